This is an optimization exercise on Yosys and OpenROAD, whose aim is small area, a short achievable clock period and few clock cycles, not a production implementation.
Function was checked by simulation only, so behaviour that the tests miss may differ from the original.
Order is by start time. A run may have started before the one above it ended, and the first run may already hold edits.
The series may have gaps, and a smaller design here may also do less where the tests do not look.

## flow/config.mk

```make
export PLATFORM = sky130hd
export DESIGN_NAME = tinyqv_top
export DESIGN_NICKNAME = tinyqv_top
export VERILOG_FILES = /design/flow/design.v
export SDC_FILE = /design/flow/constraint.sdc
export NUM_CORES = 4
export LEC_CHECK = 0
export CAP_MARGIN = 20
export CORE_MARGIN = 2
export CORE_UTILIZATION = 40
export SLEW_MARGIN = 20
```

## flow/constraint.sdc

```tcl
create_clock -name core_clock -period 15.0 [get_ports {clk}]
set_input_delay 3.0000 -clock core_clock [delete_from_list [all_inputs] [get_ports {clk}]]
set_output_delay 3.0000 -clock core_clock [all_outputs]
set_load 0.01 [all_outputs]
```

## flow/design.v

```verilog
module tinyqv_alu (
    input [3:0] op,
    input [3:0] a,
    input [3:0] b,
    input cy_in,
    input cmp_in,
    output reg [3:0] d,
    output cy_out,
    output reg cmp_res    
);
    wire [4:0] a_for_add = {1'b0, a};
    wire [4:0] b_for_add = {1'b0, (op[1] || op[3]) ? ~b : b};
    wire [4:0] sum = a_for_add + b_for_add + {4'b0, cy_in};
    wire [3:0] a_xor_b = a ^ b;
    always @(*) begin
        case (op[2:0])
            3'b000: d = sum[3:0];
            3'b111: d = a & b;
            3'b110: d = a | b;
            3'b100: d = a_xor_b;
            default: d = 4'b0;
        endcase
    end
    always @(*) begin
        if (op[0])      cmp_res = ~sum[4];
        else if (op[1]) cmp_res = a[3] ^ b_for_add[3] ^ sum[4];
        else            cmp_res = cmp_in && a_xor_b == 0;
    end
    assign cy_out = sum[4];
endmodule
module tinyqv_shifter (
    input [3:2] op,
    input [2:0] counter,
    input [31:0] a,
    input [4:0] b,
    output [3:0] d
);
    wire top_bit = op[3] ? a[31] : 1'b0;
    wire shift_right = op[2];
    wire [31:0] a_for_shift_right = shift_right ? a :
      { a[ 0], a[ 1], a[ 2], a[ 3], a[ 4], a[ 5], a[ 6], a[ 7],
        a[ 8], a[ 9], a[10], a[11], a[12], a[13], a[14], a[15],
        a[16], a[17], a[18], a[19], a[20], a[21], a[22], a[23],
        a[24], a[25], a[26], a[27], a[28], a[29], a[30], a[31]
      };
    wire [2:0] c = shift_right ? counter : ~counter;
    wire [5:0] shift_amt = {1'b0, b} + {1'b0, c, 2'b0};
    wire [5:0] adjusted_shift_amt = {1'b0, shift_amt[4:0]};
    wire [34:0] a_for_shift = {{3{top_bit}}, a_for_shift_right};
    reg [3:0] dr;
    always @(*) begin
        if (shift_amt[5]) dr = {4{top_bit}};
        else dr = a_for_shift[adjusted_shift_amt+:4];
    end
    assign d = shift_right ? dr : { dr[ 0], dr[ 1], dr[ 2], dr[ 3]};
endmodule
module tinyqv_mul #(parameter B_BITS=16) (
    input clk,
    input [3:0] a,
    input [B_BITS-1:0] b,
    output [3:0] d
);
    reg [B_BITS-1:0] accum;
    wire [B_BITS+3:0] next_accum = {4'b0, accum} + {{B_BITS{1'b0}}, a} * {4'd0, b};
    always @(posedge clk) begin
        accum <= (a != 4'b0000) ? next_accum[B_BITS+3:4] : {4'b0000, accum[B_BITS-1:4]};
    end
    assign d = next_accum[3:0];
endmodule
module tinyqv_counter #(parameter OUTPUT_WIDTH=4) (
    input clk,
    input rstn,
    input add,
    input [2:0] counter,
    input set,
    input [3:0] data_in,
    output [OUTPUT_WIDTH-1:0] data,
    output cy_out
);
    reg [31:0] register;
    reg cy;
    wire [4:0] increment_result = set ? {1'b0, data_in} : {1'b0, register[7:4]} + {4'b0000, (counter == 0) ? add : cy};
    always @(posedge clk) begin
        if (!rstn) begin
            register[3:0] <= 4'h0;
            cy <= 0;
        end else begin
            {cy, register[3:0]} <= increment_result;
        end
    end
    wire [31:4] reg_buf;
    assign reg_buf = {register[3:0], register[31:8]};
    always @(posedge clk) register[31:4] <= reg_buf;
    assign data = register[3 + OUTPUT_WIDTH:4];
    assign cy_out = increment_result[4];
endmodule
module tinyqv_registers #(parameter NUM_REGS=16, parameter REG_ADDR_BITS=4) (
    input clk,
    input rstn,
    input wr_en,   
    input [2:0] counter,
    input [REG_ADDR_BITS-1:0] rs1,
    input [REG_ADDR_BITS-1:0] rs2,
    input [REG_ADDR_BITS-1:0] rd,
    output [3:0] data_rs1,
    output [3:0] data_rs2,
    input [3:0] data_rd,
    output [23:1] return_addr
);
    reg [31:0] registers [1:NUM_REGS-1];
    wire [3:0] reg_access [0:2**REG_ADDR_BITS-1];
    genvar i;
    generate
        for (i = 0; i < 2**REG_ADDR_BITS; i = i + 1) begin
            if (i == 0 || i >= NUM_REGS) begin : gen_reg_zero
                assign reg_access[i] = 0;
            end else if (i == 3) begin : gen_reg_gp  
                assign reg_access[i] = {1'b0, (counter == 2), 1'b0, (counter == 6)};
            end else if (i == 4) begin : gen_reg_tp  
                assign reg_access[i] = {(counter == 6), 3'b0};
            end else begin : gen_reg_normal
                always @(posedge clk) begin
                    if (wr_en && rd == i)
                        registers[i][3:0] <= data_rd;
                    else
                        registers[i][3:0] <= registers[i][7:4];
                end
                wire [31:4] reg_buf;
                assign reg_buf = {registers[i][3:0], registers[i][31:8]};
                always @(posedge clk) registers[i][31:4] <= reg_buf;
                assign reg_access[i] = registers[i][7:4];
            end
        end
    endgenerate 
    assign data_rs1 = reg_access[rs1];
    assign data_rs2 = reg_access[rs2];
    assign return_addr = registers[1][31:9];
    wire _unused = &{rstn, 1'b0};
endmodule
module tinyqv_decoder #(parameter REG_ADDR_BITS=4) (
    input [31:0] instr,
    output reg [31:0] imm,
    output reg is_load,
    output reg is_alu_imm,
    output reg is_auipc,
    output reg is_store,
    output reg is_alu_reg,
    output reg is_lui,
    output reg is_branch,
    output reg is_jalr,
    output reg is_jal,
    output reg is_ret,
    output reg is_system,
    output [2:1] instr_len,
    output reg [3:0] alu_op,   
    output reg [2:0] mem_op,       
    output reg [REG_ADDR_BITS-1:0] rs1,
    output reg [REG_ADDR_BITS-1:0] rs2,
    output reg [REG_ADDR_BITS-1:0] rd,
    output reg [2:0] additional_mem_ops,
    output reg       mem_op_increment_reg
);
    wire [31:0] Uimm = {    instr[31],   instr[30:12], {12{1'b0}}};
    wire [31:0] Iimm = {{21{instr[31]}}, instr[30:20]};
    wire [31:0] Simm = {{21{instr[31]}}, instr[30:25],instr[11:7]};
    wire [31:0] Bimm = {{20{instr[31]}}, instr[7],instr[30:25],instr[11:8],1'b0};
    wire [31:0] Jimm = {{12{instr[31]}}, instr[19:12],instr[20],instr[30:21],1'b0};
    wire [31:0] CLWSPimm     = {24'b0, instr[3:2], instr[12], instr[6:4], 2'b00};
    wire [31:0] CSWSPimm     = {24'b0, instr[8:7], instr[12:9], 2'b00};
    wire [31:0] CLSWimm      = {25'b0, instr[5], instr[12:10], instr[6], 2'b00};   
    wire [31:0] CLSHimm      = {30'b0, instr[5], 1'b0};   
    wire [31:0] CLSBimm      = {30'b0, instr[5], instr[6]};   
    wire [31:0] CJimm        = {{21{instr[12]}}, instr[8], instr[10:9], instr[6], instr[7], instr[2], instr[11], instr[5:3], 1'b0};
    wire [31:0] CBimm        = {{24{instr[12]}}, instr[6:5], instr[2], instr[11:10], instr[4:3], 1'b0};
    wire [31:0] CALUimm      = {{27{instr[12]}}, instr[6:2]};           
    wire [31:0] CLUIimm      = {{15{instr[12]}}, instr[6:2], 12'b0};
    wire [31:0] CADDI16SPimm = {{23{instr[12]}}, instr[4:3], instr[5], instr[2], instr[6], 4'b0};
    wire [31:0] CADDI4SPimm  = {22'b0, instr[10:7], instr[12:11], instr[5], instr[6], 2'b0};
    wire [31:0] CSCXTimm     = {{23{instr[12]}}, instr[9:7], instr[10], instr[11], 4'b0};
    always @(*) begin
        additional_mem_ops = 3'b000;
        mem_op_increment_reg = 1;
        is_ret = 0;
        if (instr[1:0] == 2'b11) begin
            is_load    =  (instr[6:2] == 5'b00000);  
            is_alu_imm =  (instr[6:2] == 5'b00100);  
            is_auipc   =  (instr[6:2] == 5'b00101);  
            is_store   =  (instr[6:2] == 5'b01000);  
            is_alu_reg =  (instr[6:2] == 5'b01100);  
            is_lui     =  (instr[6:2] == 5'b01101);  
            is_branch  =  (instr[6:2] == 5'b11000);  
            is_jalr    =  (instr[6:2] == 5'b11001);  
            is_jal     =  (instr[6:2] == 5'b11011);  
            is_system  =  (instr[6:2] == 5'b11100);  
            if (is_auipc || is_lui) imm = Uimm;
            else if (is_store) imm = Simm;
            else if (is_branch) imm = Bimm;
            else if (is_jal) imm = Jimm;
            else imm = Iimm;
            if (is_load || is_auipc || is_store || is_jalr || is_jal) alu_op = 4'b0000;   
            else if (is_branch) alu_op = {1'b0, !instr[14], instr[14:13]};
            else if (instr[26] && is_alu_reg) alu_op = {1'b1, instr[27:26], instr[13]};   
            else alu_op = {instr[30] && (instr[5] || instr[13:12] == 2'b01),instr[14:12]};
            mem_op = instr[14:12];
            if ((is_load || is_store) && instr[13:12] == 2'b11) begin
                mem_op = 3'b010;
                additional_mem_ops = {1'b0, instr[14], 1'b1};
            end
            if (is_store && instr[14:12] == 3'b110) begin
                mem_op = 3'b010;
                additional_mem_ops = {1'b0, instr[14], 1'b1};
                mem_op_increment_reg = 0;
            end
            rs1 = instr[15+:REG_ADDR_BITS];
            rs2 = instr[20+:REG_ADDR_BITS];
            rd  = instr[ 7+:REG_ADDR_BITS];
        end else begin
            is_load    = 0;
            is_alu_imm = 0;
            is_auipc   = 0;
            is_store   = 0;
            is_alu_reg = 0;
            is_lui     = 0;
            is_branch  = 0;
            is_jalr    = 0;
            is_jal     = 0;
            is_system  = 0;
            imm = {32{1'bx}};
            alu_op = 4'b0000;
            mem_op = 3'bxxx;
            rs1 = {REG_ADDR_BITS{1'bx}};
            rs2 = {REG_ADDR_BITS{1'bx}};
            rd = {REG_ADDR_BITS{1'bx}};
            case ({instr[1:0], instr[15:13]})
                5'b00000: begin  
                    is_alu_imm = 1;
                    imm = CADDI4SPimm;
                    rs1 = 4'd2;
                    rd  = {1'b1, instr[4:2]};
                end
                5'b00010: begin  
                    is_load = 1;
                    mem_op = 3'b010;
                    imm = CLSWimm;
                    rs1 = {1'b1, instr[9:7]};
                    rd  = {1'b1, instr[4:2]};
                end 
                5'b00100: begin  
                    imm = instr[10] ? CLSHimm : CLSBimm;
                    rs1 = {1'b1, instr[9:7]};
                    if (instr[11]) begin
                        is_store = 1;
                        mem_op = {2'b00, instr[10]};
                        rs2 = {1'b1, instr[4:2]};
                    end else begin
                        is_load = 1;
                        mem_op = {~(instr[10] & instr[6]), 1'b0, instr[10]};
                        rd = {1'b1, instr[4:2]};
                    end
                end
                5'b00110: begin  
                    is_store = 1;
                    mem_op = 3'b010;
                    imm = CLSWimm;
                    rs1 = {1'b1, instr[9:7]};
                    rs2 = {1'b1, instr[4:2]};
                end
                5'b00111: begin  
                    is_store = 1;     
                    mem_op = 3'b010;
                    imm = CSCXTimm;
                    rs1 = 4'd3;
                    rs2 = {instr[5], 3'b001};
                    additional_mem_ops = instr[4:2];
                end
                5'b01000: begin  
                    is_alu_imm = 1;
                    imm = CALUimm;
                    rs1 = instr[10:7];
                    rd  = instr[10:7];
                end
                5'b01001: begin  
                    is_jal = 1;
                    imm = CJimm;
                    rd  = 4'd1;
                end
                5'b01010: begin  
                    is_alu_imm = 1;
                    imm = CALUimm;
                    rs1 = 4'd0;
                    rd  = instr[10:7];
                end
                5'b01011: begin  
                    rd  = instr[10:7];
                    if (instr[10:7] == 4'd2) begin
                        is_alu_imm = 1;
                        imm = CADDI16SPimm;
                        rs1 = 4'd2;
                    end else begin
                        is_lui = 1;
                        imm = CLUIimm;
                    end
                end
                5'b01100: begin  
                    rs1 = {1'b1, instr[9:7]};
                    rs2 = {1'b1, instr[4:2]};
                    rd  = {1'b1, instr[9:7]};
                    imm = CALUimm;
                    if (instr[11:10] != 2'b11) begin
                        is_alu_imm = 1;
                        if (instr[11] == 1'b0) begin  
                            alu_op = {instr[10], 3'b101};
                        end else begin
                            alu_op = 4'b0111;
                        end
                    end else if (instr[12]) begin
                        is_alu_imm = 1;
                        case (instr[4:2])
                            3'b101: begin   
                                    alu_op = 4'b0100;  
                                    imm = 32'hffffffff;
                            end
                            default: begin  
                                    alu_op = 4'b0111;  
                                    imm = {16'h0000, {8{instr[3]}}, 8'hff};
                            end
                        endcase
                    end else begin
                        is_alu_reg = 1;
                        case (instr[6:5])
                            2'b00: alu_op = 4'b1000;   
                            2'b01: alu_op = 4'b0100;   
                            2'b10: alu_op = 4'b0110;   
                            2'b11: alu_op = 4'b0111;   
                        endcase
                    end
                end
                5'b01101: begin  
                    is_jal = 1;
                    imm = CJimm;
                    rd  = 4'd0;
                end                
                5'b01110: begin  
                    is_branch = 1;
                    imm = CBimm;
                    rs1 = {1'b1, instr[9:7]};
                    rs2 = 4'd0;
                    alu_op = 4'b0100;
                    mem_op = 3'b000;
                end    
                5'b01111: begin  
                    is_branch = 1;
                    imm = CBimm;
                    rs1 = {1'b1, instr[9:7]};
                    rs2 = 4'd0;
                    alu_op = 4'b0100;
                    mem_op = 3'b001;
                end
                5'b10000: begin  
                    is_alu_imm = 1;
                    imm = CALUimm;
                    rs1 = instr[10:7];
                    rd  = instr[10:7];
                    alu_op = 4'b0001;
                end
                5'b10001: begin  
                    is_load = 1;      
                    mem_op = 3'b010;
                    imm = CADDI16SPimm;
                    rs1 = 4'd3;
                    rd  = {instr[10], 3'b001};
                    additional_mem_ops = instr[9:7];
                end
                5'b10010: begin  
                    is_load = 1;
                    mem_op = 3'b010;
                    imm = CLWSPimm;
                    rs1 = 4'd2;
                    rd  = instr[10:7];
                end
                5'b10011: begin  
                    is_load = 1;
                    mem_op = 3'b010;
                    imm = CLWSPimm;
                    rs1 = 4'd4;
                    rd  = instr[10:7];
                end
                5'b10100: begin 
                    if (instr[6:2] == 0) begin
                        if (instr[11:7] == 0) begin   
                            is_system = 1;
                            imm = 1;
                        end else begin  
                            if (instr[10:7] == 4'd1 && !instr[12]) is_ret = 1;
                            is_jalr = 1;
                            imm = 0;
                            rs1 = instr[10:7];
                            rd = {3'b000, instr[12]};
                        end
                    end else begin   
                        is_alu_reg = 1;
                        rs1 = instr[12] ? instr[10:7] : 4'd0;
                        rs2 = instr[5:2];
                        rd  = instr[10:7];
                    end
                end
                5'b10101: begin  
                    is_alu_reg = 1;
                    alu_op = 4'b1010;
                    rs1 = instr[10:7];
                    rs2 = instr[5:2];
                    rd  = instr[10:7];                    
                end
                5'b10110: begin  
                    is_store = 1;
                    mem_op = 3'b010;
                    imm = CSWSPimm;
                    rs1 = 4'd2;
                    rs2 = instr[5:2];
                end
                5'b10111: begin  
                    is_store = 1;
                    mem_op = 3'b010;
                    imm = CSWSPimm;
                    rs1 = 4'd4;
                    rs2 = instr[5:2];
                end
                default: begin
                    is_system = 1;
                    imm = 32'd2;
                end
            endcase
        end
    end
    assign instr_len = (instr[1:0] == 2'b11) ? 2'b10 : 2'b01;
endmodule
module tinyqv_core #(parameter NUM_REGS=16, parameter REG_ADDR_BITS=4) (
    input clk,
    input rstn,
    input [3:0] imm,
    input [11:0] imm_lo,
    input is_load,
    input is_alu_imm,
    input is_auipc,
    input is_store,
    input is_alu_reg,
    input is_lui,
    input is_branch,
    input is_jalr,
    input is_jal,
    input is_system,
    input is_interrupt,
    input is_stall,
    input [3:0] alu_op,   
    input [2:0] mem_op,
    input [REG_ADDR_BITS-1:0] rs1,
    input [REG_ADDR_BITS-1:0] rs2,
    input [REG_ADDR_BITS-1:0] rd,
    input [2:0] counter,     
    input [3:0] pc,
    input [3:0] next_pc,
    input [3:0] data_in,
    input load_data_ready,
    output reg [3:0] data_out,   
    output [27:0] addr_out,
    output address_ready,    
    output reg instr_complete,   
    output branch,           
    output [23:1] return_addr,  
    input [15:0] interrupt_req,
    input       timer_interrupt,
    output interrupt_pending,
    output       debug_reg_wen,
    output [3:0] debug_rd
);
    wire last_count = (counter == 7);
    reg [1:0] cycle;
    wire is_shift = alu_op[1:0] == 2'b01;
    wire is_mul = alu_op[3:1] == 3'b101;
    wire is_czero = alu_op[3:1] == 3'b111;
    wire is_priv = is_system && (alu_op[2:0] == 3'b000);
    wire is_trap = is_priv && (imm_lo[9:8] == 2'b00);
    wire is_exception = is_trap || is_interrupt;
    wire is_mret = is_priv && (imm_lo[9:8] == 2'b11);
    reg [23:0] mepc;
    reg mstatus_mte;    
    reg mstatus_mie;    
    reg mstatus_mpie;   
    wire is_csr = is_system && alu_op[1:0] != 2'b00;
    reg [3:0] csr_read;
    wire is_csr_write = is_csr && alu_op[1:0] == 2'b01;
    wire is_csr_set   = is_csr && alu_op[1:0] == 2'b10;
    wire is_csr_clear = is_csr && alu_op[1:0] == 2'b11;
    wire [3:0] data_rs1;
    wire [3:0] data_rs2;
    reg [3:0] data_rd;
    reg wr_en;
    reg [31:0] tmp_data;
    tinyqv_registers #(.REG_ADDR_BITS(REG_ADDR_BITS), .NUM_REGS(NUM_REGS)) 
        i_registers(clk, rstn, wr_en, counter, rs1, rs2, rd, data_rs1, data_rs2, data_rd, return_addr);
    wire is_slt = alu_op[3:1] == 3'b001;
    reg [0:0] alu_cycles;
    always @(*) begin
        if (is_slt || is_shift || is_mul) alu_cycles = 1;
        else alu_cycles = 0;
    end
    reg cy;
    reg cmp;
    wire [3:0] alu_op_in = is_czero ? 4'b0100 : alu_op;
    wire [3:0] alu_a_in = is_czero ? 4'b0000 : 
                          (is_auipc || is_jal) ? pc : data_rs1;
    wire [3:0] alu_b_in = (is_alu_reg || is_branch) ? data_rs2 : imm;
    wire [3:0] alu_out;
    wire cy_in = (counter == 0) ? (alu_op_in[1] || alu_op_in[3]) : cy;
    wire cmp_in = (counter == 0) ? 1'b1 : cmp;
    wire cy_out, cmp_out;
    tinyqv_alu i_alu(alu_op_in, alu_a_in, alu_b_in, cy_in, cmp_in, alu_out, cy_out, cmp_out);
    always @(posedge clk) begin
        cy <= cy_out;
        cmp <= cmp_out;
    end
    reg [4:0] shift_amt;
    always @(posedge clk) begin
        if (cycle == 0) begin
            if (counter == 0) shift_amt[3:0] <= is_alu_imm ? imm : data_rs2;
            else if (counter == 1) shift_amt[4] <= is_alu_imm ? imm[0] : data_rs2[0];
        end
    end
    wire [3:0] shift_out;
    tinyqv_shifter i_shift(alu_op[3:2], counter, tmp_data, shift_amt, shift_out);
    wire [3:0] mul_out;
    tinyqv_mul #(.B_BITS(16)) multiplier(clk, data_rs1 & {4{cycle[0]}}, tmp_data[15:0], mul_out);
    reg load_top_bit_next;
    reg load_top_bit;
    always @(*) begin
        load_top_bit_next = (counter == 0) ? 0 : load_top_bit;
        if (is_load && load_data_ready &&
            ((mem_op == 3'b001 && counter == 3) || 
             (mem_op == 3'b000 && counter == 1)))
        begin
            load_top_bit_next = data_in[3];
        end
    end
    always @(posedge clk)
        load_top_bit <= load_top_bit_next;
    always @(*) begin
        wr_en = 0;
        data_rd = 0;
        if (is_alu_imm || is_alu_reg || is_auipc) begin
            wr_en = 1;
            if (is_czero) begin
                if (cycle == 1) data_rd = tmp_data[3:0];
            end else if (is_slt && cycle == 1 && counter == 0)
                data_rd = {3'b000, cmp};
            else if (is_shift && cycle == 1)
                data_rd = shift_out;
            else if (is_mul) begin
                wr_en = cycle[0];
                data_rd = mul_out;
            end else
                data_rd = alu_out;
        end else if (is_load && load_data_ready) begin
            wr_en = 1;
            if ((mem_op[1:0] == 2'b00 && counter > 1) ||
                (mem_op[1:0] == 2'b01 && counter > 3))
                data_rd = {4{load_top_bit}};
            else
                data_rd = data_in;
        end else if (is_lui) begin
            wr_en = 1;
            data_rd = imm;
        end else if (is_jal || is_jalr) begin
            wr_en = 1;
            data_rd = next_pc;
        end else if (is_csr) begin
            wr_en = 1;
            data_rd = csr_read;
        end
    end
    wire take_branch = last_count && (cmp_out ^ mem_op[0]);
    assign branch = last_count && ((is_jal || is_jalr || is_trap || is_interrupt || is_mret) || (is_branch && take_branch));
    always @(posedge clk) begin
        if (!rstn) cycle <= 0;
        else if (last_count) begin
            if (instr_complete) cycle <= 0;
            else if (cycle != 2'b11) cycle <= cycle + 1;
        end
    end
    reg load_done;
    always @(*) begin
        instr_complete = 0;
        if (last_count) begin
            if (is_auipc || is_lui || is_jal || is_jalr || is_system || is_stall || is_exception || is_branch)
                instr_complete = 1;
            else if (is_store)
                if (tmp_data[31:30] == 2'b11) instr_complete = cycle[0];   
                else instr_complete = 1;
            else if (is_czero)
                instr_complete = cycle[0] || (cmp_out ^ alu_op[0]);
            else if (is_alu_imm || is_alu_reg)
                instr_complete = cycle[0:0] == alu_cycles;
            else if (load_done && is_load)
                instr_complete = 1;
        end
    end
    always @(posedge clk) begin
        if (counter == 0)
            load_done <= load_data_ready && (cycle != 0);
    end
    assign address_ready = last_count && (cycle == 0) && (is_load || is_store);
    reg [3:0] tmp_data_in;
    reg tmp_data_shift;
    always @(*) begin
        tmp_data_shift = 1;
        if (is_exception)
            tmp_data_in = (counter == 0) ? {is_interrupt, is_trap && mstatus_mte, 2'b00} : 4'b0000;
        else if (is_shift || is_czero)
            tmp_data_in = data_rs1;
        else if (is_mul)
            tmp_data_in = data_rs2;
        else if (cycle == 0)
            tmp_data_in = alu_out;
        else
            tmp_data_in = data_rs2;
        if (cycle == 1 && (is_shift || is_mul))
            tmp_data_shift = 0;
    end
    always @(posedge clk) begin
        if (tmp_data_shift)
            tmp_data <= {tmp_data_in, tmp_data[31:4]};
    end
    assign addr_out = is_mret ? {4'b0000, mepc} : tmp_data[31:4];
    always @(*) begin
        data_out = data_rs2;
        if ((mem_op[1:0] == 2'b00 && counter > 1) ||
            (mem_op[1:0] == 2'b01 && counter > 3))
            data_out = 0;
    end
    wire [6:0] cycle_count_wide;
    wire cycle_cy;
    tinyqv_counter #(.OUTPUT_WIDTH(7)) i_cycles (
        .clk(clk),
        .rstn(rstn),
        .add(1'b1),
        .counter(counter),
        .set(1'b0),
        .data_in(4'b0),
        .data(cycle_count_wide),
        .cy_out(cycle_cy)
    );
    reg [2:0] time_hi;
    always @(posedge clk) begin
        if (!rstn) time_hi <= 0;
        else if (counter == 7 && cycle_cy) time_hi <= time_hi + 3'b001;
    end
    wire [3:0] cycle_count = cycle_count_wide[3:0];
    wire [3:0] time_count = (counter == 7) ? {time_hi, cycle_count_wide[3]} : cycle_count_wide[6:3];
    wire [3:0] instrret_count;
    reg instr_retired;
    always @(posedge clk) begin
        instr_retired <= instr_complete && !is_stall;
    end
    /*verilator lint_off PINMISSING*/   
    tinyqv_counter i_instrret (
        .clk(clk),
        .rstn(rstn),
        .add(instr_retired),
        .counter(counter),
        .set(1'b0),
        .data_in(4'b0),
        .data(instrret_count)
    );
    /*verilator lint_on PINMISSING*/
    reg [17:16] mip_reg;
    wire [16:0] mip = {timer_interrupt, interrupt_req[15:2], mip_reg};
    reg [16:0] mie;
    reg [5:0] mcause;
    always @(posedge clk) begin
        if (!rstn) mcause <= 0;
        else if (counter == 0) begin
            if (is_interrupt) begin
                mcause[5] <= 1;
                casez (mip[16:0] & mie[16:0])
                    17'b1????????????????: mcause[4:0] <= 5'h07;
                    17'b0???????????????1: mcause[4:0] <= 5'h10;
                    17'b0??????????????10: mcause[4:0] <= 5'h11;
                    17'b0?????????????100: mcause[4:0] <= 5'h12;
                    17'b0????????????1000: mcause[4:0] <= 5'h13;
                    17'b0???????????10000: mcause[4:0] <= 5'h14;
                    17'b0??????????100000: mcause[4:0] <= 5'h15;
                    17'b0?????????1000000: mcause[4:0] <= 5'h16;
                    17'b0????????10000000: mcause[4:0] <= 5'h17;
                    17'b0???????100000000: mcause[4:0] <= 5'h18;
                    17'b0??????1000000000: mcause[4:0] <= 5'h19;
                    17'b0?????10000000000: mcause[4:0] <= 5'h1a;
                    17'b0????100000000000: mcause[4:0] <= 5'h1b;
                    17'b0???1000000000000: mcause[4:0] <= 5'h1c;
                    17'b0??10000000000000: mcause[4:0] <= 5'h1d;
                    17'b0?100000000000000: mcause[4:0] <= 5'h1e;
                    17'b01000000000000000: mcause[4:0] <= 5'h1f;
                    default:  mcause[4:0] <= 5'h10;   
                endcase
            end else if (is_trap) begin
                if (imm == 4'b0000)      mcause <= 6'd11;   
                else if (imm == 4'b0001) mcause <= 6'd3;    
                else                     mcause <= 6'd2;    
            end
        end
    end
    reg is_double_fault_r;
    always @(posedge clk) begin
        if (counter == 0)
            is_double_fault_r <= is_trap && !mstatus_mte;
    end
    wire is_double_fault = (counter == 0 && is_trap && !mstatus_mte) || is_double_fault_r;
    always @(posedge clk) begin
        if (counter <= 5) begin
            mepc[23:20] <= (!rstn)                             ? 4'b0000 :
                           (is_exception)                      ? pc : 
                           (is_csr_write && imm_lo == 12'h341) ? data_rs1 :
                                                                 mepc[3:0];
            mepc[19:0] <= mepc[23:4];
        end
    end
    /*verilator lint_off SYNCASYNCNET*/
    always @(posedge clk or negedge rstn) begin
        if (!rstn) begin
            mstatus_mte <= 1;
        end else if (is_double_fault) begin
            mstatus_mte <= 1;
        end else if (counter == 0 && (is_exception)) begin
            mstatus_mte <= 0;
        end else if (is_mret) begin
            mstatus_mte <= 1;
        end
    end
    /*verilator lint_on SYNCASYNCNET*/
    always @(posedge clk) begin
        if (!rstn || is_double_fault) begin
            mstatus_mie <= 1;
            mstatus_mpie <= 0;
        end else if (counter == 0 && (is_exception)) begin
            mstatus_mpie <= mstatus_mie;
            mstatus_mie <= 0;
        end else if (is_mret) begin
            mstatus_mie <= mstatus_mpie;
        end else if (imm_lo == 12'h300) begin
            if (counter == 0) begin
                if (is_csr_write) mstatus_mie <= data_rs1[3];
                else if (is_csr_set && data_rs1[3]) mstatus_mie <= 1;
                else if (is_csr_clear && data_rs1[3]) mstatus_mie <= 0;
            end else if (counter == 1) begin
                if (is_csr_write) mstatus_mpie <= data_rs1[3];
                else if (is_csr_set && data_rs1[3]) mstatus_mpie <= 1;
                else if (is_csr_clear && data_rs1[3]) mstatus_mpie <= 0;
            end
        end
    end    
    reg [1:0] last_interrupt_req;
    always @(posedge clk) begin
        if (!rstn || is_double_fault) begin
            mie <= 0;
            mip_reg <= 0;
        end else if (counter == 1) begin
            if (imm_lo == 12'h304) begin
                if (is_csr_write) mie[16] <= data_rs1[3];
                else if (is_csr_set) mie[16] <= mie[16] | data_rs1[3];
                else if (is_csr_clear) mie[16] <= mie[16] & ~data_rs1[3];
            end
        end else if (counter == 4) begin
            if (imm_lo == 12'h304) begin
                if (is_csr_write) mie[3:0] <= data_rs1;
                else if (is_csr_set) mie[3:0] <= mie[3:0] | data_rs1;
                else if (is_csr_clear) mie[3:0] <= mie[3:0] & ~data_rs1;
            end else if (imm_lo == 12'h344) begin 
                if (is_csr_write) mip_reg <= data_rs1[1:0];
                else if (is_csr_set) mip_reg <= mip_reg | data_rs1[1:0];
                else if (is_csr_clear) mip_reg <= mip_reg & ~data_rs1[1:0];
            end
        end else if (counter == 5) begin
            last_interrupt_req <= interrupt_req[1:0];
            mip_reg <= mip_reg | (interrupt_req[1:0] & ~last_interrupt_req);
            if (imm_lo == 12'h304) begin
                if (is_csr_write) mie[7:4] <= data_rs1;
                else if (is_csr_set) mie[7:4] <= mie[7:4] | data_rs1;
                else if (is_csr_clear) mie[7:4] <= mie[7:4] & ~data_rs1;
            end
        end else if (counter == 6) begin
            if (imm_lo == 12'h304) begin
                if (is_csr_write) mie[11:8] <= data_rs1;
                else if (is_csr_set) mie[11:8] <= mie[11:8] | data_rs1;
                else if (is_csr_clear) mie[11:8] <= mie[11:8] & ~data_rs1;
            end
        end else if (counter == 7) begin
            if (imm_lo == 12'h304) begin
                if (is_csr_write) mie[15:12] <= data_rs1;
                else if (is_csr_set) mie[15:12] <= mie[15:12] | data_rs1;
                else if (is_csr_clear) mie[15:12] <= mie[15:12] & ~data_rs1;
            end
        end
    end
    assign interrupt_pending = mstatus_mie && |(mip & mie);
    always @(*) begin
        case (imm_lo) 
            12'h300: csr_read = (counter == 0) ? {mstatus_mie, mstatus_mte, 2'b00} :
                                (counter == 1) ? {mstatus_mpie, 3'b000} :
                                                 4'b0000;
            12'h301: csr_read = (counter == 0 || counter == 7) ? 4'b0100 :   
                                (counter == 1) ?                 4'b0001 :   
                                                                 4'b0000;
            12'h304: csr_read = (counter == 1) ? {mie[16], 3'b000} :
                                (counter == 4) ? mie[3:0] :
                                (counter == 5) ? mie[7:4] :
                                (counter == 6) ? mie[11:8] :
                                (counter == 7) ? mie[15:12] : 4'b0000;
            12'h341: csr_read = (counter <= 5) ? mepc[3:0] : 4'b0000;
            12'h342: csr_read = (counter == 0) ? mcause[3:0] :
                                (counter == 1) ? {3'b000, mcause[4]} :
                                (counter == 7) ? {mcause[5], 3'b000} :
                                                 4'b0000;
            12'h344: csr_read = (counter == 1) ? {mip[16], 3'b000} :
                                (counter == 4) ? mip[3:0] :
                                (counter == 5) ? mip[7:4] :
                                (counter == 6) ? mip[11:8] :
                                (counter == 7) ? mip[15:12] : 4'b0000;
            12'hC00: csr_read = cycle_count;
            12'hC02: csr_read = instrret_count;
            12'hC01: csr_read = time_count;
            12'hF13: csr_read = (counter == 0) ? 4'b0011 : 4'b0000;
            default: csr_read = 4'b0000;
        endcase
    end
    assign debug_reg_wen = wr_en;
    assign debug_rd = data_rd;
endmodule
`default_nettype none
module tinyQV_time (
    input         clk,
    input         rstn,
    input         time_pulse,      
    input         set_mtime,
    input         set_mtimecmp,
    input [3:0]   data_in,
    input [2:0]   counter,
    input         read_mtimecmp,   
    output [3:0]  data_out,
    output reg    timer_interrupt
);
    wire [3:0] mtime_out;
    reg [31:0] mtimecmp;
    reg time_pulse_r;
    /*verilator lint_off PINMISSING*/   
    tinyqv_counter i_mtime (
        .clk(clk),
        .rstn(rstn),
        .add(time_pulse | time_pulse_r),
        .counter(counter),
        .set(set_mtime),
        .data_in(data_in),
        .data(mtime_out)
    );
    /*verilator lint_on PINMISSING*/
    wire [31:4] reg_buf;
    assign reg_buf = {mtimecmp[3:0], mtimecmp[31:8]};
    always @(posedge clk) mtimecmp[31:4] <= reg_buf;
    always @(posedge clk) begin
        if (!rstn)
            mtimecmp[3:0] <= 0;
        else begin
            if (set_mtimecmp) mtimecmp[3:0] <= data_in;
            else mtimecmp[3:0] <= mtimecmp[7:4];
        end
    end
    reg cy;
    wire [4:0] comparison = {1'b0, mtime_out} + {1'b0, ~mtimecmp[7:4]} + {4'b0, cy};
    always @(posedge clk) begin
        cy <= (counter == 3'd7) ? 1'b1 : comparison[4];
    end
    always @(posedge clk) begin
        if (counter == 3'd7) timer_interrupt <= (comparison[3:2] == 2'b0);
    end
    always @(posedge clk) begin
        if (counter == 0) time_pulse_r <= 0;
        else time_pulse_r <= time_pulse | time_pulse_r;
    end
    assign data_out = read_mtimecmp ? mtimecmp[7:4] : mtime_out;
    wire _unused = &{comparison[1:0], 1'b0};
endmodule
module tinyqv_cpu #(parameter NUM_REGS=16, parameter REG_ADDR_BITS=4) (
    input clk,
    input rstn,
    output [23:1] instr_addr,
    output        instr_fetch_restart,
    output        instr_fetch_stall,
    input         instr_fetch_started,
    input         instr_fetch_stopped,
    input  [15:0] instr_data_in,
    input         instr_ready,
    input  [15:0] interrupt_req,
    output reg [27:0] data_addr,
    output reg [1:0]  data_write_n,  
    output reg [1:0]  data_read_n,   
    output            data_read_complete,
    output reg [31:0] data_out,
    output reg    data_continue,
    input         data_ready,   
    input  [31:0] data_in,
    input         time_pulse,   
    output        debug_instr_complete,
    output        debug_instr_valid,
    output        debug_interrupt_pending,
    output        debug_branch,
    output        debug_early_branch,
    output        debug_ret,
    output        debug_reg_wen,
    output        debug_counter_0,
    output [3:0] debug_rd
);
    wire [31:0] instr;
    wire [31:0] imm_de;
    wire is_load_de;
    wire is_alu_imm_de;
    wire is_auipc_de;
    wire is_store_de;
    wire is_alu_reg_de;
    wire is_lui_de;
    wire is_branch_de;
    wire is_jalr_de;
    wire is_jal_de;
    wire is_ret_de;
    wire is_system_de;
    wire [2:1] instr_len_de;
    wire [3:0] alu_op_de;
    wire [2:0] mem_op_de;
    wire [3:0] rs1_de;
    wire [3:0] rs2_de;
    wire [3:0] rd_de;
    wire [2:0] additional_mem_ops_de;
    wire mem_op_increment_reg_de;
    tinyqv_decoder i_decoder(
        .instr(instr),
        .imm(imm_de),
        .is_load(is_load_de),
        .is_alu_imm(is_alu_imm_de),
        .is_auipc(is_auipc_de),
        .is_store(is_store_de),
        .is_alu_reg(is_alu_reg_de),
        .is_lui(is_lui_de),
        .is_branch(is_branch_de),
        .is_jalr(is_jalr_de),
        .is_jal(is_jal_de),
        .is_ret(is_ret_de),
        .is_system(is_system_de),
        .instr_len(instr_len_de),
        .alu_op(alu_op_de),   
        .mem_op(mem_op_de),
        .rs1(rs1_de),
        .rs2(rs2_de),
        .rd(rd_de),
        .additional_mem_ops(additional_mem_ops_de),
        .mem_op_increment_reg(mem_op_increment_reg_de)
    );
    reg [31:0] imm;
    reg is_load;
    reg is_alu_imm;
    reg is_auipc;
    reg is_store;
    reg is_alu_reg;
    reg is_lui;
    reg is_branch;
    reg is_jalr;
    reg is_jal;
    reg is_system;
    reg [2:1] instr_len;
    reg [3:0] alu_op;
    reg [2:0] mem_op;
    reg [3:0] rs1;
    reg [3:0] rs2;
    reg [3:0] rd;
    reg [2:0] additional_mem_ops;
    reg [3:2] addr_offset;
    reg mem_op_increment_reg;
    reg interrupt_core;
    reg instr_valid;
    wire [31:0] pc;
    wire [31:0] next_pc_for_core;
    wire [27:0] addr_out;
    wire address_ready;
    wire instr_complete_core;
    wire branch;
    wire [23:1] return_addr;
    wire interrupt_pending;
    wire any_additional_mem_ops = additional_mem_ops != 3'b000;
    reg [4:2] counter_hi;
    wire [4:0] counter = {counter_hi, 2'b00};
    wire timer_interrupt;
    wire [3:0] timer_data;
    wire is_timer_addr;
    reg no_write_in_progress;
    reg load_started;
    wire stall_core = !instr_valid || ((is_store || is_load) && !no_write_in_progress);
    wire instr_complete = instr_complete_core && !stall_core && !any_additional_mem_ops;
    reg [2:1] pc_offset;
    reg [3:1] instr_write_offset;
    reg was_early_branch;
    wire [3:1] next_pc_offset = {1'b0, pc_offset} + {1'b0, instr_len};
    wire [3:1] instr_avail_len = was_early_branch ? 3'b000 :
                                                    instr_write_offset - (instr_valid ? next_pc_offset : {1'b0, pc_offset});
    always @(posedge clk) begin
        if (!rstn) begin
            instr_valid <= 0;
            is_load <= 0;
            is_alu_imm <= 0;
            is_auipc <= 0;
            is_store <= 0;
            is_alu_reg <= 0;
            is_lui <= 0;
            is_branch <= 0;
            is_jalr <= 0;
            is_jal <= 0;
            is_system <= 0;
            alu_op <= 0;
            imm[9:8] <= 0;   
            instr_len <= 2'b10;
            additional_mem_ops <= 3'b000;
            addr_offset <= 2'b00;
            interrupt_core <= 0;
        end else if (any_additional_mem_ops && instr_complete_core && !stall_core) begin
            rs2 <= rs2 + {3'b000, mem_op_increment_reg};
            rd <= rd + 4'b0001;
            additional_mem_ops <= additional_mem_ops - 3'b001;
            addr_offset <= addr_offset + 2'b01;
        end else if (instr_complete_core && !any_additional_mem_ops && no_write_in_progress && interrupt_pending) begin
            instr_valid <= 0;
            interrupt_core <= 1;
        end else if ((counter_hi == 3'd7 && !instr_valid) || instr_complete || branch) begin
            interrupt_core <= 0;
            if ({1'b0,instr_len_de} <= instr_avail_len) begin
                imm <= imm_de;
                is_load <= is_load_de;
                is_alu_imm <= is_alu_imm_de;
                is_auipc <= is_auipc_de;
                is_store <= is_store_de;
                is_alu_reg <= is_alu_reg_de;
                is_lui <= is_lui_de;
                is_branch <= is_branch_de;
                is_jalr <= is_jalr_de;
                is_jal <= is_jal_de;
                is_system <= is_system_de;
                instr_len <= instr_len_de;
                alu_op <= alu_op_de;
                mem_op <= mem_op_de;
                rs1 <= rs1_de;
                rs2 <= rs2_de;
                rd <= rd_de;
                additional_mem_ops <= additional_mem_ops_de;
                addr_offset <= 2'b00;
                mem_op_increment_reg <= mem_op_increment_reg_de;
                instr_valid <= !branch && !is_ret_de;
            end else begin
                instr_valid <= 0;
            end
        end
    end
    reg early_branch;
    reg is_ret;
    always @(*) begin
        early_branch = 0;
        is_ret = 0;
        if (!rstn) begin
        end else if (any_additional_mem_ops && instr_complete_core && !stall_core) begin
        end else if (instr_complete_core && interrupt_pending) begin
        end else if (((counter_hi == 3'd7 && !instr_valid) || instr_complete) && {1'b0,instr_len_de} <= instr_avail_len) begin
            early_branch = is_jal_de && !branch;
            is_ret = is_ret_de && !branch;
        end
    end
    wire [3:0] data_out_slice;
    wire data_ready_ext = data_ready && data_addr[27:26] != 2'b11;
    reg data_ready_latch;
    reg data_ready_sync;
    wire data_ready_core;
    always @(posedge clk) begin
        if (!rstn) begin
            counter_hi <= 0;
            data_ready_sync <= 0;
            data_ready_latch <= 0;
        end else begin
            counter_hi <= counter_hi + 1;
            if (counter_hi == 3'd0) begin
                data_ready_latch <= 0;
                if (data_ready_ext || data_ready_latch || is_timer_addr) begin
                    data_ready_sync <= 1;
                end else begin
                    data_ready_sync <= 0;
                end
            end else if (!data_ready_latch) begin
                data_ready_latch <= data_ready_ext;
            end else if (address_ready) begin
                data_ready_latch <= 0;
            end
        end
    end
    assign data_ready_core = (counter_hi == 3'd0) ? (data_ready_ext || data_ready_latch || is_timer_addr) : data_ready_sync;
    always @(posedge clk) begin
        if (!rstn) begin
            data_addr <= 0;
        end else if (address_ready) begin
            data_addr <= {addr_out[27:4], addr_out[3:2] + addr_offset, addr_out[1:0]};
        end
    end
    always @(posedge clk) begin
        if (!rstn) begin
            data_write_n <= 2'b11;
            no_write_in_progress <= 1;
            data_continue <= 0;
        end else if (is_store && address_ready) begin
            data_write_n <= mem_op[1:0];
            no_write_in_progress <= addr_out[27];      
            data_continue <= any_additional_mem_ops;
        end else if (data_ready_ext) begin
            data_write_n <= 2'b11;
            if (counter_hi == 3'b111) no_write_in_progress <= 1;
        end else if (counter_hi == 3'b111) begin
            if (data_ready_sync) begin
                data_write_n <= 2'b11;
                no_write_in_progress <= 1;
            end else begin    
                no_write_in_progress <= data_write_n == 2'b11;
            end
        end
        if (is_load && !instr_complete) begin
            if (address_ready) begin
                data_read_n <= mem_op[1:0]; 
                load_started <= 1;
                data_continue <= any_additional_mem_ops;
            end 
            if (data_ready_ext && load_started) begin
                data_read_n <= 2'b11;
            end 
        end else begin
            data_read_n <= 2'b11;
            load_started <= 0;
        end
    end
    assign data_read_complete = is_load && instr_complete_core && !stall_core;
    always @(posedge clk) begin
        if (!rstn) begin
            data_out <= 0;
        end else if (is_store && no_write_in_progress) begin
            data_out[counter+:4] <= data_out_slice;
        end
    end
    always @(posedge clk) begin
        if (!rstn)
            was_early_branch <= 0;
        else if (counter_hi == 3'd7)
            was_early_branch <= early_branch && !branch;
    end
    tinyqv_core #(.REG_ADDR_BITS(REG_ADDR_BITS), .NUM_REGS(NUM_REGS))  i_core(
        .clk(clk),
        .rstn(rstn),
        .imm(imm[counter+:4]),
        .imm_lo(imm[11:0]),
        .is_load(is_load && instr_valid && no_write_in_progress),
        .is_alu_imm(is_alu_imm && instr_valid),
        .is_auipc(is_auipc && instr_valid),
        .is_store(is_store && instr_valid && no_write_in_progress),
        .is_alu_reg(is_alu_reg && instr_valid),
        .is_lui(is_lui && instr_valid),
        .is_branch(is_branch && instr_valid),
        .is_jalr(is_jalr && instr_valid),
        .is_jal(is_jal && instr_valid),
        .is_system(is_system && instr_valid),
        .is_interrupt(interrupt_core),
        .is_stall(stall_core && !interrupt_core),
        .alu_op(alu_op),
        .mem_op(mem_op),
        .rs1(rs1),
        .rs2(rs2),
        .rd(rd),
        .counter(counter[4:2]),
        .pc(pc[counter+:4]),
        .next_pc(next_pc_for_core[counter+:4]),
        .data_in(is_timer_addr ? timer_data : data_in[counter+:4]),
        .load_data_ready(data_ready_core),
        .data_out(data_out_slice),
        .addr_out(addr_out),
        .address_ready(address_ready),
        .instr_complete(instr_complete_core),
        .branch(branch),
        .return_addr(return_addr),
        .interrupt_req(interrupt_req),
        .timer_interrupt(timer_interrupt),
        .interrupt_pending(interrupt_pending),
        .debug_reg_wen(debug_reg_wen),
        .debug_rd(debug_rd)
    );
    reg [15:0] instr_data[0:3];
    reg [23:3] instr_data_start;
    reg instr_fetch_running;
    wire [23:0] next_pc = {instr_data_start, 3'b000} + {20'd0, next_pc_offset, 1'b0};
    wire pc_wrap = next_pc_offset[3] && instr_complete;
    wire [3:1] next_instr_write_offset = instr_write_offset + (instr_ready && instr_fetch_running ? 3'b001 : 3'b000) - (pc_wrap ? 3'b100 : 3'b000);
    wire next_instr_stall = (next_instr_write_offset == {1'b1, pc_offset});
    wire [23:1] early_branch_addr = pc[23:1] + imm[23:1];
    always @(posedge clk) begin
        if (!rstn) begin
            instr_data[0][1:0] <= 2'b11;
            instr_data[1][1:0] <= 2'b11;
            instr_data[2][1:0] <= 2'b11;
            instr_data[3][1:0] <= 2'b11;
            instr_data_start <= 0;
            pc_offset <= 0;
            instr_write_offset <= 0;
            instr_fetch_running <= 0;
        end else begin
            if (branch) begin
                if (is_branch && instr_valid) begin
                    instr_data_start <= early_branch_addr[23:3];
                    instr_write_offset <= {1'b0, early_branch_addr[2:1]};
                    pc_offset <= early_branch_addr[2:1];
                end else begin
                    instr_data_start <= addr_out[23:3];
                    instr_write_offset <= {1'b0, addr_out[2:1]};
                    pc_offset <= addr_out[2:1];
                end
                instr_fetch_running <= was_early_branch;
            end
            else if (is_ret) begin
                instr_data_start <= return_addr[23:3];
                instr_write_offset <= {1'b0, return_addr[2:1]};
                pc_offset <= return_addr[2:1];
                instr_fetch_running <= 0;
            end
            else begin
                if (early_branch)             instr_fetch_running <= 0;
                else if (instr_fetch_started) instr_fetch_running <= 1;
                else if (instr_fetch_stopped) instr_fetch_running <= 0;
                instr_write_offset <= next_instr_write_offset;
                if (instr_complete) begin
                    pc_offset <= next_pc_offset[2:1];
                    instr_data_start <= next_pc[23:3];
                end
                if (instr_ready && instr_fetch_running) begin
                    instr_data[instr_write_offset[2:1]] <= instr_data_in;
                end
            end
        end
    end
    assign instr_fetch_restart = !instr_fetch_running && (!branch || was_early_branch) && !early_branch && !is_ret;
    assign instr_fetch_stall = next_instr_stall;
    assign instr_addr = was_early_branch ? early_branch_addr : {instr_data_start, 2'b00} + {20'd0, instr_write_offset};
    wire [2:1] pc_offset_hi = pc_offset + 2'b01;
    wire [2:1] next_pc_offset_hi = next_pc_offset[2:1] + 2'b01;
    assign instr = instr_valid ? {instr_data[next_pc_offset_hi], instr_data[next_pc_offset[2:1]]} : {instr_data[pc_offset_hi], instr_data[pc_offset]};
    assign pc = {8'h00, instr_data_start, pc_offset, 1'b0};
    assign next_pc_for_core = {8'h00, next_pc};
    assign is_timer_addr = data_addr[27:4] == 24'hfffff0 && data_addr[3] == 0;
    wire is_timer_write = is_timer_addr && data_write_n != 2'b11;
    tinyQV_time i_timer (
        .clk(clk),
        .rstn(rstn),
        .time_pulse(time_pulse),
        .set_mtime(is_timer_write && !data_addr[2]),
        .set_mtimecmp(is_timer_write && data_addr[2]),
        .data_in(data_out_slice),
        .counter(counter_hi),
        .read_mtimecmp(data_addr[2]),
        .data_out(timer_data),
        .timer_interrupt(timer_interrupt)
    );
    assign debug_instr_complete = instr_complete;
    assign debug_instr_valid = instr_valid;
    assign debug_interrupt_pending = interrupt_pending;
    assign debug_branch = branch;
    assign debug_early_branch = early_branch;
    assign debug_ret = is_ret;
    assign debug_counter_0 = (counter_hi == 3'b000);
endmodule
module qspi_controller (
    input clk,
    input rstn,
    input      [3:0] spi_data_in,
    output reg [3:0] spi_data_out,
    output reg [3:0] spi_data_oe,
    output           spi_clk_out,
    output reg       spi_flash_select,
    output reg       spi_ram_a_select,
    output reg       spi_ram_b_select,
    input [24:0] addr_in,
    input  [7:0] data_in,
    input        start_read,
    input        start_write,
    input        stall_txn,
    input        stop_txn,
    output [7:0] data_out,
    output reg   data_req,
    output reg   data_ready,
    output       busy
);
    localparam ADDR_BITS = 24;
    localparam DATA_WIDTH_BITS = 8;   
    localparam FSM_IDLE = 0;
    localparam FSM_CMD  = 1;
    localparam FSM_ADDR = 2;
    localparam FSM_DUMMY1 = 3;
    localparam FSM_DUMMY2 = 4;
    localparam FSM_DATA = 5;
    localparam FSM_STALLED = 6;
    localparam FSM_STALL_RECOVER = 7;
    reg [2:0] fsm_state;
    reg       is_writing;
    reg [ADDR_BITS-1:0]       addr;
    reg [DATA_WIDTH_BITS-1:0] data;
    reg [2:0] nibbles_remaining;
    reg [1:0] delay_cycles_cfg;
    reg       spi_clk_use_neg;
    reg       spi_clk_pos;
    reg       spi_clk_neg;
    reg [3:0] spi_in_buffer;
    assign data_out = data;
    assign busy = fsm_state != FSM_IDLE;
    reg stop_txn_reg;
    wire stop_txn_now = stop_txn_reg || (stop_txn && (!is_writing || spi_clk_pos));
    always @(posedge clk) begin
        if (!rstn) 
            stop_txn_reg <= 0;
        else
            stop_txn_reg <= stop_txn && !stop_txn_now;
    end
    reg [1:0] read_cycles_count;
    reg last_ram_a_sel;
    reg last_ram_b_sel;
    wire ram_a_block = (last_ram_a_sel == 0) && addr_in[24:23] == 2'b10;
    wire ram_b_block = (last_ram_b_sel == 0) && addr_in[24:23] == 2'b11;
    always @(posedge clk) begin
        if (!rstn) begin
            delay_cycles_cfg <= spi_data_in[1:0];
            spi_clk_use_neg <= spi_data_in[2];
        end
    end
/*verilator lint_off WIDTH*/
    always @(posedge clk) begin
        if (!rstn || stop_txn_now) begin
            fsm_state <= FSM_IDLE;
            is_writing <= 0;
            nibbles_remaining <= 0;
            data_ready <= 0;
            spi_clk_pos <= 0;
            spi_data_oe <= 4'b0000;
            spi_flash_select <= 1;
            spi_ram_a_select <= 1;
            spi_ram_b_select <= 1;
            data_req <= 0;
            read_cycles_count <= 0;
        end else begin
            data_ready <= 0;
            data_req <= 0;
            if (fsm_state == FSM_IDLE) begin
                if ((start_read || start_write) && !ram_a_block && !ram_b_block) begin
                    fsm_state <= addr_in[24] ? FSM_CMD : FSM_ADDR;
                    is_writing <= !start_read && addr_in[24];   
                    nibbles_remaining <= addr_in[24] ? 2-1 : 6-1;
                    spi_data_oe <= 4'b1111;
                    spi_clk_pos <= 0;
                    spi_flash_select <= addr_in[24];
                    spi_ram_a_select <= addr_in[24:23] != 2'b10;
                    spi_ram_b_select <= addr_in[24:23] != 2'b11;
                end
            end else begin
                if (read_cycles_count == 0) read_cycles_count <= 2'b01;
                else read_cycles_count <= read_cycles_count - 2'b01;
                if (fsm_state == FSM_STALLED) begin
                    spi_clk_pos <= 0;
                    if (!stall_txn && !read_cycles_count[1]) begin
                        data_ready <= !is_writing;
                        if (is_writing) begin
                            fsm_state <= FSM_DATA;
                            read_cycles_count <= 2'b00;
                        end else begin
                            fsm_state <= (delay_cycles_cfg[1] == 0) ? FSM_DATA : FSM_STALL_RECOVER;
                            read_cycles_count <= {1'b0, delay_cycles_cfg[0]};
                        end
                    end
                end else begin
                    spi_clk_pos <= !spi_clk_pos;
                    if (((fsm_state == FSM_DATA && !is_writing) || fsm_state == FSM_STALL_RECOVER) ? (read_cycles_count == 0) : spi_clk_pos) begin
                        if (nibbles_remaining == 0) begin
                            if (fsm_state == FSM_DATA || fsm_state == FSM_STALL_RECOVER) begin
                                data_ready <= !is_writing && !stall_txn;
                                nibbles_remaining <= (DATA_WIDTH_BITS >> 2)-1;
                                if (stall_txn) begin
                                    fsm_state <= FSM_STALLED;
                                    read_cycles_count <= delay_cycles_cfg | 2'b01;
                                end else begin
                                    fsm_state <= FSM_DATA;
                                end
                            end else begin
                                fsm_state <= fsm_state + 1;
                                if (fsm_state == FSM_CMD) begin
                                    nibbles_remaining <= (ADDR_BITS >> 2)-1;
                                end
                                else if (fsm_state == FSM_ADDR) begin
                                    if (is_writing) begin
                                        fsm_state <= FSM_DATA;
                                        nibbles_remaining <= (DATA_WIDTH_BITS >> 2)-1;
                                    end else if (spi_flash_select) begin
                                        fsm_state <= FSM_DUMMY2;
                                        spi_data_oe <= 4'b0000;
                                        nibbles_remaining <= 4-1;
                                    end else begin
                                        nibbles_remaining <= 2-1;
                                    end
                                end
                                else if (fsm_state == FSM_DUMMY1) begin
                                    spi_data_oe <= 4'b0000;
                                    nibbles_remaining <= 4-1;
                                end
                                else if (fsm_state == FSM_DUMMY2) begin
                                    nibbles_remaining <= (DATA_WIDTH_BITS >> 2)-1;
                                    read_cycles_count <= delay_cycles_cfg;
                                end
                            end
                        end else begin
                            if (fsm_state == FSM_STALL_RECOVER) fsm_state <= FSM_DATA;
                            nibbles_remaining <= nibbles_remaining - 1;
                        end
                    end else begin
                        data_req <= is_writing && (fsm_state == FSM_DATA) && nibbles_remaining == 0;
                    end
                end
            end
        end
    end
/*verilator lint_on WIDTH*/
    always @(posedge clk) begin
        if (fsm_state == FSM_IDLE && (start_read || start_write)) begin
            addr <= addr_in[23:0];
        end else if (fsm_state == FSM_ADDR && spi_clk_pos) begin
            addr <= {addr[ADDR_BITS-5:0], 4'b0000};
        end
    end
    always @(posedge clk) begin
        if (is_writing) begin
            if (fsm_state == FSM_STALLED) begin
                data <= data_in;
            end else if (spi_clk_pos) begin
                if (nibbles_remaining == 0) begin
                    data <= data_in;
                end else if (fsm_state == FSM_DATA) begin
                    data <= {data[DATA_WIDTH_BITS-5:0], spi_data_in};
                end
            end
        end else if (read_cycles_count == 0 && fsm_state == FSM_DATA) begin
            data <= {data[DATA_WIDTH_BITS-5:0], spi_data_in};
        end else if (read_cycles_count == 0 && fsm_state == FSM_STALL_RECOVER) begin
            data <= {data[DATA_WIDTH_BITS-5:0], spi_in_buffer};
        end else if (read_cycles_count == 2'b10 && fsm_state == FSM_STALLED) begin
            spi_in_buffer <= spi_data_in;
        end
    end
    always @(*) begin
        case (fsm_state)
            FSM_CMD: begin  
                if (is_writing) begin
                    if (nibbles_remaining[0])
                        spi_data_out = 4'b0000;
                    else
                        spi_data_out = 4'b0010;
                end else begin
                    if (nibbles_remaining[0])
                        spi_data_out = 4'b0000;
                    else
                        spi_data_out = 4'b1011;
                end
            end
            FSM_ADDR:   spi_data_out = addr[ADDR_BITS-1:ADDR_BITS-4];
            FSM_DUMMY1: spi_data_out = 4'b1010;
            FSM_DATA:   spi_data_out = is_writing ? data[DATA_WIDTH_BITS-1:DATA_WIDTH_BITS-4] : 4'b1111;
            default:    spi_data_out = 4'b1010;
        endcase
    end
    always @(posedge clk) begin
        if (!rstn) begin
            last_ram_a_sel <= 1;
            last_ram_b_sel <= 1;
        end else begin
            last_ram_a_sel <= spi_ram_a_select;
            last_ram_b_sel <= spi_ram_b_select;
        end
    end
    always @(negedge clk) spi_clk_neg <= spi_clk_pos;
    assign spi_clk_out = spi_clk_use_neg ? spi_clk_neg : spi_clk_pos;
endmodule
module tinyqv_mem_ctrl (
    input clk,
    input rstn,
    input [23:1] instr_addr,
    input        instr_fetch_restart,
    input        instr_fetch_stall,
    output reg     instr_fetch_started,
    output reg     instr_fetch_stopped,
    output  [15:0] instr_data,
    output         instr_ready,
    input [24:0] data_addr,
    input [1:0]  data_write_n,  
    input [1:0]  data_read_n,   
    input [31:0] data_to_write,
    input        data_continue,  
    output         data_ready,   
    output  [31:0] data_from_read,
    input      [3:0] spi_data_in,
    output     [3:0] spi_data_out,
    output     [3:0] spi_data_oe,
    output           spi_clk_out,
    output           spi_flash_select,
    output           spi_ram_a_select,
    output           spi_ram_b_select,
    output        debug_stall_txn,
    output        debug_stop_txn
);
    reg start_instr;
    reg start_read;
    reg start_write;
    reg stop_txn;
    reg continue_txn;
    reg [1:0] data_txn_n;
    reg [1:0] data_txn_len;
    reg qspi_write_done;
    wire qspi_busy;
    reg instr_active;
    wire is_instr = instr_active || start_instr;
    wire [1:0] txn_len = is_instr ? 2'b01 : data_txn_len;
    wire [24:0] addr_in = is_instr ? {1'b0, instr_addr, 1'b0} : data_addr[24:0];
    reg [31:0] qspi_data_buf;
    reg [1:0] qspi_data_byte_idx;
    wire qspi_data_req;
    wire qspi_data_ready;
    wire [7:0] qspi_data_out;
    wire stall_txn = instr_active && instr_fetch_stall && !instr_ready && qspi_data_byte_idx == 2'b01;
    reg data_stall;
    always @(*) begin
        start_instr = 0;
        start_read = 0;
        start_write = 0;
        stop_txn = 0;
        data_txn_n = data_write_n & data_read_n;
        if (qspi_busy || qspi_write_done) begin
            if (instr_active) begin
                if (instr_fetch_restart && (!instr_fetch_started || stall_txn)) begin
                    stop_txn = 1;
                end else if ((qspi_data_ready && qspi_data_byte_idx == 2'b01) || instr_fetch_stall) begin
                    if (data_txn_n != 2'b11) begin
                        stop_txn = 1;
                    end
                end
            end else if ((qspi_data_ready || qspi_data_req) && qspi_data_byte_idx == data_txn_len && !continue_txn) begin
                stop_txn = 1;
            end
        end else begin
            if (data_read_n != 2'b11)
                start_read = 1;
            else if (data_write_n != 2'b11)
                start_write = 1;
            else if (instr_fetch_restart)
                start_instr = 1;
        end
    end
    always @(posedge clk) begin
        if (!rstn || stop_txn) begin
            instr_active <= 0;
        end else begin
            instr_active <= qspi_busy ? instr_active : start_instr;
        end
    end
    wire [1:0] write_qspi_data_byte_idx = qspi_data_byte_idx + (qspi_data_req ? 2'b01 : 2'b00);
    qspi_controller q_ctrl(
        .clk(clk),
        .rstn(rstn),
        .spi_data_in(spi_data_in),
        .spi_data_out(spi_data_out),
        .spi_data_oe(spi_data_oe),
        .spi_clk_out(spi_clk_out),
        .spi_flash_select(spi_flash_select),
        .spi_ram_a_select(spi_ram_a_select),
        .spi_ram_b_select(spi_ram_b_select),
        .addr_in(addr_in),
        .data_in(qspi_data_buf[{write_qspi_data_byte_idx,3'b000} +:8]),
        .start_read(start_read || start_instr),
        .start_write(start_write),
        .stall_txn(stall_txn || data_stall),
        .stop_txn(stop_txn),
        .data_out(qspi_data_out),
        .data_req(qspi_data_req),
        .data_ready(qspi_data_ready),
        .busy(qspi_busy)
    );
    always @(posedge clk) begin
        if (!rstn) begin
            instr_fetch_started <= 1'b0;
            instr_fetch_stopped <= 1'b0;
        end else begin
            instr_fetch_started <= start_instr;
            instr_fetch_stopped <= stop_txn;
        end
    end
    always @(posedge clk) begin
        if (!rstn || start_instr || start_read || start_write) begin
            qspi_data_byte_idx <= 2'b00;
        end else begin
            if (qspi_data_ready || qspi_data_req) begin
                qspi_data_byte_idx <= qspi_data_byte_idx + 2'b01;
                if (qspi_data_byte_idx == txn_len) begin
                    qspi_data_byte_idx <= 0;
                end
            end
        end
    end
    always @(posedge clk) begin
        if (qspi_data_ready) begin
            qspi_data_buf[{qspi_data_byte_idx,3'b000} +:8] <= qspi_data_out;
        end else if (data_write_n != 2'b11 && (data_stall || start_write)) begin
            qspi_data_buf <= data_to_write;
        end
    end
    assign instr_data = {qspi_data_out, qspi_data_buf[7:0]};
    assign instr_ready = instr_active && qspi_data_ready && qspi_data_byte_idx == 2'b01;
    always @(posedge clk) begin
        qspi_write_done <= qspi_data_req && qspi_data_byte_idx == data_txn_len;
    end
    always @(posedge clk) begin
        if (!rstn)
            data_txn_len <= 2'b11;
        else if (start_read || start_write) begin
            data_txn_len <= {data_txn_n[1], data_txn_n[1] | data_txn_n[0]};   
        end
    end
    always @(posedge clk) begin
        if (!rstn) begin
            continue_txn <= 0;
        end else begin
            if (continue_txn) begin
                if ((qspi_data_req && qspi_data_byte_idx + 2'b01 == data_txn_len) ||
                    (qspi_data_ready && qspi_data_byte_idx == data_txn_len))
                begin
                    data_stall <= 1;
                end else if (data_stall && qspi_data_byte_idx == 2'b00 && ((data_read_n != 2'b11 && !data_ready) || data_write_n != 2'b11)) begin
                    data_stall <= 0;
                    continue_txn <= data_continue;
                end
            end else begin
                data_stall <= 0;
                if (start_write || start_read) begin
                    continue_txn <= data_continue;
                end
            end
        end
    end
    assign data_ready = !instr_active && ((qspi_data_ready && qspi_data_byte_idx == data_txn_len) || (data_write_n != 2'b11 && ((data_stall && qspi_data_byte_idx == 2'b00) || start_write)));
    assign data_from_read = data_ready ? ({qspi_data_out, qspi_data_buf[23:16],
        data_txn_len == 2'b01 ? qspi_data_out : qspi_data_buf[15:8],
        data_txn_len == 2'b00 ? qspi_data_out : qspi_data_buf[7:0]}) : qspi_data_buf;
    assign debug_stall_txn = stall_txn;
    assign debug_stop_txn = stop_txn;
endmodule
`default_nettype none
module tinyQV (
    input clk,
    input rstn,
    output [27:0] data_addr,
    output  [1:0] data_write_n,  
    output  [1:0] data_read_n,   
    output        data_read_complete,
    output [31:0] data_out,    
    input         data_ready,   
    input  [31:0] data_in,
    input  [15:0] interrupt_req,
    input         time_pulse,
    input   [3:0] spi_data_in,
    output  [3:0] spi_data_out,
    output  [3:0] spi_data_oe,
    output        spi_clk_out,
    output        spi_flash_select,
    output        spi_ram_a_select,
    output        spi_ram_b_select,
    output        debug_instr_complete,
    output        debug_instr_ready,
    output        debug_instr_valid,
    output        debug_fetch_restart,
    output        debug_data_ready,
    output        debug_interrupt_pending,
    output        debug_branch,
    output        debug_early_branch,
    output        debug_ret,
    output        debug_reg_wen,
    output        debug_counter_0,
    output        debug_data_continue,
    output        debug_stall_txn,
    output        debug_stop_txn,
    output  [3:0] debug_rd
);
  wire [23:1] instr_addr;
  wire        instr_fetch_restart;
  wire        instr_fetch_stall;
  wire        instr_fetch_started;
  wire        instr_fetch_stopped;
  wire [15:0] instr_data;
  wire        instr_ready;
  wire [27:0] qv_data_addr;
  wire  [1:0] qv_data_write_n;
  wire  [1:0] qv_data_read_n;
  wire        qv_data_read_complete;
  wire [31:0] qv_data_to_write;
  wire        qv_data_ready;
  wire [31:0] qv_data_from_read;
  wire        qv_data_continue;
  wire  [1:0] mem_data_write_n;
  wire  [1:0] mem_data_read_n;
  wire        mem_data_ready;
  wire [31:0] mem_data_from_read;
  wire is_mem = qv_data_addr[27:25] == 0;
  assign qv_data_ready = is_mem ? mem_data_ready : data_ready;
  assign qv_data_from_read = is_mem ? mem_data_from_read : data_in;
  assign mem_data_write_n = is_mem ? qv_data_write_n : 2'b11;
  assign mem_data_read_n =  is_mem ? qv_data_read_n  : 2'b11;
  assign data_addr = qv_data_addr;
  assign data_write_n =       !is_mem ? qv_data_write_n       : 2'b11;
  assign data_read_n =        !is_mem ? qv_data_read_n        : 2'b11;
  assign data_read_complete = !is_mem ? qv_data_read_complete : 0;
  assign data_out = qv_data_to_write;
  reg rst_reg_n;
  always @(posedge clk) rst_reg_n <= rstn;
  tinyqv_cpu cpu(
        .clk(clk),
        .rstn(rst_reg_n),
        .instr_addr(instr_addr),
        .instr_fetch_restart(instr_fetch_restart),
        .instr_fetch_stall(instr_fetch_stall),
        .instr_fetch_started(instr_fetch_started),
        .instr_fetch_stopped(instr_fetch_stopped),
        .instr_data_in(instr_data),
        .instr_ready(instr_ready),
        .interrupt_req(interrupt_req),
        .data_addr(qv_data_addr),
        .data_write_n(qv_data_write_n),
        .data_read_n(qv_data_read_n),
        .data_read_complete(qv_data_read_complete),
        .data_out(qv_data_to_write),
        .data_continue(qv_data_continue),
        .data_ready(qv_data_ready),
        .data_in(qv_data_from_read),
        .time_pulse(time_pulse),
        .debug_instr_complete(debug_instr_complete),
        .debug_instr_valid(debug_instr_valid),
        .debug_interrupt_pending(debug_interrupt_pending),
        .debug_branch(debug_branch),
        .debug_early_branch(debug_early_branch),
        .debug_ret(debug_ret),
        .debug_reg_wen(debug_reg_wen),
        .debug_counter_0(debug_counter_0),
        .debug_rd(debug_rd)
    );
  tinyqv_mem_ctrl mem(
        .clk(clk),
        .rstn(rstn),
        .instr_addr(instr_addr),
        .instr_fetch_restart(instr_fetch_restart),
        .instr_fetch_stall(instr_fetch_stall),
        .instr_fetch_started(instr_fetch_started),
        .instr_fetch_stopped(instr_fetch_stopped),
        .instr_data(instr_data),
        .instr_ready(instr_ready),
        .data_addr(qv_data_addr[24:0]),
        .data_write_n(mem_data_write_n),
        .data_read_n(mem_data_read_n),
        .data_to_write(qv_data_to_write),
        .data_continue(qv_data_continue),
        .data_ready(mem_data_ready),
        .data_from_read(mem_data_from_read),
        .spi_data_in(spi_data_in),
        .spi_data_out(spi_data_out),
        .spi_data_oe(spi_data_oe),
        .spi_flash_select(spi_flash_select),
        .spi_ram_a_select(spi_ram_a_select),
        .spi_ram_b_select(spi_ram_b_select),
        .spi_clk_out(spi_clk_out),
        .debug_stall_txn(debug_stall_txn),
        .debug_stop_txn(debug_stop_txn)
    );
    assign debug_instr_ready = instr_ready;
    assign debug_fetch_restart = instr_fetch_restart;
    assign debug_data_ready = qv_data_ready;
    assign debug_data_continue = qv_data_continue;
endmodule
`default_nettype none
module tinyqv_top (
    input         clk,
    input         rst_n,
    output [27:0] data_addr,
    output  [1:0] data_write_n,
    output  [1:0] data_read_n,
    output [31:0] data_out,
    input         data_ready,
    input  [31:0] data_in,
    input   [3:0] spi_data_in,
    output  [3:0] spi_data_out,
    output  [3:0] spi_data_oe,
    output        spi_clk_out,
    output        spi_flash_select,
    output        spi_ram_a_select,
    output        spi_ram_b_select
);
    wire        data_read_complete;
    wire [15:0] debug_unused;
    wire  [3:0] debug_rd;
    tinyQV i_tinyqv (
        .clk(clk),
        .rstn(rst_n),
        .data_addr(data_addr),
        .data_write_n(data_write_n),
        .data_read_n(data_read_n),
        .data_read_complete(data_read_complete),
        .data_out(data_out),
        .data_ready(data_ready),
        .data_in(data_in),
        .interrupt_req(16'd0),
        .time_pulse(1'b0),
        .spi_data_in(spi_data_in),
        .spi_data_out(spi_data_out),
        .spi_data_oe(spi_data_oe),
        .spi_clk_out(spi_clk_out),
        .spi_flash_select(spi_flash_select),
        .spi_ram_a_select(spi_ram_a_select),
        .spi_ram_b_select(spi_ram_b_select),
        .debug_instr_complete(debug_unused[0]),
        .debug_instr_ready(debug_unused[1]),
        .debug_instr_valid(debug_unused[2]),
        .debug_fetch_restart(debug_unused[3]),
        .debug_data_ready(debug_unused[4]),
        .debug_interrupt_pending(debug_unused[5]),
        .debug_branch(debug_unused[6]),
        .debug_early_branch(debug_unused[7]),
        .debug_ret(debug_unused[8]),
        .debug_reg_wen(debug_unused[9]),
        .debug_counter_0(debug_unused[10]),
        .debug_data_continue(debug_unused[11]),
        .debug_stall_txn(debug_unused[12]),
        .debug_stop_txn(debug_unused[13]),
        .debug_rd(debug_rd)
    );
    assign debug_unused[15:14] = 2'b00;
    wire _unused = &{data_read_complete, debug_unused, debug_rd, 1'b0};
endmodule
```

## flow/run.sh

```bash
#!/bin/bash
# synth_recipe.tcl (not shown) runs the flow's synth.tcl, then flattens the netlist and writes it again
# the make line also repeats each setting of config.mk as NAME=value (left out here)
make -C /OpenROAD-flow-scripts/flow DESIGN_CONFIG=/design/flow/config.mk WORK_HOME=/design/flow/orfs CLKGATE_MAP_FILE= SYNTH_SCRIPT=/design/flow/synth_recipe.tcl finish
```

==> insert_results.sql, run 1 <==
INSERT INTO impl_metrics (metric_group, metric, value, unit) VALUES
('floorplan', 'die_y', '344', 'um'),
('worst_setup_path', 'reg2regPathDepth', '0', ''),
('synth', 'yosys_warnings', '14', ''),
('global_route', 'first_global_vias', '34500', ''),
('sta', 'finalHoldViolations', '0', ''),
('placement', 'globalplace.congestion', '0.989', ''),
('layout', 'largest_register', 'i_tinyqv.cpu.i_core.i_registers.registers', ''),
('floorplan', 'initial_utilization', '40.3', '%'),
('detailed_routing', 'antenna_violating_nets_post_route', '0', ''),
('placement', 'buffer_ports.inserted', '114', ''),
('synth', 'synth_top_cells_by_area', 'dfxtp_1 33%, edfxtp_1 16%, mux4_2 5.3%, nor2_1 3.9%, mux2i_1 3.5%', ''),
('synth', 'syn_area', '46100', 'um^2'),
('layout', 'layout-drive-gt1-share', '10.3', '%'),
('synth', 'synth-main-ff-cell', 'dfxtp_1', ''),
('synth', 'number_of_enable_flip_flop_cells_after_synthesis', '247', ''),
('floorplan', 'die_area', '118000', 'um^2'),
('synth', 'synth_common_cells', '756 x dfxtp_1, 479 x nor2_1, 421 x nand2_1', ''),
('clock_tree', 'post_cts_setup_repair_buffer_count', '0', ''),
('detailed_routing', 'wl_per_cell', '25.0', 'um'),
('global_route', 'grt_util_all_layers', '25.7', '%'),
('sta', 'maxSlewViolCount', '0', ''),
('synth', 'synth_largest_type_area_fraction', '32.8', '%'),
('synth', 'yosys.cell_types.count', '91', ''),
('worst_setup_path', 'worst_setup_path_start_kind', 'flip-flop', ''),
('hold_path', 'min_delay_path_depth', '0', ''),
('sta', 'clock_skew', '62.8', 'ps'),
('worst_setup_path', 'kind_of_capture_point_of_the_worst_setup_path', 'output port', ''),
('hold_path', 'min_path_type', 'flip-flop to flip-flop', ''),
('clock_tree', 'cts_resizes', '0', ''),
('global_route', 'antenna_found_initial', '3', ''),
('outcome', 'outcome', 'no timing/DRC/antenna violations', ''),
('sta', 'timing.slew.headroom', '24.1', '%'),
('global_route', 'grt_max_degree', '69', ''),
('clock_tree', 'cts-htree-levels', '3', ''),
('worst_setup_path', 'arrival', '9220', 'ps'),
('layout', 'num-nets-final', '4787', ''),
('layout', 'areaGrowthSynthToFinish', '13.5', '%'),
('global_route', 'grt_first_pass_wirelength', '228', 'mm'),
('worst_setup_path', 'worst-endpoint-required', '12000', 'ps'),
('clock_tree', 'source_to_sink_clock_delay_at_the_later_pin_of_the_worst_skew_pair', '730', 'ps'),
('synth', 'syn-num-nets', '4753', ''),
('clock_tree', 'clk_pin_slew_worst_paths', '60', 'ps'),
('clock_tree', 'holdBufCountCts', '0', ''),
('sta', 'max_slew.worst_pin.slew', '1130', 'ps'),
('layout', 'largest_reg_flops', '416', ''),
('synth', 'syn-mean-instance-area', '10.2', 'um^2'),
('worst_setup_path', 'worst-setup-path-type', 'flip-flop to output port', ''),
('placement', 'estimated_wirelength_of_the_detail_placed_design', '114', 'mm'),
('synth', 'netlist_instances', '4544', ''),
('synth', 'synth_most_common_cell', 'dfxtp_1', ''),
('global_route', 'grt-ovfl-total', '0', ''),
('clock_tree', 'clock_sinks', '1004', ''),
('synth', 'ys_async_sr_fraction', '0.0996', '%'),
('detailed_routing', 'remaining_drc_errors', '0', ''),
('sta', 'setup_total_negative_slack', '0', 'ps'),
('synth', 'seq_area_frac_synth', '48.9', '%'),
('detailed_routing', 'totalWireLength', '155', 'mm'),
('floorplan', 'num_rows', '124', ''),
('worst_setup_path', 'critical_path.max_fanout', '1', ''),
('detailed_routing', 'routed_via_density', '5.93', ''),
('clock_tree', 'tritoncts_buffer_count', '101', ''),
('run', 'maxCapViolCount', '0', ''),
('sta', 'fin_worst_hold_slack', '283', 'ps'),
('floorplan', 'die_wd', '344', 'um'),
('sta', 'rsz0062_at_grt', 'no', ''),
('detailed_routing', 'dr.first_iter.drc_count', '4143', ''),
('sta', 'final_setup_vio_count', '0', ''),
('layout', 'number_of_diodes_added_for_antenna_fixing', '0', ''),
('layout', 'nFillCells', '10600', ''),
('clock_tree', 'clock_path_buffers', '3', ''),
('detailed_routing', 'route.vias.total', '36600', ''),
('synth', 'synth.ff_latch_count', '1004', ''),
('floorplan', 'core_area', '114000', 'um^2'),
('detailed_routing', 'firstDrtPassIters', '6', ''),
('floorplan', 'design.portCount', '115', ''),
('synth', 'synthDominantAreaCellType', 'dfxtp_1', ''),
('clock_tree', 'cts_root_buf', 'clkbuf_16', ''),
('clock_tree', 'tritoncts', 'built', '');
## cells by family after synthesis
group                    synth area share, %
flip-flops                              48.9
buffers and inverters                   3.54
XOR/XNOR                                2.01
AO/OA/AOI/OAI                           14.5
AND/OR/NAND/NOR                         14.8
adder cells (fa/ha/maj)                 5.41
multiplexers                            10.8
## stage by stage
step | cells | util [%] | worst slack, ps | cell area [um^2]
2_1_floorplan | 4544 | - | 3950 | 46100
3_3_place_gp | 5985 | 42.7 | 3480 | 48800
5_1_grt | 6177 | 45.8 | 2690 | 52300
4_1_cts | 6175 | 45.7 | 2750 | 52300
6_report | 6177 | 45.8 | 2780 | 52300
3_5_place_dp | 5985 | 42.7 | 3500 | 48800
## path summary, 6_finish.rpt
| check | startpoint | end | slack [ps] |
|---|---|---|---|
| worst max-delay path | i_tinyqv.mem.q_ctrl.spi_clk_neg$_DFF_N_ | spi_clk_out | 2780 |
| max in group asynchronous | i_tinyqv.rst_reg_n$_DFF_P_ | i_tinyqv.cpu.i_core.mstatus_mte$_DFFE_PN1P_ | 14030 |
| worst min-delay path | i_tinyqv.cpu.i_core.i_registers.registers[12][2]$_DFF_P_ | i_tinyqv.cpu.i_core.i_registers.registers[12][30]$_DFF_P_ | 280 |
| worst min register to register | i_tinyqv.cpu.i_core.i_registers.registers[12][2]$_DFF_P_ | i_tinyqv.cpu.i_core.i_registers.registers[12][30]$_DFF_P_ | 280 |
| worst max register to register | i_tinyqv.mem.q_ctrl.spi_clk_pos$_SDFFE_PP0P_ | i_tinyqv.mem.q_ctrl.spi_clk_neg$_DFF_N_ | 6810 |
| min in group asynchronous | i_tinyqv.rst_reg_n$_DFF_P_ | i_tinyqv.cpu.i_core.mstatus_mte$_DFFE_PN1P_ | 950 |
## critical path, stage by stage, from the launching register on
cell             delay, ps
dfxtp_1                280
mux2_2                 250
clkdlybuf4s50_1        480
## layout make-up
class / count / area (um^2) / area share (%)
flip-flops and latches: 1004 / 22600 / 43.1
multi-input cells: 3129 / 22000 / 42.1
clock buffers: 132 / 2790 / 5.33
well taps: 1512 / 1890 / 3.61
repair buffers: 199 / 1810 / 3.46
clock inverters: 59 / 707 / 1.35
inverters: 142 / 536 / 1.02
## cell usage in the layout (no fill, tap or decap), types with 29 or more instances in the layout
master / n
dfxtp_1: 753
nor2_1: 476
nand2_1: 420
a21oi_1: 276
o21ai_0: 248
edfxtp_1: 247
mux2i_1: 155
inv_1: 134
nand3_1: 124
ha_1: 120
clkdlybuf4s50_1: 114
mux4_2: 109
nor3_1: 106
clkbuf_16: 105
a211oi_1: 87
buf_4: 83
and3_1: 68
xnor2_1: 57
a22oi_1: 56
mux2_2: 56
a221oi_1: 51
and2_1: 51
xor2_1: 49
fa_1: 48
nor2b_1: 40
a31oi_1: 40
nand2b_1: 36
o22ai_1: 33
o211ai_1: 31
nand4_1: 29
## per-layer routing
| metal | GRT usage, % | part of all wire [%] | wire [um] | up-vias |
|---|---|---|---|---|
| li1 | - | - | - | 16600 |
| met1 | 34.5 | 42 | 64600 | 17900 |
| met2 | 41.3 | 46 | 70600 | 1773 |
| met3 | 3.39 | 7.4 | 11500 | 357 |
| met5 | 0 | 0.012 | 18 | - |
| met4 | 12.2 | 5.1 | 7890 | 2 |
Testbench counts, summed over its fixed seeds: cycles 1,962,716.
Power of run 1 is not shown: the default activity estimate is doubtful for this run.
==> run 2: changes to the inputs <==
--- a/flow/design.v
+++ b/flow/design.v
@@ -480,13 +480,13 @@
     wire is_czero = alu_op[3:1] == 3'b111;
     wire is_priv = is_system && (alu_op[2:0] == 3'b000);
-    wire is_trap = is_priv && (imm_lo[9:8] == 2'b00);
+    wire is_trap = 1'b0;
     wire is_exception = is_trap || is_interrupt;
-    wire is_mret = is_priv && (imm_lo[9:8] == 2'b11);
-    reg [23:0] mepc;
+    wire is_mret = 1'b0;
+    wire [23:0] mepc = 24'd0;   
     reg mstatus_mte;    
     reg mstatus_mie;    
     reg mstatus_mpie;   
     wire is_csr = is_system && alu_op[1:0] != 2'b00;
-    reg [3:0] csr_read;
+    wire [3:0] csr_read = 4'b0000;
     wire is_csr_write = is_csr && alu_op[1:0] == 2'b01;
     wire is_csr_set   = is_csr && alu_op[1:0] == 2'b10;
@@ -614,5 +614,5 @@
         tmp_data_shift = 1;
         if (is_exception)
-            tmp_data_in = (counter == 0) ? {is_interrupt, is_trap && mstatus_mte, 2'b00} : 4'b0000;
+            tmp_data_in = (counter == 0) ? {is_interrupt, 3'b000} : 4'b0000;
         else if (is_shift || is_czero)
             tmp_data_in = data_rs1;
@@ -637,198 +637,7 @@
             data_out = 0;
     end
-    wire [6:0] cycle_count_wide;
-    wire cycle_cy;
-    tinyqv_counter #(.OUTPUT_WIDTH(7)) i_cycles (
-        .clk(clk),
-        .rstn(rstn),
-        .add(1'b1),
-        .counter(counter),
-        .set(1'b0),
-        .data_in(4'b0),
-        .data(cycle_count_wide),
-        .cy_out(cycle_cy)
-    );
-    reg [2:0] time_hi;
-    always @(posedge clk) begin
-        if (!rstn) time_hi <= 0;
-        else if (counter == 7 && cycle_cy) time_hi <= time_hi + 3'b001;
-    end
-    wire [3:0] cycle_count = cycle_count_wide[3:0];
-    wire [3:0] time_count = (counter == 7) ? {time_hi, cycle_count_wide[3]} : cycle_count_wide[6:3];
-    wire [3:0] instrret_count;
-    reg instr_retired;
-    always @(posedge clk) begin
-        instr_retired <= instr_complete && !is_stall;
-    end
-    /*verilator lint_off PINMISSING*/   
-    tinyqv_counter i_instrret (
-        .clk(clk),
-        .rstn(rstn),
-        .add(instr_retired),
-        .counter(counter),
-        .set(1'b0),
-        .data_in(4'b0),
-        .data(instrret_count)
-    );
-    /*verilator lint_on PINMISSING*/
-    reg [17:16] mip_reg;
-    wire [16:0] mip = {timer_interrupt, interrupt_req[15:2], mip_reg};
-    reg [16:0] mie;
-    reg [5:0] mcause;
-    always @(posedge clk) begin
-        if (!rstn) mcause <= 0;
-        else if (counter == 0) begin
-            if (is_interrupt) begin
-                mcause[5] <= 1;
-                casez (mip[16:0] & mie[16:0])
-                    17'b1????????????????: mcause[4:0] <= 5'h07;
-                    17'b0???????????????1: mcause[4:0] <= 5'h10;
-                    17'b0??????????????10: mcause[4:0] <= 5'h11;
-                    17'b0?????????????100: mcause[4:0] <= 5'h12;
-                    17'b0????????????1000: mcause[4:0] <= 5'h13;
-                    17'b0???????????10000: mcause[4:0] <= 5'h14;
-                    17'b0??????????100000: mcause[4:0] <= 5'h15;
-                    17'b0?????????1000000: mcause[4:0] <= 5'h16;
-                    17'b0????????10000000: mcause[4:0] <= 5'h17;
-                    17'b0???????100000000: mcause[4:0] <= 5'h18;
-                    17'b0??????1000000000: mcause[4:0] <= 5'h19;
-                    17'b0?????10000000000: mcause[4:0] <= 5'h1a;
-                    17'b0????100000000000: mcause[4:0] <= 5'h1b;
-                    17'b0???1000000000000: mcause[4:0] <= 5'h1c;
-                    17'b0??10000000000000: mcause[4:0] <= 5'h1d;
-                    17'b0?100000000000000: mcause[4:0] <= 5'h1e;
-                    17'b01000000000000000: mcause[4:0] <= 5'h1f;
-                    default:  mcause[4:0] <= 5'h10;   
-                endcase
-            end else if (is_trap) begin
-                if (imm == 4'b0000)      mcause <= 6'd11;   
-                else if (imm == 4'b0001) mcause <= 6'd3;    
-                else                     mcause <= 6'd2;    
-            end
-        end
-    end
-    reg is_double_fault_r;
-    always @(posedge clk) begin
-        if (counter == 0)
-            is_double_fault_r <= is_trap && !mstatus_mte;
-    end
-    wire is_double_fault = (counter == 0 && is_trap && !mstatus_mte) || is_double_fault_r;
-    always @(posedge clk) begin
-        if (counter <= 5) begin
-            mepc[23:20] <= (!rstn)                             ? 4'b0000 :
-                           (is_exception)                      ? pc : 
-                           (is_csr_write && imm_lo == 12'h341) ? data_rs1 :
-                                                                 mepc[3:0];
-            mepc[19:0] <= mepc[23:4];
-        end
-    end
-    /*verilator lint_off SYNCASYNCNET*/
-    always @(posedge clk or negedge rstn) begin
-        if (!rstn) begin
-            mstatus_mte <= 1;
-        end else if (is_double_fault) begin
-            mstatus_mte <= 1;
-        end else if (counter == 0 && (is_exception)) begin
-            mstatus_mte <= 0;
-        end else if (is_mret) begin
-            mstatus_mte <= 1;
-        end
-    end
-    /*verilator lint_on SYNCASYNCNET*/
-    always @(posedge clk) begin
-        if (!rstn || is_double_fault) begin
-            mstatus_mie <= 1;
-            mstatus_mpie <= 0;
-        end else if (counter == 0 && (is_exception)) begin
-            mstatus_mpie <= mstatus_mie;
-            mstatus_mie <= 0;
-        end else if (is_mret) begin
-            mstatus_mie <= mstatus_mpie;
-        end else if (imm_lo == 12'h300) begin
-            if (counter == 0) begin
-                if (is_csr_write) mstatus_mie <= data_rs1[3];
-                else if (is_csr_set && data_rs1[3]) mstatus_mie <= 1;
-                else if (is_csr_clear && data_rs1[3]) mstatus_mie <= 0;
-            end else if (counter == 1) begin
-                if (is_csr_write) mstatus_mpie <= data_rs1[3];
-                else if (is_csr_set && data_rs1[3]) mstatus_mpie <= 1;
-                else if (is_csr_clear && data_rs1[3]) mstatus_mpie <= 0;
-            end
-        end
-    end    
-    reg [1:0] last_interrupt_req;
-    always @(posedge clk) begin
-        if (!rstn || is_double_fault) begin
-            mie <= 0;
-            mip_reg <= 0;
-        end else if (counter == 1) begin
-            if (imm_lo == 12'h304) begin
-                if (is_csr_write) mie[16] <= data_rs1[3];
-                else if (is_csr_set) mie[16] <= mie[16] | data_rs1[3];
-                else if (is_csr_clear) mie[16] <= mie[16] & ~data_rs1[3];
-            end
-        end else if (counter == 4) begin
-            if (imm_lo == 12'h304) begin
-                if (is_csr_write) mie[3:0] <= data_rs1;
-                else if (is_csr_set) mie[3:0] <= mie[3:0] | data_rs1;
-                else if (is_csr_clear) mie[3:0] <= mie[3:0] & ~data_rs1;
-            end else if (imm_lo == 12'h344) begin 
-                if (is_csr_write) mip_reg <= data_rs1[1:0];
-                else if (is_csr_set) mip_reg <= mip_reg | data_rs1[1:0];
-                else if (is_csr_clear) mip_reg <= mip_reg & ~data_rs1[1:0];
-            end
-        end else if (counter == 5) begin
-            last_interrupt_req <= interrupt_req[1:0];
-            mip_reg <= mip_reg | (interrupt_req[1:0] & ~last_interrupt_req);
-            if (imm_lo == 12'h304) begin
-                if (is_csr_write) mie[7:4] <= data_rs1;
-                else if (is_csr_set) mie[7:4] <= mie[7:4] | data_rs1;
-                else if (is_csr_clear) mie[7:4] <= mie[7:4] & ~data_rs1;
-            end
-        end else if (counter == 6) begin
-            if (imm_lo == 12'h304) begin
-                if (is_csr_write) mie[11:8] <= data_rs1;
-                else if (is_csr_set) mie[11:8] <= mie[11:8] | data_rs1;
-                else if (is_csr_clear) mie[11:8] <= mie[11:8] & ~data_rs1;
-            end
-        end else if (counter == 7) begin
-            if (imm_lo == 12'h304) begin
-                if (is_csr_write) mie[15:12] <= data_rs1;
-                else if (is_csr_set) mie[15:12] <= mie[15:12] | data_rs1;
-                else if (is_csr_clear) mie[15:12] <= mie[15:12] & ~data_rs1;
-            end
-        end
-    end
-    assign interrupt_pending = mstatus_mie && |(mip & mie);
-    always @(*) begin
-        case (imm_lo) 
-            12'h300: csr_read = (counter == 0) ? {mstatus_mie, mstatus_mte, 2'b00} :
-                                (counter == 1) ? {mstatus_mpie, 3'b000} :
-                                                 4'b0000;
-            12'h301: csr_read = (counter == 0 || counter == 7) ? 4'b0100 :   
-                                (counter == 1) ?                 4'b0001 :   
-                                                                 4'b0000;
-            12'h304: csr_read = (counter == 1) ? {mie[16], 3'b000} :
-                                (counter == 4) ? mie[3:0] :
-                                (counter == 5) ? mie[7:4] :
-                                (counter == 6) ? mie[11:8] :
-                                (counter == 7) ? mie[15:12] : 4'b0000;
-            12'h341: csr_read = (counter <= 5) ? mepc[3:0] : 4'b0000;
-            12'h342: csr_read = (counter == 0) ? mcause[3:0] :
-                                (counter == 1) ? {3'b000, mcause[4]} :
-                                (counter == 7) ? {mcause[5], 3'b000} :
-                                                 4'b0000;
-            12'h344: csr_read = (counter == 1) ? {mip[16], 3'b000} :
-                                (counter == 4) ? mip[3:0] :
-                                (counter == 5) ? mip[7:4] :
-                                (counter == 6) ? mip[11:8] :
-                                (counter == 7) ? mip[15:12] : 4'b0000;
-            12'hC00: csr_read = cycle_count;
-            12'hC02: csr_read = instrret_count;
-            12'hC01: csr_read = time_count;
-            12'hF13: csr_read = (counter == 0) ? 4'b0011 : 4'b0000;
-            default: csr_read = 4'b0000;
-        endcase
-    end
+    assign interrupt_pending = 1'b0;
+    wire is_double_fault = 1'b0;
+    wire _unused_irq = &{interrupt_req, timer_interrupt, is_csr_write, is_csr_set, is_csr_clear, 1'b0};
     assign debug_reg_wen = wr_en;
     assign debug_rd = data_rd;
@@ -1257,18 +1066,8 @@
     assign pc = {8'h00, instr_data_start, pc_offset, 1'b0};
     assign next_pc_for_core = {8'h00, next_pc};
-    assign is_timer_addr = data_addr[27:4] == 24'hfffff0 && data_addr[3] == 0;
+    assign is_timer_addr = 1'b0;
+    assign timer_data = 4'b0;
+    assign timer_interrupt = 1'b0;
     wire is_timer_write = is_timer_addr && data_write_n != 2'b11;
-    tinyQV_time i_timer (
-        .clk(clk),
-        .rstn(rstn),
-        .time_pulse(time_pulse),
-        .set_mtime(is_timer_write && !data_addr[2]),
-        .set_mtimecmp(is_timer_write && data_addr[2]),
-        .data_in(data_out_slice),
-        .counter(counter_hi),
-        .read_mtimecmp(data_addr[2]),
-        .data_out(timer_data),
-        .timer_interrupt(timer_interrupt)
-    );
     assign debug_instr_complete = instr_complete;
     assign debug_instr_valid = instr_valid;
@@ -1315,8 +1114,6 @@
     reg [DATA_WIDTH_BITS-1:0] data;
     reg [2:0] nibbles_remaining;
-    reg [1:0] delay_cycles_cfg;
-    reg       spi_clk_use_neg;
+    wire [1:0] delay_cycles_cfg = 2'b01;   
     reg       spi_clk_pos;
-    reg       spi_clk_neg;
     reg [3:0] spi_in_buffer;
     assign data_out = data;
@@ -1335,10 +1132,4 @@
     wire ram_a_block = (last_ram_a_sel == 0) && addr_in[24:23] == 2'b10;
     wire ram_b_block = (last_ram_b_sel == 0) && addr_in[24:23] == 2'b11;
-    always @(posedge clk) begin
-        if (!rstn) begin
-            delay_cycles_cfg <= spi_data_in[1:0];
-            spi_clk_use_neg <= spi_data_in[2];
-        end
-    end
 /*verilator lint_off WIDTH*/
     always @(posedge clk) begin
@@ -1491,6 +1282,5 @@
         end
     end
-    always @(negedge clk) spi_clk_neg <= spi_clk_pos;
-    assign spi_clk_out = spi_clk_use_neg ? spi_clk_neg : spi_clk_pos;
+    assign spi_clk_out = spi_clk_pos;
 endmodule
 module tinyqv_mem_ctrl (
==> run 2 against run 1 <==
Compared with the run above:
- die area shrank 14%
- highest routed layer unchanged
- sequential share of layout area shrank 2.1 points
- via count shrank 14%
- count of clock-buffer cells in the layout shrank 13
- final cell count shrank 14%
- first-iteration DRC count shrank 9.7%
- core utilization shrank 0.11 points
- global-route usage grew 0.42 points
==> insert_results.sql, run 2 <==
INSERT INTO impl_metrics (metric_group, metric, value, unit) VALUES
('synth', 'number_of_enable_flip_flop_cells_after_synthesis', '218', ''),
('worst_setup_path', 'reg_to_reg_slack_setup', '7390', 'ps'),
('global_route', 'first_global_vias', '29500', ''),
('global_route', 'grt_first_pass_wirelength', '199', 'mm'),
('global_route', 'grt-ovfl-total', '0', ''),
('detailed_routing', 'routed_via_density', '5.94', ''),
('worst_setup_path', 'worst_setup_path_start_kind', 'flip-flop', ''),
('layout', 'layout_common_cells', '588 x dfxtp_1, 426 x nand2_1, 323 x nor2_1, 305 x a21oi_1, 219 x o21ai_0', ''),
('synth', 'synth.ff_latch_count', '809', ''),
('hold_path', 'hold-path-endpoint', 'i_tinyqv.cpu.i_core.i_registers.registers[2][4]$_DFF_P_', ''),
('clock_tree', 'clock_sinks', '809', ''),
('worst_setup_path', 'slowest_stage', 'a2111oi_0', ''),
('sta', 'fmax', '0.131', 'GHz'),
('floorplan', 'core_area', '98000', 'um^2'),
('worst_setup_path', 'critPathMaxStageDelay', '860', 'ps'),
('layout', 'layout.core_utilization', '45.7', '%'),
('clock_tree', 'cts_root_buf', 'clkbuf_16', ''),
('worst_setup_path', 'timing.rr.start', 'i_tinyqv.cpu.counter_hi[2]$_SDFF_PN0_', ''),
('detailed_routing', 'firstDrtPassIters', '6', ''),
('global_route', 'grt_max_degree', '72', ''),
('synth', 'synth_top_cells_by_area', 'dfxtp_1 30%, edfxtp_1 17%, mux4_2 6.5%, nand2_1 4.1%, a21oi_1 3.9%', ''),
('worst_setup_path', 'timing.critical_path.cells', 'buf_4, inv_1, ha_1, nand2_1, o21ai_0, a22oi_1, a21oi_1, a211oi_1, mux2_2, inv_1, ha_1, nor4_1, a21oi_1, or4b_2, o211ai_1, a21oi_1, nand2_1, o311ai_2, buf_4, a2111oi_0, o211ai_1, a21oi_1', ''),
('worst_setup_path', 'arrival', '8200', 'ps'),
('clock_tree', 'post_cts_setup_repair_buffer_count', '0', ''),
('sta', 'layout_min_cycle_time', '7610', 'ps'),
('clock_tree', 'clk_pin_slew_worst_paths', '60', 'ps'),
('layout', 'num-nets-final', '4150', ''),
('sta', 'fin_ws', '7390', 'ps'),
('placement', 'dp_slack', '7070', 'ps'),
('sta', 'max_slew.worst_pin.slew', '1190', 'ps'),
('placement', 'globalplace.congestion', '1.00', ''),
('synth', 'syn_area', '39400', 'um^2'),
('worst_setup_path', 'worstPathBufferInverterCount', '4', ''),
('worst_setup_path', 'worst-setup-path-type', 'flip-flop to flip-flop', ''),
('synth', 'synth_most_common_cell', 'dfxtp_1', ''),
('hold_path', 'hold_path_startpoint', 'i_tinyqv.cpu.i_core.i_registers.registers[2][8]$_DFF_P_', ''),
('synth', 'netlist_instances', '3925', ''),
('worst_setup_path', 'timing.critical_path.from', 'i_tinyqv.cpu.counter_hi[2]$_SDFF_PN0_', ''),
('worst_setup_path', 'kind_of_capture_point_of_the_worst_setup_path', 'flip-flop', ''),
('floorplan', 'num_rows', '115', ''),
('detailed_routing', 'wl_per_cell', '25.6', 'um'),
('clock_tree', 'clock_path_buffers', '3', ''),
('sta', 'final_setup_vio_count', '0', ''),
('detailed_routing', 'route.vias.total', '31600', ''),
('worst_setup_path', 'rr_endpoint', 'i_tinyqv.cpu.alu_op[1]$_SDFFE_PN0P_', ''),
('layout', 'non_filler_cells_in_the_finished_layout', '5312', ''),
('sta', 'timing.slew.headroom', '20.1', '%'),
('worst_setup_path', 'critical_path.max_fanout', '36', ''),
('worst_setup_path', 'reg2regPathDepth', '22', ''),
('floorplan', 'design.portCount', '115', ''),
('synth', 'synthDominantAreaCellType', 'dfxtp_1', ''),
('synth', 'synth_largest_type_area_fraction', '30.0', '%'),
('worst_setup_path', 'most_frequent_cell_on_the_critical_path', 'a21oi_1', ''),
('sta', 'clock_skew', '39.9', 'ps'),
('sta', 'maxSlewViolCount', '0', ''),
('synth', 'syn-mean-instance-area', '10.0', 'um^2'),
('hold_path', 'min_path_type', 'flip-flop to flip-flop', ''),
('detailed_routing', 'dr.first_iter.drc_count', '3742', ''),
('global_route', 'antenna_found_initial', '7', ''),
('layout', 'largest_register', 'i_tinyqv.cpu.i_core.i_registers.registers', ''),
('worst_setup_path', 'critical-path-top-delay-family', 'compound AO/OA/AOI/OAI gates', ''),
('layout', 'layout-drive-gt1-share', '11.5', '%'),
('layout', 'final_common_cell', 'dfxtp_1', ''),
('floorplan', 'die_y', '318', 'um'),
('placement', 'place_inst', '5152', ''),
('synth', 'synth_common_cells', '591 x dfxtp_1, 426 x nand2_1, 324 x nor2_1', ''),
('placement', 'buffer_ports.inserted', '114', ''),
('sta', 'final_min_period_over_clock_period', '50.7', '%'),
('detailed_routing', 'remaining_drc_errors', '0', ''),
('synth', 'yosys_warnings', '11', ''),
('detailed_routing', 'antenna_violating_nets_post_route', '0', ''),
('detailed_routing', 'totalWireLength', '136', 'mm'),
('placement', 'estimated_wirelength_of_the_detail_placed_design', '102', 'mm'),
('hold_path', 'min_delay_path_depth', '0', ''),
('clock_tree', 'cts-htree-levels', '3', ''),
('synth', 'yosys.cell_types.count', '102', ''),
('floorplan', 'die_area', '101000', 'um^2'),
('clock_tree', 'tritoncts', 'built', ''),
('outcome', 'outcome', 'no timing/DRC/antenna violations', ''),
('clock_tree', 'tritoncts_buffer_count', '84', ''),
('synth', 'syn-num-nets', '4122', ''),
('sta', 'setup_total_negative_slack', '0', 'ps'),
('clock_tree', 'source_to_sink_clock_delay_at_the_later_pin_of_the_worst_skew_pair', '670', 'ps'),
('worst_setup_path', 'worst-endpoint-required', '15580', 'ps'),
('synth', 'ys_async_sr_fraction', '0', '%'),
('clock_tree', 'holdBufCountCts', '0', ''),
('floorplan', 'initial_utilization', '40.2', '%'),
('clock_tree', 'cts_resizes', '0', ''),
('layout', 'areaGrowthSynthToFinish', '13.5', '%'),
('global_route', 'grt_util_all_layers', '26.2', '%'),
('synth', 'synth-main-ff-cell', 'dfxtp_1', ''),
('synth', 'seq_area_frac_synth', '46.6', '%'),
('run', 'maxCapViolCount', '0', ''),
('sta', 'rsz0062_at_grt', 'no', ''),
('floorplan', 'die_wd', '318', 'um'),
('layout', 'largest_reg_flops', '416', ''),
('sta', 'finalHoldViolations', '0', '');
==> run 2: cell types whose count changed after synthesis, sizes merged, moves of 25 or more <==
cell | previous run | this run
mux2 | 56 | 82
mux2i | 159 | 118
a211oi | 89 | 52
inv | 138 | 111
and3 | 68 | 40
dfxtp | 756 | 591
a221oi | 52 | 16
nor3 | 110 | 85
nor2b | 40 | 71
nor2 | 479 | 325
a21oi | 278 | 308
edfxtp | 247 | 218
nand3 | 124 | 93
o21ai | 254 | 227
==> run 2: kinds of logic (layout without fill, tap and decap cells) <==
kind of cell	count (synthesis)	count (layout)	share of synthesized area (%)
AOI/OAI and AO/OA	930	930	14.9
and+or+nand+nor	1252	1252	14.9
xor gates and xnor gates	99	99	2.20
other	0	1	0
muxes	314	314	11.8
DFF	809	809	46.6
buffers and inverters	363	462	3.65
adders and majority gates	158	158	5.95
==> run 2: layout make-up <==
class / instances / area [um^2]
Fill cell: 9256 / 53200
Antenna cell: 1 / 2.50
Multi-Input combinational cell: 2753 / 19700
Clock inverter: 38 / 445
Inverter: 115 / 433
Tap cell: 1287 / 1610
Clock buffer: 119 / 2420
Sequential cell: 809 / 18400
Timing Repair Buffer: 190 / 1730
==> run 2: worst reg2reg max path, cell delays in order (launching register included) <==
cell and delay (ps):
dfxtp_2 310, buf_4 420, inv_1 460, ha_1 420, nand2_1 160, o21ai_0 110, a22oi_1 180, a21oi_1 90
a211oi_1 760, mux2_2 340, inv_1 50, ha_1 290, nor4_1 510, a21oi_1 120, or4b_2 730, o211ai_1 160
a21oi_1 260, nand2_1 510, o311ai_2 180, buf_4 250, a2111oi_0 860, o211ai_1 200, a21oi_1 190
==> run 2: worst max path at each step <==
| stage | to | slack, ps | depth (start not counted) |
|---|---|---|---|
| 2_1_floorplan | i_tinyqv.cpu.imm[0]$_DFFE_PP_ | 8210 | 21 |
| 3_3_place_gp | i_tinyqv.mem.q_ctrl.addr[17]$_DFFE_PP_ | 7420 | 20 |
| 3_5_place_dp | i_tinyqv.mem.q_ctrl.addr[8]$_DFFE_PP_ | 7070 | 20 |
| 4_1_cts | i_tinyqv.mem.q_ctrl.addr[6]$_DFFE_PP_ | 7060 | 20 |
| 5_1_grt | i_tinyqv.cpu.alu_op[1]$_SDFFE_PN0P_ | 6980 | 22 |
| 6_report | i_tinyqv.cpu.alu_op[1]$_SDFFE_PN0P_ | 7390 | 22 |
==> run 2: per-stage QoR <==
| stage | area (um^2) | hold slack [ps] |
|---|---|---|
| 2_1_floorplan | 39400 | 310 |
| 3_3_place_gp | 41800 | 310 |
| 3_5_place_dp | 41800 | 312 |
| 4_1_cts | 44700 | 310 |
| 5_1_grt | 44700 | 312 |
| 6_report | 44700 | 314 |
==> run 2: per-layer routing <==
metal / track usage [%] / routed length, um
met1: 35.9 / 57300
met2: 40.5 / 59800
met3: 4.76 / 12200
met4: 11.3 / 6490
met5: 0 / 26
Testbench counts for the RTL of run 2, summed over its fixed seeds: cycles 1,962,716.
Power of run 2 is not shown: the default activity estimate is doubtful for this run.
==> run 3: changes to the inputs <==
--- a/flow/design.v
+++ b/flow/design.v
@@ -1,141 +1,2 @@
-module tinyqv_alu (
-    input [3:0] op,
-    input [3:0] a,
-    input [3:0] b,
-    input cy_in,
-    input cmp_in,
-    output reg [3:0] d,
-    output cy_out,
-    output reg cmp_res    
-);
-    wire [4:0] a_for_add = {1'b0, a};
-    wire [4:0] b_for_add = {1'b0, (op[1] || op[3]) ? ~b : b};
-    wire [4:0] sum = a_for_add + b_for_add + {4'b0, cy_in};
-    wire [3:0] a_xor_b = a ^ b;
-    always @(*) begin
-        case (op[2:0])
-            3'b000: d = sum[3:0];
-            3'b111: d = a & b;
-            3'b110: d = a | b;
-            3'b100: d = a_xor_b;
-            default: d = 4'b0;
-        endcase
-    end
-    always @(*) begin
-        if (op[0])      cmp_res = ~sum[4];
-        else if (op[1]) cmp_res = a[3] ^ b_for_add[3] ^ sum[4];
-        else            cmp_res = cmp_in && a_xor_b == 0;
-    end
-    assign cy_out = sum[4];
-endmodule
-module tinyqv_shifter (
-    input [3:2] op,
-    input [2:0] counter,
-    input [31:0] a,
-    input [4:0] b,
-    output [3:0] d
-);
-    wire top_bit = op[3] ? a[31] : 1'b0;
-    wire shift_right = op[2];
-    wire [31:0] a_for_shift_right = shift_right ? a :
-      { a[ 0], a[ 1], a[ 2], a[ 3], a[ 4], a[ 5], a[ 6], a[ 7],
-        a[ 8], a[ 9], a[10], a[11], a[12], a[13], a[14], a[15],
-        a[16], a[17], a[18], a[19], a[20], a[21], a[22], a[23],
-        a[24], a[25], a[26], a[27], a[28], a[29], a[30], a[31]
-      };
-    wire [2:0] c = shift_right ? counter : ~counter;
-    wire [5:0] shift_amt = {1'b0, b} + {1'b0, c, 2'b0};
-    wire [5:0] adjusted_shift_amt = {1'b0, shift_amt[4:0]};
-    wire [34:0] a_for_shift = {{3{top_bit}}, a_for_shift_right};
-    reg [3:0] dr;
-    always @(*) begin
-        if (shift_amt[5]) dr = {4{top_bit}};
-        else dr = a_for_shift[adjusted_shift_amt+:4];
-    end
-    assign d = shift_right ? dr : { dr[ 0], dr[ 1], dr[ 2], dr[ 3]};
-endmodule
-module tinyqv_mul #(parameter B_BITS=16) (
-    input clk,
-    input [3:0] a,
-    input [B_BITS-1:0] b,
-    output [3:0] d
-);
-    reg [B_BITS-1:0] accum;
-    wire [B_BITS+3:0] next_accum = {4'b0, accum} + {{B_BITS{1'b0}}, a} * {4'd0, b};
-    always @(posedge clk) begin
-        accum <= (a != 4'b0000) ? next_accum[B_BITS+3:4] : {4'b0000, accum[B_BITS-1:4]};
-    end
-    assign d = next_accum[3:0];
-endmodule
-module tinyqv_counter #(parameter OUTPUT_WIDTH=4) (
-    input clk,
-    input rstn,
-    input add,
-    input [2:0] counter,
-    input set,
-    input [3:0] data_in,
-    output [OUTPUT_WIDTH-1:0] data,
-    output cy_out
-);
-    reg [31:0] register;
-    reg cy;
-    wire [4:0] increment_result = set ? {1'b0, data_in} : {1'b0, register[7:4]} + {4'b0000, (counter == 0) ? add : cy};
-    always @(posedge clk) begin
-        if (!rstn) begin
-            register[3:0] <= 4'h0;
-            cy <= 0;
-        end else begin
-            {cy, register[3:0]} <= increment_result;
-        end
-    end
-    wire [31:4] reg_buf;
-    assign reg_buf = {register[3:0], register[31:8]};
-    always @(posedge clk) register[31:4] <= reg_buf;
-    assign data = register[3 + OUTPUT_WIDTH:4];
-    assign cy_out = increment_result[4];
-endmodule
-module tinyqv_registers #(parameter NUM_REGS=16, parameter REG_ADDR_BITS=4) (
-    input clk,
-    input rstn,
-    input wr_en,   
-    input [2:0] counter,
-    input [REG_ADDR_BITS-1:0] rs1,
-    input [REG_ADDR_BITS-1:0] rs2,
-    input [REG_ADDR_BITS-1:0] rd,
-    output [3:0] data_rs1,
-    output [3:0] data_rs2,
-    input [3:0] data_rd,
-    output [23:1] return_addr
-);
-    reg [31:0] registers [1:NUM_REGS-1];
-    wire [3:0] reg_access [0:2**REG_ADDR_BITS-1];
-    genvar i;
-    generate
-        for (i = 0; i < 2**REG_ADDR_BITS; i = i + 1) begin
-            if (i == 0 || i >= NUM_REGS) begin : gen_reg_zero
-                assign reg_access[i] = 0;
-            end else if (i == 3) begin : gen_reg_gp  
-                assign reg_access[i] = {1'b0, (counter == 2), 1'b0, (counter == 6)};
-            end else if (i == 4) begin : gen_reg_tp  
-                assign reg_access[i] = {(counter == 6), 3'b0};
-            end else begin : gen_reg_normal
-                always @(posedge clk) begin
-                    if (wr_en && rd == i)
-                        registers[i][3:0] <= data_rd;
-                    else
-                        registers[i][3:0] <= registers[i][7:4];
-                end
-                wire [31:4] reg_buf;
-                assign reg_buf = {registers[i][3:0], registers[i][31:8]};
-                always @(posedge clk) registers[i][31:4] <= reg_buf;
-                assign reg_access[i] = registers[i][7:4];
-            end
-        end
-    endgenerate 
-    assign data_rs1 = reg_access[rs1];
-    assign data_rs2 = reg_access[rs2];
-    assign return_addr = registers[1][31:9];
-    wire _unused = &{rstn, 1'b0};
-endmodule
 module tinyqv_decoder #(parameter REG_ADDR_BITS=4) (
     input [31:0] instr,
@@ -435,265 +296,4 @@
     assign instr_len = (instr[1:0] == 2'b11) ? 2'b10 : 2'b01;
 endmodule
-module tinyqv_core #(parameter NUM_REGS=16, parameter REG_ADDR_BITS=4) (
-    input clk,
-    input rstn,
-    input [3:0] imm,
-    input [11:0] imm_lo,
-    input is_load,
-    input is_alu_imm,
-    input is_auipc,
-    input is_store,
-    input is_alu_reg,
-    input is_lui,
-    input is_branch,
-    input is_jalr,
-    input is_jal,
-    input is_system,
-    input is_interrupt,
-    input is_stall,
-    input [3:0] alu_op,   
-    input [2:0] mem_op,
-    input [REG_ADDR_BITS-1:0] rs1,
-    input [REG_ADDR_BITS-1:0] rs2,
-    input [REG_ADDR_BITS-1:0] rd,
-    input [2:0] counter,     
-    input [3:0] pc,
-    input [3:0] next_pc,
-    input [3:0] data_in,
-    input load_data_ready,
-    output reg [3:0] data_out,   
-    output [27:0] addr_out,
-    output address_ready,    
-    output reg instr_complete,   
-    output branch,           
-    output [23:1] return_addr,  
-    input [15:0] interrupt_req,
-    input       timer_interrupt,
-    output interrupt_pending,
-    output       debug_reg_wen,
-    output [3:0] debug_rd
-);
-    wire last_count = (counter == 7);
-    reg [1:0] cycle;
-    wire is_shift = alu_op[1:0] == 2'b01;
-    wire is_mul = alu_op[3:1] == 3'b101;
-    wire is_czero = alu_op[3:1] == 3'b111;
-    wire is_priv = is_system && (alu_op[2:0] == 3'b000);
-    wire is_trap = 1'b0;
-    wire is_exception = is_trap || is_interrupt;
-    wire is_mret = 1'b0;
-    wire [23:0] mepc = 24'd0;   
-    reg mstatus_mte;    
-    reg mstatus_mie;    
-    reg mstatus_mpie;   
-    wire is_csr = is_system && alu_op[1:0] != 2'b00;
-    wire [3:0] csr_read = 4'b0000;
-    wire is_csr_write = is_csr && alu_op[1:0] == 2'b01;
-    wire is_csr_set   = is_csr && alu_op[1:0] == 2'b10;
-    wire is_csr_clear = is_csr && alu_op[1:0] == 2'b11;
-    wire [3:0] data_rs1;
-    wire [3:0] data_rs2;
-    reg [3:0] data_rd;
-    reg wr_en;
-    reg [31:0] tmp_data;
-    tinyqv_registers #(.REG_ADDR_BITS(REG_ADDR_BITS), .NUM_REGS(NUM_REGS)) 
-        i_registers(clk, rstn, wr_en, counter, rs1, rs2, rd, data_rs1, data_rs2, data_rd, return_addr);
-    wire is_slt = alu_op[3:1] == 3'b001;
-    reg [0:0] alu_cycles;
-    always @(*) begin
-        if (is_slt || is_shift || is_mul) alu_cycles = 1;
-        else alu_cycles = 0;
-    end
-    reg cy;
-    reg cmp;
-    wire [3:0] alu_op_in = is_czero ? 4'b0100 : alu_op;
-    wire [3:0] alu_a_in = is_czero ? 4'b0000 : 
-                          (is_auipc || is_jal) ? pc : data_rs1;
-    wire [3:0] alu_b_in = (is_alu_reg || is_branch) ? data_rs2 : imm;
-    wire [3:0] alu_out;
-    wire cy_in = (counter == 0) ? (alu_op_in[1] || alu_op_in[3]) : cy;
-    wire cmp_in = (counter == 0) ? 1'b1 : cmp;
-    wire cy_out, cmp_out;
-    tinyqv_alu i_alu(alu_op_in, alu_a_in, alu_b_in, cy_in, cmp_in, alu_out, cy_out, cmp_out);
-    always @(posedge clk) begin
-        cy <= cy_out;
-        cmp <= cmp_out;
-    end
-    reg [4:0] shift_amt;
-    always @(posedge clk) begin
-        if (cycle == 0) begin
-            if (counter == 0) shift_amt[3:0] <= is_alu_imm ? imm : data_rs2;
-            else if (counter == 1) shift_amt[4] <= is_alu_imm ? imm[0] : data_rs2[0];
-        end
-    end
-    wire [3:0] shift_out;
-    tinyqv_shifter i_shift(alu_op[3:2], counter, tmp_data, shift_amt, shift_out);
-    wire [3:0] mul_out;
-    tinyqv_mul #(.B_BITS(16)) multiplier(clk, data_rs1 & {4{cycle[0]}}, tmp_data[15:0], mul_out);
-    reg load_top_bit_next;
-    reg load_top_bit;
-    always @(*) begin
-        load_top_bit_next = (counter == 0) ? 0 : load_top_bit;
-        if (is_load && load_data_ready &&
-            ((mem_op == 3'b001 && counter == 3) || 
-             (mem_op == 3'b000 && counter == 1)))
-        begin
-            load_top_bit_next = data_in[3];
-        end
-    end
-    always @(posedge clk)
-        load_top_bit <= load_top_bit_next;
-    always @(*) begin
-        wr_en = 0;
-        data_rd = 0;
-        if (is_alu_imm || is_alu_reg || is_auipc) begin
-            wr_en = 1;
-            if (is_czero) begin
-                if (cycle == 1) data_rd = tmp_data[3:0];
-            end else if (is_slt && cycle == 1 && counter == 0)
-                data_rd = {3'b000, cmp};
-            else if (is_shift && cycle == 1)
-                data_rd = shift_out;
-            else if (is_mul) begin
-                wr_en = cycle[0];
-                data_rd = mul_out;
-            end else
-                data_rd = alu_out;
-        end else if (is_load && load_data_ready) begin
-            wr_en = 1;
-            if ((mem_op[1:0] == 2'b00 && counter > 1) ||
-                (mem_op[1:0] == 2'b01 && counter > 3))
-                data_rd = {4{load_top_bit}};
-            else
-                data_rd = data_in;
-        end else if (is_lui) begin
-            wr_en = 1;
-            data_rd = imm;
-        end else if (is_jal || is_jalr) begin
-            wr_en = 1;
-            data_rd = next_pc;
-        end else if (is_csr) begin
-            wr_en = 1;
-            data_rd = csr_read;
-        end
-    end
-    wire take_branch = last_count && (cmp_out ^ mem_op[0]);
-    assign branch = last_count && ((is_jal || is_jalr || is_trap || is_interrupt || is_mret) || (is_branch && take_branch));
-    always @(posedge clk) begin
-        if (!rstn) cycle <= 0;
-        else if (last_count) begin
-            if (instr_complete) cycle <= 0;
-            else if (cycle != 2'b11) cycle <= cycle + 1;
-        end
-    end
-    reg load_done;
-    always @(*) begin
-        instr_complete = 0;
-        if (last_count) begin
-            if (is_auipc || is_lui || is_jal || is_jalr || is_system || is_stall || is_exception || is_branch)
-                instr_complete = 1;
-            else if (is_store)
-                if (tmp_data[31:30] == 2'b11) instr_complete = cycle[0];   
-                else instr_complete = 1;
-            else if (is_czero)
-                instr_complete = cycle[0] || (cmp_out ^ alu_op[0]);
-            else if (is_alu_imm || is_alu_reg)
-                instr_complete = cycle[0:0] == alu_cycles;
-            else if (load_done && is_load)
-                instr_complete = 1;
-        end
-    end
-    always @(posedge clk) begin
-        if (counter == 0)
-            load_done <= load_data_ready && (cycle != 0);
-    end
-    assign address_ready = last_count && (cycle == 0) && (is_load || is_store);
-    reg [3:0] tmp_data_in;
-    reg tmp_data_shift;
-    always @(*) begin
-        tmp_data_shift = 1;
-        if (is_exception)
-            tmp_data_in = (counter == 0) ? {is_interrupt, 3'b000} : 4'b0000;
-        else if (is_shift || is_czero)
-            tmp_data_in = data_rs1;
-        else if (is_mul)
-            tmp_data_in = data_rs2;
-        else if (cycle == 0)
-            tmp_data_in = alu_out;
-        else
-            tmp_data_in = data_rs2;
-        if (cycle == 1 && (is_shift || is_mul))
-            tmp_data_shift = 0;
-    end
-    always @(posedge clk) begin
-        if (tmp_data_shift)
-            tmp_data <= {tmp_data_in, tmp_data[31:4]};
-    end
-    assign addr_out = is_mret ? {4'b0000, mepc} : tmp_data[31:4];
-    always @(*) begin
-        data_out = data_rs2;
-        if ((mem_op[1:0] == 2'b00 && counter > 1) ||
-            (mem_op[1:0] == 2'b01 && counter > 3))
-            data_out = 0;
-    end
-    assign interrupt_pending = 1'b0;
-    wire is_double_fault = 1'b0;
-    wire _unused_irq = &{interrupt_req, timer_interrupt, is_csr_write, is_csr_set, is_csr_clear, 1'b0};
-    assign debug_reg_wen = wr_en;
-    assign debug_rd = data_rd;
-endmodule
-`default_nettype none
-module tinyQV_time (
-    input         clk,
-    input         rstn,
-    input         time_pulse,      
-    input         set_mtime,
-    input         set_mtimecmp,
-    input [3:0]   data_in,
-    input [2:0]   counter,
-    input         read_mtimecmp,   
-    output [3:0]  data_out,
-    output reg    timer_interrupt
-);
-    wire [3:0] mtime_out;
-    reg [31:0] mtimecmp;
-    reg time_pulse_r;
-    /*verilator lint_off PINMISSING*/   
-    tinyqv_counter i_mtime (
-        .clk(clk),
-        .rstn(rstn),
-        .add(time_pulse | time_pulse_r),
-        .counter(counter),
-        .set(set_mtime),
-        .data_in(data_in),
-        .data(mtime_out)
-    );
-    /*verilator lint_on PINMISSING*/
-    wire [31:4] reg_buf;
-    assign reg_buf = {mtimecmp[3:0], mtimecmp[31:8]};
-    always @(posedge clk) mtimecmp[31:4] <= reg_buf;
-    always @(posedge clk) begin
-        if (!rstn)
-            mtimecmp[3:0] <= 0;
-        else begin
-            if (set_mtimecmp) mtimecmp[3:0] <= data_in;
-            else mtimecmp[3:0] <= mtimecmp[7:4];
-        end
-    end
-    reg cy;
-    wire [4:0] comparison = {1'b0, mtime_out} + {1'b0, ~mtimecmp[7:4]} + {4'b0, cy};
-    always @(posedge clk) begin
-        cy <= (counter == 3'd7) ? 1'b1 : comparison[4];
-    end
-    always @(posedge clk) begin
-        if (counter == 3'd7) timer_interrupt <= (comparison[3:2] == 2'b0);
-    end
-    always @(posedge clk) begin
-        if (counter == 0) time_pulse_r <= 0;
-        else time_pulse_r <= time_pulse | time_pulse_r;
-    end
-    assign data_out = read_mtimecmp ? mtimecmp[7:4] : mtime_out;
-    wire _unused = &{comparison[1:0], 1'b0};
-endmodule
 module tinyqv_cpu #(parameter NUM_REGS=16, parameter REG_ADDR_BITS=4) (
     input clk,
@@ -715,5 +315,5 @@
     input         data_ready,   
     input  [31:0] data_in,
-    input         time_pulse,   
+    input         time_pulse,
     output        debug_instr_complete,
     output        debug_instr_valid,
@@ -726,23 +326,23 @@
     output [3:0] debug_rd
 );
-    wire [31:0] instr;
+    reg  [23:1] pc_d;                    
+    wire [23:1] pc_d2 = pc_d + 23'd1;    
+    reg  [15:0] cache_e [0:15];          
+    reg  [15:0] cache_o [0:15];          
+    reg  [31:0] cache_v;                 
+    reg  [14:6] cache_tag [0:3];         
+    wire [3:0]  idx_e = pc_d[5:2] + {3'b000, pc_d[1]};
+    wire [15:0] hw_e = cache_e[idx_e];
+    wire [15:0] hw_o = cache_o[pc_d[5:2]];
+    wire [31:0] instr = pc_d[1] ? {hw_e, hw_o} : {hw_o, hw_e};
+    wire hit0 = cache_v[pc_d[5:1]]  && cache_tag[pc_d[5:4]]  == pc_d[14:6];
+    wire hit1 = cache_v[pc_d2[5:1]] && cache_tag[pc_d2[5:4]] == pc_d2[14:6];
     wire [31:0] imm_de;
-    wire is_load_de;
-    wire is_alu_imm_de;
-    wire is_auipc_de;
-    wire is_store_de;
-    wire is_alu_reg_de;
-    wire is_lui_de;
-    wire is_branch_de;
-    wire is_jalr_de;
-    wire is_jal_de;
-    wire is_ret_de;
-    wire is_system_de;
+    wire is_load_de, is_alu_imm_de, is_auipc_de, is_store_de, is_alu_reg_de, is_lui_de;
+    wire is_branch_de, is_jalr_de, is_jal_de, is_ret_de, is_system_de;
     wire [2:1] instr_len_de;
     wire [3:0] alu_op_de;
     wire [2:0] mem_op_de;
-    wire [3:0] rs1_de;
-    wire [3:0] rs2_de;
-    wire [3:0] rd_de;
+    wire [3:0] rs1_de, rs2_de, rd_de;
     wire [2:0] additional_mem_ops_de;
     wire mem_op_increment_reg_de;
@@ -762,5 +362,5 @@
         .is_system(is_system_de),
         .instr_len(instr_len_de),
-        .alu_op(alu_op_de),   
+        .alu_op(alu_op_de),
         .mem_op(mem_op_de),
         .rs1(rs1_de),
@@ -770,80 +370,179 @@
         .mem_op_increment_reg(mem_op_increment_reg_de)
     );
+    wire ready_d = hit0 && (!instr_len_de[2] || hit1);
+    wire [23:1] miss_addr = hit0 ? pc_d2 : pc_d;
+    localparam F_IDLE = 2'd0;    
+    localparam F_REQ  = 2'd1;    
+    localparam F_RUN  = 2'd2;    
+    reg [1:0]  fstate;
+    reg [23:1] stream_addr;
+    wire [14:1] stream_ahead = stream_addr[14:1] - pc_d[14:1];
+    wire redirect_stream = !ready_d && stream_addr != miss_addr;
+    always @(posedge clk) begin
+        if (!rstn) begin
+            fstate <= F_IDLE;
+        end else begin
+            case (fstate)
+                F_IDLE: if (!ready_d) begin
+                            fstate <= F_REQ;
+                            stream_addr <= miss_addr;
+                        end
+                F_REQ:  if (instr_fetch_started) fstate <= F_RUN;
+                default: begin
+                    if (redirect_stream) begin
+                        fstate <= F_REQ;
+                        stream_addr <= miss_addr;
+                    end else if (instr_fetch_stopped) begin
+                        fstate <= F_IDLE;
+                    end else if (instr_ready) begin
+                        stream_addr <= stream_addr + 23'd1;
+                    end
+                end
+            endcase
+        end
+    end
+    wire cache_write = fstate == F_RUN && instr_ready;
+    always @(posedge clk) begin
+        if (cache_write) begin
+            if (stream_addr[1]) cache_o[stream_addr[5:2]] <= instr_data_in;
+            else                cache_e[stream_addr[5:2]] <= instr_data_in;
+        end
+    end
+    always @(posedge clk) begin
+        if (!rstn) begin
+            cache_v <= 32'd0;
+        end else if (cache_write) begin
+            if (cache_tag[stream_addr[5:4]] != stream_addr[14:6]) begin
+                cache_tag[stream_addr[5:4]] <= stream_addr[14:6];
+                cache_v[{stream_addr[5:4], 3'b000} +: 8] <= 8'd1 << stream_addr[3:1];
+            end else begin
+                cache_v[stream_addr[5:1]] <= 1'b1;
+            end
+        end
+    end
+    assign instr_addr = stream_addr;
+    assign instr_fetch_restart = fstate == F_REQ;
+    assign instr_fetch_stall = fstate == F_RUN && stream_ahead >= 14'd8;
+    reg        e_valid;
+    reg [23:1] pc_e;
     reg [31:0] imm;
-    reg is_load;
-    reg is_alu_imm;
-    reg is_auipc;
-    reg is_store;
-    reg is_alu_reg;
-    reg is_lui;
-    reg is_branch;
-    reg is_jalr;
-    reg is_jal;
-    reg is_system;
-    reg [2:1] instr_len;
+    reg is_load, is_alu_imm, is_auipc, is_store, is_alu_reg, is_lui, is_branch, is_jalr, is_jal;
     reg [3:0] alu_op;
     reg [2:0] mem_op;
-    reg [3:0] rs1;
-    reg [3:0] rs2;
-    reg [3:0] rd;
+    reg [3:0] rs1, rs2, rd;
     reg [2:0] additional_mem_ops;
-    reg [3:2] addr_offset;
-    reg mem_op_increment_reg;
-    reg interrupt_core;
-    reg instr_valid;
-    wire [31:0] pc;
-    wire [31:0] next_pc_for_core;
-    wire [27:0] addr_out;
-    wire address_ready;
-    wire instr_complete_core;
-    wire branch;
-    wire [23:1] return_addr;
-    wire interrupt_pending;
-    wire any_additional_mem_ops = additional_mem_ops != 3'b000;
-    reg [4:2] counter_hi;
-    wire [4:0] counter = {counter_hi, 2'b00};
-    wire timer_interrupt;
-    wire [3:0] timer_data;
-    wire is_timer_addr;
-    reg no_write_in_progress;
-    reg load_started;
-    wire stall_core = !instr_valid || ((is_store || is_load) && !no_write_in_progress);
-    wire instr_complete = instr_complete_core && !stall_core && !any_additional_mem_ops;
-    reg [2:1] pc_offset;
-    reg [3:1] instr_write_offset;
-    reg was_early_branch;
-    wire [3:1] next_pc_offset = {1'b0, pc_offset} + {1'b0, instr_len};
-    wire [3:1] instr_avail_len = was_early_branch ? 3'b000 :
-                                                    instr_write_offset - (instr_valid ? next_pc_offset : {1'b0, pc_offset});
+    reg       mem_op_increment_reg;
+    localparam X_EXEC = 2'd0;    
+    localparam X_MEM  = 2'd1;    
+    localparam X_NEXT = 2'd2;    
+    localparam X_MUL  = 2'd3;    
+    reg [1:0]  xstate;
+    reg [31:0] acc;
+    reg [3:0]  mul_count;
+    reg [31:0] regs [0:15];
+    reg        wr_en;
+    reg [31:0] wr_data;
+    genvar i;
+    generate
+        for (i = 1; i < 16; i = i + 1) begin : gen_regs
+            if (i != 3 && i != 4) begin : gen_reg
+                always @(posedge clk)
+                    if (wr_en && rd == i) regs[i] <= wr_data;
+            end
+        end
+    endgenerate
+    function [31:0] read_reg(input [3:0] r);
+        case (r)
+            4'd0: read_reg = 32'd0;
+            4'd3: read_reg = 32'h01000400;   
+            4'd4: read_reg = 32'h08000000;   
+            default: read_reg = regs[r];
+        endcase
+    endfunction
+    wire [31:0] r1 = read_reg(rs1);
+    wire [31:0] r2 = read_reg(rs2);
+    wire is_mul   = alu_op[3:1] == 3'b101;
+    wire is_czero = alu_op[3:1] == 3'b111;
+    wire in_mul   = xstate == X_MUL;
+    wire [31:0] pc_e_full = {8'h00, pc_e, 1'b0};
+    wire [31:0] opa = in_mul ? {acc[30:0], 1'b0} : is_auipc ? pc_e_full : r1;
+    wire [31:0] opb = in_mul ? (r1 & {32{r2[mul_count]}}) : (is_alu_reg || is_branch) ? r2 : imm;
+    wire        sub = (alu_op[1] || alu_op[3]) && !in_mul;
+    wire [32:0] sum = {1'b0, opa} + {1'b0, opb ^ {32{sub}}} + {32'd0, sub};
+    wire eq  = r1 == opb;
+    wire ltu = !sum[32];
+    wire lt  = (r1[31] != opb[31]) ? r1[31] : sum[31];
+    wire cmp = alu_op[0] ? ltu : alu_op[1] ? lt : eq;
+    function [31:0] reverse(input [31:0] x);
+        integer k;
+        for (k = 0; k < 32; k = k + 1) reverse[k] = x[31-k];
+    endfunction
+    wire        shift_left = !alu_op[2];
+    wire [31:0] shift_in = shift_left ? reverse(r1) : r1;
+    wire        shift_fill = alu_op[3] && alu_op[2] && r1[31];
+    wire [63:0] shift_ext = {{32{shift_fill}}, shift_in} >> opb[4:0];
+    wire [31:0] shift_out = shift_left ? reverse(shift_ext[31:0]) : shift_ext[31:0];
+    reg [31:0] alu_out;
+    always @(*) begin
+        if (is_czero)
+            alu_out = ((r2 == 32'd0) ^ alu_op[0]) ? 32'd0 : r1;
+        else case (alu_op[2:0])
+            3'b000:  alu_out = sum[31:0];
+            3'b010,
+            3'b011:  alu_out = {31'd0, cmp};
+            3'b100:  alu_out = r1 ^ opb;
+            3'b110:  alu_out = r1 | opb;
+            3'b111:  alu_out = r1 & opb;
+            default: alu_out = shift_out;
+        endcase
+    end
+    wire [23:1] pc_target = pc_e + imm[23:1];
+    wire take_branch = is_jal || is_jalr || (is_branch && (cmp ^ mem_op[0]));
+    wire in_exec = e_valid && xstate == X_EXEC;
+    wire redirect = in_exec && take_branch;
+    wire is_mem_op = is_load || is_store;
+    wire mem_done  = xstate == X_MEM && data_ready;
+    wire exec_done = (in_exec && !is_mem_op && !((is_alu_imm || is_alu_reg) && is_mul)) ||
+                     (mem_done && additional_mem_ops == 3'b000) ||
+                     (in_mul && mul_count == 4'd0);
+    wire exec_free = !e_valid || exec_done;
+    wire accept = exec_free && ready_d;
+    wire [31:0] load_data = mem_op[1] ? data_in :
+                            mem_op[0] ? {{16{!mem_op[2] && data_in[15]}}, data_in[15:0]} :
+                                        {{24{!mem_op[2] && data_in[7]}}, data_in[7:0]};
+    always @(*) begin
+        wr_en = 1'b0;
+        wr_data = alu_out;
+        if (in_exec) begin
+            if (is_alu_imm || is_alu_reg) begin
+                wr_en = !is_mul;
+            end else if (is_auipc) begin
+                wr_en = 1'b1;
+            end else if (is_lui) begin
+                wr_en = 1'b1;
+                wr_data = imm;
+            end else if (is_jal || is_jalr) begin
+                wr_en = 1'b1;
+                wr_data = {8'h00, pc_d, 1'b0};
+            end
+        end else if (xstate == X_MEM) begin
+            wr_en = data_ready && is_load;
+            wr_data = load_data;
+        end else if (in_mul) begin
+            wr_en = mul_count == 4'd0;
+            wr_data = sum[31:0];
+        end
+    end
     always @(posedge clk) begin
         if (!rstn) begin
-            instr_valid <= 0;
-            is_load <= 0;
-            is_alu_imm <= 0;
-            is_auipc <= 0;
-            is_store <= 0;
-            is_alu_reg <= 0;
-            is_lui <= 0;
-            is_branch <= 0;
-            is_jalr <= 0;
-            is_jal <= 0;
-            is_system <= 0;
-            alu_op <= 0;
-            imm[9:8] <= 0;   
-            instr_len <= 2'b10;
-            additional_mem_ops <= 3'b000;
-            addr_offset <= 2'b00;
-            interrupt_core <= 0;
-        end else if (any_additional_mem_ops && instr_complete_core && !stall_core) begin
-            rs2 <= rs2 + {3'b000, mem_op_increment_reg};
-            rd <= rd + 4'b0001;
-            additional_mem_ops <= additional_mem_ops - 3'b001;
-            addr_offset <= addr_offset + 2'b01;
-        end else if (instr_complete_core && !any_additional_mem_ops && no_write_in_progress && interrupt_pending) begin
-            instr_valid <= 0;
-            interrupt_core <= 1;
-        end else if ((counter_hi == 3'd7 && !instr_valid) || instr_complete || branch) begin
-            interrupt_core <= 0;
-            if ({1'b0,instr_len_de} <= instr_avail_len) begin
+            pc_d <= 23'd0;
+            e_valid <= 1'b0;
+            xstate <= X_EXEC;
+            data_read_n <= 2'b11;
+            data_write_n <= 2'b11;
+            data_continue <= 1'b0;
+        end else begin
+            if (accept) begin
+                pc_e <= pc_d;
                 imm <= imm_de;
                 is_load <= is_load_de;
@@ -856,6 +555,4 @@
                 is_jalr <= is_jalr_de;
                 is_jal <= is_jal_de;
-                is_system <= is_system_de;
-                instr_len <= instr_len_de;
                 alu_op <= alu_op_de;
                 mem_op <= mem_op_de;
@@ -864,217 +561,69 @@
                 rd <= rd_de;
                 additional_mem_ops <= additional_mem_ops_de;
-                addr_offset <= 2'b00;
                 mem_op_increment_reg <= mem_op_increment_reg_de;
-                instr_valid <= !branch && !is_ret_de;
-            end else begin
-                instr_valid <= 0;
             end
-        end
-    end
-    reg early_branch;
-    reg is_ret;
-    always @(*) begin
-        early_branch = 0;
-        is_ret = 0;
-        if (!rstn) begin
-        end else if (any_additional_mem_ops && instr_complete_core && !stall_core) begin
-        end else if (instr_complete_core && interrupt_pending) begin
-        end else if (((counter_hi == 3'd7 && !instr_valid) || instr_complete) && {1'b0,instr_len_de} <= instr_avail_len) begin
-            early_branch = is_jal_de && !branch;
-            is_ret = is_ret_de && !branch;
-        end
-    end
-    wire [3:0] data_out_slice;
-    wire data_ready_ext = data_ready && data_addr[27:26] != 2'b11;
-    reg data_ready_latch;
-    reg data_ready_sync;
-    wire data_ready_core;
-    always @(posedge clk) begin
-        if (!rstn) begin
-            counter_hi <= 0;
-            data_ready_sync <= 0;
-            data_ready_latch <= 0;
-        end else begin
-            counter_hi <= counter_hi + 1;
-            if (counter_hi == 3'd0) begin
-                data_ready_latch <= 0;
-                if (data_ready_ext || data_ready_latch || is_timer_addr) begin
-                    data_ready_sync <= 1;
-                end else begin
-                    data_ready_sync <= 0;
-                end
-            end else if (!data_ready_latch) begin
-                data_ready_latch <= data_ready_ext;
-            end else if (address_ready) begin
-                data_ready_latch <= 0;
-            end
-        end
-    end
-    assign data_ready_core = (counter_hi == 3'd0) ? (data_ready_ext || data_ready_latch || is_timer_addr) : data_ready_sync;
-    always @(posedge clk) begin
-        if (!rstn) begin
-            data_addr <= 0;
-        end else if (address_ready) begin
-            data_addr <= {addr_out[27:4], addr_out[3:2] + addr_offset, addr_out[1:0]};
-        end
-    end
-    always @(posedge clk) begin
-        if (!rstn) begin
-            data_write_n <= 2'b11;
-            no_write_in_progress <= 1;
-            data_continue <= 0;
-        end else if (is_store && address_ready) begin
-            data_write_n <= mem_op[1:0];
-            no_write_in_progress <= addr_out[27];      
-            data_continue <= any_additional_mem_ops;
-        end else if (data_ready_ext) begin
-            data_write_n <= 2'b11;
-            if (counter_hi == 3'b111) no_write_in_progress <= 1;
-        end else if (counter_hi == 3'b111) begin
-            if (data_ready_sync) begin
-                data_write_n <= 2'b11;
-                no_write_in_progress <= 1;
-            end else begin    
-                no_write_in_progress <= data_write_n == 2'b11;
+            if (redirect) begin
+                pc_d <= is_jalr ? sum[23:1] : pc_target;
+                e_valid <= 1'b0;
+            end else if (accept) begin
+                pc_d <= pc_d + {21'd0, instr_len_de};
+                e_valid <= 1'b1;
+            end else if (exec_done) begin
+                e_valid <= 1'b0;
             end
-        end
-        if (is_load && !instr_complete) begin
-            if (address_ready) begin
-                data_read_n <= mem_op[1:0]; 
-                load_started <= 1;
-                data_continue <= any_additional_mem_ops;
-            end 
-            if (data_ready_ext && load_started) begin
-                data_read_n <= 2'b11;
-            end 
-        end else begin
-            data_read_n <= 2'b11;
-            load_started <= 0;
-        end
-    end
-    assign data_read_complete = is_load && instr_complete_core && !stall_core;
-    always @(posedge clk) begin
-        if (!rstn) begin
-            data_out <= 0;
-        end else if (is_store && no_write_in_progress) begin
-            data_out[counter+:4] <= data_out_slice;
-        end
-    end
-    always @(posedge clk) begin
-        if (!rstn)
-            was_early_branch <= 0;
-        else if (counter_hi == 3'd7)
-            was_early_branch <= early_branch && !branch;
-    end
-    tinyqv_core #(.REG_ADDR_BITS(REG_ADDR_BITS), .NUM_REGS(NUM_REGS))  i_core(
-        .clk(clk),
-        .rstn(rstn),
-        .imm(imm[counter+:4]),
-        .imm_lo(imm[11:0]),
-        .is_load(is_load && instr_valid && no_write_in_progress),
-        .is_alu_imm(is_alu_imm && instr_valid),
-        .is_auipc(is_auipc && instr_valid),
-        .is_store(is_store && instr_valid && no_write_in_progress),
-        .is_alu_reg(is_alu_reg && instr_valid),
-        .is_lui(is_lui && instr_valid),
-        .is_branch(is_branch && instr_valid),
-        .is_jalr(is_jalr && instr_valid),
-        .is_jal(is_jal && instr_valid),
-        .is_system(is_system && instr_valid),
-        .is_interrupt(interrupt_core),
-        .is_stall(stall_core && !interrupt_core),
-        .alu_op(alu_op),
-        .mem_op(mem_op),
-        .rs1(rs1),
-        .rs2(rs2),
-        .rd(rd),
-        .counter(counter[4:2]),
-        .pc(pc[counter+:4]),
-        .next_pc(next_pc_for_core[counter+:4]),
-        .data_in(is_timer_addr ? timer_data : data_in[counter+:4]),
-        .load_data_ready(data_ready_core),
-        .data_out(data_out_slice),
-        .addr_out(addr_out),
-        .address_ready(address_ready),
-        .instr_complete(instr_complete_core),
-        .branch(branch),
-        .return_addr(return_addr),
-        .interrupt_req(interrupt_req),
-        .timer_interrupt(timer_interrupt),
-        .interrupt_pending(interrupt_pending),
-        .debug_reg_wen(debug_reg_wen),
-        .debug_rd(debug_rd)
-    );
-    reg [15:0] instr_data[0:3];
-    reg [23:3] instr_data_start;
-    reg instr_fetch_running;
-    wire [23:0] next_pc = {instr_data_start, 3'b000} + {20'd0, next_pc_offset, 1'b0};
-    wire pc_wrap = next_pc_offset[3] && instr_complete;
-    wire [3:1] next_instr_write_offset = instr_write_offset + (instr_ready && instr_fetch_running ? 3'b001 : 3'b000) - (pc_wrap ? 3'b100 : 3'b000);
-    wire next_instr_stall = (next_instr_write_offset == {1'b1, pc_offset});
-    wire [23:1] early_branch_addr = pc[23:1] + imm[23:1];
-    always @(posedge clk) begin
-        if (!rstn) begin
-            instr_data[0][1:0] <= 2'b11;
-            instr_data[1][1:0] <= 2'b11;
-            instr_data[2][1:0] <= 2'b11;
-            instr_data[3][1:0] <= 2'b11;
-            instr_data_start <= 0;
-            pc_offset <= 0;
-            instr_write_offset <= 0;
-            instr_fetch_running <= 0;
-        end else begin
-            if (branch) begin
-                if (is_branch && instr_valid) begin
-                    instr_data_start <= early_branch_addr[23:3];
-                    instr_write_offset <= {1'b0, early_branch_addr[2:1]};
-                    pc_offset <= early_branch_addr[2:1];
-                end else begin
-                    instr_data_start <= addr_out[23:3];
-                    instr_write_offset <= {1'b0, addr_out[2:1]};
-                    pc_offset <= addr_out[2:1];
+            case (xstate)
+                X_EXEC: if (e_valid) begin
+                    if (is_mem_op) begin
+                        data_addr <= sum[27:0];
+                        data_read_n <= is_load ? mem_op[1:0] : 2'b11;
+                        data_write_n <= is_store ? mem_op[1:0] : 2'b11;
+                        data_out <= r2;
+                        data_continue <= additional_mem_ops != 3'b000;
+                        xstate <= X_MEM;
+                    end else if ((is_alu_imm || is_alu_reg) && is_mul) begin
+                        acc <= 32'd0;
+                        mul_count <= 4'd15;
+                        xstate <= X_MUL;
+                    end
                 end
-                instr_fetch_running <= was_early_branch;
-            end
-            else if (is_ret) begin
-                instr_data_start <= return_addr[23:3];
-                instr_write_offset <= {1'b0, return_addr[2:1]};
-                pc_offset <= return_addr[2:1];
-                instr_fetch_running <= 0;
-            end
-            else begin
-                if (early_branch)             instr_fetch_running <= 0;
-                else if (instr_fetch_started) instr_fetch_running <= 1;
-                else if (instr_fetch_stopped) instr_fetch_running <= 0;
-                instr_write_offset <= next_instr_write_offset;
-                if (instr_complete) begin
-                    pc_offset <= next_pc_offset[2:1];
-                    instr_data_start <= next_pc[23:3];
+                X_MEM: if (data_ready) begin
+                    data_read_n <= 2'b11;
+                    data_write_n <= 2'b11;
+                    if (additional_mem_ops != 3'b000) begin
+                        additional_mem_ops <= additional_mem_ops - 3'd1;
+                        rd <= rd + 4'd1;
+                        rs2 <= rs2 + {3'd0, mem_op_increment_reg};
+                        data_addr[3:2] <= data_addr[3:2] + 2'd1;
+                        xstate <= X_NEXT;
+                    end else begin
+                        xstate <= X_EXEC;
+                    end
                 end
-                if (instr_ready && instr_fetch_running) begin
-                    instr_data[instr_write_offset[2:1]] <= instr_data_in;
+                X_NEXT: begin
+                    data_read_n <= is_load ? mem_op[1:0] : 2'b11;
+                    data_write_n <= is_store ? mem_op[1:0] : 2'b11;
+                    data_out <= r2;
+                    data_continue <= additional_mem_ops != 3'b000;
+                    xstate <= X_MEM;
                 end
-            end
+                default: begin
+                    acc <= sum[31:0];
+                    mul_count <= mul_count - 4'd1;
+                    if (mul_count == 4'd0) xstate <= X_EXEC;
+                end
+            endcase
         end
     end
-    assign instr_fetch_restart = !instr_fetch_running && (!branch || was_early_branch) && !early_branch && !is_ret;
-    assign instr_fetch_stall = next_instr_stall;
-    assign instr_addr = was_early_branch ? early_branch_addr : {instr_data_start, 2'b00} + {20'd0, instr_write_offset};
-    wire [2:1] pc_offset_hi = pc_offset + 2'b01;
-    wire [2:1] next_pc_offset_hi = next_pc_offset[2:1] + 2'b01;
-    assign instr = instr_valid ? {instr_data[next_pc_offset_hi], instr_data[next_pc_offset[2:1]]} : {instr_data[pc_offset_hi], instr_data[pc_offset]};
-    assign pc = {8'h00, instr_data_start, pc_offset, 1'b0};
-    assign next_pc_for_core = {8'h00, next_pc};
-    assign is_timer_addr = 1'b0;
-    assign timer_data = 4'b0;
-    assign timer_interrupt = 1'b0;
-    wire is_timer_write = is_timer_addr && data_write_n != 2'b11;
-    assign debug_instr_complete = instr_complete;
-    assign debug_instr_valid = instr_valid;
-    assign debug_interrupt_pending = interrupt_pending;
-    assign debug_branch = branch;
-    assign debug_early_branch = early_branch;
-    assign debug_ret = is_ret;
-    assign debug_counter_0 = (counter_hi == 3'b000);
+    assign data_read_complete = 1'b0;
+    assign debug_instr_complete = exec_done;
+    assign debug_instr_valid = e_valid;
+    assign debug_interrupt_pending = 1'b0;
+    assign debug_branch = redirect;
+    assign debug_early_branch = 1'b0;
+    assign debug_ret = 1'b0;
+    assign debug_reg_wen = wr_en;
+    assign debug_counter_0 = 1'b0;
+    assign debug_rd = wr_data[3:0];
+    wire _unused = &{interrupt_req, time_pulse, is_ret_de, is_system_de, 1'b0};
 endmodule
 module qspi_controller (
==> run 3 against run 2 <==
Compared with the run above:
- still clean on timing, DRC and antenna
- fmax fell by 34%
- die area is 86% higher
- flip-flop and latch count rose by 529
- critical path depth increased by 5
- final area increased by 86%
- non-clock buffer count increased by 178
- sequential share of layout area up 5.9 points
- synthesized area is 87% higher
- routed wire length increased by 130%
- core utilization decreased by 0.15 points
- first-iteration DRC count grew to 2.6 times the previous value
- synthesized cell count is 65% higher
- critical path type unchanged
==> insert_results.sql, run 3 <==
INSERT INTO impl_metrics (metric_group, metric, value, unit) VALUES
('outcome', 'outcome', 'no timing/DRC/antenna violations', ''),
('floorplan', 'num_rows', '157', ''),
('sta', 'rsz0062_at_grt', 'no', ''),
('floorplan', 'core_area', '183000', 'um^2'),
('sta', 'finalHoldViolations', '0', ''),
('layout', 'layout_common_cells', '1,238 x edfxtp_1, 577 x nor2_1, 568 x nand2_1, 441 x a21oi_1, 306 x o21ai_0', ''),
('synth', 'seq_area_frac_synth', '53.2', '%'),
('detailed_routing', 'remaining_drc_errors', '0', ''),
('sta', 'setup_total_negative_slack', '0', 'ps'),
('synth', 'ys_async_sr_fraction', '0', '%'),
('detailed_routing', 'totalWireLength', '315', 'mm'),
('detailed_routing', 'firstDrtPassIters', '9', ''),
('clock_tree', 'cts_root_buf', 'clkbuf_16', ''),
('sta', 'max_slew.worst_pin.slew', '1280', 'ps'),
('clock_tree', 'tritoncts', 'built', ''),
('placement', 'buffer_ports.inserted', '114', ''),
('hold_path', 'min_path_type', 'flip-flop to flip-flop', ''),
('clock_tree', 'holdBufCountCts', '0', ''),
('layout', 'largest_register', 'i_tinyqv.cpu.regs', ''),
('global_route', 'grt-ovfl-total', '0', ''),
('synth', 'synth-main-ff-cell', 'edfxtp_1', ''),
('synth', 'number_of_enable_flip_flop_cells_after_synthesis', '1238', ''),
('clock_tree', 'post_cts_setup_repair_buffer_count', '0', ''),
('synth', 'syn_area', '73700', 'um^2'),
('floorplan', 'die_wd', '433', 'um'),
('floorplan', 'die_area', '188000', 'um^2'),
('worst_setup_path', 'worst-setup-path-type', 'flip-flop to flip-flop', ''),
('synth', 'yosys.cell_types.count', '106', ''),
('synth', 'netlist_instances', '6475', ''),
('floorplan', 'design.portCount', '115', ''),
('clock_tree', 'cts_resizes', '0', ''),
('detailed_routing', 'wl_per_cell', '34.5', 'um'),
('synth', 'yosys_warnings', '102', ''),
('global_route', 'antenna_found_initial', '12', ''),
('worst_setup_path', 'arrival', '12310', 'ps'),
('detailed_routing', 'route.vias.total', '60000', ''),
('worst_setup_path', 'critical_path.max_fanout', '56', ''),
('synth', 'synth_common_cells', '1,238 x edfxtp_1, 596 x nor2_1, 569 x nand2_1', ''),
('synth', 'synth_most_common_cell', 'edfxtp_1', ''),
('synth', 'synth.ff_latch_count', '1338', ''),
('detailed_routing', 'antenna_violating_nets_post_route', '0', ''),
('detailed_routing', 'routed_via_density', '6.58', ''),
('global_route', 'grt_util_all_layers', '32.8', '%'),
('synth', 'synth_largest_type_area_fraction', '50.4', '%'),
('detailed_routing', 'dr.first_iter.drc_count', '9751', ''),
('synth', 'syn-mean-instance-area', '11.4', 'um^2'),
('global_route', 'grt_first_pass_wirelength', '435', 'mm'),
('synth', 'synth_top_cells_by_area', 'edfxtp_1 50%, mux4_2 6.2%, a21oi_1 3.0%, nor2_1 3.0%, ha_1 3.0%', ''),
('clock_tree', 'clock_path_buffers', '3', ''),
('layout', 'num-nets-final', '6751', ''),
('clock_tree', 'clock_sinks', '1338', ''),
('floorplan', 'die_y', '433', 'um'),
('placement', 'globalplace.congestion', '1.04', ''),
('layout', 'final_common_cell', 'edfxtp_1', ''),
('sta', 'fmax', '0.0861', 'GHz'),
('synth', 'syn-num-nets', '6693', ''),
('global_route', 'grt_max_degree', '91', ''),
('clock_tree', 'tritoncts_buffer_count', '149', ''),
('clock_tree', 'cts-htree-levels', '4', ''),
('sta', 'clock_skew', '85.1', 'ps'),
('sta', 'final_min_period_over_clock_period', '77.4', '%'),
('layout', 'areaGrowthSynthToFinish', '13.1', '%'),
('floorplan', 'initial_utilization', '40.3', '%'),
('worst_setup_path', 'worst_setup_path_start_kind', 'flip-flop', ''),
('layout', 'largest_reg_flops', '416', ''),
('sta', 'final_setup_vio_count', '0', ''),
('sta', 'layout_min_cycle_time', '11620', 'ps'),
('run', 'maxCapViolCount', '0', ''),
('clock_tree', 'source_to_sink_clock_delay_at_the_later_pin_of_the_worst_skew_pair', '850', 'ps'),
('placement', 'estimated_wirelength_of_the_detail_placed_design', '222', 'mm'),
('sta', 'maxSlewViolCount', '0', ''),
('worst_setup_path', 'worst-endpoint-required', '15700', 'ps'),
('layout', 'layout.core_utilization', '45.5', '%'),
('clock_tree', 'clk_pin_slew_worst_paths', '60', 'ps'),
('global_route', 'first_global_vias', '55900', ''),
('sta', 'timing.slew.headroom', '14.4', '%'),
('layout', 'layout-drive-gt1-share', '12.9', '%'),
('worst_setup_path', 'kind_of_capture_point_of_the_worst_setup_path', 'flip-flop', ''),
('synth', 'synthDominantAreaCellType', 'edfxtp_1', '');
## run 3: per-layer routing
layer	up-vias	global-route usage, %	part of all wire (%)
met5	-	0	0.0044
met4	2	17.9	6.4
met3	855	7.43	11
met2	4121	48.0	43
met1	30000	45.0	40
li1	25100	-	-
## run 3: cell families after synthesis
kind of cell             after synthesis  share of synthesized area (%)
multiplexers                         454                           9.69
XOR/XNOR                             183                           2.17
buffers and inverters                656                           3.65
flip-flops                          1338                           53.2
AO/OA/AOI/OAI                       1757                           16.1
adder cells (fa/ha/maj)              179                           3.07
AND/OR/NAND/NOR                     1908                           12.1
## run 3: metrics by stage
stage | setup slack (ps) | hold slack (ps) | cells | area (um^2)
6_report | 3380 | 463 | 9126 | 83300
5_1_grt | 3020 | 493 | 9116 | 83300
4_1_cts | 3920 | 469 | 9116 | 83200
3_5_place_dp | 3930 | 456 | 8846 | 78300
3_3_place_gp | 4080 | 454 | 8845 | 78300
2_1_floorplan | 7670 | 403 | 6475 | 73700
## run 3: final timing paths
path / startpoint / endpoint / slack (ps) / depth (start not counted)
max: i_tinyqv.cpu.rs2[0]$_DFFE_PP_ / flip-flop / 3380 / 27
min: i_tinyqv.mem.q_ctrl.spi_ram_a_select$_SDFFE_PP1P_ / i_tinyqv.mem.q_ctrl.last_ram_a_sel$_SDFF_PN1_ / 460 / 1
max reg2reg: i_tinyqv.cpu.rs2[0]$_DFFE_PP_ / flip-flop / 3380 / 27
min reg2reg: i_tinyqv.mem.q_ctrl.spi_ram_a_select$_SDFFE_PP1P_ / i_tinyqv.mem.q_ctrl.last_ram_a_sel$_SDFF_PN1_ / 460 / 1
## run 3: final cells by class
type                       instances  area (um^2)
sequential                      1338        39200
fill                           16800        99800
clock buffer                     195         3990
clock inverter                    75          902
timing repair buffer             368         3050
antenna                           10         25.0
inverter                         195          732
multi-input combinational       4481        32400
tap                             2464         3080
## run 3: worst max-delay path: stages, from the launching register on
cell and delay (ps):
edfxtp_1 740, buf_4 720, and2_2 350, or3_1 650
nor2_1 160, a211oi_2 250, a2111oi_0 120, or4_4 570
nor4_1 470, or2_2 840, inv_2 500, a21oi_1 390
ha_1 330, nor2b_1 170, o31ai_1 490, a21oi_1 290
a211oi_1 510, o21ai_0 290, a221oi_1 540, o41ai_2 270
a31o_2 340, nand2_1 120, a21o_1 160, or4bb_1 470
o211ai_1 670, o21a_1 590, mux2i_1 280, nor2_1 80
Testbench counts for the RTL of run 3, summed over its fixed seeds: cycles 537,805.
Power of run 3 is not shown: the default activity estimate is doubtful for this run.
==> run 4: changes to the inputs <==
--- a/flow/design.v
+++ b/flow/design.v
@@ -326,16 +326,14 @@
     output [3:0] debug_rd
 );
+    localparam CB = 6;                   
+    localparam NE = 1 << (CB - 2);       
+    localparam NL = 1 << (CB - 4);       
+    reg  [15:0] cache_e [0:NE-1];        
+    reg  [15:0] cache_o [0:NE-1];        
+    reg  [2*NE-1:0] cache_v;             
+    reg  [14:CB] cache_tag [0:NL-1];     
     reg  [23:1] pc_d;                    
-    wire [23:1] pc_d2 = pc_d + 23'd1;    
-    reg  [15:0] cache_e [0:15];          
-    reg  [15:0] cache_o [0:15];          
-    reg  [31:0] cache_v;                 
-    reg  [14:6] cache_tag [0:3];         
-    wire [3:0]  idx_e = pc_d[5:2] + {3'b000, pc_d[1]};
-    wire [15:0] hw_e = cache_e[idx_e];
-    wire [15:0] hw_o = cache_o[pc_d[5:2]];
-    wire [31:0] instr = pc_d[1] ? {hw_e, hw_o} : {hw_o, hw_e};
-    wire hit0 = cache_v[pc_d[5:1]]  && cache_tag[pc_d[5:4]]  == pc_d[14:6];
-    wire hit1 = cache_v[pc_d2[5:1]] && cache_tag[pc_d2[5:4]] == pc_d2[14:6];
+    reg  [31:0] ibuf;                    
+    reg         ibuf_valid;
     wire [31:0] imm_de;
     wire is_load_de, is_alu_imm_de, is_auipc_de, is_store_de, is_alu_reg_de, is_lui_de;
@@ -348,5 +346,5 @@
     wire mem_op_increment_reg_de;
     tinyqv_decoder i_decoder(
-        .instr(instr),
+        .instr(ibuf),
         .imm(imm_de),
         .is_load(is_load_de),
@@ -370,6 +368,40 @@
         .mem_op_increment_reg(mem_op_increment_reg_de)
     );
-    wire ready_d = hit0 && (!instr_len_de[2] || hit1);
-    wire [23:1] miss_addr = hit0 ? pc_d2 : pc_d;
+    wire accept;                         
+    wire redirect;                       
+    wire [23:1] redirect_target;
+    wire [23:1] pc_next  = pc_d + {21'd0, instr_len_de};
+    wire [23:1] pc_next2 = pc_next + 23'd1;
+    wire [23:1] pc_d2    = pc_d + 23'd1;
+    wire [CB-1:2] idx_e_d = pc_d[CB-1:2] + {{(CB-3){1'b0}}, pc_d[1]};
+    wire [CB-1:2] idx_e_n = pc_next[CB-1:2] + {{(CB-3){1'b0}}, pc_next[1]};
+    wire [CB-1:2] idx_e = accept ? idx_e_n : idx_e_d;
+    wire [CB-1:2] idx_o = accept ? pc_next[CB-1:2] : pc_d[CB-1:2];
+    wire          swap  = accept ? pc_next[1] : pc_d[1];
+    wire [15:0] hw_e = cache_e[idx_e];
+    wire [15:0] hw_o = cache_o[idx_o];
+    wire [31:0] instr_f = swap ? {hw_e, hw_o} : {hw_o, hw_e};
+    wire hit0_d = cache_v[pc_d[CB-1:1]]     && cache_tag[pc_d[CB-1:4]]     == pc_d[14:CB];
+    wire hit1_d = cache_v[pc_d2[CB-1:1]]    && cache_tag[pc_d2[CB-1:4]]    == pc_d2[14:CB];
+    wire hit0_n = cache_v[pc_next[CB-1:1]]  && cache_tag[pc_next[CB-1:4]]  == pc_next[14:CB];
+    wire hit1_n = cache_v[pc_next2[CB-1:1]] && cache_tag[pc_next2[CB-1:4]] == pc_next2[14:CB];
+    wire hit0 = accept ? hit0_n : hit0_d;
+    wire hit1 = accept ? hit1_n : hit1_d;
+    wire valid_f = hit0 && (instr_f[1:0] != 2'b11 || hit1);
+    always @(posedge clk) begin
+        if (!rstn) begin
+            pc_d <= 23'd0;
+            ibuf_valid <= 1'b0;
+        end else if (redirect) begin
+            pc_d <= redirect_target;
+            ibuf_valid <= 1'b0;
+        end else begin
+            if (accept) pc_d <= pc_next;
+            if (accept || !ibuf_valid) begin
+                ibuf <= instr_f;
+                ibuf_valid <= valid_f;
+            end
+        end
+    end
     localparam F_IDLE = 2'd0;    
     localparam F_REQ  = 2'd1;    
@@ -377,6 +409,8 @@
     reg [1:0]  fstate;
     reg [23:1] stream_addr;
+    wire [15:0] hw_d = pc_d[1] ? cache_o[pc_d[CB-1:2]] : cache_e[pc_d[CB-1:2]];
+    wire fetch_miss = !ibuf_valid && !(hit0_d && (hw_d[1:0] != 2'b11 || hit1_d));
+    wire [23:1] miss_addr = hit0_d ? pc_d2 : pc_d;
     wire [14:1] stream_ahead = stream_addr[14:1] - pc_d[14:1];
-    wire redirect_stream = !ready_d && stream_addr != miss_addr;
     always @(posedge clk) begin
         if (!rstn) begin
@@ -384,5 +418,5 @@
         end else begin
             case (fstate)
-                F_IDLE: if (!ready_d) begin
+                F_IDLE: if (fetch_miss) begin
                             fstate <= F_REQ;
                             stream_addr <= miss_addr;
@@ -390,5 +424,5 @@
                 F_REQ:  if (instr_fetch_started) fstate <= F_RUN;
                 default: begin
-                    if (redirect_stream) begin
+                    if (fetch_miss && stream_addr != miss_addr) begin
                         fstate <= F_REQ;
                         stream_addr <= miss_addr;
@@ -405,17 +439,17 @@
     always @(posedge clk) begin
         if (cache_write) begin
-            if (stream_addr[1]) cache_o[stream_addr[5:2]] <= instr_data_in;
-            else                cache_e[stream_addr[5:2]] <= instr_data_in;
+            if (stream_addr[1]) cache_o[stream_addr[CB-1:2]] <= instr_data_in;
+            else                cache_e[stream_addr[CB-1:2]] <= instr_data_in;
         end
     end
     always @(posedge clk) begin
         if (!rstn) begin
-            cache_v <= 32'd0;
+            cache_v <= {(2*NE){1'b0}};
         end else if (cache_write) begin
-            if (cache_tag[stream_addr[5:4]] != stream_addr[14:6]) begin
-                cache_tag[stream_addr[5:4]] <= stream_addr[14:6];
-                cache_v[{stream_addr[5:4], 3'b000} +: 8] <= 8'd1 << stream_addr[3:1];
+            if (cache_tag[stream_addr[CB-1:4]] != stream_addr[14:CB]) begin
+                cache_tag[stream_addr[CB-1:4]] <= stream_addr[14:CB];
+                cache_v[{stream_addr[CB-1:4], 3'b000} +: 8] <= 8'd1 << stream_addr[3:1];
             end else begin
-                cache_v[stream_addr[5:1]] <= 1'b1;
+                cache_v[stream_addr[CB-1:1]] <= 1'b1;
             end
         end
@@ -425,22 +459,26 @@
     assign instr_fetch_stall = fstate == F_RUN && stream_ahead >= 14'd8;
     reg        e_valid;
-    reg [23:1] pc_e;
-    reg [31:0] imm;
-    reg is_load, is_alu_imm, is_auipc, is_store, is_alu_reg, is_lui, is_branch, is_jalr, is_jal;
+    reg is_load, is_store, is_alu, is_lui, is_branch, is_jalr, is_jal, is_mul, is_czero, e_sub;
     reg [3:0] alu_op;
     reg [2:0] mem_op;
-    reg [3:0] rs1, rs2, rd;
+    reg [3:0] rs2, rd;
     reg [2:0] additional_mem_ops;
     reg       mem_op_increment_reg;
-    localparam X_EXEC = 2'd0;    
-    localparam X_MEM  = 2'd1;    
-    localparam X_NEXT = 2'd2;    
-    localparam X_MUL  = 2'd3;    
-    reg [1:0]  xstate;
-    reg [31:0] acc;
-    reg [3:0]  mul_count;
+    reg [31:0] a;                
+    reg [31:0] b;                
+    reg [31:0] r2;               
+    reg [23:1] target;           
+    localparam X_EXEC = 3'd0;    
+    localparam X_MEM  = 3'd1;    
+    localparam X_WB   = 3'd2;    
+    localparam X_NEXT = 3'd3;    
+    localparam X_MUL  = 3'd4;    
+    reg [2:0]  xstate;
+    reg [3:0]  mul_count;        
+    reg [31:0] load_data;
     reg [31:0] regs [0:15];
     reg        wr_en;
     reg [31:0] wr_data;
+    wire       wr_reg = wr_en && rd != 4'd0 && rd != 4'd3 && rd != 4'd4;
     genvar i;
     generate
@@ -448,5 +486,5 @@
             if (i != 3 && i != 4) begin : gen_reg
                 always @(posedge clk)
-                    if (wr_en && rd == i) regs[i] <= wr_data;
+                    if (wr_reg && rd == i) regs[i] <= wr_data;
             end
         end
@@ -460,17 +498,48 @@
         endcase
     endfunction
-    wire [31:0] r1 = read_reg(rs1);
-    wire [31:0] r2 = read_reg(rs2);
-    wire is_mul   = alu_op[3:1] == 3'b101;
-    wire is_czero = alu_op[3:1] == 3'b111;
-    wire in_mul   = xstate == X_MUL;
-    wire [31:0] pc_e_full = {8'h00, pc_e, 1'b0};
-    wire [31:0] opa = in_mul ? {acc[30:0], 1'b0} : is_auipc ? pc_e_full : r1;
-    wire [31:0] opb = in_mul ? (r1 & {32{r2[mul_count]}}) : (is_alu_reg || is_branch) ? r2 : imm;
-    wire        sub = (alu_op[1] || alu_op[3]) && !in_mul;
-    wire [32:0] sum = {1'b0, opa} + {1'b0, opb ^ {32{sub}}} + {32'd0, sub};
-    wire eq  = r1 == opb;
+    wire [3:0]  rb = xstate == X_NEXT ? rs2 : rs2_de;
+    wire [31:0] rf_a = (wr_reg && rd == rs1_de) ? wr_data : read_reg(rs1_de);
+    wire [31:0] rf_b = (wr_reg && rd == rb) ? wr_data : read_reg(rb);
+    wire is_mul_de = (is_alu_imm_de || is_alu_reg_de) && alu_op_de[3:1] == 3'b101;
+    always @(posedge clk) begin
+        if (accept) begin
+            is_load <= is_load_de;
+            is_store <= is_store_de;
+            is_alu <= is_alu_imm_de || is_alu_reg_de || is_auipc_de;
+            is_lui <= is_lui_de;
+            is_branch <= is_branch_de;
+            is_jalr <= is_jalr_de;
+            is_jal <= is_jal_de;
+            is_mul <= is_mul_de;
+            is_czero <= is_alu_reg_de && alu_op_de[3:1] == 3'b111;
+            e_sub <= (alu_op_de[1] || alu_op_de[3]) && !is_mul_de && !is_auipc_de;
+            alu_op <= is_auipc_de ? 4'b0000 : alu_op_de;
+            mem_op <= mem_op_de;
+            rs2 <= rs2_de;
+            rd <= rd_de;
+            additional_mem_ops <= additional_mem_ops_de;
+            mem_op_increment_reg <= mem_op_increment_reg_de;
+            a <= is_auipc_de ? {8'h00, pc_d, 1'b0} : rf_a;
+            b <= (is_alu_reg_de || is_branch_de) ? rf_b : imm_de;
+            r2 <= rf_b;
+            target <= pc_d + imm_de[23:1];
+        end else if (xstate == X_MUL && mul_count != 4'd0) begin
+            a <= {sum[30:0], 1'b0};
+            b <= r2[15] ? data_out : 32'd0;
+            r2 <= {r2[30:0], 1'b0};
+        end else if (e_valid && xstate == X_EXEC && is_mul) begin
+            a <= 32'd0;
+            b <= r2[15] ? a : 32'd0;
+            r2 <= {r2[30:0], 1'b0};
+        end else if (xstate == X_WB && additional_mem_ops != 3'b000) begin
+            additional_mem_ops <= additional_mem_ops - 3'd1;
+            rd <= rd + 4'd1;
+            rs2 <= rs2 + {3'd0, mem_op_increment_reg};
+        end
+    end
+    wire [32:0] sum = {1'b0, a} + {1'b0, b ^ {32{e_sub}}} + {32'd0, e_sub};
+    wire eq  = a == b;
     wire ltu = !sum[32];
-    wire lt  = (r1[31] != opb[31]) ? r1[31] : sum[31];
+    wire lt  = (a[31] != b[31]) ? a[31] : sum[31];
     wire cmp = alu_op[0] ? ltu : alu_op[1] ? lt : eq;
     function [31:0] reverse(input [31:0] x);
@@ -479,54 +548,50 @@
     endfunction
     wire        shift_left = !alu_op[2];
-    wire [31:0] shift_in = shift_left ? reverse(r1) : r1;
-    wire        shift_fill = alu_op[3] && alu_op[2] && r1[31];
-    wire [63:0] shift_ext = {{32{shift_fill}}, shift_in} >> opb[4:0];
+    wire [31:0] shift_in = shift_left ? reverse(a) : a;
+    wire        shift_fill = alu_op[3] && alu_op[2] && a[31];
+    wire [63:0] shift_ext = {{32{shift_fill}}, shift_in} >> b[4:0];
     wire [31:0] shift_out = shift_left ? reverse(shift_ext[31:0]) : shift_ext[31:0];
     reg [31:0] alu_out;
     always @(*) begin
         if (is_czero)
-            alu_out = ((r2 == 32'd0) ^ alu_op[0]) ? 32'd0 : r1;
+            alu_out = ((r2 == 32'd0) ^ alu_op[0]) ? 32'd0 : a;
         else case (alu_op[2:0])
             3'b000:  alu_out = sum[31:0];
             3'b010,
             3'b011:  alu_out = {31'd0, cmp};
-            3'b100:  alu_out = r1 ^ opb;
-            3'b110:  alu_out = r1 | opb;
-            3'b111:  alu_out = r1 & opb;
+            3'b100:  alu_out = a ^ b;
+            3'b110:  alu_out = a | b;
+            3'b111:  alu_out = a & b;
             default: alu_out = shift_out;
         endcase
     end
-    wire [23:1] pc_target = pc_e + imm[23:1];
-    wire take_branch = is_jal || is_jalr || (is_branch && (cmp ^ mem_op[0]));
     wire in_exec = e_valid && xstate == X_EXEC;
-    wire redirect = in_exec && take_branch;
+    wire in_mul = xstate == X_MUL;
     wire is_mem_op = is_load || is_store;
-    wire mem_done  = xstate == X_MEM && data_ready;
-    wire exec_done = (in_exec && !is_mem_op && !((is_alu_imm || is_alu_reg) && is_mul)) ||
-                     (mem_done && additional_mem_ops == 3'b000) ||
+    assign redirect = in_exec && (is_jal || is_jalr || (is_branch && (cmp ^ mem_op[0])));
+    assign redirect_target = is_jalr ? sum[23:1] : target;
+    wire exec_done = (in_exec && !is_mem_op && !is_mul) ||
+                     (xstate == X_WB && additional_mem_ops == 3'b000) ||
                      (in_mul && mul_count == 4'd0);
-    wire exec_free = !e_valid || exec_done;
-    wire accept = exec_free && ready_d;
-    wire [31:0] load_data = mem_op[1] ? data_in :
-                            mem_op[0] ? {{16{!mem_op[2] && data_in[15]}}, data_in[15:0]} :
-                                        {{24{!mem_op[2] && data_in[7]}}, data_in[7:0]};
+    assign accept = (!e_valid || exec_done) && ibuf_valid;
+    wire [31:0] load_ext = mem_op[1] ? load_data :
+                           mem_op[0] ? {{16{!mem_op[2] && load_data[15]}}, load_data[15:0]} :
+                                       {{24{!mem_op[2] && load_data[7]}}, load_data[7:0]};
     always @(*) begin
         wr_en = 1'b0;
         wr_data = alu_out;
         if (in_exec) begin
-            if (is_alu_imm || is_alu_reg) begin
+            if (is_alu) begin
                 wr_en = !is_mul;
-            end else if (is_auipc) begin
-                wr_en = 1'b1;
             end else if (is_lui) begin
                 wr_en = 1'b1;
-                wr_data = imm;
+                wr_data = b;
             end else if (is_jal || is_jalr) begin
                 wr_en = 1'b1;
                 wr_data = {8'h00, pc_d, 1'b0};
             end
-        end else if (xstate == X_MEM) begin
-            wr_en = data_ready && is_load;
-            wr_data = load_data;
+        end else if (xstate == X_WB) begin
+            wr_en = is_load;
+            wr_data = load_ext;
         end else if (in_mul) begin
             wr_en = mul_count == 4'd0;
@@ -536,5 +601,4 @@
     always @(posedge clk) begin
         if (!rstn) begin
-            pc_d <= 23'd0;
             e_valid <= 1'b0;
             xstate <= X_EXEC;
@@ -543,33 +607,7 @@
             data_continue <= 1'b0;
         end else begin
-            if (accept) begin
-                pc_e <= pc_d;
-                imm <= imm_de;
-                is_load <= is_load_de;
-                is_alu_imm <= is_alu_imm_de;
-                is_auipc <= is_auipc_de;
-                is_store <= is_store_de;
-                is_alu_reg <= is_alu_reg_de;
-                is_lui <= is_lui_de;
-                is_branch <= is_branch_de;
-                is_jalr <= is_jalr_de;
-                is_jal <= is_jal_de;
-                alu_op <= alu_op_de;
-                mem_op <= mem_op_de;
-                rs1 <= rs1_de;
-                rs2 <= rs2_de;
-                rd <= rd_de;
-                additional_mem_ops <= additional_mem_ops_de;
-                mem_op_increment_reg <= mem_op_increment_reg_de;
-            end
-            if (redirect) begin
-                pc_d <= is_jalr ? sum[23:1] : pc_target;
-                e_valid <= 1'b0;
-            end else if (accept) begin
-                pc_d <= pc_d + {21'd0, instr_len_de};
-                e_valid <= 1'b1;
-            end else if (exec_done) begin
-                e_valid <= 1'b0;
-            end
+            if (redirect)       e_valid <= 1'b0;
+            else if (accept)    e_valid <= 1'b1;
+            else if (exec_done) e_valid <= 1'b0;
             case (xstate)
                 X_EXEC: if (e_valid) begin
@@ -581,6 +619,6 @@
                         data_continue <= additional_mem_ops != 3'b000;
                         xstate <= X_MEM;
-                    end else if ((is_alu_imm || is_alu_reg) && is_mul) begin
-                        acc <= 32'd0;
+                    end else if (is_mul) begin
+                        data_out <= a;
                         mul_count <= 4'd15;
                         xstate <= X_MUL;
@@ -588,10 +626,11 @@
                 end
                 X_MEM: if (data_ready) begin
+                    load_data <= data_in;
                     data_read_n <= 2'b11;
                     data_write_n <= 2'b11;
+                    xstate <= X_WB;
+                end
+                X_WB: begin
                     if (additional_mem_ops != 3'b000) begin
-                        additional_mem_ops <= additional_mem_ops - 3'd1;
-                        rd <= rd + 4'd1;
-                        rs2 <= rs2 + {3'd0, mem_op_increment_reg};
                         data_addr[3:2] <= data_addr[3:2] + 2'd1;
                         xstate <= X_NEXT;
@@ -603,10 +642,9 @@
                     data_read_n <= is_load ? mem_op[1:0] : 2'b11;
                     data_write_n <= is_store ? mem_op[1:0] : 2'b11;
-                    data_out <= r2;
+                    data_out <= rf_b;
                     data_continue <= additional_mem_ops != 3'b000;
                     xstate <= X_MEM;
                 end
                 default: begin
-                    acc <= sum[31:0];
                     mul_count <= mul_count - 4'd1;
                     if (mul_count == 4'd0) xstate <= X_EXEC;
==> run 4 against run 3 <==
Compared with the run above:
- still clean on timing, DRC and antenna
- synthesized area is 9.3% higher
- synthesized cell count is 7.1% higher
- sequential share of layout area is 0.85 points lower
- fmax is 73% higher
- critical path depth is 11 lower
- count of clock-buffer cells in the layout is 6 higher
- global-route usage is 0.61 points higher
- first-iteration DRC count is 15% higher
- largest cell class unchanged
- worst hold slack worse by 10 ps
==> insert_results.sql, run 4 <==
INSERT INTO impl_metrics (metric_group, metric, value, unit) VALUES
('outcome', 'outcome', 'no timing/DRC/antenna violations', ''),
('clock_tree', 'cts_resizes', '0', ''),
('global_route', 'grt-ovfl-total', '0', ''),
('global_route', 'grt_util_all_layers', '33.4', '%'),
('synth', 'netlist_instances', '6936', ''),
('layout', 'areaGrowthSynthToFinish', '13.1', '%'),
('synth', 'syn-mean-instance-area', '11.6', 'um^2'),
('floorplan', 'core_area', '200000', 'um^2'),
('worst_setup_path', 'rr_endpoint', 'i_tinyqv.cpu.ibuf[18]$_DFFE_PP_', ''),
('detailed_routing', 'totalWireLength', '351', 'mm'),
('sta', 'maxSlewViolCount', '0', ''),
('clock_tree', 'cts-htree-levels', '4', ''),
('sta', 'final_min_period_over_clock_period', '44.8', '%'),
('sta', 'max_slew.worst_pin.slew', '1220', 'ps'),
('clock_tree', 'tritoncts', 'built', ''),
('synth', 'yosys.cell_types.count', '107', ''),
('floorplan', 'die_area', '205000', 'um^2'),
('worst_setup_path', 'worst-setup-path-type', 'flip-flop to flip-flop', ''),
('synth', 'synth_common_cells', '1,332 x edfxtp_1, 667 x nand2_1, 461 x a21oi_1', ''),
('worst_setup_path', 'most_frequent_cell_on_the_critical_path', 'buf_4', ''),
('worst_setup_path', 'worst_setup_path_start_kind', 'flip-flop', ''),
('hold_path', 'min_path_type', 'flip-flop to flip-flop', ''),
('global_route', 'antenna_found_initial', '20', ''),
('layout', 'layout-drive-gt1-share', '14.8', '%'),
('worst_setup_path', 'critPathMaxStageDelay', '870', 'ps'),
('worst_setup_path', 'kind_of_capture_point_of_the_worst_setup_path', 'flip-flop', ''),
('clock_tree', 'post_cts_setup_repair_buffer_count', '0', ''),
('worst_setup_path', 'worstPathBufferInverterCount', '3', ''),
('clock_tree', 'cts_root_buf', 'clkbuf_16', ''),
('synth', 'synth_largest_type_area_fraction', '49.7', '%'),
('sta', 'setup_total_negative_slack', '0', 'ps'),
('synth', 'synth_top_cells_by_area', 'edfxtp_1 50%, mux4_2 8.1%, nand2_1 3.1%, a21oi_1 2.9%, ha_1 2.7%', ''),
('worst_setup_path', 'critical-path-top-delay-family', 'compound AO/OA/AOI/OAI gates', ''),
('worst_setup_path', 'slowest_stage', 'nor2_2', ''),
('synth', 'syn-num-nets', '7153', ''),
('worst_setup_path', 'timing.critical_path.from', 'i_tinyqv.cpu.b[0]$_DFFE_PP_', ''),
('sta', 'rsz0062_at_grt', 'no', ''),
('synth', 'ys_async_sr_fraction', '0', '%'),
('detailed_routing', 'firstDrtPassIters', '10', ''),
('clock_tree', 'clk_pin_slew_worst_paths', '70', 'ps'),
('worst_setup_path', 'arrival', '7200', 'ps'),
('layout', 'final_common_cell', 'edfxtp_1', ''),
('detailed_routing', 'antenna_violating_nets_post_route', '0', ''),
('detailed_routing', 'route.vias.total', '66500', ''),
('synth', 'synth.ff_latch_count', '1434', ''),
('detailed_routing', 'dr.first_iter.drc_count', '11200', ''),
('worst_setup_path', 'capture_point_of_the_worst_path', 'i_tinyqv.cpu.ibuf[18]$_DFFE_PP_', ''),
('sta', 'finalHoldViolations', '0', ''),
('worst_setup_path', 'timing.critical_path.cells', 'buf_4, mux2i_2, fa_1, nor2b_1, o31a_1, o311a_1, o311ai_0, a211o_1, a31oi_1, o211ai_1, a2111oi_0, a41o_1, buf_4, nor2_2, and3_1, buf_4', ''),
('worst_setup_path', 'timing.rr.start', 'i_tinyqv.cpu.b[0]$_DFFE_PP_', ''),
('layout', 'layout_common_cells', '1,332 x edfxtp_1, 667 x nand2_1, 457 x a21oi_1, 419 x nor2_1, 375 x o21ai_0', ''),
('worst_setup_path', 'critical_path.max_fanout', '40', ''),
('clock_tree', 'source_to_sink_clock_delay_at_the_later_pin_of_the_worst_skew_pair', '860', 'ps'),
('clock_tree', 'tritoncts_buffer_count', '159', ''),
('placement', 'buffer_ports.inserted', '114', ''),
('placement', 'globalplace.congestion', '1.06', ''),
('layout', 'multi_input_area', '36400', 'um^2'),
('floorplan', 'die_wd', '453', 'um'),
('global_route', 'grt_first_pass_wirelength', '486', 'mm'),
('layout', 'num-nets-final', '7207', ''),
('sta', 'fmax', '0.149', 'GHz'),
('floorplan', 'design.portCount', '115', ''),
('placement', 'estimated_wirelength_of_the_detail_placed_design', '244', 'mm'),
('worst_setup_path', 'worst-endpoint-required', '15480', 'ps'),
('sta', 'clock_skew', '83.5', 'ps'),
('worst_setup_path', 'reg2regPathDepth', '16', ''),
('sta', 'timing.slew.headroom', '18.1', '%'),
('run', 'maxCapViolCount', '0', ''),
('detailed_routing', 'wl_per_cell', '35.9', 'um'),
('global_route', 'first_global_vias', '62200', ''),
('synth', 'yosys_warnings', '102', ''),
('synth', 'synth_most_common_cell', 'edfxtp_1', ''),
('synth', 'synthDominantAreaCellType', 'edfxtp_1', ''),
('floorplan', 'initial_utilization', '40.3', '%'),
('worst_setup_path', 'reg_to_reg_slack_setup', '8280', 'ps'),
('floorplan', 'num_rows', '164', ''),
('layout', 'sequential_cell_area', '42000', 'um^2'),
('layout', 'largest_reg_flops', '416', ''),
('clock_tree', 'clock_sinks', '1434', ''),
('worst_setup_path', 'critical_path_cell_count', '16', ''),
('synth', 'number_of_enable_flip_flop_cells_after_synthesis', '1332', ''),
('synth', 'syn_area', '80500', 'um^2'),
('synth', 'seq_area_frac_synth', '52.2', '%'),
('layout', 'nFillCells', '18300', ''),
('clock_tree', 'holdBufCountCts', '0', ''),
('global_route', 'grt_max_degree', '110', ''),
('sta', 'final_setup_vio_count', '0', ''),
('detailed_routing', 'remaining_drc_errors', '0', ''),
('clock_tree', 'clock_path_buffers', '3', ''),
('synth', 'synth-main-ff-cell', 'edfxtp_1', ''),
('floorplan', 'die_y', '453', 'um'),
('detailed_routing', 'routed_via_density', '6.80', ''),
('layout', 'largest_register', 'i_tinyqv.cpu.regs', ''),
('sta', 'layout_min_cycle_time', '6720', 'ps');
## run 4: per-layer routing
metal,vias up,GRT usage [%],part of all wire (%)
met5,-,0.280,0.032
met4,12,19.7,7.1
met3,1106,9.67,13
met2,5104,48.0,42
met1,33000,44.7,38
li1,27300,-,-
## run 4: cell families after synthesis
logic type	share of synthesized area, %
and+or+nand+nor	10.9
AOI/OAI and AO/OA	16.3
adders and majority gates	2.81
buffers and inverters	3.47
xor gates and xnor gates	2.65
muxes	11.7
DFF	52.2
## run 4: per-stage QoR
step	cell area [um^2]	hold WS [ps]	worst slack [ps]	instances	utilization, %
detailed placement	85600	454	8280	9483	42.9
global route	91000	494	8220	9775	45.5
finish	91000	452	8280	9784	45.6
floorplan	80500	432	8960	6936	-
CTS	90900	462	8270	9772	45.5
global placement	85600	442	8310	9483	42.8
## run 4: worst min-delay path by stage
stage | startpoint | to | slack (ps) | cells past startpoint
finish | i_tinyqv.mem.q_ctrl.nibbles_remaining[1]$_SDFFE_PP0P_ | i_tinyqv.mem.q_ctrl.nibbles_remaining[1]$_SDFFE_PP0P_ | 450 | 2
global route | i_tinyqv.mem.q_ctrl.nibbles_remaining[1]$_SDFFE_PP0P_ | i_tinyqv.mem.q_ctrl.nibbles_remaining[1]$_SDFFE_PP0P_ | 490 | 2
CTS | i_tinyqv.mem.q_ctrl.nibbles_remaining[1]$_SDFFE_PP0P_ | i_tinyqv.mem.q_ctrl.nibbles_remaining[1]$_SDFFE_PP0P_ | 460 | 2
detailed placement | i_tinyqv.mem.q_ctrl.nibbles_remaining[1]$_SDFFE_PP0P_ | i_tinyqv.mem.q_ctrl.nibbles_remaining[1]$_SDFFE_PP0P_ | 450 | 2
global placement | i_tinyqv.mem.q_ctrl.nibbles_remaining[1]$_SDFFE_PP0P_ | i_tinyqv.mem.q_ctrl.nibbles_remaining[1]$_SDFFE_PP0P_ | 440 | 2
floorplan | i_tinyqv.mem.q_ctrl.nibbles_remaining[1]$_SDFFE_PP0P_ | i_tinyqv.mem.q_ctrl.nibbles_remaining[1]$_SDFFE_PP0P_ | 430 | 2
## run 4: area by class of cell
cell class / instances / share of cell area (%)
flip-flops and latches: 1434 / 46.2
multi-input cells: 4809 / 39.9
clock buffers: 201 / 4.64
well taps: 2656 / 3.65
repair buffers: 389 / 3.56
clock inverters: 88 / 1.18
inverters: 197 / 0.815
diodes: 10 / 0.0275
## run 4: tightest hold or removal path: cells and delay by family, from the launching register on
kind	cells	cell delay [ps]
simple gates	1	50
flops	1	310
compound gates	1	50
Testbench counts for the RTL of run 4, summed over its fixed seeds: cycles 554,562.
Power of run 4 is not shown: the default activity estimate is doubtful for this run.
==> run 5: changes to the inputs <==
--- a/flow/design.v
+++ b/flow/design.v
@@ -328,5 +328,7 @@
     localparam CB = 6;                   
     localparam NE = 1 << (CB - 2);       
-    localparam NL = 1 << (CB - 4);       
+    localparam LB = 4;                   
+    localparam NL = 1 << (CB - LB);      
+    localparam LIM = 8;                  
     reg  [15:0] cache_e [0:NE-1];        
     reg  [15:0] cache_o [0:NE-1];        
@@ -369,4 +371,6 @@
     );
     wire accept;                         
+    wire [23:1] target_de = pc_d + imm_de[23:1];
+    wire predict_de = is_jal_de || (is_branch_de && imm_de[31]);
     wire redirect;                       
     wire [23:1] redirect_target;
@@ -376,16 +380,16 @@
     wire [CB-1:2] idx_e_d = pc_d[CB-1:2] + {{(CB-3){1'b0}}, pc_d[1]};
     wire [CB-1:2] idx_e_n = pc_next[CB-1:2] + {{(CB-3){1'b0}}, pc_next[1]};
-    wire [CB-1:2] idx_e = accept ? idx_e_n : idx_e_d;
-    wire [CB-1:2] idx_o = accept ? pc_next[CB-1:2] : pc_d[CB-1:2];
-    wire          swap  = accept ? pc_next[1] : pc_d[1];
+    wire [CB-1:2] idx_e = ibuf_valid ? idx_e_n : idx_e_d;
+    wire [CB-1:2] idx_o = ibuf_valid ? pc_next[CB-1:2] : pc_d[CB-1:2];
+    wire          swap  = ibuf_valid ? pc_next[1] : pc_d[1];
     wire [15:0] hw_e = cache_e[idx_e];
     wire [15:0] hw_o = cache_o[idx_o];
     wire [31:0] instr_f = swap ? {hw_e, hw_o} : {hw_o, hw_e};
-    wire hit0_d = cache_v[pc_d[CB-1:1]]     && cache_tag[pc_d[CB-1:4]]     == pc_d[14:CB];
-    wire hit1_d = cache_v[pc_d2[CB-1:1]]    && cache_tag[pc_d2[CB-1:4]]    == pc_d2[14:CB];
-    wire hit0_n = cache_v[pc_next[CB-1:1]]  && cache_tag[pc_next[CB-1:4]]  == pc_next[14:CB];
-    wire hit1_n = cache_v[pc_next2[CB-1:1]] && cache_tag[pc_next2[CB-1:4]] == pc_next2[14:CB];
-    wire hit0 = accept ? hit0_n : hit0_d;
-    wire hit1 = accept ? hit1_n : hit1_d;
+    wire hit0_d = cache_v[pc_d[CB-1:1]]     && cache_tag[pc_d[CB-1:LB]]     == pc_d[14:CB];
+    wire hit1_d = cache_v[pc_d2[CB-1:1]]    && cache_tag[pc_d2[CB-1:LB]]    == pc_d2[14:CB];
+    wire hit0_n = cache_v[pc_next[CB-1:1]]  && cache_tag[pc_next[CB-1:LB]]  == pc_next[14:CB];
+    wire hit1_n = cache_v[pc_next2[CB-1:1]] && cache_tag[pc_next2[CB-1:LB]] == pc_next2[14:CB];
+    wire hit0 = ibuf_valid ? hit0_n : hit0_d;
+    wire hit1 = ibuf_valid ? hit1_n : hit1_d;
     wire valid_f = hit0 && (instr_f[1:0] != 2'b11 || hit1);
     always @(posedge clk) begin
@@ -396,4 +400,7 @@
             pc_d <= redirect_target;
             ibuf_valid <= 1'b0;
+        end else if (accept && predict_de) begin
+            pc_d <= target_de;
+            ibuf_valid <= 1'b0;
         end else begin
             if (accept) pc_d <= pc_next;
@@ -447,7 +454,7 @@
             cache_v <= {(2*NE){1'b0}};
         end else if (cache_write) begin
-            if (cache_tag[stream_addr[CB-1:4]] != stream_addr[14:CB]) begin
-                cache_tag[stream_addr[CB-1:4]] <= stream_addr[14:CB];
-                cache_v[{stream_addr[CB-1:4], 3'b000} +: 8] <= 8'd1 << stream_addr[3:1];
+            if (cache_tag[stream_addr[CB-1:LB]] != stream_addr[14:CB]) begin
+                cache_tag[stream_addr[CB-1:LB]] <= stream_addr[14:CB];
+                cache_v[{stream_addr[CB-1:LB], {(LB-1){1'b0}}} +: (1 << (LB-1))] <= {{((1 << (LB-1))-1){1'b0}}, 1'b1} << stream_addr[LB-1:1];
             end else begin
                 cache_v[stream_addr[CB-1:1]] <= 1'b1;
@@ -457,5 +464,5 @@
     assign instr_addr = stream_addr;
     assign instr_fetch_restart = fstate == F_REQ;
-    assign instr_fetch_stall = fstate == F_RUN && stream_ahead >= 14'd8;
+    assign instr_fetch_stall = fstate == F_RUN && stream_ahead >= LIM;
     reg        e_valid;
     reg is_load, is_store, is_alu, is_lui, is_branch, is_jalr, is_jal, is_mul, is_czero, e_sub;
@@ -469,4 +476,5 @@
     reg [31:0] r2;               
     reg [23:1] target;           
+    reg        e_predict;
     localparam X_EXEC = 3'd0;    
     localparam X_MEM  = 3'd1;    
@@ -476,5 +484,4 @@
     reg [2:0]  xstate;
     reg [3:0]  mul_count;        
-    reg [31:0] load_data;
     reg [31:0] regs [0:15];
     reg        wr_en;
@@ -523,5 +530,6 @@
             b <= (is_alu_reg_de || is_branch_de) ? rf_b : imm_de;
             r2 <= rf_b;
-            target <= pc_d + imm_de[23:1];
+            target <= predict_de ? pc_next : target_de;
+            e_predict <= predict_de;
         end else if (xstate == X_MUL && mul_count != 4'd0) begin
             a <= {sum[30:0], 1'b0};
@@ -532,4 +540,6 @@
             b <= r2[15] ? a : 32'd0;
             r2 <= {r2[30:0], 1'b0};
+        end else if (xstate == X_MEM && data_ready) begin
+            b <= data_in;
         end else if (xstate == X_WB && additional_mem_ops != 3'b000) begin
             additional_mem_ops <= additional_mem_ops - 3'd1;
@@ -569,5 +579,5 @@
     wire in_mul = xstate == X_MUL;
     wire is_mem_op = is_load || is_store;
-    assign redirect = in_exec && (is_jal || is_jalr || (is_branch && (cmp ^ mem_op[0])));
+    assign redirect = in_exec && (is_jalr || (is_branch && (cmp ^ mem_op[0] ^ e_predict)));
     assign redirect_target = is_jalr ? sum[23:1] : target;
     wire exec_done = (in_exec && !is_mem_op && !is_mul) ||
@@ -575,7 +585,7 @@
                      (in_mul && mul_count == 4'd0);
     assign accept = (!e_valid || exec_done) && ibuf_valid;
-    wire [31:0] load_ext = mem_op[1] ? load_data :
-                           mem_op[0] ? {{16{!mem_op[2] && load_data[15]}}, load_data[15:0]} :
-                                       {{24{!mem_op[2] && load_data[7]}}, load_data[7:0]};
+    wire [31:0] load_ext = mem_op[1] ? b :
+                           mem_op[0] ? {{16{!mem_op[2] && b[15]}}, b[15:0]} :
+                                       {{24{!mem_op[2] && b[7]}}, b[7:0]};
     always @(*) begin
         wr_en = 1'b0;
@@ -589,5 +599,5 @@
             end else if (is_jal || is_jalr) begin
                 wr_en = 1'b1;
-                wr_data = {8'h00, pc_d, 1'b0};
+                wr_data = {8'h00, is_jal ? target : pc_d, 1'b0};
             end
         end else if (xstate == X_WB) begin
@@ -626,5 +636,4 @@
                 end
                 X_MEM: if (data_ready) begin
-                    load_data <= data_in;
                     data_read_n <= 2'b11;
                     data_write_n <= 2'b11;
==> run 5 against run 4 <==
Compared with the run above:
- still clean
- core utilization shrank 0.30 points
- critical path depth shrank 11
- synthesized area shrank 0.27%
- first-iteration DRC count grew 1.7%
- worst setup slack gained 170 ps
- global-route usage shrank 0.71 points
- non-clock buffer count shrank 2
- synthesized cell count grew 3.7%
- final cell count grew 2.0%
- critical endpoint is now spi_data_out[2]
- largest cell class unchanged
==> insert_results.sql, run 5 <==
INSERT INTO impl_metrics (metric_group, metric, value, unit) VALUES
('layout', 'largest_reg_flops', '416', ''),
('layout', 'nFillCells', '18200', ''),
('synth', 'syn_area', '80300', 'um^2'),
('worst_setup_path', 'arrival', '3550', 'ps'),
('hold_path', 'min_path_type', 'flip-flop to flip-flop', ''),
('clock_tree', 'clk_pin_slew_worst_paths', '60', 'ps'),
('sta', 'final_setup_vio_count', '0', ''),
('placement', 'buffer_ports.inserted', '114', ''),
('worst_setup_path', 'reg2regPathDepth', '14', ''),
('clock_tree', 'source_to_sink_clock_delay_at_the_later_pin_of_the_worst_skew_pair', '860', 'ps'),
('worst_setup_path', 'worst_setup_path_start_kind', 'flip-flop', ''),
('clock_tree', 'clock_path_buffers', '3', ''),
('layout', 'non_filler_cells_in_the_finished_layout', '9979', ''),
('worst_setup_path', 'rr_endpoint', 'i_tinyqv.cpu.a[11]$_DFFE_PP_', ''),
('detailed_routing', 'firstDrtPassIters', '14', ''),
('synth', 'yosys.cell_types.count', '96', ''),
('sta', 'final_min_period_over_clock_period', '43.7', '%'),
('sta', 'layout_min_cycle_time', '6550', 'ps'),
('clock_tree', 'tritoncts_buffer_count', '153', ''),
('synth', 'yosys_warnings', '102', ''),
('sta', 'maxSlewViolCount', '0', ''),
('detailed_routing', 'wl_per_cell', '34.4', 'um'),
('synth', 'synth_common_cells', '1,301 x edfxtp_1, 733 x nand2_1, 591 x a21oi_1', ''),
('layout', 'layout_common_cells', '1,301 x edfxtp_1, 731 x nand2_1, 584 x a21oi_1, 513 x nor2_1, 375 x o21ai_0', ''),
('floorplan', 'die_y', '452', 'um'),
('hold_path', 'hold-path-endpoint', 'i_tinyqv.mem.q_ctrl.last_ram_a_sel$_SDFF_PN1_', ''),
('global_route', 'grt_first_pass_wirelength', '481', 'mm'),
('sta', 'clock_skew', '65.0', 'ps'),
('global_route', 'grt_max_degree', '71', ''),
('detailed_routing', 'dr.first_iter.drc_count', '11400', ''),
('layout', 'final_common_cell', 'edfxtp_1', ''),
('sta', 'rsz0062_at_grt', 'no', ''),
('global_route', 'antenna_found_initial', '12', ''),
('sta', 'setup_total_negative_slack', '0', 'ps'),
('detailed_routing', 'antenna_violating_nets_post_route', '0', ''),
('synth', 'synth.ff_latch_count', '1403', ''),
('sta', 'fmax', '0.153', 'GHz'),
('worst_setup_path', 'slowest_stage', 'dfxtp_1', ''),
('synth', 'syn-num-nets', '7408', ''),
('floorplan', 'die_area', '204000', 'um^2'),
('synth', 'syn-mean-instance-area', '11.2', 'um^2'),
('worst_setup_path', 'critical-path-top-delay-family', 'buffers and inverters', ''),
('worst_setup_path', 'timing.critical_path.cells', 'inv_1, buf_4, nor2_1, o21ai_0, clkdlybuf4s50_1', ''),
('detailed_routing', 'totalWireLength', '343', 'mm'),
('worst_setup_path', 'worst-endpoint-required', '12000', 'ps'),
('global_route', 'grt_util_all_layers', '32.7', '%'),
('floorplan', 'core_area', '200000', 'um^2'),
('floorplan', 'num_rows', '164', ''),
('synth', 'synth_top_cells_by_area', 'edfxtp_1 49%, mux4_2 7.6%, a21oi_1 3.7%, nand2_1 3.4%, ha_1 2.7%', ''),
('global_route', 'grt-ovfl-total', '0', ''),
('worst_setup_path', 'reg_to_reg_slack_setup', '8580', 'ps'),
('clock_tree', 'cts_root_buf', 'clkbuf_16', ''),
('clock_tree', 'cts_resizes', '0', ''),
('layout', 'areaGrowthSynthToFinish', '12.5', '%'),
('hold_path', 'min_delay_path_depth', '1', ''),
('sta', 'finalHoldViolations', '0', ''),
('synth', 'number_of_enable_flip_flop_cells_after_synthesis', '1301', ''),
('clock_tree', 'clock_sinks', '1403', ''),
('detailed_routing', 'route.vias.total', '67400', ''),
('sta', 'timing.slew.headroom', '15.7', '%'),
('outcome', 'outcome', 'no timing/DRC/antenna violations', ''),
('detailed_routing', 'remaining_drc_errors', '0', ''),
('floorplan', 'die_wd', '452', 'um'),
('synth', 'synthDominantAreaCellType', 'edfxtp_1', ''),
('floorplan', 'initial_utilization', '40.2', '%'),
('clock_tree', 'post_cts_setup_repair_buffer_count', '0', ''),
('global_route', 'first_global_vias', '63700', ''),
('clock_tree', 'cts-htree-levels', '4', ''),
('layout', 'num-nets-final', '7412', ''),
('synth', 'synth-main-ff-cell', 'edfxtp_1', ''),
('worst_setup_path', 'worst-setup-path-type', 'flip-flop to output port', ''),
('synth', 'seq_area_frac_synth', '51.2', '%'),
('run', 'maxCapViolCount', '0', ''),
('placement', 'globalplace.congestion', '1.04', ''),
('hold_path', 'hold_path_startpoint', 'i_tinyqv.mem.q_ctrl.spi_ram_a_select$_SDFFE_PP1P_', ''),
('synth', 'synth_largest_type_area_fraction', '48.6', '%'),
('clock_tree', 'tritoncts', 'built', ''),
('synth', 'synth_most_common_cell', 'edfxtp_1', ''),
('worst_setup_path', 'worstPathBufferInverterCount', '3', ''),
('layout', 'layout-drive-gt1-share', '13.4', '%'),
('synth', 'ys_async_sr_fraction', '0', '%'),
('worst_setup_path', 'critPathMaxStageDelay', '850', 'ps'),
('worst_setup_path', 'critical_path.max_fanout', '12', ''),
('detailed_routing', 'routed_via_density', '6.76', ''),
('worst_setup_path', 'timing.rr.start', 'i_tinyqv.cpu.alu_op[2]$_SDFFCE_PP0P_', ''),
('placement', 'estimated_wirelength_of_the_detail_placed_design', '235', 'mm'),
('clock_tree', 'holdBufCountCts', '0', ''),
('synth', 'netlist_instances', '7190', ''),
('placement', 'place_inst', '9694', ''),
('floorplan', 'design.portCount', '115', ''),
('sta', 'max_slew.worst_pin.slew', '1240', 'ps'),
('worst_setup_path', 'kind_of_capture_point_of_the_worst_setup_path', 'output port', ''),
('layout', 'largest_register', 'i_tinyqv.cpu.regs', '');
## run 5: cell count changes in the layout (fill, tap and decap cells not counted), sizes merged, moves of 39 or more
cell | previous run | this run
a22oi | 253 | 160
a221oi | 109 | 148
a21oi | 461 | 591
a211oi | 101 | 152
nand2 | 667 | 733
nor2 | 452 | 546
and3 | 42 | 81
a22o | 63 | 104
## run 5: cell type report
cell class	instances	area [um^2]	area share (%)
Tap cell	2656	3320	3.68
Clock buffer	180	3960	4.38
Inverter	186	703	0.778
Clock inverter	97	1090	1.21
Multi-Input combinational cell	5063	36900	40.9
Sequential cell	1403	41100	45.5
Antenna cell	7	17.5	0.0194
Timing Repair Buffer	387	3220	3.56
## run 5: logic make-up after synthesis
kind of cell	synth area share (%)
xor gates and xnor gates	2.70
buffers and inverters	3.59
adders and majority gates	2.82
DFF	51.2
and+or+nand+nor	11.7
muxes	10.7
AOI/OAI and AO/OA	17.4
## run 5: layer usage
metal	up-vias	part of all wire, %	global-route usage [%]
met4	12	8.1	21.3
met5	-	0.036	0.163
met3	1186	13	8.43
met1	33200	37	42.9
met2	5213	42	47.9
li1	27900	-	-
## run 5: worst max path at each step
stage,start,slack [ps],cells past startpoint,end
global placement,i_tinyqv.cpu.e_sub$_DFFE_PP_,8700,16,i_tinyqv.cpu.ibuf[21]$_DFFE_PP_
finish,i_tinyqv.mem.q_ctrl.is_writing$_SDFFE_PP0P_,8450,5,spi_data_out[2]
floorplan,i_tinyqv.cpu.b[3]$_DFFE_PP_,9340,16,i_tinyqv.cpu.ibuf[0]$_DFFE_PP_
CTS,i_tinyqv.cpu.e_sub$_DFFE_PP_,8540,16,i_tinyqv.cpu.ibuf[31]$_DFFE_PP_
detailed placement,i_tinyqv.cpu.e_sub$_DFFE_PP_,8600,16,i_tinyqv.cpu.ibuf[21]$_DFFE_PP_
global route,i_tinyqv.cpu.ibuf[4]$_DFFE_PP_,8260,21,i_tinyqv.cpu.pc_d[23]$_SDFFE_PN0N_
## run 5: worst reg2reg max path: cells and delay by family (launching register included)
| family | cells | cell delay (ps) |
|---|---|---|
| AOI/OAI and AO/OA | 6 | 2790 |
| buffers and inverters | 3 | 1440 |
| DFF | 1 | 330 |
| muxes | 3 | 1400 |
| and+or+nand+nor | 2 | 180 |
## run 5: metrics by stage
stage | hold slack [ps] | cell area [um^2] | setup WS (ps) | util (%)
after CTS | 486 | 90300 | 8540 | 45.2
final | 479 | 90400 | 8450 | 45.3
after global routing | 519 | 90300 | 8260 | 45.2
after detailed placement | 472 | 85200 | 8600 | 42.7
after global placement | 464 | 85200 | 8700 | 42.7
after floorplan | 454 | 80300 | 9340 | -
Testbench counts for the RTL of run 5, summed over its fixed seeds: cycles 547,246.
Power of run 5 is not shown: the default activity estimate is doubtful for this run.
==> run 6: changes to the inputs <==
--- a/flow/design.v
+++ b/flow/design.v
@@ -376,20 +376,25 @@
     wire [23:1] redirect_target;
     wire [23:1] pc_next  = pc_d + {21'd0, instr_len_de};
-    wire [23:1] pc_next2 = pc_next + 23'd1;
-    wire [23:1] pc_d2    = pc_d + 23'd1;
-    wire [CB-1:2] idx_e_d = pc_d[CB-1:2] + {{(CB-3){1'b0}}, pc_d[1]};
-    wire [CB-1:2] idx_e_n = pc_next[CB-1:2] + {{(CB-3){1'b0}}, pc_next[1]};
-    wire [CB-1:2] idx_e = ibuf_valid ? idx_e_n : idx_e_d;
-    wire [CB-1:2] idx_o = ibuf_valid ? pc_next[CB-1:2] : pc_d[CB-1:2];
-    wire          swap  = ibuf_valid ? pc_next[1] : pc_d[1];
+    wire [CB-1:1] h_d   = pc_d[CB-1:1];
+    wire [14:CB]  tag_d = pc_d[14:CB];
+    wire [14:CB]  tag_d1 = tag_d + 1'b1;
+    wire [1:0]    step  = ibuf_valid ? instr_len_de : 2'd0;
+    wire [CB-1:0] hf0   = {1'b0, h_d} + {{(CB-2){1'b0}}, step};
+    wire [CB-1:0] hf1   = {1'b0, h_d} + {{(CB-2){1'b0}}, step} + 1'b1;
+    wire [14:CB]  tag_f0 = hf0[CB-1] ? tag_d1 : tag_d;
+    wire [14:CB]  tag_f1 = hf1[CB-1] ? tag_d1 : tag_d;
+    wire [CB-1:2] idx_o = hf0[CB-2:1];
+    wire [CB-1:2] idx_e = hf1[CB-2:1];
+    wire          swap  = hf0[0];
     wire [15:0] hw_e = cache_e[idx_e];
     wire [15:0] hw_o = cache_o[idx_o];
     wire [31:0] instr_f = swap ? {hw_e, hw_o} : {hw_o, hw_e};
-    wire hit0_d = cache_v[pc_d[CB-1:1]]     && cache_tag[pc_d[CB-1:LB]]     == pc_d[14:CB];
-    wire hit1_d = cache_v[pc_d2[CB-1:1]]    && cache_tag[pc_d2[CB-1:LB]]    == pc_d2[14:CB];
-    wire hit0_n = cache_v[pc_next[CB-1:1]]  && cache_tag[pc_next[CB-1:LB]]  == pc_next[14:CB];
-    wire hit1_n = cache_v[pc_next2[CB-1:1]] && cache_tag[pc_next2[CB-1:LB]] == pc_next2[14:CB];
-    wire hit0 = ibuf_valid ? hit0_n : hit0_d;
-    wire hit1 = ibuf_valid ? hit1_n : hit1_d;
+    wire hit0 = cache_v[hf0[CB-2:0]] && cache_tag[hf0[CB-2:LB-1]] == tag_f0;
+    wire hit1 = cache_v[hf1[CB-2:0]] && cache_tag[hf1[CB-2:LB-1]] == tag_f1;
+    wire [CB-1:0] hd1    = {1'b0, h_d} + 1'b1;
+    wire [14:CB]  tag_dd1 = hd1[CB-1] ? tag_d1 : tag_d;
+    wire hit0_d = cache_v[h_d] && cache_tag[h_d[CB-1:LB]] == tag_d;
+    wire hit1_d = cache_v[hd1[CB-2:0]] && cache_tag[hd1[CB-2:LB-1]] == tag_dd1;
+    wire [23:1] pc_d2 = pc_d + 23'd1;
     wire valid_f = hit0 && (instr_f[1:0] != 2'b11 || hit1);
     always @(posedge clk) begin
@@ -397,18 +402,13 @@
             pc_d <= 23'd0;
             ibuf_valid <= 1'b0;
-        end else if (redirect) begin
-            pc_d <= redirect_target;
-            ibuf_valid <= 1'b0;
-        end else if (accept && predict_de) begin
-            pc_d <= target_de;
-            ibuf_valid <= 1'b0;
         end else begin
-            if (accept) pc_d <= pc_next;
-            if (accept || !ibuf_valid) begin
-                ibuf <= instr_f;
-                ibuf_valid <= valid_f;
-            end
+            if (redirect)    pc_d <= redirect_target;
+            else if (accept) pc_d <= predict_de ? target_de : pc_next;
+            if (redirect || (accept && predict_de)) ibuf_valid <= 1'b0;
+            else if (accept || !ibuf_valid)         ibuf_valid <= valid_f;
         end
     end
+    always @(posedge clk)
+        if (accept || !ibuf_valid) ibuf <= instr_f;
     localparam F_IDLE = 2'd0;    
     localparam F_REQ  = 2'd1;    
--- a/flow/config.mk
+++ b/flow/config.mk
@@ -9,3 +9,5 @@
 export CORE_MARGIN = 2
 export CORE_UTILIZATION = 40
+export CTS_CLUSTER_DIAMETER = 60
+export CTS_CLUSTER_SIZE = 25
 export SLEW_MARGIN = 20
==> run 6 against run 5 <==
Compared with the run above:
- worst hold slack lost 63 ps
- clock skew rose by 16 ps
- critical path type is now flip-flop to flip-flop
- worst setup slack worse by 230 ps
- synthesized area up 0.16%
- non-clock buffer count up 33
- routed wire length is 2.9% higher
- highest routed layer unchanged
- die area grew 0.15%
- via count rose by 1.3%
==> insert_results.sql, run 6 <==
INSERT INTO impl_metrics (metric_group, metric, value, unit) VALUES
('floorplan', 'die_y', '452', 'um'),
('outcome', 'outcome', 'no timing/DRC/antenna violations', ''),
('sta', 'finalHoldViolations', '0', ''),
('sta', 'max_slew.worst_pin.slew', '1310', 'ps'),
('synth', 'yosys_warnings', '102', ''),
('worst_setup_path', 'critical-path-top-delay-family', 'compound AO/OA/AOI/OAI gates', ''),
('worst_setup_path', 'timing.critical_path.from', 'i_tinyqv.cpu.ibuf[1]$_DFFE_PP_', ''),
('synth', 'synth_top_cells_by_area', 'edfxtp_1 49%, mux4_2 8.4%, a21oi_1 3.6%, nand2_1 3.4%, nor2_1 2.9%', ''),
('floorplan', 'die_wd', '452', 'um'),
('floorplan', 'die_area', '205000', 'um^2'),
('placement', 'buffer_ports.inserted', '114', ''),
('sta', 'rsz0062_at_grt', 'no', ''),
('floorplan', 'initial_utilization', '40.2', '%'),
('layout', 'layout-drive-gt1-share', '14.4', '%'),
('synth', 'syn-num-nets', '7401', ''),
('clock_tree', 'cts_root_buf', 'clkbuf_16', ''),
('clock_tree', 'tritoncts', 'built', ''),
('worst_setup_path', 'kind_of_capture_point_of_the_worst_setup_path', 'flip-flop', ''),
('worst_setup_path', 'critPathMaxStageDelay', '1000', 'ps'),
('synth', 'synth_largest_type_area_fraction', '48.6', '%'),
('clock_tree', 'post_cts_setup_repair_buffer_count', '0', ''),
('clock_tree', 'clock_path_buffers', '3', ''),
('layout', 'num-nets-final', '7390', ''),
('clock_tree', 'cts_resizes', '0', ''),
('detailed_routing', 'routed_via_density', '6.87', ''),
('detailed_routing', 'dr.first_iter.drc_count', '11900', ''),
('synth', 'yosys.cell_types.count', '90', ''),
('synth', 'synth-main-ff-cell', 'edfxtp_1', ''),
('worst_setup_path', 'timing.rr.start', 'i_tinyqv.cpu.ibuf[1]$_DFFE_PP_', ''),
('global_route', 'grt_util_all_layers', '33.4', '%'),
('worst_setup_path', 'worst-endpoint-required', '15470', 'ps'),
('worst_setup_path', 'worst_setup_path_start_kind', 'flip-flop', ''),
('layout', 'final_common_cell', 'edfxtp_1', ''),
('worst_setup_path', 'worst-setup-path-type', 'flip-flop to flip-flop', ''),
('worst_setup_path', 'slowest_stage', 'o31ai_1', ''),
('detailed_routing', 'antenna_violating_nets_post_route', '0', ''),
('clock_tree', 'clk_pin_slew_worst_paths', '90', 'ps'),
('sta', 'setup_total_negative_slack', '0', 'ps'),
('placement', 'estimated_wirelength_of_the_detail_placed_design', '245', 'mm'),
('clock_tree', 'holdBufCountCts', '0', ''),
('hold_path', 'min_delay_path_depth', '1', ''),
('global_route', 'grt-ovfl-total', '0', ''),
('worst_setup_path', 'critical_path_cell_count', '14', ''),
('synth', 'seq_area_frac_synth', '51.1', '%'),
('run', 'maxCapViolCount', '0', ''),
('global_route', 'antenna_found_initial', '24', ''),
('sta', 'final_min_period_over_clock_period', '45.2', '%'),
('detailed_routing', 'route.vias.total', '68300', ''),
('detailed_routing', 'totalWireLength', '353', 'mm'),
('worst_setup_path', 'timing.critical_path.cells', 'buf_4, nand2b_1, o22ai_1, a222oi_1, o21a_1, nand3_1, nor2_2, buf_4, a222oi_1, nand2_1, nor2_1, o21ai_0, a211oi_1, o31ai_1', ''),
('layout', 'largest_reg_flops', '416', ''),
('hold_path', 'min_path_type', 'flip-flop to flip-flop', ''),
('sta', 'final_setup_vio_count', '0', ''),
('worst_setup_path', 'reg2regPathDepth', '14', ''),
('synth', 'syn_area', '80400', 'um^2'),
('worst_setup_path', 'critical_path.max_fanout', '46', ''),
('clock_tree', 'cts-htree-levels', '3', ''),
('layout', 'largest_register', 'i_tinyqv.cpu.regs', ''),
('worst_setup_path', 'worstPathBufferInverterCount', '2', ''),
('sta', 'timing.slew.headroom', '11.9', '%'),
('layout', 'areaGrowthSynthToFinish', '11.9', '%'),
('sta', 'fin_ws', '8220', 'ps'),
('synth', 'synth.ff_latch_count', '1403', ''),
('sta', 'maxSlewViolCount', '0', ''),
('sta', 'fmax', '0.148', 'GHz'),
('clock_tree', 'tritoncts_buffer_count', '116', ''),
('synth', 'number_of_enable_flip_flop_cells_after_synthesis', '1301', ''),
('worst_setup_path', 'arrival', '7250', 'ps'),
('detailed_routing', 'wl_per_cell', '35.5', 'um'),
('global_route', 'grt_first_pass_wirelength', '490', 'mm'),
('synth', 'ys_async_sr_fraction', '0', '%'),
('clock_tree', 'clock_sinks', '1403', ''),
('layout', 'layout_common_cells', '1,301 x edfxtp_1, 723 x nand2_1, 591 x nor2_1, 570 x a21oi_1, 344 x o21ai_0', ''),
('detailed_routing', 'remaining_drc_errors', '0', ''),
('placement', 'globalplace.congestion', '1.06', ''),
('global_route', 'first_global_vias', '63300', ''),
('synth', 'synth_common_cells', '1,301 x edfxtp_1, 725 x nand2_1, 627 x nor2_1', ''),
('floorplan', 'num_rows', '164', ''),
('global_route', 'grt_max_degree', '80', ''),
('clock_tree', 'source_to_sink_clock_delay_at_the_later_pin_of_the_worst_skew_pair', '840', 'ps'),
('floorplan', 'core_area', '200000', 'um^2'),
('placement', 'dp_slack', '8800', 'ps'),
('hold_path', 'hold_path_startpoint', 'i_tinyqv.mem.q_ctrl.stop_txn_reg$_SDFF_PN0_', ''),
('synth', 'syn-mean-instance-area', '11.2', 'um^2'),
('synth', 'synth_most_common_cell', 'edfxtp_1', ''),
('synth', 'netlist_instances', '7182', ''),
('synth', 'synthDominantAreaCellType', 'edfxtp_1', ''),
('sta', 'layout_min_cycle_time', '6780', 'ps'),
('sta', 'clock_skew', '80.9', 'ps'),
('floorplan', 'design.portCount', '115', ''),
('detailed_routing', 'firstDrtPassIters', '10', '');
==> run 6: changes by cell type in the layout (fill, tap and decap cells not counted), sizes merged, moves of 33 or more <==
| cell | change |
|---|---|
| clkbuf | -58 |
| nor2 | +81 |
| clkinv | -38 |
| nor2b | -68 |
| inv | +61 |
| a211oi | -78 |
| buf | +33 |
==> run 6: metal layers <==
| metal | routed length, um | vias up | track usage [%] |
|---|---|---|---|
| li1 | - | 27800 | - |
| met1 | 132000 | 33800 | 44.4 |
| met2 | 149000 | 5518 | 48.3 |
| met3 | 46600 | 1166 | 9.75 |
| met4 | 25600 | 14 | 19.7 |
| met5 | 94 | - | 0 |
==> run 6: cell families (layout without fill, tap and decap cells) <==
group / count (synthesis) / count (layout) / share of synthesized area, %
AOI/OAI and AO/OA: 2050 / 2050 / 17.0
xor gates and xnor gates: 255 / 255 / 2.85
adders and majority gates: 180 / 180 / 2.84
buffers and inverters: 741 / 831 / 3.59
DFF: 1403 / 1403 / 51.1
muxes: 519 / 519 / 11.3
other: 0 / 19 / 0
and+or+nand+nor: 2034 / 2034 / 11.4
==> run 6: worst reg2reg max path: cells and delay by family, from the launching register on <==
kind                   cells  cell delay [ps]
AO/OA/AOI/OAI              7             3230
buffers and inverters      2              890
flip-flops                 1              330
AND/OR/NAND/NOR            5             1960
==> run 6: final cells by class <==
class,instances,area (um^2)
inverter,192,723
fill,18500,110000
clock buffer,122,2950
antenna,19,47.5
sequential,1403,41100
clock inverter,97,1340
multi-input combinational,5038,37100
tap,2656,3320
timing repair buffer,420,3470
==> run 6: per-stage QoR <==
| stage | util [%] | instances | area, um^2 | hold slack (ps) |
|---|---|---|---|---|
| after floorplan | - | 7182 | 80400 | 389 |
| after global placement | 42.8 | 9706 | 85600 | 395 |
| after detailed placement | 42.9 | 9709 | 85700 | 402 |
| after CTS | 45.0 | 9928 | 90000 | 414 |
| after global routing | 45.0 | 9929 | 90000 | 426 |
| final | 45.0 | 9947 | 90000 | 416 |
==> run 6: final timing paths <==
check | end | slack (ps)
worst max-delay path | i_tinyqv.cpu.a[10]$_DFFE_PP_ | 8220
worst min-delay path | i_tinyqv.mem.q_ctrl.stop_txn_reg$_SDFF_PN0_ | 420
worst max register to register | i_tinyqv.cpu.a[10]$_DFFE_PP_ | 8220
worst min register to register | i_tinyqv.mem.q_ctrl.stop_txn_reg$_SDFF_PN0_ | 420
Testbench counts for the RTL of run 6, summed over its fixed seeds: cycles 547,246.
Power of run 6 is not shown: the default activity estimate is doubtful for this run.
==> run 7: changes to the inputs <==
--- a/flow/config.mk
+++ b/flow/config.mk
@@ -6,4 +6,5 @@
 export NUM_CORES = 4
 export LEC_CHECK = 0
+export ABC_AREA = 1
 export CAP_MARGIN = 20
 export CORE_MARGIN = 2
==> run 7 against run 6 <==
Compared with the run above:
- still clean on timing, DRC and antenna
- final cell count increased by 33%
- die area increased by 4.4%
- count of clock-buffer cells in the layout increased by 6
- first-iteration DRC count increased by 19%
==> insert_results.sql, run 7 <==
INSERT INTO impl_metrics (metric_group, metric, value, unit) VALUES
('worst_setup_path', 'worstPathBufferInverterCount', '7', ''),
('synth', 'synth-main-ff-cell', 'edfxtp_1', ''),
('placement', 'globalplace.congestion', '1.07', ''),
('layout', 'layout-drive-gt1-share', '6.00', '%'),
('global_route', 'globalRouteMet1Util', '48.2', '%'),
('placement', 'buffer_ports.inserted', '114', ''),
('global_route', 'grt_util_all_layers', '35.2', '%'),
('detailed_routing', 'totalWireLength', '387', 'mm'),
('detailed_routing', 'dr.first_iter.drc_count', '14100', ''),
('synth', 'synth_most_common_cell', 'nand2_1', ''),
('synth', 'synth.ff_latch_count', '1403', ''),
('clock_tree', 'holdBufCountCts', '0', ''),
('synth', 'ys_async_sr_fraction', '0', '%'),
('detailed_routing', 'wl_per_cell', '29.3', 'um'),
('synth', 'syn_area', '84000', 'um^2'),
('synth', 'syn-mean-instance-area', '8.09', 'um^2'),
('synth', 'number_of_enable_flip_flop_cells_after_synthesis', '1301', ''),
('clock_tree', 'post_cts_setup_repair_buffer_count', '0', ''),
('floorplan', 'initial_utilization', '40.2', '%'),
('synth', 'synthDominantAreaCellType', 'edfxtp_1', ''),
('run', 'maxCapViolCount', '0', ''),
('detailed_routing', 'route.vias.total', '80900', ''),
('clock_tree', 'cts_root_buf', 'clkbuf_16', ''),
('global_route', 'grt_max_degree', '103', ''),
('sta', 'final_setup_vio_count', '0', ''),
('layout', 'largest_register', 'i_tinyqv.cpu.regs', ''),
('sta', 'fin_ws', '9000', 'ps'),
('sta', 'maxSlewViolCount', '0', ''),
('global_route', 'grt_use_met2', '50.2', '%'),
('floorplan', 'core_area', '209000', 'um^2'),
('sta', 'clock_skew', '82.9', 'ps'),
('worst_setup_path', 'critical_path.max_fanout', '58', ''),
('floorplan', 'die_area', '214000', 'um^2'),
('clock_tree', 'source_to_sink_clock_delay_at_the_later_pin_of_the_worst_skew_pair', '850', 'ps'),
('clock_tree', 'tritoncts', 'built', ''),
('layout', 'areaGrowthSynthToFinish', '10.6', '%'),
('sta', 'layout_min_cycle_time', '6000', 'ps'),
('sta', 'timing.slew.headroom', '18.8', '%'),
('worst_setup_path', 'kind_of_capture_point_of_the_worst_setup_path', 'flip-flop', ''),
('worst_setup_path', 'worst-setup-path-type', 'flip-flop to flip-flop', ''),
('sta', 'fmax', '0.167', 'GHz'),
('placement', 'dp_slack', '9160', 'ps'),
('worst_setup_path', 'slowest_stage', 'fa_2', ''),
('sta', 'rsz0062_at_grt', 'no', ''),
('sta', 'setup_total_negative_slack', '0', 'ps'),
('global_route', 'antenna_found_initial', '25', ''),
('synth', 'synth_common_cells', '2,760 x nand2_1, 1,301 x edfxtp_1, 920 x inv_1', ''),
('worst_setup_path', 'critical-path-top-delay-family', 'buffers and inverters', ''),
('layout', 'layout_common_cells', '2,750 x nand2_1, 1,301 x edfxtp_1, 917 x inv_1, 825 x o21ai_0, 818 x nand3_1', ''),
('global_route', 'grt_busiest_layer', 'met2', ''),
('layout', 'final_common_cell', 'nand2_1', ''),
('sta', 'max_slew.worst_pin.slew', '1210', 'ps'),
('synth', 'syn-num-nets', '10600', ''),
('global_route', 'grt_first_pass_wirelength', '543', 'mm'),
('worst_setup_path', 'arrival', '6560', 'ps'),
('floorplan', 'die_wd', '462', 'um'),
('layout', 'num-nets-final', '10500', ''),
('worst_setup_path', 'timing.critical_path.cells', 'nand2_1, buf_4, inv_1, nor2_1, ha_2, fa_2, inv_2, nor3_1, inv_1, nand2_1, nand2_4, inv_2, buf_4, nand2_1, a21oi_1, nor3_1, o32ai_1, inv_1, o21ai_0', ''),
('placement', 'estimated_wirelength_of_the_detail_placed_design', '272', 'mm'),
('floorplan', 'die_y', '462', 'um'),
('clock_tree', 'clk_pin_slew_worst_paths', '90', 'ps'),
('outcome', 'outcome', 'no timing/DRC/antenna violations', ''),
('global_route', 'grt_use_met3', '10.2', '%'),
('detailed_routing', 'antenna_violating_nets_post_route', '0', ''),
('worst_setup_path', 'worst-endpoint-required', '15570', 'ps'),
('clock_tree', 'clock_sinks', '1403', ''),
('worst_setup_path', 'critPathMaxStageDelay', '810', 'ps'),
('synth', 'synth_top_cells_by_area', 'edfxtp_1 47%, nand2_1 12%, o21ai_0 4.9%, nand3_1 4.9%, inv_1 4.1%', ''),
('sta', 'finalHoldViolations', '0', ''),
('clock_tree', 'tritoncts_buffer_count', '121', ''),
('synth', 'synth_largest_type_area_fraction', '46.5', '%'),
('clock_tree', 'cts-htree-levels', '3', ''),
('floorplan', 'design.portCount', '115', ''),
('layout', 'largest_reg_flops', '416', ''),
('global_route', 'first_global_vias', '73800', ''),
('sta', 'final_min_period_over_clock_period', '40.0', '%'),
('clock_tree', 'clock_path_buffers', '3', ''),
('hold_path', 'min_path_type', 'flip-flop to flip-flop', ''),
('clock_tree', 'cts_resizes', '0', ''),
('floorplan', 'num_rows', '168', ''),
('synth', 'yosys.cell_types.count', '73', ''),
('detailed_routing', 'routed_via_density', '6.12', ''),
('synth', 'yosys_warnings', '102', ''),
('synth', 'seq_area_frac_synth', '48.9', '%'),
('worst_setup_path', 'worst_setup_path_start_kind', 'flip-flop', ''),
('synth', 'netlist_instances', '10400', ''),
('global_route', 'grt-ovfl-total', '0', ''),
('detailed_routing', 'firstDrtPassIters', '7', ''),
('detailed_routing', 'remaining_drc_errors', '0', '');
-- run 7: changes by cell type in the layout (fill, tap and decap cells not counted), sizes merged, moves of 151 or more --
cell and change:
inv +778, mux4 -301, nand2 +2052, nand3 +685, nor2 +198, o21ai +550, xnor2 -151
-- run 7: layout make-up --
class / count / area [um^2]
antenna: 13 / 32.5
clock buffer: 128 / 3080
clock inverter: 102 / 1420
fill: 20600 / 116000
inverter: 993 / 3730
multi-input combinational: 7434 / 37200
sequential: 1403 / 41100
tap: 2805 / 3510
timing repair buffer: 327 / 2800
-- run 7: worst paths after layout --
path	slack, ps	end	from	cells after the start
worst max-delay path	9000	i_tinyqv.cpu.ibuf[13]$_DFFE_PP_	i_tinyqv.cpu.ibuf[1]$_DFFE_PP_	19
worst min-delay path	480	i_tinyqv.mem.q_ctrl.last_ram_b_sel$_SDFF_PN1_	i_tinyqv.mem.q_ctrl.spi_ram_b_select$_SDFFE_PP1P_	2
worst max register to register	9000	i_tinyqv.cpu.ibuf[13]$_DFFE_PP_	i_tinyqv.cpu.ibuf[1]$_DFFE_PP_	19
worst min register to register	480	i_tinyqv.mem.q_ctrl.last_ram_b_sel$_SDFF_PN1_	i_tinyqv.mem.q_ctrl.spi_ram_b_select$_SDFFE_PP1P_	2
-- run 7: tightest hold or removal path, stage by stage, from the launching register on --
cell	delay [ps]
dfxtp_1	340
inv_1	60
nand2_1	50
-- run 7: metal layers --
layer  share of wire (%)  up-vias
met1                  39    38600
met4                 5.9       26
li1                    -    35500
met2                  41     5708
met3                  14     1006
met5               0.081        -
-- run 7: per-stage QoR --
| stage | cell area [um^2] | instances | util, % | hold WS (ps) |
|---|---|---|---|---|
| 6_report | 92900 | 13200 | 44.4 | 478 |
| 5_1_grt | 92900 | 13200 | 44.4 | 503 |
| 4_1_cts | 92800 | 13200 | 44.4 | 477 |
| 3_5_place_dp | 88300 | 13000 | 42.2 | 457 |
| 3_3_place_gp | 88200 | 13000 | 42.2 | 445 |
| 2_1_floorplan | 84000 | 10400 | - | 441 |
-- run 7: cells by family after synthesis --
logic type | count (synthesis) | synth area share, %
simple gates | 4761 | 23.5
fa+ha+maj | 180 | 2.72
flops | 1403 | 48.9
compound gates | 2317 | 15.8
xor+xnor | 167 | 1.76
mux | 9 | 0.107
buf+inv | 1551 | 7.25
Power of run 7 is not shown: the default activity estimate is doubtful for this run.
==> run 8: changes to the inputs <==
--- a/flow/design.v
+++ b/flow/design.v
@@ -371,6 +371,11 @@
     );
     wire accept;                         
-    wire [23:1] target_de = pc_d + imm_de[23:1];
-    wire predict_de = is_jal_de || (is_branch_de && imm_de[31]);
+    wire [23:1] offset_de = (ibuf[1:0] == 2'b11) ?
+        (ibuf[3] ? {{4{ibuf[31]}}, ibuf[19:12], ibuf[20], ibuf[30:21]} :                       
+                   {{12{ibuf[31]}}, ibuf[7], ibuf[30:25], ibuf[11:8]}) :                       
+        (ibuf[14] ? {{16{ibuf[12]}}, ibuf[6:5], ibuf[2], ibuf[11:10], ibuf[4:3]} :             
+                    {{13{ibuf[12]}}, ibuf[8], ibuf[10:9], ibuf[6], ibuf[7], ibuf[2], ibuf[11], ibuf[5:3]});  
+    wire [23:1] target_de = pc_d + offset_de;
+    wire predict_de = is_jal_de || (is_branch_de && offset_de[23]);
     wire redirect;                       
     wire [23:1] redirect_target;
@@ -415,8 +420,8 @@
     localparam F_RUN  = 2'd2;    
     reg [1:0]  fstate;
-    reg [23:1] stream_addr;
+    reg [14:1] stream_addr;              
     wire [15:0] hw_d = pc_d[1] ? cache_o[pc_d[CB-1:2]] : cache_e[pc_d[CB-1:2]];
     wire fetch_miss = !ibuf_valid && !(hit0_d && (hw_d[1:0] != 2'b11 || hit1_d));
-    wire [23:1] miss_addr = hit0_d ? pc_d2 : pc_d;
+    wire [14:1] miss_addr = hit0_d ? pc_d2[14:1] : pc_d[14:1];
     wire [14:1] stream_ahead = stream_addr[14:1] - pc_d[14:1];
     always @(posedge clk) begin
@@ -437,5 +442,5 @@
                         fstate <= F_IDLE;
                     end else if (instr_ready) begin
-                        stream_addr <= stream_addr + 23'd1;
+                        stream_addr <= stream_addr + 14'd1;
                     end
                 end
@@ -462,5 +467,5 @@
         end
     end
-    assign instr_addr = stream_addr;
+    assign instr_addr = {9'd0, stream_addr};
     assign instr_fetch_restart = fstate == F_REQ;
     assign instr_fetch_stall = fstate == F_RUN && stream_ahead >= LIM;
==> flow/flow/run.sh (new file) <==
#!/bin/bash
set -e
export SETUP_SLACK_MARGIN=8.5
bash standard.sh > standard.log 2>&1
==> flow/standard.sh (new file) <==
#!/bin/bash
# synth_recipe.tcl (not shown) runs the flow's synth.tcl, then flattens the netlist and writes it again
# the make line also repeats each setting of config.mk as NAME=value (left out here)
make -C /OpenROAD-flow-scripts/flow DESIGN_CONFIG=/design/flow/config.mk WORK_HOME=/design/flow/orfs CLKGATE_MAP_FILE= SYNTH_SCRIPT=/design/flow/synth_recipe.tcl "${@:-finish}"
--- a/flow/config.mk
+++ b/flow/config.mk
@@ -6,5 +6,4 @@
 export NUM_CORES = 4
 export LEC_CHECK = 0
-export ABC_AREA = 1
 export CAP_MARGIN = 20
 export CORE_MARGIN = 2
removed: flow/run.sh
==> run 8 against run 7 <==
Compared with the run above:
- via count shrank 18%
- critical path type unchanged
- first-iteration DRC count fell by 23%
- non-clock buffer count is 77 higher
- die area shrank 4.6%
- still clean on timing, DRC and antenna
- final cell count is 26% lower
- global-route usage down 2.8 points
- register-to-register slack got worse by 230 ps
- worst setup slack worse by 230 ps
- final area down 3.8%
==> insert_results.sql, run 8 <==
INSERT INTO impl_metrics (metric_group, metric, value, unit) VALUES
('synth', 'yosys_warnings', '102', ''),
('worst_setup_path', 'critical_path.max_fanout', '47', ''),
('worst_setup_path', 'most_frequent_cell_on_the_critical_path', 'buf_4', ''),
('floorplan', 'core_area', '199000', 'um^2'),
('layout', 'final_common_cell', 'edfxtp_1', ''),
('layout', 'num-nets-final', '7290', ''),
('global_route', 'grt_util_all_layers', '32.5', '%'),
('worst_setup_path', 'kind_of_capture_point_of_the_worst_setup_path', 'flip-flop', ''),
('worst_setup_path', 'rr_endpoint', 'i_tinyqv.cpu.ibuf_valid$_SDFFE_PP0P_', ''),
('synth', 'syn-mean-instance-area', '11.3', 'um^2'),
('clock_tree', 'cts_root_buf', 'clkbuf_16', ''),
('sta', 'fmax', '0.161', 'GHz'),
('worst_setup_path', 'worst-setup-path-type', 'flip-flop to flip-flop', ''),
('sta', 'final_min_period_over_clock_period', '41.5', '%'),
('clock_tree', 'clock_path_buffers', '3', ''),
('synth', 'synth_common_cells', '1,292 x edfxtp_1, 747 x nand2_1, 545 x a21oi_1', ''),
('worst_setup_path', 'worst-endpoint-required', '15730', 'ps'),
('synth', 'synthDominantAreaCellType', 'edfxtp_1', ''),
('global_route', 'grt-ovfl-total', '0', ''),
('placement', 'place_inst', '9610', ''),
('synth', 'synth_top_cells_by_area', 'edfxtp_1 48%, mux4_2 8.4%, nand2_1 3.5%, a21oi_1 3.4%, ha_1 2.8%', ''),
('sta', 'timing.slew.headroom', '8.31', '%'),
('layout', 'areaGrowthSynthToFinish', '11.6', '%'),
('layout', 'layout_common_cells', '1,292 x edfxtp_1, 745 x nand2_1, 542 x a21oi_1, 479 x nor2_1, 411 x o21ai_0', ''),
('clock_tree', 'source_to_sink_clock_delay_at_the_later_pin_of_the_worst_skew_pair', '860', 'ps'),
('synth', 'ys_async_sr_fraction', '0', '%'),
('detailed_routing', 'routed_via_density', '6.78', ''),
('sta', 'clock_skew', '105', 'ps'),
('layout', 'nFillCells', '18400', ''),
('clock_tree', 'tritoncts_buffer_count', '110', ''),
('detailed_routing', 'route.vias.total', '66600', ''),
('floorplan', 'die_area', '204000', 'um^2'),
('clock_tree', 'cts-htree-levels', '3', ''),
('placement', 'buffer_ports.inserted', '114', ''),
('synth', 'syn-num-nets', '7316', ''),
('layout', 'largest_reg_flops', '416', ''),
('synth', 'synth_most_common_cell', 'edfxtp_1', ''),
('global_route', 'grt_max_degree', '118', ''),
('worst_setup_path', 'timing.critical_path.cells', 'buf_4, nand2_1, buf_4, and2_1, ha_2, fa_4, nand2_1, a2111oi_0, buf_4, nor2_1, nor3_1, xnor2_1, xnor2_1, nor4_1, nand4_1, a311o_1, a211oi_2', ''),
('floorplan', 'die_wd', '451', 'um'),
('placement', 'estimated_wirelength_of_the_detail_placed_design', '235', 'mm'),
('detailed_routing', 'remaining_drc_errors', '0', ''),
('hold_path', 'hold-path-endpoint', 'i_tinyqv.mem.q_ctrl.last_ram_b_sel$_SDFF_PN1_', ''),
('sta', 'final_setup_vio_count', '0', ''),
('clock_tree', 'clk_pin_slew_worst_paths', '90', 'ps'),
('sta', 'rsz0062_at_grt', 'yes', ''),
('layout', 'layout-drive-gt1-share', '14.4', '%'),
('sta', 'finalHoldViolations', '0', ''),
('floorplan', 'die_y', '451', 'um'),
('sta', 'maxSlewViolCount', '0', ''),
('detailed_routing', 'dr.first_iter.drc_count', '10800', ''),
('synth', 'yosys.cell_types.count', '105', ''),
('worst_setup_path', 'critPathMaxStageDelay', '1170', 'ps'),
('clock_tree', 'clock_sinks', '1394', ''),
('sta', 'setup_total_negative_slack', '0', 'ps'),
('sta', 'layout_min_cycle_time', '6220', 'ps'),
('synth', 'syn_area', '80100', 'um^2'),
('worst_setup_path', 'worst_setup_path_start_kind', 'flip-flop', ''),
('detailed_routing', 'firstDrtPassIters', '10', ''),
('hold_path', 'hold_path_startpoint', 'i_tinyqv.mem.q_ctrl.spi_ram_b_select$_SDFFE_PP1P_', ''),
('floorplan', 'num_rows', '164', ''),
('sta', 'max_slew.worst_pin.slew', '1360', 'ps'),
('detailed_routing', 'wl_per_cell', '34.8', 'um'),
('synth', 'seq_area_frac_synth', '51.0', '%'),
('worst_setup_path', 'arrival', '6950', 'ps'),
('sta', 'fin_worst_hold_slack', '481', 'ps'),
('worst_setup_path', 'slowest_stage', 'fa_4', ''),
('synth', 'synth-main-ff-cell', 'edfxtp_1', ''),
('layout', 'non_filler_cells_in_the_finished_layout', '9825', ''),
('worst_setup_path', 'critical-path-top-delay-family', 'compound AO/OA/AOI/OAI gates', ''),
('detailed_routing', 'antenna_violating_nets_post_route', '0', ''),
('hold_path', 'min_delay_path_depth', '1', ''),
('hold_path', 'min_path_type', 'flip-flop to flip-flop', ''),
('worst_setup_path', 'reg_to_reg_slack_setup', '8780', 'ps'),
('detailed_routing', 'totalWireLength', '342', 'mm'),
('layout', 'largest_register', 'i_tinyqv.cpu.regs', ''),
('synth', 'synth_largest_type_area_fraction', '48.4', '%'),
('layout', 'layout.core_utilization', '44.8', '%'),
('synth', 'synth.ff_latch_count', '1394', ''),
('run', 'maxCapViolCount', '0', ''),
('synth', 'number_of_enable_flip_flop_cells_after_synthesis', '1292', ''),
('worst_setup_path', 'reg2regPathDepth', '17', ''),
('floorplan', 'initial_utilization', '40.2', '%'),
('worst_setup_path', 'timing.rr.start', 'i_tinyqv.cpu.ibuf[0]$_DFFE_PP_', ''),
('synth', 'netlist_instances', '7096', ''),
('global_route', 'first_global_vias', '62100', ''),
('clock_tree', 'tritoncts', 'built', ''),
('placement', 'globalplace.congestion', '1.05', ''),
('worst_setup_path', 'worstPathBufferInverterCount', '3', ''),
('floorplan', 'design.portCount', '115', ''),
('global_route', 'antenna_found_initial', '16', ''),
('global_route', 'grt_first_pass_wirelength', '477', 'mm'),
('outcome', 'outcome', 'no timing/DRC/antenna violations', '');
==> run 8: cell count changes in the layout (fill, tap and decap cells not counted), moves of 297 or more <==
| cell | previous run | this run |
|---|---|---|
| inv_1 | 917 | 161 |
| nand2_1 | 2750 | 745 |
| nor2_1 | 776 | 479 |
| o21ai_0 | 825 | 411 |
| nand3_1 | 818 | 175 |
| mux4_2 | 0 | 298 |
==> run 8: worst register-to-register path, cell delays in order, from the launching register on <==
cell	delay, ps
edfxtp_1	330
buf_4	420
nand2_1	120
buf_4	280
and2_1	210
ha_2	200
fa_4	1170
nand2_1	140
a2111oi_0	860
buf_4	250
nor2_1	150
nor3_1	230
xnor2_1	120
xnor2_1	170
nor4_1	350
nand4_1	390
a311o_1	490
a211oi_2	220
==> run 8: timing repair <==
item / in CTS / in global routing
endpoints found under the setup margin: 1 / 2
hold buffers: 0 / 0
setup buffers: 0 / 1
pin swaps: 0 / 1
gates cloned: 0 / 0
gates resized for setup: 1 / 2
==> run 8: worst max-delay path by stage <==
stage,slack [ps],cells after the start,from,endpoint
6_report,8780,17,i_tinyqv.cpu.ibuf[0]$_DFFE_PP_,i_tinyqv.cpu.ibuf_valid$_SDFFE_PP0P_
3_3_place_gp,8390,18,i_tinyqv.cpu.ibuf[1]$_DFFE_PP_,i_tinyqv.cpu.ibuf_valid$_SDFFE_PP0P_
4_1_cts,8540,18,i_tinyqv.cpu.ibuf[0]$_DFFE_PP_,i_tinyqv.cpu.ibuf_valid$_SDFFE_PP0P_
2_1_floorplan,9620,15,i_tinyqv.cpu.ibuf[1]$_DFFE_PP_,i_tinyqv.cpu.ibuf[15]$_DFFE_PP_
5_1_grt,8490,18,i_tinyqv.cpu.ibuf[0]$_DFFE_PP_,i_tinyqv.cpu.ibuf_valid$_SDFFE_PP0P_
3_5_place_dp,8380,18,i_tinyqv.cpu.ibuf[1]$_DFFE_PP_,i_tinyqv.cpu.ibuf_valid$_SDFFE_PP0P_
==> run 8: per-layer routing <==
layer  vias to the layer above  routed length [um]  global-route usage, %
met5                         -                 125                      0
met4                        18               22600                   18.1
met3                       945               42300                   7.87
met2                      4872              146000                   47.7
met1                     33300              131000                   44.1
li1                      27500                   -                      -
==> run 8: kinds of logic after synthesis <==
kind of cell | share of synthesized area, %
compound gates | 17.2
xor+xnor | 2.62
fa+ha+maj | 2.87
buf+inv | 3.61
flops | 51.0
mux | 11.4
simple gates | 11.3
==> run 8: final cells by class <==
cell class                 count  area [um^2]  share of cell area (%)
sequential                  1394        40800                    45.7
multi-input combinational   4980        37000                    41.4
timing repair buffer         404         3380                    3.78
tap                         2656         3320                    3.72
clock buffer                 113         2760                    3.09
clock inverter                94         1380                    1.55
inverter                     180          681                   0.762
antenna                        4         10.0                  0.0112
==> run 8: stage by stage <==
step | setup slack [ps] | cell area, um^2
3_5_place_dp | 8380 | 85100
3_3_place_gp | 8390 | 85100
4_1_cts | 8540 | 89300
5_1_grt | 8490 | 89400
6_report | 8780 | 89400
2_1_floorplan | 9620 | 80100
Testbench counts for the RTL of run 8, summed over its fixed seeds: cycles 547,246.
Power of run 8 is not shown: the default activity estimate is doubtful for this run.
==> run 9: changes to the inputs <==
==> flow/run.sh (new file) <==
#!/bin/bash
# synth_recipe.tcl (not shown) runs the flow's synth.tcl, then flattens the netlist and writes it again
# the make line also repeats each setting of config.mk as NAME=value (left out here)
make -C /OpenROAD-flow-scripts/flow DESIGN_CONFIG=/design/flow/config.mk WORK_HOME=/design/flow/orfs CLKGATE_MAP_FILE= SYNTH_SCRIPT=/design/flow/synth_recipe.tcl finish
--- a/flow/config.mk
+++ b/flow/config.mk
@@ -6,4 +6,5 @@
 export NUM_CORES = 4
 export LEC_CHECK = 0
+export ABC_AREA = 1
 export CAP_MARGIN = 20
 export CORE_MARGIN = 2
removed: flow/flow/run.sh
removed: flow/standard.sh
==> run 9 against run 8 <==
Compared with the run above:
- die area rose by 3.7%
- final area up 2.6%
- via count is 19% higher
- global-route usage rose by 1.7 points
- non-clock buffer count down 65
- still clean on timing, DRC and antenna
- clock skew fell by 42 ps
- critical endpoint is now i_tinyqv.cpu.ibuf[11]$_DFFE_PP_
==> insert_results.sql, run 9 <==
INSERT INTO impl_metrics (metric_group, metric, value, unit) VALUES
('placement', 'estimated_wirelength_of_the_detail_placed_design', '258', 'mm'),
('global_route', 'grt_util_all_layers', '34.2', '%'),
('synth', 'syn-mean-instance-area', '8.14', 'um^2'),
('floorplan', 'die_y', '460', 'um'),
('synth', 'seq_area_frac_synth', '49.1', '%'),
('clock_tree', 'clock_path_buffers', '3', ''),
('detailed_routing', 'antenna_violating_nets_post_route', '0', ''),
('placement', 'globalplace.congestion', '1.08', ''),
('detailed_routing', 'routed_via_density', '6.15', ''),
('detailed_routing', 'wl_per_cell', '28.9', 'um'),
('synth', 'ys_async_sr_fraction', '0', '%'),
('clock_tree', 'cts-htree-levels', '3', ''),
('synth', 'yosys_warnings', '102', ''),
('synth', 'synth-main-ff-cell', 'edfxtp_1', ''),
('clock_tree', 'tritoncts_buffer_count', '117', ''),
('global_route', 'grt_first_pass_wirelength', '525', 'mm'),
('clock_tree', 'tritoncts', 'built', ''),
('clock_tree', 'post_cts_setup_repair_buffer_count', '0', ''),
('placement', 'buffer_ports.inserted', '114', ''),
('clock_tree', 'holdBufCountCts', '0', ''),
('layout', 'num-nets-final', '10300', ''),
('synth', 'synth_top_cells_by_area', 'edfxtp_1 47%, nand2_1 12%, nand3_1 5.8%, o21ai_0 4.5%, inv_1 4.2%', ''),
('worst_setup_path', 'worst_setup_path_start_kind', 'flip-flop', ''),
('hold_path', 'min_path_type', 'flip-flop to flip-flop', ''),
('sta', 'maxSlewViolCount', '0', ''),
('floorplan', 'core_area', '207000', 'um^2'),
('clock_tree', 'cts_resizes', '0', ''),
('detailed_routing', 'firstDrtPassIters', '8', ''),
('synth', 'syn_area', '83100', 'um^2'),
('floorplan', 'die_wd', '460', 'um'),
('worst_setup_path', 'worst-endpoint-required', '15650', 'ps'),
('layout', 'final_common_cell', 'nand2_1', ''),
('layout', 'largest_reg_flops', '416', ''),
('synth', 'yosys.cell_types.count', '70', ''),
('sta', 'finalHoldViolations', '0', ''),
('floorplan', 'die_area', '211000', 'um^2'),
('synth', 'netlist_instances', '10200', ''),
('layout', 'layout_common_cells', '2,616 x nand2_1, 1,292 x edfxtp_1, 961 x nand3_1, 917 x inv_1, 747 x o21ai_0', ''),
('sta', 'max_slew.worst_pin.slew', '1240', 'ps'),
('detailed_routing', 'dr.first_iter.drc_count', '12500', ''),
('run', 'maxCapViolCount', '0', ''),
('global_route', 'grt_max_degree', '95', ''),
('sta', 'layout_min_cycle_time', '5940', 'ps'),
('layout', 'nFillCells', '20500', ''),
('detailed_routing', 'route.vias.total', '79500', ''),
('sta', 'setup_total_negative_slack', '0', 'ps'),
('outcome', 'outcome', 'no timing/DRC/antenna violations', ''),
('synth', 'synth_largest_type_area_fraction', '46.7', '%'),
('worst_setup_path', 'worst-setup-path-type', 'flip-flop to flip-flop', ''),
('clock_tree', 'clock_sinks', '1394', ''),
('synth', 'synthDominantAreaCellType', 'edfxtp_1', ''),
('synth', 'synth_common_cells', '2,622 x nand2_1, 1,292 x edfxtp_1, 961 x nand3_1', ''),
('global_route', 'first_global_vias', '72800', ''),
('detailed_routing', 'totalWireLength', '373', 'mm'),
('worst_setup_path', 'arrival', '6590', 'ps'),
('sta', 'final_setup_vio_count', '0', ''),
('layout', 'areaGrowthSynthToFinish', '10.3', '%'),
('sta', 'rsz0062_at_grt', 'no', ''),
('synth', 'number_of_enable_flip_flop_cells_after_synthesis', '1292', ''),
('detailed_routing', 'remaining_drc_errors', '0', ''),
('layout', 'layout-drive-gt1-share', '6.40', '%'),
('sta', 'timing.slew.headroom', '17.2', '%'),
('clock_tree', 'clk_pin_slew_worst_paths', '90', 'ps'),
('sta', 'fmax', '0.168', 'GHz'),
('synth', 'synth_most_common_cell', 'nand2_1', ''),
('synth', 'synth.ff_latch_count', '1394', ''),
('sta', 'final_min_period_over_clock_period', '39.6', '%'),
('layout', 'largest_register', 'i_tinyqv.cpu.regs', ''),
('clock_tree', 'source_to_sink_clock_delay_at_the_later_pin_of_the_worst_skew_pair', '840', 'ps'),
('global_route', 'grt-ovfl-total', '0', ''),
('global_route', 'antenna_found_initial', '12', ''),
('synth', 'syn-num-nets', '10400', ''),
('floorplan', 'design.portCount', '115', ''),
('sta', 'clock_skew', '63.5', 'ps'),
('worst_setup_path', 'critical_path.max_fanout', '94', ''),
('floorplan', 'num_rows', '167', ''),
('clock_tree', 'cts_root_buf', 'clkbuf_16', ''),
('worst_setup_path', 'kind_of_capture_point_of_the_worst_setup_path', 'flip-flop', ''),
('floorplan', 'initial_utilization', '40.2', '%');
==> run 9: changes by cell type after synthesis, sizes merged, moves of 85 or more <==
cell    delta
nand2   +1900
inv      +804
nand3    +792
o21ai    +378
mux4     -300
nor2     +263
o22ai    +176
mux2i    -164
a22oi    -154
xnor2    -146
a21oi    +125
o211ai   +117
a221oi    -96
buf       +85
==> run 9: logic make-up (layout without fill, tap and decap cells) <==
kind of cell	after synthesis	in the layout	share of synthesized area, %
AOI/OAI and AO/OA	2182	2182	15.1
xor gates and xnor gates	152	152	1.63
adders and majority gates	181	181	2.76
buffers and inverters	1549	1552	7.34
DFF	1394	1394	49.1
muxes	8	8	0.0963
other	0	6	0
and+or+nand+nor	4739	4739	24.0
==> run 9: layout make-up <==
class	instances	area [um^2]	share of cell area [%]
antenna	6	15.0	0.0164
clock buffer	123	2970	3.24
clock inverter	98	1310	1.43
inverter	992	3730	4.06
multi-input combinational	7262	36600	39.9
sequential	1394	40800	44.5
tap	2704	3380	3.69
timing repair buffer	339	2860	3.12
==> run 9: final timing paths <==
kind / cells past startpoint / slack, ps / start / endpoint
setup / recovery: 19 / 9060 / i_tinyqv.cpu.ibuf[1]$_DFFE_PP_ / i_tinyqv.cpu.ibuf[11]$_DFFE_PP_
hold / removal: 2 / 480 / i_tinyqv.mem.q_ctrl.nibbles_remaining[1]$_SDFFE_PP0P_ / i_tinyqv.mem.q_ctrl.nibbles_remaining[1]$_SDFFE_PP0P_
setup reg to reg: 19 / 9060 / i_tinyqv.cpu.ibuf[1]$_DFFE_PP_ / i_tinyqv.cpu.ibuf[11]$_DFFE_PP_
hold reg to reg: 2 / 480 / i_tinyqv.mem.q_ctrl.nibbles_remaining[1]$_SDFFE_PP0P_ / i_tinyqv.mem.q_ctrl.nibbles_remaining[1]$_SDFFE_PP0P_
==> run 9: worst max-delay path: stages (launching register included) <==
cell and delay [ps]:
edfxtp_1 500, nand2_1 80, buf_4 280, inv_1 140
nor2_1 60, ha_2 220, fa_4 1030, inv_2 360
nor3_1 430, inv_1 80, nand2_1 120, nand2_4 230
clkinv_2 290, buf_4 810, nand2_1 130, a21oi_1 170
nor3_1 70, o32ai_1 390, inv_1 110, o21ai_1 160
==> run 9: per-layer routing <==
| metal | track usage, % | share of wire, % |
|---|---|---|
| met5 | 0 | 0.0062 |
| met4 | 17.4 | 5.9 |
| met3 | 8.84 | 13 |
| met2 | 50.2 | 42 |
| met1 | 46.4 | 40 |
==> run 9: stage by stage <==
| stage | setup slack (ps) | cell area [um^2] | util, % | hold slack [ps] | std cells |
|---|---|---|---|---|---|
| global route | 8560 | 91700 | 44.3 | 499 | 12900 |
| floorplan | 9070 | 83100 | - | 441 | 10200 |
| finish | 9060 | 91700 | 44.3 | 478 | 12900 |
| global placement | 9210 | 87400 | 42.2 | 449 | 12700 |
| detailed placement | 9180 | 87400 | 42.2 | 467 | 12700 |
| CTS | 9160 | 91700 | 44.3 | 478 | 12900 |
Power of run 9 is not shown: the default activity estimate is doubtful for this run.
==> run 10: changes to the inputs <==
--- a/flow/config.mk
+++ b/flow/config.mk
@@ -9,6 +9,7 @@
 export CAP_MARGIN = 20
 export CORE_MARGIN = 2
-export CORE_UTILIZATION = 40
+export CORE_UTILIZATION = 50
 export CTS_CLUSTER_DIAMETER = 60
 export CTS_CLUSTER_SIZE = 25
+export PLACE_DENSITY = 0.7
 export SLEW_MARGIN = 20
==> run 10 against run 9 <==
Compared with the run above:
- fmax shrank 4.5%
- synthesized area is the same
- die area shrank 20%
- worst setup slack lost 280 ps
- sequential share of layout area grew 0.27 points
- global-route usage grew 8.5 points
- register-to-register slack lost 280 ps
- count of clock-buffer cells in the layout shrank 2
- core utilization grew 11 points
- flip-flop and latch count is the same
==> insert_results.sql, run 10 <==
INSERT INTO impl_metrics (metric_group, metric, value, unit) VALUES
('outcome', 'outcome', 'no timing/DRC/antenna violations', ''),
('detailed_routing', 'antenna_violating_nets_post_route', '0', ''),
('layout', 'num-nets-final', '10300', ''),
('synth', 'synth_common_cells', '2,622 x nand2_1, 1,292 x edfxtp_1, 961 x nand3_1', ''),
('layout', 'layout-drive-gt1-share', '6.44', '%'),
('worst_setup_path', 'reg2regPathDepth', '21', ''),
('synth', 'synth_top_cells_by_area', 'edfxtp_1 47%, nand2_1 12%, nand3_1 5.8%, o21ai_0 4.5%, inv_1 4.2%', ''),
('clock_tree', 'cts-htree-levels', '3', ''),
('hold_path', 'hold-path-endpoint', 'i_tinyqv.mem.q_ctrl.last_ram_b_sel$_SDFF_PN1_', ''),
('detailed_routing', 'firstDrtPassIters', '9', ''),
('worst_setup_path', 'worst-setup-path-type', 'flip-flop to flip-flop', ''),
('sta', 'layout_min_cycle_time', '6220', 'ps'),
('hold_path', 'min_path_type', 'flip-flop to flip-flop', ''),
('layout', 'final_common_cell', 'nand2_1', ''),
('detailed_routing', 'totalWireLength', '372', 'mm'),
('clock_tree', 'post_cts_setup_repair_buffer_count', '0', ''),
('sta', 'finalHoldViolations', '0', ''),
('synth', 'yosys_warnings', '102', ''),
('global_route', 'antenna_found_initial', '17', ''),
('floorplan', 'initial_utilization', '50.4', '%'),
('worst_setup_path', 'rr_endpoint', 'i_tinyqv.cpu.ibuf[30]$_DFFE_PP_', ''),
('run', 'maxCapViolCount', '0', ''),
('global_route', 'grt_max_degree', '140', ''),
('placement', 'globalplace.congestion', '1.08', ''),
('layout', 'areaGrowthSynthToFinish', '9.67', '%'),
('synth', 'synth-main-ff-cell', 'edfxtp_1', ''),
('clock_tree', 'clock_sinks', '1394', ''),
('synth', 'ys_async_sr_fraction', '0', '%'),
('global_route', 'grt-ovfl-total', '0', ''),
('worst_setup_path', 'worst-endpoint-required', '15630', 'ps'),
('layout', 'nFillCells', '15300', ''),
('worst_setup_path', 'critical_path.max_fanout', '89', ''),
('global_route', 'grt_first_pass_wirelength', '526', 'mm'),
('placement', 'estimated_wirelength_of_the_detail_placed_design', '263', 'mm'),
('synth', 'syn-mean-instance-area', '8.14', 'um^2'),
('detailed_routing', 'route.vias.total', '80700', ''),
('worst_setup_path', 'timing.critical_path.cells', 'nand2_1, buf_4, inv_1, nor2_1, ha_2, fa_2, buf_4, inv_2, buf_4, nor3_1, inv_1, nand2_1, nand2_4, clkinv_2, buf_4, nand2_1, a21oi_1, o31ai_1, o21ai_0, inv_1, o21ai_0', ''),
('synth', 'syn-num-nets', '10400', ''),
('clock_tree', 'holdBufCountCts', '0', ''),
('worst_setup_path', 'critPathMaxStageDelay', '830', 'ps'),
('floorplan', 'die_area', '170000', 'um^2'),
('placement', 'place_inst', '12200', ''),
('floorplan', 'core_area', '165000', 'um^2'),
('layout', 'non_filler_cells_in_the_finished_layout', '12400', ''),
('worst_setup_path', 'kind_of_capture_point_of_the_worst_setup_path', 'flip-flop', ''),
('sta', 'setup_total_negative_slack', '0', 'ps'),
('synth', 'number_of_enable_flip_flop_cells_after_synthesis', '1292', ''),
('worst_setup_path', 'most_frequent_cell_on_the_critical_path', 'buf_4', ''),
('layout', 'multi_input_area', '36600', 'um^2'),
('sta', 'final_min_period_over_clock_period', '41.5', '%'),
('floorplan', 'num_rows', '149', ''),
('sta', 'max_slew.worst_pin.slew', '1340', 'ps'),
('worst_setup_path', 'timing.critical_path.from', 'i_tinyqv.cpu.ibuf[0]$_DFFE_PP_', ''),
('global_route', 'first_global_vias', '73200', ''),
('floorplan', 'design.portCount', '115', ''),
('layout', 'largest_reg_flops', '416', ''),
('synth', 'netlist_instances', '10200', ''),
('hold_path', 'min_delay_path_depth', '2', ''),
('sta', 'maxSlewViolCount', '0', ''),
('hold_path', 'hold_path_startpoint', 'i_tinyqv.mem.q_ctrl.spi_ram_b_select$_SDFFE_PP1P_', ''),
('sta', 'rsz0062_at_grt', 'no', ''),
('synth', 'syn_area', '83100', 'um^2'),
('clock_tree', 'tritoncts_buffer_count', '119', ''),
('worst_setup_path', 'reg_to_reg_slack_setup', '8780', 'ps'),
('synth', 'yosys.cell_types.count', '70', ''),
('synth', 'synth.ff_latch_count', '1394', ''),
('worst_setup_path', 'timing.rr.start', 'i_tinyqv.cpu.ibuf[0]$_DFFE_PP_', ''),
('clock_tree', 'tritoncts', 'built', ''),
('worst_setup_path', 'worst_setup_path_start_kind', 'flip-flop', ''),
('synth', 'seq_area_frac_synth', '49.1', '%'),
('synth', 'synthDominantAreaCellType', 'edfxtp_1', ''),
('layout', 'largest_register', 'i_tinyqv.cpu.regs', ''),
('sta', 'final_setup_vio_count', '0', ''),
('clock_tree', 'cts_root_buf', 'clkbuf_16', ''),
('clock_tree', 'source_to_sink_clock_delay_at_the_later_pin_of_the_worst_skew_pair', '830', 'ps'),
('clock_tree', 'cts_resizes', '0', ''),
('floorplan', 'die_y', '412', 'um'),
('layout', 'layout_common_cells', '2,615 x nand2_1, 1,292 x edfxtp_1, 961 x nand3_1, 916 x inv_1, 745 x o21ai_0', ''),
('worst_setup_path', 'arrival', '6850', 'ps'),
('global_route', 'grt_util_all_layers', '42.7', '%'),
('sta', 'timing.slew.headroom', '10.1', '%'),
('worst_setup_path', 'slowest_stage', 'buf_4', ''),
('floorplan', 'die_wd', '412', 'um'),
('detailed_routing', 'remaining_drc_errors', '0', ''),
('clock_tree', 'clk_pin_slew_worst_paths', '100', 'ps'),
('synth', 'synth_largest_type_area_fraction', '46.7', '%'),
('clock_tree', 'clock_path_buffers', '3', ''),
('detailed_routing', 'routed_via_density', '6.50', ''),
('synth', 'synth_most_common_cell', 'nand2_1', ''),
('detailed_routing', 'wl_per_cell', '30.0', 'um'),
('placement', 'buffer_ports.inserted', '114', ''),
('sta', 'clock_skew', '77.1', 'ps'),
('sta', 'fmax', '0.161', 'GHz'),
('detailed_routing', 'dr.first_iter.drc_count', '15300', ''),
('layout', 'sequential_cell_area', '40800', 'um^2');
-- run 10: cell counts after synthesis --
Identical to the previous run, type by type.
-- run 10: worst max path at each step --
| stage | cells past startpoint | to |
|---|---|---|
| 2_1_floorplan | 4 | i_tinyqv.cpu.b[0]$_DFFE_PP_ |
| 3_3_place_gp | 21 | i_tinyqv.cpu.ibuf[14]$_DFFE_PP_ |
| 3_5_place_dp | 21 | i_tinyqv.cpu.ibuf[30]$_DFFE_PP_ |
| 4_1_cts | 21 | i_tinyqv.cpu.ibuf[30]$_DFFE_PP_ |
| 5_1_grt | 21 | i_tinyqv.cpu.ibuf[30]$_DFFE_PP_ |
| 6_report | 21 | i_tinyqv.cpu.ibuf[30]$_DFFE_PP_ |
-- run 10: cell families (layout without fill, tap and decap cells) --
logic type	count (synthesis)	count (layout)	synth area share, %
AND/OR/NAND/NOR	4739	4739	24.0
AO/OA/AOI/OAI	2182	2182	15.1
buffers and inverters	1549	1554	7.34
flip-flops	1394	1394	49.1
adder cells (fa/ha/maj)	181	181	2.76
XOR/XNOR	152	152	1.63
multiplexers	8	8	0.0963
other	0	11	0
-- run 10: layout make-up --
cell class | instances | share of cell area, %
sequential | 1394 | 44.8
multi-input combinational | 7262 | 40.1
inverter | 992 | 4.09
clock buffer | 121 | 3.28
timing repair buffer | 338 | 3.16
tap | 2189 | 3.00
clock inverter | 103 | 1.51
antenna | 11 | 0.0302
-- run 10: stage by stage --
stage / area (um^2) / util [%] / hold slack [ps] / setup WS, ps
global placement: 86700 / 52.5 / 435 / 8950
CTS: 91100 / 55.2 / 464 / 8860
global route: 91100 / 55.2 / 519 / 8380
floorplan: 83100 / - / 441 / 9070
finish: 91200 / 55.2 / 466 / 8780
detailed placement: 86800 / 52.6 / 448 / 8900
-- run 10: routing by layer --
| metal | GRT usage [%] | part of all wire, % | up-vias |
|---|---|---|---|
| met5 | 0 | 0.018 | - |
| met4 | 19.0 | 5.1 | 12 |
| met3 | 12.1 | 15 | 1010 |
| met2 | 59.7 | 40 | 6535 |
| met1 | 61.2 | 39 | 38100 |
| li1 | - | - | 35000 |
-- run 10: critical path: cells and delay by family, from the launching register on --
family          cells  cell delay [ps]
buf+inv             9             2580
simple gates        6             1160
compound gates      4              980
fa+ha+maj           2              730
flops               1              480
Power of run 10 is not shown: the default activity estimate is doubtful for this run.
==> run 11: changes to the inputs <==
==> flow/flow/run.sh (new file) <==
#!/bin/bash
# The standard layout (standard.sh: standard synthesis, then ORFS to
# finish at the design's clock period and constraints), with clock tree
# synthesis told not to add dummy loads for balancing.
set -e
export CTS_ARGS="-sink_clustering_enable -repair_clock_nets -sink_clustering_size 25 -sink_clustering_max_diameter 60 -dont_use_dummy_load"
bash standard.sh > standard.log 2>&1
==> flow/standard.sh (new file) <==
#!/bin/bash
# synth_recipe.tcl (not shown) runs the flow's synth.tcl, then flattens the netlist and writes it again
# the make line also repeats each setting of config.mk as NAME=value (left out here)
make -C /OpenROAD-flow-scripts/flow DESIGN_CONFIG=/design/flow/config.mk WORK_HOME=/design/flow/orfs CLKGATE_MAP_FILE= SYNTH_SCRIPT=/design/flow/synth_recipe.tcl "${@:-finish}"
--- a/flow/config.mk
+++ b/flow/config.mk
@@ -9,7 +9,6 @@
 export CAP_MARGIN = 20
 export CORE_MARGIN = 2
-export CORE_UTILIZATION = 50
+export CORE_UTILIZATION = 40
 export CTS_CLUSTER_DIAMETER = 60
 export CTS_CLUSTER_SIZE = 25
-export PLACE_DENSITY = 0.7
 export SLEW_MARGIN = 20
removed: flow/run.sh
==> run 11 against run 10 <==
Compared with the run above:
- core utilization fell by 12 points
- final area fell by 0.88%
- fmax rose by 4.8%
- critical path depth fell by 2
- sequential share of layout area rose by 0.40 points
- largest cell class unchanged
==> insert_results.sql, run 11 <==
INSERT INTO impl_metrics (metric_group, metric, value, unit) VALUES
('run', 'maxCapViolCount', '0', ''),
('synth', 'synthDominantAreaCellType', 'edfxtp_1', ''),
('clock_tree', 'tritoncts', 'built', ''),
('sta', 'finalHoldViolations', '0', ''),
('global_route', 'grt_first_pass_wirelength', '524', 'mm'),
('global_route', 'first_global_vias', '72600', ''),
('sta', 'timing.slew.headroom', '20.2', '%'),
('clock_tree', 'cts_resizes', '0', ''),
('placement', 'globalplace.congestion', '1.08', ''),
('worst_setup_path', 'kind_of_capture_point_of_the_worst_setup_path', 'flip-flop', ''),
('floorplan', 'die_y', '460', 'um'),
('worst_setup_path', 'worstPathBufferInverterCount', '7', ''),
('synth', 'ys_async_sr_fraction', '0', '%'),
('worst_setup_path', 'worst-endpoint-required', '15660', 'ps'),
('synth', 'number_of_enable_flip_flop_cells_after_synthesis', '1292', ''),
('sta', 'maxSlewViolCount', '0', ''),
('synth', 'synth_common_cells', '2,622 x nand2_1, 1,292 x edfxtp_1, 961 x nand3_1', ''),
('floorplan', 'num_rows', '167', ''),
('synth', 'syn-num-nets', '10400', ''),
('clock_tree', 'holdBufCountCts', '0', ''),
('clock_tree', 'cts-htree-levels', '3', ''),
('sta', 'setup_total_negative_slack', '0', 'ps'),
('clock_tree', 'clock_sinks', '1394', ''),
('placement', 'estimated_wirelength_of_the_detail_placed_design', '258', 'mm'),
('detailed_routing', 'firstDrtPassIters', '8', ''),
('layout', 'num-nets-final', '10300', ''),
('worst_setup_path', 'critPathMaxStageDelay', '1030', 'ps'),
('synth', 'netlist_instances', '10200', ''),
('floorplan', 'design.portCount', '115', ''),
('clock_tree', 'tritoncts_buffer_count', '117', ''),
('detailed_routing', 'remaining_drc_errors', '0', ''),
('clock_tree', 'post_cts_setup_repair_buffer_count', '0', ''),
('synth', 'yosys_warnings', '102', ''),
('layout', 'layout_common_cells', '2,616 x nand2_1, 1,292 x edfxtp_1, 961 x nand3_1, 917 x inv_1, 747 x o21ai_0', ''),
('synth', 'synth-main-ff-cell', 'edfxtp_1', ''),
('layout', 'areaGrowthSynthToFinish', '8.71', '%'),
('placement', 'buffer_ports.inserted', '114', ''),
('synth', 'synth_top_cells_by_area', 'edfxtp_1 47%, nand2_1 12%, nand3_1 5.8%, o21ai_0 4.5%, inv_1 4.2%', ''),
('layout', 'largest_register', 'i_tinyqv.cpu.regs', ''),
('clock_tree', 'clock_path_buffers', '3', ''),
('detailed_routing', 'antenna_violating_nets_post_route', '0', ''),
('worst_setup_path', 'critical_path.max_fanout', '94', ''),
('layout', 'final_common_cell', 'nand2_1', ''),
('hold_path', 'hold_path_startpoint', 'i_tinyqv.mem.q_ctrl.nibbles_remaining[1]$_SDFFE_PP0P_', ''),
('sta', 'final_min_period_over_clock_period', '39.6', '%'),
('sta', 'max_slew.worst_pin.slew', '1190', 'ps'),
('floorplan', 'initial_utilization', '40.2', '%'),
('synth', 'synth_largest_type_area_fraction', '46.7', '%'),
('clock_tree', 'clk_pin_slew_worst_paths', '80', 'ps'),
('global_route', 'grt_util_all_layers', '34.1', '%'),
('detailed_routing', 'route.vias.total', '79200', ''),
('layout', 'nFillCells', '20600', ''),
('floorplan', 'core_area', '207000', 'um^2'),
('sta', 'layout_min_cycle_time', '5940', 'ps'),
('clock_tree', 'cts_root_buf', 'clkbuf_16', ''),
('hold_path', 'min_delay_path_depth', '2', ''),
('floorplan', 'die_wd', '460', 'um'),
('sta', 'clock_skew', '110', 'ps'),
('synth', 'synth.ff_latch_count', '1394', ''),
('worst_setup_path', 'timing.rr.start', 'i_tinyqv.cpu.ibuf[0]$_DFFE_PP_', ''),
('global_route', 'grt-ovfl-total', '0', ''),
('worst_setup_path', 'timing.critical_path.cells', 'nand2_1, buf_4, inv_1, nor2_1, ha_2, fa_4, inv_2, nor3_1, inv_1, nand2_1, nand2_4, clkinv_2, buf_4, nand2_1, a21oi_1, o31ai_1, o21ai_0, inv_1, o21ai_0', ''),
('worst_setup_path', 'arrival', '6590', 'ps'),
('worst_setup_path', 'reg2regPathDepth', '19', ''),
('detailed_routing', 'dr.first_iter.drc_count', '12400', ''),
('sta', 'final_setup_vio_count', '0', ''),
('detailed_routing', 'routed_via_density', '6.18', ''),
('synth', 'yosys.cell_types.count', '70', ''),
('worst_setup_path', 'critical-path-top-delay-family', 'buffers and inverters', ''),
('synth', 'syn-mean-instance-area', '8.14', 'um^2'),
('hold_path', 'hold-path-endpoint', 'i_tinyqv.mem.q_ctrl.nibbles_remaining[1]$_SDFFE_PP0P_', ''),
('worst_setup_path', 'reg_to_reg_slack_setup', '9060', 'ps'),
('worst_setup_path', 'worst_setup_path_start_kind', 'flip-flop', ''),
('layout', 'sequential_cell_area', '40800', 'um^2'),
('layout', 'largest_reg_flops', '416', ''),
('worst_setup_path', 'critical_path_cell_count', '19', ''),
('floorplan', 'die_area', '211000', 'um^2'),
('outcome', 'outcome', 'no timing/DRC/antenna violations', ''),
('hold_path', 'min_path_type', 'flip-flop to flip-flop', ''),
('sta', 'fmax', '0.168', 'GHz'),
('global_route', 'antenna_found_initial', '13', ''),
('global_route', 'grt_max_degree', '95', ''),
('detailed_routing', 'totalWireLength', '372', 'mm'),
('clock_tree', 'source_to_sink_clock_delay_at_the_later_pin_of_the_worst_skew_pair', '830', 'ps'),
('detailed_routing', 'wl_per_cell', '29.1', 'um'),
('worst_setup_path', 'worst-setup-path-type', 'flip-flop to flip-flop', ''),
('sta', 'rsz0062_at_grt', 'no', ''),
('worst_setup_path', 'slowest_stage', 'fa_4', ''),
('synth', 'seq_area_frac_synth', '49.1', '%'),
('layout', 'layout-drive-gt1-share', '5.52', '%'),
('layout', 'multi_input_area', '36600', 'um^2'),
('synth', 'syn_area', '83100', 'um^2'),
('synth', 'synth_most_common_cell', 'nand2_1', ''),
('worst_setup_path', 'rr_endpoint', 'i_tinyqv.cpu.ibuf[30]$_DFFE_PP_', '');
==> run 11: stage by stage <==
step                      instance area [um^2]  setup WS, ps  hold slack (ps)  std cells  util, %
after floorplan                          83100          9070              441      10200        -
after global placement                   87400          9210              449      12700     42.2
after detailed placement                 87400          9180              467      12700     42.2
after CTS                                90300          9190              478      12800     43.7
after global routing                     90300          8580              499      12800     43.7
final                                    90400          9060              479      12800     43.7
==> run 11: kinds of logic (layout without fill, tap and decap cells) <==
family                   after synthesis  count (layout)  share of synthesized area [%]
multiplexers                           8               8                         0.0963
flip-flops                          1394            1394                           49.1
adder cells (fa/ha/maj)              181             181                           2.76
AND/OR/NAND/NOR                     4739            4739                           24.0
other                                  0               9                              0
XOR/XNOR                             152             152                           1.63
AO/OA/AOI/OAI                       2182            2182                           15.1
buffers and inverters               1549            1448                           7.34
==> run 11: cell type report <==
type / count / area share [%]
Antenna cell: 9 / 0.0249
Clock buffer: 117 / 3.24
Inverter: 992 / 4.12
Multi-Input combinational cell: 7262 / 40.5
Sequential cell: 1394 / 45.2
Tap cell: 2704 / 3.74
Timing Repair Buffer: 339 / 3.16
==> run 11: worst max-delay path by stage <==
stage,from,end,slack [ps]
floorplan,data_ready,i_tinyqv.cpu.b[0]$_DFFE_PP_,9070
global placement,i_tinyqv.cpu.ibuf[1]$_DFFE_PP_,i_tinyqv.cpu.ibuf[14]$_DFFE_PP_,9210
detailed placement,i_tinyqv.cpu.ibuf[1]$_DFFE_PP_,i_tinyqv.cpu.ibuf[30]$_DFFE_PP_,9180
CTS,i_tinyqv.cpu.ibuf[0]$_DFFE_PP_,i_tinyqv.cpu.ibuf[30]$_DFFE_PP_,9190
global route,i_tinyqv.cpu.ibuf[1]$_DFFE_PP_,i_tinyqv.cpu.ibuf[8]$_DFFE_PP_,8580
finish,i_tinyqv.cpu.ibuf[0]$_DFFE_PP_,i_tinyqv.cpu.ibuf[30]$_DFFE_PP_,9060
==> run 11: worst min-delay path: stages (launching register included) <==
cell and delay (ps):
dfxtp_1 320, nand2_1 60, a21oi_1 60
==> run 11: metal layers <==
metal	GRT usage, %	wire length (um)	vias to the layer above
met3	8.32	47000	964
met4	17.4	22100	8
met5	0	45	-
met1	46.6	147000	38000
li1	-	-	34800
met2	50.2	156000	5372
Power of run 11 is not shown: the default activity estimate is doubtful for this run.
==> run 12: changes to the inputs <==
==> flow/flow/run.sh (replaced) <==
#!/bin/bash
# The standard layout (standard.sh: standard synthesis, then ORFS to
# finish at the design's clock period and constraints), with clock tree
# synthesis told not to add dummy loads for balancing, and timing repair
# aiming for 9 ns of setup slack.
set -e
export CTS_ARGS="-sink_clustering_enable -repair_clock_nets -sink_clustering_size 25 -sink_clustering_max_diameter 60 -dont_use_dummy_load"
export SETUP_SLACK_MARGIN=9
bash standard.sh > standard.log 2>&1
==> run 12 against run 11 <==
Compared with the run above:
- register-to-register slack improved by 170 ps
- synthesized cell count did not move
- worst setup slack improved by 170 ps
- still clean
- final cell count about the same
- critical path type unchanged
- die area did not move
==> insert_results.sql, run 12 <==
INSERT INTO impl_metrics (metric_group, metric, value, unit) VALUES
('worst_setup_path', 'worst-setup-path-type', 'flip-flop to flip-flop', ''),
('layout', 'layout_common_cells', '2,616 x nand2_1, 1,292 x edfxtp_1, 961 x nand3_1, 917 x inv_1, 747 x o21ai_0', ''),
('floorplan', 'design.portCount', '115', ''),
('sta', 'timing.slew.headroom', '18.4', '%'),
('detailed_routing', 'remaining_drc_errors', '0', ''),
('synth', 'synthDominantAreaCellType', 'edfxtp_1', ''),
('synth', 'synth_top_cells_by_area', 'edfxtp_1 47%, nand2_1 12%, nand3_1 5.8%, o21ai_0 4.5%, inv_1 4.2%', ''),
('synth', 'synth_largest_type_area_fraction', '46.7', '%'),
('worst_setup_path', 'arrival', '6280', 'ps'),
('global_route', 'first_global_vias', '72600', ''),
('sta', 'clock_skew', '106', 'ps'),
('layout', 'sequential_cell_area', '40800', 'um^2'),
('sta', 'final_setup_vio_count', '0', ''),
('sta', 'setup_total_negative_slack', '0', 'ps'),
('global_route', 'grt_use_met2', '50.2', '%'),
('floorplan', 'num_rows', '167', ''),
('worst_setup_path', 'slowest_stage', 'edfxtp_1', ''),
('detailed_routing', 'dr.first_iter.drc_count', '12400', ''),
('synth', 'synth_common_cells', '2,622 x nand2_1, 1,292 x edfxtp_1, 961 x nand3_1', ''),
('sta', 'final_min_period_over_clock_period', '38.4', '%'),
('layout', 'layout-drive-gt1-share', '5.52', '%'),
('floorplan', 'die_area', '211000', 'um^2'),
('global_route', 'grt_busiest_layer', 'met2', ''),
('synth', 'synth-main-ff-cell', 'edfxtp_1', ''),
('synth', 'synth.ff_latch_count', '1394', ''),
('synth', 'netlist_instances', '10200', ''),
('global_route', 'grt_first_pass_wirelength', '524', 'mm'),
('worst_setup_path', 'critical_path.max_fanout', '27', ''),
('synth', 'synth_most_common_cell', 'nand2_1', ''),
('clock_tree', 'cts_resizes', '0', ''),
('synth', 'syn-mean-instance-area', '8.14', 'um^2'),
('sta', 'layout_min_cycle_time', '5760', 'ps'),
('synth', 'number_of_enable_flip_flop_cells_after_synthesis', '1292', ''),
('detailed_routing', 'firstDrtPassIters', '8', ''),
('sta', 'fmax', '0.173', 'GHz'),
('worst_setup_path', 'worstPathBufferInverterCount', '3', ''),
('sta', 'maxSlewViolCount', '0', ''),
('clock_tree', 'tritoncts', 'built', ''),
('detailed_routing', 'route.vias.total', '79200', ''),
('sta', 'max_slew.worst_pin.slew', '1220', 'ps'),
('layout', 'multi_input_area', '36600', 'um^2'),
('clock_tree', 'post_cts_setup_repair_buffer_count', '0', ''),
('floorplan', 'die_wd', '460', 'um'),
('layout', 'largest_register', 'i_tinyqv.cpu.regs', ''),
('synth', 'ys_async_sr_fraction', '0', '%'),
('run', 'maxCapViolCount', '0', ''),
('clock_tree', 'clk_pin_slew_worst_paths', '80', 'ps'),
('synth', 'seq_area_frac_synth', '49.1', '%'),
('global_route', 'grt_max_degree', '95', ''),
('layout', 'num-nets-final', '10300', ''),
('placement', 'buffer_ports.inserted', '114', ''),
('detailed_routing', 'wl_per_cell', '29.1', 'um'),
('sta', 'rsz0062_at_grt', 'no', ''),
('floorplan', 'core_area', '207000', 'um^2'),
('synth', 'yosys_warnings', '102', ''),
('clock_tree', 'clock_sinks', '1394', ''),
('layout', 'nFillCells', '20600', ''),
('placement', 'estimated_wirelength_of_the_detail_placed_design', '258', 'mm'),
('worst_setup_path', 'kind_of_capture_point_of_the_worst_setup_path', 'flip-flop', ''),
('clock_tree', 'tritoncts_buffer_count', '117', ''),
('worst_setup_path', 'worst_setup_path_start_kind', 'flip-flop', ''),
('global_route', 'grt_util_all_layers', '34.1', '%'),
('placement', 'globalplace.congestion', '1.08', ''),
('detailed_routing', 'antenna_violating_nets_post_route', '0', ''),
('synth', 'syn-num-nets', '10400', ''),
('synth', 'yosys.cell_types.count', '70', ''),
('detailed_routing', 'routed_via_density', '6.18', ''),
('global_route', 'grt-ovfl-total', '0', ''),
('worst_setup_path', 'critPathMaxStageDelay', '860', 'ps'),
('global_route', 'antenna_found_initial', '13', ''),
('floorplan', 'initial_utilization', '40.2', '%'),
('layout', 'final_common_cell', 'nand2_1', ''),
('layout', 'largest_reg_flops', '416', ''),
('synth', 'syn_area', '83100', 'um^2'),
('worst_setup_path', 'worst-endpoint-required', '15520', 'ps'),
('detailed_routing', 'totalWireLength', '372', 'mm'),
('sta', 'finalHoldViolations', '0', ''),
('worst_setup_path', 'critical-path-top-delay-family', 'simple AND/OR/NAND/NOR gates', ''),
('layout', 'areaGrowthSynthToFinish', '8.72', '%'),
('floorplan', 'die_y', '460', 'um'),
('clock_tree', 'cts_root_buf', 'clkbuf_16', ''),
('clock_tree', 'holdBufCountCts', '0', ''),
('global_route', 'globalRouteMet1Util', '46.6', '%'),
('hold_path', 'min_path_type', 'flip-flop to flip-flop', ''),
('outcome', 'outcome', 'no timing/DRC/antenna violations', ''),
('worst_setup_path', 'timing.critical_path.cells', 'nand2_1, inv_2, nand3_2, nand3_2, nand2_1, nand3_1, nand3_1, nand2_2, inv_2, nor2_4, buf_4, nand2_2, o21ai_0, nor2_1, nand3_1, nand2_1, a31oi_1', ''),
('clock_tree', 'source_to_sink_clock_delay_at_the_later_pin_of_the_worst_skew_pair', '830', 'ps'),
('clock_tree', 'cts-htree-levels', '3', ''),
('clock_tree', 'clock_path_buffers', '3', ''),
('global_route', 'grt_use_met3', '8.32', '%');
[run 12: cell families after synthesis]
kind of cell             count (synthesis)  share of synthesized area (%)
AND/OR/NAND/NOR                       4739                           24.0
multiplexers                             8                         0.0963
buffers and inverters                 1549                           7.34
AO/OA/AOI/OAI                         2182                           15.1
flip-flops                            1394                           49.1
XOR/XNOR                               152                           1.63
adder cells (fa/ha/maj)                181                           2.76
[run 12: through the flow]
| stage | cells | hold slack [ps] | setup WS [ps] | instance area [um^2] | util, % |
|---|---|---|---|---|---|
| floorplan | 10200 | 441 | 9070 | 83100 | - |
| global placement | 12700 | 449 | 9210 | 87400 | 42.2 |
| detailed placement | 12700 | 467 | 9180 | 87400 | 42.2 |
| CTS | 12800 | 478 | 9190 | 90300 | 43.7 |
| global route | 12800 | 499 | 9050 | 90300 | 43.7 |
| finish | 12800 | 478 | 9240 | 90400 | 43.7 |
[run 12: final timing paths]
path | from | depth (start not counted) | to | slack, ps
max | i_tinyqv.cpu.ibuf[14]$_DFFE_PP_ | 17 | i_tinyqv.cpu.data_out[11]$_DFFE_PP_ | 9240
min | i_tinyqv.mem.q_ctrl.nibbles_remaining[1]$_SDFFE_PP0P_ | 2 | i_tinyqv.mem.q_ctrl.nibbles_remaining[1]$_SDFFE_PP0P_ | 480
max reg2reg | i_tinyqv.cpu.ibuf[14]$_DFFE_PP_ | 17 | i_tinyqv.cpu.data_out[11]$_DFFE_PP_ | 9240
min reg2reg | i_tinyqv.mem.q_ctrl.nibbles_remaining[1]$_SDFFE_PP0P_ | 2 | i_tinyqv.mem.q_ctrl.nibbles_remaining[1]$_SDFFE_PP0P_ | 480
[run 12: tightest hold or removal path: cells and delay by family (launching register included)]
kind	cells	cell delay [ps]
AO/OA/AOI/OAI	1	60
flip-flops	1	320
AND/OR/NAND/NOR	1	60
[run 12: final cells by class]
type	instances	area share, %
Multi-Input combinational cell	7262	40.5
Tap cell	2704	3.74
Inverter	992	4.12
Antenna cell	6	0.0166
Timing Repair Buffer	339	3.18
Sequential cell	1394	45.2
Clock buffer	117	3.24
[run 12: layer usage]
layer  vias up  part of all wire [%]
met5         -                 0.012
met4         8                   5.9
met3       969                    13
met2      5491                    42
met1     37900                    39
li1      34800                     -
Power of run 12 is not shown: the default activity estimate is doubtful for this run.
==> run 13: changes to the inputs <==
--- a/flow/design.v
+++ b/flow/design.v
@@ -384,7 +384,6 @@
     wire [14:CB]  tag_d = pc_d[14:CB];
     wire [14:CB]  tag_d1 = tag_d + 1'b1;
-    wire [1:0]    step  = ibuf_valid ? instr_len_de : 2'd0;
-    wire [CB-1:0] hf0   = {1'b0, h_d} + {{(CB-2){1'b0}}, step};
-    wire [CB-1:0] hf1   = {1'b0, h_d} + {{(CB-2){1'b0}}, step} + 1'b1;
+    reg  [CB-1:0] hf0;
+    wire [CB-1:0] hf1   = hf0 + 1'b1;
     wire [14:CB]  tag_f0 = hf0[CB-1] ? tag_d1 : tag_d;
     wire [14:CB]  tag_f1 = hf1[CB-1] ? tag_d1 : tag_d;
@@ -414,4 +413,11 @@
         end
     end
+    wire [CB-1:0] hf0_fill = {1'b0, hf0[CB-2:0]} + {{(CB-2){1'b0}}, valid_f ? (instr_f[1:0] == 2'b11 ? 2'd2 : 2'd1) : 2'd0};
+    always @(posedge clk) begin
+        if (!rstn)                        hf0 <= {CB{1'b0}};
+        else if (redirect)                hf0 <= {1'b0, redirect_target[CB-1:1]};
+        else if (accept && predict_de)    hf0 <= {1'b0, target_de[CB-1:1]};
+        else if (accept || !ibuf_valid)   hf0 <= hf0_fill;
+    end
     always @(posedge clk)
         if (accept || !ibuf_valid) ibuf <= instr_f;
==> flow/run.sh (new file) <==
#!/bin/bash
# synth_recipe.tcl (not shown) runs the flow's synth.tcl, then flattens the netlist and writes it again
# the make line also repeats each setting of config.mk as NAME=value (left out here)
make -C /OpenROAD-flow-scripts/flow DESIGN_CONFIG=/design/flow/config.mk WORK_HOME=/design/flow/orfs CLKGATE_MAP_FILE= SYNTH_SCRIPT=/design/flow/synth_recipe.tcl finish
removed: flow/flow/run.sh
removed: flow/standard.sh
==> run 13 against run 12 <==
Compared with the run above:
- still clean on timing, DRC and antenna
- first-iteration DRC count decreased by 0.16%
- critical path depth decreased by 11
- global-route usage increased by 0.56 points
- routed wire length increased by 1.4%
- clock skew decreased by 52 ps
- worst hold slack got worse by 6.9 ps
- count of clock-buffer cells in the layout increased by 29
- non-clock buffer count decreased by 25
==> insert_results.sql, run 13 <==
INSERT INTO impl_metrics (metric_group, metric, value, unit) VALUES
('sta', 'maxSlewViolCount', '0', ''),
('layout', 'layout-drive-gt1-share', '5.91', '%'),
('detailed_routing', 'wl_per_cell', '29.2', 'um'),
('floorplan', 'initial_utilization', '40.2', '%'),
('layout', 'num-nets-final', '10200', ''),
('sta', 'finalHoldViolations', '0', ''),
('clock_tree', 'source_to_sink_clock_delay_at_the_later_pin_of_the_worst_skew_pair', '860', 'ps'),
('layout', 'areaGrowthSynthToFinish', '10.8', '%'),
('synth', 'synth_largest_type_area_fraction', '46.6', '%'),
('worst_setup_path', 'worst-setup-path-type', 'flip-flop to output port', ''),
('floorplan', 'num_rows', '167', ''),
('synth', 'ys_async_sr_fraction', '0', '%'),
('synth', 'syn-mean-instance-area', '8.24', 'um^2'),
('outcome', 'outcome', 'no timing/DRC/antenna violations', ''),
('sta', 'final_min_period_over_clock_period', '39.0', '%'),
('synth', 'number_of_enable_flip_flop_cells_after_synthesis', '1292', ''),
('synth', 'syn-num-nets', '10300', ''),
('worst_setup_path', 'worstPathBufferInverterCount', '4', ''),
('synth', 'synth_top_cells_by_area', 'edfxtp_1 47%, nand2_1 10%, nand3_1 5.5%, o21ai_0 4.9%, inv_1 4.8%', ''),
('detailed_routing', 'firstDrtPassIters', '10', ''),
('global_route', 'first_global_vias', '70400', ''),
('run', 'maxCapViolCount', '0', ''),
('placement', 'estimated_wirelength_of_the_detail_placed_design', '271', 'mm'),
('worst_setup_path', 'critical_path.max_fanout', '61', ''),
('hold_path', 'min_path_type', 'flip-flop to flip-flop', ''),
('sta', 'fmax', '0.171', 'GHz'),
('global_route', 'grt_busiest_layer', 'met1', ''),
('synth', 'synthDominantAreaCellType', 'edfxtp_1', ''),
('floorplan', 'die_wd', '460', 'um'),
('synth', 'synth_common_cells', '2,327 x nand2_1, 1,292 x edfxtp_1, 1,067 x inv_1', ''),
('synth', 'synth-main-ff-cell', 'edfxtp_1', ''),
('synth', 'syn_area', '83300', 'um^2'),
('worst_setup_path', 'arrival', '2840', 'ps'),
('floorplan', 'die_area', '212000', 'um^2'),
('detailed_routing', 'routed_via_density', '6.04', ''),
('sta', 'rsz0062_at_grt', 'no', ''),
('floorplan', 'design.portCount', '115', ''),
('global_route', 'grt_use_met2', '48.6', '%'),
('global_route', 'grt_max_degree', '137', ''),
('global_route', 'grt_use_met3', '8.69', '%'),
('sta', 'max_slew.worst_pin.slew', '1160', 'ps'),
('worst_setup_path', 'reg_to_reg_slack_setup', '9510', 'ps'),
('floorplan', 'die_y', '460', 'um'),
('worst_setup_path', 'kind_of_capture_point_of_the_worst_setup_path', 'output port', ''),
('synth', 'yosys_warnings', '102', ''),
('detailed_routing', 'totalWireLength', '378', 'mm'),
('detailed_routing', 'route.vias.total', '78100', ''),
('worst_setup_path', 'most_frequent_cell_on_the_critical_path', 'buf_4', ''),
('clock_tree', 'clock_path_buffers', '3', ''),
('detailed_routing', 'antenna_violating_nets_post_route', '0', ''),
('clock_tree', 'clock_sinks', '1404', ''),
('detailed_routing', 'dr.first_iter.drc_count', '12300', ''),
('global_route', 'grt_util_all_layers', '34.7', '%'),
('global_route', 'globalRouteMet1Util', '51.1', '%'),
('clock_tree', 'cts_resizes', '0', ''),
('clock_tree', 'tritoncts_buffer_count', '131', ''),
('clock_tree', 'holdBufCountCts', '0', ''),
('global_route', 'antenna_found_initial', '19', ''),
('worst_setup_path', 'slowest_stage', 'clkdlybuf4s50_1', ''),
('placement', 'buffer_ports.inserted', '114', ''),
('worst_setup_path', 'worst_setup_path_start_kind', 'flip-flop', ''),
('layout', 'largest_reg_flops', '416', ''),
('clock_tree', 'tritoncts', 'built', ''),
('global_route', 'grt_first_pass_wirelength', '528', 'mm'),
('layout', 'largest_register', 'i_tinyqv.cpu.regs', ''),
('floorplan', 'core_area', '207000', 'um^2'),
('global_route', 'grt-ovfl-total', '0', ''),
('placement', 'globalplace.congestion', '1.04', ''),
('sta', 'final_setup_vio_count', '0', ''),
('synth', 'yosys.cell_types.count', '71', ''),
('clock_tree', 'clk_pin_slew_worst_paths', '70', 'ps'),
('synth', 'seq_area_frac_synth', '49.3', '%'),
('sta', 'layout_min_cycle_time', '5840', 'ps'),
('clock_tree', 'cts-htree-levels', '4', ''),
('detailed_routing', 'remaining_drc_errors', '0', ''),
('worst_setup_path', 'critical-path-top-delay-family', 'buffers and inverters', ''),
('sta', 'clock_skew', '53.2', 'ps'),
('layout', 'layout_common_cells', '2,321 x nand2_1, 1,292 x edfxtp_1, 1,063 x inv_1, 914 x nand3_1, 813 x o21ai_0', ''),
('worst_setup_path', 'worst-endpoint-required', '12000', 'ps'),
('sta', 'setup_total_negative_slack', '0', 'ps'),
('synth', 'synth_most_common_cell', 'nand2_1', ''),
('clock_tree', 'post_cts_setup_repair_buffer_count', '0', ''),
('synth', 'netlist_instances', '10100', ''),
('worst_setup_path', 'timing.critical_path.cells', 'nor3_2, buf_4, clkinv_1, buf_4, nand2_1, clkdlybuf4s50_1', ''),
('sta', 'timing.slew.headroom', '21.9', '%'),
('worst_setup_path', 'critPathMaxStageDelay', '550', 'ps'),
('synth', 'synth.ff_latch_count', '1404', ''),
('layout', 'final_common_cell', 'nand2_1', ''),
('clock_tree', 'cts_root_buf', 'clkbuf_16', '');
==> run 13: final cells by class <==
cell class	instances	area, um^2
fill	20500	115000
clock buffer	146	3410
clock inverter	98	1310
timing repair buffer	314	2660
inverter	1128	4240
tap	2788	3490
multi-input combinational	7038	36100
sequential	1404	41000
antenna	16	40.0
==> run 13: routing by layer <==
layer | vias up | routed length, um
met2 | 4948 | 153000
met4 | 16 | 15300
li1 | 34800 | -
met5 | - | 114
met3 | 664 | 46000
met1 | 37700 | 163000
==> run 13: cell families after synthesis <==
kind of cell             count (synthesis)  synth area share (%)
multiplexers                            61                 0.735
AND/OR/NAND/NOR                       4319                  21.8
XOR/XNOR                               161                  1.69
AO/OA/AOI/OAI                         2317                  16.0
adder cells (fa/ha/maj)                180                  2.74
flip-flops                            1404                  49.3
buffers and inverters                 1668                  7.79
==> run 13: per-stage QoR <==
step,hold slack (ps),instances,worst slack [ps],util [%],instance area [um^2]
floorplan,441,10100,9080,-,83300
global placement,452,12700,9670,42.2,87500
detailed placement,462,12700,9700,42.3,87500
CTS,472,12900,9070,44.5,92200
global route,510,12900,9000,44.5,92200
finish,471,12900,9160,44.6,92200
==> run 13: worst paths after layout <==
check | to | from | cells after the start
max | data_read_n[1] | i_tinyqv.cpu.data_addr[26]$_DFFE_PP_ | 6
min | i_tinyqv.mem.q_ctrl.nibbles_remaining[1]$_SDFFE_PP0P_ | i_tinyqv.mem.q_ctrl.nibbles_remaining[1]$_SDFFE_PP0P_ | 2
max reg2reg | i_tinyqv.cpu.data_out[18]$_DFFE_PP_ | i_tinyqv.cpu.ibuf[1]$_DFFE_PP_ | 18
min reg2reg | i_tinyqv.mem.q_ctrl.nibbles_remaining[1]$_SDFFE_PP0P_ | i_tinyqv.mem.q_ctrl.nibbles_remaining[1]$_SDFFE_PP0P_ | 2
==> run 13: worst min-delay path, cell delays in order (launching register included) <==
cell	delay [ps]
dfxtp_1	320
nand2_1	60
a21oi_1	50
Testbench counts for the RTL of run 13, summed over its fixed seeds: cycles 547,246.
Power of run 13 is not shown: the default activity estimate is doubtful for this run.
==> run 14: changes to the inputs <==
==> flow/flow/run.sh (new file) <==
#!/bin/bash
# The standard layout (standard.sh: standard synthesis, then ORFS to
# finish at the design's clock period and constraints), with clock tree
# synthesis told not to add dummy loads for balancing, and timing repair
# aiming for 9 ns of setup slack.
set -e
export CTS_ARGS="-sink_clustering_enable -repair_clock_nets -sink_clustering_size 25 -sink_clustering_max_diameter 60 -dont_use_dummy_load"
export SETUP_SLACK_MARGIN=9
bash standard.sh > standard.log 2>&1
==> flow/standard.sh (new file) <==
#!/bin/bash
# synth_recipe.tcl (not shown) runs the flow's synth.tcl, then flattens the netlist and writes it again
# the make line also repeats each setting of config.mk as NAME=value (left out here)
make -C /OpenROAD-flow-scripts/flow DESIGN_CONFIG=/design/flow/config.mk WORK_HOME=/design/flow/orfs CLKGATE_MAP_FILE= SYNTH_SCRIPT=/design/flow/synth_recipe.tcl "${@:-finish}"
removed: flow/run.sh
==> run 14 against run 13 <==
Compared with the run above:
- still clean on timing, DRC and antenna
- count of clock-buffer cells in the layout shrank 15
- sequential share of layout area grew 0.72 points
- routed wire length is 0.29% lower
==> insert_results.sql, run 14 <==
INSERT INTO impl_metrics (metric_group, metric, value, unit) VALUES
('synth', 'seq_area_frac_synth', '49.3', '%'),
('synth', 'yosys_warnings', '102', ''),
('layout', 'largest_reg_flops', '416', ''),
('detailed_routing', 'route.vias.total', '77900', ''),
('global_route', 'antenna_found_initial', '23', ''),
('placement', 'buffer_ports.inserted', '114', ''),
('clock_tree', 'cts_root_buf', 'clkbuf_16', ''),
('clock_tree', 'post_cts_setup_repair_buffer_count', '0', ''),
('hold_path', 'min_path_type', 'flip-flop to flip-flop', ''),
('global_route', 'grt_first_pass_wirelength', '527', 'mm'),
('layout', 'num-nets-final', '10200', ''),
('global_route', 'first_global_vias', '70200', ''),
('worst_setup_path', 'worst_setup_path_start_kind', 'flip-flop', ''),
('sta', 'clock_skew', '94.1', 'ps'),
('sta', 'final_min_period_over_clock_period', '38.4', '%'),
('synth', 'syn-mean-instance-area', '8.24', 'um^2'),
('synth', 'synth_most_common_cell', 'nand2_1', ''),
('clock_tree', 'holdBufCountCts', '0', ''),
('worst_setup_path', 'timing.critical_path.cells', 'inv_1, o21ai_0, nand4_1, clkdlybuf4s50_1', ''),
('synth', 'ys_async_sr_fraction', '0', '%'),
('synth', 'synth-main-ff-cell', 'edfxtp_1', ''),
('detailed_routing', 'antenna_violating_nets_post_route', '0', ''),
('floorplan', 'num_rows', '167', ''),
('detailed_routing', 'remaining_drc_errors', '0', ''),
('detailed_routing', 'wl_per_cell', '29.4', 'um'),
('clock_tree', 'cts-htree-levels', '4', ''),
('clock_tree', 'tritoncts_buffer_count', '131', ''),
('floorplan', 'die_y', '460', 'um'),
('placement', 'dpl-instance-area', '87500', 'um^2'),
('detailed_routing', 'routed_via_density', '6.08', ''),
('floorplan', 'die_wd', '460', 'um'),
('layout', 'layout_common_cells', '2,321 x nand2_1, 1,292 x edfxtp_1, 1,063 x inv_1, 914 x nand3_1, 813 x o21ai_0', ''),
('detailed_routing', 'dr.first_iter.drc_count', '12100', ''),
('placement', 'globalplace.congestion', '1.04', ''),
('layout', 'areaGrowthSynthToFinish', '9.02', '%'),
('synth', 'synth.ff_latch_count', '1404', ''),
('detailed_routing', 'totalWireLength', '377', 'mm'),
('worst_setup_path', 'worst-setup-path-type', 'flip-flop to output port', ''),
('layout', 'layout-drive-gt1-share', '5.01', '%'),
('layout', 'largest_register', 'i_tinyqv.cpu.regs', ''),
('detailed_routing', 'firstDrtPassIters', '6', ''),
('synth', 'syn-num-nets', '10300', ''),
('sta', 'setup_total_negative_slack', '0', 'ps'),
('clock_tree', 'cts_resizes', '0', ''),
('synth', 'netlist_instances', '10100', ''),
('floorplan', 'design.portCount', '115', ''),
('global_route', 'grt-ovfl-total', '0', ''),
('clock_tree', 'clk_pin_slew_worst_paths', '60', 'ps'),
('clock_tree', 'clock_sinks', '1404', ''),
('synth', 'synthDominantAreaCellType', 'edfxtp_1', ''),
('sta', 'max_slew.worst_pin.slew', '1200', 'ps'),
('layout', 'fin_area', '90800', 'um^2'),
('worst_setup_path', 'reg2regPathDepth', '18', ''),
('sta', 'rsz0062_at_grt', 'no', ''),
('synth', 'synth_common_cells', '2,327 x nand2_1, 1,292 x edfxtp_1, 1,067 x inv_1', ''),
('synth', 'number_of_enable_flip_flop_cells_after_synthesis', '1292', ''),
('sta', 'finalHoldViolations', '0', ''),
('synth', 'synth_largest_type_area_fraction', '46.6', '%'),
('global_route', 'grt_util_all_layers', '34.6', '%'),
('clock_tree', 'source_to_sink_clock_delay_at_the_later_pin_of_the_worst_skew_pair', '840', 'ps'),
('hold_path', 'min_delay_path_depth', '2', ''),
('worst_setup_path', 'critPathMaxStageDelay', '620', 'ps'),
('worst_setup_path', 'kind_of_capture_point_of_the_worst_setup_path', 'output port', ''),
('layout', 'final_common_cell', 'nand2_1', ''),
('floorplan', 'core_area', '207000', 'um^2'),
('clock_tree', 'tritoncts', 'built', ''),
('sta', 'maxSlewViolCount', '0', ''),
('run', 'maxCapViolCount', '0', ''),
('worst_setup_path', 'worst-endpoint-required', '12000', 'ps'),
('floorplan', 'initial_utilization', '40.2', '%'),
('synth', 'synth_top_cells_by_area', 'edfxtp_1 47%, nand2_1 10%, nand3_1 5.5%, o21ai_0 4.9%, inv_1 4.8%', ''),
('synth', 'syn_area', '83300', 'um^2'),
('global_route', 'grt_max_degree', '137', ''),
('clock_tree', 'clock_path_buffers', '3', ''),
('outcome', 'outcome', 'no timing/DRC/antenna violations', ''),
('placement', 'estimated_wirelength_of_the_detail_placed_design', '271', 'mm'),
('worst_setup_path', 'slowest_stage', 'dfxtp_1', ''),
('worst_setup_path', 'critical_path.max_fanout', '17', ''),
('synth', 'yosys.cell_types.count', '71', ''),
('floorplan', 'die_area', '212000', 'um^2'),
('sta', 'final_setup_vio_count', '0', ''),
('sta', 'layout_min_cycle_time', '5760', 'ps'),
('layout', 'layout.core_utilization', '43.8', '%'),
('worst_setup_path', 'arrival', '2760', 'ps'),
('sta', 'fmax', '0.173', 'GHz'),
('sta', 'timing.slew.headroom', '19.5', '%');
[run 14: per-stage QoR]
step | instances | setup slack [ps] | hold slack [ps]
global route | 12800 | 9060 | 507
detailed placement | 12700 | 9700 | 462
global placement | 12700 | 9670 | 452
finish | 12800 | 9240 | 470
floorplan | 10100 | 9080 | 441
CTS | 12800 | 9140 | 470
[run 14: area by class of cell]
type	instances	area [um^2]
fill	20600	116000
antenna	3	7.51
inverter	1128	4240
multi-input combinational	7038	36100
sequential	1404	41000
tap	2788	3490
clock buffer	131	3280
timing repair buffer	314	2660
[run 14: final timing paths]
check	to	slack [ps]	start
max reg2reg	i_tinyqv.cpu.b[2]$_DFFE_PP_	9530	i_tinyqv.cpu.ibuf[1]$_DFFE_PP_
min reg2reg	i_tinyqv.mem.q_ctrl.nibbles_remaining[1]$_SDFFE_PP0P_	470	i_tinyqv.mem.q_ctrl.nibbles_remaining[1]$_SDFFE_PP0P_
max	spi_data_out[1]	9240	i_tinyqv.mem.q_ctrl.is_writing$_SDFFE_PP0P_
min	i_tinyqv.mem.q_ctrl.nibbles_remaining[1]$_SDFFE_PP0P_	470	i_tinyqv.mem.q_ctrl.nibbles_remaining[1]$_SDFFE_PP0P_
[run 14: worst max-delay path: cells and delay by family (launching register included)]
kind,cells,cell delay (ps)
buffers and inverters,2,920
AO/OA/AOI/OAI,1,300
AND/OR/NAND/NOR,1,110
flip-flops,1,620
[run 14: per-layer routing]
layer  track usage (%)  vias up  wire length, um
met5                 0        -              120
met1              51.0    37600           162000
met2              48.5     4915           152000
li1                  -    34700                -
met4              12.9       18            16100
met3              8.53      705            46400
[run 14: cell families after synthesis]
group	synth area share, %
adder cells (fa/ha/maj)	2.74
multiplexers	0.735
AO/OA/AOI/OAI	16.0
AND/OR/NAND/NOR	21.8
buffers and inverters	7.79
flip-flops	49.3
XOR/XNOR	1.69
Power of run 14 is not shown: the default activity estimate is doubtful for this run.
==> run 15: changes to the inputs <==
==> flow/flow/run.sh (replaced) <==
#!/bin/bash
# The standard layout (standard.sh: standard synthesis, then ORFS to
# finish at the design's clock period and constraints), with clock tree
# synthesis told not to add dummy loads for balancing, and timing repair
# aiming for 9.5 ns of setup slack.
set -e
export CTS_ARGS="-sink_clustering_enable -repair_clock_nets -sink_clustering_size 25 -sink_clustering_max_diameter 60 -dont_use_dummy_load"
export SETUP_SLACK_MARGIN=9.5
bash standard.sh > standard.log 2>&1
==> run 15 against run 14 <==
Compared with the run above:
- routed wire length is 2.7% lower
- fmax up 7.6%
- synthesized area did not move
- global-route usage shrank 0.92 points
- final area about the same
- flip-flop and latch count stayed put
- critical path depth increased by 2
- worst setup slack better by 410 ps
- sequential share of layout area is essentially flat
- core utilization hardly changed
- worst hold slack got worse by 6.6 ps
- critical path type unchanged
==> insert_results.sql, run 15 <==
INSERT INTO impl_metrics (metric_group, metric, value, unit) VALUES
('layout', 'layout.core_utilization', '43.8', '%'),
('layout', 'layout_common_cells', '2,317 x nand2_1, 1,292 x edfxtp_1, 1,059 x inv_1, 913 x nand3_1, 813 x o21ai_0', ''),
('worst_setup_path', 'worst-setup-path-type', 'flip-flop to output port', ''),
('layout', 'final_common_cell', 'nand2_1', ''),
('run', 'maxCapViolCount', '0', ''),
('clock_tree', 'clock_sinks', '1404', ''),
('clock_tree', 'source_to_sink_clock_delay_at_the_later_pin_of_the_worst_skew_pair', '840', 'ps'),
('worst_setup_path', 'worstPathBufferInverterCount', '2', ''),
('layout', 'largest_reg_flops', '416', ''),
('detailed_routing', 'met1Wirelength', '152', 'mm'),
('detailed_routing', 'dr.first_iter.drc_count', '12400', ''),
('synth', 'syn_area', '83300', 'um^2'),
('worst_setup_path', 'worst_setup_path_start_kind', 'flip-flop', ''),
('synth', 'syn-num-nets', '10300', ''),
('global_route', 'first_global_vias', '71000', ''),
('worst_setup_path', 'arrival', '2360', 'ps'),
('detailed_routing', 'detailroute.wirelength.met3', '46.9', 'mm'),
('clock_tree', 'tritoncts_buffer_count', '119', ''),
('synth', 'syn-mean-instance-area', '8.24', 'um^2'),
('sta', 'max_slew.worst_pin.slew', '1180', 'ps'),
('hold_path', 'min_path_type', 'flip-flop to flip-flop', ''),
('synth', 'synth_largest_type_area_fraction', '46.6', '%'),
('synth', 'yosys_warnings', '102', ''),
('detailed_routing', 'wl_per_cell', '28.6', 'um'),
('sta', 'rsz0062_at_grt', 'no', ''),
('placement', 'estimated_wirelength_of_the_detail_placed_design', '263', 'mm'),
('worst_setup_path', 'timing.critical_path.cells', 'inv_1, ha_1, nand2_2, nand2_1, nand4_1, clkdlybuf4s50_1', ''),
('synth', 'netlist_instances', '10100', ''),
('sta', 'final_setup_vio_count', '0', ''),
('detailed_routing', 'antenna_violating_nets_post_route', '0', ''),
('detailed_routing', 'met2WireLength', '152', 'mm'),
('worst_setup_path', 'kind_of_capture_point_of_the_worst_setup_path', 'output port', ''),
('placement', 'globalplace.congestion', '1.06', ''),
('detailed_routing', 'firstDrtPassIters', '7', ''),
('synth', 'synth_top_cells_by_area', 'edfxtp_1 47%, nand2_1 10%, nand3_1 5.5%, o21ai_0 4.9%, inv_1 4.8%', ''),
('placement', 'buffer_ports.inserted', '114', ''),
('floorplan', 'core_area', '207000', 'um^2'),
('worst_setup_path', 'worst-endpoint-required', '12000', 'ps'),
('global_route', 'grt_max_degree', '87', ''),
('worst_setup_path', 'critical_path.max_fanout', '5', ''),
('sta', 'final_min_period_over_clock_period', '35.7', '%'),
('global_route', 'grt_first_pass_wirelength', '518', 'mm'),
('synth', 'synthDominantAreaCellType', 'edfxtp_1', ''),
('synth', 'number_of_enable_flip_flop_cells_after_synthesis', '1292', ''),
('sta', 'finalHoldViolations', '0', ''),
('synth', 'seq_area_frac_synth', '49.3', '%'),
('sta', 'clock_skew', '126', 'ps'),
('clock_tree', 'clock_path_buffers', '3', ''),
('floorplan', 'num_rows', '167', ''),
('sta', 'fmax', '0.187', 'GHz'),
('detailed_routing', 'routed_via_density', '6.07', ''),
('layout', 'areaGrowthSynthToFinish', '8.97', '%'),
('global_route', 'antenna_found_initial', '16', ''),
('outcome', 'outcome', 'no timing/DRC/antenna violations', ''),
('layout', 'largest_register', 'i_tinyqv.cpu.regs', ''),
('clock_tree', 'cts_root_buf', 'clkbuf_16', ''),
('global_route', 'grt-ovfl-total', '0', ''),
('layout', 'num-nets-final', '10200', ''),
('sta', 'setup_total_negative_slack', '0', 'ps'),
('worst_setup_path', 'critPathMaxStageDelay', '540', 'ps'),
('detailed_routing', 'route.vias.total', '77900', ''),
('sta', 'layout_min_cycle_time', '5360', 'ps'),
('sta', 'timing.slew.headroom', '20.7', '%'),
('sta', 'fin_worst_hold_slack', '463', 'ps'),
('detailed_routing', 'top_layer_used', 'met5', ''),
('clock_tree', 'cts-htree-levels', '3', ''),
('synth', 'ys_async_sr_fraction', '0', '%'),
('synth', 'synth-main-ff-cell', 'edfxtp_1', ''),
('floorplan', 'design.portCount', '115', ''),
('detailed_routing', 'remaining_drc_errors', '0', ''),
('synth', 'synth_most_common_cell', 'nand2_1', ''),
('clock_tree', 'clk_pin_slew_worst_paths', '50', 'ps'),
('worst_setup_path', 'reg_to_reg_slack_setup', '9670', 'ps'),
('clock_tree', 'tritoncts', 'built', ''),
('synth', 'synth_common_cells', '2,327 x nand2_1, 1,292 x edfxtp_1, 1,067 x inv_1', ''),
('sta', 'maxSlewViolCount', '0', ''),
('floorplan', 'die_y', '460', 'um'),
('synth', 'yosys.cell_types.count', '71', ''),
('layout', 'fin_area', '90700', 'um^2'),
('floorplan', 'die_area', '212000', 'um^2'),
('worst_setup_path', 'slowest_stage', 'clkdlybuf4s50_1', ''),
('global_route', 'grt_util_all_layers', '33.7', '%'),
('placement', 'dpl-instance-area', '87500', 'um^2'),
('layout', 'layout-drive-gt1-share', '5.20', '%'),
('synth', 'synth.ff_latch_count', '1404', ''),
('detailed_routing', 'totalWireLength', '366', 'mm'),
('floorplan', 'die_wd', '460', 'um'),
('worst_setup_path', 'critical-path-top-delay-family', 'buffers and inverters', ''),
('floorplan', 'initial_utilization', '40.2', '%');
[run 15: cell counts after synthesis]
No cell type changed its count.
[run 15: timing repair]
item / 4_1_cts / 5_1_grt
buffers inserted: 5 / 2
setup endpoints to repair: 10 / 33
hold buffers: 0 / 0
pin swaps: 1 / 0
cloned: 1 / 0
resized for setup: 16 / 13
[run 15: cell type report]
type	count	area, um^2
tap	2788	3490
timing repair buffer	331	2830
sequential	1404	41100
multi-input combinational	7038	36100
fill	20400	116000
clock buffer	119	2980
antenna	10	25.0
inverter	1128	4260
[run 15: logic make-up (layout without fill, tap and decap cells)]
logic type                 after synthesis  in the layout  synth area share [%]
xor gates and xnor gates               161            161                  1.69
and+or+nand+nor                       4319           4319                  21.8
DFF                                   1404           1404                  49.3
muxes                                   61             61                 0.735
buffers and inverters                 1668           1578                  7.79
adders and majority gates              180            180                  2.74
other                                    0             10                     0
AOI/OAI and AO/OA                     2317           2317                  16.0
[run 15: final timing paths]
kind	start	to	cells after the start
worst max-delay path	i_tinyqv.mem.q_ctrl.fsm_state[0]$_SDFFE_PP0P_	spi_data_out[3]	6
worst min register to register	i_tinyqv.mem.q_ctrl.nibbles_remaining[1]$_SDFFE_PP0P_	i_tinyqv.mem.q_ctrl.nibbles_remaining[1]$_SDFFE_PP0P_	2
worst min-delay path	i_tinyqv.mem.q_ctrl.nibbles_remaining[1]$_SDFFE_PP0P_	i_tinyqv.mem.q_ctrl.nibbles_remaining[1]$_SDFFE_PP0P_	2
worst max register to register	i_tinyqv.cpu.b[0]$_DFFE_PP_	i_tinyqv.cpu.pc_d[3]$_SDFFE_PN0N_	28
[run 15: metrics by stage]
stage | setup WS, ps | instances
after floorplan | 9950 | 10100
after global placement | 9300 | 12700
after detailed placement | 9480 | 12700
after CTS | 9530 | 12800
after global routing | 9510 | 12800
final | 9640 | 12800
[run 15: per-layer routing]
metal / up-vias / GRT usage, %
met5: - / 0
met4: 8 / 12.9
met3: 703 / 8.71
met2: 4983 / 48.7
met1: 37500 / 48.0
li1: 34600 / -
[run 15: worst min-delay path, cell delays in order, from the launching register on]
cell and delay, ps:
dfxtp_1 310, nand2_1 60, a21oi_1 50
Power of run 15 is not shown: the default activity estimate is doubtful for this run.
==> run 16: changes to the inputs <==
--- a/flow/design.v
+++ b/flow/design.v
@@ -313,4 +313,6 @@
     output reg [31:0] data_out,
     output reg    data_continue,
+    output reg [1:0] per_write_n,    
+    output reg [1:0] per_read_n,
     input         data_ready,   
     input  [31:0] data_in,
@@ -626,4 +628,6 @@
             data_read_n <= 2'b11;
             data_write_n <= 2'b11;
+            per_read_n <= 2'b11;
+            per_write_n <= 2'b11;
             data_continue <= 1'b0;
         end else begin
@@ -637,4 +641,6 @@
                         data_read_n <= is_load ? mem_op[1:0] : 2'b11;
                         data_write_n <= is_store ? mem_op[1:0] : 2'b11;
+                        per_read_n <= (is_load && sum[27:25] != 3'b000) ? mem_op[1:0] : 2'b11;
+                        per_write_n <= (is_store && sum[27:25] != 3'b000) ? mem_op[1:0] : 2'b11;
                         data_out <= r2;
                         data_continue <= additional_mem_ops != 3'b000;
@@ -649,4 +655,6 @@
                     data_read_n <= 2'b11;
                     data_write_n <= 2'b11;
+                    per_read_n <= 2'b11;
+                    per_write_n <= 2'b11;
                     xstate <= X_WB;
                 end
@@ -662,4 +670,6 @@
                     data_read_n <= is_load ? mem_op[1:0] : 2'b11;
                     data_write_n <= is_store ? mem_op[1:0] : 2'b11;
+                    per_read_n <= (is_load && data_addr[27:25] != 3'b000) ? mem_op[1:0] : 2'b11;
+                    per_write_n <= (is_store && data_addr[27:25] != 3'b000) ? mem_op[1:0] : 2'b11;
                     data_out <= rf_b;
                     data_continue <= additional_mem_ops != 3'b000;
@@ -859,23 +869,106 @@
         end
     end
+    reg [2:0] fsm_state_n;
+    reg       is_writing_n;
+    reg [2:0] nibbles_remaining_n;
+    reg [ADDR_BITS-1:0] addr_n;
+    reg [DATA_WIDTH_BITS-1:0] data_n;
+/*verilator lint_off WIDTH*/
     always @(*) begin
-        case (fsm_state)
+        fsm_state_n = fsm_state;
+        is_writing_n = is_writing;
+        nibbles_remaining_n = nibbles_remaining;
+        if (!rstn || stop_txn_now) begin
+            fsm_state_n = FSM_IDLE;
+            is_writing_n = 0;
+            nibbles_remaining_n = 0;
+        end else if (fsm_state == FSM_IDLE) begin
+            if ((start_read || start_write) && !ram_a_block && !ram_b_block) begin
+                fsm_state_n = addr_in[24] ? FSM_CMD : FSM_ADDR;
+                is_writing_n = !start_read && addr_in[24];
+                nibbles_remaining_n = addr_in[24] ? 2-1 : 6-1;
+            end
+        end else if (fsm_state == FSM_STALLED) begin
+            if (!stall_txn && !read_cycles_count[1]) begin
+                if (is_writing) fsm_state_n = FSM_DATA;
+                else            fsm_state_n = (delay_cycles_cfg[1] == 0) ? FSM_DATA : FSM_STALL_RECOVER;
+            end
+        end else if (((fsm_state == FSM_DATA && !is_writing) || fsm_state == FSM_STALL_RECOVER) ? (read_cycles_count == 0) : spi_clk_pos) begin
+            if (nibbles_remaining == 0) begin
+                if (fsm_state == FSM_DATA || fsm_state == FSM_STALL_RECOVER) begin
+                    nibbles_remaining_n = (DATA_WIDTH_BITS >> 2)-1;
+                    fsm_state_n = stall_txn ? FSM_STALLED : FSM_DATA;
+                end else begin
+                    fsm_state_n = fsm_state + 1;
+                    if (fsm_state == FSM_CMD) begin
+                        nibbles_remaining_n = (ADDR_BITS >> 2)-1;
+                    end else if (fsm_state == FSM_ADDR) begin
+                        if (is_writing) begin
+                            fsm_state_n = FSM_DATA;
+                            nibbles_remaining_n = (DATA_WIDTH_BITS >> 2)-1;
+                        end else if (spi_flash_select) begin
+                            fsm_state_n = FSM_DUMMY2;
+                            nibbles_remaining_n = 4-1;
+                        end else begin
+                            nibbles_remaining_n = 2-1;
+                        end
+                    end else if (fsm_state == FSM_DUMMY1) begin
+                        nibbles_remaining_n = 4-1;
+                    end else if (fsm_state == FSM_DUMMY2) begin
+                        nibbles_remaining_n = (DATA_WIDTH_BITS >> 2)-1;
+                    end
+                end
+            end else begin
+                if (fsm_state == FSM_STALL_RECOVER) fsm_state_n = FSM_DATA;
+                nibbles_remaining_n = nibbles_remaining - 1;
+            end
+        end
+    end
+/*verilator lint_on WIDTH*/
+    always @(*) begin
+        addr_n = addr;
+        if (fsm_state == FSM_IDLE && (start_read || start_write)) begin
+            addr_n = addr_in[23:0];
+        end else if (fsm_state == FSM_ADDR && spi_clk_pos) begin
+            addr_n = {addr[ADDR_BITS-5:0], 4'b0000};
+        end
+    end
+    always @(*) begin
+        data_n = data;
+        if (is_writing) begin
+            if (fsm_state == FSM_STALLED) begin
+                data_n = data_in;
+            end else if (spi_clk_pos) begin
+                if (nibbles_remaining == 0) begin
+                    data_n = data_in;
+                end else if (fsm_state == FSM_DATA) begin
+                    data_n = {data[DATA_WIDTH_BITS-5:0], spi_data_in};
+                end
+            end
+        end else if (read_cycles_count == 0 && fsm_state == FSM_DATA) begin
+            data_n = {data[DATA_WIDTH_BITS-5:0], spi_data_in};
+        end else if (read_cycles_count == 0 && fsm_state == FSM_STALL_RECOVER) begin
+            data_n = {data[DATA_WIDTH_BITS-5:0], spi_in_buffer};
+        end
+    end
+    always @(posedge clk) begin
+        case (fsm_state_n)
             FSM_CMD: begin  
-                if (is_writing) begin
-                    if (nibbles_remaining[0])
-                        spi_data_out = 4'b0000;
+                if (is_writing_n) begin
+                    if (nibbles_remaining_n[0])
+                        spi_data_out <= 4'b0000;
                     else
-                        spi_data_out = 4'b0010;
+                        spi_data_out <= 4'b0010;
                 end else begin
-                    if (nibbles_remaining[0])
-                        spi_data_out = 4'b0000;
+                    if (nibbles_remaining_n[0])
+                        spi_data_out <= 4'b0000;
                     else
-                        spi_data_out = 4'b1011;
+                        spi_data_out <= 4'b1011;
                 end
             end
-            FSM_ADDR:   spi_data_out = addr[ADDR_BITS-1:ADDR_BITS-4];
-            FSM_DUMMY1: spi_data_out = 4'b1010;
-            FSM_DATA:   spi_data_out = is_writing ? data[DATA_WIDTH_BITS-1:DATA_WIDTH_BITS-4] : 4'b1111;
-            default:    spi_data_out = 4'b1010;
+            FSM_ADDR:   spi_data_out <= addr_n[ADDR_BITS-1:ADDR_BITS-4];
+            FSM_DUMMY1: spi_data_out <= 4'b1010;
+            FSM_DATA:   spi_data_out <= is_writing_n ? data_n[DATA_WIDTH_BITS-1:DATA_WIDTH_BITS-4] : 4'b1111;
+            default:    spi_data_out <= 4'b1010;
         endcase
     end
@@ -1123,6 +1216,8 @@
   assign mem_data_read_n =  is_mem ? qv_data_read_n  : 2'b11;
   assign data_addr = qv_data_addr;
-  assign data_write_n =       !is_mem ? qv_data_write_n       : 2'b11;
-  assign data_read_n =        !is_mem ? qv_data_read_n        : 2'b11;
+  wire  [1:0] per_write_n;
+  wire  [1:0] per_read_n;
+  assign data_write_n = per_write_n;
+  assign data_read_n = per_read_n;
   assign data_read_complete = !is_mem ? qv_data_read_complete : 0;
   assign data_out = qv_data_to_write;
@@ -1146,4 +1241,6 @@
         .data_out(qv_data_to_write),
         .data_continue(qv_data_continue),
+        .per_write_n(per_write_n),
+        .per_read_n(per_read_n),
         .data_ready(qv_data_ready),
         .data_in(qv_data_from_read),
==> run 16 against run 15 <==
Compared with the run above:
- core utilization barely moved
- fmax fell by 2.4%
- flip-flop and latch count rose by 8
- worst hold slack improved by 2.7 ps
- die area rose by 1.2%
- sequential share of layout area fell by 0.42 points
- final cell count rose by 0.64%
- worst setup slack got worse by 130 ps
- routed wire length rose by 2.6%
- final area rose by 1.1%
- critical path type is now flip-flop to flip-flop
- largest cell class unchanged
- highest routed layer unchanged
==> insert_results.sql, run 16 <==
INSERT INTO impl_metrics (metric_group, metric, value, unit) VALUES
('layout', 'final_common_cell', 'nand2_1', ''),
('detailed_routing', 'routed_via_density', '6.12', ''),
('layout', 'layout-drive-gt1-share', '5.97', '%'),
('layout', 'layout.core_utilization', '43.8', '%'),
('placement', 'estimated_wirelength_of_the_detail_placed_design', '266', 'mm'),
('synth', 'syn_area', '84300', 'um^2'),
('floorplan', 'initial_utilization', '40.2', '%'),
('synth', 'syn-num-nets', '10400', ''),
('worst_setup_path', 'critical_path.max_fanout', '32', ''),
('synth', 'yosys.cell_types.count', '75', ''),
('placement', 'dpl-instance-area', '88400', 'um^2'),
('synth', 'synth_common_cells', '2,326 x nand2_1, 1,284 x edfxtp_1, 1,045 x inv_1', ''),
('worst_setup_path', 'worst-setup-path-type', 'flip-flop to flip-flop', ''),
('worst_setup_path', 'worst_setup_path_start_kind', 'flip-flop', ''),
('layout', 'largest_register', 'i_tinyqv.cpu.regs', ''),
('sta', 'clock_skew', '125', 'ps'),
('sta', 'maxSlewViolCount', '0', ''),
('detailed_routing', 'totalWireLength', '376', 'mm'),
('worst_setup_path', 'worst-endpoint-required', '15470', 'ps'),
('global_route', 'grt_max_degree', '153', ''),
('floorplan', 'die_y', '463', 'um'),
('sta', 'fin_worst_hold_slack', '466', 'ps'),
('clock_tree', 'clk_pin_slew_worst_paths', '60', 'ps'),
('synth', 'seq_area_frac_synth', '48.8', '%'),
('synth', 'synth_largest_type_area_fraction', '45.7', '%'),
('synth', 'synth_most_common_cell', 'nand2_1', ''),
('clock_tree', 'clock_sinks', '1412', ''),
('placement', 'buffer_ports.inserted', '114', ''),
('synth', 'synth-main-ff-cell', 'edfxtp_1', ''),
('global_route', 'antenna_found_initial', '28', ''),
('synth', 'synth_top_family_by_area', 'simple AND/OR/NAND/NOR gates', ''),
('hold_path', 'min_path_type', 'flip-flop to flip-flop', ''),
('clock_tree', 'clock_path_buffers', '3', ''),
('synth', 'post_synth_and_or_nand_nor_area_fraction', '20.9', '%'),
('sta', 'setup_total_negative_slack', '0', 'ps'),
('synth', 'yosys_warnings', '102', ''),
('global_route', 'grt_first_pass_wirelength', '531', 'mm'),
('outcome', 'outcome', 'no timing/DRC/antenna violations', ''),
('floorplan', 'die_area', '214000', 'um^2'),
('detailed_routing', 'wl_per_cell', '29.2', 'um'),
('synth', 'synth_top_cells_by_area', 'edfxtp_1 46%, nand2_1 10%, o21ai_0 4.9%, inv_1 4.7%, a21oi_1 4.6%', ''),
('detailed_routing', 'route.vias.total', '79000', ''),
('clock_tree', 'source_to_sink_clock_delay_at_the_later_pin_of_the_worst_skew_pair', '850', 'ps'),
('sta', 'finalHoldViolations', '0', ''),
('layout', 'areaGrowthSynthToFinish', '8.85', '%'),
('synth', 'post_synth_fa_ha_maj_area_fraction', '2.72', '%'),
('sta', 'final_setup_vio_count', '0', ''),
('clock_tree', 'tritoncts', 'built', ''),
('layout', 'fin_area', '91800', 'um^2'),
('floorplan', 'die_wd', '463', 'um'),
('clock_tree', 'cts_root_buf', 'clkbuf_16', ''),
('sta', 'timing.slew.headroom', '11.9', '%'),
('synth', 'muxShareOfSynthArea', '0.784', '%'),
('synth', 'synth_xor_area_share', '1.77', '%'),
('clock_tree', 'cts-htree-levels', '4', ''),
('synth', 'ys_async_sr_fraction', '0', '%'),
('clock_tree', 'tritoncts_buffer_count', '131', ''),
('floorplan', 'num_rows', '168', ''),
('synth', 'synthDominantAreaCellType', 'edfxtp_1', ''),
('detailed_routing', 'remaining_drc_errors', '0', ''),
('layout', 'layout_common_cells', '2,319 x nand2_1, 1,284 x edfxtp_1, 1,039 x inv_1, 828 x o21ai_0', ''),
('global_route', 'grt_util_all_layers', '33.8', '%'),
('placement', 'globalplace.congestion', '1.08', ''),
('sta', 'layout_min_cycle_time', '5490', 'ps'),
('synth', 'syn-mean-instance-area', '8.26', 'um^2'),
('synth', 'number_of_enable_flip_flop_cells_after_synthesis', '1284', ''),
('layout', 'num-nets-final', '10300', ''),
('global_route', 'first_global_vias', '72700', ''),
('sta', 'fmax', '0.182', 'GHz'),
('sta', 'rsz0062_at_grt', 'yes', ''),
('detailed_routing', 'dr.first_iter.drc_count', '12700', ''),
('layout', 'nFillCells', '20800', ''),
('synth', 'synth.ff_latch_count', '1412', ''),
('worst_setup_path', 'kind_of_capture_point_of_the_worst_setup_path', 'flip-flop', ''),
('detailed_routing', 'firstDrtPassIters', '9', ''),
('synth', 'netlist_instances', '10200', ''),
('detailed_routing', 'antenna_violating_nets_post_route', '0', ''),
('sta', 'max_slew.worst_pin.slew', '1320', 'ps'),
('layout', 'largest_reg_flops', '416', ''),
('synth', 'synth_compound_gate_area_share', '17.2', '%'),
('sta', 'final_min_period_over_clock_period', '36.6', '%'),
('global_route', 'grt-ovfl-total', '0', ''),
('worst_setup_path', 'arrival', '5960', 'ps'),
('floorplan', 'design.portCount', '115', ''),
('floorplan', 'core_area', '210000', 'um^2'),
('run', 'maxCapViolCount', '0', '');
-- run 16: cell count changes in the layout (fill, tap and decap cells not counted), moves of 20 or more --
cell and change:
nand3_1 -147, a21oi_1 +99, nor2_1 -81, o21ai_1 +69, o211ai_1 +34, o22ai_1 -29, nor3_1 +25, inv_2 +24
inv_1 -20
-- run 16: kinds of logic after synthesis --
family,count (synthesis)
flops,1412
buf+inv,1689
simple gates,4158
compound gates,2531
xor+xnor,168
fa+ha+maj,181
mux,66
-- run 16: layout make-up --
cell class              instances  area [um^2]  area share, %
diodes                          7         17.5         0.0191
clock buffers                 131         3280           3.57
inverters                    1126         4240           4.62
multi-input cells            7104        36900           40.2
flip-flops and latches       1412        41100           44.8
well taps                    2805         3510           3.82
repair buffers                314         2680           2.92
repair inverters                1         5.00        0.00545
-- run 16: stage by stage --
stage	setup slack, ps	std cells
detailed placement	9430	12800
floorplan	9870	10200
global placement	9400	12800
finish	9510	12900
global route	9410	12900
CTS	9540	12900
-- run 16: path summary, 6_finish.rpt --
kind	from	end	slack, ps	cells past startpoint
max reg2reg	i_tinyqv.cpu.e_sub$_DFFE_PP_	i_tinyqv.cpu.b[3]$_DFFE_PP_	9510	18
max	i_tinyqv.cpu.e_sub$_DFFE_PP_	i_tinyqv.cpu.b[3]$_DFFE_PP_	9510	18
min reg2reg	i_tinyqv.cpu.cache_v[12]$_SDFFE_PN0P_	i_tinyqv.cpu.cache_v[12]$_SDFFE_PN0P_	470	2
min	i_tinyqv.cpu.cache_v[12]$_SDFFE_PN0P_	i_tinyqv.cpu.cache_v[12]$_SDFFE_PN0P_	470	2
-- run 16: worst max-delay path: stages (launching register included) --
cell       delay, ps
edfxtp_1         320
buf_4            480
xor2_1           150
ha_1             360
nand2_1           90
nand2_1           40
inv_1             40
nand2_1          120
or2_2            300
nand2_1          480
nor2_1            90
a2111oi_0        840
o21ai_0          660
nand2_1          220
o21ai_0          190
nand3_1          200
nand3_1          110
nand2_1          290
nand2_1          180
-- run 16: routing by layer --
metal	routed length (um)	up-vias	track usage, %	part of all wire [%]
met5	170	-	0	0.045
met4	23000	22	18.1	6.1
met3	46100	955	8.56	12
met2	158000	5284	49.7	42
met1	149000	37800	45.7	40
li1	-	35000	-	-
-- run 16: what timing repair did --
item	CTS	global route
resized for setup	1	13
endpoints found under the setup margin	8	79
cloned	0	1
hold buffers	0	0
setup buffers	1	0
Testbench counts for the RTL of run 16, summed over its fixed seeds: cycles 547,246.
Power of run 16 is not shown: the default activity estimate is doubtful for this run.
==> run 17: changes to the inputs <==
==> flow/run.sh (new file) <==
#!/bin/bash
# synth_recipe.tcl (not shown) runs the flow's synth.tcl, then flattens the netlist and writes it again
# the make line also repeats each setting of config.mk as NAME=value (left out here)
make -C /OpenROAD-flow-scripts/flow DESIGN_CONFIG=/design/flow/config.mk WORK_HOME=/design/flow/orfs CLKGATE_MAP_FILE= SYNTH_SCRIPT=/design/flow/synth_recipe.tcl finish
removed: flow/flow/run.sh
removed: flow/standard.sh
==> run 17 against run 16 <==
Compared with the run above:
- still clean
- routed wire length about the same
- count of clock-buffer cells in the layout is 5 higher
- register-to-register slack lost 440 ps
- sequential share of layout area down 0.57 points
- core utilization increased by 0.57 points
- flip-flop and latch count is the same
- critical path type unchanged
==> insert_results.sql, run 17 <==
INSERT INTO impl_metrics (metric_group, metric, value, unit) VALUES
('sta', 'fmax', '0.169', 'GHz'),
('layout', 'largest_register', 'i_tinyqv.cpu.regs', ''),
('synth', 'seq_area_frac_synth', '48.8', '%'),
('layout', 'layout-drive-gt1-share', '6.78', '%'),
('placement', 'buffer_ports.inserted', '114', ''),
('detailed_routing', 'dr.first_iter.drc_count', '12500', ''),
('detailed_routing', 'route.vias.total', '79200', ''),
('synth', 'number_of_enable_flip_flop_cells_after_synthesis', '1284', ''),
('sta', 'layout_min_cycle_time', '5920', 'ps'),
('worst_setup_path', 'worst_setup_path_start_kind', 'flip-flop', ''),
('clock_tree', 'clk_pin_slew_worst_paths', '80', 'ps'),
('synth', 'ys_async_sr_fraction', '0', '%'),
('layout', 'areaGrowthSynthToFinish', '10.3', '%'),
('global_route', 'grt_util_all_layers', '33.8', '%'),
('clock_tree', 'clock_path_buffers', '3', ''),
('detailed_routing', 'antenna_violating_nets_post_route', '0', ''),
('layout', 'num-nets-final', '10300', ''),
('clock_tree', 'cts_root_buf', 'clkbuf_16', ''),
('floorplan', 'die_area', '214000', 'um^2'),
('synth', 'synth-main-ff-cell', 'edfxtp_1', ''),
('placement', 'globalplace.congestion', '1.08', ''),
('worst_setup_path', 'critPathMaxStageDelay', '1150', 'ps'),
('floorplan', 'num_rows', '168', ''),
('worst_setup_path', 'worstPathBufferInverterCount', '6', ''),
('clock_tree', 'tritoncts', 'built', ''),
('synth', 'synth_xor_area_share', '1.77', '%'),
('clock_tree', 'cts-htree-levels', '4', ''),
('run', 'maxCapViolCount', '0', ''),
('sta', 'fin_ws', '9080', 'ps'),
('sta', 'fin_worst_hold_slack', '469', 'ps'),
('floorplan', 'initial_utilization', '40.2', '%'),
('synth', 'post_synth_fa_ha_maj_area_fraction', '2.72', '%'),
('synth', 'synth_common_cells', '2,326 x nand2_1, 1,284 x edfxtp_1, 1,045 x inv_1', ''),
('sta', 'timing.slew.headroom', '10.3', '%'),
('floorplan', 'design.portCount', '115', ''),
('worst_setup_path', 'arrival', '6540', 'ps'),
('synth', 'muxShareOfSynthArea', '0.784', '%'),
('synth', 'synth_compound_gate_area_share', '17.2', '%'),
('synth', 'synth.ff_latch_count', '1412', ''),
('synth', 'post_synth_and_or_nand_nor_area_fraction', '20.9', '%'),
('synth', 'synth_top_cells_by_area', 'edfxtp_1 46%, nand2_1 10%, o21ai_0 4.9%, inv_1 4.7%, a21oi_1 4.6%', ''),
('synth', 'yosys_warnings', '102', ''),
('sta', 'finalHoldViolations', '0', ''),
('detailed_routing', 'routed_via_density', '6.09', ''),
('sta', 'setup_total_negative_slack', '0', 'ps'),
('synth', 'syn-num-nets', '10400', ''),
('clock_tree', 'source_to_sink_clock_delay_at_the_later_pin_of_the_worst_skew_pair', '850', 'ps'),
('worst_setup_path', 'critical_path.max_fanout', '35', ''),
('sta', 'max_slew.worst_pin.slew', '1350', 'ps'),
('synth', 'netlist_instances', '10200', ''),
('layout', 'final_common_cell', 'nand2_1', ''),
('worst_setup_path', 'timing.critical_path.cells', 'inv_1, a21oi_2, buf_4, clkinv_1, buf_4, o211ai_1, and3_1, inv_2, a21oi_1, nand3_1, nand2b_4, inv_2, nand3_1, nand3_1, nand2_1, nand2_1', ''),
('sta', 'final_setup_vio_count', '0', ''),
('synth', 'synthDominantAreaCellType', 'edfxtp_1', ''),
('synth', 'syn_area', '84300', 'um^2'),
('placement', 'dp_slack', '9430', 'ps'),
('hold_path', 'min_path_type', 'flip-flop to flip-flop', ''),
('detailed_routing', 'firstDrtPassIters', '12', ''),
('layout', 'largest_reg_flops', '416', ''),
('synth', 'synth_most_common_cell', 'nand2_1', ''),
('detailed_routing', 'remaining_drc_errors', '0', ''),
('sta', 'clock_skew', '61.1', 'ps'),
('layout', 'layout_common_cells', '2,320 x nand2_1, 1,284 x edfxtp_1, 1,041 x inv_1, 829 x o21ai_0, 767 x a21oi_1', ''),
('worst_setup_path', 'worst-setup-path-type', 'flip-flop to flip-flop', ''),
('sta', 'maxSlewViolCount', '0', ''),
('global_route', 'first_global_vias', '72800', ''),
('worst_setup_path', 'most_frequent_cell_on_the_critical_path', 'nand3_1', ''),
('floorplan', 'die_wd', '463', 'um'),
('placement', 'estimated_wirelength_of_the_detail_placed_design', '266', 'mm'),
('worst_setup_path', 'slowest_stage', 'edfxtp_1', ''),
('synth', 'syn-mean-instance-area', '8.26', 'um^2'),
('synth', 'synth_largest_type_area_fraction', '45.7', '%'),
('worst_setup_path', 'worst-endpoint-required', '15620', 'ps'),
('global_route', 'grt_first_pass_wirelength', '532', 'mm'),
('worst_setup_path', 'kind_of_capture_point_of_the_worst_setup_path', 'flip-flop', ''),
('detailed_routing', 'wl_per_cell', '28.9', 'um'),
('clock_tree', 'clock_sinks', '1412', ''),
('worst_setup_path', 'critical-path-top-delay-family', 'buffers and inverters', ''),
('clock_tree', 'holdBufCountCts', '0', ''),
('detailed_routing', 'totalWireLength', '377', 'mm'),
('synth', 'yosys.cell_types.count', '75', ''),
('floorplan', 'core_area', '210000', 'um^2'),
('floorplan', 'die_y', '463', 'um'),
('global_route', 'antenna_found_initial', '28', ''),
('outcome', 'outcome', 'no timing/DRC/antenna violations', ''),
('sta', 'rsz0062_at_grt', 'no', ''),
('global_route', 'grt_max_degree', '153', ''),
('synth', 'synth_top_family_by_area', 'simple AND/OR/NAND/NOR gates', ''),
('clock_tree', 'cts_resizes', '0', ''),
('sta', 'final_min_period_over_clock_period', '39.5', '%'),
('global_route', 'grt-ovfl-total', '0', ''),
('clock_tree', 'tritoncts_buffer_count', '131', ''),
('clock_tree', 'post_cts_setup_repair_buffer_count', '0', '');
## run 17: cell counts after synthesis
No cell type changed its count.
## run 17: final cells by class
cell class	instances	area, um^2
Antenna cell	12	30.0
Clock buffer	136	3350
Clock inverter	102	1160
Fill cell	20700	117000
Inverter	1126	4230
Multi-Input combinational cell	7104	36900
Sequential cell	1412	41100
Tap cell	2805	3510
Timing Repair Buffer	313	2660
## run 17: cell families (layout without fill, tap and decap cells)
family	count (synthesis)	after routing
AND/OR/NAND/NOR	4158	4158
AO/OA/AOI/OAI	2531	2531
buffers and inverters	1689	1677
flip-flops	1412	1412
adder cells (fa/ha/maj)	181	181
XOR/XNOR	168	168
multiplexers	66	66
other	0	12
## run 17: worst register-to-register path: stages, from the launching register on
cell	delay, ps
edfxtp_1	1150
inv_1	740
a21oi_2	300
buf_4	310
clkinv_1	120
buf_4	240
o211ai_1	300
and3_1	320
inv_2	80
a21oi_1	120
nand3_1	80
nand2b_4	260
inv_2	670
nand3_1	460
nand3_1	160
nand2_1	150
nand2_1	240
## run 17: worst paths after layout
path | depth (start not counted) | slack, ps | to | startpoint
min | 2 | 470 | i_tinyqv.cpu.cache_v[12]$_SDFFE_PN0P_ | i_tinyqv.cpu.cache_v[12]$_SDFFE_PN0P_
min reg2reg | 2 | 470 | i_tinyqv.cpu.cache_v[12]$_SDFFE_PN0P_ | i_tinyqv.cpu.cache_v[12]$_SDFFE_PN0P_
max reg2reg | 16 | 9080 | i_tinyqv.cpu.b[0]$_DFFE_PP_ | i_tinyqv.cpu.is_lui$_DFFE_PP_
max | 16 | 9080 | i_tinyqv.cpu.b[0]$_DFFE_PP_ | i_tinyqv.cpu.is_lui$_DFFE_PP_
## run 17: routing by layer
metal	part of all wire, %	track usage, %
met2	42	49.8
met3	12	7.95
met4	6.0	17.8
met1	40	46.1
met5	0.037	0
## run 17: stage by stage
step	util [%]	instance area, um^2	std cells
final	44.4	92900	13000
after global routing	44.3	92900	13000
after CTS	44.3	92900	13000
after detailed placement	42.2	88400	12800
after global placement	42.2	88400	12800
after floorplan	-	84300	10200
Power of run 17 is not shown: the default activity estimate is doubtful for this run.
==> run 18: changes to the inputs <==
==> flow/design.v: back to that of run 13 <==
==> flow/flow/run.sh (new file) <==
#!/bin/bash
# The standard layout (standard.sh: standard synthesis, then ORFS to
# finish at the design's clock period and constraints), with clock tree
# synthesis told not to add dummy loads for balancing, and timing repair
# aiming for 10.5 ns of setup slack.
set -e
export CTS_ARGS="-sink_clustering_enable -repair_clock_nets -sink_clustering_size 25 -sink_clustering_max_diameter 60 -dont_use_dummy_load"
export SETUP_SLACK_MARGIN=10.5
bash standard.sh > standard.log 2>&1
==> flow/standard.sh (new file) <==
#!/bin/bash
# synth_recipe.tcl (not shown) runs the flow's synth.tcl, then flattens the netlist and writes it again
# the make line also repeats each setting of config.mk as NAME=value (left out here)
make -C /OpenROAD-flow-scripts/flow DESIGN_CONFIG=/design/flow/config.mk WORK_HOME=/design/flow/orfs CLKGATE_MAP_FILE= SYNTH_SCRIPT=/design/flow/synth_recipe.tcl "${@:-finish}"
removed: flow/run.sh
==> run 18 against run 17 <==
Compared with the run above:
- final area hardly changed
- synthesized area decreased by 1.2%
- largest cell class unchanged
- sequential share of layout area down 0.062 points
- critical endpoint is now data_read_n[1]
- non-clock buffer count rose by 126
- count of clock-buffer cells in the layout decreased by 5
- first-iteration DRC count is 2.6% higher
==> insert_results.sql, run 18 <==
INSERT INTO impl_metrics (metric_group, metric, value, unit) VALUES
('outcome', 'outcome', 'no timing/DRC/antenna violations', ''),
('worst_setup_path', 'slowest_stage', 'edfxtp_1', ''),
('clock_tree', 'clock_path_buffers', '3', ''),
('layout', 'largest_reg_flops', '416', ''),
('layout', 'areaGrowthSynthToFinish', '11.6', '%'),
('layout', 'num-nets-final', '10400', ''),
('global_route', 'grt_first_pass_wirelength', '522', 'mm'),
('worst_setup_path', 'critical-path-top-delay-family', 'buffers and inverters', ''),
('clock_tree', 'clock_sinks', '1404', ''),
('clock_tree', 'cts-htree-levels', '4', ''),
('synth', 'synth_most_common_cell', 'nand2_1', ''),
('layout', 'largest_register', 'i_tinyqv.cpu.regs', ''),
('floorplan', 'die_wd', '460', 'um'),
('worst_setup_path', 'kind_of_capture_point_of_the_worst_setup_path', 'output port', ''),
('placement', 'estimated_wirelength_of_the_detail_placed_design', '264', 'mm'),
('floorplan', 'initial_utilization', '40.2', '%'),
('clock_tree', 'tritoncts', 'built', ''),
('sta', 'clock_skew', '114', 'ps'),
('worst_setup_path', 'most_frequent_cell_on_the_critical_path', 'buf_6', ''),
('synth', 'yosys.cell_types.count', '71', ''),
('clock_tree', 'tritoncts_buffer_count', '131', ''),
('detailed_routing', 'wl_per_cell', '28.9', 'um'),
('detailed_routing', 'totalWireLength', '373', 'mm'),
('synth', 'seq_area_frac_synth', '49.3', '%'),
('sta', 'final_min_period_over_clock_period', '32.7', '%'),
('worst_setup_path', 'reg_to_reg_slack_setup', '10540', 'ps'),
('detailed_routing', 'antenna_violating_nets_post_route', '0', ''),
('global_route', 'grt_util_all_layers', '34.1', '%'),
('worst_setup_path', 'worst-setup-path-type', 'flip-flop to output port', ''),
('floorplan', 'die_y', '460', 'um'),
('sta', 'final_setup_vio_count', '0', ''),
('worst_setup_path', 'critical_path.max_fanout', '5', ''),
('worst_setup_path', 'critPathMaxStageDelay', '410', 'ps'),
('floorplan', 'num_rows', '167', ''),
('synth', 'syn-mean-instance-area', '8.24', 'um^2'),
('sta', 'rsz0062_at_grt', 'yes', ''),
('sta', 'timing.slew.headroom', '22.2', '%'),
('layout', 'layout.core_utilization', '44.9', '%'),
('worst_setup_path', 'worst_setup_path_start_kind', 'flip-flop', ''),
('clock_tree', 'source_to_sink_clock_delay_at_the_later_pin_of_the_worst_skew_pair', '840', 'ps'),
('detailed_routing', 'dr.first_iter.drc_count', '12800', ''),
('floorplan', 'core_area', '207000', 'um^2'),
('worst_setup_path', 'worst-endpoint-required', '12000', 'ps'),
('synth', 'synth_largest_type_area_fraction', '46.6', '%'),
('floorplan', 'die_area', '212000', 'um^2'),
('global_route', 'first_global_vias', '71700', ''),
('synth', 'synth.ff_latch_count', '1404', ''),
('detailed_routing', 'firstDrtPassIters', '8', ''),
('hold_path', 'min_path_type', 'flip-flop to flip-flop', ''),
('placement', 'globalplace.congestion', '1.05', ''),
('worst_setup_path', 'arrival', '1910', 'ps'),
('synth', 'syn_area', '83300', 'um^2'),
('detailed_routing', 'routed_via_density', '6.07', ''),
('global_route', 'grt_max_degree', '95', ''),
('synth', 'syn-num-nets', '10300', ''),
('detailed_routing', 'route.vias.total', '78500', ''),
('synth', 'ys_async_sr_fraction', '0', '%'),
('global_route', 'antenna_found_initial', '16', ''),
('layout', 'non_filler_cells_in_the_finished_layout', '12900', ''),
('clock_tree', 'clk_pin_slew_worst_paths', '70', 'ps'),
('layout', 'layout_common_cells', '2,305 x nand2_1, 1,292 x edfxtp_1, 1,040 x inv_1, 909 x nand3_1, 792 x o21ai_0', ''),
('clock_tree', 'cts_root_buf', 'clkbuf_16', ''),
('detailed_routing', 'remaining_drc_errors', '0', ''),
('synth', 'synth_common_cells', '2,327 x nand2_1, 1,292 x edfxtp_1, 1,067 x inv_1', ''),
('sta', 'max_slew.worst_pin.slew', '1160', 'ps'),
('run', 'maxCapViolCount', '0', ''),
('sta', 'maxSlewViolCount', '0', ''),
('placement', 'buffer_ports.inserted', '114', ''),
('sta', 'layout_min_cycle_time', '4910', 'ps'),
('worst_setup_path', 'worstPathBufferInverterCount', '4', ''),
('synth', 'synthDominantAreaCellType', 'edfxtp_1', ''),
('sta', 'finalHoldViolations', '0', ''),
('worst_setup_path', 'timing.critical_path.cells', 'nor3_2, buf_6, clkinv_8, buf_16, nand2_4, buf_6', ''),
('synth', 'yosys_warnings', '102', ''),
('layout', 'nFillCells', '20400', ''),
('placement', 'place_inst', '12700', ''),
('clock_tree', 'holdBufCountCts', '0', ''),
('sta', 'fmax', '0.204', 'GHz'),
('global_route', 'grt-ovfl-total', '0', ''),
('sta', 'setup_total_negative_slack', '0', 'ps'),
('floorplan', 'design.portCount', '115', ''),
('synth', 'netlist_instances', '10100', ''),
('synth', 'number_of_enable_flip_flop_cells_after_synthesis', '1292', ''),
('synth', 'synth-main-ff-cell', 'edfxtp_1', ''),
('layout', 'final_common_cell', 'nand2_1', ''),
('synth', 'synth_top_cells_by_area', 'edfxtp_1 47%, nand2_1 10%, nand3_1 5.5%, o21ai_0 4.9%, inv_1 4.8%', ''),
('layout', 'layout-drive-gt1-share', '7.86', '%');
-- run 18: cell count changes in the layout (fill, tap and decap cells not counted), sizes merged, moves of 65 or more --
cell / previous run / this run
buf: 199 / 379
o21ai: 977 / 889
inv: 1149 / 1084
nand3: 771 / 916
clkdlybuf4s50: 114 / 38
a21oi: 773 / 672
-- run 18: timing repair --
item | 4_1_cts | 5_1_grt
gates resized for setup | 430 | 163
cloned | 2 | 5
endpoints found under the setup margin | 410 | 565
pin swaps | 6 | 7
setup buffers | 82 | 25
-- run 18: metrics by stage --
| stage | hold WS [ps] | setup slack (ps) | cell area, um^2 |
|---|---|---|---|
| floorplan | 441 | 10560 | 83300 |
| global placement | 451 | 9390 | 87500 |
| detailed placement | 476 | 9330 | 87600 |
| CTS | 487 | 10040 | 92100 |
| global route | 506 | 10030 | 92900 |
| finish | 484 | 10090 | 93000 |
-- run 18: worst reg2reg max path: stages (launching register included) --
cell and delay (ps):
edfxtp_1 770, ha_1 550, nand2_1 120, nor2_1 210
inv_1 120, nor3_2 240, nand2_1 100, nand2_1 220
xor2_1 240, buf_4 260, nand2_1 80, o2111ai_1 90
o21ai_1 150, o21ai_1 520, nand2_1 140, inv_1 390
-- run 18: layout make-up --
| class | count | area [um^2] | area share, % |
|---|---|---|---|
| flip-flops and latches | 1404 | 41100 | 44.2 |
| multi-input cells | 7038 | 36500 | 39.2 |
| inverters | 1128 | 4380 | 4.71 |
| repair buffers | 439 | 4210 | 4.53 |
| well taps | 2788 | 3490 | 3.75 |
| clock buffers | 131 | 3280 | 3.53 |
| repair inverters | 3 | 23.8 | 0.0256 |
| diodes | 5 | 12.5 | 0.0135 |
-- run 18: logic make-up (layout without fill, tap and decap cells) --
family | after synthesis | count (layout) | synth area share (%)
AND/OR/NAND/NOR | 4319 | 4319 | 21.8
AO/OA/AOI/OAI | 2317 | 2317 | 16.0
buffers and inverters | 1668 | 1701 | 7.79
flip-flops | 1404 | 1404 | 49.3
adder cells (fa/ha/maj) | 180 | 180 | 2.74
XOR/XNOR | 161 | 161 | 1.69
multiplexers | 61 | 61 | 0.735
other | 0 | 5 | 0
-- run 18: final timing paths --
check             depth (start not counted)                                                   from                                               endpoint
setup / recovery                          6                   i_tinyqv.cpu.data_addr[27]$_DFFE_PP_                                         data_read_n[1]
hold / removal                            2  i_tinyqv.mem.q_ctrl.read_cycles_count[1]$_SDFFE_PP0N_  i_tinyqv.mem.q_ctrl.read_cycles_count[1]$_SDFFE_PP0N_
setup reg to reg                         15                           i_tinyqv.cpu.a[11]$_DFFE_PP_                     i_tinyqv.cpu.regs[7][13]$_DFFE_PP_
hold reg to reg                           2  i_tinyqv.mem.q_ctrl.read_cycles_count[1]$_SDFFE_PP0N_  i_tinyqv.mem.q_ctrl.read_cycles_count[1]$_SDFFE_PP0N_
-- run 18: per-layer routing --
| metal | part of all wire, % | vias up | GRT usage, % | wire length (um) |
|---|---|---|---|---|
| li1 | - | 34900 | - | - |
| met1 | 41 | 37600 | 48.3 | 154000 |
| met2 | 41 | 5134 | 49.0 | 154000 |
| met3 | 13 | 776 | 8.86 | 47300 |
| met4 | 4.8 | 8 | 14.4 | 18000 |
| met5 | 0.012 | - | 0 | 46 |
Testbench counts for the RTL of run 18, summed over its fixed seeds: cycles 547,246.
Power of run 18 is not shown: the default activity estimate is doubtful for this run.
==> run 19: changes to the inputs <==
==> flow/design.v: back to that of run 16 <==
==> run 19 against run 18 <==
Compared with the run above:
- fmax up 7.4%
- die area is 1.2% higher
- flip-flop and latch count is 8 higher
- worst setup slack gained 340 ps
- sequential share of layout area decreased by 0.26 points
- synthesized cell count increased by 0.94%
- synthesized area up 1.2%
- core utilization down 0.20 points
- final area up 0.75%
==> insert_results.sql, run 19 <==
INSERT INTO impl_metrics (metric_group, metric, value, unit) VALUES
('floorplan', 'die_wd', '463', 'um'),
('floorplan', 'design.portCount', '115', ''),
('placement', 'estimated_wirelength_of_the_detail_placed_design', '273', 'mm'),
('sta', 'clock_skew', '115', 'ps'),
('sta', 'fmax', '0.219', 'GHz'),
('synth', 'synth_largest_type_area_fraction', '45.7', '%'),
('synth', 'netlist_instances', '10200', ''),
('synth', 'synth_top_cells_by_area', 'edfxtp_1 46%, nand2_1 10%, o21ai_0 4.9%, inv_1 4.7%, a21oi_1 4.6%', ''),
('clock_tree', 'source_to_sink_clock_delay_at_the_later_pin_of_the_worst_skew_pair', '820', 'ps'),
('synth', 'synth-main-ff-cell', 'edfxtp_1', ''),
('sta', 'rsz0062_at_grt', 'yes', ''),
('layout', 'largest_register', 'i_tinyqv.cpu.regs', ''),
('detailed_routing', 'wl_per_cell', '29.7', 'um'),
('global_route', 'grt_util_all_layers', '34.7', '%'),
('worst_setup_path', 'worst_setup_path_start_kind', 'flip-flop', ''),
('floorplan', 'core_area', '210000', 'um^2'),
('sta', 'finalHoldViolations', '0', ''),
('sta', 'max_slew.worst_pin.slew', '1320', 'ps'),
('worst_setup_path', 'kind_of_capture_point_of_the_worst_setup_path', 'output port', ''),
('clock_tree', 'cts_root_buf', 'clkbuf_16', ''),
('layout', 'final_common_cell', 'nand2_1', ''),
('outcome', 'outcome', 'no timing/DRC/antenna violations', ''),
('clock_tree', 'clock_sinks', '1412', ''),
('global_route', 'first_global_vias', '72300', ''),
('synth', 'number_of_enable_flip_flop_cells_after_synthesis', '1284', ''),
('sta', 'final_setup_vio_count', '0', ''),
('synth', 'synth_common_cells', '2,326 x nand2_1, 1,284 x edfxtp_1, 1,045 x inv_1', ''),
('sta', 'timing.slew.headroom', '11.1', '%'),
('detailed_routing', 'remaining_drc_errors', '0', ''),
('worst_setup_path', 'worst-setup-path-type', 'flip-flop to output port', ''),
('layout', 'largest_reg_flops', '416', ''),
('synth', 'yosys.cell_types.count', '75', ''),
('sta', 'setup_total_negative_slack', '0', 'ps'),
('sta', 'maxSlewViolCount', '0', ''),
('layout', 'num-nets-final', '10400', ''),
('layout', 'areaGrowthSynthToFinish', '11.1', '%'),
('floorplan', 'initial_utilization', '40.2', '%'),
('clock_tree', 'tritoncts_buffer_count', '135', ''),
('detailed_routing', 'totalWireLength', '387', 'mm'),
('global_route', 'antenna_found_initial', '26', ''),
('worst_setup_path', 'critical-path-top-delay-family', 'flip-flops', ''),
('synth', 'synth_most_common_cell', 'nand2_1', ''),
('clock_tree', 'cts-htree-levels', '4', ''),
('worst_setup_path', 'worst-endpoint-required', '12000', 'ps'),
('synth', 'synth.ff_latch_count', '1412', ''),
('synth', 'ys_async_sr_fraction', '0', '%'),
('floorplan', 'die_y', '463', 'um'),
('worst_setup_path', 'timing.critical_path.cells', 'buf_2', ''),
('detailed_routing', 'antenna_violating_nets_post_route', '0', ''),
('synth', 'syn-num-nets', '10400', ''),
('synth', 'synthDominantAreaCellType', 'edfxtp_1', ''),
('hold_path', 'min_path_type', 'flip-flop to flip-flop', ''),
('detailed_routing', 'routed_via_density', '6.12', ''),
('detailed_routing', 'route.vias.total', '79600', ''),
('worst_setup_path', 'slowest_stage', 'edfxtp_1', ''),
('detailed_routing', 'dr.first_iter.drc_count', '12300', ''),
('placement', 'globalplace.congestion', '1.06', ''),
('global_route', 'grt_first_pass_wirelength', '540', 'mm'),
('worst_setup_path', 'critPathMaxStageDelay', '580', 'ps'),
('sta', 'layout_min_cycle_time', '4570', 'ps'),
('worst_setup_path', 'critical_path.max_fanout', '2', ''),
('synth', 'syn-mean-instance-area', '8.26', 'um^2'),
('synth', 'yosys_warnings', '102', ''),
('worst_setup_path', 'arrival', '1570', 'ps'),
('floorplan', 'num_rows', '168', ''),
('layout', 'sequential_cell_area', '41100', 'um^2'),
('layout', 'nFillCells', '20700', ''),
('global_route', 'grt_max_degree', '94', ''),
('clock_tree', 'clk_pin_slew_worst_paths', '60', 'ps'),
('global_route', 'grt-ovfl-total', '0', ''),
('worst_setup_path', 'worstPathBufferInverterCount', '1', ''),
('placement', 'buffer_ports.inserted', '114', ''),
('synth', 'seq_area_frac_synth', '48.8', '%'),
('clock_tree', 'clock_path_buffers', '3', ''),
('detailed_routing', 'firstDrtPassIters', '7', ''),
('clock_tree', 'holdBufCountCts', '0', ''),
('synth', 'syn_area', '84300', 'um^2'),
('layout', 'multi_input_area', '37300', 'um^2'),
('sta', 'final_min_period_over_clock_period', '30.5', '%'),
('floorplan', 'die_area', '214000', 'um^2'),
('run', 'maxCapViolCount', '0', ''),
('layout', 'layout-drive-gt1-share', '8.38', '%'),
('layout', 'layout_common_cells', '2,304 x nand2_1, 1,284 x edfxtp_1, 1,016 x inv_1, 810 x o21ai_0, 761 x a21oi_1', ''),
('clock_tree', 'tritoncts', 'built', '');
[run 19: worst paths after layout]
| kind | from | endpoint | slack [ps] | cells after the start |
|---|---|---|---|---|
| max reg2reg | i_tinyqv.cpu.ibuf[0]$_DFFE_PP_ | i_tinyqv.cpu.a[7]$_DFFE_PP_ | 10530 | 19 |
| min reg2reg | i_tinyqv.cpu.cache_v[16]$_SDFFE_PN0P_ | i_tinyqv.cpu.cache_v[16]$_SDFFE_PN0P_ | 460 | 2 |
| max | i_tinyqv.cpu.data_out[9]$_DFFE_PP_ | data_out[9] | 10430 | 1 |
| min | i_tinyqv.cpu.cache_v[16]$_SDFFE_PN0P_ | i_tinyqv.cpu.cache_v[16]$_SDFFE_PN0P_ | 460 | 2 |
[run 19: cell families (layout without fill, tap and decap cells)]
group	after synthesis	in the layout	share of synthesized area, %
adders and majority gates	181	181	2.72
other	0	9	0
and+or+nand+nor	4158	4158	20.9
DFF	1412	1412	48.8
AOI/OAI and AO/OA	2531	2531	17.2
muxes	66	66	0.784
xor gates and xnor gates	168	168	1.77
buffers and inverters	1689	1678	7.89
[run 19: stage by stage]
| step | util [%] | cell area [um^2] | setup WS (ps) | hold slack [ps] | cells |
|---|---|---|---|---|---|
| after floorplan | - | 84300 | 10550 | 444 | 10200 |
| after global placement | 42.2 | 88400 | 9410 | 452 | 12800 |
| after detailed placement | 42.2 | 88400 | 9310 | 456 | 12800 |
| after CTS | 44.3 | 92800 | 10440 | 463 | 13000 |
| after global routing | 44.7 | 93600 | 10440 | 488 | 13000 |
| final | 44.7 | 93700 | 10430 | 462 | 13000 |
[run 19: area by class of cell]
cell class              count  area share [%]
well taps                2805            3.75
clock buffers             135            3.61
inverters                1126            4.67
flip-flops and latches   1412            43.9
repair buffers            415            4.17
multi-input cells        7104            39.8
diodes                      9          0.0240
repair inverters            2          0.0160
[run 19: tightest hold or removal path, delay by kind of cell, from the launching register on]
| family | cells | cell delay, ps |
|---|---|---|
| flops | 1 | 300 |
| compound gates | 1 | 50 |
| simple gates | 1 | 60 |
[run 19: what timing repair did]
action | CTS | global route
buffers inserted | 64 | 33
cloned | 0 | 5
pin swaps | 2 | 6
endpoints found under the setup margin | 1027 | 566
resized for setup | 381 | 152
[run 19: per-layer routing]
metal	GRT usage, %	share of wire (%)
met5	0	0.024
met4	14.8	4.9
met3	7.99	12
met2	50.7	42
met1	49.0	41
Testbench counts for the RTL of run 19, summed over its fixed seeds: cycles 547,246.
Power of run 19 is not shown: the default activity estimate is doubtful for this run.

afterwards: timing with drivers on the ports:
No port has a modelled driver above. Below, the same layouts with a new extraction and two added sets of constraints.
Step 1: set_driving_cell puts a clkbuf_16 on clk and a buf_2 on each other input, an assumption about the parent block.
Step 2 times the ports against the registers' clock, not the clock port: input delays grow and output delays shrink by t, the midpoint of the rising clock arrivals with the driver on.
a / b / c = ideal ports / drivers / drivers and shift; a / b = the first two.
run | shift t [ns] | slack for setup (ns) | hold WS [ns]
run 2 | 0.722 | 7.389 / 7.389 / 7.389 | 0.314 / 0.314 / 0.314
run 3 | 0.899 | 3.383 / 3.383 / 3.383 | 0.463 / 0.463 / 0.463
run 4 | 0.905 | 8.279 / 8.279 / 8.279 | 0.452 / 0.452 / 0.452
run 5 | 0.917 | 8.449 / 8.357 / 8.581 | 0.479 / 0.479 / 0.479
run 6 | 0.879 | 8.223 / 8.223 / 8.223 | 0.416 / 0.416 / 0.416
run 7 | 0.894 | 9.004 / 9.004 / 9.004 | 0.478 / 0.478 / 0.478
run 8 | 0.883 | 8.776 / 8.776 / 8.776 | 0.481 / 0.481 / 0.481
run 9 | 0.885 | 9.061 / 9.061 / 9.061 | 0.478 / 0.478 / 0.478
run 10 | 0.871 | 8.779 / 8.779 / 8.779 | 0.466 / 0.466 / 0.466
run 11 | 0.863 | 9.064 / 9.064 / 9.064 | 0.479 / 0.479 / 0.479
run 12 | 0.852 | 9.236 / 9.236 / 9.236 | 0.478 / 0.478 / 0.478
run 13 | 0.914 | 9.156 / 9.075 / 9.512 | 0.471 / 0.471 / 0.471
run 14 | 0.870 | 9.236 / 9.154 / 9.534 | 0.470 / 0.470 / 0.470
run 15 | 0.865 | 9.644 / 9.560 / 9.670 | 0.463 / 0.463 / 0.463
run 16 | 0.891 | 9.513 / 9.513 / 9.513 | 0.466 / 0.466 / 0.466
run 17 | 0.916 | 9.076 / 9.076 / 9.076 | 0.469 / 0.469 / 0.469
run 18 | 0.871 | 10.089 / 10.002 / 9.787 | 0.484 / 0.484 / 0.484
run 19 | 0.864 | 10.429 / 10.344 / 9.863 | 0.462 / 0.462 / 0.462
After both steps every run listed still meets setup and hold. The setup slack of run 19, which loses most, moves by -0.085 ns with the drivers and by -0.566 ns with both steps.
